Background: an optimization exercise with open tools, aiming at small area and a short achievable clock period. Do not read the settings as production practice.
In this exercise RTL edits were held to simulation tests only and were not proved equivalent to the original.
Order is by start time. A run may have started before the one above it ended, and the first run may already hold edits.
Some runs may be left out. An edit can pass the tests and still lose a function that they never use.
Power figures rest on the tool's default switching activity, not on a simulated workload.

`flow/constraint.sdc`:
```
create_clock -name core_clock -period 120.0 [get_ports {baseClk}]
set_input_delay 24.0000 -clock core_clock [delete_from_list [all_inputs] [get_ports {baseClk}]]
set_output_delay 24.0000 -clock core_clock [all_outputs]
set_load 0.01 [all_outputs]
```
`flow/config.mk`:
```
export PLATFORM = sky130hd
export DESIGN_NAME = buzzer
export DESIGN_NICKNAME = buzzer
export VERILOG_FILES = /design/flow/design.v
export SDC_FILE = /design/flow/constraint.sdc
export NUM_CORES = 4
export LEC_CHECK = 0
export CAP_MARGIN = 20
export CORE_MARGIN = 2
export CORE_UTILIZATION = 40
export SLEW_MARGIN = 20
```
`flow/design.v`:
```
module clock_divider #(
        parameter BASESPEED = 50000000  
) (
        input clk,
        input [$clog2(1000000) - 1:0] speed,  
        input rst,
        output logic outClk
);
        logic [$clog2(BASESPEED) - 1:0] ratio;
        logic [$clog2(BASESPEED) - 1:0] counter;
        logic outClk_d;
        assign ratio = BASESPEED / speed;  
        always_comb begin
                if (rst) begin
                        outClk_d = 0;
                end else if (counter < (ratio / 2)) begin
                        outClk_d = 0;
                end else begin
                        outClk_d = 1;
                end
        end
        always @(posedge clk) begin
                if (rst) begin
                        counter <= 0;
                end else begin
                        if (counter < (ratio - 1)) begin
                                counter <= counter + 1;
                        end else begin
                                counter <= 0;
                        end
                end
                outClk <= outClk_d;
        end
endmodule
module buzzer(
        input baseClk,
        input [$clog2(1000000) - 1:0] freq,
        input rst,
        output buzz_clk
);
        clock_divider freq_generator(
                .clk(baseClk),
                .speed(freq),
                .rst(rst),
                .outClk(buzz_clk)
        );
endmodule
```
`flow/run.sh`:
```
#!/bin/bash
# synth_recipe.tcl (not shown) runs the flow's synth.tcl, then flattens the netlist and writes it again
# the make line also repeats each setting of config.mk as NAME=value (left out here)
make -C /OpenROAD-flow-scripts/flow DESIGN_CONFIG=/design/flow/config.mk WORK_HOME=/design/flow/orfs CLKGATE_MAP_FILE= SYNTH_SCRIPT=/design/flow/synth_recipe.tcl finish
```
==> results.txt, run 1 <==
number of vias after detailed routing 31300; average via count per standard cell 6.13; top cells by area, synth ha_1 (20%), xnor2_1 (6.4%), a21oi_1 (6.2%); worst slew margin relative to its limit 31.4%; starting utilization of the core area 40.5%; DPL Wire Length 77600 um; starting DRC count in detailed routing 2950; Layout Area Growth over Synthesis 5.53%; fill count 7501; multiplexer fraction of the synthesized cell area 5.43%; worst-skew pair later-pin latency 0.26 ns; post-detailed-route wirelength per cell 19.3 um; register clock-pin slew on the reported worst setup and hold paths 0.07 ns; All-Layer GR Usage 25.3%; count of standard-cell rows 98; share of cells above drive strength 1 7.65%; setup slack on the worst flop-to-flop path 117.06 ns; time the final worst path needs with I/O delays and setup 112.70 ns; Post-Route Skew 0.00187 ns; Critical R2R Capture freq_generator.counter[11]; most used cell, CP o21a_1; critical path's largest stage delay 0.92 ns; top achievable clock speed 8.87 MHz; combinational family with the most area after synthesis compound AO/OA/AOI/OAI gates; critical path launch point freq[19]; total congestion overflow 0; mean instance size in the synthesized netlist 6.94 um^2; width of the chip 273 um; Cells on Worst Hold Path 1; share of the synthesized area in the top cell type 20.2%; vias in the first global route 28500; Worst Hold Path EP freq_generator.counter[0]; run status finished clean; area of the die 74800 um^2; remaining antenna violation count 0; # diodes 0; Crit Path Category input pin to register; count of pins over their slew limit 0; required time of the critical path 120.21 ns; net total in the final layout 4647; pin count of the biggest net entering global routing 50; post-place instance area 30200 um^2; kind of end point of the critical path register; Bufs on Longest Clock Path 2; Post-Syn Instances 4181; share of the synthesized area in compound gates (AO/OA/AOI/OAI) 34.0%; sequential area share after synthesis 1.86%; CTS Root Buffer Type clkbuf_16; post-synthesis instance area 29000 um^2; xor/xnor cell area share of the yosys netlist 9.62%; worst reg2reg path startpoint freq_generator.counter[17]; element type at the critical path start input pin; number of iterations in the first detailed-routing pass 8; number of enable-type register cells in the synthesized netlist 0; Synthesized Nets 4671; # IOs 23; CP Max Fanout 49; Period Utilization, post-route 93.9%; post-synthesis register bit count 27; signal arrival time at the worst endpoint 112.91 ns; biggest area consumer among synthesized cells ha_1; wire length of the first global-routing pass 155000 um; # setup viols final 0; residual DRC count 0; CTS Hold Buffers Added 0; register area 541 um^2; Worst R2R Path Depth 16; clock buffer count from CTS 3; class of the most critical hold timing path register to register; Adder-Cell Fraction of Synth Area 20.2%; multi-input combinational cell area 27500 um^2; initial antenna violation count 0; routability cong. 0.935; # H-tree levels 1; final std cell area, no fill 30600 um^2; clock tree from TritonCTS built; transition at the pin with the smallest max-transition slack 1.03 ns; # clock sinks 27; core outline area 71700 um^2; input/output buffers 22; async set-reset flop share out of synthesis 0%; number of distinct library cell variants in the gate-level netlist after synthesis 115; primary flip-flop cell chosen by synthesis mapping dfxtp_1; startpoint of the worst hold path freq_generator.counter[0]; post-synthesis simple-gate area fraction 24.8%; Final Hold Violating Endpoints 0; Die Ht 273 um; critical-path cell with the highest stage delay nor4_1; Max Cap Violations 0; drt total wl 98700 um; Synthesis Warnings 1
-- registers in the layout, summed over array words and instances, names as in the netlist --
register and cells:
freq_generator.counter 26, freq_generator.outClk 1
-- placed cells by master (no fill, tap or decap), types with 42 or more instances in the layout --
| master | count |
|---|---|
| and3_1 | 46 |
| nand2_1 | 369 |
| a211oi_1 | 42 |
| a21o_1 | 153 |
| a21oi_1 | 355 |
| xor2_1 | 108 |
| nand2b_1 | 93 |
| o31ai_1 | 101 |
| buf_4 | 50 |
| inv_1 | 161 |
| nand3_1 | 95 |
| nor3_1 | 133 |
| nor2_1 | 402 |
| o21a_1 | 145 |
| o211ai_1 | 47 |
| nand4_1 | 47 |
| mux2_2 | 100 |
| ha_1 | 468 |
| nor2b_1 | 51 |
| o21ai_0 | 265 |
| xnor2_1 | 211 |
-- critical path, delay by kind of cell --
| family | cells | cell delay, ns |
|---|---|---|
| fa+ha+maj | 31 | 9.79 |
| buf+inv | 37 | 9.13 |
| xor+xnor | 1 | 0.29 |
| compound gates | 232 | 49.46 |
| simple gates | 88 | 17.19 |
| mux | 9 | 2.83 |
-- area by class of cell --
type                    count  share of cell area, %
repair inverters            5                 0.0817
multi-input cells        3863                   89.7
repair buffers             74                   2.00
well taps                 950                   3.88
clock buffers               4                  0.257
flip-flops and latches     27                   1.76
inverters                 183                   2.34
-- timing repair --
action,CTS,global route
buffers inserted,0,13
gates resized for setup,0,54
endpoints found under the setup margin,0,27
-- metal layers --
metal / global-route usage, % / up-vias / wire length [um]
met5: 0 / - / 0
met4: 5.09 / 0 / 2400
met3: 1.86 / 133 / 6780
met2: 40.3 / 1053 / 41800
met1: 37.0 / 14400 / 47700
li1: - / 15700 / -
-- logic make-up after synthesis --
group / Yosys count
and+or+nand+nor: 1469
AOI/OAI and AO/OA: 1462
adders and majority gates: 468
xor gates and xnor gates: 319
buffers and inverters: 291
muxes: 144
DFF: 27
other: 1
-- cells in the mapped netlist (all sizes together) (19+ instances only) --
cell,instances
nor3,138
a21boi,30
and2,35
o21bai,27
dfxtp,27
clkbuf,58
a21oi,358
inv,180
or2,26
nor2,428
and3,46
a21o,153
nand2,372
o31ai,105
nor2b,52
o211ai,48
xnor2,211
buf,50
ha,468
o21ai,279
mux2i,41
a2111oi,19
o21a,146
a31oi,44
xor2,108
a211oi,46
mux2,103
nand3,96
nand2b,93
nor4,36
or3,39
nand4,49
-- stage by stage --
| stage | utilization, % | std cells | hold slack (ns) | setup TNS [ns] | setup WS [ns] |
|---|---|---|---|---|---|
| after floorplan | - | 4181 | 0.470 | 0 | 13.55 |
| after global placement | 42.2 | 5083 | 0.569 | 0 | 3.51 |
| after detailed placement | 42.2 | 5083 | 0.576 | 0 | 1.71 |
| after CTS | 42.3 | 5087 | 0.596 | 0 | 1.71 |
| after global routing | 42.7 | 5106 | 0.635 | -1.98 | -0.112 |
| final | 42.7 | 5106 | 0.598 | 0 | 7.30 |
-- worst max path at each step --
stage | depth (start not counted) | to
CTS | 397 | freq_generator.counter[11]
global route | 400 | freq_generator.counter[24]
detailed placement | 398 | freq_generator.counter[11]
global placement | 392 | freq_generator.counter[20]
floorplan | 424 | freq_generator.counter[10]
finish | 398 | freq_generator.counter[11]
Power of run 1 is left out: the tool's default activity adds up to more than one toggle a clock period on the data nets, which glitch-free logic cannot reach.
==> run 2, diff against run 1 <==
==> flow/design.v (replaced) <==
module clock_divider (
        input clk,
        input [19:0] speed,
        input rst,
        output logic outClk
);
        logic [25:0] m;      
        wire  buzz, wrap;
        bd_core u_core (.m(m), .f(speed), .buzz(buzz), .wrap(wrap));
        always @(posedge clk) begin
                if (rst | wrap)
                        m <= 26'd1;
                else
                        m <= m + 26'd1;
                outClk <= ~rst & buzz;
        end
endmodule
module bd_core (
        input  [25:0] m,
        input  [19:0] f,
        output buzz,
        output wrap
);
        wire  [25:0] mhi;    
        assign mhi[25] = m[25];
        genvar gi;
        for (gi = 0; gi < 25; gi = gi + 1) begin : g_mhi
                assign mhi[gi] = mhi[gi + 1] | m[gi];
        end
        wire pn1, pn2, pn3, pn4, pn5, pn6, pn7, pn8, pn9, pn10, pn11, pn12, pn13, pn14, pn15, pn16, pn17, pn18, pn19, pn20, pn21, pn22, pn23, pn24, pn25, pn26, pn27, pn28, pn29, pn30, pn31, pn32, pn33, pn34, pn35, pn36, pn37, pn38, pn39, pn40, pn41, pn42, pn43, pn44, pn45, pn46, pn47, pn48, pn49, pn50, pn51, pn52, pn53, pn54, pn55, pn56, pn57, pn58, pn59, pn60, pn61, pn62, pn63, pn64, pn65, pn66, pn67, pn68, pn69, pn70, pn71, pn72, pn73, pn74, pn75, pn76, pn77, pn78, pn79, pn80, pn81, pn82, pn83, pn84, pn85, pn86, pn87, pn88, pn89, pn90, pn91, pn92, pn93, pn94, pn95, pn96, pn97, pn98, pn99, pn100, pn101, pn102, pn103, pn104, pn105, pn106, pn107, pn108, pn109, pn110, pn111, pn112, pn113, pn114, pn115, pn116, pn117, pn118, pn119, pn120, pn121, pn122, pn123, pn124, pn125, pn126, pn127, pn128, pn129, pn130, pn131, pn132, pn133, pn134, pn135, pn136, pn137, pn138, pn139, pn140, pn141, pn142, pn143, pn144, pn145, pn146, pn147, pn148, pn149, pn150, pn151, pn152, pn153, pn154, pn155, pn156, pn157, pn158, pn159, pn160, pn161, pn162, pn163, pn164, pn165, pn166, pn167, pn168, pn169, pn170, pn171, pn172, pn173, pn174, pn175, pn176, pn177, pn178, pn179, pn180, pn181, pn182, pn183, pn184, pn185, pn186, pn187, pn188, pn189, pn190, pn191, pn192, pn193, pn194, pn195, pn196, pn197, pn198, pn199, pn200, pn201, pn202, pn203, pn204, pn205, pn206, pn207, pn208, pn209, pn210, pn211, pn212, pn213, pn214, pn215, pn216, pn217, pn218, pn219, pn220, pn221, pn222, pn223, pn224, pn225, pn226, pn227, pn228, pn229, pn230, pn231, pn232, pn233, pn234, pn235, pn236, pn237, pn238, pn239, pn240, pn241, pn242, pn243, pn244, pn245, pn246, pn247, pn248, pn249, pn250, pn251, pn252, pn253, pn254, pn255, pn256, pn257, pn258, pn259, pn260, pn261, pn262, pn263, pn264, pn265, pn266, pn267, pn268, pn269, pn270, pn271, pn272, pn273, pn274, pn275, pn276, pn277, pn278, pn279, pn280, pn281, pn282, pn283, pn284, pn285, pn286, pn287, pn288, pn289, pn290, pn291, pn292, pn293, pn294, pn295, pn296, pn297, pn298, pn299, pn300, pn301, pn302, pn303, pn304, pn305, pn306, pn307, pn308, pn309, pn310, pn311, pn312, pn313, pn314, pn315, pn316, pn317, pn318, pn319, pn320, pn321, pn322, pn323, pn324, pn325, pn326, pn327, pn328, pn329, pn330, o331, o332, o333, o334, o335, o336, o337, o338, o339, o340, o341, o342, o343, o344, o345, o346, o347, o348, o349, y350, y351, sn352, cn353, sn354, cn355, sn356, cn357, sn358, cn359, sn360, cn361, sn362, cn363, y364, y365, sn366, cn367, y368, y369, sn370, cn371, sn372, cn373, y374, y375, sn376, cn377, sn378, cn379, sn380, cn381, y382, y383, sn384, cn385, sn386, cn387, sn388, cn389, sn390, cn391, y392, y393, sn394, cn395, sn396, cn397, sn398, cn399, sn400, cn401, sn402, cn403, y404, y405, sn406, cn407, sn408, cn409, sn410, cn411, sn412, cn413, sn414, cn415, sn416, cn417, sn418, cn419, sn420, cn421, sn422, cn423, sn424, cn425, sn426, cn427, sn428, cn429, sn430, cn431, sn432, cn433, sn434, cn435, sn436, cn437, sn438, cn439, sn440, cn441, sn442, cn443, sn444, cn445, sn446, cn447, sn448, cn449, sn450, cn451, sn452, cn453, sn454, cn455, sn456, cn457, sn458, cn459, sn460, cn461, sn462, cn463, sn464, cn465, sn466, cn467, sn468, cn469, sn470, cn471, sn472, cn473, sn474, cn475, sn476, cn477, sn478, cn479, sn480, cn481, sn482, cn483, sn484, cn485, sn486, cn487, sn488, cn489, y490, y491, sn492, cn493, y494, y495, sn496, cn497, sn498, cn499, y500, y501, sn502, cn503, sn504, cn505, sn506, cn507, y508, y509, sn510, cn511, sn512, cn513, sn514, cn515, sn516, cn517, sn518, cn519, sn520, cn521, sn522, cn523, sn524, cn525, sn526, cn527, sn528, cn529, sn530, cn531, sn532, cn533, sn534, cn535, sn536, cn537, sn538, cn539, sn540, cn541, sn542, cn543, sn544, cn545, sn546, cn547, sn548, cn549, sn550, cn551, sn552, cn553, sn554, cn555, sn556, cn557, sn558, cn559, sn560, cn561, sn562, cn563, sn564, cn565, sn566, cn567, sn568, cn569, sn570, cn571, sn572, cn573, sn574, cn575, sn576, cn577, sn578, cn579, sn580, cn581, sn582, cn583, sn584, cn585, sn586, cn587, sn588, cn589, sn590, cn591, sn592, cn593, sn594, cn595, sn596, cn597, sn598, cn599, sn600, cn601, sn602, cn603, sn604, cn605, sn606, cn607, sn608, cn609, sn610, cn611, sn612, cn613, y614, y615, sn616, cn617, y618, y619, sn620, cn621, sn622, cn623, y624, y625, sn626, cn627, sn628, cn629, sn630, cn631, sn632, cn633, sn634, cn635, sn636, cn637, sn638, cn639, sn640, cn641, sn642, cn643, sn644, cn645, sn646, cn647, sn648, cn649, sn650, cn651, sn652, cn653, sn654, cn655, sn656, cn657, sn658, cn659, sn660, cn661, sn662, cn663, sn664, cn665, sn666, cn667, sn668, cn669, sn670, cn671, sn672, cn673, sn674, cn675, sn676, cn677, sn678, cn679, sn680, cn681, sn682, cn683, sn684, cn685, sn686, cn687, sn688, cn689, sn690, cn691, sn692, cn693, sn694, cn695, sn696, cn697, sn698, cn699, sn700, cn701, sn702, cn703, sn704, cn705, sn706, cn707, sn708, cn709, sn710, cn711, sn712, cn713, sn714, cn715, sn716, cn717, sn718, cn719, sn720, cn721, sn722, cn723, sn724, cn725, sn726, cn727, y728, y729, sn730, cn731, y732, y733, sn734, cn735, sn736, cn737, sn738, cn739, sn740, cn741, sn742, cn743, sn744, cn745, sn746, cn747, sn748, cn749, sn750, cn751, sn752, cn753, sn754, cn755, sn756, cn757, sn758, cn759, sn760, cn761, sn762, cn763, sn764, cn765, sn766, cn767, sn768, cn769, sn770, cn771, sn772, cn773, sn774, cn775, sn776, cn777, sn778, cn779, sn780, cn781, sn782, cn783, sn784, cn785, sn786, cn787, sn788, cn789, sn790, cn791, sn792, cn793, sn794, cn795, sn796, cn797, sn798, cn799, sn800, cn801, sn802, cn803, sn804, cn805, sn806, cn807, sn808, cn809, sn810, cn811, sn812, cn813, y814, y815, sn816, cn817, sn818, cn819, sn820, cn821, sn822, cn823, sn824, cn825, sn826, cn827, sn828, cn829, sn830, cn831, sn832, cn833, sn834, cn835, sn836, cn837, sn838, cn839, sn840, cn841, sn842, cn843, sn844, cn845, sn846, cn847, sn848, cn849, sn850, cn851, sn852, cn853, sn854, cn855, sn856, cn857, sn858, cn859, y860, y861, sn862, cn863, sn864, cn865, sn866, cn867, sn868, cn869, sn870, cn871, sn872, cn873, sn874, cn875, sn876, cn877, sn878, cn879, sn880, cn881, sn882, cn883, sn884, cn885, sn886, cn887, sn888, cn889, sn890, cn891, sn892, cn893, sn894, cn895, sn896, cn897, sn898, cn899, sn900, cn901, sn902, cn903, sn904, cn905, sn906, cn907, y908, y909, y910, y911, y912, y913, y914, y915, y916, y917, y918, y919, y920, y921, y922, y923, y924, y925, y926, y927, y928, y929, y930, y931, y932, y933, y934, y935, y936, y937, y938, y939, y940, y941, y942, y943, y944, y945, y946, y947, y948, y949, y950, y951, y952, y953, y954, y955, y956, y957, g958, q959, g960, q961, g962, q963, g964, q965, g966, q967, g968, q969, g970, q971, g972, q973, g974, q975, g976, q977, g978, q979, g980, q981, g982, q983, g984, q985, g986, q987, g988, q989, g990, q991, g992, q993, g994, q995, g996, q997, g998, q999, g1000, q1001, g1002, q1003, g1004, q1005, g1006, q1007, g1008, q1009, g1010, q1011, g1012, q1013, g1014, q1015, g1016, q1017, g1018, q1019, g1020, q1021, g1022, q1023, g1024, q1025, g1026, q1027, g1028, q1029, g1030, q1031, g1032, q1033, g1034, q1035, g1036, q1037, g1038, q1039, g1040, q1041, g1042, q1043, g1044, q1045, g1046, q1047, g1048, q1049, g1050, q1051, g1052, q1053, g1054, q1055, g1056, q1057, g1058, q1059, gt1_1060, fn1061, y1062, y1063, fn1064, sn1065, cn1066, fn1067, sn1068, cn1069, fn1070, sn1071, cn1072, fn1073, sn1074, cn1075, fn1076, sn1077, cn1078, fn1079, sn1080, cn1081, fn1082, sn1083, cn1084, fn1085, sn1086, cn1087, fn1088, sn1089, cn1090, fn1091, sn1092, cn1093, fn1094, sn1095, cn1096, fn1097, sn1098, cn1099, fn1100, sn1101, cn1102, fn1103, sn1104, cn1105, fn1106, sn1107, cn1108, fn1109, sn1110, cn1111, fn1112, sn1113, cn1114, fn1115, sn1116, cn1117, fn1118, sn1119, cn1120, y1121, y1122, y1123, y1124, y1125, y1126, y1127, y1128, y1129, y1130, y1131, y1132, y1133, y1134, y1135, y1136, y1137, y1138, y1139, y1140, y1141, y1142, y1143, y1144, y1145, y1146, y1147, y1148, y1149, y1150, y1151, y1152, y1153, y1154, y1155, y1156, y1157, y1158, y1159, y1160, y1161, y1162, y1163, y1164, y1165, y1166, y1167, y1168, y1169, y1170, y1171, y1172, y1173, y1174, y1175, y1176, y1177, y1178, y1179, y1180, y1181, y1182, g1183, q1184, g1185, q1186, g1187, q1188, g1189, q1190, g1191, q1192, g1193, q1194, g1195, q1196, g1197, q1198, g1199, q1200, g1201, q1202, g1203, q1204, g1205, q1206, g1207, q1208, g1209, q1210, g1211, q1212, g1213, q1214, g1215, q1216, g1217, q1218, g1219, q1220, g1221, q1222, g1223, q1224, g1225, q1226, g1227, q1228, g1229, q1230, g1231, q1232, g1233, q1234, g1235, q1236, g1237, q1238, g1239, q1240, g1241, q1242, g1243, q1244, g1245, q1246, g1247, q1248, g1249, q1250, g1251, q1252, g1253, q1254, g1255, q1256, g1257, q1258, g1259, q1260, g1261, q1262, g1263, q1264, g1265, q1266, g1267, q1268, g1269, q1270, g1271, q1272, g1273, q1274, g1275, q1276, g1277, q1278, g1279, q1280, g1281, q1282, g1283, q1284, gt2_1285, ovf1286;
        assign pn1 = ~(m[0] & f[0]);
        assign pn2 = ~(m[1] & f[0]);
        assign pn3 = ~(m[2] & f[0]);
        assign pn4 = ~(m[3] & f[0]);
        assign pn5 = ~(m[4] & f[0]);
        assign pn6 = ~(m[5] & f[0]);
        assign pn7 = ~(m[6] & f[0]);
        assign pn8 = ~(m[7] & f[0]);
        assign pn9 = ~(m[8] & f[0]);
        assign pn10 = ~(m[9] & f[0]);
        assign pn11 = ~(m[10] & f[0]);
        assign pn12 = ~(m[11] & f[0]);
        assign pn13 = ~(m[12] & f[0]);
        assign pn14 = ~(m[13] & f[0]);
        assign pn15 = ~(m[14] & f[0]);
        assign pn16 = ~(m[15] & f[0]);
        assign pn17 = ~(m[16] & f[0]);
        assign pn18 = ~(m[17] & f[0]);
        assign pn19 = ~(m[18] & f[0]);
        assign pn20 = ~(m[19] & f[0]);
        assign pn21 = ~(m[20] & f[0]);
        assign pn22 = ~(m[21] & f[0]);
        assign pn23 = ~(m[22] & f[0]);
        assign pn24 = ~(m[23] & f[0]);
        assign pn25 = ~(m[24] & f[0]);
        assign pn26 = ~(m[25] & f[0]);
        assign pn27 = ~(m[0] & f[1]);
        assign pn28 = ~(m[1] & f[1]);
        assign pn29 = ~(m[2] & f[1]);
        assign pn30 = ~(m[3] & f[1]);
        assign pn31 = ~(m[4] & f[1]);
        assign pn32 = ~(m[5] & f[1]);
        assign pn33 = ~(m[6] & f[1]);
        assign pn34 = ~(m[7] & f[1]);
        assign pn35 = ~(m[8] & f[1]);
        assign pn36 = ~(m[9] & f[1]);
        assign pn37 = ~(m[10] & f[1]);
        assign pn38 = ~(m[11] & f[1]);
        assign pn39 = ~(m[12] & f[1]);
        assign pn40 = ~(m[13] & f[1]);
        assign pn41 = ~(m[14] & f[1]);
        assign pn42 = ~(m[15] & f[1]);
        assign pn43 = ~(m[16] & f[1]);
        assign pn44 = ~(m[17] & f[1]);
        assign pn45 = ~(m[18] & f[1]);
        assign pn46 = ~(m[19] & f[1]);
        assign pn47 = ~(m[20] & f[1]);
        assign pn48 = ~(m[21] & f[1]);
        assign pn49 = ~(m[22] & f[1]);
        assign pn50 = ~(m[23] & f[1]);
        assign pn51 = ~(m[24] & f[1]);
        assign pn52 = ~(m[0] & f[2]);
        assign pn53 = ~(m[1] & f[2]);
        assign pn54 = ~(m[2] & f[2]);
        assign pn55 = ~(m[3] & f[2]);
        assign pn56 = ~(m[4] & f[2]);
        assign pn57 = ~(m[5] & f[2]);
        assign pn58 = ~(m[6] & f[2]);
        assign pn59 = ~(m[7] & f[2]);
        assign pn60 = ~(m[8] & f[2]);
        assign pn61 = ~(m[9] & f[2]);
        assign pn62 = ~(m[10] & f[2]);
        assign pn63 = ~(m[11] & f[2]);
        assign pn64 = ~(m[12] & f[2]);
        assign pn65 = ~(m[13] & f[2]);
        assign pn66 = ~(m[14] & f[2]);
        assign pn67 = ~(m[15] & f[2]);
        assign pn68 = ~(m[16] & f[2]);
        assign pn69 = ~(m[17] & f[2]);
        assign pn70 = ~(m[18] & f[2]);
        assign pn71 = ~(m[19] & f[2]);
        assign pn72 = ~(m[20] & f[2]);
        assign pn73 = ~(m[21] & f[2]);
        assign pn74 = ~(m[22] & f[2]);
        assign pn75 = ~(m[23] & f[2]);
        assign pn76 = ~(m[0] & f[3]);
        assign pn77 = ~(m[1] & f[3]);
        assign pn78 = ~(m[2] & f[3]);
        assign pn79 = ~(m[3] & f[3]);
        assign pn80 = ~(m[4] & f[3]);
        assign pn81 = ~(m[5] & f[3]);
        assign pn82 = ~(m[6] & f[3]);
        assign pn83 = ~(m[7] & f[3]);
        assign pn84 = ~(m[8] & f[3]);
        assign pn85 = ~(m[9] & f[3]);
        assign pn86 = ~(m[10] & f[3]);
        assign pn87 = ~(m[11] & f[3]);
        assign pn88 = ~(m[12] & f[3]);
        assign pn89 = ~(m[13] & f[3]);
        assign pn90 = ~(m[14] & f[3]);
        assign pn91 = ~(m[15] & f[3]);
        assign pn92 = ~(m[16] & f[3]);
        assign pn93 = ~(m[17] & f[3]);
        assign pn94 = ~(m[18] & f[3]);
        assign pn95 = ~(m[19] & f[3]);
        assign pn96 = ~(m[20] & f[3]);
        assign pn97 = ~(m[21] & f[3]);
        assign pn98 = ~(m[22] & f[3]);
        assign pn99 = ~(m[0] & f[4]);
        assign pn100 = ~(m[1] & f[4]);
        assign pn101 = ~(m[2] & f[4]);
        assign pn102 = ~(m[3] & f[4]);
        assign pn103 = ~(m[4] & f[4]);
        assign pn104 = ~(m[5] & f[4]);
        assign pn105 = ~(m[6] & f[4]);
        assign pn106 = ~(m[7] & f[4]);
        assign pn107 = ~(m[8] & f[4]);
        assign pn108 = ~(m[9] & f[4]);
        assign pn109 = ~(m[10] & f[4]);
        assign pn110 = ~(m[11] & f[4]);
        assign pn111 = ~(m[12] & f[4]);
        assign pn112 = ~(m[13] & f[4]);
        assign pn113 = ~(m[14] & f[4]);
        assign pn114 = ~(m[15] & f[4]);
        assign pn115 = ~(m[16] & f[4]);
        assign pn116 = ~(m[17] & f[4]);
        assign pn117 = ~(m[18] & f[4]);
        assign pn118 = ~(m[19] & f[4]);
        assign pn119 = ~(m[20] & f[4]);
        assign pn120 = ~(m[21] & f[4]);
        assign pn121 = ~(m[0] & f[5]);
        assign pn122 = ~(m[1] & f[5]);
        assign pn123 = ~(m[2] & f[5]);
        assign pn124 = ~(m[3] & f[5]);
        assign pn125 = ~(m[4] & f[5]);
        assign pn126 = ~(m[5] & f[5]);
        assign pn127 = ~(m[6] & f[5]);
        assign pn128 = ~(m[7] & f[5]);
        assign pn129 = ~(m[8] & f[5]);
        assign pn130 = ~(m[9] & f[5]);
        assign pn131 = ~(m[10] & f[5]);
        assign pn132 = ~(m[11] & f[5]);
        assign pn133 = ~(m[12] & f[5]);
        assign pn134 = ~(m[13] & f[5]);
        assign pn135 = ~(m[14] & f[5]);
        assign pn136 = ~(m[15] & f[5]);
        assign pn137 = ~(m[16] & f[5]);
        assign pn138 = ~(m[17] & f[5]);
        assign pn139 = ~(m[18] & f[5]);
        assign pn140 = ~(m[19] & f[5]);
        assign pn141 = ~(m[20] & f[5]);
        assign pn142 = ~(m[0] & f[6]);
        assign pn143 = ~(m[1] & f[6]);
        assign pn144 = ~(m[2] & f[6]);
        assign pn145 = ~(m[3] & f[6]);
        assign pn146 = ~(m[4] & f[6]);
        assign pn147 = ~(m[5] & f[6]);
        assign pn148 = ~(m[6] & f[6]);
        assign pn149 = ~(m[7] & f[6]);
        assign pn150 = ~(m[8] & f[6]);
        assign pn151 = ~(m[9] & f[6]);
        assign pn152 = ~(m[10] & f[6]);
        assign pn153 = ~(m[11] & f[6]);
        assign pn154 = ~(m[12] & f[6]);
        assign pn155 = ~(m[13] & f[6]);
        assign pn156 = ~(m[14] & f[6]);
        assign pn157 = ~(m[15] & f[6]);
        assign pn158 = ~(m[16] & f[6]);
        assign pn159 = ~(m[17] & f[6]);
        assign pn160 = ~(m[18] & f[6]);
        assign pn161 = ~(m[19] & f[6]);
        assign pn162 = ~(m[0] & f[7]);
        assign pn163 = ~(m[1] & f[7]);
        assign pn164 = ~(m[2] & f[7]);
        assign pn165 = ~(m[3] & f[7]);
        assign pn166 = ~(m[4] & f[7]);
        assign pn167 = ~(m[5] & f[7]);
        assign pn168 = ~(m[6] & f[7]);
        assign pn169 = ~(m[7] & f[7]);
        assign pn170 = ~(m[8] & f[7]);
        assign pn171 = ~(m[9] & f[7]);
        assign pn172 = ~(m[10] & f[7]);
        assign pn173 = ~(m[11] & f[7]);
        assign pn174 = ~(m[12] & f[7]);
        assign pn175 = ~(m[13] & f[7]);
        assign pn176 = ~(m[14] & f[7]);
        assign pn177 = ~(m[15] & f[7]);
        assign pn178 = ~(m[16] & f[7]);
        assign pn179 = ~(m[17] & f[7]);
        assign pn180 = ~(m[18] & f[7]);
        assign pn181 = ~(m[0] & f[8]);
        assign pn182 = ~(m[1] & f[8]);
        assign pn183 = ~(m[2] & f[8]);
        assign pn184 = ~(m[3] & f[8]);
        assign pn185 = ~(m[4] & f[8]);
        assign pn186 = ~(m[5] & f[8]);
        assign pn187 = ~(m[6] & f[8]);
        assign pn188 = ~(m[7] & f[8]);
        assign pn189 = ~(m[8] & f[8]);
        assign pn190 = ~(m[9] & f[8]);
        assign pn191 = ~(m[10] & f[8]);
        assign pn192 = ~(m[11] & f[8]);
        assign pn193 = ~(m[12] & f[8]);
        assign pn194 = ~(m[13] & f[8]);
        assign pn195 = ~(m[14] & f[8]);
        assign pn196 = ~(m[15] & f[8]);
        assign pn197 = ~(m[16] & f[8]);
        assign pn198 = ~(m[17] & f[8]);
        assign pn199 = ~(m[0] & f[9]);
        assign pn200 = ~(m[1] & f[9]);
        assign pn201 = ~(m[2] & f[9]);
        assign pn202 = ~(m[3] & f[9]);
        assign pn203 = ~(m[4] & f[9]);
        assign pn204 = ~(m[5] & f[9]);
        assign pn205 = ~(m[6] & f[9]);
        assign pn206 = ~(m[7] & f[9]);
        assign pn207 = ~(m[8] & f[9]);
        assign pn208 = ~(m[9] & f[9]);
        assign pn209 = ~(m[10] & f[9]);
        assign pn210 = ~(m[11] & f[9]);
        assign pn211 = ~(m[12] & f[9]);
        assign pn212 = ~(m[13] & f[9]);
        assign pn213 = ~(m[14] & f[9]);
        assign pn214 = ~(m[15] & f[9]);
        assign pn215 = ~(m[16] & f[9]);
        assign pn216 = ~(m[0] & f[10]);
        assign pn217 = ~(m[1] & f[10]);
        assign pn218 = ~(m[2] & f[10]);
        assign pn219 = ~(m[3] & f[10]);
        assign pn220 = ~(m[4] & f[10]);
        assign pn221 = ~(m[5] & f[10]);
        assign pn222 = ~(m[6] & f[10]);
        assign pn223 = ~(m[7] & f[10]);
        assign pn224 = ~(m[8] & f[10]);
        assign pn225 = ~(m[9] & f[10]);
        assign pn226 = ~(m[10] & f[10]);
        assign pn227 = ~(m[11] & f[10]);
        assign pn228 = ~(m[12] & f[10]);
        assign pn229 = ~(m[13] & f[10]);
        assign pn230 = ~(m[14] & f[10]);
        assign pn231 = ~(m[15] & f[10]);
        assign pn232 = ~(m[0] & f[11]);
        assign pn233 = ~(m[1] & f[11]);
        assign pn234 = ~(m[2] & f[11]);
        assign pn235 = ~(m[3] & f[11]);
        assign pn236 = ~(m[4] & f[11]);
        assign pn237 = ~(m[5] & f[11]);
        assign pn238 = ~(m[6] & f[11]);
        assign pn239 = ~(m[7] & f[11]);
        assign pn240 = ~(m[8] & f[11]);
        assign pn241 = ~(m[9] & f[11]);
        assign pn242 = ~(m[10] & f[11]);
        assign pn243 = ~(m[11] & f[11]);
        assign pn244 = ~(m[12] & f[11]);
        assign pn245 = ~(m[13] & f[11]);
        assign pn246 = ~(m[14] & f[11]);
        assign pn247 = ~(m[0] & f[12]);
        assign pn248 = ~(m[1] & f[12]);
        assign pn249 = ~(m[2] & f[12]);
        assign pn250 = ~(m[3] & f[12]);
        assign pn251 = ~(m[4] & f[12]);
        assign pn252 = ~(m[5] & f[12]);
        assign pn253 = ~(m[6] & f[12]);
        assign pn254 = ~(m[7] & f[12]);
        assign pn255 = ~(m[8] & f[12]);
        assign pn256 = ~(m[9] & f[12]);
        assign pn257 = ~(m[10] & f[12]);
        assign pn258 = ~(m[11] & f[12]);
        assign pn259 = ~(m[12] & f[12]);
        assign pn260 = ~(m[13] & f[12]);
        assign pn261 = ~(m[0] & f[13]);
        assign pn262 = ~(m[1] & f[13]);
        assign pn263 = ~(m[2] & f[13]);
        assign pn264 = ~(m[3] & f[13]);
        assign pn265 = ~(m[4] & f[13]);
        assign pn266 = ~(m[5] & f[13]);
        assign pn267 = ~(m[6] & f[13]);
        assign pn268 = ~(m[7] & f[13]);
        assign pn269 = ~(m[8] & f[13]);
        assign pn270 = ~(m[9] & f[13]);
        assign pn271 = ~(m[10] & f[13]);
        assign pn272 = ~(m[11] & f[13]);
        assign pn273 = ~(m[12] & f[13]);
        assign pn274 = ~(m[0] & f[14]);
        assign pn275 = ~(m[1] & f[14]);
        assign pn276 = ~(m[2] & f[14]);
        assign pn277 = ~(m[3] & f[14]);
        assign pn278 = ~(m[4] & f[14]);
        assign pn279 = ~(m[5] & f[14]);
        assign pn280 = ~(m[6] & f[14]);
        assign pn281 = ~(m[7] & f[14]);
        assign pn282 = ~(m[8] & f[14]);
        assign pn283 = ~(m[9] & f[14]);
        assign pn284 = ~(m[10] & f[14]);
        assign pn285 = ~(m[11] & f[14]);
        assign pn286 = ~(m[0] & f[15]);
        assign pn287 = ~(m[1] & f[15]);
        assign pn288 = ~(m[2] & f[15]);
        assign pn289 = ~(m[3] & f[15]);
        assign pn290 = ~(m[4] & f[15]);
        assign pn291 = ~(m[5] & f[15]);
        assign pn292 = ~(m[6] & f[15]);
        assign pn293 = ~(m[7] & f[15]);
        assign pn294 = ~(m[8] & f[15]);
        assign pn295 = ~(m[9] & f[15]);
        assign pn296 = ~(m[10] & f[15]);
        assign pn297 = ~(m[0] & f[16]);
        assign pn298 = ~(m[1] & f[16]);
        assign pn299 = ~(m[2] & f[16]);
        assign pn300 = ~(m[3] & f[16]);
        assign pn301 = ~(m[4] & f[16]);
        assign pn302 = ~(m[5] & f[16]);
        assign pn303 = ~(m[6] & f[16]);
        assign pn304 = ~(m[7] & f[16]);
        assign pn305 = ~(m[8] & f[16]);
        assign pn306 = ~(m[9] & f[16]);
        assign pn307 = ~(m[0] & f[17]);
        assign pn308 = ~(m[1] & f[17]);
        assign pn309 = ~(m[2] & f[17]);
        assign pn310 = ~(m[3] & f[17]);
        assign pn311 = ~(m[4] & f[17]);
        assign pn312 = ~(m[5] & f[17]);
        assign pn313 = ~(m[6] & f[17]);
        assign pn314 = ~(m[7] & f[17]);
        assign pn315 = ~(m[8] & f[17]);
        assign pn316 = ~(m[0] & f[18]);
        assign pn317 = ~(m[1] & f[18]);
        assign pn318 = ~(m[2] & f[18]);
        assign pn319 = ~(m[3] & f[18]);
        assign pn320 = ~(m[4] & f[18]);
        assign pn321 = ~(m[5] & f[18]);
        assign pn322 = ~(m[6] & f[18]);
        assign pn323 = ~(m[7] & f[18]);
        assign pn324 = ~(m[0] & f[19]);
        assign pn325 = ~(m[1] & f[19]);
        assign pn326 = ~(m[2] & f[19]);
        assign pn327 = ~(m[3] & f[19]);
        assign pn328 = ~(m[4] & f[19]);
        assign pn329 = ~(m[5] & f[19]);
        assign pn330 = ~(m[6] & f[19]);
        assign o331 = f[1] & mhi[25];
        assign o332 = f[2] & mhi[24];
        assign o333 = f[3] & mhi[23];
        assign o334 = f[4] & mhi[22];
        assign o335 = f[5] & mhi[21];
        assign o336 = f[6] & mhi[20];
        assign o337 = f[7] & mhi[19];
        assign o338 = f[8] & mhi[18];
        assign o339 = f[9] & mhi[17];
        assign o340 = f[10] & mhi[16];
        assign o341 = f[11] & mhi[15];
        assign o342 = f[12] & mhi[14];
        assign o343 = f[13] & mhi[13];
        assign o344 = f[14] & mhi[12];
        assign o345 = f[15] & mhi[11];
        assign o346 = f[16] & mhi[10];
        assign o347 = f[17] & mhi[9];
        assign o348 = f[18] & mhi[8];
        assign o349 = f[19] & mhi[7];
        bd_xnor u_y350 (.a(pn20), .b(pn45), .y(y350));
        bd_or u_y351 (.a(pn20), .b(pn45), .y(y351));
        bd_fa u_sn352 (.a(pn21), .b(pn46), .c(pn70), .s(sn352), .co(cn353));
        bd_fa u_sn354 (.a(pn22), .b(pn47), .c(pn71), .s(sn354), .co(cn355));
        bd_fa u_sn356 (.a(pn23), .b(pn48), .c(pn72), .s(sn356), .co(cn357));
        bd_fa u_sn358 (.a(pn24), .b(pn49), .c(pn73), .s(sn358), .co(cn359));
        bd_fa u_sn360 (.a(pn25), .b(pn50), .c(pn74), .s(sn360), .co(cn361));
        bd_fa u_sn362 (.a(pn26), .b(pn51), .c(pn75), .s(sn362), .co(cn363));
        bd_xnor u_y364 (.a(pn14), .b(pn39), .y(y364));
        bd_or u_y365 (.a(pn14), .b(pn39), .y(y365));
        bd_fa u_sn366 (.a(pn15), .b(pn40), .c(pn64), .s(sn366), .co(cn367));
        bd_xnor u_y368 (.a(pn87), .b(pn109), .y(y368));
        bd_or u_y369 (.a(pn87), .b(pn109), .y(y369));
        bd_fa u_sn370 (.a(pn16), .b(pn41), .c(pn65), .s(sn370), .co(cn371));
        bd_fa u_sn372 (.a(pn88), .b(pn110), .c(pn131), .s(sn372), .co(cn373));
        bd_xnor u_y374 (.a(pn151), .b(pn170), .y(y374));
        bd_or u_y375 (.a(pn151), .b(pn170), .y(y375));
        bd_fa u_sn376 (.a(pn17), .b(pn42), .c(pn66), .s(sn376), .co(cn377));
        bd_fa u_sn378 (.a(pn89), .b(pn111), .c(pn132), .s(sn378), .co(cn379));
        bd_fa u_sn380 (.a(pn152), .b(pn171), .c(pn189), .s(sn380), .co(cn381));
        bd_xnor u_y382 (.a(pn206), .b(pn222), .y(y382));
        bd_or u_y383 (.a(pn206), .b(pn222), .y(y383));
        bd_fa u_sn384 (.a(pn18), .b(pn43), .c(pn67), .s(sn384), .co(cn385));
        bd_fa u_sn386 (.a(pn90), .b(pn112), .c(pn133), .s(sn386), .co(cn387));
        bd_fa u_sn388 (.a(pn153), .b(pn172), .c(pn190), .s(sn388), .co(cn389));
        bd_fa u_sn390 (.a(pn207), .b(pn223), .c(pn238), .s(sn390), .co(cn391));
        bd_xnor u_y392 (.a(pn252), .b(pn265), .y(y392));
        bd_or u_y393 (.a(pn252), .b(pn265), .y(y393));
        bd_fa u_sn394 (.a(pn19), .b(pn44), .c(pn68), .s(sn394), .co(cn395));
        bd_fa u_sn396 (.a(pn91), .b(pn113), .c(pn134), .s(sn396), .co(cn397));
        bd_fa u_sn398 (.a(pn154), .b(pn173), .c(pn191), .s(sn398), .co(cn399));
        bd_fa u_sn400 (.a(pn208), .b(pn224), .c(pn239), .s(sn400), .co(cn401));
        bd_fa u_sn402 (.a(pn253), .b(pn266), .c(pn278), .s(sn402), .co(cn403));
        bd_xnor u_y404 (.a(pn289), .b(pn299), .y(y404));
        bd_or u_y405 (.a(pn289), .b(pn299), .y(y405));
        bd_fa u_sn406 (.a(pn69), .b(pn92), .c(pn114), .s(sn406), .co(cn407));
        bd_fa u_sn408 (.a(pn135), .b(pn155), .c(pn174), .s(sn408), .co(cn409));
        bd_fa u_sn410 (.a(pn192), .b(pn209), .c(pn225), .s(sn410), .co(cn411));
        bd_fa u_sn412 (.a(pn240), .b(pn254), .c(pn267), .s(sn412), .co(cn413));
        bd_fa u_sn414 (.a(pn279), .b(pn290), .c(pn300), .s(sn414), .co(cn415));
        bd_fa u_sn416 (.a(pn309), .b(pn317), .c(pn324), .s(sn416), .co(cn417));
        bd_fa u_sn418 (.a(pn93), .b(pn115), .c(pn136), .s(sn418), .co(cn419));
        bd_fa u_sn420 (.a(pn156), .b(pn175), .c(pn193), .s(sn420), .co(cn421));
        bd_fa u_sn422 (.a(pn210), .b(pn226), .c(pn241), .s(sn422), .co(cn423));
        bd_fa u_sn424 (.a(pn255), .b(pn268), .c(pn280), .s(sn424), .co(cn425));
        bd_fa u_sn426 (.a(pn291), .b(pn301), .c(pn310), .s(sn426), .co(cn427));
        bd_fa u_sn428 (.a(pn318), .b(pn325), .c(sn352), .s(sn428), .co(cn429));
        bd_fa u_sn430 (.a(pn94), .b(pn116), .c(pn137), .s(sn430), .co(cn431));
        bd_fa u_sn432 (.a(pn157), .b(pn176), .c(pn194), .s(sn432), .co(cn433));
        bd_fa u_sn434 (.a(pn211), .b(pn227), .c(pn242), .s(sn434), .co(cn435));
        bd_fa u_sn436 (.a(pn256), .b(pn269), .c(pn281), .s(sn436), .co(cn437));
        bd_fa u_sn438 (.a(pn292), .b(pn302), .c(pn311), .s(sn438), .co(cn439));
        bd_fa u_sn440 (.a(pn319), .b(pn326), .c(sn354), .s(sn440), .co(cn441));
        bd_fa u_sn442 (.a(pn95), .b(pn117), .c(pn138), .s(sn442), .co(cn443));
        bd_fa u_sn444 (.a(pn158), .b(pn177), .c(pn195), .s(sn444), .co(cn445));
        bd_fa u_sn446 (.a(pn212), .b(pn228), .c(pn243), .s(sn446), .co(cn447));
        bd_fa u_sn448 (.a(pn257), .b(pn270), .c(pn282), .s(sn448), .co(cn449));
        bd_fa u_sn450 (.a(pn293), .b(pn303), .c(pn312), .s(sn450), .co(cn451));
        bd_fa u_sn452 (.a(pn320), .b(pn327), .c(sn356), .s(sn452), .co(cn453));
        bd_fa u_sn454 (.a(pn96), .b(pn118), .c(pn139), .s(sn454), .co(cn455));
        bd_fa u_sn456 (.a(pn159), .b(pn178), .c(pn196), .s(sn456), .co(cn457));
        bd_fa u_sn458 (.a(pn213), .b(pn229), .c(pn244), .s(sn458), .co(cn459));
        bd_fa u_sn460 (.a(pn258), .b(pn271), .c(pn283), .s(sn460), .co(cn461));
        bd_fa u_sn462 (.a(pn294), .b(pn304), .c(pn313), .s(sn462), .co(cn463));
        bd_fa u_sn464 (.a(pn321), .b(pn328), .c(sn358), .s(sn464), .co(cn465));
        bd_fa u_sn466 (.a(pn97), .b(pn119), .c(pn140), .s(sn466), .co(cn467));
        bd_fa u_sn468 (.a(pn160), .b(pn179), .c(pn197), .s(sn468), .co(cn469));
        bd_fa u_sn470 (.a(pn214), .b(pn230), .c(pn245), .s(sn470), .co(cn471));
        bd_fa u_sn472 (.a(pn259), .b(pn272), .c(pn284), .s(sn472), .co(cn473));
        bd_fa u_sn474 (.a(pn295), .b(pn305), .c(pn314), .s(sn474), .co(cn475));
        bd_fa u_sn476 (.a(pn322), .b(pn329), .c(sn360), .s(sn476), .co(cn477));
        bd_fa u_sn478 (.a(pn98), .b(pn120), .c(pn141), .s(sn478), .co(cn479));
        bd_fa u_sn480 (.a(pn161), .b(pn180), .c(pn198), .s(sn480), .co(cn481));
        bd_fa u_sn482 (.a(pn215), .b(pn231), .c(pn246), .s(sn482), .co(cn483));
        bd_fa u_sn484 (.a(pn260), .b(pn273), .c(pn285), .s(sn484), .co(cn485));
        bd_fa u_sn486 (.a(pn296), .b(pn306), .c(pn315), .s(sn486), .co(cn487));
        bd_fa u_sn488 (.a(pn323), .b(pn330), .c(sn362), .s(sn488), .co(cn489));
        bd_xnor u_y490 (.a(pn10), .b(pn35), .y(y490));
        bd_or u_y491 (.a(pn10), .b(pn35), .y(y491));
        bd_fa u_sn492 (.a(pn11), .b(pn36), .c(pn60), .s(sn492), .co(cn493));
        bd_xnor u_y494 (.a(pn83), .b(pn105), .y(y494));
        bd_or u_y495 (.a(pn83), .b(pn105), .y(y495));
        bd_fa u_sn496 (.a(pn12), .b(pn37), .c(pn61), .s(sn496), .co(cn497));
        bd_fa u_sn498 (.a(pn84), .b(pn106), .c(pn127), .s(sn498), .co(cn499));
        bd_xnor u_y500 (.a(pn147), .b(pn166), .y(y500));
        bd_or u_y501 (.a(pn147), .b(pn166), .y(y501));
        bd_fa u_sn502 (.a(pn13), .b(pn38), .c(pn62), .s(sn502), .co(cn503));
        bd_fa u_sn504 (.a(pn85), .b(pn107), .c(pn128), .s(sn504), .co(cn505));
        bd_fa u_sn506 (.a(pn148), .b(pn167), .c(pn185), .s(sn506), .co(cn507));
        bd_xnor u_y508 (.a(pn202), .b(pn218), .y(y508));
        bd_or u_y509 (.a(pn202), .b(pn218), .y(y509));
        bd_fa u_sn510 (.a(pn63), .b(pn86), .c(pn108), .s(sn510), .co(cn511));
        bd_fa u_sn512 (.a(pn129), .b(pn149), .c(pn168), .s(sn512), .co(cn513));
        bd_fa u_sn514 (.a(pn186), .b(pn203), .c(pn219), .s(sn514), .co(cn515));
        bd_fa u_sn516 (.a(pn234), .b(pn248), .c(pn261), .s(sn516), .co(cn517));
        bd_fa u_sn518 (.a(pn130), .b(pn150), .c(pn169), .s(sn518), .co(cn519));
        bd_fa u_sn520 (.a(pn187), .b(pn204), .c(pn220), .s(sn520), .co(cn521));
        bd_fa u_sn522 (.a(pn235), .b(pn249), .c(pn262), .s(sn522), .co(cn523));
        bd_fa u_sn524 (.a(pn274), .b(sn366), .c(y368), .s(sn524), .co(cn525));
        bd_fa u_sn526 (.a(pn188), .b(pn205), .c(pn221), .s(sn526), .co(cn527));
        bd_fa u_sn528 (.a(pn236), .b(pn250), .c(pn263), .s(sn528), .co(cn529));
        bd_fa u_sn530 (.a(pn275), .b(pn286), .c(sn370), .s(sn530), .co(cn531));
        bd_fa u_sn532 (.a(sn372), .b(y374), .c(cn367), .s(sn532), .co(cn533));
        bd_fa u_sn534 (.a(pn237), .b(pn251), .c(pn264), .s(sn534), .co(cn535));
        bd_fa u_sn536 (.a(pn276), .b(pn287), .c(pn297), .s(sn536), .co(cn537));
        bd_fa u_sn538 (.a(sn376), .b(sn378), .c(sn380), .s(sn538), .co(cn539));
        bd_fa u_sn540 (.a(y382), .b(cn371), .c(cn373), .s(sn540), .co(cn541));
        bd_fa u_sn542 (.a(pn277), .b(pn288), .c(pn298), .s(sn542), .co(cn543));
        bd_fa u_sn544 (.a(pn307), .b(sn384), .c(sn386), .s(sn544), .co(cn545));
        bd_fa u_sn546 (.a(sn388), .b(sn390), .c(y392), .s(sn546), .co(cn547));
        bd_fa u_sn548 (.a(cn377), .b(cn379), .c(cn381), .s(sn548), .co(cn549));
        bd_fa u_sn550 (.a(pn308), .b(pn316), .c(sn394), .s(sn550), .co(cn551));
        bd_fa u_sn552 (.a(sn396), .b(sn398), .c(sn400), .s(sn552), .co(cn553));
        bd_fa u_sn554 (.a(sn402), .b(y404), .c(cn385), .s(sn554), .co(cn555));
        bd_fa u_sn556 (.a(cn387), .b(cn389), .c(cn391), .s(sn556), .co(cn557));
        bd_fa u_sn558 (.a(y350), .b(sn406), .c(sn408), .s(sn558), .co(cn559));
        bd_fa u_sn560 (.a(sn410), .b(sn412), .c(sn414), .s(sn560), .co(cn561));
        bd_fa u_sn562 (.a(sn416), .b(cn395), .c(cn397), .s(sn562), .co(cn563));
        bd_fa u_sn564 (.a(cn399), .b(cn401), .c(cn403), .s(sn564), .co(cn565));
        bd_fa u_sn566 (.a(y351), .b(sn418), .c(sn420), .s(sn566), .co(cn567));
        bd_fa u_sn568 (.a(sn422), .b(sn424), .c(sn426), .s(sn568), .co(cn569));
        bd_fa u_sn570 (.a(sn428), .b(cn407), .c(cn409), .s(sn570), .co(cn571));
        bd_fa u_sn572 (.a(cn411), .b(cn413), .c(cn415), .s(sn572), .co(cn573));
        bd_fa u_sn574 (.a(cn353), .b(sn430), .c(sn432), .s(sn574), .co(cn575));
        bd_fa u_sn576 (.a(sn434), .b(sn436), .c(sn438), .s(sn576), .co(cn577));
        bd_fa u_sn578 (.a(sn440), .b(cn419), .c(cn421), .s(sn578), .co(cn579));
        bd_fa u_sn580 (.a(cn423), .b(cn425), .c(cn427), .s(sn580), .co(cn581));
        bd_fa u_sn582 (.a(cn355), .b(sn442), .c(sn444), .s(sn582), .co(cn583));
        bd_fa u_sn584 (.a(sn446), .b(sn448), .c(sn450), .s(sn584), .co(cn585));
        bd_fa u_sn586 (.a(sn452), .b(cn431), .c(cn433), .s(sn586), .co(cn587));
        bd_fa u_sn588 (.a(cn435), .b(cn437), .c(cn439), .s(sn588), .co(cn589));
        bd_fa u_sn590 (.a(cn357), .b(sn454), .c(sn456), .s(sn590), .co(cn591));
        bd_fa u_sn592 (.a(sn458), .b(sn460), .c(sn462), .s(sn592), .co(cn593));
        bd_fa u_sn594 (.a(sn464), .b(cn443), .c(cn445), .s(sn594), .co(cn595));
        bd_fa u_sn596 (.a(cn447), .b(cn449), .c(cn451), .s(sn596), .co(cn597));
        bd_fa u_sn598 (.a(cn359), .b(sn466), .c(sn468), .s(sn598), .co(cn599));
        bd_fa u_sn600 (.a(sn470), .b(sn472), .c(sn474), .s(sn600), .co(cn601));
        bd_fa u_sn602 (.a(sn476), .b(cn455), .c(cn457), .s(sn602), .co(cn603));
        bd_fa u_sn604 (.a(cn459), .b(cn461), .c(cn463), .s(sn604), .co(cn605));
        bd_fa u_sn606 (.a(cn361), .b(sn478), .c(sn480), .s(sn606), .co(cn607));
        bd_fa u_sn608 (.a(sn482), .b(sn484), .c(sn486), .s(sn608), .co(cn609));
        bd_fa u_sn610 (.a(sn488), .b(cn467), .c(cn469), .s(sn610), .co(cn611));
        bd_fa u_sn612 (.a(cn471), .b(cn473), .c(cn475), .s(sn612), .co(cn613));
        bd_xnor u_y614 (.a(pn7), .b(pn32), .y(y614));
        bd_or u_y615 (.a(pn7), .b(pn32), .y(y615));
        bd_fa u_sn616 (.a(pn8), .b(pn33), .c(pn57), .s(sn616), .co(cn617));
        bd_xnor u_y618 (.a(pn80), .b(pn102), .y(y618));
        bd_or u_y619 (.a(pn80), .b(pn102), .y(y619));
        bd_fa u_sn620 (.a(pn9), .b(pn34), .c(pn58), .s(sn620), .co(cn621));
        bd_fa u_sn622 (.a(pn81), .b(pn103), .c(pn124), .s(sn622), .co(cn623));
        bd_xnor u_y624 (.a(pn144), .b(pn163), .y(y624));
        bd_or u_y625 (.a(pn144), .b(pn163), .y(y625));
        bd_fa u_sn626 (.a(pn59), .b(pn82), .c(pn104), .s(sn626), .co(cn627));
        bd_fa u_sn628 (.a(pn125), .b(pn145), .c(pn164), .s(sn628), .co(cn629));
        bd_fa u_sn630 (.a(pn182), .b(pn199), .c(y490), .s(sn630), .co(cn631));
        bd_fa u_sn632 (.a(pn126), .b(pn146), .c(pn165), .s(sn632), .co(cn633));
        bd_fa u_sn634 (.a(pn183), .b(pn200), .c(pn216), .s(sn634), .co(cn635));
        bd_fa u_sn636 (.a(sn492), .b(y494), .c(y491), .s(sn636), .co(cn637));
        bd_fa u_sn638 (.a(pn184), .b(pn201), .c(pn217), .s(sn638), .co(cn639));
        bd_fa u_sn640 (.a(pn232), .b(sn496), .c(sn498), .s(sn640), .co(cn641));
        bd_fa u_sn642 (.a(y500), .b(cn493), .c(y495), .s(sn642), .co(cn643));
        bd_fa u_sn644 (.a(pn233), .b(pn247), .c(sn502), .s(sn644), .co(cn645));
        bd_fa u_sn646 (.a(sn504), .b(sn506), .c(y508), .s(sn646), .co(cn647));
        bd_fa u_sn648 (.a(cn497), .b(cn499), .c(y501), .s(sn648), .co(cn649));
        bd_fa u_sn650 (.a(y364), .b(sn510), .c(sn512), .s(sn650), .co(cn651));
        bd_fa u_sn652 (.a(sn514), .b(sn516), .c(cn503), .s(sn652), .co(cn653));
        bd_fa u_sn654 (.a(cn505), .b(cn507), .c(y509), .s(sn654), .co(cn655));
        bd_fa u_sn656 (.a(y365), .b(sn518), .c(sn520), .s(sn656), .co(cn657));
        bd_fa u_sn658 (.a(sn522), .b(sn524), .c(cn511), .s(sn658), .co(cn659));
        bd_fa u_sn660 (.a(cn513), .b(cn515), .c(cn517), .s(sn660), .co(cn661));
        bd_fa u_sn662 (.a(y369), .b(sn526), .c(sn528), .s(sn662), .co(cn663));
        bd_fa u_sn664 (.a(sn530), .b(sn532), .c(cn519), .s(sn664), .co(cn665));
        bd_fa u_sn666 (.a(cn521), .b(cn523), .c(cn525), .s(sn666), .co(cn667));
        bd_fa u_sn668 (.a(y375), .b(sn534), .c(sn536), .s(sn668), .co(cn669));
        bd_fa u_sn670 (.a(sn538), .b(sn540), .c(cn527), .s(sn670), .co(cn671));
        bd_fa u_sn672 (.a(cn529), .b(cn531), .c(cn533), .s(sn672), .co(cn673));
        bd_fa u_sn674 (.a(y383), .b(sn542), .c(sn544), .s(sn674), .co(cn675));
        bd_fa u_sn676 (.a(sn546), .b(sn548), .c(cn535), .s(sn676), .co(cn677));
        bd_fa u_sn678 (.a(cn537), .b(cn539), .c(cn541), .s(sn678), .co(cn679));
        bd_fa u_sn680 (.a(y393), .b(sn550), .c(sn552), .s(sn680), .co(cn681));
        bd_fa u_sn682 (.a(sn554), .b(sn556), .c(cn543), .s(sn682), .co(cn683));
        bd_fa u_sn684 (.a(cn545), .b(cn547), .c(cn549), .s(sn684), .co(cn685));
        bd_fa u_sn686 (.a(y405), .b(sn558), .c(sn560), .s(sn686), .co(cn687));
        bd_fa u_sn688 (.a(sn562), .b(sn564), .c(cn551), .s(sn688), .co(cn689));
        bd_fa u_sn690 (.a(cn553), .b(cn555), .c(cn557), .s(sn690), .co(cn691));
        bd_fa u_sn692 (.a(cn417), .b(sn566), .c(sn568), .s(sn692), .co(cn693));
        bd_fa u_sn694 (.a(sn570), .b(sn572), .c(cn559), .s(sn694), .co(cn695));
        bd_fa u_sn696 (.a(cn561), .b(cn563), .c(cn565), .s(sn696), .co(cn697));
        bd_fa u_sn698 (.a(cn429), .b(sn574), .c(sn576), .s(sn698), .co(cn699));
        bd_fa u_sn700 (.a(sn578), .b(sn580), .c(cn567), .s(sn700), .co(cn701));
        bd_fa u_sn702 (.a(cn569), .b(cn571), .c(cn573), .s(sn702), .co(cn703));
        bd_fa u_sn704 (.a(cn441), .b(sn582), .c(sn584), .s(sn704), .co(cn705));
        bd_fa u_sn706 (.a(sn586), .b(sn588), .c(cn575), .s(sn706), .co(cn707));
        bd_fa u_sn708 (.a(cn577), .b(cn579), .c(cn581), .s(sn708), .co(cn709));
        bd_fa u_sn710 (.a(cn453), .b(sn590), .c(sn592), .s(sn710), .co(cn711));
        bd_fa u_sn712 (.a(sn594), .b(sn596), .c(cn583), .s(sn712), .co(cn713));
        bd_fa u_sn714 (.a(cn585), .b(cn587), .c(cn589), .s(sn714), .co(cn715));
        bd_fa u_sn716 (.a(cn465), .b(sn598), .c(sn600), .s(sn716), .co(cn717));
        bd_fa u_sn718 (.a(sn602), .b(sn604), .c(cn591), .s(sn718), .co(cn719));
        bd_fa u_sn720 (.a(cn593), .b(cn595), .c(cn597), .s(sn720), .co(cn721));
        bd_fa u_sn722 (.a(cn477), .b(sn606), .c(sn608), .s(sn722), .co(cn723));
        bd_fa u_sn724 (.a(sn610), .b(sn612), .c(cn599), .s(sn724), .co(cn725));
        bd_fa u_sn726 (.a(cn601), .b(cn603), .c(cn605), .s(sn726), .co(cn727));
        bd_xnor u_y728 (.a(pn5), .b(pn30), .y(y728));
        bd_or u_y729 (.a(pn5), .b(pn30), .y(y729));
        bd_fa u_sn730 (.a(pn6), .b(pn31), .c(pn55), .s(sn730), .co(cn731));
        bd_xnor u_y732 (.a(pn78), .b(pn100), .y(y732));
        bd_or u_y733 (.a(pn78), .b(pn100), .y(y733));
        bd_fa u_sn734 (.a(pn56), .b(pn79), .c(pn101), .s(sn734), .co(cn735));
        bd_fa u_sn736 (.a(pn122), .b(pn142), .c(y614), .s(sn736), .co(cn737));
        bd_fa u_sn738 (.a(pn123), .b(pn143), .c(pn162), .s(sn738), .co(cn739));
        bd_fa u_sn740 (.a(sn616), .b(y618), .c(y615), .s(sn740), .co(cn741));
        bd_fa u_sn742 (.a(pn181), .b(sn620), .c(sn622), .s(sn742), .co(cn743));
        bd_fa u_sn744 (.a(y624), .b(cn617), .c(y619), .s(sn744), .co(cn745));
        bd_fa u_sn746 (.a(sn626), .b(sn628), .c(sn630), .s(sn746), .co(cn747));
        bd_fa u_sn748 (.a(cn621), .b(cn623), .c(y625), .s(sn748), .co(cn749));
        bd_fa u_sn750 (.a(sn632), .b(sn634), .c(sn636), .s(sn750), .co(cn751));
        bd_fa u_sn752 (.a(cn627), .b(cn629), .c(cn631), .s(sn752), .co(cn753));
        bd_fa u_sn754 (.a(sn638), .b(sn640), .c(sn642), .s(sn754), .co(cn755));
        bd_fa u_sn756 (.a(cn633), .b(cn635), .c(cn637), .s(sn756), .co(cn757));
        bd_fa u_sn758 (.a(sn644), .b(sn646), .c(sn648), .s(sn758), .co(cn759));
        bd_fa u_sn760 (.a(cn639), .b(cn641), .c(cn643), .s(sn760), .co(cn761));
        bd_fa u_sn762 (.a(sn650), .b(sn652), .c(sn654), .s(sn762), .co(cn763));
        bd_fa u_sn764 (.a(cn645), .b(cn647), .c(cn649), .s(sn764), .co(cn765));
        bd_fa u_sn766 (.a(sn656), .b(sn658), .c(sn660), .s(sn766), .co(cn767));
        bd_fa u_sn768 (.a(cn651), .b(cn653), .c(cn655), .s(sn768), .co(cn769));
        bd_fa u_sn770 (.a(sn662), .b(sn664), .c(sn666), .s(sn770), .co(cn771));
        bd_fa u_sn772 (.a(cn657), .b(cn659), .c(cn661), .s(sn772), .co(cn773));
        bd_fa u_sn774 (.a(sn668), .b(sn670), .c(sn672), .s(sn774), .co(cn775));
        bd_fa u_sn776 (.a(cn663), .b(cn665), .c(cn667), .s(sn776), .co(cn777));
        bd_fa u_sn778 (.a(sn674), .b(sn676), .c(sn678), .s(sn778), .co(cn779));
        bd_fa u_sn780 (.a(cn669), .b(cn671), .c(cn673), .s(sn780), .co(cn781));
        bd_fa u_sn782 (.a(sn680), .b(sn682), .c(sn684), .s(sn782), .co(cn783));
        bd_fa u_sn784 (.a(cn675), .b(cn677), .c(cn679), .s(sn784), .co(cn785));
        bd_fa u_sn786 (.a(sn686), .b(sn688), .c(sn690), .s(sn786), .co(cn787));
        bd_fa u_sn788 (.a(cn681), .b(cn683), .c(cn685), .s(sn788), .co(cn789));
        bd_fa u_sn790 (.a(sn692), .b(sn694), .c(sn696), .s(sn790), .co(cn791));
        bd_fa u_sn792 (.a(cn687), .b(cn689), .c(cn691), .s(sn792), .co(cn793));
        bd_fa u_sn794 (.a(sn698), .b(sn700), .c(sn702), .s(sn794), .co(cn795));
        bd_fa u_sn796 (.a(cn693), .b(cn695), .c(cn697), .s(sn796), .co(cn797));
        bd_fa u_sn798 (.a(sn704), .b(sn706), .c(sn708), .s(sn798), .co(cn799));
        bd_fa u_sn800 (.a(cn699), .b(cn701), .c(cn703), .s(sn800), .co(cn801));
        bd_fa u_sn802 (.a(sn710), .b(sn712), .c(sn714), .s(sn802), .co(cn803));
        bd_fa u_sn804 (.a(cn705), .b(cn707), .c(cn709), .s(sn804), .co(cn805));
        bd_fa u_sn806 (.a(sn716), .b(sn718), .c(sn720), .s(sn806), .co(cn807));
        bd_fa u_sn808 (.a(cn711), .b(cn713), .c(cn715), .s(sn808), .co(cn809));
        bd_fa u_sn810 (.a(sn722), .b(sn724), .c(sn726), .s(sn810), .co(cn811));
        bd_fa u_sn812 (.a(cn717), .b(cn719), .c(cn721), .s(sn812), .co(cn813));
        bd_xnor u_y814 (.a(pn4), .b(pn29), .y(y814));
        bd_or u_y815 (.a(pn4), .b(pn29), .y(y815));
        bd_fa u_sn816 (.a(pn54), .b(pn77), .c(pn99), .s(sn816), .co(cn817));
        bd_fa u_sn818 (.a(pn121), .b(sn730), .c(y732), .s(sn818), .co(cn819));
        bd_fa u_sn820 (.a(sn734), .b(sn736), .c(cn731), .s(sn820), .co(cn821));
        bd_fa u_sn822 (.a(sn738), .b(sn740), .c(cn735), .s(sn822), .co(cn823));
        bd_fa u_sn824 (.a(sn742), .b(sn744), .c(cn739), .s(sn824), .co(cn825));
        bd_fa u_sn826 (.a(sn746), .b(sn748), .c(cn743), .s(sn826), .co(cn827));
        bd_fa u_sn828 (.a(sn750), .b(sn752), .c(cn747), .s(sn828), .co(cn829));
        bd_fa u_sn830 (.a(sn754), .b(sn756), .c(cn751), .s(sn830), .co(cn831));
        bd_fa u_sn832 (.a(sn758), .b(sn760), .c(cn755), .s(sn832), .co(cn833));
        bd_fa u_sn834 (.a(sn762), .b(sn764), .c(cn759), .s(sn834), .co(cn835));
        bd_fa u_sn836 (.a(sn766), .b(sn768), .c(cn763), .s(sn836), .co(cn837));
        bd_fa u_sn838 (.a(sn770), .b(sn772), .c(cn767), .s(sn838), .co(cn839));
        bd_fa u_sn840 (.a(sn774), .b(sn776), .c(cn771), .s(sn840), .co(cn841));
        bd_fa u_sn842 (.a(sn778), .b(sn780), .c(cn775), .s(sn842), .co(cn843));
        bd_fa u_sn844 (.a(sn782), .b(sn784), .c(cn779), .s(sn844), .co(cn845));
        bd_fa u_sn846 (.a(sn786), .b(sn788), .c(cn783), .s(sn846), .co(cn847));
        bd_fa u_sn848 (.a(sn790), .b(sn792), .c(cn787), .s(sn848), .co(cn849));
        bd_fa u_sn850 (.a(sn794), .b(sn796), .c(cn791), .s(sn850), .co(cn851));
        bd_fa u_sn852 (.a(sn798), .b(sn800), .c(cn795), .s(sn852), .co(cn853));
        bd_fa u_sn854 (.a(sn802), .b(sn804), .c(cn799), .s(sn854), .co(cn855));
        bd_fa u_sn856 (.a(sn806), .b(sn808), .c(cn803), .s(sn856), .co(cn857));
        bd_fa u_sn858 (.a(sn810), .b(sn812), .c(cn807), .s(sn858), .co(cn859));
        bd_xnor u_y860 (.a(pn3), .b(pn28), .y(y860));
        bd_or u_y861 (.a(pn3), .b(pn28), .y(y861));
        bd_fa u_sn862 (.a(pn53), .b(pn76), .c(y814), .s(sn862), .co(cn863));
        bd_fa u_sn864 (.a(y728), .b(sn816), .c(y815), .s(sn864), .co(cn865));
        bd_fa u_sn866 (.a(y729), .b(sn818), .c(cn817), .s(sn866), .co(cn867));
        bd_fa u_sn868 (.a(y733), .b(sn820), .c(cn819), .s(sn868), .co(cn869));
        bd_fa u_sn870 (.a(cn737), .b(sn822), .c(cn821), .s(sn870), .co(cn871));
        bd_fa u_sn872 (.a(cn741), .b(sn824), .c(cn823), .s(sn872), .co(cn873));
        bd_fa u_sn874 (.a(cn745), .b(sn826), .c(cn825), .s(sn874), .co(cn875));
        bd_fa u_sn876 (.a(cn749), .b(sn828), .c(cn827), .s(sn876), .co(cn877));
        bd_fa u_sn878 (.a(cn753), .b(sn830), .c(cn829), .s(sn878), .co(cn879));
        bd_fa u_sn880 (.a(cn757), .b(sn832), .c(cn831), .s(sn880), .co(cn881));
        bd_fa u_sn882 (.a(cn761), .b(sn834), .c(cn833), .s(sn882), .co(cn883));
        bd_fa u_sn884 (.a(cn765), .b(sn836), .c(cn835), .s(sn884), .co(cn885));
        bd_fa u_sn886 (.a(cn769), .b(sn838), .c(cn837), .s(sn886), .co(cn887));
        bd_fa u_sn888 (.a(cn773), .b(sn840), .c(cn839), .s(sn888), .co(cn889));
        bd_fa u_sn890 (.a(cn777), .b(sn842), .c(cn841), .s(sn890), .co(cn891));
        bd_fa u_sn892 (.a(cn781), .b(sn844), .c(cn843), .s(sn892), .co(cn893));
        bd_fa u_sn894 (.a(cn785), .b(sn846), .c(cn845), .s(sn894), .co(cn895));
        bd_fa u_sn896 (.a(cn789), .b(sn848), .c(cn847), .s(sn896), .co(cn897));
        bd_fa u_sn898 (.a(cn793), .b(sn850), .c(cn849), .s(sn898), .co(cn899));
        bd_fa u_sn900 (.a(cn797), .b(sn852), .c(cn851), .s(sn900), .co(cn901));
        bd_fa u_sn902 (.a(cn801), .b(sn854), .c(cn853), .s(sn902), .co(cn903));
        bd_fa u_sn904 (.a(cn805), .b(sn856), .c(cn855), .s(sn904), .co(cn905));
        bd_fa u_sn906 (.a(cn809), .b(sn858), .c(cn857), .s(sn906), .co(cn907));
        bd_xnor u_y908 (.a(pn2), .b(pn27), .y(y908));
        bd_nand u_y909 (.a(pn2), .b(pn27), .y(y909));
        bd_xnor u_y910 (.a(pn52), .b(y860), .y(y910));
        bd_nand u_y911 (.a(pn52), .b(y860), .y(y911));
        bd_xnor u_y912 (.a(sn862), .b(y861), .y(y912));
        bd_nand u_y913 (.a(sn862), .b(y861), .y(y913));
        bd_xnor u_y914 (.a(sn864), .b(cn863), .y(y914));
        bd_nand u_y915 (.a(sn864), .b(cn863), .y(y915));
        bd_xnor u_y916 (.a(sn866), .b(cn865), .y(y916));
        bd_nand u_y917 (.a(sn866), .b(cn865), .y(y917));
        bd_xor u_y918 (.a(sn868), .b(cn867), .y(y918));
        bd_nor u_y919 (.a(sn868), .b(cn867), .y(y919));
        bd_xnor u_y920 (.a(sn870), .b(cn869), .y(y920));
        bd_nand u_y921 (.a(sn870), .b(cn869), .y(y921));
        bd_xnor u_y922 (.a(sn872), .b(cn871), .y(y922));
        bd_nand u_y923 (.a(sn872), .b(cn871), .y(y923));
        bd_xnor u_y924 (.a(sn874), .b(cn873), .y(y924));
        bd_nand u_y925 (.a(sn874), .b(cn873), .y(y925));
        bd_xnor u_y926 (.a(sn876), .b(cn875), .y(y926));
        bd_nand u_y927 (.a(sn876), .b(cn875), .y(y927));
        bd_xor u_y928 (.a(sn878), .b(cn877), .y(y928));
        bd_nor u_y929 (.a(sn878), .b(cn877), .y(y929));
        bd_xor u_y930 (.a(sn880), .b(cn879), .y(y930));
        bd_nor u_y931 (.a(sn880), .b(cn879), .y(y931));
        bd_xor u_y932 (.a(sn882), .b(cn881), .y(y932));
        bd_nor u_y933 (.a(sn882), .b(cn881), .y(y933));
        bd_xor u_y934 (.a(sn884), .b(cn883), .y(y934));
        bd_nor u_y935 (.a(sn884), .b(cn883), .y(y935));
        bd_xnor u_y936 (.a(sn886), .b(cn885), .y(y936));
        bd_nand u_y937 (.a(sn886), .b(cn885), .y(y937));
        bd_xor u_y938 (.a(sn888), .b(cn887), .y(y938));
        bd_nor u_y939 (.a(sn888), .b(cn887), .y(y939));
        bd_xnor u_y940 (.a(sn890), .b(cn889), .y(y940));
        bd_nand u_y941 (.a(sn890), .b(cn889), .y(y941));
        bd_xor u_y942 (.a(sn892), .b(cn891), .y(y942));
        bd_nor u_y943 (.a(sn892), .b(cn891), .y(y943));
        bd_xor u_y944 (.a(sn894), .b(cn893), .y(y944));
        bd_nor u_y945 (.a(sn894), .b(cn893), .y(y945));
        bd_xor u_y946 (.a(sn896), .b(cn895), .y(y946));
        bd_nor u_y947 (.a(sn896), .b(cn895), .y(y947));
        bd_xor u_y948 (.a(sn898), .b(cn897), .y(y948));
        bd_nor u_y949 (.a(sn898), .b(cn897), .y(y949));
        bd_xor u_y950 (.a(sn900), .b(cn899), .y(y950));
        bd_nor u_y951 (.a(sn900), .b(cn899), .y(y951));
        bd_xnor u_y952 (.a(sn902), .b(cn901), .y(y952));
        bd_nand u_y953 (.a(sn902), .b(cn901), .y(y953));
        bd_xor u_y954 (.a(sn904), .b(cn903), .y(y954));
        bd_nor u_y955 (.a(sn904), .b(cn903), .y(y955));
        bd_xnor u_y956 (.a(sn906), .b(cn905), .y(y956));
        bd_nand u_y957 (.a(sn906), .b(cn905), .y(y957));
        assign g958 = pn1 & 1'b0;
        assign q959 = pn1 | 1'b0;
        assign g960 = y908 & ~pn1;
        assign q961 = y908 | ~pn1;
        assign g962 = y910 & y909;
        assign q963 = y910 | y909;
        assign g964 = y912 & y911;
        assign q965 = y912 | y911;
        assign g966 = y914 & y913;
        assign q967 = y914 | y913;
        assign g968 = y916 & y915;
        assign q969 = y916 | y915;
        assign g970 = y918 & y917;
        assign q971 = y918 | y917;
        assign g972 = y920 & y919;
        assign q973 = y920 | y919;
        assign g974 = y922 & y921;
        assign q975 = y922 | y921;
        assign g976 = y924 & y923;
        assign q977 = y924 | y923;
        assign g978 = y926 & y925;
        assign q979 = y926 | y925;
        assign g980 = y928 & y927;
        assign q981 = y928 | y927;
        assign g982 = y930 & y929;
        assign q983 = y930 | y929;
        assign g984 = y932 & y931;
        assign q985 = y932 | y931;
        assign g986 = y934 & y933;
        assign q987 = y934 | y933;
        assign g988 = y936 & y935;
        assign q989 = y936 | y935;
        assign g990 = y938 & y937;
        assign q991 = y938 | y937;
        assign g992 = y940 & y939;
        assign q993 = y940 | y939;
        assign g994 = y942 & y941;
        assign q995 = y942 | y941;
        assign g996 = y944 & y943;
        assign q997 = y944 | y943;
        assign g998 = y946 & y945;
        assign q999 = y946 | y945;
        assign g1000 = y948 & y947;
        assign q1001 = y948 | y947;
        assign g1002 = y950 & y949;
        assign q1003 = y950 | y949;
        assign g1004 = y952 & y951;
        assign q1005 = y952 | y951;
        assign g1006 = y954 & y953;
        assign q1007 = y954 | y953;
        assign g1008 = y956 & y955;
        assign q1009 = y956 | y955;
        assign g1010 = g960 | (q961 & g958);
        assign q1011 = q961 & q959;
        assign g1012 = g964 | (q965 & g962);
        assign q1013 = q965 & q963;
        assign g1014 = g968 | (q969 & g966);
        assign q1015 = q969 & q967;
        assign g1016 = g972 | (q973 & g970);
        assign q1017 = q973 & q971;
        assign g1018 = g976 | (q977 & g974);
        assign q1019 = q977 & q975;
        assign g1020 = g980 | (q981 & g978);
        assign q1021 = q981 & q979;
        assign g1022 = g984 | (q985 & g982);
        assign q1023 = q985 & q983;
        assign g1024 = g988 | (q989 & g986);
        assign q1025 = q989 & q987;
        assign g1026 = g992 | (q993 & g990);
        assign q1027 = q993 & q991;
        assign g1028 = g996 | (q997 & g994);
        assign q1029 = q997 & q995;
        assign g1030 = g1000 | (q1001 & g998);
        assign q1031 = q1001 & q999;
        assign g1032 = g1004 | (q1005 & g1002);
        assign q1033 = q1005 & q1003;
        assign g1034 = g1008 | (q1009 & g1006);
        assign q1035 = q1009 & q1007;
        assign g1036 = g1012 | (q1013 & g1010);
        assign q1037 = q1013 & q1011;
        assign g1038 = g1016 | (q1017 & g1014);
        assign q1039 = q1017 & q1015;
        assign g1040 = g1020 | (q1021 & g1018);
        assign q1041 = q1021 & q1019;
        assign g1042 = g1024 | (q1025 & g1022);
        assign q1043 = q1025 & q1023;
        assign g1044 = g1028 | (q1029 & g1026);
        assign q1045 = q1029 & q1027;
        assign g1046 = g1032 | (q1033 & g1030);
        assign q1047 = q1033 & q1031;
        assign g1048 = g1038 | (q1039 & g1036);
        assign q1049 = q1039 & q1037;
        assign g1050 = g1042 | (q1043 & g1040);
        assign q1051 = q1043 & q1041;
        assign g1052 = g1046 | (q1047 & g1044);
        assign q1053 = q1047 & q1045;
        assign g1054 = g1050 | (q1051 & g1048);
        assign q1055 = q1051 & q1049;
        assign g1056 = g1034 | (q1035 & g1052);
        assign q1057 = q1035 & q1053;
        assign g1058 = g1056 | (q1057 & g1054);
        assign q1059 = q1057 & q1055;
        assign gt1_1060 = y957 | g1058;
        assign fn1061 = ~f[0];
        bd_xnor u_y1062 (.a(pn1), .b(fn1061), .y(y1062));
        bd_or u_y1063 (.a(pn1), .b(fn1061), .y(y1063));
        assign fn1064 = ~f[1];
        bd_fa u_sn1065 (.a(pn2), .b(pn27), .c(fn1064), .s(sn1065), .co(cn1066));
        assign fn1067 = ~f[2];
        bd_fa u_sn1068 (.a(pn52), .b(y860), .c(fn1067), .s(sn1068), .co(cn1069));
        assign fn1070 = ~f[3];
        bd_fa u_sn1071 (.a(sn862), .b(y861), .c(fn1070), .s(sn1071), .co(cn1072));
        assign fn1073 = ~f[4];
        bd_fa u_sn1074 (.a(sn864), .b(cn863), .c(fn1073), .s(sn1074), .co(cn1075));
        assign fn1076 = ~f[5];
        bd_fa u_sn1077 (.a(sn866), .b(cn865), .c(fn1076), .s(sn1077), .co(cn1078));
        assign fn1079 = ~f[6];
        bd_fa u_sn1080 (.a(sn868), .b(cn867), .c(fn1079), .s(sn1080), .co(cn1081));
        assign fn1082 = ~f[7];
        bd_fa u_sn1083 (.a(sn870), .b(cn869), .c(fn1082), .s(sn1083), .co(cn1084));
        assign fn1085 = ~f[8];
        bd_fa u_sn1086 (.a(sn872), .b(cn871), .c(fn1085), .s(sn1086), .co(cn1087));
        assign fn1088 = ~f[9];
        bd_fa u_sn1089 (.a(sn874), .b(cn873), .c(fn1088), .s(sn1089), .co(cn1090));
        assign fn1091 = ~f[10];
        bd_fa u_sn1092 (.a(sn876), .b(cn875), .c(fn1091), .s(sn1092), .co(cn1093));
        assign fn1094 = ~f[11];
        bd_fa u_sn1095 (.a(sn878), .b(cn877), .c(fn1094), .s(sn1095), .co(cn1096));
        assign fn1097 = ~f[12];
        bd_fa u_sn1098 (.a(sn880), .b(cn879), .c(fn1097), .s(sn1098), .co(cn1099));
        assign fn1100 = ~f[13];
        bd_fa u_sn1101 (.a(sn882), .b(cn881), .c(fn1100), .s(sn1101), .co(cn1102));
        assign fn1103 = ~f[14];
        bd_fa u_sn1104 (.a(sn884), .b(cn883), .c(fn1103), .s(sn1104), .co(cn1105));
        assign fn1106 = ~f[15];
        bd_fa u_sn1107 (.a(sn886), .b(cn885), .c(fn1106), .s(sn1107), .co(cn1108));
        assign fn1109 = ~f[16];
        bd_fa u_sn1110 (.a(sn888), .b(cn887), .c(fn1109), .s(sn1110), .co(cn1111));
        assign fn1112 = ~f[17];
        bd_fa u_sn1113 (.a(sn890), .b(cn889), .c(fn1112), .s(sn1113), .co(cn1114));
        assign fn1115 = ~f[18];
        bd_fa u_sn1116 (.a(sn892), .b(cn891), .c(fn1115), .s(sn1116), .co(cn1117));
        assign fn1118 = ~f[19];
        bd_fa u_sn1119 (.a(sn894), .b(cn893), .c(fn1118), .s(sn1119), .co(cn1120));
        bd_xnor u_y1121 (.a(sn896), .b(cn895), .y(y1121));
        bd_or u_y1122 (.a(sn896), .b(cn895), .y(y1122));
        bd_xnor u_y1123 (.a(sn898), .b(cn897), .y(y1123));
        bd_or u_y1124 (.a(sn898), .b(cn897), .y(y1124));
        bd_xnor u_y1125 (.a(sn900), .b(cn899), .y(y1125));
        bd_or u_y1126 (.a(sn900), .b(cn899), .y(y1126));
        bd_xnor u_y1127 (.a(sn902), .b(cn901), .y(y1127));
        bd_or u_y1128 (.a(sn902), .b(cn901), .y(y1128));
        bd_xnor u_y1129 (.a(sn904), .b(cn903), .y(y1129));
        bd_or u_y1130 (.a(sn904), .b(cn903), .y(y1130));
        bd_xnor u_y1131 (.a(sn906), .b(cn905), .y(y1131));
        bd_or u_y1132 (.a(sn906), .b(cn905), .y(y1132));
        bd_xnor u_y1133 (.a(sn1065), .b(y1063), .y(y1133));
        bd_nand u_y1134 (.a(sn1065), .b(y1063), .y(y1134));
        bd_xnor u_y1135 (.a(sn1068), .b(cn1066), .y(y1135));
        bd_nand u_y1136 (.a(sn1068), .b(cn1066), .y(y1136));
        bd_xnor u_y1137 (.a(sn1071), .b(cn1069), .y(y1137));
        bd_nand u_y1138 (.a(sn1071), .b(cn1069), .y(y1138));
        bd_xnor u_y1139 (.a(sn1074), .b(cn1072), .y(y1139));
        bd_nand u_y1140 (.a(sn1074), .b(cn1072), .y(y1140));
        bd_xnor u_y1141 (.a(sn1077), .b(cn1075), .y(y1141));
        bd_nand u_y1142 (.a(sn1077), .b(cn1075), .y(y1142));
        bd_xnor u_y1143 (.a(sn1080), .b(cn1078), .y(y1143));
        bd_nand u_y1144 (.a(sn1080), .b(cn1078), .y(y1144));
        bd_xor u_y1145 (.a(sn1083), .b(cn1081), .y(y1145));
        bd_nor u_y1146 (.a(sn1083), .b(cn1081), .y(y1146));
        bd_xnor u_y1147 (.a(sn1086), .b(cn1084), .y(y1147));
        bd_nand u_y1148 (.a(sn1086), .b(cn1084), .y(y1148));
        bd_xnor u_y1149 (.a(sn1089), .b(cn1087), .y(y1149));
        bd_nand u_y1150 (.a(sn1089), .b(cn1087), .y(y1150));
        bd_xnor u_y1151 (.a(sn1092), .b(cn1090), .y(y1151));
        bd_nand u_y1152 (.a(sn1092), .b(cn1090), .y(y1152));
        bd_xnor u_y1153 (.a(sn1095), .b(cn1093), .y(y1153));
        bd_nand u_y1154 (.a(sn1095), .b(cn1093), .y(y1154));
        bd_xor u_y1155 (.a(sn1098), .b(cn1096), .y(y1155));
        bd_nor u_y1156 (.a(sn1098), .b(cn1096), .y(y1156));
        bd_xor u_y1157 (.a(sn1101), .b(cn1099), .y(y1157));
        bd_nor u_y1158 (.a(sn1101), .b(cn1099), .y(y1158));
        bd_xor u_y1159 (.a(sn1104), .b(cn1102), .y(y1159));
        bd_nor u_y1160 (.a(sn1104), .b(cn1102), .y(y1160));
        bd_xor u_y1161 (.a(sn1107), .b(cn1105), .y(y1161));
        bd_nor u_y1162 (.a(sn1107), .b(cn1105), .y(y1162));
        bd_xnor u_y1163 (.a(sn1110), .b(cn1108), .y(y1163));
        bd_nand u_y1164 (.a(sn1110), .b(cn1108), .y(y1164));
        bd_xor u_y1165 (.a(sn1113), .b(cn1111), .y(y1165));
        bd_nor u_y1166 (.a(sn1113), .b(cn1111), .y(y1166));
        bd_xnor u_y1167 (.a(sn1116), .b(cn1114), .y(y1167));
        bd_nand u_y1168 (.a(sn1116), .b(cn1114), .y(y1168));
        bd_xor u_y1169 (.a(sn1119), .b(cn1117), .y(y1169));
        bd_nor u_y1170 (.a(sn1119), .b(cn1117), .y(y1170));
        bd_xor u_y1171 (.a(y1121), .b(cn1120), .y(y1171));
        bd_nor u_y1172 (.a(y1121), .b(cn1120), .y(y1172));
        bd_xor u_y1173 (.a(y1123), .b(y1122), .y(y1173));
        bd_nor u_y1174 (.a(y1123), .b(y1122), .y(y1174));
        bd_xor u_y1175 (.a(y1125), .b(y1124), .y(y1175));
        bd_nor u_y1176 (.a(y1125), .b(y1124), .y(y1176));
        bd_xor u_y1177 (.a(y1127), .b(y1126), .y(y1177));
        bd_nor u_y1178 (.a(y1127), .b(y1126), .y(y1178));
        bd_xnor u_y1179 (.a(y1129), .b(y1128), .y(y1179));
        bd_nand u_y1180 (.a(y1129), .b(y1128), .y(y1180));
        bd_xor u_y1181 (.a(y1131), .b(y1130), .y(y1181));
        bd_nor u_y1182 (.a(y1131), .b(y1130), .y(y1182));
        assign g1183 = y1062 & 1'b0;
        assign q1184 = y1062 | 1'b0;
        assign g1185 = y1133 & ~y1062;
        assign q1186 = y1133 | ~y1062;
        assign g1187 = y1135 & y1134;
        assign q1188 = y1135 | y1134;
        assign g1189 = y1137 & y1136;
        assign q1190 = y1137 | y1136;
        assign g1191 = y1139 & y1138;
        assign q1192 = y1139 | y1138;
        assign g1193 = y1141 & y1140;
        assign q1194 = y1141 | y1140;
        assign g1195 = y1143 & y1142;
        assign q1196 = y1143 | y1142;
        assign g1197 = y1145 & y1144;
        assign q1198 = y1145 | y1144;
        assign g1199 = y1147 & y1146;
        assign q1200 = y1147 | y1146;
        assign g1201 = y1149 & y1148;
        assign q1202 = y1149 | y1148;
        assign g1203 = y1151 & y1150;
        assign q1204 = y1151 | y1150;
        assign g1205 = y1153 & y1152;
        assign q1206 = y1153 | y1152;
        assign g1207 = y1155 & y1154;
        assign q1208 = y1155 | y1154;
        assign g1209 = y1157 & y1156;
        assign q1210 = y1157 | y1156;
        assign g1211 = y1159 & y1158;
        assign q1212 = y1159 | y1158;
        assign g1213 = y1161 & y1160;
        assign q1214 = y1161 | y1160;
        assign g1215 = y1163 & y1162;
        assign q1216 = y1163 | y1162;
        assign g1217 = y1165 & y1164;
        assign q1218 = y1165 | y1164;
        assign g1219 = y1167 & y1166;
        assign q1220 = y1167 | y1166;
        assign g1221 = y1169 & y1168;
        assign q1222 = y1169 | y1168;
        assign g1223 = y1171 & y1170;
        assign q1224 = y1171 | y1170;
        assign g1225 = y1173 & y1172;
        assign q1226 = y1173 | y1172;
        assign g1227 = y1175 & y1174;
        assign q1228 = y1175 | y1174;
        assign g1229 = y1177 & y1176;
        assign q1230 = y1177 | y1176;
        assign g1231 = y1179 & y1178;
        assign q1232 = y1179 | y1178;
        assign g1233 = y1181 & y1180;
        assign q1234 = y1181 | y1180;
        assign g1235 = g1185 | (q1186 & g1183);
        assign q1236 = q1186 & q1184;
        assign g1237 = g1189 | (q1190 & g1187);
        assign q1238 = q1190 & q1188;
        assign g1239 = g1193 | (q1194 & g1191);
        assign q1240 = q1194 & q1192;
        assign g1241 = g1197 | (q1198 & g1195);
        assign q1242 = q1198 & q1196;
        assign g1243 = g1201 | (q1202 & g1199);
        assign q1244 = q1202 & q1200;
        assign g1245 = g1205 | (q1206 & g1203);
        assign q1246 = q1206 & q1204;
        assign g1247 = g1209 | (q1210 & g1207);
        assign q1248 = q1210 & q1208;
        assign g1249 = g1213 | (q1214 & g1211);
        assign q1250 = q1214 & q1212;
        assign g1251 = g1217 | (q1218 & g1215);
        assign q1252 = q1218 & q1216;
        assign g1253 = g1221 | (q1222 & g1219);
        assign q1254 = q1222 & q1220;
        assign g1255 = g1225 | (q1226 & g1223);
        assign q1256 = q1226 & q1224;
        assign g1257 = g1229 | (q1230 & g1227);
        assign q1258 = q1230 & q1228;
        assign g1259 = g1233 | (q1234 & g1231);
        assign q1260 = q1234 & q1232;
        assign g1261 = g1237 | (q1238 & g1235);
        assign q1262 = q1238 & q1236;
        assign g1263 = g1241 | (q1242 & g1239);
        assign q1264 = q1242 & q1240;
        assign g1265 = g1245 | (q1246 & g1243);
        assign q1266 = q1246 & q1244;
        assign g1267 = g1249 | (q1250 & g1247);
        assign q1268 = q1250 & q1248;
        assign g1269 = g1253 | (q1254 & g1251);
        assign q1270 = q1254 & q1252;
        assign g1271 = g1257 | (q1258 & g1255);
        assign q1272 = q1258 & q1256;
        assign g1273 = g1263 | (q1264 & g1261);
        assign q1274 = q1264 & q1262;
        assign g1275 = g1267 | (q1268 & g1265);
        assign q1276 = q1268 & q1266;
        assign g1277 = g1271 | (q1272 & g1269);
        assign q1278 = q1272 & q1270;
        assign g1279 = g1275 | (q1276 & g1273);
        assign q1280 = q1276 & q1274;
        assign g1281 = g1259 | (q1260 & g1277);
        assign q1282 = q1260 & q1278;
        assign g1283 = g1281 | (q1282 & g1279);
        assign q1284 = q1282 & q1280;
        assign gt2_1285 = y1182 | g1283;
        assign ovf1286 = o331 | o332 | o333 | o334 | o335 | o336 | o337 | o338 | o339 | o340 | o341 | o342 | o343 | o344 | o345 | o346 | o347 | o348 | o349 | ~cn363 | ~cn479 | ~cn481 | ~cn483 | ~cn485 | ~cn487 | ~cn489 | ~cn607 | ~cn609 | ~cn611 | ~cn613 | ~cn723 | ~cn725 | ~cn727 | ~cn811 | ~cn813 | ~cn859 | ~cn907 | ~y1132;
        assign buzz = ovf1286 | gt1_1060;
        assign wrap = ovf1286 | gt2_1285;
endmodule
module bd_fa (input a, input b, input c, output s, output co);
        assign s = a ^ b ^ c;
        assign co = (a & b) | (c & (a ^ b));
endmodule
module bd_xor (input a, input b, output y);
        assign y = a ^ b;
endmodule
module bd_xnor (input a, input b, output y);
        assign y = ~(a ^ b);
endmodule
module bd_nand (input a, input b, output y);
        assign y = ~(a & b);
endmodule
module bd_nor (input a, input b, output y);
        assign y = ~(a | b);
endmodule
module bd_or (input a, input b, output y);
        assign y = a | b;
endmodule
module buzzer(
        input baseClk,
        input [$clog2(1000000) - 1:0] freq,
        input rst,
        output buzz_clk
);
        clock_divider freq_generator(
                .clk(baseClk),
                .speed(freq),
                .rst(rst),
                .outClk(buzz_clk)
        );
endmodule
--- a/flow/config.mk
+++ b/flow/config.mk
@@ -9,3 +9,5 @@
 export CORE_MARGIN = 2
 export CORE_UTILIZATION = 40
 export SLEW_MARGIN = 20
+export SYNTH_HIERARCHICAL = 1
+export SYNTH_MINIMUM_KEEP_SIZE = 0
==> run 2 against run 1 <==
Still clean. First-iteration DRC count shrank 76%. Sequential cell count is the same. Non-clock buffer count shrank 23. Final cell count shrank 72%. Synthesized cell count shrank 73%. Fmax grew to 3.6 times the previous value. Die area shrank 64%.
==> results.txt, run 2 <==
Worst IR Drop VDD 0.00000767 V; Crit Path Category input pin to register; share of the synthesized area in the top cell type 53.9%; count of standard-cell rows 58; required time of the critical path 120.20 ns; static power due to leakage 2.34 nW; # H-tree levels 1; final std cell area, no fill 11000 um^2; async set-reset flop share out of synthesis 0%; Synthesized Nets 1439; clock buffer count from CTS 3; input/output buffers 22; initial antenna violation count 0; post-synthesis register bit count 27; run status finished clean; setup tns final 0 ns; Worst R2R Path Depth 19; Post-Syn Instances 1136; part of the total power dissipated in sequential elements 13.6%; area of the die 27300 um^2; relative contribution of the clock network to total power 11.8%; switching fraction of total power 50.0%; wire length of the first global-routing pass 51500 um; top achievable clock speed 31.9 MHz; number of enable-type register cells in the synthesized netlist 0; transition at the pin with the smallest max-transition slack 1.04 ns; Die Ht 165 um; RSZ-0062 raised after global routing false; mean instance size in the synthesized netlist 9.15 um^2; residual DRC count 0; average via count per standard cell 5.85; Layout Area Growth over Synthesis 6.19%; signal arrival time at the worst endpoint 31.53 ns; biggest area consumer among synthesized cells fa_1; share of total power in combinational logic 74.5%; clock tree from TritonCTS built; worst slew margin relative to its limit 30.7%; post-synthesis instance area 10400 um^2; cell types with the highest counts after synthesis nand2_1 (379), fa_1 (280), clkbuf_1 (60); top cells by area, synth fa_1 (54%), nand2_1 (14%), dfxtp_1 (5.2%); # diodes 0; All-Layer GR Usage 25.5%; register clock-pin slew on the reported worst setup and hold paths 0.07 ns; width of the chip 165 um; Max Cap Violations 0; post-place instance area 11000 um^2; class of the most critical hold timing path register to register; vias in the first global route 9058; most common library cell in the layout ignoring fill and taps nand2_1; Post-Route Skew 0.00470 ns; pin count of the biggest net entering global routing 29; number of vias after detailed routing 8489; design internal power 0.0000335 W; post-detailed-route wirelength per cell 22.7 um; ratio of total power to cell area 6.07 nW/um^2; # IOs 23; number of iterations in the first detailed-routing pass 7; net total in the final layout 1424; Cells on Worst Hold Path 3; Final Hold Violating Endpoints 0; drt total wl 32900 um; post_cts resized 0; CTS Root Buffer Type clkbuf_16; starting utilization of the core area 41.0%; Largest regs freq_generator.m: 26 flops, freq_generator.outClk: 1 flops; starting DRC count in detailed routing 721; # clock sinks 27; post-CTS setup repair buffer count 0; Synthesis Warnings 7; # setup viols final 0; core outline area 25300 um^2; primary flip-flop cell chosen by synthesis mapping dfxtp_1; worst-skew pair later-pin latency 0.27 ns; time the final worst path needs with I/O delays and setup 31.33 ns; max FFs per register 26; most frequent cells in the layout nand2_1 (379), fa_1 (280), xnor2_1 (55); routability cong. 0.855; Period Utilization, post-route 26.1%; sequential area share after synthesis 5.20%; most common cell in the netlist nand2_1; count of pins over their slew limit 0; number of distinct library cell variants in the gate-level netlist after synthesis 59; remaining antenna violation count 0; share of cells above drive strength 1 4.02%; power spent charging and discharging nets 0.0000335 W; register with the most flip-flops freq_generator.m; Bufs on Longest Clock Path 2; element type at the critical path start input pin; total congestion overflow 0; CTS Hold Buffers Added 0; DPL Wire Length 23300 um; kind of end point of the critical path register; CP Max Fanout 27
[run 2: cell types whose count changed after synthesis, moves of 150 or more]
cell,delta
a21o_1,-150
a21oi_1,-335
fa_1,+280
ha_1,-467
nor2_1,-354
o21ai_0,-255
xnor2_1,-156
[run 2: area by class of cell]
type / instances / area [um^2]
clock inverters: 1 / 7.51
repair buffers: 51 / 438
multi-input cells: 1016 / 9480
clock buffers: 3 / 75.1
inverters: 22 / 82.6
fillers: 2506 / 14300
well taps: 330 / 413
flip-flops and latches: 27 / 541
[run 2: routing by layer]
layer  up-vias  GRT usage [%]  part of all wire, %
li1       3631              -                    -
met1      4358           33.6                   40
met2       432           41.6                   47
met3        68           6.67                   11
met4         0           7.08                  2.8
met5         -              0                    0
[run 2: power groups by stage]
| stage | Clock [W] | Sequential, W | Combinational [W] |
|---|---|---|---|
| floorplan | 0 | 0.00000947 | 0.0000375 |
| global placement | 0 | 0.00000934 | 0.0000487 |
| detailed placement | 0 | 0.00000935 | 0.0000494 |
| CTS | 0.00000793 | 0.00000914 | 0.0000497 |
| global route | 0.00000825 | 0.00000915 | 0.0000555 |
| finish | 0.00000793 | 0.00000913 | 0.0000499 |
[run 2: path summary, 6_finish.rpt]
path / start / end / slack [ns]
setup / recovery: freq[1] / freq_generator.m[20] / 88.67
hold / removal: freq_generator.m[2] / freq_generator.m[3] / 0.61
setup reg to reg: freq_generator.m[6] / freq_generator.m[20] / 112.49
hold reg to reg: freq_generator.m[2] / freq_generator.m[3] / 0.61
[run 2: per-module statistics from Yosys, one instance, submodules excluded, excerpt]
module	times used	cells	flops+latches	cell area (um^2)
bd_xnor	51	1	0	8.76
bd_fa	280	1	0	20.0
bd_nand	26	1	0	3.75
bd_nor	24	1	0	3.75
clock_divider	1	133	27	1200
bd_xor	24	1	0	8.76
bd_or	25	1	0	6.26
bd_core	1	573	0	2580
[run 2: logic make-up (layout without fill, tap and decap cells)]
kind of cell / count (synthesis) / count (layout) / synth area share, %
simple gates: 529 / 529 / 22.2
fa+ha+maj: 282 / 282 / 54.2
flops: 27 / 27 / 5.20
buf+inv: 93 / 77 / 3.59
compound gates: 119 / 119 / 7.62
xor+xnor: 86 / 86 / 7.25
[run 2: worst max-delay path: stages]
cell and delay (ns):
clkdlybuf4s50_1 0.45, buf_4 0.37, nand2_1 0.14, fa_1 0.55, fa_1 0.44, fa_1 0.52
fa_1 0.57, fa_1 0.46, fa_1 0.53, fa_1 0.61, or2_1 0.13, nand3_1 0.07
nor4bb_1 0.26, o2111ai_1 0.15, nand3b_1 0.21, or4b_1 0.53, a221o_1 0.30, or2_1 0.51
or4_1 0.60, o21ai_1 0.09
[run 2: per-stage QoR]
step | worst slack [ns] | hold slack [ns] | std cells | utilization [%] | power [W]
after floorplan | 89.34 | 0.421 | 1136 | - | 0.0000469
after global placement | 88.51 | 0.579 | 1446 | 43.2 | 0.0000581
after detailed placement | 88.42 | 0.590 | 1446 | 43.2 | 0.0000587
after CTS | 88.69 | 0.611 | 1450 | 43.6 | 0.0000667
after global routing | 88.31 | 0.645 | 1450 | 43.6 | 0.0000729
final | 88.67 | 0.609 | 1450 | 43.6 | 0.0000669
==> run 3, diff against run 2 <==
==> flow/design.v (replaced) <==
module clock_divider (
        input clk,
        input [19:0] speed,
        input rst,
        output logic outClk
);
        logic [25:0] m;      
        wire  buzz, wrap;
        bd_core u_core (.m(m), .f(speed), .buzz(buzz), .wrap(wrap));
        always @(posedge clk) begin
                if (rst | wrap)
                        m <= 26'd1;
                else
                        m <= m + 26'd1;
                outClk <= ~rst & buzz;
        end
endmodule
module bd_core (
        input  [25:0] m,
        input  [19:0] f,
        output buzz,
        output wrap
);
        wire  [25:0] mhi;    
        wire  [27:0] t;      
        wire  [27:0] thi;    
        assign mhi[25] = m[25];
        assign thi[27] = t[27];
        genvar gi;
        for (gi = 0; gi < 25; gi = gi + 1) begin : g_mhi
                assign mhi[gi] = mhi[gi + 1] | m[gi];
        end
        for (gi = 0; gi < 27; gi = gi + 1) begin : g_thi
                assign thi[gi] = thi[gi + 1] | t[gi];
        end
        wire y1, y2, sn3, cn4, sn5, cn6, sn7, cn8, sn9, cn10, sn11, cn12, sn13, cn14, sn15, cn16, sn17, cn18, sn19, cn20, sn21, cn22, sn23, cn24, sn25, cn26, sn27, cn28, sn29, cn30, sn31, cn32, sn33, cn34, sn35, cn36, sn37, cn38, sn39, cn40, sn41, cn42, sn43, cn44, sn45, cn46, sn47, cn48, sn49, cn50, y51, y52, sa53, sb54, sc55, pn56, pn57, pn58, pn59, pn60, pn61, pn62, pn63, pn64, pn65, pn66, pn67, pn68, pn69, pn70, pn71, pn72, pn73, pn74, pn75, pn76, pn77, pn78, pn79, pn80, pn81, o82, sa83, sb84, sc85, pn86, pn87, pn88, pn89, pn90, pn91, pn92, pn93, pn94, pn95, pn96, pn97, pn98, pn99, pn100, pn101, pn102, pn103, pn104, pn105, pn106, pn107, pn108, pn109, o110, sa111, sb112, sc113, pn114, pn115, pn116, pn117, pn118, pn119, pn120, pn121, pn122, pn123, pn124, pn125, pn126, pn127, pn128, pn129, pn130, pn131, pn132, pn133, pn134, pn135, o136, sa137, sb138, sc139, pn140, pn141, pn142, pn143, pn144, pn145, pn146, pn147, pn148, pn149, pn150, pn151, pn152, pn153, pn154, pn155, pn156, pn157, pn158, pn159, o160, sa161, sb162, sc163, pn164, pn165, pn166, pn167, pn168, pn169, pn170, pn171, pn172, pn173, pn174, pn175, pn176, pn177, pn178, pn179, pn180, pn181, o182, sa183, sb184, sc185, pn186, pn187, pn188, pn189, pn190, pn191, pn192, pn193, pn194, pn195, pn196, pn197, pn198, pn199, pn200, pn201, o202, sa203, sb204, sc205, pn206, pn207, pn208, pn209, pn210, pn211, pn212, pn213, pn214, pn215, pn216, pn217, pn218, pn219, o220, sa221, sb222, sc223, pn224, pn225, pn226, pn227, pn228, pn229, pn230, pn231, pn232, pn233, pn234, pn235, o236, sa237, sb238, sc239, pn240, pn241, pn242, pn243, pn244, pn245, pn246, pn247, pn248, pn249, o250, sa251, sb252, sc253, pn254, pn255, pn256, pn257, pn258, pn259, pn260, pn261, o262, y263, y264, sn265, cn266, sn267, cn268, sn269, cn270, sn271, cn272, sn273, cn274, sn275, cn276, sn277, cn278, y279, y280, sn281, cn282, sn283, cn284, y285, y286, sn287, cn288, sn289, cn290, sn291, cn292, sn293, cn294, y295, y296, sn297, cn298, sn299, cn300, sn301, cn302, sn303, cn304, sn305, cn306, sn307, cn308, sn309, cn310, sn311, cn312, sn313, cn314, sn315, cn316, sn317, cn318, sn319, cn320, sn321, cn322, sn323, cn324, sn325, cn326, sn327, cn328, sn329, cn330, sn331, cn332, sn333, cn334, sn335, cn336, sn337, cn338, sn339, cn340, sn341, cn342, sn343, cn344, sn345, cn346, sn347, cn348, sn349, cn350, y351, y352, sn353, cn354, sn355, cn356, y357, y358, sn359, cn360, sn361, cn362, sn363, cn364, sn365, cn366, sn367, cn368, sn369, cn370, sn371, cn372, sn373, cn374, sn375, cn376, sn377, cn378, sn379, cn380, sn381, cn382, sn383, cn384, sn385, cn386, sn387, cn388, sn389, cn390, sn391, cn392, sn393, cn394, sn395, cn396, sn397, cn398, sn399, cn400, sn401, cn402, sn403, cn404, sn405, cn406, sn407, cn408, sn409, cn410, sn411, cn412, sn413, cn414, sn415, cn416, sn417, cn418, y419, y420, sn421, cn422, sn423, cn424, sn425, cn426, sn427, cn428, sn429, cn430, sn431, cn432, sn433, cn434, sn435, cn436, sn437, cn438, sn439, cn440, sn441, cn442, sn443, cn444, sn445, cn446, sn447, cn448, sn449, cn450, sn451, cn452, sn453, cn454, sn455, cn456, sn457, cn458, y459, y460, sn461, cn462, sn463, cn464, sn465, cn466, sn467, cn468, sn469, cn470, sn471, cn472, sn473, cn474, sn475, cn476, sn477, cn478, sn479, cn480, sn481, cn482, sn483, cn484, sn485, cn486, sn487, cn488, sn489, cn490, sn491, cn492, sn493, cn494, sn495, cn496, sn497, cn498, sn499, cn500, sn501, cn502, y503, y504, y505, y506, y507, y508, y509, y510, y511, y512, y513, y514, y515, y516, y517, y518, y519, y520, y521, y522, y523, y524, y525, y526, y527, y528, y529, y530, y531, y532, y533, y534, y535, y536, y537, y538, y539, y540, y541, y542, y543, y544, y545, y546, y547, y548, y549, y550, g551, q552, g553, q554, g555, q556, g557, q558, g559, q560, g561, q562, g563, q564, g565, q566, g567, q568, g569, q570, g571, q572, g573, q574, g575, q576, g577, q578, g579, q580, g581, q582, g583, q584, g585, q586, g587, q588, g589, q590, g591, q592, g593, q594, g595, q596, g597, q598, g599, q600, g601, q602, g603, q604, g605, q606, g607, q608, g609, q610, g611, q612, g613, q614, g615, q616, g617, q618, g619, q620, g621, q622, g623, q624, g625, q626, g627, q628, g629, q630, g631, q632, g633, q634, g635, q636, g637, q638, g639, q640, g641, q642, g643, q644, g645, q646, g647, q648, g649, q650, g651, q652, gt1_653, fn654, y655, y656, fn657, y658, y659, fn660, sn661, cn662, fn663, sn664, cn665, fn666, sn667, cn668, fn669, sn670, cn671, fn672, sn673, cn674, fn675, sn676, cn677, fn678, sn679, cn680, fn681, sn682, cn683, fn684, sn685, cn686, fn687, sn688, cn689, fn690, sn691, cn692, fn693, sn694, cn695, fn696, sn697, cn698, fn699, sn700, cn701, fn702, sn703, cn704, fn705, sn706, cn707, fn708, sn709, cn710, fn711, sn712, cn713, y714, y715, y716, y717, y718, y719, y720, y721, y722, y723, y724, y725, y726, y727, y728, y729, y730, y731, y732, y733, y734, y735, y736, y737, y738, y739, y740, y741, y742, y743, y744, y745, y746, y747, y748, y749, y750, y751, y752, y753, y754, y755, y756, y757, y758, y759, y760, y761, y762, y763, y764, y765, y766, y767, y768, y769, y770, y771, y772, y773, y774, y775, g776, q777, g778, q779, g780, q781, g782, q783, g784, q785, g786, q787, g788, q789, g790, q791, g792, q793, g794, q795, g796, q797, g798, q799, g800, q801, g802, q803, g804, q805, g806, q807, g808, q809, g810, q811, g812, q813, g814, q815, g816, q817, g818, q819, g820, q821, g822, q823, g824, q825, g826, q827, g828, q829, g830, q831, g832, q833, g834, q835, g836, q837, g838, q839, g840, q841, g842, q843, g844, q845, g846, q847, g848, q849, g850, q851, g852, q853, g854, q855, g856, q857, g858, q859, g860, q861, g862, q863, g864, q865, g866, q867, g868, q869, g870, q871, g872, q873, g874, q875, g876, q877, gt2_878, ovf879;
        bd_xor u_y1 (.a(m[1]), .b(m[0]), .y(y1));
        bd_and u_y2 (.a(m[1]), .b(m[0]), .y(y2));
        bd_fa u_sn3 (.a(m[2]), .b(m[1]), .c(y2), .s(sn3), .co(cn4));
        bd_fa u_sn5 (.a(m[3]), .b(m[2]), .c(cn4), .s(sn5), .co(cn6));
        bd_fa u_sn7 (.a(m[4]), .b(m[3]), .c(cn6), .s(sn7), .co(cn8));
        bd_fa u_sn9 (.a(m[5]), .b(m[4]), .c(cn8), .s(sn9), .co(cn10));
        bd_fa u_sn11 (.a(m[6]), .b(m[5]), .c(cn10), .s(sn11), .co(cn12));
        bd_fa u_sn13 (.a(m[7]), .b(m[6]), .c(cn12), .s(sn13), .co(cn14));
        bd_fa u_sn15 (.a(m[8]), .b(m[7]), .c(cn14), .s(sn15), .co(cn16));
        bd_fa u_sn17 (.a(m[9]), .b(m[8]), .c(cn16), .s(sn17), .co(cn18));
        bd_fa u_sn19 (.a(m[10]), .b(m[9]), .c(cn18), .s(sn19), .co(cn20));
        bd_fa u_sn21 (.a(m[11]), .b(m[10]), .c(cn20), .s(sn21), .co(cn22));
        bd_fa u_sn23 (.a(m[12]), .b(m[11]), .c(cn22), .s(sn23), .co(cn24));
        bd_fa u_sn25 (.a(m[13]), .b(m[12]), .c(cn24), .s(sn25), .co(cn26));
        bd_fa u_sn27 (.a(m[14]), .b(m[13]), .c(cn26), .s(sn27), .co(cn28));
        bd_fa u_sn29 (.a(m[15]), .b(m[14]), .c(cn28), .s(sn29), .co(cn30));
        bd_fa u_sn31 (.a(m[16]), .b(m[15]), .c(cn30), .s(sn31), .co(cn32));
        bd_fa u_sn33 (.a(m[17]), .b(m[16]), .c(cn32), .s(sn33), .co(cn34));
        bd_fa u_sn35 (.a(m[18]), .b(m[17]), .c(cn34), .s(sn35), .co(cn36));
        bd_fa u_sn37 (.a(m[19]), .b(m[18]), .c(cn36), .s(sn37), .co(cn38));
        bd_fa u_sn39 (.a(m[20]), .b(m[19]), .c(cn38), .s(sn39), .co(cn40));
        bd_fa u_sn41 (.a(m[21]), .b(m[20]), .c(cn40), .s(sn41), .co(cn42));
        bd_fa u_sn43 (.a(m[22]), .b(m[21]), .c(cn42), .s(sn43), .co(cn44));
        bd_fa u_sn45 (.a(m[23]), .b(m[22]), .c(cn44), .s(sn45), .co(cn46));
        bd_fa u_sn47 (.a(m[24]), .b(m[23]), .c(cn46), .s(sn47), .co(cn48));
        bd_fa u_sn49 (.a(m[25]), .b(m[24]), .c(cn48), .s(sn49), .co(cn50));
        bd_xor u_y51 (.a(m[25]), .b(cn50), .y(y51));
        bd_and u_y52 (.a(m[25]), .b(cn50), .y(y52));
        assign t = {y52, y51, sn49, sn47, sn45, sn43, sn41, sn39, sn37, sn35, sn33, sn31, sn29, sn27, sn25, sn23, sn21, sn19, sn17, sn15, sn13, sn11, sn9, sn7, sn5, sn3, y1, m[0]};
        assign sa53 = f[0] & ~f[1];
        assign sb54 = ~f[0] & f[1];
        assign sc55 = f[0] & f[1];
        bd_pp2 u_pn56 (.s1(sa53), .a(m[0]), .s3(sc55), .c(t[0]), .y(pn56));
        bd_pp3 u_pn57 (.s1(sa53), .a(m[1]), .s2(sb54), .b(m[0]), .s3(sc55), .c(t[1]), .y(pn57));
        bd_pp3 u_pn58 (.s1(sa53), .a(m[2]), .s2(sb54), .b(m[1]), .s3(sc55), .c(t[2]), .y(pn58));
        bd_pp3 u_pn59 (.s1(sa53), .a(m[3]), .s2(sb54), .b(m[2]), .s3(sc55), .c(t[3]), .y(pn59));
        bd_pp3 u_pn60 (.s1(sa53), .a(m[4]), .s2(sb54), .b(m[3]), .s3(sc55), .c(t[4]), .y(pn60));
        bd_pp3 u_pn61 (.s1(sa53), .a(m[5]), .s2(sb54), .b(m[4]), .s3(sc55), .c(t[5]), .y(pn61));
        bd_pp3 u_pn62 (.s1(sa53), .a(m[6]), .s2(sb54), .b(m[5]), .s3(sc55), .c(t[6]), .y(pn62));
        bd_pp3 u_pn63 (.s1(sa53), .a(m[7]), .s2(sb54), .b(m[6]), .s3(sc55), .c(t[7]), .y(pn63));
        bd_pp3 u_pn64 (.s1(sa53), .a(m[8]), .s2(sb54), .b(m[7]), .s3(sc55), .c(t[8]), .y(pn64));
        bd_pp3 u_pn65 (.s1(sa53), .a(m[9]), .s2(sb54), .b(m[8]), .s3(sc55), .c(t[9]), .y(pn65));
        bd_pp3 u_pn66 (.s1(sa53), .a(m[10]), .s2(sb54), .b(m[9]), .s3(sc55), .c(t[10]), .y(pn66));
        bd_pp3 u_pn67 (.s1(sa53), .a(m[11]), .s2(sb54), .b(m[10]), .s3(sc55), .c(t[11]), .y(pn67));
        bd_pp3 u_pn68 (.s1(sa53), .a(m[12]), .s2(sb54), .b(m[11]), .s3(sc55), .c(t[12]), .y(pn68));
        bd_pp3 u_pn69 (.s1(sa53), .a(m[13]), .s2(sb54), .b(m[12]), .s3(sc55), .c(t[13]), .y(pn69));
        bd_pp3 u_pn70 (.s1(sa53), .a(m[14]), .s2(sb54), .b(m[13]), .s3(sc55), .c(t[14]), .y(pn70));
        bd_pp3 u_pn71 (.s1(sa53), .a(m[15]), .s2(sb54), .b(m[14]), .s3(sc55), .c(t[15]), .y(pn71));
        bd_pp3 u_pn72 (.s1(sa53), .a(m[16]), .s2(sb54), .b(m[15]), .s3(sc55), .c(t[16]), .y(pn72));
        bd_pp3 u_pn73 (.s1(sa53), .a(m[17]), .s2(sb54), .b(m[16]), .s3(sc55), .c(t[17]), .y(pn73));
        bd_pp3 u_pn74 (.s1(sa53), .a(m[18]), .s2(sb54), .b(m[17]), .s3(sc55), .c(t[18]), .y(pn74));
        bd_pp3 u_pn75 (.s1(sa53), .a(m[19]), .s2(sb54), .b(m[18]), .s3(sc55), .c(t[19]), .y(pn75));
        bd_pp3 u_pn76 (.s1(sa53), .a(m[20]), .s2(sb54), .b(m[19]), .s3(sc55), .c(t[20]), .y(pn76));
        bd_pp3 u_pn77 (.s1(sa53), .a(m[21]), .s2(sb54), .b(m[20]), .s3(sc55), .c(t[21]), .y(pn77));
        bd_pp3 u_pn78 (.s1(sa53), .a(m[22]), .s2(sb54), .b(m[21]), .s3(sc55), .c(t[22]), .y(pn78));
        bd_pp3 u_pn79 (.s1(sa53), .a(m[23]), .s2(sb54), .b(m[22]), .s3(sc55), .c(t[23]), .y(pn79));
        bd_pp3 u_pn80 (.s1(sa53), .a(m[24]), .s2(sb54), .b(m[23]), .s3(sc55), .c(t[24]), .y(pn80));
        bd_pp3 u_pn81 (.s1(sa53), .a(m[25]), .s2(sb54), .b(m[24]), .s3(sc55), .c(t[25]), .y(pn81));
        assign o82 = (sb54 & mhi[25]) | (sc55 & thi[26]);
        assign sa83 = f[2] & ~f[3];
        assign sb84 = ~f[2] & f[3];
        assign sc85 = f[2] & f[3];
        bd_pp2 u_pn86 (.s1(sa83), .a(m[0]), .s3(sc85), .c(t[0]), .y(pn86));
        bd_pp3 u_pn87 (.s1(sa83), .a(m[1]), .s2(sb84), .b(m[0]), .s3(sc85), .c(t[1]), .y(pn87));
        bd_pp3 u_pn88 (.s1(sa83), .a(m[2]), .s2(sb84), .b(m[1]), .s3(sc85), .c(t[2]), .y(pn88));
        bd_pp3 u_pn89 (.s1(sa83), .a(m[3]), .s2(sb84), .b(m[2]), .s3(sc85), .c(t[3]), .y(pn89));
        bd_pp3 u_pn90 (.s1(sa83), .a(m[4]), .s2(sb84), .b(m[3]), .s3(sc85), .c(t[4]), .y(pn90));
        bd_pp3 u_pn91 (.s1(sa83), .a(m[5]), .s2(sb84), .b(m[4]), .s3(sc85), .c(t[5]), .y(pn91));
        bd_pp3 u_pn92 (.s1(sa83), .a(m[6]), .s2(sb84), .b(m[5]), .s3(sc85), .c(t[6]), .y(pn92));
        bd_pp3 u_pn93 (.s1(sa83), .a(m[7]), .s2(sb84), .b(m[6]), .s3(sc85), .c(t[7]), .y(pn93));
        bd_pp3 u_pn94 (.s1(sa83), .a(m[8]), .s2(sb84), .b(m[7]), .s3(sc85), .c(t[8]), .y(pn94));
        bd_pp3 u_pn95 (.s1(sa83), .a(m[9]), .s2(sb84), .b(m[8]), .s3(sc85), .c(t[9]), .y(pn95));
        bd_pp3 u_pn96 (.s1(sa83), .a(m[10]), .s2(sb84), .b(m[9]), .s3(sc85), .c(t[10]), .y(pn96));
        bd_pp3 u_pn97 (.s1(sa83), .a(m[11]), .s2(sb84), .b(m[10]), .s3(sc85), .c(t[11]), .y(pn97));
        bd_pp3 u_pn98 (.s1(sa83), .a(m[12]), .s2(sb84), .b(m[11]), .s3(sc85), .c(t[12]), .y(pn98));
        bd_pp3 u_pn99 (.s1(sa83), .a(m[13]), .s2(sb84), .b(m[12]), .s3(sc85), .c(t[13]), .y(pn99));
        bd_pp3 u_pn100 (.s1(sa83), .a(m[14]), .s2(sb84), .b(m[13]), .s3(sc85), .c(t[14]), .y(pn100));
        bd_pp3 u_pn101 (.s1(sa83), .a(m[15]), .s2(sb84), .b(m[14]), .s3(sc85), .c(t[15]), .y(pn101));
        bd_pp3 u_pn102 (.s1(sa83), .a(m[16]), .s2(sb84), .b(m[15]), .s3(sc85), .c(t[16]), .y(pn102));
        bd_pp3 u_pn103 (.s1(sa83), .a(m[17]), .s2(sb84), .b(m[16]), .s3(sc85), .c(t[17]), .y(pn103));
        bd_pp3 u_pn104 (.s1(sa83), .a(m[18]), .s2(sb84), .b(m[17]), .s3(sc85), .c(t[18]), .y(pn104));
        bd_pp3 u_pn105 (.s1(sa83), .a(m[19]), .s2(sb84), .b(m[18]), .s3(sc85), .c(t[19]), .y(pn105));
        bd_pp3 u_pn106 (.s1(sa83), .a(m[20]), .s2(sb84), .b(m[19]), .s3(sc85), .c(t[20]), .y(pn106));
        bd_pp3 u_pn107 (.s1(sa83), .a(m[21]), .s2(sb84), .b(m[20]), .s3(sc85), .c(t[21]), .y(pn107));
        bd_pp3 u_pn108 (.s1(sa83), .a(m[22]), .s2(sb84), .b(m[21]), .s3(sc85), .c(t[22]), .y(pn108));
        bd_pp3 u_pn109 (.s1(sa83), .a(m[23]), .s2(sb84), .b(m[22]), .s3(sc85), .c(t[23]), .y(pn109));
        assign o110 = (sa83 & mhi[24]) | (sb84 & mhi[23]) | (sc85 & thi[24]);
        assign sa111 = f[4] & ~f[5];
        assign sb112 = ~f[4] & f[5];
        assign sc113 = f[4] & f[5];
        bd_pp2 u_pn114 (.s1(sa111), .a(m[0]), .s3(sc113), .c(t[0]), .y(pn114));
        bd_pp3 u_pn115 (.s1(sa111), .a(m[1]), .s2(sb112), .b(m[0]), .s3(sc113), .c(t[1]), .y(pn115));
        bd_pp3 u_pn116 (.s1(sa111), .a(m[2]), .s2(sb112), .b(m[1]), .s3(sc113), .c(t[2]), .y(pn116));
        bd_pp3 u_pn117 (.s1(sa111), .a(m[3]), .s2(sb112), .b(m[2]), .s3(sc113), .c(t[3]), .y(pn117));
        bd_pp3 u_pn118 (.s1(sa111), .a(m[4]), .s2(sb112), .b(m[3]), .s3(sc113), .c(t[4]), .y(pn118));
        bd_pp3 u_pn119 (.s1(sa111), .a(m[5]), .s2(sb112), .b(m[4]), .s3(sc113), .c(t[5]), .y(pn119));
        bd_pp3 u_pn120 (.s1(sa111), .a(m[6]), .s2(sb112), .b(m[5]), .s3(sc113), .c(t[6]), .y(pn120));
        bd_pp3 u_pn121 (.s1(sa111), .a(m[7]), .s2(sb112), .b(m[6]), .s3(sc113), .c(t[7]), .y(pn121));
        bd_pp3 u_pn122 (.s1(sa111), .a(m[8]), .s2(sb112), .b(m[7]), .s3(sc113), .c(t[8]), .y(pn122));
        bd_pp3 u_pn123 (.s1(sa111), .a(m[9]), .s2(sb112), .b(m[8]), .s3(sc113), .c(t[9]), .y(pn123));
        bd_pp3 u_pn124 (.s1(sa111), .a(m[10]), .s2(sb112), .b(m[9]), .s3(sc113), .c(t[10]), .y(pn124));
        bd_pp3 u_pn125 (.s1(sa111), .a(m[11]), .s2(sb112), .b(m[10]), .s3(sc113), .c(t[11]), .y(pn125));
        bd_pp3 u_pn126 (.s1(sa111), .a(m[12]), .s2(sb112), .b(m[11]), .s3(sc113), .c(t[12]), .y(pn126));
        bd_pp3 u_pn127 (.s1(sa111), .a(m[13]), .s2(sb112), .b(m[12]), .s3(sc113), .c(t[13]), .y(pn127));
        bd_pp3 u_pn128 (.s1(sa111), .a(m[14]), .s2(sb112), .b(m[13]), .s3(sc113), .c(t[14]), .y(pn128));
        bd_pp3 u_pn129 (.s1(sa111), .a(m[15]), .s2(sb112), .b(m[14]), .s3(sc113), .c(t[15]), .y(pn129));
        bd_pp3 u_pn130 (.s1(sa111), .a(m[16]), .s2(sb112), .b(m[15]), .s3(sc113), .c(t[16]), .y(pn130));
        bd_pp3 u_pn131 (.s1(sa111), .a(m[17]), .s2(sb112), .b(m[16]), .s3(sc113), .c(t[17]), .y(pn131));
        bd_pp3 u_pn132 (.s1(sa111), .a(m[18]), .s2(sb112), .b(m[17]), .s3(sc113), .c(t[18]), .y(pn132));
        bd_pp3 u_pn133 (.s1(sa111), .a(m[19]), .s2(sb112), .b(m[18]), .s3(sc113), .c(t[19]), .y(pn133));
        bd_pp3 u_pn134 (.s1(sa111), .a(m[20]), .s2(sb112), .b(m[19]), .s3(sc113), .c(t[20]), .y(pn134));
        bd_pp3 u_pn135 (.s1(sa111), .a(m[21]), .s2(sb112), .b(m[20]), .s3(sc113), .c(t[21]), .y(pn135));
        assign o136 = (sa111 & mhi[22]) | (sb112 & mhi[21]) | (sc113 & thi[22]);
        assign sa137 = f[6] & ~f[7];
        assign sb138 = ~f[6] & f[7];
        assign sc139 = f[6] & f[7];
        bd_pp2 u_pn140 (.s1(sa137), .a(m[0]), .s3(sc139), .c(t[0]), .y(pn140));
        bd_pp3 u_pn141 (.s1(sa137), .a(m[1]), .s2(sb138), .b(m[0]), .s3(sc139), .c(t[1]), .y(pn141));
        bd_pp3 u_pn142 (.s1(sa137), .a(m[2]), .s2(sb138), .b(m[1]), .s3(sc139), .c(t[2]), .y(pn142));
        bd_pp3 u_pn143 (.s1(sa137), .a(m[3]), .s2(sb138), .b(m[2]), .s3(sc139), .c(t[3]), .y(pn143));
        bd_pp3 u_pn144 (.s1(sa137), .a(m[4]), .s2(sb138), .b(m[3]), .s3(sc139), .c(t[4]), .y(pn144));
        bd_pp3 u_pn145 (.s1(sa137), .a(m[5]), .s2(sb138), .b(m[4]), .s3(sc139), .c(t[5]), .y(pn145));
        bd_pp3 u_pn146 (.s1(sa137), .a(m[6]), .s2(sb138), .b(m[5]), .s3(sc139), .c(t[6]), .y(pn146));
        bd_pp3 u_pn147 (.s1(sa137), .a(m[7]), .s2(sb138), .b(m[6]), .s3(sc139), .c(t[7]), .y(pn147));
        bd_pp3 u_pn148 (.s1(sa137), .a(m[8]), .s2(sb138), .b(m[7]), .s3(sc139), .c(t[8]), .y(pn148));
        bd_pp3 u_pn149 (.s1(sa137), .a(m[9]), .s2(sb138), .b(m[8]), .s3(sc139), .c(t[9]), .y(pn149));
        bd_pp3 u_pn150 (.s1(sa137), .a(m[10]), .s2(sb138), .b(m[9]), .s3(sc139), .c(t[10]), .y(pn150));
        bd_pp3 u_pn151 (.s1(sa137), .a(m[11]), .s2(sb138), .b(m[10]), .s3(sc139), .c(t[11]), .y(pn151));
        bd_pp3 u_pn152 (.s1(sa137), .a(m[12]), .s2(sb138), .b(m[11]), .s3(sc139), .c(t[12]), .y(pn152));
        bd_pp3 u_pn153 (.s1(sa137), .a(m[13]), .s2(sb138), .b(m[12]), .s3(sc139), .c(t[13]), .y(pn153));
        bd_pp3 u_pn154 (.s1(sa137), .a(m[14]), .s2(sb138), .b(m[13]), .s3(sc139), .c(t[14]), .y(pn154));
        bd_pp3 u_pn155 (.s1(sa137), .a(m[15]), .s2(sb138), .b(m[14]), .s3(sc139), .c(t[15]), .y(pn155));
        bd_pp3 u_pn156 (.s1(sa137), .a(m[16]), .s2(sb138), .b(m[15]), .s3(sc139), .c(t[16]), .y(pn156));
        bd_pp3 u_pn157 (.s1(sa137), .a(m[17]), .s2(sb138), .b(m[16]), .s3(sc139), .c(t[17]), .y(pn157));
        bd_pp3 u_pn158 (.s1(sa137), .a(m[18]), .s2(sb138), .b(m[17]), .s3(sc139), .c(t[18]), .y(pn158));
        bd_pp3 u_pn159 (.s1(sa137), .a(m[19]), .s2(sb138), .b(m[18]), .s3(sc139), .c(t[19]), .y(pn159));
        assign o160 = (sa137 & mhi[20]) | (sb138 & mhi[19]) | (sc139 & thi[20]);
        assign sa161 = f[8] & ~f[9];
        assign sb162 = ~f[8] & f[9];
        assign sc163 = f[8] & f[9];
        bd_pp2 u_pn164 (.s1(sa161), .a(m[0]), .s3(sc163), .c(t[0]), .y(pn164));
        bd_pp3 u_pn165 (.s1(sa161), .a(m[1]), .s2(sb162), .b(m[0]), .s3(sc163), .c(t[1]), .y(pn165));
        bd_pp3 u_pn166 (.s1(sa161), .a(m[2]), .s2(sb162), .b(m[1]), .s3(sc163), .c(t[2]), .y(pn166));
        bd_pp3 u_pn167 (.s1(sa161), .a(m[3]), .s2(sb162), .b(m[2]), .s3(sc163), .c(t[3]), .y(pn167));
        bd_pp3 u_pn168 (.s1(sa161), .a(m[4]), .s2(sb162), .b(m[3]), .s3(sc163), .c(t[4]), .y(pn168));
        bd_pp3 u_pn169 (.s1(sa161), .a(m[5]), .s2(sb162), .b(m[4]), .s3(sc163), .c(t[5]), .y(pn169));
        bd_pp3 u_pn170 (.s1(sa161), .a(m[6]), .s2(sb162), .b(m[5]), .s3(sc163), .c(t[6]), .y(pn170));
        bd_pp3 u_pn171 (.s1(sa161), .a(m[7]), .s2(sb162), .b(m[6]), .s3(sc163), .c(t[7]), .y(pn171));
        bd_pp3 u_pn172 (.s1(sa161), .a(m[8]), .s2(sb162), .b(m[7]), .s3(sc163), .c(t[8]), .y(pn172));
        bd_pp3 u_pn173 (.s1(sa161), .a(m[9]), .s2(sb162), .b(m[8]), .s3(sc163), .c(t[9]), .y(pn173));
        bd_pp3 u_pn174 (.s1(sa161), .a(m[10]), .s2(sb162), .b(m[9]), .s3(sc163), .c(t[10]), .y(pn174));
        bd_pp3 u_pn175 (.s1(sa161), .a(m[11]), .s2(sb162), .b(m[10]), .s3(sc163), .c(t[11]), .y(pn175));
        bd_pp3 u_pn176 (.s1(sa161), .a(m[12]), .s2(sb162), .b(m[11]), .s3(sc163), .c(t[12]), .y(pn176));
        bd_pp3 u_pn177 (.s1(sa161), .a(m[13]), .s2(sb162), .b(m[12]), .s3(sc163), .c(t[13]), .y(pn177));
        bd_pp3 u_pn178 (.s1(sa161), .a(m[14]), .s2(sb162), .b(m[13]), .s3(sc163), .c(t[14]), .y(pn178));
        bd_pp3 u_pn179 (.s1(sa161), .a(m[15]), .s2(sb162), .b(m[14]), .s3(sc163), .c(t[15]), .y(pn179));
        bd_pp3 u_pn180 (.s1(sa161), .a(m[16]), .s2(sb162), .b(m[15]), .s3(sc163), .c(t[16]), .y(pn180));
        bd_pp3 u_pn181 (.s1(sa161), .a(m[17]), .s2(sb162), .b(m[16]), .s3(sc163), .c(t[17]), .y(pn181));
        assign o182 = (sa161 & mhi[18]) | (sb162 & mhi[17]) | (sc163 & thi[18]);
        assign sa183 = f[10] & ~f[11];
        assign sb184 = ~f[10] & f[11];
        assign sc185 = f[10] & f[11];
        bd_pp2 u_pn186 (.s1(sa183), .a(m[0]), .s3(sc185), .c(t[0]), .y(pn186));
        bd_pp3 u_pn187 (.s1(sa183), .a(m[1]), .s2(sb184), .b(m[0]), .s3(sc185), .c(t[1]), .y(pn187));
        bd_pp3 u_pn188 (.s1(sa183), .a(m[2]), .s2(sb184), .b(m[1]), .s3(sc185), .c(t[2]), .y(pn188));
        bd_pp3 u_pn189 (.s1(sa183), .a(m[3]), .s2(sb184), .b(m[2]), .s3(sc185), .c(t[3]), .y(pn189));
        bd_pp3 u_pn190 (.s1(sa183), .a(m[4]), .s2(sb184), .b(m[3]), .s3(sc185), .c(t[4]), .y(pn190));
        bd_pp3 u_pn191 (.s1(sa183), .a(m[5]), .s2(sb184), .b(m[4]), .s3(sc185), .c(t[5]), .y(pn191));
        bd_pp3 u_pn192 (.s1(sa183), .a(m[6]), .s2(sb184), .b(m[5]), .s3(sc185), .c(t[6]), .y(pn192));
        bd_pp3 u_pn193 (.s1(sa183), .a(m[7]), .s2(sb184), .b(m[6]), .s3(sc185), .c(t[7]), .y(pn193));
        bd_pp3 u_pn194 (.s1(sa183), .a(m[8]), .s2(sb184), .b(m[7]), .s3(sc185), .c(t[8]), .y(pn194));
        bd_pp3 u_pn195 (.s1(sa183), .a(m[9]), .s2(sb184), .b(m[8]), .s3(sc185), .c(t[9]), .y(pn195));
        bd_pp3 u_pn196 (.s1(sa183), .a(m[10]), .s2(sb184), .b(m[9]), .s3(sc185), .c(t[10]), .y(pn196));
        bd_pp3 u_pn197 (.s1(sa183), .a(m[11]), .s2(sb184), .b(m[10]), .s3(sc185), .c(t[11]), .y(pn197));
        bd_pp3 u_pn198 (.s1(sa183), .a(m[12]), .s2(sb184), .b(m[11]), .s3(sc185), .c(t[12]), .y(pn198));
        bd_pp3 u_pn199 (.s1(sa183), .a(m[13]), .s2(sb184), .b(m[12]), .s3(sc185), .c(t[13]), .y(pn199));
        bd_pp3 u_pn200 (.s1(sa183), .a(m[14]), .s2(sb184), .b(m[13]), .s3(sc185), .c(t[14]), .y(pn200));
        bd_pp3 u_pn201 (.s1(sa183), .a(m[15]), .s2(sb184), .b(m[14]), .s3(sc185), .c(t[15]), .y(pn201));
        assign o202 = (sa183 & mhi[16]) | (sb184 & mhi[15]) | (sc185 & thi[16]);
        assign sa203 = f[12] & ~f[13];
        assign sb204 = ~f[12] & f[13];
        assign sc205 = f[12] & f[13];
        bd_pp2 u_pn206 (.s1(sa203), .a(m[0]), .s3(sc205), .c(t[0]), .y(pn206));
        bd_pp3 u_pn207 (.s1(sa203), .a(m[1]), .s2(sb204), .b(m[0]), .s3(sc205), .c(t[1]), .y(pn207));
        bd_pp3 u_pn208 (.s1(sa203), .a(m[2]), .s2(sb204), .b(m[1]), .s3(sc205), .c(t[2]), .y(pn208));
        bd_pp3 u_pn209 (.s1(sa203), .a(m[3]), .s2(sb204), .b(m[2]), .s3(sc205), .c(t[3]), .y(pn209));
        bd_pp3 u_pn210 (.s1(sa203), .a(m[4]), .s2(sb204), .b(m[3]), .s3(sc205), .c(t[4]), .y(pn210));
        bd_pp3 u_pn211 (.s1(sa203), .a(m[5]), .s2(sb204), .b(m[4]), .s3(sc205), .c(t[5]), .y(pn211));
        bd_pp3 u_pn212 (.s1(sa203), .a(m[6]), .s2(sb204), .b(m[5]), .s3(sc205), .c(t[6]), .y(pn212));
        bd_pp3 u_pn213 (.s1(sa203), .a(m[7]), .s2(sb204), .b(m[6]), .s3(sc205), .c(t[7]), .y(pn213));
        bd_pp3 u_pn214 (.s1(sa203), .a(m[8]), .s2(sb204), .b(m[7]), .s3(sc205), .c(t[8]), .y(pn214));
        bd_pp3 u_pn215 (.s1(sa203), .a(m[9]), .s2(sb204), .b(m[8]), .s3(sc205), .c(t[9]), .y(pn215));
        bd_pp3 u_pn216 (.s1(sa203), .a(m[10]), .s2(sb204), .b(m[9]), .s3(sc205), .c(t[10]), .y(pn216));
        bd_pp3 u_pn217 (.s1(sa203), .a(m[11]), .s2(sb204), .b(m[10]), .s3(sc205), .c(t[11]), .y(pn217));
        bd_pp3 u_pn218 (.s1(sa203), .a(m[12]), .s2(sb204), .b(m[11]), .s3(sc205), .c(t[12]), .y(pn218));
        bd_pp3 u_pn219 (.s1(sa203), .a(m[13]), .s2(sb204), .b(m[12]), .s3(sc205), .c(t[13]), .y(pn219));
        assign o220 = (sa203 & mhi[14]) | (sb204 & mhi[13]) | (sc205 & thi[14]);
        assign sa221 = f[14] & ~f[15];
        assign sb222 = ~f[14] & f[15];
        assign sc223 = f[14] & f[15];
        bd_pp2 u_pn224 (.s1(sa221), .a(m[0]), .s3(sc223), .c(t[0]), .y(pn224));
        bd_pp3 u_pn225 (.s1(sa221), .a(m[1]), .s2(sb222), .b(m[0]), .s3(sc223), .c(t[1]), .y(pn225));
        bd_pp3 u_pn226 (.s1(sa221), .a(m[2]), .s2(sb222), .b(m[1]), .s3(sc223), .c(t[2]), .y(pn226));
        bd_pp3 u_pn227 (.s1(sa221), .a(m[3]), .s2(sb222), .b(m[2]), .s3(sc223), .c(t[3]), .y(pn227));
        bd_pp3 u_pn228 (.s1(sa221), .a(m[4]), .s2(sb222), .b(m[3]), .s3(sc223), .c(t[4]), .y(pn228));
        bd_pp3 u_pn229 (.s1(sa221), .a(m[5]), .s2(sb222), .b(m[4]), .s3(sc223), .c(t[5]), .y(pn229));
        bd_pp3 u_pn230 (.s1(sa221), .a(m[6]), .s2(sb222), .b(m[5]), .s3(sc223), .c(t[6]), .y(pn230));
        bd_pp3 u_pn231 (.s1(sa221), .a(m[7]), .s2(sb222), .b(m[6]), .s3(sc223), .c(t[7]), .y(pn231));
        bd_pp3 u_pn232 (.s1(sa221), .a(m[8]), .s2(sb222), .b(m[7]), .s3(sc223), .c(t[8]), .y(pn232));
        bd_pp3 u_pn233 (.s1(sa221), .a(m[9]), .s2(sb222), .b(m[8]), .s3(sc223), .c(t[9]), .y(pn233));
        bd_pp3 u_pn234 (.s1(sa221), .a(m[10]), .s2(sb222), .b(m[9]), .s3(sc223), .c(t[10]), .y(pn234));
        bd_pp3 u_pn235 (.s1(sa221), .a(m[11]), .s2(sb222), .b(m[10]), .s3(sc223), .c(t[11]), .y(pn235));
        assign o236 = (sa221 & mhi[12]) | (sb222 & mhi[11]) | (sc223 & thi[12]);
        assign sa237 = f[16] & ~f[17];
        assign sb238 = ~f[16] & f[17];
        assign sc239 = f[16] & f[17];
        bd_pp2 u_pn240 (.s1(sa237), .a(m[0]), .s3(sc239), .c(t[0]), .y(pn240));
        bd_pp3 u_pn241 (.s1(sa237), .a(m[1]), .s2(sb238), .b(m[0]), .s3(sc239), .c(t[1]), .y(pn241));
        bd_pp3 u_pn242 (.s1(sa237), .a(m[2]), .s2(sb238), .b(m[1]), .s3(sc239), .c(t[2]), .y(pn242));
        bd_pp3 u_pn243 (.s1(sa237), .a(m[3]), .s2(sb238), .b(m[2]), .s3(sc239), .c(t[3]), .y(pn243));
        bd_pp3 u_pn244 (.s1(sa237), .a(m[4]), .s2(sb238), .b(m[3]), .s3(sc239), .c(t[4]), .y(pn244));
        bd_pp3 u_pn245 (.s1(sa237), .a(m[5]), .s2(sb238), .b(m[4]), .s3(sc239), .c(t[5]), .y(pn245));
        bd_pp3 u_pn246 (.s1(sa237), .a(m[6]), .s2(sb238), .b(m[5]), .s3(sc239), .c(t[6]), .y(pn246));
        bd_pp3 u_pn247 (.s1(sa237), .a(m[7]), .s2(sb238), .b(m[6]), .s3(sc239), .c(t[7]), .y(pn247));
        bd_pp3 u_pn248 (.s1(sa237), .a(m[8]), .s2(sb238), .b(m[7]), .s3(sc239), .c(t[8]), .y(pn248));
        bd_pp3 u_pn249 (.s1(sa237), .a(m[9]), .s2(sb238), .b(m[8]), .s3(sc239), .c(t[9]), .y(pn249));
        assign o250 = (sa237 & mhi[10]) | (sb238 & mhi[9]) | (sc239 & thi[10]);
        assign sa251 = f[18] & ~f[19];
        assign sb252 = ~f[18] & f[19];
        assign sc253 = f[18] & f[19];
        bd_pp2 u_pn254 (.s1(sa251), .a(m[0]), .s3(sc253), .c(t[0]), .y(pn254));
        bd_pp3 u_pn255 (.s1(sa251), .a(m[1]), .s2(sb252), .b(m[0]), .s3(sc253), .c(t[1]), .y(pn255));
        bd_pp3 u_pn256 (.s1(sa251), .a(m[2]), .s2(sb252), .b(m[1]), .s3(sc253), .c(t[2]), .y(pn256));
        bd_pp3 u_pn257 (.s1(sa251), .a(m[3]), .s2(sb252), .b(m[2]), .s3(sc253), .c(t[3]), .y(pn257));
        bd_pp3 u_pn258 (.s1(sa251), .a(m[4]), .s2(sb252), .b(m[3]), .s3(sc253), .c(t[4]), .y(pn258));
        bd_pp3 u_pn259 (.s1(sa251), .a(m[5]), .s2(sb252), .b(m[4]), .s3(sc253), .c(t[5]), .y(pn259));
        bd_pp3 u_pn260 (.s1(sa251), .a(m[6]), .s2(sb252), .b(m[5]), .s3(sc253), .c(t[6]), .y(pn260));
        bd_pp3 u_pn261 (.s1(sa251), .a(m[7]), .s2(sb252), .b(m[6]), .s3(sc253), .c(t[7]), .y(pn261));
        assign o262 = (sa251 & mhi[8]) | (sb252 & mhi[7]) | (sc253 & thi[8]);
        bd_xnor u_y263 (.a(pn74), .b(pn102), .y(y263));
        bd_or u_y264 (.a(pn74), .b(pn102), .y(y264));
        bd_fa u_sn265 (.a(pn75), .b(pn103), .c(pn129), .s(sn265), .co(cn266));
        bd_fa u_sn267 (.a(pn76), .b(pn104), .c(pn130), .s(sn267), .co(cn268));
        bd_fa u_sn269 (.a(pn77), .b(pn105), .c(pn131), .s(sn269), .co(cn270));
        bd_fa u_sn271 (.a(pn78), .b(pn106), .c(pn132), .s(sn271), .co(cn272));
        bd_fa u_sn273 (.a(pn79), .b(pn107), .c(pn133), .s(sn273), .co(cn274));
        bd_fa u_sn275 (.a(pn80), .b(pn108), .c(pn134), .s(sn275), .co(cn276));
        bd_fa u_sn277 (.a(pn81), .b(pn109), .c(pn135), .s(sn277), .co(cn278));
        bd_xnor u_y279 (.a(pn68), .b(pn96), .y(y279));
        bd_or u_y280 (.a(pn68), .b(pn96), .y(y280));
        bd_fa u_sn281 (.a(pn69), .b(pn97), .c(pn123), .s(sn281), .co(cn282));
        bd_fa u_sn283 (.a(pn70), .b(pn98), .c(pn124), .s(sn283), .co(cn284));
        bd_xnor u_y285 (.a(pn148), .b(pn170), .y(y285));
        bd_or u_y286 (.a(pn148), .b(pn170), .y(y286));
        bd_fa u_sn287 (.a(pn71), .b(pn99), .c(pn125), .s(sn287), .co(cn288));
        bd_fa u_sn289 (.a(pn149), .b(pn171), .c(pn191), .s(sn289), .co(cn290));
        bd_fa u_sn291 (.a(pn72), .b(pn100), .c(pn126), .s(sn291), .co(cn292));
        bd_fa u_sn293 (.a(pn150), .b(pn172), .c(pn192), .s(sn293), .co(cn294));
        bd_xnor u_y295 (.a(pn210), .b(pn226), .y(y295));
        bd_or u_y296 (.a(pn210), .b(pn226), .y(y296));
        bd_fa u_sn297 (.a(pn73), .b(pn101), .c(pn127), .s(sn297), .co(cn298));
        bd_fa u_sn299 (.a(pn151), .b(pn173), .c(pn193), .s(sn299), .co(cn300));
        bd_fa u_sn301 (.a(pn211), .b(pn227), .c(pn241), .s(sn301), .co(cn302));
        bd_fa u_sn303 (.a(pn128), .b(pn152), .c(pn174), .s(sn303), .co(cn304));
        bd_fa u_sn305 (.a(pn194), .b(pn212), .c(pn228), .s(sn305), .co(cn306));
        bd_fa u_sn307 (.a(pn242), .b(pn254), .c(y263), .s(sn307), .co(cn308));
        bd_fa u_sn309 (.a(pn153), .b(pn175), .c(pn195), .s(sn309), .co(cn310));
        bd_fa u_sn311 (.a(pn213), .b(pn229), .c(pn243), .s(sn311), .co(cn312));
        bd_fa u_sn313 (.a(pn255), .b(sn265), .c(y264), .s(sn313), .co(cn314));
        bd_fa u_sn315 (.a(pn154), .b(pn176), .c(pn196), .s(sn315), .co(cn316));
        bd_fa u_sn317 (.a(pn214), .b(pn230), .c(pn244), .s(sn317), .co(cn318));
        bd_fa u_sn319 (.a(pn256), .b(sn267), .c(cn266), .s(sn319), .co(cn320));
        bd_fa u_sn321 (.a(pn155), .b(pn177), .c(pn197), .s(sn321), .co(cn322));
        bd_fa u_sn323 (.a(pn215), .b(pn231), .c(pn245), .s(sn323), .co(cn324));
        bd_fa u_sn325 (.a(pn257), .b(sn269), .c(cn268), .s(sn325), .co(cn326));
        bd_fa u_sn327 (.a(pn156), .b(pn178), .c(pn198), .s(sn327), .co(cn328));
        bd_fa u_sn329 (.a(pn216), .b(pn232), .c(pn246), .s(sn329), .co(cn330));
        bd_fa u_sn331 (.a(pn258), .b(sn271), .c(cn270), .s(sn331), .co(cn332));
        bd_fa u_sn333 (.a(pn157), .b(pn179), .c(pn199), .s(sn333), .co(cn334));
        bd_fa u_sn335 (.a(pn217), .b(pn233), .c(pn247), .s(sn335), .co(cn336));
        bd_fa u_sn337 (.a(pn259), .b(sn273), .c(cn272), .s(sn337), .co(cn338));
        bd_fa u_sn339 (.a(pn158), .b(pn180), .c(pn200), .s(sn339), .co(cn340));
        bd_fa u_sn341 (.a(pn218), .b(pn234), .c(pn248), .s(sn341), .co(cn342));
        bd_fa u_sn343 (.a(pn260), .b(sn275), .c(cn274), .s(sn343), .co(cn344));
        bd_fa u_sn345 (.a(pn159), .b(pn181), .c(pn201), .s(sn345), .co(cn346));
        bd_fa u_sn347 (.a(pn219), .b(pn235), .c(pn249), .s(sn347), .co(cn348));
        bd_fa u_sn349 (.a(pn261), .b(sn277), .c(cn276), .s(sn349), .co(cn350));
        bd_xnor u_y351 (.a(pn64), .b(pn92), .y(y351));
        bd_or u_y352 (.a(pn64), .b(pn92), .y(y352));
        bd_fa u_sn353 (.a(pn65), .b(pn93), .c(pn119), .s(sn353), .co(cn354));
        bd_fa u_sn355 (.a(pn66), .b(pn94), .c(pn120), .s(sn355), .co(cn356));
        bd_xnor u_y357 (.a(pn144), .b(pn166), .y(y357));
        bd_or u_y358 (.a(pn144), .b(pn166), .y(y358));
        bd_fa u_sn359 (.a(pn67), .b(pn95), .c(pn121), .s(sn359), .co(cn360));
        bd_fa u_sn361 (.a(pn145), .b(pn167), .c(pn187), .s(sn361), .co(cn362));
        bd_fa u_sn363 (.a(pn122), .b(pn146), .c(pn168), .s(sn363), .co(cn364));
        bd_fa u_sn365 (.a(pn188), .b(pn206), .c(y279), .s(sn365), .co(cn366));
        bd_fa u_sn367 (.a(pn147), .b(pn169), .c(pn189), .s(sn367), .co(cn368));
        bd_fa u_sn369 (.a(pn207), .b(sn281), .c(y280), .s(sn369), .co(cn370));
        bd_fa u_sn371 (.a(pn190), .b(pn208), .c(pn224), .s(sn371), .co(cn372));
        bd_fa u_sn373 (.a(sn283), .b(y285), .c(cn282), .s(sn373), .co(cn374));
        bd_fa u_sn375 (.a(pn209), .b(pn225), .c(sn287), .s(sn375), .co(cn376));
        bd_fa u_sn377 (.a(sn289), .b(cn284), .c(y286), .s(sn377), .co(cn378));
        bd_fa u_sn379 (.a(pn240), .b(sn291), .c(sn293), .s(sn379), .co(cn380));
        bd_fa u_sn381 (.a(y295), .b(cn288), .c(cn290), .s(sn381), .co(cn382));
        bd_fa u_sn383 (.a(sn297), .b(sn299), .c(sn301), .s(sn383), .co(cn384));
        bd_fa u_sn385 (.a(cn292), .b(cn294), .c(y296), .s(sn385), .co(cn386));
        bd_fa u_sn387 (.a(sn303), .b(sn305), .c(sn307), .s(sn387), .co(cn388));
        bd_fa u_sn389 (.a(cn298), .b(cn300), .c(cn302), .s(sn389), .co(cn390));
        bd_fa u_sn391 (.a(sn309), .b(sn311), .c(sn313), .s(sn391), .co(cn392));
        bd_fa u_sn393 (.a(cn304), .b(cn306), .c(cn308), .s(sn393), .co(cn394));
        bd_fa u_sn395 (.a(sn315), .b(sn317), .c(sn319), .s(sn395), .co(cn396));
        bd_fa u_sn397 (.a(cn310), .b(cn312), .c(cn314), .s(sn397), .co(cn398));
        bd_fa u_sn399 (.a(sn321), .b(sn323), .c(sn325), .s(sn399), .co(cn400));
        bd_fa u_sn401 (.a(cn316), .b(cn318), .c(cn320), .s(sn401), .co(cn402));
        bd_fa u_sn403 (.a(sn327), .b(sn329), .c(sn331), .s(sn403), .co(cn404));
        bd_fa u_sn405 (.a(cn322), .b(cn324), .c(cn326), .s(sn405), .co(cn406));
        bd_fa u_sn407 (.a(sn333), .b(sn335), .c(sn337), .s(sn407), .co(cn408));
        bd_fa u_sn409 (.a(cn328), .b(cn330), .c(cn332), .s(sn409), .co(cn410));
        bd_fa u_sn411 (.a(sn339), .b(sn341), .c(sn343), .s(sn411), .co(cn412));
        bd_fa u_sn413 (.a(cn334), .b(cn336), .c(cn338), .s(sn413), .co(cn414));
        bd_fa u_sn415 (.a(sn345), .b(sn347), .c(sn349), .s(sn415), .co(cn416));
        bd_fa u_sn417 (.a(cn340), .b(cn342), .c(cn344), .s(sn417), .co(cn418));
        bd_xnor u_y419 (.a(pn62), .b(pn90), .y(y419));
        bd_or u_y420 (.a(pn62), .b(pn90), .y(y420));
        bd_fa u_sn421 (.a(pn63), .b(pn91), .c(pn117), .s(sn421), .co(cn422));
        bd_fa u_sn423 (.a(pn118), .b(pn142), .c(pn164), .s(sn423), .co(cn424));
        bd_fa u_sn425 (.a(pn143), .b(pn165), .c(sn353), .s(sn425), .co(cn426));
        bd_fa u_sn427 (.a(pn186), .b(sn355), .c(y357), .s(sn427), .co(cn428));
        bd_fa u_sn429 (.a(sn359), .b(sn361), .c(cn356), .s(sn429), .co(cn430));
        bd_fa u_sn431 (.a(sn363), .b(sn365), .c(cn360), .s(sn431), .co(cn432));
        bd_fa u_sn433 (.a(sn367), .b(sn369), .c(cn364), .s(sn433), .co(cn434));
        bd_fa u_sn435 (.a(sn371), .b(sn373), .c(cn368), .s(sn435), .co(cn436));
        bd_fa u_sn437 (.a(sn375), .b(sn377), .c(cn372), .s(sn437), .co(cn438));
        bd_fa u_sn439 (.a(sn379), .b(sn381), .c(cn376), .s(sn439), .co(cn440));
        bd_fa u_sn441 (.a(sn383), .b(sn385), .c(cn380), .s(sn441), .co(cn442));
        bd_fa u_sn443 (.a(sn387), .b(sn389), .c(cn384), .s(sn443), .co(cn444));
        bd_fa u_sn445 (.a(sn391), .b(sn393), .c(cn388), .s(sn445), .co(cn446));
        bd_fa u_sn447 (.a(sn395), .b(sn397), .c(cn392), .s(sn447), .co(cn448));
        bd_fa u_sn449 (.a(sn399), .b(sn401), .c(cn396), .s(sn449), .co(cn450));
        bd_fa u_sn451 (.a(sn403), .b(sn405), .c(cn400), .s(sn451), .co(cn452));
        bd_fa u_sn453 (.a(sn407), .b(sn409), .c(cn404), .s(sn453), .co(cn454));
        bd_fa u_sn455 (.a(sn411), .b(sn413), .c(cn408), .s(sn455), .co(cn456));
        bd_fa u_sn457 (.a(sn415), .b(sn417), .c(cn412), .s(sn457), .co(cn458));
        bd_xnor u_y459 (.a(pn60), .b(pn88), .y(y459));
        bd_or u_y460 (.a(pn60), .b(pn88), .y(y460));
        bd_fa u_sn461 (.a(pn61), .b(pn89), .c(pn115), .s(sn461), .co(cn462));
        bd_fa u_sn463 (.a(pn116), .b(pn140), .c(y419), .s(sn463), .co(cn464));
        bd_fa u_sn465 (.a(pn141), .b(sn421), .c(y420), .s(sn465), .co(cn466));
        bd_fa u_sn467 (.a(y351), .b(sn423), .c(cn422), .s(sn467), .co(cn468));
        bd_fa u_sn469 (.a(y352), .b(sn425), .c(cn424), .s(sn469), .co(cn470));
        bd_fa u_sn471 (.a(cn354), .b(sn427), .c(cn426), .s(sn471), .co(cn472));
        bd_fa u_sn473 (.a(y358), .b(sn429), .c(cn428), .s(sn473), .co(cn474));
        bd_fa u_sn475 (.a(cn362), .b(sn431), .c(cn430), .s(sn475), .co(cn476));
        bd_fa u_sn477 (.a(cn366), .b(sn433), .c(cn432), .s(sn477), .co(cn478));
        bd_fa u_sn479 (.a(cn370), .b(sn435), .c(cn434), .s(sn479), .co(cn480));
        bd_fa u_sn481 (.a(cn374), .b(sn437), .c(cn436), .s(sn481), .co(cn482));
        bd_fa u_sn483 (.a(cn378), .b(sn439), .c(cn438), .s(sn483), .co(cn484));
        bd_fa u_sn485 (.a(cn382), .b(sn441), .c(cn440), .s(sn485), .co(cn486));
        bd_fa u_sn487 (.a(cn386), .b(sn443), .c(cn442), .s(sn487), .co(cn488));
        bd_fa u_sn489 (.a(cn390), .b(sn445), .c(cn444), .s(sn489), .co(cn490));
        bd_fa u_sn491 (.a(cn394), .b(sn447), .c(cn446), .s(sn491), .co(cn492));
        bd_fa u_sn493 (.a(cn398), .b(sn449), .c(cn448), .s(sn493), .co(cn494));
        bd_fa u_sn495 (.a(cn402), .b(sn451), .c(cn450), .s(sn495), .co(cn496));
        bd_fa u_sn497 (.a(cn406), .b(sn453), .c(cn452), .s(sn497), .co(cn498));
        bd_fa u_sn499 (.a(cn410), .b(sn455), .c(cn454), .s(sn499), .co(cn500));
        bd_fa u_sn501 (.a(cn414), .b(sn457), .c(cn456), .s(sn501), .co(cn502));
        bd_xnor u_y503 (.a(pn58), .b(pn86), .y(y503));
        bd_nand u_y504 (.a(pn58), .b(pn86), .y(y504));
        bd_xnor u_y505 (.a(pn59), .b(pn87), .y(y505));
        bd_nand u_y506 (.a(pn59), .b(pn87), .y(y506));
        bd_xnor u_y507 (.a(pn114), .b(y459), .y(y507));
        bd_nand u_y508 (.a(pn114), .b(y459), .y(y508));
        bd_xnor u_y509 (.a(sn461), .b(y460), .y(y509));
        bd_nand u_y510 (.a(sn461), .b(y460), .y(y510));
        bd_xor u_y511 (.a(sn463), .b(cn462), .y(y511));
        bd_nor u_y512 (.a(sn463), .b(cn462), .y(y512));
        bd_xnor u_y513 (.a(sn465), .b(cn464), .y(y513));
        bd_nand u_y514 (.a(sn465), .b(cn464), .y(y514));
        bd_xnor u_y515 (.a(sn467), .b(cn466), .y(y515));
        bd_nand u_y516 (.a(sn467), .b(cn466), .y(y516));
        bd_xnor u_y517 (.a(sn469), .b(cn468), .y(y517));
        bd_nand u_y518 (.a(sn469), .b(cn468), .y(y518));
        bd_xnor u_y519 (.a(sn471), .b(cn470), .y(y519));
        bd_nand u_y520 (.a(sn471), .b(cn470), .y(y520));
        bd_xor u_y521 (.a(sn473), .b(cn472), .y(y521));
        bd_nor u_y522 (.a(sn473), .b(cn472), .y(y522));
        bd_xor u_y523 (.a(sn475), .b(cn474), .y(y523));
        bd_nor u_y524 (.a(sn475), .b(cn474), .y(y524));
        bd_xor u_y525 (.a(sn477), .b(cn476), .y(y525));
        bd_nor u_y526 (.a(sn477), .b(cn476), .y(y526));
        bd_xor u_y527 (.a(sn479), .b(cn478), .y(y527));
        bd_nor u_y528 (.a(sn479), .b(cn478), .y(y528));
        bd_xnor u_y529 (.a(sn481), .b(cn480), .y(y529));
        bd_nand u_y530 (.a(sn481), .b(cn480), .y(y530));
        bd_xor u_y531 (.a(sn483), .b(cn482), .y(y531));
        bd_nor u_y532 (.a(sn483), .b(cn482), .y(y532));
        bd_xnor u_y533 (.a(sn485), .b(cn484), .y(y533));
        bd_nand u_y534 (.a(sn485), .b(cn484), .y(y534));
        bd_xor u_y535 (.a(sn487), .b(cn486), .y(y535));
        bd_nor u_y536 (.a(sn487), .b(cn486), .y(y536));
        bd_xor u_y537 (.a(sn489), .b(cn488), .y(y537));
        bd_nor u_y538 (.a(sn489), .b(cn488), .y(y538));
        bd_xor u_y539 (.a(sn491), .b(cn490), .y(y539));
        bd_nor u_y540 (.a(sn491), .b(cn490), .y(y540));
        bd_xor u_y541 (.a(sn493), .b(cn492), .y(y541));
        bd_nor u_y542 (.a(sn493), .b(cn492), .y(y542));
        bd_xor u_y543 (.a(sn495), .b(cn494), .y(y543));
        bd_nor u_y544 (.a(sn495), .b(cn494), .y(y544));
        bd_xnor u_y545 (.a(sn497), .b(cn496), .y(y545));
        bd_nand u_y546 (.a(sn497), .b(cn496), .y(y546));
        bd_xor u_y547 (.a(sn499), .b(cn498), .y(y547));
        bd_nor u_y548 (.a(sn499), .b(cn498), .y(y548));
        bd_xnor u_y549 (.a(sn501), .b(cn500), .y(y549));
        bd_nand u_y550 (.a(sn501), .b(cn500), .y(y550));
        assign g551 = pn56 & 1'b0;
        assign q552 = pn56 | 1'b0;
        assign g553 = pn57 & ~pn56;
        assign q554 = pn57 | ~pn56;
        assign g555 = y503 & ~pn57;
        assign q556 = y503 | ~pn57;
        assign g557 = y505 & y504;
        assign q558 = y505 | y504;
        assign g559 = y507 & y506;
        assign q560 = y507 | y506;
        assign g561 = y509 & y508;
        assign q562 = y509 | y508;
        assign g563 = y511 & y510;
        assign q564 = y511 | y510;
        assign g565 = y513 & y512;
        assign q566 = y513 | y512;
        assign g567 = y515 & y514;
        assign q568 = y515 | y514;
        assign g569 = y517 & y516;
        assign q570 = y517 | y516;
        assign g571 = y519 & y518;
        assign q572 = y519 | y518;
        assign g573 = y521 & y520;
        assign q574 = y521 | y520;
        assign g575 = y523 & y522;
        assign q576 = y523 | y522;
        assign g577 = y525 & y524;
        assign q578 = y525 | y524;
        assign g579 = y527 & y526;
        assign q580 = y527 | y526;
        assign g581 = y529 & y528;
        assign q582 = y529 | y528;
        assign g583 = y531 & y530;
        assign q584 = y531 | y530;
        assign g585 = y533 & y532;
        assign q586 = y533 | y532;
        assign g587 = y535 & y534;
        assign q588 = y535 | y534;
        assign g589 = y537 & y536;
        assign q590 = y537 | y536;
        assign g591 = y539 & y538;
        assign q592 = y539 | y538;
        assign g593 = y541 & y540;
        assign q594 = y541 | y540;
        assign g595 = y543 & y542;
        assign q596 = y543 | y542;
        assign g597 = y545 & y544;
        assign q598 = y545 | y544;
        assign g599 = y547 & y546;
        assign q600 = y547 | y546;
        assign g601 = y549 & y548;
        assign q602 = y549 | y548;
        assign g603 = g553 | (q554 & g551);
        assign q604 = q554 & q552;
        assign g605 = g557 | (q558 & g555);
        assign q606 = q558 & q556;
        assign g607 = g561 | (q562 & g559);
        assign q608 = q562 & q560;
        assign g609 = g565 | (q566 & g563);
        assign q610 = q566 & q564;
        assign g611 = g569 | (q570 & g567);
        assign q612 = q570 & q568;
        assign g613 = g573 | (q574 & g571);
        assign q614 = q574 & q572;
        assign g615 = g577 | (q578 & g575);
        assign q616 = q578 & q576;
        assign g617 = g581 | (q582 & g579);
        assign q618 = q582 & q580;
        assign g619 = g585 | (q586 & g583);
        assign q620 = q586 & q584;
        assign g621 = g589 | (q590 & g587);
        assign q622 = q590 & q588;
        assign g623 = g593 | (q594 & g591);
        assign q624 = q594 & q592;
        assign g625 = g597 | (q598 & g595);
        assign q626 = q598 & q596;
        assign g627 = g601 | (q602 & g599);
        assign q628 = q602 & q600;
        assign g629 = g605 | (q606 & g603);
        assign q630 = q606 & q604;
        assign g631 = g609 | (q610 & g607);
        assign q632 = q610 & q608;
        assign g633 = g613 | (q614 & g611);
        assign q634 = q614 & q612;
        assign g635 = g617 | (q618 & g615);
        assign q636 = q618 & q616;
        assign g637 = g621 | (q622 & g619);
        assign q638 = q622 & q620;
        assign g639 = g625 | (q626 & g623);
        assign q640 = q626 & q624;
        assign g641 = g631 | (q632 & g629);
        assign q642 = q632 & q630;
        assign g643 = g635 | (q636 & g633);
        assign q644 = q636 & q634;
        assign g645 = g639 | (q640 & g637);
        assign q646 = q640 & q638;
        assign g647 = g643 | (q644 & g641);
        assign q648 = q644 & q642;
        assign g649 = g627 | (q628 & g645);
        assign q650 = q628 & q646;
        assign g651 = g649 | (q650 & g647);
        assign q652 = q650 & q648;
        assign gt1_653 = y550 | g651;
        assign fn654 = ~f[0];
        bd_xnor u_y655 (.a(pn56), .b(fn654), .y(y655));
        bd_or u_y656 (.a(pn56), .b(fn654), .y(y656));
        assign fn657 = ~f[1];
        bd_xnor u_y658 (.a(pn57), .b(fn657), .y(y658));
        bd_or u_y659 (.a(pn57), .b(fn657), .y(y659));
        assign fn660 = ~f[2];
        bd_fa u_sn661 (.a(pn58), .b(pn86), .c(fn660), .s(sn661), .co(cn662));
        assign fn663 = ~f[3];
        bd_fa u_sn664 (.a(pn59), .b(pn87), .c(fn663), .s(sn664), .co(cn665));
        assign fn666 = ~f[4];
        bd_fa u_sn667 (.a(pn114), .b(y459), .c(fn666), .s(sn667), .co(cn668));
        assign fn669 = ~f[5];
        bd_fa u_sn670 (.a(sn461), .b(y460), .c(fn669), .s(sn670), .co(cn671));
        assign fn672 = ~f[6];
        bd_fa u_sn673 (.a(sn463), .b(cn462), .c(fn672), .s(sn673), .co(cn674));
        assign fn675 = ~f[7];
        bd_fa u_sn676 (.a(sn465), .b(cn464), .c(fn675), .s(sn676), .co(cn677));
        assign fn678 = ~f[8];
        bd_fa u_sn679 (.a(sn467), .b(cn466), .c(fn678), .s(sn679), .co(cn680));
        assign fn681 = ~f[9];
        bd_fa u_sn682 (.a(sn469), .b(cn468), .c(fn681), .s(sn682), .co(cn683));
        assign fn684 = ~f[10];
        bd_fa u_sn685 (.a(sn471), .b(cn470), .c(fn684), .s(sn685), .co(cn686));
        assign fn687 = ~f[11];
        bd_fa u_sn688 (.a(sn473), .b(cn472), .c(fn687), .s(sn688), .co(cn689));
        assign fn690 = ~f[12];
        bd_fa u_sn691 (.a(sn475), .b(cn474), .c(fn690), .s(sn691), .co(cn692));
        assign fn693 = ~f[13];
        bd_fa u_sn694 (.a(sn477), .b(cn476), .c(fn693), .s(sn694), .co(cn695));
        assign fn696 = ~f[14];
        bd_fa u_sn697 (.a(sn479), .b(cn478), .c(fn696), .s(sn697), .co(cn698));
        assign fn699 = ~f[15];
        bd_fa u_sn700 (.a(sn481), .b(cn480), .c(fn699), .s(sn700), .co(cn701));
        assign fn702 = ~f[16];
        bd_fa u_sn703 (.a(sn483), .b(cn482), .c(fn702), .s(sn703), .co(cn704));
        assign fn705 = ~f[17];
        bd_fa u_sn706 (.a(sn485), .b(cn484), .c(fn705), .s(sn706), .co(cn707));
        assign fn708 = ~f[18];
        bd_fa u_sn709 (.a(sn487), .b(cn486), .c(fn708), .s(sn709), .co(cn710));
        assign fn711 = ~f[19];
        bd_fa u_sn712 (.a(sn489), .b(cn488), .c(fn711), .s(sn712), .co(cn713));
        bd_xnor u_y714 (.a(sn491), .b(cn490), .y(y714));
        bd_or u_y715 (.a(sn491), .b(cn490), .y(y715));
        bd_xnor u_y716 (.a(sn493), .b(cn492), .y(y716));
        bd_or u_y717 (.a(sn493), .b(cn492), .y(y717));
        bd_xnor u_y718 (.a(sn495), .b(cn494), .y(y718));
        bd_or u_y719 (.a(sn495), .b(cn494), .y(y719));
        bd_xnor u_y720 (.a(sn497), .b(cn496), .y(y720));
        bd_or u_y721 (.a(sn497), .b(cn496), .y(y721));
        bd_xnor u_y722 (.a(sn499), .b(cn498), .y(y722));
        bd_or u_y723 (.a(sn499), .b(cn498), .y(y723));
        bd_xnor u_y724 (.a(sn501), .b(cn500), .y(y724));
        bd_or u_y725 (.a(sn501), .b(cn500), .y(y725));
        bd_xnor u_y726 (.a(y658), .b(y656), .y(y726));
        bd_nand u_y727 (.a(y658), .b(y656), .y(y727));
        bd_xnor u_y728 (.a(sn661), .b(y659), .y(y728));
        bd_nand u_y729 (.a(sn661), .b(y659), .y(y729));
        bd_xnor u_y730 (.a(sn664), .b(cn662), .y(y730));
        bd_nand u_y731 (.a(sn664), .b(cn662), .y(y731));
        bd_xnor u_y732 (.a(sn667), .b(cn665), .y(y732));
        bd_nand u_y733 (.a(sn667), .b(cn665), .y(y733));
        bd_xnor u_y734 (.a(sn670), .b(cn668), .y(y734));
        bd_nand u_y735 (.a(sn670), .b(cn668), .y(y735));
        bd_xnor u_y736 (.a(sn673), .b(cn671), .y(y736));
        bd_nand u_y737 (.a(sn673), .b(cn671), .y(y737));
        bd_xor u_y738 (.a(sn676), .b(cn674), .y(y738));
        bd_nor u_y739 (.a(sn676), .b(cn674), .y(y739));
        bd_xnor u_y740 (.a(sn679), .b(cn677), .y(y740));
        bd_nand u_y741 (.a(sn679), .b(cn677), .y(y741));
        bd_xnor u_y742 (.a(sn682), .b(cn680), .y(y742));
        bd_nand u_y743 (.a(sn682), .b(cn680), .y(y743));
        bd_xnor u_y744 (.a(sn685), .b(cn683), .y(y744));
        bd_nand u_y745 (.a(sn685), .b(cn683), .y(y745));
        bd_xnor u_y746 (.a(sn688), .b(cn686), .y(y746));
        bd_nand u_y747 (.a(sn688), .b(cn686), .y(y747));
        bd_xor u_y748 (.a(sn691), .b(cn689), .y(y748));
        bd_nor u_y749 (.a(sn691), .b(cn689), .y(y749));
        bd_xor u_y750 (.a(sn694), .b(cn692), .y(y750));
        bd_nor u_y751 (.a(sn694), .b(cn692), .y(y751));
        bd_xor u_y752 (.a(sn697), .b(cn695), .y(y752));
        bd_nor u_y753 (.a(sn697), .b(cn695), .y(y753));
        bd_xor u_y754 (.a(sn700), .b(cn698), .y(y754));
        bd_nor u_y755 (.a(sn700), .b(cn698), .y(y755));
        bd_xnor u_y756 (.a(sn703), .b(cn701), .y(y756));
        bd_nand u_y757 (.a(sn703), .b(cn701), .y(y757));
        bd_xor u_y758 (.a(sn706), .b(cn704), .y(y758));
        bd_nor u_y759 (.a(sn706), .b(cn704), .y(y759));
        bd_xnor u_y760 (.a(sn709), .b(cn707), .y(y760));
        bd_nand u_y761 (.a(sn709), .b(cn707), .y(y761));
        bd_xor u_y762 (.a(sn712), .b(cn710), .y(y762));
        bd_nor u_y763 (.a(sn712), .b(cn710), .y(y763));
        bd_xor u_y764 (.a(y714), .b(cn713), .y(y764));
        bd_nor u_y765 (.a(y714), .b(cn713), .y(y765));
        bd_xor u_y766 (.a(y716), .b(y715), .y(y766));
        bd_nor u_y767 (.a(y716), .b(y715), .y(y767));
        bd_xor u_y768 (.a(y718), .b(y717), .y(y768));
        bd_nor u_y769 (.a(y718), .b(y717), .y(y769));
        bd_xor u_y770 (.a(y720), .b(y719), .y(y770));
        bd_nor u_y771 (.a(y720), .b(y719), .y(y771));
        bd_xnor u_y772 (.a(y722), .b(y721), .y(y772));
        bd_nand u_y773 (.a(y722), .b(y721), .y(y773));
        bd_xor u_y774 (.a(y724), .b(y723), .y(y774));
        bd_nor u_y775 (.a(y724), .b(y723), .y(y775));
        assign g776 = y655 & 1'b0;
        assign q777 = y655 | 1'b0;
        assign g778 = y726 & ~y655;
        assign q779 = y726 | ~y655;
        assign g780 = y728 & y727;
        assign q781 = y728 | y727;
        assign g782 = y730 & y729;
        assign q783 = y730 | y729;
        assign g784 = y732 & y731;
        assign q785 = y732 | y731;
        assign g786 = y734 & y733;
        assign q787 = y734 | y733;
        assign g788 = y736 & y735;
        assign q789 = y736 | y735;
        assign g790 = y738 & y737;
        assign q791 = y738 | y737;
        assign g792 = y740 & y739;
        assign q793 = y740 | y739;
        assign g794 = y742 & y741;
        assign q795 = y742 | y741;
        assign g796 = y744 & y743;
        assign q797 = y744 | y743;
        assign g798 = y746 & y745;
        assign q799 = y746 | y745;
        assign g800 = y748 & y747;
        assign q801 = y748 | y747;
        assign g802 = y750 & y749;
        assign q803 = y750 | y749;
        assign g804 = y752 & y751;
        assign q805 = y752 | y751;
        assign g806 = y754 & y753;
        assign q807 = y754 | y753;
        assign g808 = y756 & y755;
        assign q809 = y756 | y755;
        assign g810 = y758 & y757;
        assign q811 = y758 | y757;
        assign g812 = y760 & y759;
        assign q813 = y760 | y759;
        assign g814 = y762 & y761;
        assign q815 = y762 | y761;
        assign g816 = y764 & y763;
        assign q817 = y764 | y763;
        assign g818 = y766 & y765;
        assign q819 = y766 | y765;
        assign g820 = y768 & y767;
        assign q821 = y768 | y767;
        assign g822 = y770 & y769;
        assign q823 = y770 | y769;
        assign g824 = y772 & y771;
        assign q825 = y772 | y771;
        assign g826 = y774 & y773;
        assign q827 = y774 | y773;
        assign g828 = g778 | (q779 & g776);
        assign q829 = q779 & q777;
        assign g830 = g782 | (q783 & g780);
        assign q831 = q783 & q781;
        assign g832 = g786 | (q787 & g784);
        assign q833 = q787 & q785;
        assign g834 = g790 | (q791 & g788);
        assign q835 = q791 & q789;
        assign g836 = g794 | (q795 & g792);
        assign q837 = q795 & q793;
        assign g838 = g798 | (q799 & g796);
        assign q839 = q799 & q797;
        assign g840 = g802 | (q803 & g800);
        assign q841 = q803 & q801;
        assign g842 = g806 | (q807 & g804);
        assign q843 = q807 & q805;
        assign g844 = g810 | (q811 & g808);
        assign q845 = q811 & q809;
        assign g846 = g814 | (q815 & g812);
        assign q847 = q815 & q813;
        assign g848 = g818 | (q819 & g816);
        assign q849 = q819 & q817;
        assign g850 = g822 | (q823 & g820);
        assign q851 = q823 & q821;
        assign g852 = g826 | (q827 & g824);
        assign q853 = q827 & q825;
        assign g854 = g830 | (q831 & g828);
        assign q855 = q831 & q829;
        assign g856 = g834 | (q835 & g832);
        assign q857 = q835 & q833;
        assign g858 = g838 | (q839 & g836);
        assign q859 = q839 & q837;
        assign g860 = g842 | (q843 & g840);
        assign q861 = q843 & q841;
        assign g862 = g846 | (q847 & g844);
        assign q863 = q847 & q845;
        assign g864 = g850 | (q851 & g848);
        assign q865 = q851 & q849;
        assign g866 = g856 | (q857 & g854);
        assign q867 = q857 & q855;
        assign g868 = g860 | (q861 & g858);
        assign q869 = q861 & q859;
        assign g870 = g864 | (q865 & g862);
        assign q871 = q865 & q863;
        assign g872 = g868 | (q869 & g866);
        assign q873 = q869 & q867;
        assign g874 = g852 | (q853 & g870);
        assign q875 = q853 & q871;
        assign g876 = g874 | (q875 & g872);
        assign q877 = q875 & q873;
        assign gt2_878 = y775 | g876;
        assign ovf879 = o82 | o110 | o136 | o160 | o182 | o202 | o220 | o236 | o250 | o262 | ~cn278 | ~cn346 | ~cn348 | ~cn350 | ~cn416 | ~cn418 | ~cn458 | ~cn502 | ~y725;
        assign buzz = ovf879 | gt1_653;
        assign wrap = ovf879 | gt2_878;
endmodule
module bd_fa (input a, input b, input c, output s, output co);
        assign s = a ^ b ^ c;
        assign co = (a & b) | (c & (a ^ b));
endmodule
module bd_pp3 (input s1, input a, input s2, input b, input s3, input c, output y);
        assign y = ~((s1 & a) | (s2 & b) | (s3 & c));
endmodule
module bd_pp2 (input s1, input a, input s3, input c, output y);
        assign y = ~((s1 & a) | (s3 & c));
endmodule
module bd_and (input a, input b, output y);
        assign y = a & b;
endmodule
module bd_xor (input a, input b, output y);
        assign y = a ^ b;
endmodule
module bd_xnor (input a, input b, output y);
        assign y = ~(a ^ b);
endmodule
module bd_nand (input a, input b, output y);
        assign y = ~(a & b);
endmodule
module bd_nor (input a, input b, output y);
        assign y = ~(a | b);
endmodule
module bd_or (input a, input b, output y);
        assign y = a | b;
endmodule
module buzzer(
        input baseClk,
        input [$clog2(1000000) - 1:0] freq,
        input rst,
        output buzz_clk
);
        clock_divider freq_generator(
                .clk(baseClk),
                .speed(freq),
                .rst(rst),
                .outClk(buzz_clk)
        );
endmodule
==> run 3 against run 2 <==
Still clean on timing, DRC and antenna. Design area shrank 18%. First-iteration DRC count rose to 2.8 times the previous value. Fmax rose by 0.65%. Register-to-register slack worse by 9.4 ns. Combinational power decreased by about 20%. Count of clock-buffer cells in the layout up 1. Largest cell class unchanged. Highest routed layer unchanged.
==> results.txt, run 3 <==
vias in the first global route 8098; top achievable clock speed 32.1 MHz; Layout Area Growth over Synthesis 11.2%; ratio of total power to cell area 6.28 nW/um^2; Post-Syn Instances 813; CP Max Fanout 26; wire length of the first global-routing pass 46400 um; All-Layer GR Usage 27.2%; most common cell in the netlist a222oi_1; number of iterations in the first detailed-routing pass 17; total congestion overflow 0; average via count per standard cell 7.14; signal arrival time at the worst endpoint 31.33 ns; required time of the critical path 120.21 ns; Worst R2R Path Depth 42; worst reg2reg path startpoint freq_generator.m[1]; Worst Hold Path EP freq_generator.m[20]; time the final worst path needs with I/O delays and setup 31.13 ns; RSZ-0062 raised after global routing false; biggest area consumer among synthesized cells fa_1; register clock-pin slew on the reported worst setup and hold paths 0.06 ns; async set-reset flop share out of synthesis 0%; mean instance size in the synthesized netlist 10.0 um^2; number of vias after detailed routing 8164; worst-skew pair later-pin latency 0.27 ns; area of the die 21600 um^2; DPL Wire Length 21500 um; share of the synthesized area in the top cell type 37.8%; Critical R2R Capture freq_generator.m[20]; Bufs and invs on worst path 3; run status finished clean; post-synthesis instance area 8160 um^2; Die Ht 147 um; critical path's largest stage delay 0.60 ns; list of cells traversed by the critical path clkdlybuf4s50_1, inv_1, nor2_1, buf_4, a222oi_1, fa_1, fa_1, fa_1, fa_1, fa_1, xor2_1, o31ai_1, a31oi_1, o221ai_1, o221a_2, o21a_1, o31ai_1, maj3_1, a2111o_1, or2_1, or4_1, o21ai_1; residual DRC count 0; Synthesized Nets 990; kind of end point of the critical path register; worst slew margin relative to its limit 35.2%; Bufs on Longest Clock Path 2; startpoint of the worst hold path freq_generator.m[20]; most used cell, CP fa_1; post-CTS setup repair buffer count 0; CTS Root Buffer Type clkbuf_16; max FFs per register 26; Final Hold Violating Endpoints 0; setup tns final 0 ns; static power due to leakage 2.43 nW; # IOs 23; count of pins over their slew limit 0; starting utilization of the core area 40.6%; post_cts resized 0; # H-tree levels 1; primary flip-flop cell chosen by synthesis mapping dfxtp_1; net total in the final layout 1052; Max Cap Violations 0; most frequent cells in the layout a222oi_1 (161), fa_1 (154), nor2_1 (82); Period Utilization, post-route 25.9%; Post-Route Skew 0.00169 ns; clock buffer count from CTS 3; post-synthesis register bit count 27; count of standard-cell rows 52; pin count of the biggest net entering global routing 36; number of enable-type register cells in the synthesized netlist 0; top cells by area, synth fa_1 (38%), a222oi_1 (20%), dfxtp_1 (6.6%); Cells on Worst Hold Path 2; element type at the critical path start input pin; routability cong. 1.04; clock tree from TritonCTS built; Final Hold Slack 0.686 ns; critical-path cell with the highest stage delay or4_1; sequential area share after synthesis 6.62%; post-detailed-route wirelength per cell 25.5 um; Largest regs freq_generator.m: 26 flops, freq_generator.outClk: 1 flops; register with the most flip-flops freq_generator.m; class of the most critical hold timing path register to register; # clock sinks 27; final std cell area, no fill 9070 um^2; Crit Path Category input pin to register; starting DRC count in detailed routing 2001; setup slack on the worst flop-to-flop path 103.07 ns; width of the chip 147 um; input/output buffers 22; initial antenna violation count 0; # diodes 0; # setup viols final 0; fill count 1933; transition at the pin with the smallest max-transition slack 0.968 ns; share of cells above drive strength 1 7.44%; remaining antenna violation count 0; CTS Hold Buffers Added 0; Crit path max-delay family adder cells; core outline area 20100 um^2; Worst IR Drop VDD 0.00000588 V; number of distinct library cell variants in the gate-level netlist after synthesis 58; Synthesis Warnings 7; cell types with the highest counts after synthesis a222oi_1 (161), fa_1 (154), nor2_1 (82); drt total wl 29200 um; most common library cell in the layout ignoring fill and taps a222oi_1; post-place instance area 8990 um^2
run 3: cell types whose count changed in the layout (fill, tap and decap cells not counted), moves of 5 or more:
cell      delta
buf_4        +9
maj3_1       +6
fa_1       -126
nor3_1       -5
a22oi_2     +10
nand2_1    -321
nor2_1      +31
xnor2_1     -10
or2_1        -9
a222oi_1   +161
run 3: worst max-delay path by stage:
| stage | cells past startpoint | startpoint | slack, ns | end |
|---|---|---|---|---|
| 5_1_grt | 22 | freq[5] | 88.48 | freq_generator.m[20] |
| 3_5_place_dp | 19 | freq[2] | 88.64 | freq_generator.m[20] |
| 4_1_cts | 22 | freq[0] | 88.88 | freq_generator.m[20] |
| 6_report | 22 | freq[0] | 88.87 | freq_generator.m[20] |
| 2_1_floorplan | 20 | freq[0] | 89.43 | freq_generator.m[20] |
| 3_3_place_gp | 21 | freq[2] | 88.64 | freq_generator.m[19] |
run 3: Yosys stat by module (local to each module, per instance), a selection:
module	times used	flops+latches
bd_nand	25	0
bd_fa	154	0
bd_pp3	160	0
bd_and	2	0
bd_xnor	41	0
bd_core	1	0
clock_divider	1	27
bd_pp2	10	0
bd_xor	26	0
bd_nor	24	0
run 3: cell type report:
type / count / area (um^2) / area share [%]
Sequential cell: 27 / 542 / 5.97
Multi-Input combinational cell: 759 / 7520 / 82.9
Clock buffer: 4 / 78.8 / 0.869
Tap cell: 270 / 338 / 3.72
Timing Repair Buffer: 60 / 505 / 5.57
Inverter: 24 / 90.1 / 0.993
run 3: logic make-up (layout without fill, tap and decap cells):
family                     Yosys count  count (layout)  synth area share, %
buffers and inverters               27              88                 1.26
adders and majority gates          162             162                 38.8
xor gates and xnor gates            78              78                 8.37
and+or+nand+nor                    236             236                 14.4
DFF                                 27              27                 6.62
AOI/OAI and AO/OA                  283             283                 30.6
run 3: metal layers:
layer / up-vias / GRT usage (%) / part of all wire [%] / wire length [um]
li1: 3526 / - / - / -
met1: 4040 / 37.1 / 39 / 11500
met2: 531 / 43.7 / 46 / 13500
met3: 67 / 3.98 / 9.7 / 2840
met4: 0 / 11.0 / 4.3 / 1270
met5: - / 0 / 0 / 0
run 3: worst reg2reg max path: cells and delay by family (launching register included):
kind            cells  cell delay (ns)
compound gates      5             1.64
fa+ha+maj          29            12.40
buf+inv             1             0.23
flops               1             0.30
simple gates        7             2.31
run 3: where the power goes:
| part | leakage, nW | total [W] | switching (W) | internal, W |
|---|---|---|---|---|
| combinational | 2.18 | 0.0000401 | 0.0000241 | 0.0000160 |
| sequential | 0.218 | 0.00000914 | 0.0000000463 | 0.00000909 |
| clock | 0.0382 | 0.00000775 | 0.00000319 | 0.00000456 |
| total | 2.43 | 0.0000570 | 0.0000273 | 0.0000296 |
run 3: per-stage QoR:
stage	power, W	worst slack (ns)	util (%)	std cells
after global routing	0.0000620	88.48	45.1	1144
after detailed placement	0.0000492	88.64	44.7	1140
after CTS	0.0000571	88.88	45.1	1144
after global placement	0.0000485	88.64	44.7	1140
after floorplan	0.0000390	89.43	-	813
final	0.0000570	88.87	45.1	1144
==> run 4: too many edits to list; what changed since run 3 <==
flow/design.v: 806 -> 822 lines; modules unchanged: 4
  clock_divider: edited, 17 -> 25 lines
  bd_core: edited, 748 -> 747 lines, shown in part
  bd_inv: new, 3 lines
  bd_and2: new, 3 lines
  bd_or2: new, 3 lines
  bd_nand2: new, 3 lines
  bd_nor2: new, 3 lines
  bd_xor2: new, 3 lines
  bd_xnor2: new, 3 lines
  bd_a21oi: new, 3 lines
  bd_o21ai: new, 3 lines
  removed: bd_and, bd_xor, bd_xnor, bd_nand, bd_nor, bd_or
==> module clock_divider as of run 4 <==
module clock_divider (
        input clk,
        input [19:0] speed,
        input rst,
        output logic outClk
);
        logic [25:0] m;      
        wire  buzz, wrap_n, wrap;
        wire  [25:0] inc = m + 26'd1;
        wire  [25:0] hold;   
        wire  [25:0] mnext;
        bd_core u_core (.m(m), .f(speed), .buzz(buzz), .wrap_n(wrap_n));
        bd_inv u_wrap (.a(wrap_n), .y(wrap));
        assign hold[0] = rst | inc[0];
        bd_or2 u_n0 (.a(wrap), .b(hold[0]), .y(mnext[0]));
        genvar gi;
        for (gi = 1; gi < 26; gi = gi + 1) begin : g_next
                assign hold[gi] = rst | ~inc[gi];
                bd_nor2 u_n (.a(wrap), .b(hold[gi]), .y(mnext[gi]));
        end
        always @(posedge clk) begin
                m <= mnext;
                outClk <= ~rst & buzz;
        end
endmodule
==> module bd_core as of run 4, first 18 of 747 lines <==
module bd_core (
        input  [25:0] m,
        input  [19:0] f,
        output buzz,
        output wrap_n
);
        wire  [25:0] mhi;    
        wire  [27:0] t;      
        wire  [27:0] thi;    
        assign mhi[25] = m[25];
        assign thi[27] = t[27];
        genvar gi;
        for (gi = 0; gi < 25; gi = gi + 1) begin : g_mhi
                assign mhi[gi] = mhi[gi + 1] | m[gi];
        end
        for (gi = 0; gi < 27; gi = gi + 1) begin : g_thi
                assign thi[gi] = thi[gi + 1] | t[gi];
        end
==> module bd_inv as of run 4 <==
module bd_inv (input a, output y);
        assign y = ~a;
endmodule
==> module bd_and2 as of run 4 <==
module bd_and2 (input a, input b, output y);
        assign y = a & b;
endmodule
==> module bd_or2 as of run 4 <==
module bd_or2 (input a, input b, output y);
        assign y = a | b;
endmodule
==> module bd_nand2 as of run 4 <==
module bd_nand2 (input a, input b, output y);
        assign y = ~(a & b);
endmodule
==> module bd_nor2 as of run 4 <==
module bd_nor2 (input a, input b, output y);
        assign y = ~(a | b);
endmodule
==> module bd_xor2 as of run 4 <==
module bd_xor2 (input a, input b, output y);
        assign y = a ^ b;
endmodule
==> module bd_xnor2 as of run 4 <==
module bd_xnor2 (input a, input b, output y);
        assign y = ~(a ^ b);
endmodule
==> module bd_a21oi as of run 4 <==
module bd_a21oi (input a1, input a2, input b1, output y);
        assign y = ~((a1 & a2) | b1);
endmodule
==> module bd_o21ai as of run 4 <==
module bd_o21ai (input a1, input a2, input b1, output y);
        assign y = ~((a1 | a2) & b1);
endmodule
==> run 4 against run 3 <==
Combinational power shrank 2%. Fmax grew 2.0%. Clock power is essentially flat. Worst hold slack gained 0.097 ns. Register-to-register slack gained 1.5 ns. Highest routed layer unchanged. Design area grew 3.7%.
==> results.txt, run 4 <==
Post-Syn Instances 943; number of enable-type register cells in the synthesized netlist 0; vias in the first global route 8041; combinational family with the most area after synthesis adder cells; sequential area share after synthesis 6.31%; # IOs 23; setup slack on the worst flop-to-flop path 104.55 ns; worst-skew pair later-pin latency 0.27 ns; Crit Path Category input pin to register; biggest area consumer among synthesized cells fa_1; width of the chip 150 um; Synthesized Nets 1120; setup tns final 0 ns; element type at the critical path start input pin; number of distinct library cell variants in the gate-level netlist after synthesis 48; required time of the critical path 120.12 ns; CP Max Fanout 26; number of vias after detailed routing 8454; multiplexer fraction of the synthesized cell area 0.350%; remaining antenna violation count 0; startpoint of the worst hold path freq_generator.m[22]; count of standard-cell rows 53; starting utilization of the core area 40.8%; max FFs per register 26; # setup viols final 0; starting DRC count in detailed routing 2043; worst slew margin relative to its limit 20.1%; post-synthesis simple-gate area fraction 20.1%; transition at the pin with the smallest max-transition slack 1.20 ns; CTS Hold Buffers Added 0; Adder-Cell Fraction of Synth Area 36.1%; core outline area 21000 um^2; Cells on Worst Hold Path 3; clock tree from TritonCTS built; cell types with the highest counts after synthesis a222oi_1 (160), fa_1 (154), nor2_1 (143); register with the most flip-flops freq_generator.m; residual DRC count 0; average via count per standard cell 6.67; Bufs on Longest Clock Path 2; post-synthesis register bit count 27; share of the synthesized area in compound gates (AO/OA/AOI/OAI) 26.6%; worst reg2reg path startpoint freq_generator.m[0]; DPL Wire Length 20700 um; Critical R2R Capture freq_generator.m[0]; number of iterations in the first detailed-routing pass 17; count of pins over their slew limit 0; CTS Root Buffer Type clkbuf_16; initial antenna violation count 0; top cells by area, synth fa_1 (36%), a222oi_1 (19%), dfxtp_1 (6.3%); primary flip-flop cell chosen by synthesis mapping dfxtp_1; Period Utilization, post-route 25.4%; register clock-pin slew on the reported worst setup and hold paths 0.06 ns; net total in the final layout 1171; class of the most critical hold timing path register to register; most common library cell in the layout ignoring fill and taps a222oi_1; most frequent cells in the layout a222oi_1 (160), fa_1 (154), nor2_1 (143); mean instance size in the synthesized netlist 9.09 um^2; # diodes 0; clock buffer count from CTS 3; # H-tree levels 1; most common cell in the netlist a222oi_1; static power due to leakage 2.73 nW; post-synthesis instance area 8570 um^2; Synthesis Warnings 7; top routing layer in use met4; post_cts resized 0; Final Hold Slack 0.783 ns; post-CTS setup repair buffer count 0; Worst R2R Path Depth 41; time the final worst path needs with I/O delays and setup 30.53 ns; post-detailed-route wirelength per cell 22.1 um; share of cells above drive strength 1 7.35%; area of the die 22600 um^2; All-Layer GR Usage 24.9%; drt total wl 28000 um; total congestion overflow 0; kind of end point of the critical path register; length of routed met2 wiring 12800 um; # clock sinks 27; input/output buffers 22; Worst IR Drop VDD 0.00000435 V; run status finished clean; top achievable clock speed 32.8 MHz; wire length of the first global-routing pass 44500 um; share of the synthesized area in the top cell type 36.0%; signal arrival time at the worst endpoint 30.65 ns; xor/xnor cell area share of the yosys netlist 8.28%; Max Cap Violations 0; post-layout util 44.7%; Final Hold Violating Endpoints 0; met1 routed wirelength after detailed routing 11100 um; RSZ-0062 raised after global routing false; routed wl met3 2930 um; routability cong. 0.919; Worst Hold Path EP freq_generator.m[22]; ratio of total power to cell area 5.97 nW/um^2; pin count of the biggest net entering global routing 37; async set-reset flop share out of synthesis 0%; Post-Route Skew 0.00738 ns; Layout Area Growth over Synthesis 9.72%; Die Ht 150 um; Largest regs freq_generator.m: 26 flops, freq_generator.outClk: 1 flops; total power draw 0.0000561 W
-- run 4: kinds of logic after synthesis --
| group | after synthesis |
|---|---|
| flip-flops | 27 |
| buffers and inverters | 47 |
| AND/OR/NAND/NOR | 375 |
| multiplexers | 3 |
| adder cells (fa/ha/maj) | 155 |
| AO/OA/AOI/OAI | 255 |
| XOR/XNOR | 81 |
-- run 4: power breakdown --
part | switching [W] | internal [W] | leakage, nW | total, W
Clock | 0.00000321 | 0.00000450 | 0.0409 | 0.00000772
Sequential | 0.0000000295 | 0.00000908 | 0.218 | 0.00000911
Combinational | 0.0000247 | 0.0000146 | 2.47 | 0.0000393
Total | 0.0000279 | 0.0000282 | 2.73 | 0.0000561
-- run 4: critical path: stages --
cell and delay (ns):
clkdlybuf4s50_1 0.55, and2_1 0.81, a222oi_1 0.27, fa_1 0.55, fa_1 0.60, fa_1 0.47, fa_1 0.57, fa_1 0.49
fa_1 0.60, xor2_1 0.19, nor2_1 0.06, nor2_1 0.17, a21oi_2 0.08, o21ai_1 0.16, a21oi_2 0.06, o21ai_1 0.15
nor2_1 0.11, inv_1 0.64, nor2_1 0.09
-- run 4: per-stage QoR --
step | instance area, um^2 | std cells | worst slack, ns
floorplan | 8570 | 943 | 90.28
global placement | 9330 | 1264 | 89.37
detailed placement | 9330 | 1264 | 89.22
CTS | 9410 | 1268 | 89.51
global route | 9410 | 1268 | 89.13
finish | 9410 | 1268 | 89.47
-- run 4: layout make-up --
cell class              count  area (um^2)
clock buffers               3         75.1
clock inverters             1         5.00
fillers                  2045        11600
inverters                  42          158
multi-input cells         869         7850
flip-flops and latches     27          541
well taps                 275          344
repair buffers             51          438
-- run 4: how the worst max path moves through the flow --
stage / to / from / cells past startpoint / slack (ns)
finish: freq_generator.m[18] / freq[3] / 19 / 89.47
global route: freq_generator.m[21] / freq[2] / 19 / 89.13
CTS: freq_generator.m[0] / freq[3] / 19 / 89.51
detailed placement: freq_generator.m[18] / freq[2] / 19 / 89.22
global placement: freq_generator.m[0] / freq[2] / 19 / 89.37
floorplan: freq_generator.m[0] / freq[0] / 18 / 90.28
-- run 4: Yosys stat by module (local to each module, per instance), a selection --
| module | flops+latches | cells inside | times used | area [um^2] |
|---|---|---|---|---|
| bd_pp3 | 0 | 1 | 160 | 10.0 |
| bd_pp2 | 0 | 1 | 10 | 12.5 |
| bd_inv | 0 | 1 | 36 | 3.75 |
| bd_fa | 0 | 1 | 154 | 20.0 |
| bd_o21ai | 0 | 1 | 32 | 5.00 |
| bd_and2 | 0 | 1 | 2 | 6.26 |
| bd_xor2 | 0 | 1 | 26 | 8.76 |
| bd_a21oi | 0 | 1 | 16 | 8.76 |
| bd_nand2 | 0 | 1 | 87 | 3.75 |
| bd_xnor2 | 0 | 1 | 41 | 8.76 |
| bd_nor2 | 0 | 1 | 124 | 3.75 |
| bd_core | 0 | 100 | 1 | 632 |
| clock_divider | 27 | 137 | 1 | 1190 |
| bd_or2 | 0 | 1 | 18 | 6.26 |
-- run 4: layer usage --
layer  GRT usage, %  vias to the layer above
met5              0                        -
met2           39.8                      597
met1           34.3                     4005
met3           3.82                       90
li1               -                     3762
met4           9.20                        0
--- run 5: outline of the changes from run 4 ---
flow/design.v: 822 -> 808 lines; modules unchanged: 12
  clock_divider: edited, 25 -> 28 lines
  bd_core: edited, 747 -> 713 lines, shown in part
  bd_gp3l: new, 6 lines
  bd_gp4: new, 8 lines
  bd_gp4l: new, 6 lines
  removed: bd_pp2
==> module clock_divider as of run 5 <==
module clock_divider (
        input clk,
        input [19:0] speed,
        input rst,
        output logic outClk
);
        logic [25:0] m;      
        wire  buzz_n;
        wire  [25:1] ic;     
        wire  [25:1] ninc;   
        wire  [25:0] mnext;
        wire  [2:0]  wrap;   
        bd_core u_core (.m(m), .f(speed), .rst(rst), .buzz_n(buzz_n), .wrap(wrap));
        assign mnext[0] = wrap[0] | ~m[0];
        assign ic[1] = m[0];
        genvar gi;
        for (gi = 1; gi < 25; gi = gi + 1) begin : g_inc
                bd_and2 u_c (.a(ic[gi]), .b(m[gi]), .y(ic[gi + 1]));
        end
        for (gi = 1; gi < 26; gi = gi + 1) begin : g_next
                bd_xnor2 u_s (.a(m[gi]), .b(ic[gi]), .y(ninc[gi]));
                bd_nor2 u_n (.a(wrap[gi / 9]), .b(ninc[gi]), .y(mnext[gi]));
        end
        always @(posedge clk) begin
                m <= mnext;
                outClk <= ~(rst | buzz_n);
        end
endmodule
==> module bd_core as of run 5, first 19 of 713 lines <==
module bd_core (
        input  [25:0] m,
        input  [19:0] f,
        input  rst,
        output buzz_n,
        output [2:0] wrap
);
        wire  [25:0] mhi;    
        wire  [27:0] t;      
        wire  [27:0] thi;    
        assign mhi[25] = m[25];
        assign thi[27] = t[27];
        genvar gi;
        for (gi = 0; gi < 25; gi = gi + 1) begin : g_mhi
                assign mhi[gi] = mhi[gi + 1] | m[gi];
        end
        for (gi = 0; gi < 27; gi = gi + 1) begin : g_thi
                assign thi[gi] = thi[gi + 1] | t[gi];
        end
==> module bd_gp3l as of run 5 <==
module bd_gp3l (input g0, input g1, input p1, input g2, input p2, output G);
        wire x0 = ~(g1 | (p1 & g0));
        wire x2 = ~g2;
        wire y2 = ~p2;
        assign G = ~(x2 & (y2 | x0));
endmodule
==> module bd_gp4 as of run 5 <==
module bd_gp4 (input g0, input p0, input g1, input p1, input g2, input p2, input g3, input p3, output G, output P);
        wire x0 = ~(g1 | (p1 & g0));
        wire y0 = ~(p1 & p0);
        wire x2 = ~(g3 | (p3 & g2));
        wire y2 = ~(p3 & p2);
        assign G = ~(x2 & (y2 | x0));
        assign P = ~(y2 | y0);
endmodule
==> module bd_gp4l as of run 5 <==
module bd_gp4l (input g0, input g1, input p1, input g2, input p2, input g3, input p3, output G);
        wire x0 = ~(g1 | (p1 & g0));
        wire x2 = ~(g3 | (p3 & g2));
        wire y2 = ~(p3 & p2);
        assign G = ~(x2 & (y2 | x0));
endmodule
--- a/flow/config.mk
+++ b/flow/config.mk
@@ -6,8 +6,11 @@
 export NUM_CORES = 4
 export LEC_CHECK = 0
 export CAP_MARGIN = 20
+export CELL_PAD_IN_SITES_DETAIL_PLACEMENT = 1
+export CELL_PAD_IN_SITES_GLOBAL_PLACEMENT = 1
 export CORE_MARGIN = 2
-export CORE_UTILIZATION = 40
+export CORE_UTILIZATION = 30
+export PLACE_DENSITY = 0.45
 export SLEW_MARGIN = 20
 export SYNTH_HIERARCHICAL = 1
 export SYNTH_MINIMUM_KEEP_SIZE = 0
==> run 5 against run 4 <==
Critical endpoint is now freq_generator.m[0]. Worst setup slack better by 0.67 ns. Sequential cell count stayed put. Highest routed layer unchanged. Global-route usage is 0.52 points lower. Final cell count is 1.5% higher. Sequential power is 2.3% higher. Utilization is 11 points lower.
==> results.txt, run 5 <==
run status finished clean; part of the total power dissipated in sequential elements 12.4%; count of pins over their slew limit 0; most common library cell in the layout ignoring fill and taps nor2_1; CTS Root Buffer Type clkbuf_16; DPL Wire Length 27100 um; routability cong. 0.845; All-Layer GR Usage 24.4%; average via count per standard cell 6.37; register with the most flip-flops freq_generator.m; vias in the first global route 8737; critical path's largest stage delay 0.78 ns; count of standard-cell rows 60; Period Utilization, post-route 24.9%; fill count 3137; clock buffer count from CTS 3; transition at the pin with the smallest max-transition slack 1.09 ns; top achievable clock speed 33.5 MHz; # clock sinks 27; # diodes 0; Layout Area Growth over Synthesis 11.8%; Die Ht 168 um; number of distinct library cell variants in the gate-level netlist after synthesis 39; number of vias after detailed routing 8199; number of iterations in the first detailed-routing pass 12; initial antenna violation count 0; Crit path max-delay family adder cells; # IOs 23; pin count of the biggest net entering global routing 25; most used cell, CP fa_1; critical-path cell with the highest stage delay nor2_1; signal arrival time at the worst endpoint 30.01 ns; worst slew margin relative to its limit 27.4%; ratio of total power to cell area 8.29 nW/um^2; drt total wl 34200 um; clock tree from TritonCTS built; Synthesized Nets 1068; Post-Syn Instances 892; Synthesis Warnings 7; Crit Path Category input pin to register; Post-Route Skew 0.00817 ns; Max Cap Violations 0; time the final worst path needs with I/O delays and setup 29.86 ns; mean instance size in the synthesized netlist 9.06 um^2; cell types with the highest counts after synthesis nor2_1 (175), a222oi_1 (160), fa_1 (154); Bufs on Longest Clock Path 2; kind of end point of the critical path register; switching fraction of total power 54.7%; CP Max Fanout 13; biggest area consumer among synthesized cells fa_1; most frequent cells in the layout nor2_1 (170), a222oi_1 (160), fa_1 (154); starting utilization of the core area 30.2%; static power due to leakage 2.75 nW; Largest regs freq_generator.m: 26 flops, freq_generator.outClk: 1 flops; Final Hold Violating Endpoints 0; net total in the final layout 1123; CTS Hold Buffers Added 0; core outline area 26700 um^2; async set-reset flop share out of synthesis 0%; post-synthesis instance area 8080 um^2; max FFs per register 26; Worst IR Drop VDD 0.00000447 V; relative contribution of the clock network to total power 11.3%; width of the chip 168 um; post_cts resized 0; element type at the critical path start input pin; register clock-pin slew on the reported worst setup and hold paths 0.08 ns; input/output buffers 22; share of total power in combinational logic 76.2%; starting DRC count in detailed routing 1289; RSZ-0062 raised after global routing false; DP Cell Count 1283; worst-skew pair later-pin latency 0.28 ns; post-route non-filler standard cell count 1287; # setup viols final 0; post-synthesis register bit count 27; setup slack on the worst flop-to-flop path 105.09 ns; class of the most critical hold timing path register to register; top cells by area, synth fa_1 (38%), a222oi_1 (20%), nor2_1 (8.1%); most common cell in the netlist nor2_1; post-place instance area 8940 um^2; power spent charging and discharging nets 0.0000410 W; remaining antenna violation count 0; residual DRC count 0; final std cell area, no fill 9030 um^2; list of cells traversed by the critical path clkdlybuf4s50_1, inv_1, nor2_1, a222oi_1, fa_1, fa_1, fa_1, fa_1, fa_1, nand2_1, a21oi_1, o21ai_1, a21oi_1, o21ai_1, a21oi_2, nand2_1, nand2b_1; total power draw 0.0000749 W; area of the die 28300 um^2; share of the synthesized area in the top cell type 38.1%; # H-tree levels 1; sequential area share after synthesis 6.69%; total congestion overflow 0; required time of the critical path 120.15 ns; design internal power 0.0000339 W; share of cells above drive strength 1 5.39%; number of enable-type register cells in the synthesized netlist 0; post-CTS setup repair buffer count 0; primary flip-flop cell chosen by synthesis mapping dfxtp_1; post-detailed-route wirelength per cell 26.6 um; Bufs and invs on worst path 2; wire length of the first global-routing pass 53500 um; setup tns final 0 ns
[run 5: cell types whose count changed in the layout (fill, tap and decap cells not counted), sizes merged, moves of 7 or more]
cell | previous run | this run
nor2 | 143 | 175
and2 | 12 | 38
nor2b | 24 | 0
nand2 | 118 | 104
nand3 | 16 | 2
a22oi | 12 | 0
nor4 | 13 | 3
xor2 | 35 | 25
nand4 | 9 | 2
[run 5: modules after synthesis, one instance, submodules excluded, a selection]
module / times used / cell area, um^2 / cells / flip-flops and latches
bd_fa: 154 / 20.0 / 1 / 0
bd_a21oi: 1 / 8.76 / 1 / 0
bd_nor2: 154 / 3.75 / 1 / 0
bd_nand2: 81 / 3.75 / 1 / 0
bd_and2: 38 / 6.26 / 1 / 0
bd_xor2: 25 / 8.76 / 1 / 0
[run 5: worst paths after layout]
kind	start	to	cells after the start
hold / removal	freq_generator.m[25]	freq_generator.m[25]	2
setup reg to reg	freq_generator.m[1]	freq_generator.m[0]	40
setup / recovery	freq[0]	freq_generator.m[0]	17
hold reg to reg	freq_generator.m[25]	freq_generator.m[25]	2
[run 5: worst register-to-register path: cells and delay by family, from the launching register on]
family / cells / cell delay (ns)
xor+xnor: 2 / 0.58
simple gates: 4 / 0.89
fa+ha+maj: 28 / 11.56
flops: 1 / 0.45
compound gates: 6 / 1.34
[run 5: routing by layer]
metal / track usage, % / routed length (um) / part of all wire, %
met1: 31.9 / 13800 / 40
met2: 42.4 / 16800 / 49
met5: 0 / 0 / 0
met4: 8.77 / 1320 / 3.9
met3: 2.12 / 2260 / 6.6
[run 5: power groups by stage]
stage / clock network, W / logic [W] / registers, W
4_1_cts: 0.00000877 / 0.0000578 / 0.00000933
3_5_place_dp: 0 / 0.0000574 / 0.00000954
5_1_grt: 0.00000890 / 0.0000644 / 0.00000935
6_report: 0.00000847 / 0.0000571 / 0.00000932
3_3_place_gp: 0 / 0.0000555 / 0.00000954
2_1_floorplan: 0 / 0.0000384 / 0.00000997
[run 5: per-stage QoR]
stage	hold WS (ns)	utilization, %	setup WS, ns
5_1_grt	0.719	33.8	89.70
4_1_cts	0.664	33.8	90.00
3_5_place_dp	0.639	33.5	89.74
3_3_place_gp	0.644	33.4	89.59
6_report	0.653	33.8	90.14
2_1_floorplan	0.588	-	91.65
[run 5: kinds of logic (layout without fill, tap and decap cells)]
family	count (synthesis)	in the layout	share of synthesized area [%]
flip-flops	27	27	6.69
XOR/XNOR	77	77	8.34
AO/OA/AOI/OAI	243	243	25.8
buffers and inverters	41	95	2.14
AND/OR/NAND/NOR	350	350	18.9
adder cells (fa/ha/maj)	154	154	38.1
[run 5: cell type report]
cell class	instances	area (um^2)	area share, %
Clock buffer	3	75.1	0.831
Inverter	37	139	1.54
Clock inverter	1	7.51	0.0831
Tap cell	341	427	4.72
Sequential cell	27	541	5.98
Multi-Input combinational cell	824	7380	81.7
Timing Repair Buffer	54	464	5.14
==> run 6, diff against run 5 <==
==> flow/flow/run.sh (new file) <==
#!/bin/bash
# The standard layout (standard.sh), with plain port buffers in place of the
# default delay buffer; every port still gets its buffer.
set -euo pipefail
export BUFFER_PORTS_ARGS="-buffer_cell sky130_fd_sc_hd__buf_1"
bash standard.sh > standard.log 2>&1
==> flow/standard.sh (new file) <==
#!/bin/bash
# synth_recipe.tcl (not shown) runs the flow's synth.tcl, then flattens the netlist and writes it again
# the make line also repeats each setting of config.mk as NAME=value (left out here)
make -C /OpenROAD-flow-scripts/flow DESIGN_CONFIG=/design/flow/config.mk WORK_HOME=/design/flow/orfs CLKGATE_MAP_FILE= SYNTH_SCRIPT=/design/flow/synth_recipe.tcl "${@:-finish}"
removed: flow/run.sh
==> run 6 against run 5 <==
Still clean. Die area did not move. Critical path depth rose by 2. Final cell count fell by 0.47%. First-iteration DRC count rose by 4.4%. Non-clock buffer count fell by 6. Clock power fell by 6.6%. Total power fell by 4.1%. Register-to-register slack got worse by 0.16 ns. Sequential share of layout area rose by 0.13 points. Fmax rose by 1.0%.
==> results.txt, run 6 <==
run status finished clean; Crit Path Category input pin to register; Bufs on Longest Clock Path 2; Synthesized Nets 1068; Bufs and invs on worst path 2; routability cong. 0.854; power spent charging and discharging nets 0.0000385 W; post_cts resized 0; post-route non-filler standard cell count 1281; # H-tree levels 1; top cells by area, synth fa_1 (38%), a222oi_1 (20%), nor2_1 (8.1%); part of the total power dissipated in sequential elements 13.1%; drt total wl 33400 um; post-place instance area 8740 um^2; CP Max Fanout 14; xor/xnor cell area share of the yosys netlist 8.34%; static power due to leakage 2.66 nW; worst-skew pair later-pin latency 0.27 ns; switching fraction of total power 53.7%; total congestion overflow 0; post-detailed-route wirelength per cell 26.1 um; average via count per standard cell 6.30; ratio of total power to cell area 8.12 nW/um^2; mean instance size in the synthesized netlist 9.06 um^2; post-synthesis instance area 8080 um^2; post-synthesis register bit count 27; pin count of the biggest net entering global routing 25; biggest area consumer among synthesized cells fa_1; CTS Root Buffer Type clkbuf_16; DPL Wire Length 26600 um; most common cell in the netlist nor2_1; worst slew margin relative to its limit 21.4%; Period Utilization, post-route 24.6%; time the final worst path needs with I/O delays and setup 29.56 ns; initial antenna violation count 0; Worst R2R Path Depth 40; most frequent cells in the layout nor2_1 (173), a222oi_1 (160), fa_1 (154); number of enable-type register cells in the synthesized netlist 0; cell types with the highest counts after synthesis nor2_1 (175), a222oi_1 (160), fa_1 (154); # IOs 23; Layout Area Growth over Synthesis 9.33%; final std cell area, no fill 8840 um^2; residual DRC count 0; Max Cap Violations 0; net total in the final layout 1117; multi-input combinational cell area 7370 um^2; kind of end point of the critical path register; Post-Route Skew 0.00380 ns; list of cells traversed by the critical path buf_1, inv_1, nor2_1, a222oi_1, xor2_1, fa_1, fa_1, fa_1, fa_1, xnor2_1, xnor2_1, nand2_1, a21oi_1, o21ai_1, a21oi_1, o21ai_1, a21oi_2, nand2_1, nand2b_1; register area 541 um^2; clock tree from TritonCTS built; most used cell, CP fa_1; Die Ht 168 um; most common library cell in the layout ignoring fill and taps nor2_1; sequential area share after synthesis 6.69%; design internal power 0.0000332 W; Cells on Worst Hold Path 2; share of cells above drive strength 1 4.36%; async set-reset flop share out of synthesis 0%; # clock sinks 27; wire length of the first global-routing pass 51700 um; DP Cell Count 1275; post-synthesis simple-gate area fraction 18.9%; transition at the pin with the smallest max-transition slack 1.18 ns; Adder-Cell Fraction of Synth Area 38.1%; share of the synthesized area in compound gates (AO/OA/AOI/OAI) 25.8%; remaining antenna violation count 0; required time of the critical path 120.15 ns; RSZ-0062 raised after global routing false; critical-path cell with the highest stage delay nor2_1; # diodes 0; register clock-pin slew on the reported worst setup and hold paths 0.07 ns; Post-Syn Instances 892; number of vias after detailed routing 8073; starting DRC count in detailed routing 1346; Worst IR Drop VDD 0.00000383 V; top achievable clock speed 33.8 MHz; input/output buffers 22; primary flip-flop cell chosen by synthesis mapping dfxtp_1; CTS Hold Buffers Added 0; All-Layer GR Usage 23.8%; clock buffer count from CTS 3; post-CTS setup repair buffer count 0; signal arrival time at the worst endpoint 29.71 ns; share of the synthesized area in the top cell type 38.1%; setup tns final 0 ns; multiplexer fraction of the synthesized cell area 0%; class of the most critical hold timing path register to register; CP Depth 19; critical path's largest stage delay 0.85 ns; relative contribution of the clock network to total power 11.0%; # setup viols final 0; width of the chip 168 um; element type at the critical path start input pin; count of standard-cell rows 60; max FFs per register 26; Crit path max-delay family adder cells; share of total power in combinational logic 75.9%; vias in the first global route 8488; register with the most flip-flops freq_generator.m; Largest regs freq_generator.m: 26 flops, freq_generator.outClk: 1 flops; fill count 3145; count of pins over their slew limit 0; core outline area 26700 um^2; number of distinct library cell variants in the gate-level netlist after synthesis 39; starting utilization of the core area 30.2%; combinational family with the most area after synthesis adder cells; Final Hold Violating Endpoints 0; area of the die 28300 um^2; Synthesis Warnings 7; number of iterations in the first detailed-routing pass 12
-- run 6: worst min-delay path, stage by stage (launching register included) --
cell      delay (ns)
dfxtp_1         0.31
buf_4           0.23
nand2b_1        0.10
-- run 6: cells by family (layout without fill, tap and decap cells) --
family,Yosys count,after routing
AND/OR/NAND/NOR,350,350
AO/OA/AOI/OAI,243,243
buffers and inverters,41,89
XOR/XNOR,77,77
adder cells (fa/ha/maj),154,154
flip-flops,27,27
-- run 6: Yosys stat by module, one instance, submodules excluded, excerpt --
module    flip-flops and latches  cells inside
bd_a21oi                       0             1
bd_gp4                         0             6
bd_inv                         0             1
bd_nor2                        0             1
bd_pp3                         0             1
bd_xnor2                       0             1
-- run 6: layout make-up --
class,count,share of cell area (%)
multi-input cells,824,83.4
flip-flops and latches,27,6.12
well taps,341,4.83
repair buffers,48,3.14
inverters,37,1.57
clock buffers,4,0.892
-- run 6: power groups by stage --
stage          combinational [W]   clock (W)  sequential [W]
3_5_place_dp           0.0000551           0      0.00000960
4_1_cts                0.0000553  0.00000817      0.00000938
6_report               0.0000545  0.00000791      0.00000938
2_1_floorplan          0.0000384           0      0.00000997
3_3_place_gp           0.0000538           0      0.00000959
5_1_grt                0.0000620  0.00000860      0.00000941
-- run 6: final timing paths --
path / from / to / slack, ns
max: freq[2] / freq_generator.m[0] / 90.44
min: freq_generator.m[0] / freq_generator.m[0] / 0.67
max reg2reg: freq_generator.m[1] / freq_generator.m[0] / 104.93
min reg2reg: freq_generator.m[0] / freq_generator.m[0] / 0.67
-- run 6: layer usage --
layer | share of wire (%) | vias up | GRT usage [%]
li1 | - | 3517 | -
met1 | 41 | 4154 | 31.5
met2 | 50 | 361 | 41.9
met3 | 6.5 | 41 | 1.93
met4 | 2.9 | 0 | 6.67
met5 | 0 | - | 0
-- run 6: through the flow --
step,power (W),hold WS [ns],utilization [%],setup WS (ns)
after floorplan,0.0000484,0.588,-,91.65
after global placement,0.0000634,0.668,32.7,90.27
after detailed placement,0.0000647,0.664,32.7,90.16
after CTS,0.0000729,0.680,33.0,90.43
after global routing,0.0000800,0.687,33.1,90.06
final,0.0000718,0.675,33.1,90.44
==> run 7, diff against run 6 <==
--- a/flow/config.mk
+++ b/flow/config.mk
@@ -10,6 +10,7 @@
 export CELL_PAD_IN_SITES_GLOBAL_PLACEMENT = 1
 export CORE_MARGIN = 2
 export CORE_UTILIZATION = 30
+export GPL_TIMING_DRIVEN = 0
 export PLACE_DENSITY = 0.45
 export SLEW_MARGIN = 20
 export SYNTH_HIERARCHICAL = 1
==> run 7 against run 6 <==
First-iteration DRC count is 0.30% higher. Via count down 0.99%. Sequential power is 12% higher. Clock power down 3.9%. Total power shrank 2.4%. Worst hold slack improved by 0.011 ns. Fmax is 0.51% lower.
==> results.txt, run 7 <==
width of the chip 168 um; CTS Hold Buffers Added 0; static power due to leakage 2.56 nW; count of standard-cell rows 60; list of cells traversed by the critical path buf_1, inv_1, nor2_1, a222oi_1, xor2_1, fa_1, fa_1, fa_1, fa_1, fa_1, nand2_1, a21oi_1, o21ai_1, a21oi_1, o21ai_1, a21oi_2, nand2_1, buf_4, nand2b_1; post-route non-filler standard cell count 1261; Post-Syn Instances 892; area of the die 28300 um^2; DP Cell Count 1257; setup tns final 0 ns; worst reg2reg path startpoint freq_generator.m[1]; # diodes 0; Setup crit end freq_generator.m[0]; initial antenna violation count 0; input/output buffers 22; Critical R2R Capture freq_generator.outClk; Die Ht 168 um; Worst IR Drop VDD 0.00000500 V; post_cts resized 0; Synthesized Nets 1068; max FFs per register 26; pin count of the biggest net entering global routing 26; post-detailed-route wirelength per cell 25.5 um; kind of end point of the critical path register; number of iterations in the first detailed-routing pass 13; worst slew margin relative to its limit 20.5%; critical path's largest stage delay 0.84 ns; most frequent cells in the layout nor2_1 (172), a222oi_1 (160), fa_1 (154); Period Utilization, post-route 24.8%; share of cells above drive strength 1 3.04%; share of the synthesized area in the top cell type 38.1%; top cells by area, synth fa_1 (38%), a222oi_1 (20%), nor2_1 (8.1%); run status finished clean; number of enable-type register cells in the synthesized netlist 0; signal arrival time at the worst endpoint 29.84 ns; Layout Area Growth over Synthesis 7.76%; CP Depth 19; Cells on Worst Hold Path 2; total power draw 0.0000701 W; starting utilization of the core area 30.2%; # H-tree levels 1; class of the most critical hold timing path register to register; setup slack on the worst flop-to-flop path 104.93 ns; register with the most flip-flops freq_generator.m; residual DRC count 0; Bufs and invs on worst path 3; # clock sinks 27; Largest regs freq_generator.m: 26 flops, freq_generator.outClk: 1 flops; clock buffer count from CTS 3; number of vias after detailed routing 7993; vias in the first global route 8635; most used cell, CP fa_1; post-CTS setup repair buffer count 0; count of pins over their slew limit 0; sequential area share after synthesis 6.69%; Synthesis Warnings 7; most common library cell in the layout ignoring fill and taps nor2_1; primary flip-flop cell chosen by synthesis mapping dfxtp_1; async set-reset flop share out of synthesis 0%; Crit Path Category input pin to register; post-place instance area 8620 um^2; worst-skew pair later-pin latency 0.26 ns; remaining antenna violation count 0; RSZ-0062 raised after global routing false; DPL Wire Length 25900 um; critical-path cell with the highest stage delay nor2_1; time the final worst path needs with I/O delays and setup 29.71 ns; ratio of total power to cell area 8.04 nW/um^2; register clock-pin slew on the reported worst setup and hold paths 0.07 ns; drt total wl 32200 um; All-Layer GR Usage 23.1%; clock tree from TritonCTS built; required time of the critical path 120.13 ns; mean instance size in the synthesized netlist 9.06 um^2; core outline area 26700 um^2; element type at the critical path start input pin; CP Max Fanout 13; routability cong. 0.854; post-synthesis instance area 8080 um^2; Final Hold Violating Endpoints 0; number of distinct library cell variants in the gate-level netlist after synthesis 39; average via count per standard cell 6.34; biggest area consumer among synthesized cells fa_1; net total in the final layout 1097; wire length of the first global-routing pass 51100 um; critical path launch point freq[0]; cell types with the highest counts after synthesis nor2_1 (175), a222oi_1 (160), fa_1 (154); # setup viols final 0; Worst R2R Path Depth 40; Crit path max-delay family adder cells; CTS Root Buffer Type clkbuf_16; Post-Route Skew 0.00484 ns; Max Cap Violations 0; starting DRC count in detailed routing 1350; final std cell area, no fill 8710 um^2; transition at the pin with the smallest max-transition slack 1.19 ns; top achievable clock speed 33.7 MHz; post-synthesis register bit count 27; Bufs on Longest Clock Path 2; total congestion overflow 0; most common cell in the netlist nor2_1; # IOs 23
run 7: cell counts after synthesis:
No cell type changed its count.
run 7: modules after synthesis, one instance, submodules excluded, excerpt:
| module | cells inside | flip-flops and latches |
|---|---|---|
| clock_divider | 29 | 27 |
| bd_gp3l | 3 | 0 |
| bd_pp3 | 1 | 0 |
| bd_xnor2 | 1 | 0 |
| bd_xor2 | 1 | 0 |
| bd_a21oi | 1 | 0 |
| bd_or2 | 1 | 0 |
| bd_inv | 1 | 0 |
| bd_nor2 | 1 | 0 |
run 7: routing by layer:
metal / track usage (%) / up-vias / wire length (um)
li1: - / 3473 / -
met1: 30.3 / 4123 / 13400
met2: 39.8 / 348 / 15700
met3: 2.28 / 49 / 1860
met4: 8.51 / 0 / 1180
met5: 0 / - / 0
run 7: layout make-up:
class | count | area (um^2)
fillers | 3131 | 18000
multi-input cells | 824 | 7380
flip-flops and latches | 27 | 546
well taps | 341 | 427
inverters | 37 | 139
repair buffers | 24 | 97.6
clock buffers | 3 | 75.1
plain buffers | 4 | 33.8
clock inverters | 1 | 7.51
run 7: kinds of logic (layout without fill, tap and decap cells):
family / count (synthesis) / in the layout / share of synthesized area, %
buffers and inverters: 41 / 69 / 2.14
AOI/OAI and AO/OA: 243 / 243 / 25.8
and+or+nand+nor: 350 / 350 / 18.9
xor gates and xnor gates: 77 / 77 / 8.34
DFF: 27 / 27 / 6.69
adders and majority gates: 154 / 154 / 38.1
run 7: worst min path at each step:
stage,startpoint,end,slack (ns)
2_1_floorplan,freq_generator.m[25],freq_generator.m[25],0.59
6_report,freq_generator.m[25],freq_generator.m[25],0.69
3_5_place_dp,freq_generator.m[25],freq_generator.m[25],0.68
3_3_place_gp,freq_generator.m[25],freq_generator.m[25],0.64
5_1_grt,freq_generator.m[25],freq_generator.m[25],0.73
4_1_cts,freq_generator.m[25],freq_generator.m[25],0.70
run 7: power by group:
| part | internal [W] | switching [W] |
|---|---|---|
| Combinational | 0.0000192 | 0.0000328 |
| Clock | 0.00000453 | 0.00000307 |
| Sequential | 0.00000912 | 0.00000133 |
run 7: through the flow:
| step | hold WS, ns | setup WS (ns) | utilization, % |
|---|---|---|---|
| 4_1_cts | 0.696 | 90.24 | 32.6 |
| 2_1_floorplan | 0.588 | 91.65 | - |
| 3_3_place_gp | 0.638 | 89.95 | 32.1 |
| 6_report | 0.685 | 90.29 | 32.6 |
| 3_5_place_dp | 0.683 | 90.00 | 32.2 |
| 5_1_grt | 0.729 | 90.06 | 32.6 |
run 7: worst reg2reg max path, delay by kind of cell (launching register included):
family	cells	cell delay, ns
XOR/XNOR	2	0.61
adder cells (fa/ha/maj)	28	11.50
AO/OA/AOI/OAI	2	0.93
flip-flops	1	0.51
AND/OR/NAND/NOR	8	1.45
--- run 8: outline of the changes from run 7 ---
flow/design.v: 808 -> 790 lines; modules unchanged: 15
  clock_divider: edited, 28 -> 28 lines
  bd_core: edited, 713 -> 692 lines, shown in part
  bd_ornb: new, 3 lines
==> module clock_divider, changes in run 8 <==
@@ -11,7 +11,7 @@
         wire  [25:0] mnext;
         wire  [2:0]  wrap;   
         bd_core u_core (.m(m), .f(speed), .rst(rst), .buzz_n(buzz_n), .wrap(wrap));
-        assign mnext[0] = wrap[0] | ~m[0];
+        bd_ornb u_n0 (.a(wrap[0]), .b(m[0]), .y(mnext[0]));
         assign ic[1] = m[0];
         genvar gi;
         for (gi = 1; gi < 25; gi = gi + 1) begin : g_inc
==> module bd_core as of run 8, first 19 of 692 lines <==
module bd_core (
        input  [25:0] m,
        input  [19:0] f,
        input  rst,
        output buzz_n,
        output [2:0] wrap
);
        wire  [25:0] mhi;    
        wire  [27:0] t;      
        wire  [27:0] thi;    
        assign mhi[25] = m[25];
        assign thi[27] = t[27];
        genvar gi;
        for (gi = 0; gi < 25; gi = gi + 1) begin : g_mhi
                assign mhi[gi] = mhi[gi + 1] | m[gi];
        end
        for (gi = 0; gi < 27; gi = gi + 1) begin : g_thi
                assign thi[gi] = thi[gi + 1] | t[gi];
        end
==> module bd_ornb as of run 8 <==
module bd_ornb (input a, input b, output y);
        assign y = a | ~b;
endmodule
==> run 8 against run 7 <==
Still clean. Register-to-register slack got worse by 0.36 ns. First-iteration DRC count rose by 0.22%. Clock skew rose by 0.0014 ns. Count of clock-buffer cells in the layout did not move. Non-clock buffer count fell by 3. Via count fell by 0.79%. Critical path type unchanged. Critical endpoint unchanged. Largest power group unchanged.
==> results.txt, run 8 <==
run status finished clean; RSZ-0062 raised after global routing false; Die Ht 168 um; clock tree from TritonCTS built; length of routed met2 wiring 15600 um; design internal power 0.0000313 W; Final Hold Slack 0.679 ns; Worst Hold Path EP freq_generator.m[25]; CTS Hold Buffers Added 0; register with the most flip-flops freq_generator.m; # clock sinks 27; primary flip-flop cell chosen by synthesis mapping dfxtp_1; top achievable clock speed 33.7 MHz; post-synthesis register bit count 27; # H-tree levels 1; DPL Wire Length 24500 um; Synthesized Nets 1047; residual DRC count 0; multi-input combinational cell area 7350 um^2; CTS Root Buffer Type clkbuf_16; Post-Route Skew 0.00621 ns; post-detailed-route wirelength per cell 25.9 um; sequential area share after synthesis 6.72%; # setup viols final 0; Cells on Worst Hold Path 2; list of cells traversed by the critical path buf_1, inv_1, and2_1, a222oi_1, xor2_1, fa_1, fa_1, fa_1, fa_1, fa_1, nand2_1, a21oi_1, o21ai_1, a21oi_1, o21ai_1, a21oi_2, nand2_1, buf_4, nand2b_1; number of vias after detailed routing 7930; core outline area 26200 um^2; width of the chip 168 um; routability cong. 0.845; post-CTS setup repair buffer count 0; register clock-pin slew on the reported worst setup and hold paths 0.07 ns; All-Layer GR Usage 23.2%; critical-path cell with the highest stage delay and2_1; clock buffer count from CTS 3; Largest regs freq_generator.m: 26 flops, freq_generator.outClk: 1 flops; part of the total power dissipated in sequential elements 15.5%; input/output buffers 22; element type at the critical path start input pin; worst slew margin relative to its limit 23.1%; kind of end point of the critical path register; Worst Setup Slack, final 90.35 ns; Synthesis Warnings 7; most frequent cells in the layout a222oi_1 (163), fa_1 (154), nor2_1 (119); power spent charging and discharging nets 0.0000347 W; cell types with the highest counts after synthesis a222oi_1 (163), fa_1 (154), nor2_1 (119); met1 routed wirelength after detailed routing 13300 um; Critical R2R Capture freq_generator.m[0]; Worst R2R Path Depth 41; wire length of the first global-routing pass 51400 um; most common cell in the netlist a222oi_1; share of cells above drive strength 1 2.45%; most common library cell in the layout ignoring fill and taps a222oi_1; setup slack on the worst flop-to-flop path 104.57 ns; switching fraction of total power 52.5%; number of enable-type register cells in the synthesized netlist 0; Max Cap Violations 0; vias in the first global route 8735; class of the most critical hold timing path register to register; Layout Area Growth over Synthesis 7.48%; critical path's largest stage delay 0.89 ns; # diodes 0; relative contribution of the clock network to total power 11.8%; biggest area consumer among synthesized cells fa_1; net total in the final layout 1074; starting utilization of the core area 30.7%; Worst IR Drop VDD 0.00000545 V; max FFs per register 26; Period Utilization, post-route 24.7%; ratio of total power to cell area 7.63 nW/um^2; post-synthesis instance area 8050 um^2; initial antenna violation count 0; startpoint of the worst hold path freq_generator.m[25]; pre-CTS setup slack 90.00 ns; count of pins over their slew limit 0; required time of the critical path 120.13 ns; signal arrival time at the worst endpoint 29.78 ns; post_cts resized 0; setup tns final 0 ns; Post-Syn Instances 871; # IOs 23; share of the synthesized area in the top cell type 38.3%; time the final worst path needs with I/O delays and setup 29.65 ns; pin count of the biggest net entering global routing 28; total congestion overflow 0; remaining antenna violation count 0; number of distinct library cell variants in the gate-level netlist after synthesis 34; static power due to leakage 2.54 nW; worst reg2reg path startpoint freq_generator.m[0]; starting DRC count in detailed routing 1353; Crit Path Category input pin to register; most used cell, CP fa_1; average via count per standard cell 6.44; drt total wl 32000 um; Final Hold Violating Endpoints 0; mean instance size in the synthesized netlist 9.24 um^2; register area 546 um^2; Bufs on Longest Clock Path 2; count of standard-cell rows 59; fill count 3100; top routing layer in use met4; routed wl met3 2280 um; CP Max Fanout 25; async set-reset flop share out of synthesis 0%; area of the die 28100 um^2; share of total power in combinational logic 72.7%; transition at the pin with the smallest max-transition slack 1.15 ns; number of iterations in the first detailed-routing pass 12; top cells by area, synth fa_1 (38%), a222oi_1 (20%), dfxtp_1 (6.7%); worst-skew pair later-pin latency 0.27 ns
-- run 8: worst max-delay path by stage --
stage          startpoint                     to  slack [ns]  depth (start not counted)
6_report          freq[3]    freq_generator.m[0]       90.35                         19
5_1_grt           freq[3]  freq_generator.outClk       89.91                         19
4_1_cts           freq[1]  freq_generator.outClk       90.28                         18
3_5_place_dp      freq[1]  freq_generator.outClk       90.00                         18
3_3_place_gp      freq[1]  freq_generator.outClk       90.03                         19
2_1_floorplan     freq[1]    freq_generator.m[0]       91.60                         17
-- run 8: stage by stage --
step,instances,util (%),total power (W),cell area (um^2)
detailed placement,1228,32.6,0.0000587,8550
floorplan,871,-,0.0000455,8050
CTS,1232,32.9,0.0000671,8630
global route,1232,33.0,0.0000739,8650
global placement,1228,32.6,0.0000567,8550
finish,1232,33.0,0.0000660,8650
-- run 8: cell families (layout without fill, tap and decap cells) --
logic type      count (synthesis)  after routing  synth area share [%]
fa+ha+maj                     154            154                  38.3
compound gates                237            237                  25.4
simple gates                  335            335                  19.1
flops                          27             27                  6.72
xor+xnor                       77             77                  8.38
buf+inv                        41             67                  2.05
-- run 8: power by group through the flow --
stage                     sequential (W)   clock (W)  combinational, W
after floorplan               0.00000992           0         0.0000356
after global placement         0.0000104           0         0.0000463
after detailed placement       0.0000104           0         0.0000483
after CTS                      0.0000102  0.00000827         0.0000486
after global routing           0.0000103  0.00000865         0.0000550
final                          0.0000102  0.00000781         0.0000480
-- run 8: worst max-delay path, delay by kind of cell --
kind            cells  cell delay, ns
buf+inv             3            0.34
compound gates      6            1.59
xor+xnor            1            0.28
fa+ha+maj           5            2.36
simple gates        4            1.18
-- run 8: final cells by class --
cell class                      count  share of cell area (%)
Inverter                           38                    1.65
Clock inverter                      1                  0.0868
Clock buffer                        3                   0.868
Buffer                              3                   0.260
Sequential cell                    27                    6.31
Timing Repair Buffer               22                   0.955
Multi-Input combinational cell    803                    85.0
Tap cell                          335                    4.85
-- run 8: per-module statistics from Yosys, one instance, submodules excluded, excerpt --
module / flops+latches / area [um^2] / cells
bd_a21oi: 0 / 8.76 / 1
clock_divider: 27 / 544 / 28
bd_xor2: 0 / 8.76 / 1
bd_ornb: 0 / 6.26 / 1
bd_xnor2: 0 / 8.76 / 1
bd_pp3: 0 / 10.0 / 1
-- run 8: per-layer routing --
layer / up-vias / global-route usage, %
li1: 3410 / -
met1: 4085 / 30.3
met2: 379 / 40.3
met3: 56 / 3.43
met4: 0 / 5.71
met5: - / 0
==> run 9, diff against run 8 <==
--- a/flow/config.mk
+++ b/flow/config.mk
@@ -11,7 +11,7 @@
 export CORE_MARGIN = 2
 export CORE_UTILIZATION = 30
 export GPL_TIMING_DRIVEN = 0
-export PLACE_DENSITY = 0.45
+export PLACE_DENSITY = 0.6
 export SLEW_MARGIN = 20
 export SYNTH_HIERARCHICAL = 1
 export SYNTH_MINIMUM_KEEP_SIZE = 0
==> run 9 against run 8 <==
Routed wire length down 11%. Combinational power down 2%. Register-to-register slack better by 0.13 ns. Die area unchanged. Design area about the same. Synthesized cell count unchanged. Global-route usage down 2.8 points. Critical endpoint unchanged. Worst hold slack better by 0.013 ns. Critical path depth unchanged. Worst setup slack better by 0.20 ns. Sequential power about the same. Synthesized area unchanged.
==> results.txt, run 9 <==
run status finished clean; cell types with the highest counts after synthesis a222oi_1 (163), fa_1 (154), nor2_1 (119); register with the most flip-flops freq_generator.m; share of the synthesized area in the top cell type 38.3%; most common library cell in the layout ignoring fill and taps a222oi_1; wire length of the first global-routing pass 46000 um; register clock-pin slew on the reported worst setup and hold paths 0.07 ns; # clock sinks 27; primary flip-flop cell chosen by synthesis mapping dfxtp_1; top achievable clock speed 34.0 MHz; fill count 3031; Post-Syn Instances 871; starting DRC count in detailed routing 1567; most frequent cells in the layout a222oi_1 (163), fa_1 (154), nor2_1 (119); # setup viols final 0; CTS Hold Buffers Added 0; Synthesis Warnings 7; pin count of the biggest net entering global routing 28; ratio of total power to cell area 7.54 nW/um^2; number of enable-type register cells in the synthesized netlist 0; starting utilization of the core area 30.7%; CTS Root Buffer Type clkbuf_16; drt total wl 28300 um; # diodes 0; share of cells above drive strength 1 1.90%; gr busiest metal met2; Final Hold Violating Endpoints 0; post-route non-filler standard cell count 1232; Post-Route Skew 0.00502 ns; initial antenna violation count 0; Final Hold Slack 0.692 ns; number of vias after detailed routing 7793; routability cong. 0.859; number of distinct library cell variants in the gate-level netlist after synthesis 34; post-CTS setup repair buffer count 0; average via count per standard cell 6.33; multi-input combinational cell area 7350 um^2; most common cell in the netlist a222oi_1; Layout Area Growth over Synthesis 7.40%; Period Utilization, post-route 24.5%; area of the die 28100 um^2; # IOs 23; register area 541 um^2; signal arrival time at the worst endpoint 29.57 ns; worst slew margin relative to its limit 23.4%; # H-tree levels 1; biggest area consumer among synthesized cells fa_1; Max Cap Violations 0; clock buffer count from CTS 3; DPL Wire Length 21700 um; CP Max Fanout 26; Bufs on Longest Clock Path 2; class of the most critical hold timing path register to register; worst-skew pair later-pin latency 0.27 ns; mean instance size in the synthesized netlist 9.24 um^2; Worst Setup Slack, final 90.55 ns; sequential area share after synthesis 6.72%; Global Route met2 Usage 33.3%; net total in the final layout 1074; time the final worst path needs with I/O delays and setup 29.45 ns; core outline area 26200 um^2; input/output buffers 22; post-layout util 33.0%; Worst IR Drop VDD 0.00000460 V; fraction of met3 tracks used by global routing 3.00%; DP Cell Count 1228; RSZ-0062 raised after global routing false; kind of end point of the critical path register; Largest regs freq_generator.m: 26 flops, freq_generator.outClk: 1 flops; Die Ht 168 um; required time of the critical path 120.12 ns; All-Layer GR Usage 20.4%; static power due to leakage 2.54 nW; setup tns final 0 ns; post-detailed-route wirelength per cell 23.0 um; number of iterations in the first detailed-routing pass 17; vias in the first global route 8060; async set-reset flop share out of synthesis 0%; global-route met1 utilization 28.1%; post-synthesis register bit count 27; transition at the pin with the smallest max-transition slack 1.15 ns; width of the chip 168 um; residual DRC count 0; count of standard-cell rows 59; pre-CTS setup slack 90.18 ns; Crit Path Category input pin to register; top cells by area, synth fa_1 (38%), a222oi_1 (20%), dfxtp_1 (6.7%); remaining antenna violation count 0; clock tree from TritonCTS built; element type at the critical path start input pin; post-synthesis instance area 8050 um^2; post_cts resized 0; max FFs per register 26; Synthesized Nets 1047; total congestion overflow 0; count of pins over their slew limit 0
==> run 9: cell counts after synthesis <==
No cell type changed its count.
==> run 9: worst max-delay path, stage by stage <==
cell and delay, ns:
buf_1 0.13, inv_1 0.09, and2_1 0.47, a222oi_1 0.77
xor2_1 0.27, fa_1 0.47, fa_1 0.40, fa_1 0.51
fa_1 0.48, fa_1 0.53, nand2_1 0.07, a21oi_1 0.17
o21ai_1 0.09, a21oi_1 0.21, o21ai_1 0.12, a21oi_2 0.37
nand2_1 0.10, buf_4 0.18, nand2b_1 0.13
==> run 9: area by class of cell <==
cell class,instances,area share (%)
multi-input cells,803,85.1
flip-flops and latches,27,6.26
well taps,335,4.85
inverters,38,1.65
repair buffers,22,0.956
clock buffers,3,0.869
plain buffers,3,0.261
clock inverters,1,0.0869
==> run 9: where the power goes <==
part	switching, W	internal, W
clock	0.00000340	0.00000454
combinational	0.0000295	0.0000175
sequential	0.00000112	0.00000908
==> run 9: modules after synthesis, one instance, submodules excluded, excerpt <==
| module | area [um^2] | cells inside |
|---|---|---|
| clock_divider | 544 | 28 |
| bd_core | 419 | 67 |
| bd_fa | 20.0 | 1 |
| bd_gp4l | 18.8 | 4 |
| bd_xnor2 | 8.76 | 1 |
| bd_a21oi | 8.76 | 1 |
| bd_xor2 | 8.76 | 1 |
| bd_ornb | 6.26 | 1 |
| bd_and2 | 6.26 | 1 |
| bd_nand2 | 3.75 | 1 |
==> run 9: cell families (layout without fill, tap and decap cells) <==
kind of cell	Yosys count	in the layout	synth area share, %
AO/OA/AOI/OAI	237	237	25.4
adder cells (fa/ha/maj)	154	154	38.3
AND/OR/NAND/NOR	335	335	19.1
XOR/XNOR	77	77	8.38
flip-flops	27	27	6.72
buffers and inverters	41	67	2.05
==> run 9: per-layer routing <==
| metal | vias to the layer above | part of all wire [%] |
|---|---|---|
| li1 | 3410 | - |
| met1 | 3949 | 42 |
| met2 | 394 | 46 |
| met3 | 40 | 8.5 |
| met4 | 0 | 2.7 |
| met5 | - | 0 |
==> run 9: path summary, 6_finish.rpt <==
path                        start  cells after the start                    to  slack, ns
max                       freq[1]                     19   freq_generator.m[0]      90.55
min          freq_generator.m[25]                      2  freq_generator.m[25]       0.69
max reg2reg   freq_generator.m[1]                     41   freq_generator.m[0]     104.70
min reg2reg  freq_generator.m[25]                      2  freq_generator.m[25]       0.69
==> run 9: through the flow <==
stage / cell area [um^2] / total power [W]
final: 8640 / 0.0000651
after global routing: 8640 / 0.0000728
after CTS: 8630 / 0.0000660
after detailed placement: 8550 / 0.0000579
after global placement: 8550 / 0.0000567
after floorplan: 8050 / 0.0000455
==> run 10, diff against run 9 <==
--- a/flow/design.v
+++ b/flow/design.v
@@ -45,7 +45,7 @@
         for (gi = 0; gi < 27; gi = gi + 1) begin : g_thi
                 assign thi[gi] = thi[gi + 1] | t[gi];
         end
-        wire y1, y2, s3, c4, s5, c6, s7, c8, s9, c10, s11, c12, s13, c14, s15, c16, s17, c18, s19, c20, s21, c22, s23, c24, s25, c26, s27, c28, s29, c30, s31, c32, s33, c34, s35, c36, s37, c38, s39, c40, s41, c42, s43, c44, s45, c46, s47, c48, s49, c50, y51, y52, y53, y54, y55, y56, y57, y58, y59, y60, y61, y62, y63, y64, y65, y66, y67, y68, y69, y70, y71, y72, y73, y74, y75, pn76, pn77, pn78, pn79, pn80, pn81, pn82, pn83, pn84, pn85, pn86, pn87, pn88, pn89, pn90, pn91, pn92, pn93, pn94, pn95, pn96, pn97, pn98, pn99, pn100, pn101, o102, y103, y104, y105, pn106, pn107, pn108, pn109, pn110, pn111, pn112, pn113, pn114, pn115, pn116, pn117, pn118, pn119, pn120, pn121, pn122, pn123, pn124, pn125, pn126, pn127, pn128, pn129, o130, y131, y132, y133, pn134, pn135, pn136, pn137, pn138, pn139, pn140, pn141, pn142, pn143, pn144, pn145, pn146, pn147, pn148, pn149, pn150, pn151, pn152, pn153, pn154, pn155, o156, y157, y158, y159, pn160, pn161, pn162, pn163, pn164, pn165, pn166, pn167, pn168, pn169, pn170, pn171, pn172, pn173, pn174, pn175, pn176, pn177, pn178, pn179, o180, y181, y182, y183, pn184, pn185, pn186, pn187, pn188, pn189, pn190, pn191, pn192, pn193, pn194, pn195, pn196, pn197, pn198, pn199, pn200, pn201, o202, y203, y204, y205, pn206, pn207, pn208, pn209, pn210, pn211, pn212, pn213, pn214, pn215, pn216, pn217, pn218, pn219, pn220, pn221, o222, y223, y224, y225, pn226, pn227, pn228, pn229, pn230, pn231, pn232, pn233, pn234, pn235, pn236, pn237, pn238, pn239, o240, y241, y242, y243, pn244, pn245, pn246, pn247, pn248, pn249, pn250, pn251, pn252, pn253, pn254, pn255, o256, y257, y258, y259, pn260, pn261, pn262, pn263, pn264, pn265, pn266, pn267, pn268, pn269, o270, y271, y272, y273, pn274, pn275, pn276, pn277, pn278, pn279, pn280, pn281, o282, y283, y284, y285, y286, y287, y288, y289, y290, y291, s292, c293, y294, y295, s296, c297, y298, y299, s300, c301, s302, c303, y304, y305, y306, y307, s308, c309, s310, c311, y312, y313, y314, y315, s316, c317, s318, c319, s320, c321, y322, y323, s324, c325, s326, c327, s328, c329, y330, y331, y332, y333, s334, c335, s336, c337, s338, c339, s340, c341, s342, c343, s344, c345, s346, c347, s348, c349, s350, c351, s352, c353, s354, c355, s356, c357, s358, c359, s360, c361, s362, c363, s364, c365, s366, c367, s368, c369, s370, c371, y372, y373, s374, c375, s376, c377, s378, c379, s380, c381, s382, c383, s384, c385, y386, y387, s388, c389, s390, c391, s392, c393, s394, c395, s396, c397, s398, c399, s400, c401, s402, c403, s404, c405, s406, c407, s408, c409, s410, c411, s412, c413, y414, y415, s416, c417, s418, c419, s420, c421, s422, c423, s424, c425, s426, c427, s428, c429, s430, c431, s432, c433, s434, c435, s436, c437, s438, c439, s440, c441, s442, c443, s444, c445, s446, c447, s448, c449, s450, c451, s452, c453, s454, c455, s456, c457, s458, c459, s460, c461, s462, c463, s464, c465, s466, c467, s468, c469, s470, c471, s472, c473, s474, c475, s476, c477, s478, c479, s480, c481, s482, c483, s484, c485, s486, c487, s488, c489, s490, c491, s492, c493, s494, c495, s496, c497, s498, c499, s500, c501, s502, c503, s504, c505, s506, c507, s508, c509, y510, y511, s512, c513, s514, c515, s516, c517, s518, c519, s520, c521, s522, c523, s524, c525, y526, y527, s528, c529, s530, c531, s532, c533, s534, c535, s536, c537, s538, c539, s540, c541, s542, c543, y544, y545, y546, y547, y548, y549, y550, y551, y552, y553, y554, y555, y556, y557, y558, y559, y560, y561, y562, y563, y564, y565, y566, y567, y568, y569, y570, y571, y572, y573, y574, y575, y576, y577, y578, y579, y580, y581, y582, y583, y584, y585, y586, y587, y588, y589, y590, y591, y592, y593, y594, y595, y596, y597, y598, y599, y600, y601, y602, y603, y604, y605, y606, y607, y608, y609, y610, y611, y612, y613, y614, y615, y616, y617, y618, y619, y620, y621, y622, y623, y624, y625, y626, y627, y628, y629, y630, y631, y632, y633, y634, y635, y636, y637, y638, y639, y640, y641, y642, y643, y644, y645, y646, y647, y648, y649, y650, y651, y652, y653, y654, y655, y656, y657, y658, y659, y660, y661, y662, y663, y664, y665, y666, y667, y668, y669, g670, q671, g672, q673, g674, q675, g676, y677, y678, y679, y680, s681, c682, s683, c684, s685, c686, s687, c688, s689, c690, s691, c692, s693, c694, s695, c696, s697, c698, s699, c700, s701, c702, s703, c704, s705, c706, s707, c708, s709, c710, s711, c712, s713, c714, s715, c716, y717, y718, y719, y720, y721, y722, y723, y724, y725, y726, y727, y728, y729, y730, y731, y732, y733, y734, y735, y736, y737, y738, y739, y740, y741, y742, y743, y744, y745, y746, y747, y748, y749, y750, y751, y752, y753, y754, y755, y756, y757, y758, y759, y760, y761, y762, y763, y764, y765, y766, y767, y768, y769, y770, y771, y772, y773, y774, y775, y776, y777, g778, q779, g780, q781, g782, q783, g784, q785, g786, q787, g788, q789, g790, q791, g792, y793, ove794, y795, y796, y797, y798, y799, y800, y801, y802, y803, y804, y805, y806, y807, y808, y809, y810, y811, y812, y813, y814, y815, y816, y817, y818, y819, y820, y821, y822, y823, y824, y825, y826, y827, y828, y829, y830, y831, y832;
+        wire y1, y2, s3, c4, s5, c6, s7, c8, s9, c10, s11, c12, s13, c14, s15, c16, s17, c18, s19, c20, s21, c22, s23, c24, s25, c26, s27, c28, s29, c30, s31, c32, s33, c34, s35, c36, s37, c38, s39, c40, s41, c42, s43, c44, s45, c46, s47, c48, s49, c50, y51, y52, y53, y54, y55, y56, y57, y58, y59, y60, y61, y62, y63, y64, y65, y66, y67, y68, y69, y70, y71, y72, y73, y74, y75, pn76, pn77, pn78, pn79, pn80, pn81, pn82, pn83, pn84, pn85, pn86, pn87, pn88, pn89, pn90, pn91, pn92, pn93, pn94, pn95, pn96, pn97, pn98, pn99, pn100, pn101, o102, y103, y104, y105, pn106, pn107, pn108, pn109, pn110, pn111, pn112, pn113, pn114, pn115, pn116, pn117, pn118, pn119, pn120, pn121, pn122, pn123, pn124, pn125, pn126, pn127, pn128, pn129, o130, y131, y132, y133, pn134, pn135, pn136, pn137, pn138, pn139, pn140, pn141, pn142, pn143, pn144, pn145, pn146, pn147, pn148, pn149, pn150, pn151, pn152, pn153, pn154, pn155, o156, y157, y158, y159, pn160, pn161, pn162, pn163, pn164, pn165, pn166, pn167, pn168, pn169, pn170, pn171, pn172, pn173, pn174, pn175, pn176, pn177, pn178, pn179, o180, y181, y182, y183, pn184, pn185, pn186, pn187, pn188, pn189, pn190, pn191, pn192, pn193, pn194, pn195, pn196, pn197, pn198, pn199, pn200, pn201, o202, y203, y204, y205, pn206, pn207, pn208, pn209, pn210, pn211, pn212, pn213, pn214, pn215, pn216, pn217, pn218, pn219, pn220, pn221, o222, y223, y224, y225, pn226, pn227, pn228, pn229, pn230, pn231, pn232, pn233, pn234, pn235, pn236, pn237, pn238, pn239, o240, y241, y242, y243, pn244, pn245, pn246, pn247, pn248, pn249, pn250, pn251, pn252, pn253, pn254, pn255, o256, y257, y258, y259, pn260, pn261, pn262, pn263, pn264, pn265, pn266, pn267, pn268, pn269, o270, y271, y272, y273, pn274, pn275, pn276, pn277, pn278, pn279, pn280, pn281, o282, y283, y284, y285, y286, y287, y288, y289, y290, y291, s292, c293, y294, y295, s296, c297, y298, y299, s300, c301, s302, c303, y304, y305, y306, y307, s308, c309, s310, c311, y312, y313, y314, y315, s316, c317, s318, c319, s320, c321, y322, y323, s324, c325, s326, c327, s328, c329, y330, y331, y332, y333, s334, c335, s336, c337, s338, c339, s340, c341, s342, c343, s344, c345, s346, c347, s348, c349, s350, c351, s352, c353, s354, c355, s356, c357, s358, c359, s360, c361, s362, c363, s364, c365, s366, c367, s368, c369, s370, c371, y372, y373, s374, c375, s376, c377, s378, c379, s380, c381, s382, c383, s384, c385, y386, y387, s388, c389, s390, c391, s392, c393, s394, c395, s396, c397, s398, c399, s400, c401, s402, c403, s404, c405, s406, c407, s408, c409, s410, c411, s412, c413, y414, y415, s416, c417, s418, c419, s420, c421, s422, c423, s424, c425, s426, c427, s428, c429, s430, c431, s432, c433, s434, c435, s436, c437, s438, c439, s440, c441, s442, c443, s444, c445, s446, c447, s448, c449, s450, c451, s452, c453, s454, c455, s456, c457, s458, c459, s460, c461, s462, c463, s464, c465, s466, c467, s468, c469, s470, c471, s472, c473, s474, c475, s476, c477, s478, c479, s480, c481, s482, c483, s484, c485, s486, c487, s488, c489, s490, c491, s492, c493, s494, c495, s496, c497, s498, c499, s500, c501, s502, c503, s504, c505, s506, c507, s508, c509, y510, y511, s512, c513, s514, c515, s516, c517, s518, c519, s520, c521, s522, c523, s524, c525, y526, y527, s528, c529, s530, c531, s532, c533, s534, c535, s536, c537, s538, c539, s540, c541, s542, c543, y544, y545, y546, y547, y548, y549, y550, y551, y552, y553, y554, y555, y556, y557, y558, y559, y560, y561, y562, y563, y564, y565, y566, y567, y568, y569, y570, y571, y572, y573, y574, y575, y576, y577, y578, y579, y580, y581, y582, y583, y584, y585, y586, y587, y588, y589, y590, y591, y592, y593, y594, y595, y596, y597, y598, y599, y600, y601, y602, y603, y604, y605, y606, y607, y608, y609, y610, y611, y612, y613, y614, y615, y616, y617, y618, y619, y620, y621, y622, y623, y624, y625, y626, y627, y628, y629, y630, y631, y632, y633, y634, y635, y636, y637, y638, y639, y640, y641, y642, y643, y644, y645, y646, y647, y648, y649, y650, y651, y652, y653, y654, y655, y656, y657, y658, y659, y660, y661, y662, y663, y664, y665, y666, y667, y668, y669, g670, q671, g672, q673, g674, q675, g676, y677, y678, y679, s680, c681, s682, c683, s684, c685, s686, c687, s688, c689, s690, c691, s692, c693, s694, c695, s696, c697, s698, c699, s700, c701, s702, c703, s704, c705, s706, c707, s708, c709, s710, c711, s712, c713, s714, c715, y716, y717, y718, y719, y720, y721, y722, y723, y724, y725, y726, y727, y728, y729, y730, y731, y732, y733, y734, y735, y736, y737, y738, y739, y740, y741, y742, y743, y744, y745, y746, y747, y748, y749, y750, y751, y752, y753, y754, y755, y756, y757, y758, y759, y760, y761, y762, y763, y764, y765, y766, y767, y768, y769, y770, y771, y772, y773, y774, y775, y776, g777, q778, g779, q780, g781, q782, g783, q784, g785, q786, g787, q788, g789, q790, g791, y792, ove793, y794, y795, y796, y797, y798, y799, y800, y801, y802, y803, y804, y805, y806, y807, y808, y809, y810, y811, y812, y813, y814, y815, y816, y817, y818, y819, y820, y821, y822, y823, y824, y825, y826, y827, y828, y829, y830, y831;
         bd_xor2 u_y1 (.a(m[1]), .b(m[0]), .y(y1));
         bd_and2 u_y2 (.a(m[1]), .b(m[0]), .y(y2));
         bd_fa u_s3 (.a(m[2]), .b(m[1]), .c(y2), .s(s3), .co(c4));
@@ -584,139 +584,138 @@
         bd_gp4 u_g672 (.g0(y650), .p0(y652), .g1(y646), .p1(y648), .g2(y642), .p2(y644), .g3(y638), .p3(y640), .G(g672), .P(q673));
         bd_gp4 u_g674 (.g0(y666), .p0(y668), .g1(y662), .p1(y664), .g2(y658), .p2(y660), .g3(y654), .p3(y656), .G(g674), .P(q675));
         bd_gp4l u_g676 (.g0(y669), .g1(g674), .p1(q675), .g2(g672), .p2(q673), .g3(g670), .p3(q671), .G(g676));
-        bd_xor2 u_y677 (.a(pn76), .b(y53), .y(y677));
-        bd_and2 u_y678 (.a(pn76), .b(y53), .y(y678));
-        bd_xnor2 u_y679 (.a(pn77), .b(y54), .y(y679));
-        bd_or2 u_y680 (.a(pn77), .b(y54), .y(y680));
-        bd_fa u_s681 (.a(pn106), .b(y283), .c(y55), .s(s681), .co(c682));
-        bd_fa u_s683 (.a(pn78), .b(y56), .c(y284), .s(s683), .co(c684));
-        bd_fa u_s685 (.a(y57), .b(y286), .c(y288), .s(s685), .co(c686));
-        bd_fa u_s687 (.a(y58), .b(y289), .c(s292), .s(s687), .co(c688));
-        bd_fa u_s689 (.a(y59), .b(s296), .c(y298), .s(s689), .co(c690));
-        bd_fa u_s691 (.a(y60), .b(s302), .c(y304), .s(s691), .co(c692));
-        bd_fa u_s693 (.a(y61), .b(y305), .c(y312), .s(s693), .co(c694));
-        bd_fa u_s695 (.a(y62), .b(y313), .c(s320), .s(s695), .co(c696));
-        bd_fa u_s697 (.a(y63), .b(c321), .c(y330), .s(s697), .co(c698));
-        bd_fa u_s699 (.a(y64), .b(y331), .c(s340), .s(s699), .co(c700));
-        bd_fa u_s701 (.a(y65), .b(c341), .c(s350), .s(s701), .co(c702));
-        bd_fa u_s703 (.a(y66), .b(c351), .c(s360), .s(s703), .co(c704));
-        bd_fa u_s705 (.a(y67), .b(c361), .c(y372), .s(s705), .co(c706));
-        bd_fa u_s707 (.a(y68), .b(y373), .c(s384), .s(s707), .co(c708));
-        bd_fa u_s709 (.a(y69), .b(c385), .c(s398), .s(s709), .co(c710));
-        bd_fa u_s711 (.a(y70), .b(c399), .c(s412), .s(s711), .co(c712));
-        bd_fa u_s713 (.a(y71), .b(c413), .c(s428), .s(s713), .co(c714));
-        bd_fa u_s715 (.a(y72), .b(c429), .c(s444), .s(s715), .co(c716));
-        bd_xnor2 u_y717 (.a(c445), .b(s460), .y(y717));
-        bd_or2 u_y718 (.a(c445), .b(s460), .y(y718));
-        bd_xnor2 u_y719 (.a(c461), .b(s476), .y(y719));
-        bd_or2 u_y720 (.a(c461), .b(s476), .y(y720));
-        bd_xnor2 u_y721 (.a(c477), .b(s492), .y(y721));
-        bd_or2 u_y722 (.a(c477), .b(s492), .y(y722));
-        bd_xnor2 u_y723 (.a(c493), .b(s508), .y(y723));
-        bd_or2 u_y724 (.a(c493), .b(s508), .y(y724));
-        bd_xnor2 u_y725 (.a(c509), .b(y526), .y(y725));
-        bd_or2 u_y726 (.a(c509), .b(y526), .y(y726));
-        bd_xnor2 u_y727 (.a(y527), .b(y544), .y(y727));
-        bd_or2 u_y728 (.a(y527), .b(y544), .y(y728));
-        bd_nand2 u_y729 (.a(y679), .b(y678), .y(y729));
-        bd_nor2 u_y730 (.a(s681), .b(y680), .y(y730));
-        bd_nand2 u_y731 (.a(s681), .b(y680), .y(y731));
-        bd_nor2 u_y732 (.a(s683), .b(c682), .y(y732));
-        bd_nand2 u_y733 (.a(s683), .b(c682), .y(y733));
-        bd_nor2 u_y734 (.a(s685), .b(c684), .y(y734));
-        bd_nand2 u_y735 (.a(s685), .b(c684), .y(y735));
-        bd_nor2 u_y736 (.a(s687), .b(c686), .y(y736));
-        bd_nand2 u_y737 (.a(s687), .b(c686), .y(y737));
-        bd_nor2 u_y738 (.a(s689), .b(c688), .y(y738));
-        bd_nand2 u_y739 (.a(s689), .b(c688), .y(y739));
-        bd_nor2 u_y740 (.a(s691), .b(c690), .y(y740));
-        bd_nand2 u_y741 (.a(s691), .b(c690), .y(y741));
-        bd_nor2 u_y742 (.a(s693), .b(c692), .y(y742));
-        bd_nand2 u_y743 (.a(s693), .b(c692), .y(y743));
-        bd_nor2 u_y744 (.a(s695), .b(c694), .y(y744));
-        bd_nand2 u_y745 (.a(s695), .b(c694), .y(y745));
-        bd_nor2 u_y746 (.a(s697), .b(c696), .y(y746));
-        bd_nand2 u_y747 (.a(s697), .b(c696), .y(y747));
-        bd_nor2 u_y748 (.a(s699), .b(c698), .y(y748));
-        bd_nand2 u_y749 (.a(s699), .b(c698), .y(y749));
-        bd_nor2 u_y750 (.a(s701), .b(c700), .y(y750));
-        bd_nand2 u_y751 (.a(s701), .b(c700), .y(y751));
-        bd_nor2 u_y752 (.a(s703), .b(c702), .y(y752));
-        bd_nand2 u_y753 (.a(s703), .b(c702), .y(y753));
-        bd_nor2 u_y754 (.a(s705), .b(c704), .y(y754));
-        bd_nand2 u_y755 (.a(s705), .b(c704), .y(y755));
-        bd_nor2 u_y756 (.a(s707), .b(c706), .y(y756));
-        bd_nand2 u_y757 (.a(s707), .b(c706), .y(y757));
-        bd_nor2 u_y758 (.a(s709), .b(c708), .y(y758));
-        bd_nand2 u_y759 (.a(s709), .b(c708), .y(y759));
-        bd_nor2 u_y760 (.a(s711), .b(c710), .y(y760));
-        bd_nand2 u_y761 (.a(s711), .b(c710), .y(y761));
-        bd_nor2 u_y762 (.a(s713), .b(c712), .y(y762));
-        bd_nand2 u_y763 (.a(s713), .b(c712), .y(y763));
-        bd_nor2 u_y764 (.a(s715), .b(c714), .y(y764));
-        bd_nand2 u_y765 (.a(s715), .b(c714), .y(y765));
-        bd_nor2 u_y766 (.a(y717), .b(c716), .y(y766));
-        bd_nand2 u_y767 (.a(y717), .b(c716), .y(y767));
-        bd_nor2 u_y768 (.a(y719), .b(y718), .y(y768));
-        bd_nand2 u_y769 (.a(y719), .b(y718), .y(y769));
-        bd_nor2 u_y770 (.a(y721), .b(y720), .y(y770));
-        bd_nand2 u_y771 (.a(y721), .b(y720), .y(y771));
-        bd_nor2 u_y772 (.a(y723), .b(y722), .y(y772));
-        bd_nand2 u_y773 (.a(y723), .b(y722), .y(y773));
-        bd_nor2 u_y774 (.a(y725), .b(y724), .y(y774));
-        bd_nand2 u_y775 (.a(y725), .b(y724), .y(y775));
-        bd_nor2 u_y776 (.a(y727), .b(y726), .y(y776));
-        bd_nand2 u_y777 (.a(y727), .b(y726), .y(y777));
-        bd_gp4 u_g778 (.g0(y770), .p0(y771), .g1(y772), .p1(y773), .g2(y774), .p2(y775), .g3(y776), .p3(y777), .G(g778), .P(q779));
-        bd_gp4 u_g780 (.g0(y762), .p0(y763), .g1(y764), .p1(y765), .g2(y766), .p2(y767), .g3(y768), .p3(y769), .G(g780), .P(q781));
-        bd_gp4 u_g782 (.g0(y754), .p0(y755), .g1(y756), .p1(y757), .g2(y758), .p2(y759), .g3(y760), .p3(y761), .G(g782), .P(q783));
-        bd_gp4 u_g784 (.g0(y746), .p0(y747), .g1(y748), .p1(y749), .g2(y750), .p2(y751), .g3(y752), .p3(y753), .G(g784), .P(q785));
-        bd_gp4 u_g786 (.g0(y738), .p0(y739), .g1(y740), .p1(y741), .g2(y742), .p2(y743), .g3(y744), .p3(y745), .G(g786), .P(q787));
-        bd_gp4 u_g788 (.g0(y730), .p0(y731), .g1(y732), .p1(y733), .g2(y734), .p2(y735), .g3(y736), .p3(y737), .G(g788), .P(q789));
-        bd_gp4 u_g790 (.g0(g784), .p0(q785), .g1(g782), .p1(q783), .g2(g780), .p2(q781), .g3(g778), .p3(q779), .G(g790), .P(q791));
-        bd_gp3l u_g792 (.g0(y729), .g1(g788), .p1(q789), .g2(g786), .p2(q787), .G(g792));
-        bd_a21oi u_y793 (.a1(q791), .a2(g792), .b1(g790), .y(y793));
-        assign ove794 = o102 | o130 | o156 | o180 | o202 | o222 | o240 | o256 | o270 | o282;
-        bd_nand2 u_y795 (.a(c529), .b(c531), .y(y795));
-        bd_inv u_y796 (.a(c533), .y(y796));
-        bd_nor2 u_y797 (.a(y796), .b(y795), .y(y797));
-        bd_nand2 u_y798 (.a(y797), .b(c535), .y(y798));
-        bd_nor2 u_y799 (.a(ove794), .b(y798), .y(y799));
-        bd_nand2 u_y800 (.a(c537), .b(y799), .y(y800));
-        bd_inv u_y801 (.a(y800), .y(y801));
-        bd_nand2 u_y802 (.a(y801), .b(c539), .y(y802));
-        bd_inv u_y803 (.a(y802), .y(y803));
-        bd_nand2 u_y804 (.a(y803), .b(c541), .y(y804));
-        bd_inv u_y805 (.a(y804), .y(y805));
-        bd_nand2 u_y806 (.a(y805), .b(c543), .y(y806));
-        bd_inv u_y807 (.a(y806), .y(y807));
-        bd_nand2 u_y808 (.a(y807), .b(y545), .y(y808));
-        bd_nor2 u_y809 (.a(y808), .b(y595), .y(y809));
-        bd_inv u_y810 (.a(y809), .y(y810));
-        bd_nor2 u_y811 (.a(y810), .b(g676), .y(y811));
-        bd_inv u_y812 (.a(rst), .y(y812));
-        bd_nand2 u_y813 (.a(y812), .b(c529), .y(y813));
-        bd_nand2 u_y814 (.a(c531), .b(c533), .y(y814));
-        bd_nor2 u_y815 (.a(y813), .b(y814), .y(y815));
-        bd_nand2 u_y816 (.a(y815), .b(c535), .y(y816));
-        bd_nor2 u_y817 (.a(ove794), .b(y816), .y(y817));
-        bd_nand2 u_y818 (.a(c537), .b(y817), .y(y818));
-        bd_inv u_y819 (.a(y818), .y(y819));
-        bd_nand2 u_y820 (.a(y819), .b(c539), .y(y820));
-        bd_inv u_y821 (.a(y820), .y(y821));
-        bd_nand2 u_y822 (.a(y821), .b(c541), .y(y822));
-        bd_inv u_y823 (.a(y822), .y(y823));
-        bd_nand2 u_y824 (.a(y823), .b(c543), .y(y824));
-        bd_inv u_y825 (.a(y824), .y(y825));
-        bd_nand2 u_y826 (.a(y825), .b(y545), .y(y826));
-        bd_inv u_y827 (.a(y826), .y(y827));
-        bd_nand2 u_y828 (.a(y827), .b(y728), .y(y828));
-        bd_inv u_y829 (.a(y828), .y(y829));
-        bd_nand2 u_y830 (.a(y793), .b(y829), .y(y830));
-        bd_nand2 u_y831 (.a(y793), .b(y829), .y(y831));
-        bd_nand2 u_y832 (.a(y793), .b(y829), .y(y832));
-        assign buzz_n = y811;
-        assign wrap = {y830, y831, y832};
+        bd_and2 u_y677 (.a(pn76), .b(y53), .y(y677));
+        bd_xnor2 u_y678 (.a(pn77), .b(y54), .y(y678));
+        bd_or2 u_y679 (.a(pn77), .b(y54), .y(y679));
+        bd_fa u_s680 (.a(pn106), .b(y283), .c(y55), .s(s680), .co(c681));
+        bd_fa u_s682 (.a(pn78), .b(y56), .c(y284), .s(s682), .co(c683));
+        bd_fa u_s684 (.a(y57), .b(y286), .c(y288), .s(s684), .co(c685));
+        bd_fa u_s686 (.a(y58), .b(y289), .c(s292), .s(s686), .co(c687));
+        bd_fa u_s688 (.a(y59), .b(s296), .c(y298), .s(s688), .co(c689));
+        bd_fa u_s690 (.a(y60), .b(s302), .c(y304), .s(s690), .co(c691));
+        bd_fa u_s692 (.a(y61), .b(y305), .c(y312), .s(s692), .co(c693));
+        bd_fa u_s694 (.a(y62), .b(y313), .c(s320), .s(s694), .co(c695));
+        bd_fa u_s696 (.a(y63), .b(c321), .c(y330), .s(s696), .co(c697));
+        bd_fa u_s698 (.a(y64), .b(y331), .c(s340), .s(s698), .co(c699));
+        bd_fa u_s700 (.a(y65), .b(c341), .c(s350), .s(s700), .co(c701));
+        bd_fa u_s702 (.a(y66), .b(c351), .c(s360), .s(s702), .co(c703));
+        bd_fa u_s704 (.a(y67), .b(c361), .c(y372), .s(s704), .co(c705));
+        bd_fa u_s706 (.a(y68), .b(y373), .c(s384), .s(s706), .co(c707));
+        bd_fa u_s708 (.a(y69), .b(c385), .c(s398), .s(s708), .co(c709));
+        bd_fa u_s710 (.a(y70), .b(c399), .c(s412), .s(s710), .co(c711));
+        bd_fa u_s712 (.a(y71), .b(c413), .c(s428), .s(s712), .co(c713));
+        bd_fa u_s714 (.a(y72), .b(c429), .c(s444), .s(s714), .co(c715));
+        bd_xnor2 u_y716 (.a(c445), .b(s460), .y(y716));
+        bd_or2 u_y717 (.a(c445), .b(s460), .y(y717));
+        bd_xnor2 u_y718 (.a(c461), .b(s476), .y(y718));
+        bd_or2 u_y719 (.a(c461), .b(s476), .y(y719));
+        bd_xnor2 u_y720 (.a(c477), .b(s492), .y(y720));
+        bd_or2 u_y721 (.a(c477), .b(s492), .y(y721));
+        bd_xnor2 u_y722 (.a(c493), .b(s508), .y(y722));
+        bd_or2 u_y723 (.a(c493), .b(s508), .y(y723));
+        bd_xnor2 u_y724 (.a(c509), .b(y526), .y(y724));
+        bd_or2 u_y725 (.a(c509), .b(y526), .y(y725));
+        bd_xnor2 u_y726 (.a(y527), .b(y544), .y(y726));
+        bd_or2 u_y727 (.a(y527), .b(y544), .y(y727));
+        bd_nand2 u_y728 (.a(y678), .b(y677), .y(y728));
+        bd_nor2 u_y729 (.a(s680), .b(y679), .y(y729));
+        bd_nand2 u_y730 (.a(s680), .b(y679), .y(y730));
+        bd_nor2 u_y731 (.a(s682), .b(c681), .y(y731));
+        bd_nand2 u_y732 (.a(s682), .b(c681), .y(y732));
+        bd_nor2 u_y733 (.a(s684), .b(c683), .y(y733));
+        bd_nand2 u_y734 (.a(s684), .b(c683), .y(y734));
+        bd_nor2 u_y735 (.a(s686), .b(c685), .y(y735));
+        bd_nand2 u_y736 (.a(s686), .b(c685), .y(y736));
+        bd_nor2 u_y737 (.a(s688), .b(c687), .y(y737));
+        bd_nand2 u_y738 (.a(s688), .b(c687), .y(y738));
+        bd_nor2 u_y739 (.a(s690), .b(c689), .y(y739));
+        bd_nand2 u_y740 (.a(s690), .b(c689), .y(y740));
+        bd_nor2 u_y741 (.a(s692), .b(c691), .y(y741));
+        bd_nand2 u_y742 (.a(s692), .b(c691), .y(y742));
+        bd_nor2 u_y743 (.a(s694), .b(c693), .y(y743));
+        bd_nand2 u_y744 (.a(s694), .b(c693), .y(y744));
+        bd_nor2 u_y745 (.a(s696), .b(c695), .y(y745));
+        bd_nand2 u_y746 (.a(s696), .b(c695), .y(y746));
+        bd_nor2 u_y747 (.a(s698), .b(c697), .y(y747));
+        bd_nand2 u_y748 (.a(s698), .b(c697), .y(y748));
+        bd_nor2 u_y749 (.a(s700), .b(c699), .y(y749));
+        bd_nand2 u_y750 (.a(s700), .b(c699), .y(y750));
+        bd_nor2 u_y751 (.a(s702), .b(c701), .y(y751));
+        bd_nand2 u_y752 (.a(s702), .b(c701), .y(y752));
+        bd_nor2 u_y753 (.a(s704), .b(c703), .y(y753));
+        bd_nand2 u_y754 (.a(s704), .b(c703), .y(y754));
+        bd_nor2 u_y755 (.a(s706), .b(c705), .y(y755));
+        bd_nand2 u_y756 (.a(s706), .b(c705), .y(y756));
+        bd_nor2 u_y757 (.a(s708), .b(c707), .y(y757));
+        bd_nand2 u_y758 (.a(s708), .b(c707), .y(y758));
+        bd_nor2 u_y759 (.a(s710), .b(c709), .y(y759));
+        bd_nand2 u_y760 (.a(s710), .b(c709), .y(y760));
+        bd_nor2 u_y761 (.a(s712), .b(c711), .y(y761));
+        bd_nand2 u_y762 (.a(s712), .b(c711), .y(y762));
+        bd_nor2 u_y763 (.a(s714), .b(c713), .y(y763));
+        bd_nand2 u_y764 (.a(s714), .b(c713), .y(y764));
+        bd_nor2 u_y765 (.a(y716), .b(c715), .y(y765));
+        bd_nand2 u_y766 (.a(y716), .b(c715), .y(y766));
+        bd_nor2 u_y767 (.a(y718), .b(y717), .y(y767));
+        bd_nand2 u_y768 (.a(y718), .b(y717), .y(y768));
+        bd_nor2 u_y769 (.a(y720), .b(y719), .y(y769));
+        bd_nand2 u_y770 (.a(y720), .b(y719), .y(y770));
+        bd_nor2 u_y771 (.a(y722), .b(y721), .y(y771));
+        bd_nand2 u_y772 (.a(y722), .b(y721), .y(y772));
+        bd_nor2 u_y773 (.a(y724), .b(y723), .y(y773));
+        bd_nand2 u_y774 (.a(y724), .b(y723), .y(y774));
+        bd_nor2 u_y775 (.a(y726), .b(y725), .y(y775));
+        bd_nand2 u_y776 (.a(y726), .b(y725), .y(y776));
+        bd_gp4 u_g777 (.g0(y769), .p0(y770), .g1(y771), .p1(y772), .g2(y773), .p2(y774), .g3(y775), .p3(y776), .G(g777), .P(q778));
+        bd_gp4 u_g779 (.g0(y761), .p0(y762), .g1(y763), .p1(y764), .g2(y765), .p2(y766), .g3(y767), .p3(y768), .G(g779), .P(q780));
+        bd_gp4 u_g781 (.g0(y753), .p0(y754), .g1(y755), .p1(y756), .g2(y757), .p2(y758), .g3(y759), .p3(y760), .G(g781), .P(q782));
+        bd_gp4 u_g783 (.g0(y745), .p0(y746), .g1(y747), .p1(y748), .g2(y749), .p2(y750), .g3(y751), .p3(y752), .G(g783), .P(q784));
+        bd_gp4 u_g785 (.g0(y737), .p0(y738), .g1(y739), .p1(y740), .g2(y741), .p2(y742), .g3(y743), .p3(y744), .G(g785), .P(q786));
+        bd_gp4 u_g787 (.g0(y729), .p0(y730), .g1(y731), .p1(y732), .g2(y733), .p2(y734), .g3(y735), .p3(y736), .G(g787), .P(q788));
+        bd_gp4 u_g789 (.g0(g783), .p0(q784), .g1(g781), .p1(q782), .g2(g779), .p2(q780), .g3(g777), .p3(q778), .G(g789), .P(q790));
+        bd_gp3l u_g791 (.g0(y728), .g1(g787), .p1(q788), .g2(g785), .p2(q786), .G(g791));
+        bd_a21oi u_y792 (.a1(q790), .a2(g791), .b1(g789), .y(y792));
+        assign ove793 = o102 | o130 | o156 | o180 | o202 | o222 | o240 | o256 | o270 | o282;
+        bd_nand2 u_y794 (.a(c529), .b(c531), .y(y794));
+        bd_inv u_y795 (.a(c533), .y(y795));
+        bd_nor2 u_y796 (.a(y795), .b(y794), .y(y796));
+        bd_nand2 u_y797 (.a(y796), .b(c535), .y(y797));
+        bd_nor2 u_y798 (.a(ove793), .b(y797), .y(y798));
+        bd_nand2 u_y799 (.a(c537), .b(y798), .y(y799));
+        bd_inv u_y800 (.a(y799), .y(y800));
+        bd_nand2 u_y801 (.a(y800), .b(c539), .y(y801));
+        bd_inv u_y802 (.a(y801), .y(y802));
+        bd_nand2 u_y803 (.a(y802), .b(c541), .y(y803));
+        bd_inv u_y804 (.a(y803), .y(y804));
+        bd_nand2 u_y805 (.a(y804), .b(c543), .y(y805));
+        bd_inv u_y806 (.a(y805), .y(y806));
+        bd_nand2 u_y807 (.a(y806), .b(y545), .y(y807));
+        bd_nor2 u_y808 (.a(y807), .b(y595), .y(y808));
+        bd_inv u_y809 (.a(y808), .y(y809));
+        bd_nor2 u_y810 (.a(y809), .b(g676), .y(y810));
+        bd_inv u_y811 (.a(rst), .y(y811));
+        bd_nand2 u_y812 (.a(y811), .b(c529), .y(y812));
+        bd_nand2 u_y813 (.a(c531), .b(c533), .y(y813));
+        bd_nor2 u_y814 (.a(y812), .b(y813), .y(y814));
+        bd_nand2 u_y815 (.a(y814), .b(c535), .y(y815));
+        bd_nor2 u_y816 (.a(ove793), .b(y815), .y(y816));
+        bd_nand2 u_y817 (.a(c537), .b(y816), .y(y817));
+        bd_inv u_y818 (.a(y817), .y(y818));
+        bd_nand2 u_y819 (.a(y818), .b(c539), .y(y819));
+        bd_inv u_y820 (.a(y819), .y(y820));
+        bd_nand2 u_y821 (.a(y820), .b(c541), .y(y821));
+        bd_inv u_y822 (.a(y821), .y(y822));
+        bd_nand2 u_y823 (.a(y822), .b(c543), .y(y823));
+        bd_inv u_y824 (.a(y823), .y(y824));
+        bd_nand2 u_y825 (.a(y824), .b(y545), .y(y825));
+        bd_inv u_y826 (.a(y825), .y(y826));
+        bd_nand2 u_y827 (.a(y826), .b(y727), .y(y827));
+        bd_inv u_y828 (.a(y827), .y(y828));
+        bd_nand2 u_y829 (.a(y792), .b(y828), .y(y829));
+        bd_nand2 u_y830 (.a(y792), .b(y828), .y(y830));
+        bd_nand2 u_y831 (.a(y792), .b(y828), .y(y831));
+        assign buzz_n = y810;
+        assign wrap = {y829, y830, y831};
 endmodule
 module bd_fa (input a, input b, input c, output s, output co);
         assign s = a ^ b ^ c;
==> run 10 against run 9 <==
Via count up 0.92%. Count of clock-buffer cells in the layout did not move. Register-to-register slack improved by 0.12 ns. Sequential power barely moved. Die area unchanged. Critical path type unchanged. Synthesized cell count unchanged. Sequential cell count unchanged. Clock skew fell by 0.0012 ns. Fmax is essentially flat. Design area is 0.13% higher. Combinational power grew 1%. Sequential share of layout area is essentially flat.
==> results.txt, run 10 <==
vias in the first global route 8007; worst slew margin relative to its limit 23.6%; Largest regs freq_generator.m: 26 flops, freq_generator.outClk: 1 flops; register clock-pin slew on the reported worst setup and hold paths 0.07 ns; count of pins over their slew limit 0; element type at the critical path start input pin; post-route non-filler standard cell count 1233; worst-skew pair later-pin latency 0.26 ns; CP Max Fanout 26; Crit Path Category input pin to register; post-detailed-route wirelength per cell 23.0 um; # clock sinks 27; required time of the critical path 120.12 ns; net total in the final layout 1075; number of iterations in the first detailed-routing pass 17; top achievable clock speed 33.9 MHz; Max Cap Violations 0; # diodes 0; count of standard-cell rows 59; routability cong. 0.828; clock buffer count from CTS 3; Layout Area Growth over Synthesis 7.54%; Die Ht 168 um; post-CTS setup repair buffer count 0; sequential area share after synthesis 6.72%; static power due to leakage 2.54 nW; # IOs 23; post-synthesis instance area 8050 um^2; primary flip-flop cell chosen by synthesis mapping dfxtp_1; wire length of the first global-routing pass 45700 um; number of enable-type register cells in the synthesized netlist 0; mean instance size in the synthesized netlist 9.24 um^2; pin count of the biggest net entering global routing 28; input/output buffers 22; run status finished clean; biggest area consumer among synthesized cells fa_1; power spent charging and discharging nets 0.0000344 W; top cells by area, synth fa_1 (38%), a222oi_1 (20%), dfxtp_1 (6.7%); most frequent cells in the layout a222oi_1 (163), fa_1 (154), nor2_1 (119); max FFs per register 26; # setup viols final 0; class of the most critical hold timing path register to register; total power draw 0.0000656 W; number of distinct library cell variants in the gate-level netlist after synthesis 34; share of the synthesized area in the top cell type 38.3%; transition at the pin with the smallest max-transition slack 1.15 ns; initial antenna violation count 0; total congestion overflow 0; register with the most flip-flops freq_generator.m; Final Hold Slack 0.673 ns; residual DRC count 0; Post-Route Skew 0.00385 ns; most common cell in the netlist a222oi_1; time the final worst path needs with I/O delays and setup 29.47 ns; signal arrival time at the worst endpoint 29.59 ns; pre-CTS setup slack 90.21 ns; Bufs on Longest Clock Path 2; starting utilization of the core area 30.7%; Worst IR Drop VDD 0.00000366 V; setup tns final 0 ns; switching fraction of total power 52.4%; share of total power in combinational logic 72.4%; # H-tree levels 1; Synthesized Nets 1047; number of vias after detailed routing 7865; area of the die 28100 um^2; relative contribution of the clock network to total power 11.9%; Synthesis Warnings 7; Final Hold Violating Endpoints 0; part of the total power dissipated in sequential elements 15.6%; Period Utilization, post-route 24.6%; average via count per standard cell 6.38; cell types with the highest counts after synthesis a222oi_1 (163), fa_1 (154), nor2_1 (119); drt total wl 28400 um; design internal power 0.0000312 W; remaining antenna violation count 0; Post-Syn Instances 871; kind of end point of the critical path register; async set-reset flop share out of synthesis 0%; CTS Hold Buffers Added 0; starting DRC count in detailed routing 1566; CTS Root Buffer Type clkbuf_16; clock tree from TritonCTS built; share of cells above drive strength 1 2.00%; width of the chip 168 um; post_cts resized 0; core outline area 26200 um^2; most common library cell in the layout ignoring fill and taps a222oi_1; Worst Setup Slack, final 90.53 ns; DPL Wire Length 21700 um; All-Layer GR Usage 20.2%; RSZ-0062 raised after global routing false; ratio of total power to cell area 7.59 nW/um^2; post-synthesis register bit count 27; DP Cell Count 1229
run 10: cell counts after synthesis:
No cell type changed its count.
run 10: logic make-up (layout without fill, tap and decap cells):
family	after synthesis	in the layout	share of synthesized area [%]
AND/OR/NAND/NOR	335	335	19.1
AO/OA/AOI/OAI	237	237	25.4
adder cells (fa/ha/maj)	154	154	38.3
XOR/XNOR	77	77	8.38
buffers and inverters	41	68	2.05
flip-flops	27	27	6.72
run 10: path summary, 6_finish.rpt:
check,start,endpoint,slack (ns),depth (start not counted)
setup / recovery,freq[1],freq_generator.m[0],90.53,19
hold reg to reg,freq_generator.m[25],freq_generator.m[25],0.67,2
setup reg to reg,freq_generator.m[0],freq_generator.m[0],104.82,41
hold / removal,freq_generator.m[25],freq_generator.m[25],0.67,2
run 10: per-module statistics from Yosys (local to each module, per instance), a selection:
module / times used / area, um^2 / flops+latches
bd_gp3l: 1 / 17.5 / 0
bd_or2: 15 / 6.26 / 0
bd_nand2: 81 / 3.75 / 0
bd_a21oi: 1 / 8.76 / 0
bd_pp3: 160 / 10.0 / 0
bd_core: 1 / 419 / 0
bd_xor2: 25 / 8.76 / 0
bd_xnor2: 52 / 8.76 / 0
run 10: metrics by stage:
| stage | util (%) | cell area (um^2) |
|---|---|---|
| after global routing | 33.0 | 8650 |
| final | 33.0 | 8650 |
| after CTS | 33.0 | 8640 |
| after global placement | 32.6 | 8550 |
| after detailed placement | 32.7 | 8560 |
| after floorplan | - | 8050 |
run 10: power groups by stage:
stage	clock, W	combinational (W)	sequential [W]
6_report	0.00000784	0.0000475	0.0000103
4_1_cts	0.00000812	0.0000482	0.0000102
3_3_place_gp	0	0.0000463	0.0000104
5_1_grt	0.00000845	0.0000543	0.0000103
3_5_place_dp	0	0.0000479	0.0000104
2_1_floorplan	0	0.0000356	0.00000992
run 10: cell type report:
class | instances | area [um^2]
clock buffers | 3 | 75.1
flip-flops and latches | 27 | 542
repair buffers | 23 | 93.8
clock inverters | 1 | 7.51
inverters | 38 | 143
fillers | 3054 | 17600
well taps | 335 | 419
plain buffers | 3 | 22.5
multi-input cells | 803 | 7350
run 10: worst max-delay path: stages:
cell      delay [ns]
buf_1           0.13
inv_1           0.08
and2_1          0.47
a222oi_1        0.78
xor2_1          0.26
fa_1            0.47
fa_1            0.41
fa_1            0.51
fa_1            0.48
fa_1            0.53
nand2_1         0.07
a21oi_1         0.18
o21ai_1         0.09
a21oi_1         0.21
o21ai_1         0.12
a21oi_2         0.36
nand2_1         0.10
buf_4           0.18
nand2b_1        0.14
run 10: metal layers:
metal / GRT usage [%] / vias up / part of all wire [%] / wire length, um
met1: 27.4 / 4009 / 41 / 11700
met5: 0 / - / 0 / 0
met4: 4.99 / 0 / 1.7 / 476
met3: 3.62 / 32 / 9.2 / 2630
li1: - / 3420 / - / -
met2: 33.4 / 404 / 48 / 13500
==> run 11, diff against run 10 <==
--- a/flow/design.v
+++ b/flow/design.v
@@ -10,7 +10,11 @@
         wire  [25:1] ninc;   
         wire  [25:0] mnext;
         wire  [2:0]  wrap;   
-        bd_core u_core (.m(m), .f(speed), .rst(rst), .buzz_n(buzz_n), .wrap(wrap));
+        wire  wrap_a, wrap_b;
+        bd_core u_core (.m(m), .f(speed), .rst(rst), .buzz_n(buzz_n), .wrap_a(wrap_a), .wrap_b(wrap_b));
+        bd_nand2 u_wrap0 (.a(wrap_a), .b(wrap_b), .y(wrap[0]));
+        bd_nand2 u_wrap1 (.a(wrap_a), .b(wrap_b), .y(wrap[1]));
+        bd_nand2 u_wrap2 (.a(wrap_a), .b(wrap_b), .y(wrap[2]));
         bd_ornb u_n0 (.a(wrap[0]), .b(m[0]), .y(mnext[0]));
         assign ic[1] = m[0];
         genvar gi;
@@ -31,7 +35,8 @@
         input  [19:0] f,
         input  rst,
         output buzz_n,
-        output [2:0] wrap
+        output wrap_a,
+        output wrap_b
 );
         wire  [25:0] mhi;    
         wire  [27:0] t;      
@@ -45,7 +50,7 @@
         for (gi = 0; gi < 27; gi = gi + 1) begin : g_thi
                 assign thi[gi] = thi[gi + 1] | t[gi];
         end
-        wire y1, y2, s3, c4, s5, c6, s7, c8, s9, c10, s11, c12, s13, c14, s15, c16, s17, c18, s19, c20, s21, c22, s23, c24, s25, c26, s27, c28, s29, c30, s31, c32, s33, c34, s35, c36, s37, c38, s39, c40, s41, c42, s43, c44, s45, c46, s47, c48, s49, c50, y51, y52, y53, y54, y55, y56, y57, y58, y59, y60, y61, y62, y63, y64, y65, y66, y67, y68, y69, y70, y71, y72, y73, y74, y75, pn76, pn77, pn78, pn79, pn80, pn81, pn82, pn83, pn84, pn85, pn86, pn87, pn88, pn89, pn90, pn91, pn92, pn93, pn94, pn95, pn96, pn97, pn98, pn99, pn100, pn101, o102, y103, y104, y105, pn106, pn107, pn108, pn109, pn110, pn111, pn112, pn113, pn114, pn115, pn116, pn117, pn118, pn119, pn120, pn121, pn122, pn123, pn124, pn125, pn126, pn127, pn128, pn129, o130, y131, y132, y133, pn134, pn135, pn136, pn137, pn138, pn139, pn140, pn141, pn142, pn143, pn144, pn145, pn146, pn147, pn148, pn149, pn150, pn151, pn152, pn153, pn154, pn155, o156, y157, y158, y159, pn160, pn161, pn162, pn163, pn164, pn165, pn166, pn167, pn168, pn169, pn170, pn171, pn172, pn173, pn174, pn175, pn176, pn177, pn178, pn179, o180, y181, y182, y183, pn184, pn185, pn186, pn187, pn188, pn189, pn190, pn191, pn192, pn193, pn194, pn195, pn196, pn197, pn198, pn199, pn200, pn201, o202, y203, y204, y205, pn206, pn207, pn208, pn209, pn210, pn211, pn212, pn213, pn214, pn215, pn216, pn217, pn218, pn219, pn220, pn221, o222, y223, y224, y225, pn226, pn227, pn228, pn229, pn230, pn231, pn232, pn233, pn234, pn235, pn236, pn237, pn238, pn239, o240, y241, y242, y243, pn244, pn245, pn246, pn247, pn248, pn249, pn250, pn251, pn252, pn253, pn254, pn255, o256, y257, y258, y259, pn260, pn261, pn262, pn263, pn264, pn265, pn266, pn267, pn268, pn269, o270, y271, y272, y273, pn274, pn275, pn276, pn277, pn278, pn279, pn280, pn281, o282, y283, y284, y285, y286, y287, y288, y289, y290, y291, s292, c293, y294, y295, s296, c297, y298, y299, s300, c301, s302, c303, y304, y305, y306, y307, s308, c309, s310, c311, y312, y313, y314, y315, s316, c317, s318, c319, s320, c321, y322, y323, s324, c325, s326, c327, s328, c329, y330, y331, y332, y333, s334, c335, s336, c337, s338, c339, s340, c341, s342, c343, s344, c345, s346, c347, s348, c349, s350, c351, s352, c353, s354, c355, s356, c357, s358, c359, s360, c361, s362, c363, s364, c365, s366, c367, s368, c369, s370, c371, y372, y373, s374, c375, s376, c377, s378, c379, s380, c381, s382, c383, s384, c385, y386, y387, s388, c389, s390, c391, s392, c393, s394, c395, s396, c397, s398, c399, s400, c401, s402, c403, s404, c405, s406, c407, s408, c409, s410, c411, s412, c413, y414, y415, s416, c417, s418, c419, s420, c421, s422, c423, s424, c425, s426, c427, s428, c429, s430, c431, s432, c433, s434, c435, s436, c437, s438, c439, s440, c441, s442, c443, s444, c445, s446, c447, s448, c449, s450, c451, s452, c453, s454, c455, s456, c457, s458, c459, s460, c461, s462, c463, s464, c465, s466, c467, s468, c469, s470, c471, s472, c473, s474, c475, s476, c477, s478, c479, s480, c481, s482, c483, s484, c485, s486, c487, s488, c489, s490, c491, s492, c493, s494, c495, s496, c497, s498, c499, s500, c501, s502, c503, s504, c505, s506, c507, s508, c509, y510, y511, s512, c513, s514, c515, s516, c517, s518, c519, s520, c521, s522, c523, s524, c525, y526, y527, s528, c529, s530, c531, s532, c533, s534, c535, s536, c537, s538, c539, s540, c541, s542, c543, y544, y545, y546, y547, y548, y549, y550, y551, y552, y553, y554, y555, y556, y557, y558, y559, y560, y561, y562, y563, y564, y565, y566, y567, y568, y569, y570, y571, y572, y573, y574, y575, y576, y577, y578, y579, y580, y581, y582, y583, y584, y585, y586, y587, y588, y589, y590, y591, y592, y593, y594, y595, y596, y597, y598, y599, y600, y601, y602, y603, y604, y605, y606, y607, y608, y609, y610, y611, y612, y613, y614, y615, y616, y617, y618, y619, y620, y621, y622, y623, y624, y625, y626, y627, y628, y629, y630, y631, y632, y633, y634, y635, y636, y637, y638, y639, y640, y641, y642, y643, y644, y645, y646, y647, y648, y649, y650, y651, y652, y653, y654, y655, y656, y657, y658, y659, y660, y661, y662, y663, y664, y665, y666, y667, y668, y669, g670, q671, g672, q673, g674, q675, g676, y677, y678, y679, s680, c681, s682, c683, s684, c685, s686, c687, s688, c689, s690, c691, s692, c693, s694, c695, s696, c697, s698, c699, s700, c701, s702, c703, s704, c705, s706, c707, s708, c709, s710, c711, s712, c713, s714, c715, y716, y717, y718, y719, y720, y721, y722, y723, y724, y725, y726, y727, y728, y729, y730, y731, y732, y733, y734, y735, y736, y737, y738, y739, y740, y741, y742, y743, y744, y745, y746, y747, y748, y749, y750, y751, y752, y753, y754, y755, y756, y757, y758, y759, y760, y761, y762, y763, y764, y765, y766, y767, y768, y769, y770, y771, y772, y773, y774, y775, y776, g777, q778, g779, q780, g781, q782, g783, q784, g785, q786, g787, q788, g789, q790, g791, y792, ove793, y794, y795, y796, y797, y798, y799, y800, y801, y802, y803, y804, y805, y806, y807, y808, y809, y810, y811, y812, y813, y814, y815, y816, y817, y818, y819, y820, y821, y822, y823, y824, y825, y826, y827, y828, y829, y830, y831;
+        wire y1, y2, s3, c4, s5, c6, s7, c8, s9, c10, s11, c12, s13, c14, s15, c16, s17, c18, s19, c20, s21, c22, s23, c24, s25, c26, s27, c28, s29, c30, s31, c32, s33, c34, s35, c36, s37, c38, s39, c40, s41, c42, s43, c44, s45, c46, s47, c48, s49, c50, y51, y52, y53, y54, y55, y56, y57, y58, y59, y60, y61, y62, y63, y64, y65, y66, y67, y68, y69, y70, y71, y72, y73, y74, y75, pn76, pn77, pn78, pn79, pn80, pn81, pn82, pn83, pn84, pn85, pn86, pn87, pn88, pn89, pn90, pn91, pn92, pn93, pn94, pn95, pn96, pn97, pn98, pn99, pn100, pn101, o102, y103, y104, y105, pn106, pn107, pn108, pn109, pn110, pn111, pn112, pn113, pn114, pn115, pn116, pn117, pn118, pn119, pn120, pn121, pn122, pn123, pn124, pn125, pn126, pn127, pn128, pn129, o130, y131, y132, y133, pn134, pn135, pn136, pn137, pn138, pn139, pn140, pn141, pn142, pn143, pn144, pn145, pn146, pn147, pn148, pn149, pn150, pn151, pn152, pn153, pn154, pn155, o156, y157, y158, y159, pn160, pn161, pn162, pn163, pn164, pn165, pn166, pn167, pn168, pn169, pn170, pn171, pn172, pn173, pn174, pn175, pn176, pn177, pn178, pn179, o180, y181, y182, y183, pn184, pn185, pn186, pn187, pn188, pn189, pn190, pn191, pn192, pn193, pn194, pn195, pn196, pn197, pn198, pn199, pn200, pn201, o202, y203, y204, y205, pn206, pn207, pn208, pn209, pn210, pn211, pn212, pn213, pn214, pn215, pn216, pn217, pn218, pn219, pn220, pn221, o222, y223, y224, y225, pn226, pn227, pn228, pn229, pn230, pn231, pn232, pn233, pn234, pn235, pn236, pn237, pn238, pn239, o240, y241, y242, y243, pn244, pn245, pn246, pn247, pn248, pn249, pn250, pn251, pn252, pn253, pn254, pn255, o256, y257, y258, y259, pn260, pn261, pn262, pn263, pn264, pn265, pn266, pn267, pn268, pn269, o270, y271, y272, y273, pn274, pn275, pn276, pn277, pn278, pn279, pn280, pn281, o282, y283, y284, y285, y286, y287, y288, y289, y290, y291, s292, c293, y294, y295, s296, c297, y298, y299, s300, c301, s302, c303, y304, y305, y306, y307, s308, c309, s310, c311, y312, y313, y314, y315, s316, c317, s318, c319, s320, c321, y322, y323, s324, c325, s326, c327, s328, c329, y330, y331, y332, y333, s334, c335, s336, c337, s338, c339, s340, c341, s342, c343, s344, c345, s346, c347, s348, c349, s350, c351, s352, c353, s354, c355, s356, c357, s358, c359, s360, c361, s362, c363, s364, c365, s366, c367, s368, c369, s370, c371, y372, y373, s374, c375, s376, c377, s378, c379, s380, c381, s382, c383, s384, c385, y386, y387, s388, c389, s390, c391, s392, c393, s394, c395, s396, c397, s398, c399, s400, c401, s402, c403, s404, c405, s406, c407, s408, c409, s410, c411, s412, c413, y414, y415, s416, c417, s418, c419, s420, c421, s422, c423, s424, c425, s426, c427, s428, c429, s430, c431, s432, c433, s434, c435, s436, c437, s438, c439, s440, c441, s442, c443, s444, c445, s446, c447, s448, c449, s450, c451, s452, c453, s454, c455, s456, c457, s458, c459, s460, c461, s462, c463, s464, c465, s466, c467, s468, c469, s470, c471, s472, c473, s474, c475, s476, c477, s478, c479, s480, c481, s482, c483, s484, c485, s486, c487, s488, c489, s490, c491, s492, c493, s494, c495, s496, c497, s498, c499, s500, c501, s502, c503, s504, c505, s506, c507, s508, c509, y510, y511, s512, c513, s514, c515, s516, c517, s518, c519, s520, c521, s522, c523, s524, c525, y526, y527, s528, c529, s530, c531, s532, c533, s534, c535, s536, c537, s538, c539, s540, c541, s542, c543, y544, y545, y546, y547, y548, y549, y550, y551, y552, y553, y554, y555, y556, y557, y558, y559, y560, y561, y562, y563, y564, y565, y566, y567, y568, y569, y570, y571, y572, y573, y574, y575, y576, y577, y578, y579, y580, y581, y582, y583, y584, y585, y586, y587, y588, y589, y590, y591, y592, y593, y594, y595, y596, y597, y598, y599, y600, y601, y602, y603, y604, y605, y606, y607, y608, y609, y610, y611, y612, y613, y614, y615, y616, y617, y618, y619, y620, y621, y622, y623, y624, y625, y626, y627, y628, y629, y630, y631, y632, y633, y634, y635, y636, y637, y638, y639, y640, y641, y642, y643, y644, y645, y646, y647, y648, y649, y650, y651, y652, y653, y654, y655, y656, y657, y658, y659, y660, y661, y662, y663, y664, y665, y666, y667, y668, y669, g670, q671, g672, q673, g674, q675, g676, y677, y678, y679, s680, c681, s682, c683, s684, c685, s686, c687, s688, c689, s690, c691, s692, c693, s694, c695, s696, c697, s698, c699, s700, c701, s702, c703, s704, c705, s706, c707, s708, c709, s710, c711, s712, c713, s714, c715, y716, y717, y718, y719, y720, y721, y722, y723, y724, y725, y726, y727, y728, y729, y730, y731, y732, y733, y734, y735, y736, y737, y738, y739, y740, y741, y742, y743, y744, y745, y746, y747, y748, y749, y750, y751, y752, y753, y754, y755, y756, y757, y758, y759, y760, y761, y762, y763, y764, y765, y766, y767, y768, y769, y770, y771, y772, y773, y774, y775, y776, g777, q778, g779, q780, g781, q782, g783, q784, g785, q786, g787, q788, g789, q790, g791, y792, ove793, y794, y795, y796, y797, y798, y799, y800, y801, y802, y803, y804, y805, y806, y807, y808, y809, y810, y811, y812, y813, y814, y815, y816, y817, y818, y819, y820, y821, y822, y823, y824, y825, y826, y827, y828;
         bd_xor2 u_y1 (.a(m[1]), .b(m[0]), .y(y1));
         bd_and2 u_y2 (.a(m[1]), .b(m[0]), .y(y2));
         bd_fa u_s3 (.a(m[2]), .b(m[1]), .c(y2), .s(s3), .co(c4));
@@ -711,11 +716,9 @@
         bd_inv u_y826 (.a(y825), .y(y826));
         bd_nand2 u_y827 (.a(y826), .b(y727), .y(y827));
         bd_inv u_y828 (.a(y827), .y(y828));
-        bd_nand2 u_y829 (.a(y792), .b(y828), .y(y829));
-        bd_nand2 u_y830 (.a(y792), .b(y828), .y(y830));
-        bd_nand2 u_y831 (.a(y792), .b(y828), .y(y831));
         assign buzz_n = y810;
-        assign wrap = {y829, y830, y831};
+        assign wrap_a = y792;
+        assign wrap_b = y828;
 endmodule
 module bd_fa (input a, input b, input c, output s, output co);
         assign s = a ^ b ^ c;
==> run 11 against run 10 <==
Synthesized cell count fell by 0.34%. Global-route usage barely moved. First-iteration DRC count rose by 8.0%. Combinational power fell by 1%. Synthesized area fell by 0.28%. Count of clock-buffer cells in the layout did not move. Register-to-register slack got worse by 0.17 ns. Utilization barely moved. Worst setup slack got worse by 0.093 ns. Sequential cell count did not move. Non-clock buffer count fell by 4. Sequential share of layout area barely moved. Largest power group unchanged. Highest routed layer unchanged.
==> results.txt, run 11 <==
run status finished clean; kind of end point of the critical path register; Worst R2R Path Depth 40; # diodes 0; top achievable clock speed 33.8 MHz; Die Ht 168 um; DP Cell Count 1225; core outline area 26100 um^2; wire length of the first global-routing pass 45400 um; RSZ-0062 raised after global routing false; Cells on Worst Hold Path 2; Period Utilization, post-route 24.6%; # IOs 23; post-CTS setup repair buffer count 0; static power due to leakage 2.52 nW; Worst Hold Path EP freq_generator.m[24]; element type at the critical path start input pin; register with the most flip-flops freq_generator.m; vias in the first global route 8003; time the final worst path needs with I/O delays and setup 29.57 ns; post-synthesis instance area 8020 um^2; startpoint of the worst hold path freq_generator.m[24]; post-synthesis simple-gate area fraction 19.1%; CTS Root Buffer Type clkbuf_16; worst reg2reg path startpoint freq_generator.m[1]; post_cts resized 0; number of vias after detailed routing 7860; class of the most critical hold timing path register to register; Synthesized Nets 1044; multi-input combinational cell area 7350 um^2; starting DRC count in detailed routing 1691; Final Hold Violating Endpoints 0; Worst IR Drop VDD 0.00000403 V; count of standard-cell rows 59; share of the synthesized area in the top cell type 38.4%; list of cells traversed by the critical path buf_1, inv_1, and2_1, a222oi_1, xor2_1, fa_1, fa_1, fa_1, fa_1, fa_1, nand2_1, a21oi_1, o21ai_1, a21oi_1, o21ai_1, a21oi_2, nand2_1, nand2b_1; Adder-Cell Fraction of Synth Area 38.4%; biggest area consumer among synthesized cells fa_1; top cells by area, synth fa_1 (38%), a222oi_1 (20%), dfxtp_1 (6.7%); Crit Path Category input pin to register; primary flip-flop cell chosen by synthesis mapping dfxtp_1; ratio of total power to cell area 7.55 nW/um^2; post-synthesis register bit count 27; required time of the critical path 120.12 ns; most frequent cells in the layout a222oi_1 (163), fa_1 (154), nor2_1 (119); mean instance size in the synthesized netlist 9.24 um^2; transition at the pin with the smallest max-transition slack 1.15 ns; worst slew margin relative to its limit 23.5%; count of pins over their slew limit 0; residual DRC count 0; pin count of the biggest net entering global routing 28; DPL Wire Length 21400 um; most used cell, CP fa_1; CTS Hold Buffers Added 0; # setup viols final 0; drt total wl 28100 um; register clock-pin slew on the reported worst setup and hold paths 0.07 ns; fill count 3076; routability cong. 0.824; register area 541 um^2; # clock sinks 27; starting utilization of the core area 30.7%; async set-reset flop share out of synthesis 0%; combinational family with the most area after synthesis adder cells; average via count per standard cell 6.40; critical path's largest stage delay 0.79 ns; Layout Area Growth over Synthesis 7.41%; most common cell in the netlist a222oi_1; Crit path max-delay family adder cells; clock tree from TritonCTS built; total congestion overflow 0; Bufs on Longest Clock Path 2; Largest regs freq_generator.m: 26 flops, freq_generator.outClk: 1 flops; setup tns final 0 ns; Post-Syn Instances 868; width of the chip 168 um; CP Max Fanout 26; clock buffer count from CTS 3; sequential area share after synthesis 6.74%; number of enable-type register cells in the synthesized netlist 0; signal arrival time at the worst endpoint 29.69 ns; Synthesis Warnings 7; All-Layer GR Usage 20.2%; input/output buffers 22; # H-tree levels 1; area of the die 28100 um^2; Bufs and invs on worst path 2; post-detailed-route wirelength per cell 22.9 um; worst-skew pair later-pin latency 0.27 ns; Post-Route Skew 0.00505 ns; share of cells above drive strength 1 1.45%; setup slack on the worst flop-to-flop path 104.65 ns; share of the synthesized area in compound gates (AO/OA/AOI/OAI) 25.5%; most common library cell in the layout ignoring fill and taps a222oi_1; critical-path cell with the highest stage delay a222oi_1; max FFs per register 26; Critical R2R Capture freq_generator.m[0]; Max Cap Violations 0; multiplexer fraction of the synthesized cell area 0%; initial antenna violation count 0; number of distinct library cell variants in the gate-level netlist after synthesis 33; number of iterations in the first detailed-routing pass 22; post-route non-filler standard cell count 1229; xor/xnor cell area share of the yosys netlist 8.41%; cell types with the highest counts after synthesis a222oi_1 (163), fa_1 (154), nor2_1 (119); remaining antenna violation count 0; net total in the final layout 1071
run 11: changes by cell type after synthesis:
| cell | delta |
|---|---|
| buf_4 | -3 |
run 11: per-module statistics from Yosys, one instance, submodules excluded, excerpt:
module | times used | cell area [um^2]
bd_a21oi | 1 | 8.76
bd_and2 | 68 | 6.26
bd_core | 1 | 397
bd_fa | 154 | 20.0
bd_gp3l | 1 | 17.5
bd_gp4l | 1 | 18.8
bd_inv | 37 | 3.75
bd_nand2 | 81 | 3.75
bd_nor2 | 103 | 3.75
bd_o21ai | 12 | 5.00
bd_or2 | 15 | 6.26
bd_ornb | 1 | 6.26
bd_pp3 | 160 | 10.0
bd_xnor2 | 52 | 8.76
bd_xor2 | 25 | 8.76
clock_divider | 1 | 544
run 11: kinds of logic (layout without fill, tap and decap cells):
family | count (synthesis) | in the layout
flops | 27 | 27
simple gates | 335 | 335
fa+ha+maj | 154 | 154
compound gates | 237 | 237
buf+inv | 38 | 64
xor+xnor | 77 | 77
run 11: final cells by class:
type                            instances  share of cell area [%]
Tap cell                              335                    4.86
Multi-Input combinational cell        803                    85.3
Timing Repair Buffer                   22                   0.958
Clock buffer                            3                   0.871
Inverter                               38                    1.66
Sequential cell                        27                    6.27
Clock inverter                          1                  0.0871
run 11: worst max path at each step:
stage | cells past startpoint | endpoint | start
4_1_cts | 19 | freq_generator.m[0] | freq[3]
3_5_place_dp | 19 | freq_generator.m[0] | freq[3]
5_1_grt | 19 | freq_generator.m[0] | freq[3]
2_1_floorplan | 16 | freq_generator.m[0] | freq[1]
3_3_place_gp | 19 | freq_generator.m[0] | freq[3]
6_report | 18 | freq_generator.m[0] | freq[1]
run 11: where the power goes:
group          switching [W]  leakage [nW]  internal (W)    total, W
Clock             0.00000333        0.0371    0.00000454  0.00000787
Combinational      0.0000295          2.27     0.0000175   0.0000470
Sequential        0.00000112         0.218    0.00000908   0.0000102
run 11: stage by stage:
step	total power [W]	hold WS [ns]	setup slack [ns]	util (%)	instance area (um^2)
6_report	0.0000650	0.703	90.43	33.0	8620
5_1_grt	0.0000725	0.763	90.02	33.0	8620
4_1_cts	0.0000660	0.708	90.32	32.9	8610
3_5_place_dp	0.0000577	0.698	90.06	32.6	8520
3_3_place_gp	0.0000566	0.673	90.10	32.6	8520
2_1_floorplan	0.0000454	0.606	91.61	-	8020
run 11: per-layer routing:
layer	global-route usage [%]	up-vias	share of wire, %
met5	0	-	0
met4	5.03	0	2.0
met3	2.77	47	8.9
met2	33.6	410	47
met1	27.7	3995	42
li1	-	3408	-
run 11: worst reg2reg max path: cells and delay by family, from the launching register on:
kind | cells | cell delay [ns]
AO/OA/AOI/OAI | 6 | 1.30
XOR/XNOR | 2 | 0.59
adder cells (fa/ha/maj) | 28 | 11.63
flip-flops | 1 | 0.68
AND/OR/NAND/NOR | 4 | 1.02
==> run 12, diff against run 11 <==
--- a/flow/config.mk
+++ b/flow/config.mk
@@ -9,7 +9,7 @@
 export CELL_PAD_IN_SITES_DETAIL_PLACEMENT = 1
 export CELL_PAD_IN_SITES_GLOBAL_PLACEMENT = 1
 export CORE_MARGIN = 2
-export CORE_UTILIZATION = 30
+export CORE_UTILIZATION = 50
 export GPL_TIMING_DRIVEN = 0
 export PLACE_DENSITY = 0.6
 export SLEW_MARGIN = 20
==> run 12 against run 11 <==
Still clean. Global-route usage rose by 14 points. Count of clock-buffer cells in the layout did not move. Sequential power barely moved. Sequential share of layout area rose by 0.12 points. Design area fell by 1.8%. Worst hold slack got worse by 0.015 ns. Non-clock buffer count did not move. Clock skew fell by 0.0014 ns. Register-to-register slack got worse by 0.02 ns. Synthesized cell count did not move. Fmax barely moved. Critical path type unchanged. Critical endpoint unchanged. Largest cell class unchanged.
==> results.txt, run 12 <==
vias in the first global route 8244; Final Hold Violating Endpoints 0; Post-Syn Instances 868; signal arrival time at the worst endpoint 29.71 ns; class of the most critical hold timing path register to register; net total in the final layout 1071; required time of the critical path 120.12 ns; total power draw 0.0000658 W; drt total wl 28700 um; clock tree from TritonCTS built; post-detailed-route wirelength per cell 25.8 um; area of the die 17100 um^2; register with the most flip-flops freq_generator.m; # diodes 0; residual DRC count 0; count of standard-cell rows 46; pin count of the biggest net entering global routing 28; sequential area share after synthesis 6.74%; Post-Route Skew 0.00365 ns; Worst IR Drop VDD 0.00000518 V; core outline area 15800 um^2; Die Ht 131 um; biggest area consumer among synthesized cells fa_1; # H-tree levels 1; Period Utilization, post-route 24.7%; share of cells above drive strength 1 1.12%; Synthesized Nets 1044; # setup viols final 0; # IOs 23; starting utilization of the core area 50.9%; mean instance size in the synthesized netlist 9.24 um^2; post_cts resized 0; most frequent cells in the layout a222oi_1 (163), fa_1 (154), nor2_1 (119); setup tns final 0 ns; run status finished clean; worst-skew pair later-pin latency 0.26 ns; most common library cell in the layout ignoring fill and taps a222oi_1; kind of end point of the critical path register; total congestion overflow 0; routability cong. 0.922; worst slew margin relative to its limit 21.0%; fill count 1880; CTS Root Buffer Type clkbuf_16; Final Hold Slack 0.688 ns; Max Cap Violations 0; critical-path cell with the highest stage delay and2_1; post-synthesis instance area 8020 um^2; remaining antenna violation count 0; number of distinct library cell variants in the gate-level netlist after synthesis 33; share of the synthesized area in the top cell type 38.4%; Crit Path Category input pin to register; Bufs on Longest Clock Path 2; post-CTS setup repair buffer count 0; clock buffer count from CTS 3; element type at the critical path start input pin; cell types with the highest counts after synthesis a222oi_1 (163), fa_1 (154), nor2_1 (119); most used cell, CP fa_1; RSZ-0062 raised after global routing false; Bufs and invs on worst path 2; starting DRC count in detailed routing 1917; CP Max Fanout 23; register clock-pin slew on the reported worst setup and hold paths 0.07 ns; async set-reset flop share out of synthesis 0%; Synthesis Warnings 7; number of enable-type register cells in the synthesized netlist 0; transition at the pin with the smallest max-transition slack 1.19 ns; count of pins over their slew limit 0; static power due to leakage 2.52 nW; ratio of total power to cell area 7.78 nW/um^2; # clock sinks 27; most common cell in the netlist a222oi_1; Layout Area Growth over Synthesis 5.43%; time the final worst path needs with I/O delays and setup 29.59 ns; list of cells traversed by the critical path buf_1, inv_1, and2_1, a222oi_1, fa_1, fa_1, fa_1, fa_1, fa_1, nand2_1, a21oi_1, o21ai_1, a21oi_1, o21ai_1, a21oi_2, nand2_1, nand2b_1; Crit path max-delay family adder cells; CTS Hold Buffers Added 0; input/output buffers 22; width of the chip 131 um; primary flip-flop cell chosen by synthesis mapping dfxtp_1; number of iterations in the first detailed-routing pass 15; All-Layer GR Usage 34.3%; critical path's largest stage delay 0.89 ns; Largest regs freq_generator.m: 26 flops, freq_generator.outClk: 1 flops; number of vias after detailed routing 8174; max FFs per register 26; top cells by area, synth fa_1 (38%), a222oi_1 (20%), dfxtp_1 (6.7%); top achievable clock speed 33.8 MHz; average via count per standard cell 7.36; wire length of the first global-routing pass 45300 um; initial antenna violation count 0; DPL Wire Length 21600 um; post-synthesis register bit count 27
==> run 12: changes by cell type in the layout (fill, tap and decap cells not counted) <==
cell	change
and2_2	-2
xor2_2	-1
and2_1	+2
xor2_1	+1
==> run 12: logic make-up after synthesis <==
logic type | count (synthesis) | share of synthesized area [%]
compound gates | 237 | 25.5
xor+xnor | 77 | 8.41
fa+ha+maj | 154 | 38.4
buf+inv | 38 | 1.78
flops | 27 | 6.74
simple gates | 335 | 19.1
==> run 12: metrics by stage <==
step,std cells,worst slack [ns],cell area [um^2],util (%)
after floorplan,868,91.61,8020,-
after global placement,1106,90.38,8380,53.1
after detailed placement,1106,90.19,8380,53.1
after CTS,1110,90.45,8460,53.6
after global routing,1110,90.08,8460,53.6
final,1110,90.41,8460,53.6
==> run 12: report_power, final <==
part / switching, W / internal [W] / leakage [nW] / total (W)
Combinational: 0.0000302 / 0.0000176 / 2.27 / 0.0000478
Sequential: 0.00000110 / 0.00000908 / 0.218 / 0.0000102
Clock: 0.00000329 / 0.00000454 / 0.0371 / 0.00000783
Total: 0.0000346 / 0.0000312 / 2.52 / 0.0000658
==> run 12: layer usage <==
layer  vias up  wire length (um)  track usage (%)
met5         -                 0                0
li1       3415                 -                -
met1      4041             10700             44.8
met3       117              2810             4.76
met4         0              1200             12.4
met2       601             14000             58.5
==> run 12: worst paths after layout <==
kind	start	end	slack (ns)	cells past startpoint
max	freq[5]	freq_generator.m[0]	90.41	17
min	freq_generator.m[24]	freq_generator.m[24]	0.69	2
max reg2reg	freq_generator.m[1]	freq_generator.m[0]	104.63	40
min reg2reg	freq_generator.m[24]	freq_generator.m[24]	0.69	2
==> run 12: worst register-to-register path: cells and delay by family (launching register included) <==
family | cells | cell delay, ns
fa+ha+maj | 28 | 11.59
compound gates | 6 | 1.49
flops | 1 | 0.66
xor+xnor | 2 | 0.56
simple gates | 4 | 0.91
==> run 12: area by class of cell <==
class	count	area (um^2)	area share (%)
multi-input combinational	803	7340	86.8
sequential	27	541	6.39
tap	216	270	3.20
inverter	38	143	1.69
timing repair buffer	22	82.6	0.976
clock buffer	3	75.1	0.888
clock inverter	1	7.51	0.0888
==> run 12: per-module statistics from Yosys, one instance, submodules excluded, excerpt <==
module | copies in the design | cells inside
bd_fa | 154 | 1
bd_inv | 37 | 1
bd_ornb | 1 | 1
bd_a21oi | 1 | 1
clock_divider | 1 | 28
bd_nand2 | 81 | 1
bd_gp3l | 1 | 3
bd_gp4l | 1 | 4
bd_xnor2 | 52 | 1
bd_core | 1 | 64
bd_pp3 | 160 | 1
bd_or2 | 15 | 1
bd_and2 | 68 | 1
bd_xor2 | 25 | 1
bd_nor2 | 103 | 1
bd_o21ai | 12 | 1

[port drivers added, routing unchanged]
The results above use ideal ports. As a check the final layouts listed here were re-extracted and re-timed, cells and wires unchanged. Step 1 sets driving cells, clkbuf_16 on the clock port and buf_2 on the other inputs (assumed; they add their load-dependent delay and slew). Step 2, shift: input delay + t, output delay - t, t = (earliest + latest rising clock arrival at the registers) / 2. This alone moves slack from input paths to output paths. Three values: no drivers, after step 1, after step 2; two values: the first two.
| run | t (ns) | setup WS [ns] | worst slew at a driven data input, ns |
|---|---|---|---|
| run 1 | 0.312 | 7.300 / 7.327 / 7.015 | 0.04 |
| run 2 | 0.298 | 88.670 / 88.681 / 88.383 | 0.03 |
| run 3 | 0.296 | 88.871 / 88.880 / 88.584 | 0.04 |
| run 4 | 0.293 | 89.470 / 89.477 / 89.184 | 0.03 |
| run 5 | 0.312 | 90.139 / 90.150 / 89.838 | 0.04 |
| run 6 | 0.303 | 90.442 / 90.452 / 90.149 | 0.04 |
| run 7 | 0.287 | 90.289 / 90.295 / 90.007 | 0.04 |
| run 8 | 0.296 | 90.350 / 90.359 / 90.063 | 0.04 |
| run 9 | 0.296 | 90.554 / 90.565 / 90.268 | 0.04 |
| run 10 | 0.294 | 90.528 / 90.539 / 90.245 | 0.04 |
| run 11 | 0.300 | 90.435 / 90.448 / 90.148 | 0.04 |
| run 12 | 0.295 | 90.412 / 90.421 / 90.126 | 0.04 |
After both steps every run listed still meets setup and hold. The setup slack of run 5, which loses most, moves by +0.011 ns with the drivers and by -0.301 ns with both steps.
